This design comes from an exercise in tuning for small area on the open sky130 flow, not from production work. Where RTL was checked, it was by simulation tests only, not by an equivalence proof against the original. The runs stand in the order in which they began. Some may have run side by side, so a run need not build on the results above it, and the first need not be the original design. The series may have gaps, and a smaller design here may also do less where the tests do not look. Function not checked in run 2: the RTL went through the layout flow alone. The clock port is modelled as an ideal driver; clocking choices that lean on that would not hold on a real chip.

`flow/run.sh`:
```
#!/bin/bash
# synth_recipe.tcl (not shown) runs the flow's synth.tcl, then flattens the netlist and writes it again
# the make line also repeats each setting of config.mk as NAME=value (left out here)
make -C /OpenROAD-flow-scripts/flow DESIGN_CONFIG=/design/flow/config.mk WORK_HOME=/design/flow/orfs CLKGATE_MAP_FILE= SYNTH_SCRIPT=/design/flow/synth_recipe.tcl finish
```
`flow/config.mk`:
```
export PLATFORM = sky130hd
export DESIGN_NAME = opll_top
export DESIGN_NICKNAME = opll_top
export VERILOG_FILES = /design/flow/design.v
export SDC_FILE = /design/flow/constraint.sdc
export NUM_CORES = 4
export LEC_CHECK = 0
export CAP_MARGIN = 20
export CORE_MARGIN = 2
export CORE_UTILIZATION = 35
export SLEW_MARGIN = 20
```
`flow/constraint.sdc`:
```
create_clock -name core_clock -period 9.0 [get_ports {i_CLK}]
set_input_delay 1.8000 -clock core_clock [delete_from_list [all_inputs] [get_ports {i_CLK}]]
set_output_delay 1.8000 -clock core_clock [all_outputs]
set_load 0.01 [all_outputs]
```
`flow/design.v`:
```
module IKAOPLL_srlatch (
    input   wire            i_S,
    input   wire            i_R,
    output  reg             o_Q
);
always @(*) begin
    case({i_S, i_R})
        2'b00: o_Q = o_Q;
        2'b01: o_Q = 1'b0;
        2'b10: o_Q = 1'b1;
        2'b11: o_Q = 1'b0;  
    endcase
end
endmodule
module IKAOPLL_dlatch #(parameter WIDTH = 8) (
    input   wire                    i_EN,
    input   wire    [WIDTH-1:0]     i_D,
    output  reg     [WIDTH-1:0]     o_Q
);
always @(*) begin
    if(i_EN) o_Q = i_D;
    else o_Q = o_Q;
end
endmodule
module IKAOPLL_sr #(parameter WIDTH = 1, parameter LENGTH = 9, parameter TAP0 = LENGTH, parameter TAP1 = LENGTH, parameter TAP2 = LENGTH) (
    input   wire                    i_EMUCLK,
    input   wire                    i_CEN_n,
    input   wire    [WIDTH-1:0]     i_D,
    output  wire    [WIDTH-1:0]     o_Q_TAP0,
    output  wire    [WIDTH-1:0]     o_Q_TAP1,
    output  wire    [WIDTH-1:0]     o_Q_TAP2,
    output  wire    [WIDTH-1:0]     o_Q_LAST
);
reg     [WIDTH-1:0]     sr[0:LENGTH-1];
always @(posedge i_EMUCLK) if(!i_CEN_n) begin
    sr[0] <= i_D;
end
genvar stage;
generate
for(stage = 0; stage < LENGTH-1; stage = stage + 1) begin : primitive_sr
always @(posedge i_EMUCLK) if(!i_CEN_n) begin
    sr[stage + 1] <= sr[stage];
end
end
endgenerate
assign  o_Q_LAST = sr[LENGTH-1];
assign  o_Q_TAP0 = (TAP0 == 0) ? i_D : sr[TAP0-1];
assign  o_Q_TAP1 = (TAP1 == 0) ? i_D : sr[TAP1-1];
assign  o_Q_TAP2 = (TAP2 == 0) ? i_D : sr[TAP2-1];
endmodule
module IKAOPLL_timinggen #(parameter FULLY_SYNCHRONOUS = 1, parameter FAST_RESET = 0) (
    input   wire            i_EMUCLK,  
    input   wire            i_phiM_PCEN_n,
    input   wire            i_IC_n,
    output  wire            o_RST_n,
    output  wire            o_phi1_PCEN_n,  
    output  wire            o_phi1_NCEN_n,  
    output  wire            o_DAC_EN,
    input   wire            i_RHYTHM_EN,
    output  wire            o_CYCLE_00, o_CYCLE_12, o_CYCLE_17, o_CYCLE_20, o_CYCLE_21,
    output  wire            o_CYCLE_D3_ZZ, o_CYCLE_D4, o_CYCLE_D4_ZZ,
    output  wire            o_MnC_SEL, o_INHIBIT_FDBK,
    output  reg             o_HH_TT_SEL,
    output  wire            o_MO_CTRL, o_RO_CTRL
);
wire            phi1ncen_n = o_phi1_NCEN_n;
wire            ic_n_zzzz;
reg             ic_n_negedge;  
wire            phi1_init = ic_n_negedge;
generate
if(FULLY_SYNCHRONOUS == 0) begin : FULLY_SYNCHRONOUS_0_reset_syncchain
    reg     [2:0]   ic_n_internal;
    always @(posedge i_EMUCLK) if(!i_phiM_PCEN_n) begin 
        ic_n_internal[0] <= i_IC_n; 
        ic_n_internal[2:1] <= ic_n_internal[1:0];  
    end
    always @(posedge i_EMUCLK) if(!i_phiM_PCEN_n) begin
        ic_n_negedge <= ic_n_internal[0] & ~ic_n_internal[2];
    end
    assign  ic_n_zzzz = ic_n_internal[1];
    assign  o_RST_n = ic_n_internal[2];
end
else begin : FULLY_SYNCHRONOUS_1_reset_syncchain
    reg     [4:0]   ic_n_internal;
    always @(posedge i_EMUCLK) if(!i_phiM_PCEN_n) begin 
        ic_n_internal[0] <= i_IC_n; 
        ic_n_internal[4:1] <= ic_n_internal[3:0];  
    end
    always @(posedge i_EMUCLK) if(!i_phiM_PCEN_n) begin
        ic_n_negedge <= ic_n_internal[2] & ~ic_n_internal[4];
    end
    assign  ic_n_zzzz = ic_n_internal[3];
    assign  o_RST_n = ic_n_internal[4];
end
endgenerate
reg     [3:0]   phisr;
wire            phi1p = phisr[1];
wire            phi1n = phisr[3];
assign          o_DAC_EN = phisr[0];
generate
if(FAST_RESET == 0) begin : FAST_RESET_0_phi1gen
    always @(posedge i_EMUCLK) if(!i_phiM_PCEN_n) begin
        if(phi1_init)   phisr <= 4'b1111;  
        else      begin phisr[3:1] <= phisr[2:0]; phisr[0] <= ~&{phisr} & phisr[3]; end  
    end
end
else begin : FAST_RESET_1_phi1gen
    always @(posedge i_EMUCLK) if(!(i_phiM_PCEN_n & ic_n_zzzz)) begin
        if(phi1_init)   phisr <= 4'b1111;  
        else      begin phisr[3:1] <= phisr[2:0]; phisr[0] <= ~&{phisr} & phisr[3]; end  
    end
end
endgenerate
generate
if(FAST_RESET == 0) begin : FAST_RESET_0_cenout
    assign  o_phi1_PCEN_n = phi1p | i_phiM_PCEN_n;  
    assign  o_phi1_NCEN_n = phi1n | i_phiM_PCEN_n;
end
else begin : FAST_RESET_1_cenout
    assign  o_phi1_PCEN_n = (phi1p | i_phiM_PCEN_n | ic_n_negedge) & ic_n_zzzz;  
    assign  o_phi1_NCEN_n = (phi1n | i_phiM_PCEN_n | ic_n_negedge) & ic_n_zzzz;
end
endgenerate
reg     [2:0]   mcyccntr_lo;
reg     [1:0]   mcyccntr_hi;
wire    [4:0]   mc = {mcyccntr_hi, mcyccntr_lo};
always @(posedge i_EMUCLK) if(!phi1ncen_n || phi1_init) begin  
    if(phi1_init) begin
        mcyccntr_lo <= 3'd0;
        mcyccntr_hi <= 2'd0;
    end
    else begin
        mcyccntr_lo <= (mcyccntr_lo == 3'd5) ? 3'd0 : mcyccntr_lo + 3'd1;
        if(mcyccntr_lo == 3'd5) mcyccntr_hi <= (mcyccntr_hi == 2'd2) ? 2'd0 : mcyccntr_hi + 2'd1;
    end
end
assign  o_CYCLE_21 = mc == 5'd21;
assign  o_CYCLE_20 = mc == 5'd20;
assign  o_CYCLE_17 = mc == 5'd17;
assign  o_CYCLE_12 = mc == 5'd12;
assign  o_CYCLE_00 = mc == 5'd0;
reg     [1:0]   mc_d4_dly, mc_d3_dly;
assign  o_CYCLE_D4 = mc[4];
assign  o_CYCLE_D4_ZZ = mc_d4_dly[1];
assign  o_CYCLE_D3_ZZ = mc_d3_dly[1];
always @(posedge i_EMUCLK) if(!phi1ncen_n) begin
    mc_d4_dly[1] <= mc_d4_dly[0];
    mc_d4_dly[0] <= mc[4];
    mc_d3_dly[1] <= mc_d3_dly[0];
    mc_d3_dly[0] <= mc[3];
end
assign  o_MnC_SEL       =  &{(~mc[2] | mc[0]), (mc[2] | ~mc[1])};  
assign  o_INHIBIT_FDBK  = ~|{o_MnC_SEL, ((mc == 5'd20) & i_RHYTHM_EN), ((mc == 5'd19) & i_RHYTHM_EN)};
assign  o_MO_CTRL       = ~|{(i_RHYTHM_EN & o_CYCLE_D4_ZZ), ~o_MnC_SEL};
assign  o_RO_CTRL       =  &{(~o_MnC_SEL | o_CYCLE_D4_ZZ), ~(mc == 5'd18), ~(mc == 5'd12), i_RHYTHM_EN};  
always @(posedge i_EMUCLK) if(!phi1ncen_n) o_HH_TT_SEL <= &{o_MnC_SEL, ~((mc[4:1] == 4'b1000) & i_RHYTHM_EN)};
endmodule
module IKAOPLL_reg #(parameter FULLY_SYNCHRONOUS = 1, parameter ALTPATCH_CONFIG_MODE = 0, parameter INSTROM_STYLE = 0) (
    input   wire            i_EMUCLK,  
    input   wire            i_phiM_PCEN_n,
    input   wire            i_RST_n,
    input   wire            i_phi1_PCEN_n,  
    input   wire            i_phi1_NCEN_n,  
    input   wire            i_CS_n,
    input   wire            i_WR_n,
    input   wire            i_A0,
    input   wire    [7:0]   i_D,
    output  wire    [1:0]   o_D,
    output  wire            o_D_OE,
    input   wire            i_ALTPATCH_EN,
    input   wire            i_CYCLE_00, i_CYCLE_12, i_CYCLE_21, i_CYCLE_D3_ZZ, i_CYCLE_D4_ZZ, i_MnC_SEL,
    output  wire    [3:0]   o_TEST,
    output  wire            o_RHYTHM_EN,
    output  wire    [8:0]   o_FNUM,
    output  wire    [2:0]   o_BLOCK,
    output  reg             o_KON,
    output  wire            o_SUSEN,
    output  reg     [5:0]   o_TL,
    output  reg             o_DC, o_DM,
    output  reg     [2:0]   o_FB,
    output  reg             o_AM, o_PM, o_ETYP, o_KSR,
    output  reg     [3:0]   o_MUL,
    output  reg     [1:0]   o_KSL,
    output  wire    [3:0]   o_AR, o_DR, o_RR,
    output  reg     [3:0]   o_SL,
    output  wire            o_EG_ENVCNTR_TEST_DATA,
    input   wire    [9:0]   i_REG_TEST_PHASE,
    input   wire    [6:0]   i_REG_TEST_ATTNLV,
    input   wire    [8:0]   i_REG_TEST_SNDDATA
);
wire            emuclk = i_EMUCLK;
wire            phiMpcen_n = i_phiM_PCEN_n;
wire            phi1pcen_n = i_phi1_PCEN_n;
wire            phi1ncen_n = i_phi1_NCEN_n;
assign  o_D_OE = |{i_CS_n, ~i_WR_n, i_A0, ~i_RST_n};
wire            addrreg_wrrq, datareg_wrrq;
IKAOPLL_rw_synchronizer #(.FULLY_SYNCHRONOUS(FULLY_SYNCHRONOUS)) u_sync_addrreg(
    .i_EMUCLK(emuclk), .i_phiM_PCEN_n(phiMpcen_n), .i_phi1_PCEN_n(phi1pcen_n), .i_phi1_NCEN_n(phi1ncen_n),
    .i_RST_n(i_RST_n), .i_IN(~|{i_CS_n, i_WR_n, i_A0}), .o_OUT(addrreg_wrrq)
);
IKAOPLL_rw_synchronizer #(.FULLY_SYNCHRONOUS(FULLY_SYNCHRONOUS)) u_sync_datareg(
    .i_EMUCLK(emuclk), .i_phiM_PCEN_n(phiMpcen_n), .i_phi1_PCEN_n(phi1pcen_n), .i_phi1_NCEN_n(phi1ncen_n),
    .i_RST_n(i_RST_n), .i_IN(~|{i_CS_n, i_WR_n, ~i_A0}), .o_OUT(datareg_wrrq)
);
wire    [7:0]   dbus_inlatch;
assign  o_EG_ENVCNTR_TEST_DATA = dbus_inlatch[2];
generate
if(FULLY_SYNCHRONOUS == 0) begin : FULLY_SYNCHRONOUS_0_inlatch
wire    [7:0]   dbus_inlatch_temp;
IKAOPLL_dlatch #(.WIDTH(8)) u_dbus_inlatch_temp (
    .i_EN(~|{i_CS_n, i_WR_n, ~i_RST_n}), .i_D(i_D), .o_Q(dbus_inlatch_temp)
);
assign  dbus_inlatch = dbus_inlatch_temp;
end
else begin : FULLY_SYNCHRONOUS_1_inlatch
reg     [7:0]   din_syncchain[0:1];
reg     [1:0]   cs_n_syncchain, wr_n_syncchain;
reg     [7:0]   dbus_inlatch_temp;
wire            cs_n = cs_n_syncchain[1];
wire            wr_n = wr_n_syncchain[1];
wire    [7:0]   din = din_syncchain[1];
always @(posedge emuclk) begin
    din_syncchain[0] <= i_D;
    din_syncchain[1] <= din_syncchain[0];
    cs_n_syncchain[0] <= i_CS_n;
    cs_n_syncchain[1] <= cs_n_syncchain[0];
    wr_n_syncchain[0] <= i_WR_n;
    wr_n_syncchain[1] <= wr_n_syncchain[0];
    if(~|{cs_n, wr_n}) dbus_inlatch_temp <= din;
end
assign  dbus_inlatch = dbus_inlatch_temp;
end
endgenerate
reg     [7:0]   d1reg_addr;
always @(posedge emuclk) if(!phi1ncen_n) if(addrreg_wrrq) d1reg_addr <= dbus_inlatch;
reg     [1:0]   am_reg, pm_reg, etyp_reg, ksr_reg;
reg     [3:0]   mul_reg[0:1];
reg     [1:0]   ksl_reg[0:1];
reg     [3:0]   ar_reg[0:1];
reg     [3:0]   dr_reg[0:1];
reg     [3:0]   sl_reg[0:1];
reg     [3:0]   rr_reg[0:1];
reg     [5:0]   tl_reg;
reg             dc_reg, dm_reg;
reg     [2:0]   fb_reg;
reg     [3:0]   test_reg;
reg     [5:0]   rhythm_reg;
reg             altpatch_en_reg;
assign  o_TEST = test_reg;
assign  o_RHYTHM_EN = rhythm_reg[5];
always @(posedge emuclk)
begin
    if(!i_RST_n) begin
        am_reg <= 2'b00; pm_reg <= 2'b00; etyp_reg <= 2'b00; ksr_reg <= 2'b00;
        mul_reg[0] <= 4'd0; mul_reg[1] <= 4'd0;
        ksl_reg[0] <= 2'd0; ksl_reg[1] <= 2'd0;
        ar_reg[0] <= 4'd0; ar_reg[1] <= 4'd0;
        dr_reg[0] <= 4'd0; dr_reg[1] <= 4'd0;
        sl_reg[0] <= 4'd0; sl_reg[1] <= 4'd0;
        rr_reg[0] <= 4'd0; rr_reg[1] <= 4'd0;
        tl_reg <= 6'd0;
        dc_reg <= 1'b0; dm_reg <= 1'b0;
        fb_reg <= 1'b0;
        test_reg <= 4'b0000;
        rhythm_reg <= 6'b000000;
    end
    else begin if(!phi1ncen_n) begin
        if(datareg_wrrq) begin
                 if(d1reg_addr == 8'h0) {am_reg[0], pm_reg[0], etyp_reg[0], ksr_reg[0], mul_reg[0]} <= dbus_inlatch;
            else if(d1reg_addr == 8'h1) {am_reg[1], pm_reg[1], etyp_reg[1], ksr_reg[1], mul_reg[1]} <= dbus_inlatch;
            else if(d1reg_addr == 8'h2) {ksl_reg[0], tl_reg} <= dbus_inlatch;
            else if(d1reg_addr == 8'h3) {ksl_reg[1], dc_reg, dm_reg, fb_reg} <= {dbus_inlatch[7:6], dbus_inlatch[4:0]};
            else if(d1reg_addr == 8'h4) {ar_reg[0], dr_reg[0]} <= dbus_inlatch;
            else if(d1reg_addr == 8'h5) {ar_reg[1], dr_reg[1]} <= dbus_inlatch;
            else if(d1reg_addr == 8'h6) {sl_reg[0], rr_reg[0]} <= dbus_inlatch;
            else if(d1reg_addr == 8'h7) {sl_reg[1], rr_reg[1]} <= dbus_inlatch;
            else if(d1reg_addr == 8'hE) rhythm_reg <= dbus_inlatch[5:0];
            else if(d1reg_addr == 8'hF) {altpatch_en_reg, test_reg} <= dbus_inlatch[4:0];
        end
    end end
end
reg     [5:0]   d9reg_addr;
always @(posedge emuclk) if(!phi1ncen_n) if(addrreg_wrrq && dbus_inlatch[7:6] == 2'b00) d9reg_addr <= dbus_inlatch[5:0];
reg             d9reg_en;
always @(posedge emuclk) begin
    if(!i_RST_n) d9reg_en <= 1'b0;
    else begin if(!phi1ncen_n) begin
        if(addrreg_wrrq) d9reg_en <= dbus_inlatch[7:6] == 2'b00;
    end end
end
reg     [7:0]   d9reg_data;
always @(posedge emuclk) begin
    if(!i_RST_n) d9reg_data <= 8'h00;
    else begin if(!phi1ncen_n) begin
        if(d9reg_en && datareg_wrrq) d9reg_data <= dbus_inlatch;
    end end
end
reg     [4:0]   d9reg_addrcntr;
always @(posedge emuclk) if(!phi1ncen_n) begin
    if(i_CYCLE_21) d9reg_addrcntr <= 5'd0;
    else d9reg_addrcntr <= d9reg_addrcntr + 5'd1;
end
reg             d9reg_wrdata_queued_n;  
wire            trace_d9reg_addrcntr = ~|{~i_RST_n, addrreg_wrrq, d9reg_wrdata_queued_n};
always @(posedge emuclk) if(!phi1ncen_n) begin
    d9reg_wrdata_queued_n <= ~(trace_d9reg_addrcntr | (d9reg_en && datareg_wrrq));
end
wire            d9reg_addr_match = ~d9reg_addrcntr[4] & (d9reg_addrcntr[3:0] == d9reg_addr[3:0]) & trace_d9reg_addrcntr;
wire            reg10_18_en = ((d9reg_addr[5:4] == 2'b01) & d9reg_addr_match) | ~i_RST_n;
wire            reg20_28_en = ((d9reg_addr[5:4] == 2'b10) & d9reg_addr_match) | ~i_RST_n;
wire            reg30_38_en = ((d9reg_addr[5:4] == 2'b11) & d9reg_addr_match) | ~i_RST_n;
wire            kon_reg;
wire    [3:0]   vol_reg, inst_reg;
IKAOPLL_d9reg #(8) u_fnum_lsbs (.i_EMUCLK(emuclk), .i_phi1_NCEN_n(phi1ncen_n), 
                                .i_EN(reg10_18_en), .i_TAPSEL({i_CYCLE_D4_ZZ, i_CYCLE_D3_ZZ}), .i_D(i_RST_n ? d9reg_data : 8'd0), .o_Q(o_FNUM[7:0]));
IKAOPLL_d9reg #(1) u_fnum_msb  (.i_EMUCLK(emuclk), .i_phi1_NCEN_n(phi1ncen_n), 
                                .i_EN(reg20_28_en), .i_TAPSEL({i_CYCLE_D4_ZZ, i_CYCLE_D3_ZZ}), .i_D(i_RST_n ? d9reg_data[0]: 1'b0), .o_Q(o_FNUM[8]));
IKAOPLL_d9reg #(3) u_block     (.i_EMUCLK(emuclk), .i_phi1_NCEN_n(phi1ncen_n), 
                                .i_EN(reg20_28_en), .i_TAPSEL({i_CYCLE_D4_ZZ, i_CYCLE_D3_ZZ}), .i_D(i_RST_n ? d9reg_data[3:1] : 3'd0), .o_Q(o_BLOCK));
IKAOPLL_d9reg #(1) u_kon       (.i_EMUCLK(emuclk), .i_phi1_NCEN_n(phi1ncen_n), 
                                .i_EN(reg20_28_en), .i_TAPSEL({i_CYCLE_D4_ZZ, i_CYCLE_D3_ZZ}), .i_D(i_RST_n ? d9reg_data[4] : 1'b0), .o_Q(kon_reg));
IKAOPLL_d9reg #(1) u_susen     (.i_EMUCLK(emuclk), .i_phi1_NCEN_n(phi1ncen_n), 
                                .i_EN(reg20_28_en), .i_TAPSEL({i_CYCLE_D4_ZZ, i_CYCLE_D3_ZZ}), .i_D(i_RST_n ? d9reg_data[5] : 1'b0), .o_Q(o_SUSEN));
IKAOPLL_d9reg #(4) u_vol       (.i_EMUCLK(emuclk), .i_phi1_NCEN_n(phi1ncen_n), 
                                .i_EN(reg30_38_en), .i_TAPSEL({i_CYCLE_D4_ZZ, i_CYCLE_D3_ZZ}), .i_D(i_RST_n ? d9reg_data[3:0] : 4'd0), .o_Q(vol_reg));
IKAOPLL_d9reg #(4) u_inst      (.i_EMUCLK(emuclk), .i_phi1_NCEN_n(phi1ncen_n), 
                                .i_EN(reg30_38_en), .i_TAPSEL({i_CYCLE_D4_ZZ, i_CYCLE_D3_ZZ}), .i_D(i_RST_n ? d9reg_data[7:4] : 4'd0), .o_Q(inst_reg));
reg             cyc13;
always @(posedge i_EMUCLK) if(!phi1ncen_n) cyc13 <= i_CYCLE_12;
wire            perc_proc_d = rhythm_reg[5] & cyc13;
reg     [4:0]   perc_proc;
always @(posedge i_EMUCLK) if(!phi1ncen_n) begin
    perc_proc[0] <= perc_proc_d;
    perc_proc[4:1] <= perc_proc[3:0];
end
wire            am_rom, pm_rom, etyp_rom, ksr_rom;
wire    [3:0]   mul_rom;
wire    [1:0]   ksl_rom;
wire    [3:0]   ar_rom;
wire    [3:0]   dr_rom;
wire    [3:0]   sl_rom;
wire    [3:0]   rr_rom;
wire    [5:0]   tl_rom;
wire            dc_rom, dm_rom;
wire    [2:0]   fb_rom;
IKAOPLL_instrom #(INSTROM_STYLE) u_instrom (
    .i_EMUCLK                   (emuclk                     ),
    .i_phi1_PCEN_n              (phi1pcen_n                 ),
    .i_ALTPATCH_EN              (ALTPATCH_CONFIG_MODE ? altpatch_en_reg : i_ALTPATCH_EN),
    .i_INST_ADDR                (inst_reg                   ),
    .i_BD0_SEL(perc_proc_d), .i_HH_SEL(perc_proc[0]), .i_TT_SEL(perc_proc[1]), .i_BD1_SEL(perc_proc[2]), .i_SD_SEL(perc_proc[3]), .i_TC_SEL(perc_proc[4]), 
    .i_MnC_SEL(i_MnC_SEL),
    .o_TL_ROM(tl_rom), .o_DC_ROM(dc_rom), .o_DM_ROM(dm_rom), .o_FB_ROM(fb_rom),
    .o_AM_ROM(am_rom), .o_PM_ROM(pm_rom), .o_ETYP_ROM(etyp_rom), .o_KSR_ROM(ksr_rom),
    .o_MUL_ROM(mul_rom), .o_KSL_ROM(ksl_rom),
    .o_AR_ROM(ar_rom), .o_DR_ROM(dr_rom), .o_SL_ROM(sl_rom), .o_RR_ROM(rr_rom)
);
always @(*) begin
    o_KON = (rhythm_reg[4] & perc_proc_d) |
            (rhythm_reg[0] & perc_proc[0]) |
            (rhythm_reg[2] & perc_proc[1]) |
            (rhythm_reg[4] & perc_proc[2]) |
            (rhythm_reg[3] & perc_proc[3]) | 
            (rhythm_reg[1] & perc_proc[4]) | 
            kon_reg;
end
wire            cust_inst_sel = ~|{perc_proc_d, perc_proc[0], perc_proc[1], perc_proc[2], perc_proc[3], perc_proc[4]} & inst_reg == 4'h0;
reg             m_nc_sel_z, cust_inst_sel_z;
always @(posedge i_EMUCLK) if(!phi1pcen_n) begin  
    m_nc_sel_z <= i_MnC_SEL;
    cust_inst_sel_z <= cust_inst_sel;
end
wire            reg_mod_oe = cust_inst_sel_z &  m_nc_sel_z;  
wire            reg_car_oe = cust_inst_sel_z & ~m_nc_sel_z;  
wire            fdbk_reg_oe = cust_inst_sel_z;  
wire            vol_latch_oe = ~m_nc_sel_z;  
reg             inst_latch_oe;
always @(posedge i_EMUCLK) if(!phi1pcen_n) inst_latch_oe <= perc_proc[0] | perc_proc[1];
wire            rom_general_oe = ~cust_inst_sel_z;
wire            tl_rom_oe = ~|{inst_latch_oe, reg_mod_oe, vol_latch_oe};
reg     [3:0]   vol_reg_latch, inst_reg_latch;
always @(posedge i_EMUCLK) if(!phi1pcen_n) vol_reg_latch <= vol_reg;
always @(posedge i_EMUCLK) if(!phi1pcen_n) inst_reg_latch <= inst_reg;
reg             kon_z;
always @(posedge i_EMUCLK) if(!phi1pcen_n) begin
    kon_z <= o_KON;
end
wire            force_egparam_zero = ~inst_latch_oe & m_nc_sel_z & ~kon_z;
reg     [3:0]   ar_muxed, dr_muxed, rr_muxed;
assign  o_AR = force_egparam_zero ? 4'd0 : ar_muxed;
assign  o_DR = force_egparam_zero ? 4'd0 : dr_muxed;
assign  o_RR = force_egparam_zero ? 4'd0 : rr_muxed;
always @(*) begin
    case({tl_rom_oe, reg_mod_oe, vol_latch_oe, inst_latch_oe})
        4'b1000: o_TL = tl_rom;
        4'b0100: o_TL = tl_reg;
        4'b0010: o_TL = {vol_reg_latch, 2'b00};
        4'b0001: o_TL = {inst_reg_latch, 2'b00};
        default: o_TL = {6{1'b0}};
    endcase
    case({rom_general_oe, fdbk_reg_oe})
        2'b10:   begin o_DC = dc_rom; o_DM = dm_rom; o_FB = fb_rom; end
        2'b01:   begin o_DC = dc_reg; o_DM = dm_reg; o_FB = fb_reg; end
        default: begin o_DC = 1'b0; o_DM = 1'b0; o_FB = {3{1'b0}}; end
    endcase
    case({rom_general_oe, reg_mod_oe, reg_car_oe})
        3'b100: begin
            o_AM = am_rom; o_PM = pm_rom; o_ETYP = etyp_rom; o_KSR = ksr_rom;
            o_MUL = mul_rom;
            o_KSL = ksl_rom;
            ar_muxed = ar_rom; dr_muxed = dr_rom; rr_muxed = rr_rom; o_SL = sl_rom; 
        end
        3'b010: begin
            o_AM = am_reg[0]; o_PM = pm_reg[0]; o_ETYP = etyp_reg[0]; o_KSR = ksr_reg[0];
            o_MUL = mul_reg[0];
            o_KSL = ksl_reg[0];
            ar_muxed = ar_reg[0]; dr_muxed = dr_reg[0]; rr_muxed = rr_reg[0]; o_SL = sl_reg[0]; 
        end
        3'b001: begin
            o_AM = am_reg[1]; o_PM = pm_reg[1]; o_ETYP = etyp_reg[1]; o_KSR = ksr_reg[1];
            o_MUL = mul_reg[1];
            o_KSL = ksl_reg[1];
            ar_muxed = ar_reg[1]; dr_muxed = dr_reg[1]; rr_muxed = rr_reg[1]; o_SL = sl_reg[1]; 
        end
        default: begin
            o_AM = 1'b0; o_PM = 1'b0; o_ETYP = 1'b0; o_KSR = 1'b0;
            o_MUL = {4{1'b0}};
            o_KSL = {2{1'b0}};
            ar_muxed = {4{1'b0}}; dr_muxed = {4{1'b0}}; rr_muxed = {4{1'b0}}; o_SL = {4{1'b0}}; 
        end
    endcase
end
reg     [16:0]  d0_testreg;
reg     [8:0]   d1_testreg;
assign  o_D[0] = d0_testreg[0];
assign  o_D[1] = d1_testreg[8];
always @(posedge emuclk) if(!phi1ncen_n) begin
    if(i_CYCLE_00) d0_testreg <= {i_REG_TEST_ATTNLV, i_REG_TEST_PHASE};
    else d0_testreg <= d0_testreg >> 1;
    if(i_CYCLE_00) d1_testreg <= i_REG_TEST_SNDDATA;
    else d1_testreg <= d1_testreg << 1;
end
endmodule
module IKAOPLL_rw_synchronizer #(parameter FULLY_SYNCHRONOUS = 1) (
    input   wire            i_EMUCLK,
    input   wire            i_phiM_PCEN_n,
    input   wire            i_phi1_PCEN_n,
    input   wire            i_phi1_NCEN_n,
    input   wire            i_RST_n,
    input   wire            i_IN,
    output  wire            o_OUT
);
generate
if(FULLY_SYNCHRONOUS == 0) begin : FULLY_SYNCHRONOUS_0_busrq
wire            busrq_latched;
IKAOPLL_srlatch u_busrq_srlatch (
    .i_S((i_IN & i_RST_n) & ~o_OUT), .i_R(o_OUT | ~i_RST_n), .o_Q(busrq_latched)
);
reg     [2:0]   inreg;
assign          o_OUT = inreg[2];
always @(posedge i_EMUCLK) begin
    if(!i_RST_n) inreg <= 3'b000;
    else begin
        if(!i_phiM_PCEN_n) inreg[0] <= busrq_latched;
        if(!i_phi1_PCEN_n) inreg[1] <= inreg[0];
        if(!i_phi1_NCEN_n) inreg[2] <= inreg[1];
    end
end
end
else begin : FULLY_SYNCHRONOUS_1_busrq
reg     [2:0]   inreg;
assign          o_OUT = inreg[2];
always @(posedge i_EMUCLK) begin
    if(!i_RST_n) inreg <= 3'b000;
    else begin
        if(!i_phiM_PCEN_n) begin
            case({o_OUT, i_IN})
                2'b00: inreg[0] <= inreg[0];
                2'b01: inreg[0] <= 1'b1;
                2'b10: inreg[0] <= 1'b0;
                2'b11: inreg[0] <= 1'b0;
            endcase
        end
        if(!i_phi1_PCEN_n) inreg[1] <= inreg[0];
        if(!i_phi1_NCEN_n) inreg[2] <= inreg[1];
    end
end
end
endgenerate
endmodule
module IKAOPLL_d9reg #(parameter WIDTH = 1) (
    input   wire                    i_EMUCLK,
    input   wire                    i_phi1_NCEN_n,
    input   wire                    i_EN,
    input   wire    [1:0]           i_TAPSEL,
    input   wire    [WIDTH-1:0]     i_D,
    output  reg     [WIDTH-1:0]     o_Q
);
wire    [WIDTH-1:0]     d, q_0, q_1, q_2, q_last;
IKAOPLL_sr #(.WIDTH(WIDTH), .LENGTH(9), .TAP0(2), .TAP1(5), .TAP2(8)) u_d9reg 
(.i_EMUCLK(i_EMUCLK), .i_CEN_n(i_phi1_NCEN_n), .i_D(d), .o_Q_TAP0(q_0), .o_Q_TAP1(q_1), .o_Q_TAP2(q_2), .o_Q_LAST(q_last));
assign  d = i_EN ? i_D : q_last;
always @(*) begin
    case(i_TAPSEL)
        2'd0: o_Q = q_0;
        2'd1: o_Q = q_1;
        2'd2: o_Q = q_2;
        2'd3: o_Q = {WIDTH{1'b0}};
    endcase
end
endmodule
module IKAOPLL_instrom #(parameter INSTROM_STYLE = 0) (
    input   wire            i_EMUCLK,
    input   wire            i_phi1_PCEN_n,  
    input   wire            i_ALTPATCH_EN,
    input   wire    [3:0]   i_INST_ADDR,
    input   wire            i_BD0_SEL, i_HH_SEL, i_TT_SEL, i_BD1_SEL, i_SD_SEL, i_TC_SEL,
    input   wire            i_MnC_SEL,  
    output  wire    [5:0]   o_TL_ROM,
    output  wire            o_DC_ROM, o_DM_ROM,
    output  wire    [2:0]   o_FB_ROM,
    output  wire            o_AM_ROM, o_PM_ROM, o_ETYP_ROM, o_KSR_ROM,
    output  wire    [3:0]   o_MUL_ROM,
    output  wire    [1:0]   o_KSL_ROM,
    output  wire    [3:0]   o_AR_ROM, o_DR_ROM, o_SL_ROM, o_RR_ROM
);
wire            percussion_sel = |{i_BD0_SEL, i_HH_SEL, i_TT_SEL, i_BD1_SEL, i_SD_SEL, i_TC_SEL};
reg     [5:0]   mem_addr;
always @(*) begin
    if(percussion_sel) begin
        case({i_BD0_SEL, i_HH_SEL, i_TT_SEL, i_BD1_SEL, i_SD_SEL, i_TC_SEL})
            6'b100000: mem_addr = {i_ALTPATCH_EN, 1'b1, 4'h0};
            6'b010000: mem_addr = {i_ALTPATCH_EN, 1'b1, 4'h1};
            6'b001000: mem_addr = {i_ALTPATCH_EN, 1'b1, 4'h2};
            6'b000100: mem_addr = {i_ALTPATCH_EN, 1'b1, 4'h3};
            6'b000010: mem_addr = {i_ALTPATCH_EN, 1'b1, 4'h4};
            6'b000001: mem_addr = {i_ALTPATCH_EN, 1'b1, 4'h5};
            default:   mem_addr = {i_ALTPATCH_EN, 1'b1, 4'hF};
        endcase
    end
    else begin
        mem_addr = {i_ALTPATCH_EN, 1'b0, i_INST_ADDR};
    end
end
reg     [62:0]  mem_q;
generate
if(INSTROM_STYLE == 0) begin
always @(posedge i_EMUCLK) if(!i_phi1_PCEN_n) begin
    case(mem_addr)
        6'h00: mem_q <= 63'b000000_0_0_000_00_00_00_00_00000000_0000_00000000_00000000_00000000_00000000;
        6'h01: mem_q <= 63'b011110_1_0_111_00_11_11_10_00010001_0000_11010111_00001000_00000001_00000111;
        6'h02: mem_q <= 63'b011010_0_1_101_00_01_00_10_00110001_0000_11011111_10000111_00100001_00110011;
        6'h03: mem_q <= 63'b011001_0_0_000_00_00_00_10_00110001_1000_11111100_00100100_00010010_00010011;
        6'h04: mem_q <= 63'b001110_0_0_111_00_01_11_10_00010001_0000_10100110_10000100_01110010_00000111;
        6'h05: mem_q <= 63'b011110_0_0_110_00_00_11_10_00100001_0000_11100111_00000110_00000010_00001000;
        6'h06: mem_q <= 63'b010110_0_0_101_00_00_11_10_00010010_0000_11100111_00000001_00000001_00001000;
        6'h07: mem_q <= 63'b011101_0_0_111_00_01_11_00_00010001_0000_10001000_00100001_00010000_00000111;
        6'h08: mem_q <= 63'b101101_1_0_100_00_00_11_00_00110001_0000_10100111_00100010_00000000_00000111;
        6'h09: mem_q <= 63'b011011_0_0_110_00_11_11_00_00010001_0000_01100110_01000101_00010001_00000111;
        6'h0A: mem_q <= 63'b001011_1_1_000_00_11_01_00_00010001_0000_10001111_01010111_01110000_00010111;
        6'h0B: mem_q <= 63'b000011_1_0_001_00_00_00_10_00110001_1000_11111110_10100100_00010000_00000100;
        6'h0C: mem_q <= 63'b100100_0_0_111_01_01_00_10_01110001_0000_11111111_10001000_00100001_00100010;
        6'h0D: mem_q <= 63'b001100_0_0_101_00_11_10_01_00010000_0000_11001111_00100101_00100100_00000010;
        6'h0E: mem_q <= 63'b010101_0_0_011_00_00_00_00_00010001_0100_11001001_10010101_00000000_00110010;
        6'h0F: mem_q <= 63'b001001_0_0_011_00_11_10_00_00010001_1000_11111110_00010100_01000001_00000011;
        6'h10: mem_q <= 63'b011000_0_1_111_00_00_00_00_00010000_0000_11010000_11110000_01100000_10100000;  
        6'h11: mem_q <= 63'b000000_0_0_000_00_00_00_00_00010000_0000_11000000_10000000_10100000_01110000;  
        6'h12: mem_q <= 63'b000000_0_0_000_00_00_00_00_01010000_0000_11110000_10000000_01010000_10010000;  
        6'h13: mem_q <= 63'b000000_0_0_000_00_00_00_00_00000001_0000_00001111_00001000_00000110_00001101;  
        6'h14: mem_q <= 63'b000000_0_0_000_00_00_00_00_00000001_0000_00001101_00001000_00000100_00001000;  
        6'h15: mem_q <= 63'b000000_0_0_000_00_00_00_00_00000001_0000_00001010_00001010_00000101_00000101;  
        6'h16: mem_q <= 63'b000000_0_0_000_00_00_00_00_00000000_0000_00000000_00000000_00000000_00000000;
        6'h17: mem_q <= 63'b000000_0_0_000_00_00_00_00_00000000_0000_00000000_00000000_00000000_00000000;
        6'h18: mem_q <= 63'b000000_0_0_000_00_00_00_00_00000000_0000_00000000_00000000_00000000_00000000;
        6'h19: mem_q <= 63'b000000_0_0_000_00_00_00_00_00000000_0000_00000000_00000000_00000000_00000000;
        6'h1A: mem_q <= 63'b000000_0_0_000_00_00_00_00_00000000_0000_00000000_00000000_00000000_00000000;
        6'h1B: mem_q <= 63'b000000_0_0_000_00_00_00_00_00000000_0000_00000000_00000000_00000000_00000000;
        6'h1C: mem_q <= 63'b000000_0_0_000_00_00_00_00_00000000_0000_00000000_00000000_00000000_00000000;
        6'h1D: mem_q <= 63'b000000_0_0_000_00_00_00_00_00000000_0000_00000000_00000000_00000000_00000000;
        6'h1E: mem_q <= 63'b000000_0_0_000_00_00_00_00_00000000_0000_00000000_00000000_00000000_00000000;
        6'h1F: mem_q <= 63'b000000_0_0_000_00_00_00_00_00000000_0000_00000000_00000000_00000000_00000000;
        6'h20: mem_q <= 63'b000000_0_0_000_00_00_00_00_00000000_0000_00000000_00000000_00000000_00000000;
        6'h21: mem_q <= 63'b000101_0_0_110_00_00_01_00_00110001_0000_11101000_10000001_01000010_00100111;
        6'h22: mem_q <= 63'b010100_0_1_101_00_01_00_10_00110001_0000_11011111_10000110_00100001_00110010;
        6'h23: mem_q <= 63'b001000_0_1_000_00_00_00_11_00010001_0000_11111011_10100010_00100001_00000010;
        6'h24: mem_q <= 63'b001100_0_0_111_00_01_11_10_00010001_0000_10100110_10000100_01100010_00010111;
        6'h25: mem_q <= 63'b011110_0_0_110_00_00_11_10_00100001_0000_11100111_00010110_00000010_00011000;
        6'h26: mem_q <= 63'b000110_0_0_000_00_00_00_00_00100001_0000_10101110_00110010_11111111_01000100;
        6'h27: mem_q <= 63'b011101_0_0_111_00_01_11_00_00010001_0000_10001000_00100001_00010000_00010111;
        6'h28: mem_q <= 63'b100010_1_0_111_00_00_11_00_00110001_0000_10100111_00100010_00000001_00010111;
        6'h29: mem_q <= 63'b100101_0_0_000_00_00_10_11_01010001_0000_01000111_00000011_01110000_00100001;
        6'h2A: mem_q <= 63'b001111_0_1_111_10_00_10_10_01010001_0000_10101010_10000101_01010000_00010010;
        6'h2B: mem_q <= 63'b100100_0_0_111_01_01_00_10_01110001_0000_11111111_10001000_00100001_00100010;
        6'h2C: mem_q <= 63'b010001_0_0_110_00_10_11_10_00010011_0000_01100111_01010100_00010001_10000110;
        6'h2D: mem_q <= 63'b010011_0_0_101_00_00_00_00_00010010_1100_11001001_10010101_00000000_00110010;
        6'h2E: mem_q <= 63'b001100_0_0_000_00_11_11_00_00010011_0000_10011100_01000000_00111111_00110110;
        6'h2F: mem_q <= 63'b001101_0_0_000_00_01_11_01_00010010_0000_11001101_00010101_01010000_01100110;
        6'h30: mem_q <= 63'b011000_0_1_111_00_00_00_00_00010000_0000_11010000_11110000_01100000_10100000;  
        6'h31: mem_q <= 63'b000000_0_0_000_00_00_00_00_00010000_0000_11000000_10000000_10100000_01110000;  
        6'h32: mem_q <= 63'b000000_0_0_000_00_00_00_00_01010000_0000_11110000_10000000_01010000_10010000;  
        6'h33: mem_q <= 63'b000000_0_0_000_00_00_00_00_00000001_0000_00001111_00001000_00000110_00001101;  
        6'h34: mem_q <= 63'b000000_0_0_000_00_00_00_00_00000001_0000_00001101_00001000_00000100_00001000;  
        6'h35: mem_q <= 63'b000000_0_0_000_00_00_00_00_00000001_0000_00001010_00001010_00000101_00000101;  
        6'h36: mem_q <= 63'b000000_0_0_000_00_00_00_00_00000000_0000_00000000_00000000_00000000_00000000;
        6'h37: mem_q <= 63'b000000_0_0_000_00_00_00_00_00000000_0000_00000000_00000000_00000000_00000000;
        6'h38: mem_q <= 63'b000000_0_0_000_00_00_00_00_00000000_0000_00000000_00000000_00000000_00000000;
        6'h39: mem_q <= 63'b000000_0_0_000_00_00_00_00_00000000_0000_00000000_00000000_00000000_00000000;
        6'h3A: mem_q <= 63'b000000_0_0_000_00_00_00_00_00000000_0000_00000000_00000000_00000000_00000000;
        6'h3B: mem_q <= 63'b000000_0_0_000_00_00_00_00_00000000_0000_00000000_00000000_00000000_00000000;
        6'h3C: mem_q <= 63'b000000_0_0_000_00_00_00_00_00000000_0000_00000000_00000000_00000000_00000000;
        6'h3D: mem_q <= 63'b000000_0_0_000_00_00_00_00_00000000_0000_00000000_00000000_00000000_00000000;
        6'h3E: mem_q <= 63'b000000_0_0_000_00_00_00_00_00000000_0000_00000000_00000000_00000000_00000000;
        6'h3F: mem_q <= 63'b000000_0_0_000_00_00_00_00_00000000_0000_00000000_00000000_00000000_00000000;
    endcase
end
end
else if(INSTROM_STYLE == 1) begin
reg     [62:0]  inst_q;
reg     [62:0]  perc_q;
reg             ipsel;  
always @(posedge i_EMUCLK) if(!i_phi1_PCEN_n) ipsel <= mem_addr[4];  
always @(*) mem_q = ipsel ? perc_q : inst_q;
always @(posedge i_EMUCLK) if(!i_phi1_PCEN_n) begin
    case({mem_addr[5], mem_addr[3:0]})
        5'h00: inst_q <= 63'b000000_0_0_000_00_00_00_00_00000000_0000_00000000_00000000_00000000_00000000;
        5'h01: inst_q <= 63'b011110_1_0_111_00_11_11_10_00010001_0000_11010111_00001000_00000001_00000111;
        5'h02: inst_q <= 63'b011010_0_1_101_00_01_00_10_00110001_0000_11011111_10000111_00100001_00110011;
        5'h03: inst_q <= 63'b011001_0_0_000_00_00_00_10_00110001_1000_11111100_00100100_00010010_00010011;
        5'h04: inst_q <= 63'b001110_0_0_111_00_01_11_10_00010001_0000_10100110_10000100_01110010_00000111;
        5'h05: inst_q <= 63'b011110_0_0_110_00_00_11_10_00100001_0000_11100111_00000110_00000010_00001000;
        5'h06: inst_q <= 63'b010110_0_0_101_00_00_11_10_00010010_0000_11100111_00000001_00000001_00001000;
        5'h07: inst_q <= 63'b011101_0_0_111_00_01_11_00_00010001_0000_10001000_00100001_00010000_00000111;
        5'h08: inst_q <= 63'b101101_1_0_100_00_00_11_00_00110001_0000_10100111_00100010_00000000_00000111;
        5'h09: inst_q <= 63'b011011_0_0_110_00_11_11_00_00010001_0000_01100110_01000101_00010001_00000111;
        5'h0A: inst_q <= 63'b001011_1_1_000_00_11_01_00_00010001_0000_10001111_01010111_01110000_00010111;
        5'h0B: inst_q <= 63'b000011_1_0_001_00_00_00_10_00110001_1000_11111110_10100100_00010000_00000100;
        5'h0C: inst_q <= 63'b100100_0_0_111_01_01_00_10_01110001_0000_11111111_10001000_00100001_00100010;
        5'h0D: inst_q <= 63'b001100_0_0_101_00_11_10_01_00010000_0000_11001111_00100101_00100100_00000010;
        5'h0E: inst_q <= 63'b010101_0_0_011_00_00_00_00_00010001_0100_11001001_10010101_00000000_00110010;
        5'h0F: inst_q <= 63'b001001_0_0_011_00_11_10_00_00010001_1000_11111110_00010100_01000001_00000011;
        5'h10: inst_q <= 63'b000000_0_0_000_00_00_00_00_00000000_0000_00000000_00000000_00000000_00000000;
        5'h11: inst_q <= 63'b000101_0_0_110_00_00_01_00_00110001_0000_11101000_10000001_01000010_00100111;
        5'h12: inst_q <= 63'b010100_0_1_101_00_01_00_10_00110001_0000_11011111_10000110_00100001_00110010;
        5'h13: inst_q <= 63'b001000_0_1_000_00_00_00_11_00010001_0000_11111011_10100010_00100001_00000010;
        5'h14: inst_q <= 63'b001100_0_0_111_00_01_11_10_00010001_0000_10100110_10000100_01100010_00010111;
        5'h15: inst_q <= 63'b011110_0_0_110_00_00_11_10_00100001_0000_11100111_00010110_00000010_00011000;
        5'h16: inst_q <= 63'b000110_0_0_000_00_00_00_00_00100001_0000_10101110_00110010_11111111_01000100;
        5'h17: inst_q <= 63'b011101_0_0_111_00_01_11_00_00010001_0000_10001000_00100001_00010000_00010111;
        5'h18: inst_q <= 63'b100010_1_0_111_00_00_11_00_00110001_0000_10100111_00100010_00000001_00010111;
        5'h19: inst_q <= 63'b100101_0_0_000_00_00_10_11_01010001_0000_01000111_00000011_01110000_00100001;
        5'h1A: inst_q <= 63'b001111_0_1_111_10_00_10_10_01010001_0000_10101010_10000101_01010000_00010010;
        5'h1B: inst_q <= 63'b100100_0_0_111_01_01_00_10_01110001_0000_11111111_10001000_00100001_00100010;
        5'h1C: inst_q <= 63'b010001_0_0_110_00_10_11_10_00010011_0000_01100111_01010100_00010001_10000110;
        5'h1D: inst_q <= 63'b010011_0_0_101_00_00_00_00_00010010_1100_11001001_10010101_00000000_00110010;
        5'h1E: inst_q <= 63'b001100_0_0_000_00_11_11_00_00010011_0000_10011100_01000000_00111111_00110110;
        5'h1F: inst_q <= 63'b001101_0_0_000_00_01_11_01_00010010_0000_11001101_00010101_01010000_01100110;
    endcase
    case(mem_addr[2:0])
        3'h0:  perc_q <= 63'b011000_0_1_111_00_00_00_00_00010000_0000_11010000_11110000_01100000_10100000;  
        3'h1:  perc_q <= 63'b000000_0_0_000_00_00_00_00_00010000_0000_11000000_10000000_10100000_01110000;  
        3'h2:  perc_q <= 63'b000000_0_0_000_00_00_00_00_01010000_0000_11110000_10000000_01010000_10010000;  
        3'h3:  perc_q <= 63'b000000_0_0_000_00_00_00_00_00000001_0000_00001111_00001000_00000110_00001101;  
        3'h4:  perc_q <= 63'b000000_0_0_000_00_00_00_00_00000001_0000_00001101_00001000_00000100_00001000;  
        3'h5:  perc_q <= 63'b000000_0_0_000_00_00_00_00_00000001_0000_00001010_00001010_00000101_00000101;  
        default: perc_q <= 63'b000000_0_0_000_00_00_00_00_00000000_0000_00000000_00000000_00000000_00000000;  
    endcase
end
end
else if(INSTROM_STYLE == 2) begin
always @(posedge i_EMUCLK) if(!i_phi1_PCEN_n) begin
    case(mem_addr)
        6'h01: mem_q <= 63'b011110_1_0_111_00_11_11_10_00010001_0000_11010111_00001000_00000001_00000111;
        6'h02: mem_q <= 63'b011010_0_1_101_00_01_00_10_00110001_0000_11011111_10000111_00100001_00110011;
        6'h03: mem_q <= 63'b011001_0_0_000_00_00_00_10_00110001_1000_11111100_00100100_00010010_00010011;
        6'h04: mem_q <= 63'b001110_0_0_111_00_01_11_10_00010001_0000_10100110_10000100_01110010_00000111;
        6'h05: mem_q <= 63'b011110_0_0_110_00_00_11_10_00100001_0000_11100111_00000110_00000010_00001000;
        6'h06: mem_q <= 63'b010110_0_0_101_00_00_11_10_00010010_0000_11100111_00000001_00000001_00001000;
        6'h07: mem_q <= 63'b011101_0_0_111_00_01_11_00_00010001_0000_10001000_00100001_00010000_00000111;
        6'h08: mem_q <= 63'b101101_1_0_100_00_00_11_00_00110001_0000_10100111_00100010_00000000_00000111;
        6'h09: mem_q <= 63'b011011_0_0_110_00_11_11_00_00010001_0000_01100110_01000101_00010001_00000111;
        6'h0A: mem_q <= 63'b001011_1_1_000_00_11_01_00_00010001_0000_10001111_01010111_01110000_00010111;
        6'h0B: mem_q <= 63'b000011_1_0_001_00_00_00_10_00110001_1000_11111110_10100100_00010000_00000100;
        6'h0C: mem_q <= 63'b100100_0_0_111_01_01_00_10_01110001_0000_11111111_10001000_00100001_00100010;
        6'h0D: mem_q <= 63'b001100_0_0_101_00_11_10_01_00010000_0000_11001111_00100101_00100100_00000010;
        6'h0E: mem_q <= 63'b010101_0_0_011_00_00_00_00_00010001_0100_11001001_10010101_00000000_00110010;
        6'h0F: mem_q <= 63'b001001_0_0_011_00_11_10_00_00010001_1000_11111110_00010100_01000001_00000011;
        6'h10: mem_q <= 63'b011000_0_1_111_00_00_00_00_00010000_0000_11010000_11110000_01100000_10100000;  
        6'h11: mem_q <= 63'b000000_0_0_000_00_00_00_00_00010000_0000_11000000_10000000_10100000_01110000;  
        6'h12: mem_q <= 63'b000000_0_0_000_00_00_00_00_01010000_0000_11110000_10000000_01010000_10010000;  
        6'h13: mem_q <= 63'b000000_0_0_000_00_00_00_00_00000001_0000_00001111_00001000_00000110_00001101;  
        6'h14: mem_q <= 63'b000000_0_0_000_00_00_00_00_00000001_0000_00001101_00001000_00000100_00001000;  
        6'h15: mem_q <= 63'b000000_0_0_000_00_00_00_00_00000001_0000_00001010_00001010_00000101_00000101;  
        6'h21: mem_q <= 63'b000101_0_0_110_00_00_01_00_00110001_0000_11101000_10000001_01000010_00100111;
        6'h22: mem_q <= 63'b010100_0_1_101_00_01_00_10_00110001_0000_11011111_10000110_00100001_00110010;
        6'h23: mem_q <= 63'b001000_0_1_000_00_00_00_11_00010001_0000_11111011_10100010_00100001_00000010;
        6'h24: mem_q <= 63'b001100_0_0_111_00_01_11_10_00010001_0000_10100110_10000100_01100010_00010111;
        6'h25: mem_q <= 63'b011110_0_0_110_00_00_11_10_00100001_0000_11100111_00010110_00000010_00011000;
        6'h26: mem_q <= 63'b000110_0_0_000_00_00_00_00_00100001_0000_10101110_00110010_11111111_01000100;
        6'h27: mem_q <= 63'b011101_0_0_111_00_01_11_00_00010001_0000_10001000_00100001_00010000_00010111;
        6'h28: mem_q <= 63'b100010_1_0_111_00_00_11_00_00110001_0000_10100111_00100010_00000001_00010111;
        6'h29: mem_q <= 63'b100101_0_0_000_00_00_10_11_01010001_0000_01000111_00000011_01110000_00100001;
        6'h2A: mem_q <= 63'b001111_0_1_111_10_00_10_10_01010001_0000_10101010_10000101_01010000_00010010;
        6'h2B: mem_q <= 63'b100100_0_0_111_01_01_00_10_01110001_0000_11111111_10001000_00100001_00100010;
        6'h2C: mem_q <= 63'b010001_0_0_110_00_10_11_10_00010011_0000_01100111_01010100_00010001_10000110;
        6'h2D: mem_q <= 63'b010011_0_0_101_00_00_00_00_00010010_1100_11001001_10010101_00000000_00110010;
        6'h2E: mem_q <= 63'b001100_0_0_000_00_11_11_00_00010011_0000_10011100_01000000_00111111_00110110;
        6'h2F: mem_q <= 63'b001101_0_0_000_00_01_11_01_00010010_0000_11001101_00010101_01010000_01100110;
        6'h30: mem_q <= 63'b011000_0_1_111_00_00_00_00_00010000_0000_11010000_11110000_01100000_10100000;  
        6'h31: mem_q <= 63'b000000_0_0_000_00_00_00_00_00010000_0000_11000000_10000000_10100000_01110000;  
        6'h32: mem_q <= 63'b000000_0_0_000_00_00_00_00_01010000_0000_11110000_10000000_01010000_10010000;  
        6'h33: mem_q <= 63'b000000_0_0_000_00_00_00_00_00000001_0000_00001111_00001000_00000110_00001101;  
        6'h34: mem_q <= 63'b000000_0_0_000_00_00_00_00_00000001_0000_00001101_00001000_00000100_00001000;  
        6'h35: mem_q <= 63'b000000_0_0_000_00_00_00_00_00000001_0000_00001010_00001010_00000101_00000101;  
        default: mem_q <= 63'b000000_0_0_000_00_00_00_00_00000000_0000_00000000_00000000_00000000_00000000;   
    endcase
end
end
endgenerate
reg             m_nc_sel_z;
always @(posedge i_EMUCLK) if(!i_phi1_PCEN_n) m_nc_sel_z <= i_MnC_SEL;  
assign  o_RR_ROM   = m_nc_sel_z ? mem_q[7:4] : mem_q[3:0];
assign  o_SL_ROM   = m_nc_sel_z ? mem_q[15:12] : mem_q[11:8];
assign  o_DR_ROM   = m_nc_sel_z ? mem_q[23:20] : mem_q[19:16];
assign  o_AR_ROM   = m_nc_sel_z ? mem_q[31:28] : mem_q[27:24];
assign  o_KSL_ROM  = m_nc_sel_z ? mem_q[35:34] : mem_q[33:32];
assign  o_MUL_ROM  = m_nc_sel_z ? mem_q[43:40] : mem_q[39:36];
assign  o_KSR_ROM  = m_nc_sel_z ? mem_q[45] : mem_q[44];
assign  o_ETYP_ROM = m_nc_sel_z ? mem_q[47] : mem_q[46];
assign  o_PM_ROM   = m_nc_sel_z ? mem_q[49] : mem_q[48];
assign  o_AM_ROM   = m_nc_sel_z ? mem_q[51] : mem_q[50];
assign  o_FB_ROM   = mem_q[54:52];
assign  o_DM_ROM   = mem_q[55];
assign  o_DC_ROM   = mem_q[56];
assign  o_TL_ROM   = mem_q[62:57];
endmodule
module IKAOPLL_lfo (
    input   wire            i_EMUCLK,  
    input   wire            i_phi1_PCEN_n,  
    input   wire            i_phi1_NCEN_n,  
    input   wire            i_RST_n,
    input   wire            i_CYCLE_00, i_CYCLE_21, i_CYCLE_D4, i_CYCLE_D3_ZZ,
    input   wire    [3:0]   i_TEST,
    output  wire    [2:0]   o_PMVAL,
    output  reg     [3:0]   o_AMVAL
);
wire            emuclk = i_EMUCLK;
wire            phi1pcen_n = i_phi1_PCEN_n;
wire            phi1ncen_n = i_phi1_NCEN_n;
reg     [5:0]   prescaler;
wire            prescaler_co = (prescaler == 6'd63) & i_CYCLE_21;
always @(posedge emuclk) if(!phi1ncen_n) begin
    if(i_TEST[1] || ~i_RST_n) prescaler <= 6'd0;
    else begin
        if(i_CYCLE_21) prescaler <= prescaler + 6'd1;
    end
end
reg     [3:0]   pm_prescaler;
wire            pm_prescaler_co = (pm_prescaler == 4'd15) & prescaler_co;
always @(posedge emuclk) if(!phi1ncen_n) begin
    if(i_TEST[1] || ~i_RST_n) pm_prescaler <= 4'd0;
    else begin
        if(prescaler_co) pm_prescaler <= pm_prescaler + 4'd1;
    end
end
reg     [2:0]   pm_cntr;
always @(posedge emuclk) if(!phi1ncen_n) begin
    if(i_TEST[1] || ~i_RST_n) pm_cntr <= 3'd0;
    else begin
        if(pm_prescaler_co || (i_CYCLE_21 && i_TEST[3])) pm_cntr <= pm_cntr + 3'd1;
    end
end
assign  o_PMVAL = pm_cntr;
reg             amval_cntup;
always @(posedge emuclk) if(!phi1pcen_n) if(i_CYCLE_21) amval_cntup <= prescaler_co;
reg             cycle_d3_zzz;
always @(posedge emuclk) if(!phi1ncen_n) cycle_d3_zzz <= i_CYCLE_D3_ZZ;
wire            amval_addend_en0 = amval_cntup | i_TEST[3];  
wire            amval_addend_en1 = ~(i_CYCLE_D4 | cycle_d3_zzz);
wire            amval_addend_src0;  
wire            amval_addend_src1 = i_CYCLE_00;
reg             amval_addend_co_z;  
wire            amval_addend_cin = amval_addend_co_z & amval_addend_en1;
wire            amval_addend_a;  
wire            amval_addend_b = ((amval_addend_src0 & amval_addend_en0) | (amval_addend_src1 & amval_addend_en0)) & amval_addend_en1;
wire    [1:0]   sum = amval_addend_a + amval_addend_b + amval_addend_cin;
always @(posedge emuclk) if(!phi1ncen_n) amval_addend_co_z <= sum[1] & i_RST_n;
wire            amval_sr_000_000_0XX;
wire            amval_sr_1XX_1X1_1XX;
reg             amval_tff;
assign  amval_addend_src0 = amval_tff;
always @(posedge emuclk) if(!phi1ncen_n) begin
    if(i_TEST[1] || ~i_RST_n) amval_tff <= 1'b0;
    else begin
        if((amval_sr_000_000_0XX || amval_sr_1XX_1X1_1XX) && amval_cntup) amval_tff <= ~amval_tff;
    end    
end
reg     [8:0]   amval_sr;
wire            amval_sr_d = ~(~i_RST_n | i_TEST[1] | ~sum[0]);
assign  amval_addend_a = amval_sr[0];
always @(posedge emuclk) if(!phi1ncen_n) begin
    amval_sr[8] <= amval_sr_d;
    amval_sr[7:0] <= amval_sr[8:1];
end
assign  amval_sr_000_000_0XX = ~|{amval_sr[6:0], ~amval_tff, ~i_CYCLE_00};
assign  amval_sr_1XX_1X1_1XX = ~|{~amval_sr[6:5], ~amval_sr[3], ~amval_sr[0], amval_tff, ~i_CYCLE_00};
always @(posedge emuclk) if(!phi1pcen_n) if(i_CYCLE_00) o_AMVAL <= amval_sr[6:3];
endmodule
module IKAOPLL_pg #(parameter USE_PIPELINED_MULTIPLIER = 1) (
    input   wire            i_EMUCLK,  
    input   wire            i_RST_n,
    input   wire            i_phi1_PCEN_n,  
    input   wire            i_phi1_NCEN_n,  
    input   wire            i_CYCLE_17, i_CYCLE_20, i_CYCLE_21,
    input   wire    [3:0]   i_TEST,
    input   wire            i_RHYTHM_EN,
    input   wire    [8:0]   i_FNUM,
    input   wire    [2:0]   i_BLOCK,
    input   wire            i_PM,
    input   wire    [2:0]   i_PMVAL,
    input   wire    [3:0]   i_MUL,
    input   wire            i_PG_PHASE_RST,
    output  wire    [9:0]   o_OP_PHASE
);
wire            emuclk = i_EMUCLK;
wire            phi1pcen_n = i_phi1_PCEN_n;
wire            phi1ncen_n = i_phi1_NCEN_n;
reg     [8:0]   cyc0r_fnum;
reg     [2:0]   cyc0r_block;
reg     [3:0]   cyc0r_mul;
reg             cyc0r_pm;
always @(posedge emuclk) if(!phi1ncen_n) begin
    cyc0r_fnum <= i_FNUM;
    cyc0r_block <= i_BLOCK;
    cyc0r_mul <= i_MUL;
    cyc0r_pm <= i_PM;
end
reg     [18:0]  cyc3r_phase_current;
wire    [18:0]  cyc18r_phase_sr_out;
generate
if(USE_PIPELINED_MULTIPLIER == 1) begin : USE_PIPELINED_MULTIPLIER_1
wire            cyc1c_pmamt_sign = i_PMVAL[2] & cyc0r_pm;
reg     [2:0]   cyc1c_pmamt_val;
always @(*) begin
    case(i_PMVAL[1:0] & {2{cyc0r_pm}})
        2'b00: cyc1c_pmamt_val = 3'b000                  ^ {3{cyc1c_pmamt_sign}};
        2'b01: cyc1c_pmamt_val = {1'b0, cyc0r_fnum[8:7]} ^ {3{cyc1c_pmamt_sign}};
        2'b10: cyc1c_pmamt_val = {cyc0r_fnum[8:6]}       ^ {3{cyc1c_pmamt_sign}};
        2'b11: cyc1c_pmamt_val = {1'b0, cyc0r_fnum[8:7]} ^ {3{cyc1c_pmamt_sign}};
    endcase
end
wire    [9:0]   debug_cyc1c_pmamt_full = {{7{cyc1c_pmamt_sign}}, cyc1c_pmamt_val} + cyc1c_pmamt_sign;
wire    [10:0]  cyc1c_phase_modded_val = {cyc0r_fnum, 1'b0} + {{7{cyc1c_pmamt_sign}}, cyc1c_pmamt_val} + cyc1c_pmamt_sign;
wire            cyc1c_phase_modded_msb = cyc1c_phase_modded_val[10] & ~cyc1c_pmamt_sign;
wire    [10:0]  cyc1c_phase_modded = {cyc1c_phase_modded_msb, cyc1c_phase_modded_val[9:0]}; 
reg     [13:0]  cyc1c_blockshifter0;
reg     [16:0]  cyc1c_blockshifter1;
always @(*) begin
    case(cyc0r_block[1:0])
        2'b00: cyc1c_blockshifter0 = {3'b000, cyc1c_phase_modded};
        2'b01: cyc1c_blockshifter0 = {2'b00, cyc1c_phase_modded, 1'b0};
        2'b10: cyc1c_blockshifter0 = {1'b0, cyc1c_phase_modded, 2'b00};
        2'b11: cyc1c_blockshifter0 = {cyc1c_phase_modded, 3'b000};
    endcase
    case(cyc0r_block[2])
        1'b0: cyc1c_blockshifter1 = {4'b0000, cyc1c_blockshifter0[13:1]};
        1'b1: cyc1c_blockshifter1 = {cyc1c_blockshifter0, 3'b000};
    endcase
end
reg     [3:0]   cyc1r_mul;
reg     [16:0]  cyc1r_phase_shifted;
reg     [18:0]  cyc1r_phase_prev;
always @(posedge emuclk) if(!phi1ncen_n) begin
    case(cyc0r_mul)
        4'h0: cyc1r_mul <= 4'd0;
        4'h1: cyc1r_mul <= 4'd1;
        4'h2: cyc1r_mul <= 4'd2;
        4'h3: cyc1r_mul <= 4'd3;
        4'h4: cyc1r_mul <= 4'd4;
        4'h5: cyc1r_mul <= 4'd5;
        4'h6: cyc1r_mul <= 4'd6;
        4'h7: cyc1r_mul <= 4'd7;
        4'h8: cyc1r_mul <= 4'd8;
        4'h9: cyc1r_mul <= 4'd9;
        4'hA: cyc1r_mul <= 4'd10;
        4'hB: cyc1r_mul <= 4'd10;
        4'hC: cyc1r_mul <= 4'd12;
        4'hD: cyc1r_mul <= 4'd12;
        4'hE: cyc1r_mul <= 4'd15;
        4'hF: cyc1r_mul <= 4'd15;
    endcase
    cyc1r_phase_shifted <= cyc1c_blockshifter1;
    cyc1r_phase_prev <= ~(i_PG_PHASE_RST | i_TEST[2]) ? cyc18r_phase_sr_out : 19'd0;
end
reg     [20:0]  cyc2r_phase_multiplied;  
reg     [18:0]  cyc2r_phase_prev;
always @(posedge emuclk) if(!phi1ncen_n) begin
    if(cyc1r_mul == 4'd0) cyc2r_phase_multiplied <= {5'b00000, cyc1r_phase_shifted[16:1]};
    else begin
        cyc2r_phase_multiplied <= cyc1r_phase_shifted * cyc1r_mul;
    end
    cyc2r_phase_prev <= cyc1r_phase_prev;
end
always @(posedge emuclk) if(!phi1ncen_n) begin
    cyc3r_phase_current <= cyc2r_phase_multiplied[18:0] + cyc2r_phase_prev;
end
end
else begin : USE_PIPELINED_MULTIPLIER_0
wire            cyc1c_pmamt_sign = i_PMVAL[2] & cyc0r_pm;
reg     [2:0]   cyc1c_pmamt_val;
always @(*) begin
    case(i_PMVAL[1:0] & {2{cyc0r_pm}})
        2'b00: cyc1c_pmamt_val = 3'b000                  ^ {3{cyc1c_pmamt_sign}};
        2'b01: cyc1c_pmamt_val = {1'b0, cyc0r_fnum[8:7]} ^ {3{cyc1c_pmamt_sign}};
        2'b10: cyc1c_pmamt_val = {cyc0r_fnum[8:6]}       ^ {3{cyc1c_pmamt_sign}};
        2'b11: cyc1c_pmamt_val = {1'b0, cyc0r_fnum[8:7]} ^ {3{cyc1c_pmamt_sign}};
    endcase
end
wire    [10:0]  cyc1c_phase_modded_val = {cyc0r_fnum, 1'b0} + {{7{cyc1c_pmamt_sign}}, cyc1c_pmamt_val} + cyc1c_pmamt_sign;
wire            cyc1c_phase_modded_sign = cyc1c_phase_modded_val[10] & ~cyc1c_pmamt_sign;
wire    [10:0]  cyc1c_phase_modded = {cyc1c_phase_modded_sign, cyc1c_phase_modded_val[9:0]}; 
reg     [13:0]  cyc1c_blockshifter0;
reg     [16:0]  cyc1c_blockshifter1;
always @(*) begin
    case(cyc0r_block[1:0])
        2'b00: cyc1c_blockshifter0 = {3'b000, cyc1c_phase_modded};
        2'b01: cyc1c_blockshifter0 = {2'b00, cyc1c_phase_modded, 1'b0};
        2'b10: cyc1c_blockshifter0 = {1'b0, cyc1c_phase_modded, 2'b00};
        2'b11: cyc1c_blockshifter0 = {cyc1c_phase_modded, 3'b000};
    endcase
    case(cyc0r_block[2])
        1'b0: cyc1c_blockshifter1 = {4'b0000, cyc1c_blockshifter0[13:1]};
        1'b1: cyc1c_blockshifter1 = {cyc1c_blockshifter0, 3'b000};
    endcase
end
reg     [20:0]  cyc1c_phase_multiplied;
always @(*) begin
    case(cyc0r_mul)
        4'h0: cyc1c_phase_multiplied = {5'b00000, cyc1c_blockshifter1[16:1]};
        4'h1: cyc1c_phase_multiplied = cyc1c_blockshifter1 * 4'd1;
        4'h2: cyc1c_phase_multiplied = cyc1c_blockshifter1 * 4'd2;
        4'h3: cyc1c_phase_multiplied = cyc1c_blockshifter1 * 4'd3;
        4'h4: cyc1c_phase_multiplied = cyc1c_blockshifter1 * 4'd4;
        4'h5: cyc1c_phase_multiplied = cyc1c_blockshifter1 * 4'd5;
        4'h6: cyc1c_phase_multiplied = cyc1c_blockshifter1 * 4'd6;
        4'h7: cyc1c_phase_multiplied = cyc1c_blockshifter1 * 4'd7;
        4'h8: cyc1c_phase_multiplied = cyc1c_blockshifter1 * 4'd8;
        4'h9: cyc1c_phase_multiplied = cyc1c_blockshifter1 * 4'd9;
        4'hA: cyc1c_phase_multiplied = cyc1c_blockshifter1 * 4'd10;
        4'hB: cyc1c_phase_multiplied = cyc1c_blockshifter1 * 4'd10;
        4'hC: cyc1c_phase_multiplied = cyc1c_blockshifter1 * 4'd12;
        4'hD: cyc1c_phase_multiplied = cyc1c_blockshifter1 * 4'd12;
        4'hE: cyc1c_phase_multiplied = cyc1c_blockshifter1 * 4'd15;
        4'hF: cyc1c_phase_multiplied = cyc1c_blockshifter1 * 4'd15;
    endcase
end
wire    [18:0]  cyc1c_phase_prev;
reg     [18:0]  cyc1r_phase_multiplied;
reg     [18:0]  cyc1r_phase_prev;
always @(posedge emuclk) if(!phi1ncen_n) begin
    cyc1r_phase_multiplied <= cyc1c_phase_multiplied[18:0];
    cyc1r_phase_prev <= ~(~i_PG_PHASE_RST | i_TEST[2]) ? cyc18r_phase_sr_out : 19'd0;
end
reg     [18:0]  cyc2r_phase_current;
always @(posedge emuclk) if(!phi1ncen_n) begin
    cyc2r_phase_current <= cyc1r_phase_multiplied + cyc1r_phase_prev;
end
always @(posedge emuclk) if(!phi1ncen_n) begin
    cyc3r_phase_current <= cyc2r_phase_current;
end
end
endgenerate
IKAOPLL_sr #(.WIDTH(19), .LENGTH(15)) u_cyc4r_cyc18r_phase_sr
(.i_EMUCLK(emuclk), .i_CEN_n(phi1ncen_n), .i_D(i_RST_n ? cyc3r_phase_current : 19'd0), .o_Q_LAST(cyc18r_phase_sr_out),
 .o_Q_TAP0(), .o_Q_TAP1(), .o_Q_TAP2());  
wire            hh_phase_en = i_CYCLE_17 & i_RHYTHM_EN;
wire            sd_phase_en = i_CYCLE_20 & i_RHYTHM_EN;
wire            tc_phase_en = i_CYCLE_21 & i_RHYTHM_EN;
reg     [3:0]   hh_phase_z;
reg     [1:0]   tc_phase_z;
always @(posedge emuclk) if(!phi1pcen_n) begin
    if(i_CYCLE_17)  hh_phase_z <= {cyc18r_phase_sr_out[17:16], cyc18r_phase_sr_out[12:11]};
    if(!i_RST_n) tc_phase_z <= 2'b00;  
    else if(tc_phase_en) tc_phase_z <= {cyc18r_phase_sr_out[14], cyc18r_phase_sr_out[12]};
end
wire            hh_phase_z_d17 = hh_phase_z[3];
wire            hh_phase_z_d16 = hh_phase_z[2];
wire            hh_phase_z_d12 = hh_phase_z[1];
wire            hh_phase_z_d11 = hh_phase_z[0];
wire            tc_phase_z_d14 = tc_phase_z[1];
wire            tc_phase_z_d12 = tc_phase_z[0];
wire            scramble_phase = |{(hh_phase_z_d16 ^ hh_phase_z_d11),
                                   (hh_phase_z_d12 ^ tc_phase_z_d14),
                                   (tc_phase_z_d14 ^ tc_phase_z_d12)};
wire            noise_out;
wire            noise_inv = noise_out ^ scramble_phase;
reg     [9:0]   rhythm_phase;
always @(*) begin
    case({hh_phase_en, sd_phase_en, tc_phase_en})
        3'b100:  rhythm_phase = {scramble_phase, 1'b0, {2{noise_inv}}, ~noise_inv, 1'b1, 1'b0, ~noise_inv, 2'b00};  
        3'b010:  rhythm_phase = {hh_phase_z_d17, noise_out ^ hh_phase_z_d17, 8'b0000_0000};  
        3'b001:  rhythm_phase = {scramble_phase, 1'b1, 8'b0000_0000};
        default: rhythm_phase = 10'b00_0000_0000;
    endcase
end
wire            pgmem_out_en = ~((i_CYCLE_17 | i_CYCLE_20 | i_CYCLE_21) & i_RHYTHM_EN);
assign  o_OP_PHASE = rhythm_phase | (cyc18r_phase_sr_out[18:9] & {10{pgmem_out_en}});
reg     [22:0]  noise_lfsr;
wire            noise_lfsr_zero = noise_lfsr == 23'd0;
assign  noise_out = noise_lfsr[22];
always @(posedge emuclk) begin
    if(!i_RST_n) noise_lfsr <= 23'd0;  
    else begin if(!phi1ncen_n) begin
        noise_lfsr[0] <= (noise_lfsr[22] ^ noise_lfsr[8]) | noise_lfsr_zero | i_TEST[1];
        noise_lfsr[22:1] <= noise_lfsr[21:0];
    end end
end
reg     [4:0]   debug_cyccntr;
reg     [9:0]   debug_phasereg_static[0:17];
always @(posedge emuclk) if(!phi1ncen_n) begin
    if(i_CYCLE_21) debug_cyccntr <= 5'd0;
    else debug_cyccntr <= debug_cyccntr + 5'd1;
    case(debug_cyccntr)
        5'd0 : debug_phasereg_static[0]  <= o_OP_PHASE;  
        5'd3 : debug_phasereg_static[1]  <= o_OP_PHASE;  
        5'd1 : debug_phasereg_static[2]  <= o_OP_PHASE;  
        5'd4 : debug_phasereg_static[3]  <= o_OP_PHASE;  
        5'd2 : debug_phasereg_static[4]  <= o_OP_PHASE;  
        5'd5 : debug_phasereg_static[5]  <= o_OP_PHASE;  
        5'd6 : debug_phasereg_static[6]  <= o_OP_PHASE;  
        5'd9 : debug_phasereg_static[7]  <= o_OP_PHASE;  
        5'd7 : debug_phasereg_static[8]  <= o_OP_PHASE;  
        5'd10: debug_phasereg_static[9]  <= o_OP_PHASE;  
        5'd8 : debug_phasereg_static[10] <= o_OP_PHASE;  
        5'd11: debug_phasereg_static[11] <= o_OP_PHASE;  
        5'd12: debug_phasereg_static[12] <= o_OP_PHASE;  
        5'd15: debug_phasereg_static[13] <= o_OP_PHASE;  
        5'd13: debug_phasereg_static[14] <= o_OP_PHASE;  
        5'd16: debug_phasereg_static[15] <= o_OP_PHASE;  
        5'd14: debug_phasereg_static[16] <= o_OP_PHASE;  
        5'd17: debug_phasereg_static[17] <= o_OP_PHASE;  
        default: ;
    endcase
end
endmodule
module IKAOPLL_eg (
    input   wire            i_EMUCLK,  
    input   wire            i_RST_n,
    input   wire            i_phi1_PCEN_n,  
    input   wire            i_phi1_NCEN_n,  
    input   wire            i_CYCLE_00, i_CYCLE_21, i_MnC_SEL, i_HH_TT_SEL,
    input   wire    [3:0]   i_TEST,
    input   wire    [8:0]   i_FNUM,
    input   wire    [2:0]   i_BLOCK,
    input   wire            i_KON,
    input   wire            i_SUSEN,
    input   wire    [5:0]   i_TL,
    input   wire            i_ETYP,
    input   wire            i_AM,
    input   wire    [3:0]   i_AMVAL,
    input   wire            i_KSR,
    input   wire    [1:0]   i_KSL,
    input   wire    [3:0]   i_AR, i_DR, i_RR, i_SL,
    input   wire            i_EG_ENVCNTR_TEST_DATA,
    output  wire            o_PG_PHASE_RST,
    output  wire    [6:0]   o_OP_ATTNLV,
    output  wire            o_OP_ATTNLV_MAX
);
wire            emuclk = i_EMUCLK;
wire            phi1pcen_n = i_phi1_PCEN_n;
wire            phi1ncen_n = i_phi1_NCEN_n;
reg     [1:0]   eg_prescaler;
reg             eg_prescaler_d0_z;
wire            serial_val_latch = i_CYCLE_00 & eg_prescaler_d0_z;
always @(posedge emuclk) begin
    if(!i_RST_n) eg_prescaler <= 2'd0;
    else begin if(!phi1ncen_n) begin
        if(i_CYCLE_21) eg_prescaler <= eg_prescaler + 2'd1;
    end end
    if(!phi1ncen_n) eg_prescaler_d0_z <= eg_prescaler[0];
end
reg     [17:0]  envcntr_sr;
reg             envcntr_adder_co_z;
wire    [1:0]   envcntr_adder = ((envcntr_adder_co_z | i_CYCLE_00) & eg_prescaler == 2'd3) + envcntr_sr[0];
always @(posedge emuclk) if(!phi1ncen_n) begin
    envcntr_adder_co_z <= envcntr_adder[1] & i_RST_n;  
    envcntr_sr[17] <= envcntr_adder[0] & i_RST_n;
    envcntr_sr[16] <= i_TEST[3] ? i_EG_ENVCNTR_TEST_DATA : envcntr_sr[17];
    envcntr_sr[15:0] <= envcntr_sr[16:1]; 
end
reg     [1:0]   envcntr;
always @(posedge emuclk) if(!phi1pcen_n) if(serial_val_latch) envcntr <= envcntr_sr[1:0];
reg     [16:0]  debug_envcntr;
always @(posedge emuclk) if(!phi1pcen_n) if(serial_val_latch) debug_envcntr <= envcntr_sr[16:0];
reg             rst_z;
reg             det_one;
reg     [16:0]  zb_sr;
always @(posedge emuclk) if(!phi1ncen_n) begin
    rst_z <= ~i_RST_n;
    det_one <= ~(~(i_CYCLE_00 | rst_z) & (envcntr_sr[17] | ~det_one));
    zb_sr[16] <= det_one & envcntr_sr[17];
    zb_sr[15:0] <= zb_sr[16:1];
end
reg     [3:0]   conseczerobitcntr;
always @(posedge emuclk) if(!phi1pcen_n) if(serial_val_latch) begin
    conseczerobitcntr[3] <= zb_sr[7] | zb_sr[8] | zb_sr[9] | zb_sr[10] | zb_sr[11] | zb_sr[12];
    conseczerobitcntr[2] <= zb_sr[3] | zb_sr[4] | zb_sr[5] | zb_sr[6]  | zb_sr[11] | zb_sr[12];
    conseczerobitcntr[1] <= zb_sr[1] | zb_sr[2] | zb_sr[5] | zb_sr[6]  | zb_sr[9]  | zb_sr[10];
    conseczerobitcntr[0] <= zb_sr[0] | zb_sr[2] | zb_sr[4] | zb_sr[6]  | zb_sr[8]  | zb_sr[10] | zb_sr[12];
end
wire    [1:0]   cyc2c_next_envstat;
wire    [1:0]   cyc17r_envstat, cyc19r_envstat;
IKAOPLL_sr #(.WIDTH(2), .LENGTH(18), .TAP0(16)) u_cyc2r_cyc19r_envstatreg
(.i_EMUCLK(i_EMUCLK), .i_CEN_n(i_phi1_NCEN_n), .i_D(cyc2c_next_envstat), .o_Q_TAP0(cyc17r_envstat), .o_Q_LAST(cyc19r_envstat),
 .o_Q_TAP1(), .o_Q_TAP2());
wire            cyc2c_decay_end, cyc2c_attnlv_min, cyc18c_attnlv_quite;  
reg             cyc18r_kon, cyc19r_kon;
reg             cyc18r_attnlv_quite, cyc19r_attnlv_quite;
always @(posedge emuclk) if(!phi1ncen_n) begin
    cyc18r_kon <= i_KON;
    cyc19r_kon <= cyc18r_kon;
    cyc18r_attnlv_quite <= cyc18c_attnlv_quite;
    cyc19r_attnlv_quite <= cyc18r_attnlv_quite;
end
wire            cyc18c_start_attack = cyc17r_envstat == 2'd3 & cyc18c_attnlv_quite & i_KON;
reg             cyc18r_start_attack, cyc19r_start_attack;
always @(posedge emuclk) if(!phi1ncen_n) begin
    cyc18r_start_attack <= cyc18c_start_attack;
    cyc19r_start_attack <= cyc18r_start_attack;
end
reg     [14:0]  hh_tt_start_attack_dly;  
assign  o_PG_PHASE_RST = i_HH_TT_SEL ? hh_tt_start_attack_dly[14] : cyc18r_start_attack;
always @(posedge emuclk) if(!phi1ncen_n) begin
    hh_tt_start_attack_dly[0] <= cyc18r_start_attack;
    hh_tt_start_attack_dly[14:1] <= hh_tt_start_attack_dly[13:0];
end
wire    [1:0]   envstat_masked = cyc17r_envstat & {2{~cyc18c_start_attack}};
assign  cyc2c_next_envstat[1] = |{~i_RST_n,
                                  ~cyc19r_start_attack & ~cyc19r_kon,
                                  ~cyc19r_start_attack &  cyc19r_envstat == 2'd3,
                                  ~cyc19r_start_attack &  cyc19r_envstat == 2'd2,
                                  ~cyc19r_start_attack &  cyc19r_envstat == 2'd1 &  cyc2c_decay_end};
assign  cyc2c_next_envstat[0] = |{~i_RST_n,
                                  ~cyc19r_start_attack & ~cyc19r_kon,
                                  ~cyc19r_start_attack &  cyc19r_envstat == 2'd3,
                                  ~cyc19r_start_attack &  cyc19r_envstat == 2'd1 & ~cyc2c_decay_end,
                                  ~cyc19r_start_attack &  cyc19r_envstat == 2'd0 &  cyc2c_attnlv_min};
wire    [1:0]   cyc0c_egparam_sel = {( i_KON & cyc17r_envstat == 2'd3 & ~cyc18c_attnlv_quite), (~i_KON & ~i_SUSEN & ~i_MnC_SEL & ~i_ETYP)};
reg     [3:0]   cyc0r_egparam_muxed;
reg     [3:0]   cyc0r_ksr_factor;
always @(posedge emuclk) if(!phi1ncen_n) begin
    case(cyc0c_egparam_sel)
        2'b10: cyc0r_egparam_muxed <= 4'd12;  
        2'b01: cyc0r_egparam_muxed <= 4'd7;   
        2'b00: begin
            case(envstat_masked)
                2'd0: cyc0r_egparam_muxed <= i_AR;
                2'd1: cyc0r_egparam_muxed <= i_DR;
                2'd2: cyc0r_egparam_muxed <= i_ETYP ? 4'd0 : i_RR;
                2'd3: cyc0r_egparam_muxed <= i_SUSEN ? 4'd5 : i_RR;
            endcase
        end
        2'b11: cyc0r_egparam_muxed <= 4'd15;  
    endcase
    cyc0r_ksr_factor <= i_KSR ? {i_BLOCK[2:0], i_FNUM[8]} : {2'b00, i_BLOCK[2:1]};
end
wire    [4:0]   cyc1c_egparam_scaled = cyc0r_egparam_muxed + cyc0r_ksr_factor[3:2];
wire    [3:0]   cyc1c_egparam_saturated = cyc1c_egparam_scaled[4] ? 4'd15 : cyc1c_egparam_scaled[3:0];  
reg     [1:0]   cyc1r_eg_prescaler;
reg     [3:0]   cyc1r_egparam_saturated;
reg     [3:0]   cyc1r_attenrate;  
reg             cyc1r_envdeltaweight_intensity;
reg     [1:0]   cyc1r_ksr_factor_lo;
reg             cyc1r_egparam_zero;
always @(posedge emuclk) if(!phi1ncen_n) begin
    cyc1r_eg_prescaler <= eg_prescaler;
    cyc1r_egparam_saturated <= cyc1c_egparam_saturated;
    cyc1r_attenrate <= conseczerobitcntr;
    cyc1r_envdeltaweight_intensity <= (cyc0r_ksr_factor[1]      & ~envcntr[0]) |
							          (cyc0r_ksr_factor[0]      &  envcntr == 2'd0) |
							          (cyc0r_ksr_factor == 2'd3 &  envcntr == 2'd1);
    cyc1r_ksr_factor_lo <= cyc0r_ksr_factor[1:0];
    cyc1r_egparam_zero <= cyc0r_egparam_muxed == 4'd0;
end
wire    [3:0]   cyc2c_egparam_final = cyc1r_egparam_saturated + cyc1r_attenrate;  
wire            cyc2c_slow_atten = (cyc2c_egparam_final == 4'd12 & cyc1r_egparam_saturated < 4'd12 & ~cyc1r_egparam_zero) |
                                   (cyc2c_egparam_final == 4'd13 & cyc1r_egparam_saturated < 4'd12 & ~cyc1r_egparam_zero & cyc1r_ksr_factor_lo[1]) |
                                   (cyc2c_egparam_final == 4'd14 & cyc1r_egparam_saturated < 4'd12 & ~cyc1r_egparam_zero & cyc1r_ksr_factor_lo[0]);
wire            cyc2c_attn_act = (~cyc19r_attnlv_quite & cyc19r_envstat[1]      & ~cyc19r_start_attack) |
                                 (~cyc19r_attnlv_quite & cyc19r_envstat == 2'd1 & ~cyc19r_start_attack & ~cyc2c_decay_end);
wire    [3:0]   cyc2c_attndelta_sel;
assign  cyc2c_attndelta_sel[0] =  cyc2c_slow_atten | 
                                 (cyc1r_egparam_saturated == 4'd12 & ~cyc1r_envdeltaweight_intensity);
assign  cyc2c_attndelta_sel[1] = (cyc1r_egparam_saturated == 4'd12 &  cyc1r_envdeltaweight_intensity) |
                                 (cyc1r_egparam_saturated == 4'd13 & ~cyc1r_envdeltaweight_intensity);
assign  cyc2c_attndelta_sel[2] = (cyc1r_egparam_saturated == 4'd13 &                               cyc1r_envdeltaweight_intensity) |
                                 (cyc1r_egparam_saturated == 4'd14 &                              ~cyc1r_envdeltaweight_intensity) |
                                 (cyc1r_egparam_saturated == 4'd12 & cyc1r_eg_prescaler == 2'd3 & ~cyc1r_envdeltaweight_intensity & cyc2c_attn_act) |
                                 (cyc1r_egparam_saturated == 4'd12 & cyc1r_eg_prescaler[0]      &  cyc1r_envdeltaweight_intensity & cyc2c_attn_act) |
                                 (cyc1r_egparam_saturated == 4'd13 & cyc1r_eg_prescaler[0]      & ~cyc1r_envdeltaweight_intensity & cyc2c_attn_act) |
                                 (cyc2c_slow_atten                 & cyc1r_eg_prescaler == 2'd3                                   & cyc2c_attn_act);
assign  cyc2c_attndelta_sel[3] = (cyc1r_egparam_saturated == 4'd14 &  cyc1r_envdeltaweight_intensity) |
                                  cyc1r_egparam_saturated == 4'd15;
wire            cyc2c_dec_attnlv = cyc19r_envstat == 2'd0 & cyc19r_kon & cyc1r_egparam_saturated != 4'd15 & ~cyc2c_attnlv_min;
wire    [6:0]   cyc19r_attnlv;
wire    [6:0]   cyc19r_attnlv_masked = cyc2c_dec_attnlv ? ~cyc19r_attnlv : 7'd0;
wire    [6:0]   cyc2c_attndelta_in0 = cyc2c_attndelta_sel[0] ? {{4{cyc2c_dec_attnlv}}, cyc19r_attnlv_masked[6:4]} : 7'd0;
wire    [6:0]   cyc2c_attndelta_in1 = cyc2c_attndelta_sel[1] ? {{3{cyc2c_dec_attnlv}}, cyc19r_attnlv_masked[6:3]} : 7'd0;
wire    [6:0]   cyc2c_attndelta_in2 = cyc2c_attndelta_sel[2] ? {{2{cyc2c_dec_attnlv}}, cyc19r_attnlv_masked[6:3], cyc2c_attn_act | cyc19r_attnlv_masked[2]} : 7'd0;
wire    [6:0]   cyc2c_attndelta_in3 = cyc2c_attndelta_sel[3] ? {{1{cyc2c_dec_attnlv}}, cyc19r_attnlv_masked[6:3], cyc2c_attn_act | cyc19r_attnlv_masked[2], cyc19r_attnlv_masked[1]} : 7'd0;
wire    [6:0]   cyc2c_attndelta = cyc2c_attndelta_in0 | cyc2c_attndelta_in1 | cyc2c_attndelta_in2 | cyc2c_attndelta_in3;
wire            cyc2c_curr_attnlv_en = ~(cyc1r_egparam_saturated == 4'd15 & cyc19r_start_attack);
wire            cyc2c_curr_attnlv_force_max = (cyc19r_attnlv_quite & |{cyc19r_envstat} & ~cyc19r_start_attack) | ~i_RST_n;
wire    [6:0]   cyc2c_curr_attnlv = cyc2c_curr_attnlv_force_max ? 7'd127 :
                                                                  cyc2c_curr_attnlv_en ? cyc19r_attnlv : 7'd0;
wire    [6:0]   cyc2c_next_attnlv = cyc2c_curr_attnlv + cyc2c_attndelta;  
reg     [6:0]   cyc2r_attnlv;
always @(posedge emuclk) if(!phi1ncen_n) cyc2r_attnlv <= i_RST_n ? cyc2c_next_attnlv : 7'd127;
wire    [6:0]   cyc17r_attnlv, cyc18r_attnlv;
IKAOPLL_sr #(.WIDTH(7), .LENGTH(17), .TAP0(15), .TAP1(16)) u_cyc3r_cyc19r_attnlvreg
(.i_EMUCLK(i_EMUCLK), .i_CEN_n(phi1ncen_n), .i_D(cyc2r_attnlv), .o_Q_TAP0(cyc17r_attnlv), .o_Q_TAP1(cyc18r_attnlv), .o_Q_LAST(cyc19r_attnlv),
 .o_Q_TAP2());
assign  cyc18c_attnlv_quite = cyc17r_attnlv[6:2] == 5'b11111;
reg     [3:0]   cyc18r_sl;
always @(posedge emuclk) if(!phi1ncen_n) cyc18r_sl <= i_SL;
reg     [3:0]   cyc19r_sl;
always @(posedge emuclk) if(!phi1ncen_n) cyc19r_sl <= cyc18r_sl;
assign  cyc2c_attnlv_min = cyc19r_attnlv == 7'd0;
assign  o_OP_ATTNLV_MAX = cyc19r_attnlv == 7'd127;
assign  cyc2c_decay_end = cyc19r_attnlv[6:3] == cyc19r_sl;
reg     [6:0]   cyc18c_ksval_base;
always @(*) begin
    case(i_FNUM[8:5])
        4'h0: cyc18c_ksval_base = 7'd0;
        4'h1: cyc18c_ksval_base = 7'd32;
        4'h2: cyc18c_ksval_base = 7'd40;
        4'h3: cyc18c_ksval_base = 7'd45;
        4'h4: cyc18c_ksval_base = 7'd48;
        4'h5: cyc18c_ksval_base = 7'd51;
        4'h6: cyc18c_ksval_base = 7'd53;
        4'h7: cyc18c_ksval_base = 7'd55;
        4'h8: cyc18c_ksval_base = 7'd56;
        4'h9: cyc18c_ksval_base = 7'd58;
        4'hA: cyc18c_ksval_base = 7'd59;
        4'hB: cyc18c_ksval_base = 7'd60;
        4'hC: cyc18c_ksval_base = 7'd61;
        4'hD: cyc18c_ksval_base = 7'd62;
        4'hE: cyc18c_ksval_base = 7'd63;
        4'hF: cyc18c_ksval_base = 7'd64;
    endcase
end
wire    [3:0]   cyc18c_ksval_adder_hi = cyc18c_ksval_base[5:3] + i_BLOCK;
wire    [5:0]   cyc18c_ksval = (cyc18c_ksval_adder_hi[3] | cyc18c_ksval_base[6]) ? {cyc18c_ksval_adder_hi[2:0], cyc18c_ksval_base[2:0]} : 6'd0;
reg     [6:0]   cyc18c_ksval_shifted;
always @(*) begin
    case(i_KSL)
        2'd0: cyc18c_ksval_shifted = 7'd0;
        2'd1: cyc18c_ksval_shifted = {2'b00, cyc18c_ksval[5:1]};
        2'd2: cyc18c_ksval_shifted = {1'b0, cyc18c_ksval};
        2'd3: cyc18c_ksval_shifted = {cyc18c_ksval, 1'b0};
    endcase
end
reg     [7:0]   cyc18r_ksval_tl;
always @(posedge emuclk) if(!phi1ncen_n) cyc18r_ksval_tl <= cyc18c_ksval_shifted + {i_TL, 1'b0};
reg     [7:0]   cyc18r_am;
always @(posedge emuclk) if(!phi1ncen_n) cyc18r_am <= i_AM;
wire    [7:0]   cyc19c_ksval_am = cyc18r_ksval_tl[6:0] + (cyc18r_am ? i_AMVAL : 4'd0);
wire    [7:0]   cyc19c_attnlv_scaled = cyc19c_ksval_am[6:0] + cyc18r_attnlv;
wire            cyc19c_ksval_ovfl = cyc18r_ksval_tl[7] | cyc19c_ksval_am[7] | cyc19c_attnlv_scaled[7];
wire    [6:0]   cyc19c_attnlv_saturated = cyc19c_ksval_ovfl ? 7'd127 : cyc19c_attnlv_scaled[6:0];
reg     [6:0]   cyc19r_final_attnlv;
always @(posedge emuclk) if(!phi1ncen_n) cyc19r_final_attnlv <= i_TEST[0] ? 7'd0 : cyc19c_attnlv_saturated;
assign  o_OP_ATTNLV = cyc19r_final_attnlv;
reg     [4:0]   debug_cyccntr;
reg     [6:0]   debug_envreg_static[0:17];
reg     [1:0]   debug_envstat_static[0:17];
reg     [1:0]   debug_cyc2r_next_envstat;
always @(posedge emuclk) if(!phi1ncen_n) begin
    if(i_CYCLE_21) debug_cyccntr <= 5'd0;
    else debug_cyccntr <= debug_cyccntr + 5'd1;
    case(debug_cyccntr)
        5'd1 : debug_envreg_static[0]  <= ~o_OP_ATTNLV;  
        5'd4 : debug_envreg_static[1]  <= ~o_OP_ATTNLV;  
        5'd2 : debug_envreg_static[2]  <= ~o_OP_ATTNLV;  
        5'd5 : debug_envreg_static[3]  <= ~o_OP_ATTNLV;  
        5'd3 : debug_envreg_static[4]  <= ~o_OP_ATTNLV;  
        5'd6 : debug_envreg_static[5]  <= ~o_OP_ATTNLV;  
        5'd7 : debug_envreg_static[6]  <= ~o_OP_ATTNLV;  
        5'd10: debug_envreg_static[7]  <= ~o_OP_ATTNLV;  
        5'd8 : debug_envreg_static[8]  <= ~o_OP_ATTNLV;  
        5'd11: debug_envreg_static[9]  <= ~o_OP_ATTNLV;  
        5'd9 : debug_envreg_static[10] <= ~o_OP_ATTNLV;  
        5'd12: debug_envreg_static[11] <= ~o_OP_ATTNLV;  
        5'd13: debug_envreg_static[12] <= ~o_OP_ATTNLV;  
        5'd16: debug_envreg_static[13] <= ~o_OP_ATTNLV;  
        5'd14: debug_envreg_static[14] <= ~o_OP_ATTNLV;  
        5'd17: debug_envreg_static[15] <= ~o_OP_ATTNLV;  
        5'd15: debug_envreg_static[16] <= ~o_OP_ATTNLV;  
        5'd0 : debug_envreg_static[17] <= ~o_OP_ATTNLV;  
        default: ;
    endcase
    debug_cyc2r_next_envstat <= cyc2c_next_envstat;
    case(debug_cyccntr)
        5'd2 : debug_envstat_static[0]  <= debug_cyc2r_next_envstat;  
        5'd5 : debug_envstat_static[1]  <= debug_cyc2r_next_envstat;  
        5'd3 : debug_envstat_static[2]  <= debug_cyc2r_next_envstat;  
        5'd6 : debug_envstat_static[3]  <= debug_cyc2r_next_envstat;  
        5'd4 : debug_envstat_static[4]  <= debug_cyc2r_next_envstat;  
        5'd7 : debug_envstat_static[5]  <= debug_cyc2r_next_envstat;  
        5'd8 : debug_envstat_static[6]  <= debug_cyc2r_next_envstat;  
        5'd11: debug_envstat_static[7]  <= debug_cyc2r_next_envstat;  
        5'd9 : debug_envstat_static[8]  <= debug_cyc2r_next_envstat;  
        5'd12: debug_envstat_static[9]  <= debug_cyc2r_next_envstat;  
        5'd10: debug_envstat_static[10] <= debug_cyc2r_next_envstat;  
        5'd13: debug_envstat_static[11] <= debug_cyc2r_next_envstat;  
        5'd14: debug_envstat_static[12] <= debug_cyc2r_next_envstat;  
        5'd17: debug_envstat_static[13] <= debug_cyc2r_next_envstat;  
        5'd15: debug_envstat_static[14] <= debug_cyc2r_next_envstat;  
        5'd0 : debug_envstat_static[15] <= debug_cyc2r_next_envstat;  
        5'd16: debug_envstat_static[16] <= debug_cyc2r_next_envstat;  
        5'd1 : debug_envstat_static[17] <= debug_cyc2r_next_envstat;  
        default: ;
    endcase
end
endmodule
module IKAOPLL_op (
    input   wire            i_EMUCLK,  
    input   wire            i_RST_n,
    input   wire            i_phi1_PCEN_n,  
    input   wire            i_phi1_NCEN_n,  
    input   wire            i_CYCLE_00, i_CYCLE_21, i_HH_TT_SEL, i_INHIBIT_FDBK,
    input   wire    [3:0]   i_TEST,
    input   wire            i_DC, i_DM,
    input   wire    [2:0]   i_FB,
    input   wire    [9:0]   i_OP_PHASE,
    input   wire    [6:0]   i_OP_ATTNLV,
    input   wire            i_OP_ATTNLV_MAX,
    output  wire    [8:0]   o_DAC_OPDATA
);
wire            emuclk = i_EMUCLK;
wire            phi1pcen_n = i_phi1_PCEN_n;
wire            phi1ncen_n = i_phi1_NCEN_n;
reg             cyc18r_dc, cyc18r_dm;
reg     [2:0]   cyc18r_fb;
always @(posedge emuclk) if(!phi1ncen_n) begin
    cyc18r_dc <= i_DC;
    cyc18r_dm <= i_DM;
    cyc18r_fb <= i_FB;
end
reg     [9:0]   cyc19c_op_fdbk;
wire    [9:0]   cyc19c_phase_modded = i_OP_PHASE + cyc19c_op_fdbk;
wire    [7:0]   cyc19c_logsin_addr = cyc19c_phase_modded[8] ? ~cyc19c_phase_modded[7:0] : cyc19c_phase_modded[7:0];  
wire    [45:0]  cyc19c_logsin_data;
IKAOPLL_logsinrom u_cyc19c_logsinrom (.i_EMUCLK(emuclk), .i_CEN_n(phi1pcen_n), .i_ADDR(cyc19c_logsin_addr[5:1]), .o_DATA(cyc19c_logsin_data));
wire    [45:0]  ls = cyc19c_logsin_data;
reg     [10:0]  cyc19c_logsin_op0, cyc19c_logsin_op1;
always @(*) begin
    case(cyc19c_logsin_addr[7:6])
        2'd0: cyc19c_logsin_op0 = {ls[45], ls[44], ls[42], ls[40], ls[36], ls[32], ls[27], ls[22], ls[17], ls[11],  ls[4]};
        2'd1: cyc19c_logsin_op0 = {  1'b0,   1'b0, ls[43], ls[41], ls[37], ls[33], ls[28], ls[23], ls[18], ls[12],  ls[5]};
        2'd2: cyc19c_logsin_op0 = {  1'b0,   1'b0,   1'b0,   1'b0, ls[38], ls[34], ls[29], ls[24], ls[19], ls[13],  ls[6]};
        2'd3: cyc19c_logsin_op0 = {  1'b0,   1'b0,   1'b0,   1'b0,   1'b0,   1'b0, ls[30], ls[25], ls[20], ls[14],  ls[7]};
    endcase
    case(cyc19c_logsin_addr[7:6])
        2'd0: cyc19c_logsin_op1 = {  1'b0,   1'b0, ls[39], ls[39], ls[35], ls[31], ls[26], ls[21], ls[15],  ls[8],  ls[0]} & {10{~cyc19c_logsin_addr[0]}};
        2'd1: cyc19c_logsin_op1 = {  1'b0,   1'b0,   1'b0,   1'b0,   1'b0,   1'b0,   1'b0,   1'b0, ls[16],  ls[9],  ls[1]} & {10{~cyc19c_logsin_addr[0]}};
        2'd2: cyc19c_logsin_op1 = {  1'b0,   1'b0,   1'b0,   1'b0,   1'b0,   1'b0,   1'b0,   1'b0,   1'b0, ls[10],  ls[2]} & {10{~cyc19c_logsin_addr[0]}};
        2'd3: cyc19c_logsin_op1 = {  1'b0,   1'b0,   1'b0,   1'b0,   1'b0,   1'b0,   1'b0,   1'b0,   1'b0,   1'b0,  ls[3]} & {10{~cyc19c_logsin_addr[0]}};
    endcase 
end
reg     [11:0]  cyc19r_lswave_raw;
reg             cyc19r_lswave_sign;
reg             cyc19r_dc, cyc19r_dm;
always @(posedge emuclk) if(!phi1ncen_n) begin
    cyc19r_lswave_raw <= cyc19c_logsin_op0 + cyc19c_logsin_op1;
    cyc19r_lswave_sign <= cyc19c_phase_modded[9];
    cyc19r_dc <= cyc18r_dc;
    cyc19r_dm <= cyc18r_dm;
end
wire    [12:0]  cyc20c_lswave_attenuated = cyc19r_lswave_raw + {i_OP_ATTNLV, 4'd0};  
wire    [11:0]  cyc20c_lswave_saturated = cyc20c_lswave_attenuated[12] ? 11'd0 : ~cyc20c_lswave_attenuated[11:0];  
wire    [47:0]  cyc20c_exp_data;
IKAOPLL_exprom u_cyc20c_exprom (.i_EMUCLK(emuclk), .i_CEN_n(phi1pcen_n), .i_ADDR(cyc20c_lswave_saturated[5:1]), .o_DATA(cyc20c_exp_data));
wire    [47:0]  e = cyc20c_exp_data;
reg     [9:0]   cyc20c_exp_op0, cyc20c_exp_op1;
always @(*) begin
    case(cyc20c_lswave_saturated[7:6])
        2'd0: cyc20c_exp_op0 = {  1'b0,   1'b0,  e[39],  e[35],  e[31],  e[27],  e[23],  e[15],   e[8],   e[0]};
        2'd1: cyc20c_exp_op0 = {  1'b0,  e[43],  e[40],  e[36],  e[32],  e[28],  e[24],  e[16],   e[9],   e[1]};
        2'd2: cyc20c_exp_op0 = { e[46],  e[44],  e[41],  e[37],  e[33],  e[29],  e[25],  e[17],  e[10],   e[2]};
        2'd3: cyc20c_exp_op0 = { e[47],  e[45],  e[42],  e[38],  e[34],  e[30],  e[26],  e[18],  e[11],   e[3]};
    endcase
    case(cyc20c_lswave_saturated[7:6])
        2'd0: cyc20c_exp_op1 = {  1'b0,   1'b0,   1'b0,   1'b0,   1'b0,   1'b0,   1'b0,  e[19],  e[12],   e[4]} & {7'b0000000, {3{cyc20c_lswave_saturated[0]}}};
        2'd1: cyc20c_exp_op1 = {  1'b0,   1'b0,   1'b0,   1'b0,   1'b0,   1'b0,   1'b0,  e[20],  e[13],   e[5]} & {7'b0000000, {3{cyc20c_lswave_saturated[0]}}};
        2'd2: cyc20c_exp_op1 = {  1'b0,   1'b0,   1'b0,   1'b0,   1'b0,   1'b0,   1'b0,  e[21],   1'b0,   e[6]} & {7'b0000000, {3{cyc20c_lswave_saturated[0]}}};
        2'd3: cyc20c_exp_op1 = {  1'b0,   1'b0,   1'b0,   1'b0,   1'b0,   1'b0,   1'b0,  e[22],  e[14],   e[7]} & {7'b0000000, {3{cyc20c_lswave_saturated[0]}}};
    endcase 
end
reg     [9:0]   cyc20r_fpwave_mantissa;
reg     [3:0]   cyc20r_fpwave_exponent;
reg             cyc20r_fpwave_sign;
reg             cyc20r_dc, cyc20r_dm, cyc20r_attnlv_max;
always @(posedge emuclk) if(!phi1ncen_n) begin
    cyc20r_fpwave_mantissa <= cyc20c_exp_op0 + cyc20c_exp_op1;  
    cyc20r_fpwave_exponent <= cyc20c_lswave_saturated[11:8];
    cyc20r_fpwave_sign <= cyc19r_lswave_sign;
    cyc20r_dc <= cyc19r_dc;
    cyc20r_dm <= cyc19r_dm;
    cyc20r_attnlv_max <= i_OP_ATTNLV_MAX;
end
wire            cyc21c_fpwave_shifter_mute =  cyc20r_attnlv_max | 
                                             ( i_INHIBIT_FDBK & cyc20r_dm & cyc20r_fpwave_sign) | 
                                             (~i_INHIBIT_FDBK & cyc20r_dc & cyc20r_fpwave_sign);
wire            cyc21c_intwave_flip = cyc20r_fpwave_sign & ~cyc20r_attnlv_max;
reg     [10:0]  cyc21c_fpwave_shifter0, cyc21c_fpwave_shifter1;
always @(*) begin
    case(cyc20r_fpwave_exponent[1:0])
        2'd0: cyc21c_fpwave_shifter0 = {4'b0001, cyc20r_fpwave_mantissa[9:3]};
        2'd1: cyc21c_fpwave_shifter0 = {3'b001, cyc20r_fpwave_mantissa[9:2]};
        2'd2: cyc21c_fpwave_shifter0 = {2'b01, cyc20r_fpwave_mantissa[9:1]};
        2'd3: cyc21c_fpwave_shifter0 = {1'b1, cyc20r_fpwave_mantissa[9:0]};
    endcase
    if(cyc21c_fpwave_shifter_mute) cyc21c_fpwave_shifter1 = 11'd0;
    else begin
        case(cyc20r_fpwave_exponent[3:2])
            2'd0: cyc21c_fpwave_shifter1 = 11'd0;
            2'd1: cyc21c_fpwave_shifter1 = {8'b0, cyc21c_fpwave_shifter0[10:8]};
            2'd2: cyc21c_fpwave_shifter1 = {4'b0, cyc21c_fpwave_shifter0[10:4]};
            2'd3: cyc21c_fpwave_shifter1 = cyc21c_fpwave_shifter0;
        endcase
    end
end
wire    [11:0]  cyc21c_intwave_flipped = cyc21c_intwave_flip ? {1'b1, ~cyc21c_fpwave_shifter1} : {1'b0, cyc21c_fpwave_shifter1};
assign  o_DAC_OPDATA = cyc21c_intwave_flipped[11:3];
wire    [11:0]  cyc21c_mod_z_tap6, cyc21c_mod_zz_tap6;
wire    [11:0]  cyc21c_mod_z_tap9, cyc21c_mod_zz_tap9;
wire    [12:0]  cyc21c_modsum = {cyc21c_mod_z_tap6[11], cyc21c_mod_z_tap6} + {cyc21c_mod_zz_tap6[11], cyc21c_mod_zz_tap6};
wire    [11:0]  op_z_reg_d = i_RST_n ? (i_INHIBIT_FDBK ? cyc21c_intwave_flipped : cyc21c_mod_z_tap9) : 12'd0;
IKAOPLL_sr #(.WIDTH(12), .LENGTH(9), .TAP0(6)) u_op_z_reg
(.i_EMUCLK(i_EMUCLK), .i_CEN_n(phi1ncen_n), .i_D(op_z_reg_d), .o_Q_TAP0(cyc21c_mod_z_tap6), .o_Q_LAST(cyc21c_mod_z_tap9),
 .o_Q_TAP1(), .o_Q_TAP2());
wire    [11:0]  op_zz_reg_d = i_RST_n ? (i_INHIBIT_FDBK ? cyc21c_mod_z_tap9 : cyc21c_mod_zz_tap9) : 12'd0;
IKAOPLL_sr #(.WIDTH(12), .LENGTH(9), .TAP0(6)) u_op_zz_reg
(.i_EMUCLK(i_EMUCLK), .i_CEN_n(phi1ncen_n), .i_D(op_zz_reg_d), .o_Q_TAP0(cyc21c_mod_zz_tap6), .o_Q_LAST(cyc21c_mod_zz_tap9),
 .o_Q_TAP1(), .o_Q_TAP2());
reg     [8:0]   cyc21r_intwave;
reg     [11:0]  cyc21r_modsum;
reg             cyc21r_inhibit_fdbk;
always @(posedge emuclk) if(!phi1ncen_n) begin
    cyc21r_intwave <= cyc21c_intwave_flipped[8:0];  
    cyc21r_modsum <= cyc21c_modsum[12:1];  
    cyc21r_inhibit_fdbk <= i_INHIBIT_FDBK;
end
always @(*) begin
    case({i_HH_TT_SEL, cyc21r_inhibit_fdbk})
        2'b10: begin
            case(cyc18r_fb)
                3'd1: cyc19c_op_fdbk = {{4{cyc21r_modsum[11]}}, cyc21r_modsum[11:6]}; 
                3'd2: cyc19c_op_fdbk = {{3{cyc21r_modsum[11]}}, cyc21r_modsum[11:5]}; 
                3'd3: cyc19c_op_fdbk = {{2{cyc21r_modsum[11]}}, cyc21r_modsum[11:4]}; 
                3'd4: cyc19c_op_fdbk = {{1{cyc21r_modsum[11]}}, cyc21r_modsum[11:3]}; 
                3'd5: cyc19c_op_fdbk = cyc21r_modsum[11:2];
                3'd6: cyc19c_op_fdbk = cyc21r_modsum[10:1];
                3'd7: cyc19c_op_fdbk = cyc21r_modsum[9:0];
                3'd0: cyc19c_op_fdbk = 10'd0;
            endcase
        end
        2'b01: cyc19c_op_fdbk = {cyc21r_intwave, 1'b0};
        default: cyc19c_op_fdbk = 10'd0;
    endcase
end
reg     [4:0]   debug_cyccntr;
reg     [11:0]  debug_opwavereg_static[0:17];
always @(posedge emuclk) if(!phi1ncen_n) begin
    if(i_CYCLE_21) debug_cyccntr <= 5'd0;
    else debug_cyccntr <= debug_cyccntr + 5'd1;
    case(debug_cyccntr)
        5'd2 : debug_opwavereg_static[0]  <= cyc21c_intwave_flipped;  
        5'd5 : debug_opwavereg_static[1]  <= cyc21c_intwave_flipped;  
        5'd3 : debug_opwavereg_static[2]  <= cyc21c_intwave_flipped;  
        5'd6 : debug_opwavereg_static[3]  <= cyc21c_intwave_flipped;  
        5'd4 : debug_opwavereg_static[4]  <= cyc21c_intwave_flipped;  
        5'd7 : debug_opwavereg_static[5]  <= cyc21c_intwave_flipped;  
        5'd8 : debug_opwavereg_static[6]  <= cyc21c_intwave_flipped;  
        5'd11: debug_opwavereg_static[7]  <= cyc21c_intwave_flipped;  
        5'd9 : debug_opwavereg_static[8]  <= cyc21c_intwave_flipped;  
        5'd12: debug_opwavereg_static[9]  <= cyc21c_intwave_flipped;  
        5'd10: debug_opwavereg_static[10] <= cyc21c_intwave_flipped;  
        5'd13: debug_opwavereg_static[11] <= cyc21c_intwave_flipped;  
        5'd14: debug_opwavereg_static[12] <= cyc21c_intwave_flipped;  
        5'd17: debug_opwavereg_static[13] <= cyc21c_intwave_flipped;  
        5'd15: debug_opwavereg_static[14] <= cyc21c_intwave_flipped;  
        5'd0 : debug_opwavereg_static[15] <= cyc21c_intwave_flipped;  
        5'd16: debug_opwavereg_static[16] <= cyc21c_intwave_flipped;  
        5'd1 : debug_opwavereg_static[17] <= cyc21c_intwave_flipped;  
        default: ;
    endcase
end
endmodule
module IKAOPLL_logsinrom (
    input   wire            i_EMUCLK,  
    input   wire            i_CEN_n,  
    input   wire    [4:0]   i_ADDR,
    output  reg     [45:0]  o_DATA
);
always @(posedge i_EMUCLK) if(!i_CEN_n) begin
    case(i_ADDR)
        5'd0 : o_DATA <= 46'b11100111110100011101111_00110011001110101111010;
        5'd1 : o_DATA <= 46'b10110101101100111101110_11000011100110000011010;
        5'd2 : o_DATA <= 46'b10100101111101011000100_01011110001010100001010;
        5'd3 : o_DATA <= 46'b10100001010111111111001_00101011100010010010011;
        5'd4 : o_DATA <= 46'b10100001000110110110010_11110010001110010101001;
        5'd5 : o_DATA <= 46'b01110101010110110010011_00100010000110100110010;
        5'd6 : o_DATA <= 46'b01110101000110010011000_11010011100010000101001;
        5'd7 : o_DATA <= 46'b01110001010101010101001_01000110000010010010001;
        5'd8 : o_DATA <= 46'b01110001000001001011111_10111011101010010111011;
        5'd9 : o_DATA <= 46'b01110001000000001011110_00101010101010101111001;
        5'd10: o_DATA <= 46'b01001101110011001101101_10111110001010111110000;
        5'd11: o_DATA <= 46'b01001101110010001100101_11100101010001100010111;
        5'd12: o_DATA <= 46'b01001101100011000100110_11010111110110100011000;
        5'd13: o_DATA <= 46'b01001101100010000010111_01000001010111011111011;
        5'd14: o_DATA <= 46'b01001001110011000010110_11000001001011000011011;
        5'd15: o_DATA <= 46'b01001001110001000100001_01110001101001011111110;
        5'd16: o_DATA <= 46'b01001001110000000100000_11101000110101110010111;
        5'd17: o_DATA <= 46'b01001000100101001010011_01111110110100101100100;
        5'd18: o_DATA <= 46'b01001000100101001000010_01111000001111110100010;
        5'd19: o_DATA <= 46'b01001000100100001000010_11100100000111001111011;
        5'd20: o_DATA <= 46'b00011100010111001110001_11110100011001001110111;
        5'd21: o_DATA <= 46'b00011100010111001100000_11011100100001010100111;
        5'd22: o_DATA <= 46'b00011100010110001010001_11001100101011001101010;
        5'd23: o_DATA <= 46'b00011100010110000000011_10010101110001101110111;
        5'd24: o_DATA <= 46'b00011100000111000010010_10011101000101111001111;
        5'd25: o_DATA <= 46'b00011100000101000110011_00001001011001110100101;
        5'd26: o_DATA <= 46'b00011100000101000100011_00000001000101110100111;
        5'd27: o_DATA <= 46'b00011100000100000110000_00011101010001110010110;
        5'd28: o_DATA <= 46'b00011100000100000000001_10011001001001100100111;
        5'd29: o_DATA <= 46'b00011000010101000010001_10000101011001100000110;
        5'd30: o_DATA <= 46'b00011000010101000010000_00001001001001100010100;
        5'd31: o_DATA <= 46'b00011000010001001000010_00010101010101000100101;
    endcase
end
endmodule
module IKAOPLL_exprom (
    input   wire            i_EMUCLK,  
    input   wire            i_CEN_n,  
    input   wire    [4:0]   i_ADDR,
    output  reg     [47:0]  o_DATA
);
always @(posedge i_EMUCLK) if(!i_CEN_n) begin
    case(i_ADDR)
        5'd0 : o_DATA <= 48'b1001011100010110010001100_11000000011101010110000;
        5'd1 : o_DATA <= 48'b1001011101010010001000010_11101001001000100000000;
        5'd2 : o_DATA <= 48'b1001011101010010001001111_11001010011001110111011;
        5'd3 : o_DATA <= 48'b1001011101110000010110000_11001010011101010110001;
        5'd4 : o_DATA <= 48'b1001011101110100000110110_11100011001000110010000;
        5'd5 : o_DATA <= 48'b1001011101110101001011001_11100001001001010011010;
        5'd6 : o_DATA <= 48'b1001011101110101111000110_11000000011101110111000;
        5'd7 : o_DATA <= 48'b1001011101110111110101001_11001000011000010101010;
        5'd8 : o_DATA <= 48'b1011001100110011100100111_11001001011100010110001;
        5'd9 : o_DATA <= 48'b1011001100110011111110010_11000010011001111110011;
        5'd10: o_DATA <= 48'b1011101000100010111011101_11000010011101010110101;
        5'd11: o_DATA <= 48'b1110100000000100100010011_11101011001000110010101;
        5'd12: o_DATA <= 48'b1110100000001100000101100_11001011011100011110101;
        5'd13: o_DATA <= 48'b1110100000001100011101011_11000000011011110110011;
        5'd14: o_DATA <= 48'b1110100001001001001010100_11000000011111010110001;
        5'd15: o_DATA <= 48'b1110100001001011000011010_11001001011010110110111;
        5'd16: o_DATA <= 48'b1110100001001011010110101_11101001001110011010101;
        5'd17: o_DATA <= 48'b1110100001001111101100000_11100110001001110010011;
        5'd18: o_DATA <= 48'b1110100001001111101101111_11100110101101001010001;
        5'd19: o_DATA <= 48'b1110100001111100110000001_11001111011001110111101;
        5'd20: o_DATA <= 48'b1110100001111100110011110_11101111001110010011011;
        5'd21: o_DATA <= 48'b1110110000111000101111001_11100110001110110010101;
        5'd22: o_DATA <= 48'b1110110010110000011100110_11101110001010111010100;
        5'd23: o_DATA <= 48'b1110110010110011010001101_11101000001101011011010;
        5'd24: o_DATA <= 48'b1110110010110111001001011_11100001001001111011110;
        5'd25: o_DATA <= 48'b1110110010110111011110100_11111001000011011000000;
        5'd26: o_DATA <= 48'b1110111010010101010111011_11101000001111111011101;
        5'd27: o_DATA <= 48'b1110111111000000100001100_11100100101000001011011;
        5'd28: o_DATA <= 48'b1110111111000000111000011_11101100101000001010110;
        5'd29: o_DATA <= 48'b1110111111000000111101101_11101101001110111011010;
        5'd30: o_DATA <= 48'b1110111111000110100111110_11000001011100010110011;
        5'd31: o_DATA <= 48'b1110111111000111111010001_11101000001000110011101;
    endcase
end
endmodule
module IKAOPLL_dac (
    input   wire            i_EMUCLK,  
    input   wire            i_RST_n,
    input   wire            i_phi1_NCEN_n,  
    input   wire            i_DAC_EN, i_CYCLE_00, i_MO_CTRL, i_RO_CTRL, i_INHIBIT_FDBK,
    input   wire            i_RHYTHM_EN,
    output  wire    [8:0]   o_REG_TEST_SNDDATA,
    input   wire    [8:0]   i_DAC_OPDATA,
    output  wire                o_DAC_EN_MO,
    output  wire                o_DAC_EN_RO,
    output  wire                o_IMP_NOFLUC_SIGN,
    output  wire        [7:0]   o_IMP_NOFLUC_MAG,
    output  wire signed [9:0]   o_IMP_FLUC_SIGNED_MO,    
    output  wire signed [9:0]   o_IMP_FLUC_SIGNED_RO,
    input   wire signed [4:0]   i_ACC_SIGNED_MOVOL,
    input   wire signed [4:0]   i_ACC_SIGNED_ROVOL,
    output  reg                 o_ACC_SIGNED_STRB,
    output  reg  signed [15:0]  o_ACC_SIGNED
);
wire            emuclk = i_EMUCLK;
wire            phi1ncen_n = i_phi1_NCEN_n;
wire            perc_sr_shift_n = ~(~i_RHYTHM_EN | i_RO_CTRL) & i_RST_n;
wire    [8:0]   perc_sr_q;
wire    [8:0]   perc_sr_d = i_INHIBIT_FDBK ? ((i_RHYTHM_EN & i_RST_n) ? perc_sr_q : 9'd0) : i_DAC_OPDATA;
IKAOPLL_sr #(.WIDTH(9), .LENGTH(5)) u_percussion_sr
(.i_EMUCLK(emuclk), .i_CEN_n(phi1ncen_n | perc_sr_shift_n), .i_D(perc_sr_d), .o_Q_LAST(perc_sr_q),
 .o_Q_TAP0(), .o_Q_TAP1(), .o_Q_TAP2());
reg     [8:0]   snddata_signmag;
assign  o_REG_TEST_SNDDATA = snddata_signmag;
always @(posedge emuclk) if(!phi1ncen_n) begin
    snddata_signmag[8] <= perc_sr_d[8];
    snddata_signmag[7:0] <= perc_sr_d[8] ? ~perc_sr_d[7:0] : perc_sr_d[7:0];
end
reg             mo_ctrl_z, ro_ctrl_z;
wire            fm_dac_en = mo_ctrl_z & i_DAC_EN;
wire            perc_dac_en = ro_ctrl_z & i_DAC_EN;
assign  o_DAC_EN_MO = fm_dac_en;
assign  o_DAC_EN_RO = perc_dac_en;
always @(posedge emuclk) if(!phi1ncen_n) begin
    mo_ctrl_z <= i_MO_CTRL;
    ro_ctrl_z <= i_RO_CTRL;
end
assign  o_IMP_NOFLUC_SIGN = snddata_signmag[8];
assign  o_IMP_NOFLUC_MAG = snddata_signmag[7:0];
wire signed [9:0]   dac_out = snddata_signmag[8] ? {2'b11, ~snddata_signmag[7:0]}: {2'b00, snddata_signmag[7:0]} + 10'b1;
wire signed [9:0]   dac_zlv = snddata_signmag[8] ? 10'h3FF : 10'h1;  
assign  o_IMP_FLUC_SIGNED_MO = fm_dac_en   ? dac_out : dac_zlv;
assign  o_IMP_FLUC_SIGNED_RO = perc_dac_en ? dac_out : dac_zlv;
reg         [2:0]   cyc0_dly;
reg                 dac_acc_en;
reg signed  [16:0]  dac_acc;
always @(posedge emuclk) if(!phi1ncen_n) begin
    cyc0_dly[0] <= i_CYCLE_00;
    cyc0_dly[2:1] <= cyc0_dly[1:0];
    dac_acc_en <= ~i_INHIBIT_FDBK;
    if(cyc0_dly[2]) begin
        dac_acc <= 17'sd0;
             if(dac_acc >  17'sd32767) o_ACC_SIGNED <= 16'sd32767;
        else if(dac_acc < -17'sd32768) o_ACC_SIGNED <= -16'sd32768;
        else o_ACC_SIGNED <= dac_acc[15:0];
    end
    else begin if(dac_acc_en) begin
        if(ro_ctrl_z) dac_acc <= dac_acc + ($signed(snddata_signmag[8] ? {1'b1, ~snddata_signmag[7:0]} : {1'b0, snddata_signmag[7:0]}) * i_ACC_SIGNED_ROVOL);
        else          dac_acc <= dac_acc + ($signed(snddata_signmag[8] ? {1'b1, ~snddata_signmag[7:0]} : {1'b0, snddata_signmag[7:0]}) * i_ACC_SIGNED_MOVOL);
    end end
end
reg     [4:0]   dac_acc_outcyc;
always @(posedge emuclk) if(!phi1ncen_n) begin
    if(cyc0_dly[2]) dac_acc_outcyc <= 5'd0;
    else dac_acc_outcyc <= dac_acc_outcyc + 5'd1;
    if(dac_acc_outcyc == 5'd1) o_ACC_SIGNED_STRB <= 1'b1;
    else if(dac_acc_outcyc == 5'd10) o_ACC_SIGNED_STRB <= 1'b0;
end
endmodule
module IKAOPLL #(
    parameter FULLY_SYNCHRONOUS = 1,         
    parameter FAST_RESET = 0,                
    parameter ALTPATCH_CONFIG_MODE = 0,      
    parameter USE_PIPELINED_MULTIPLIER = 0   
    ) (
    input   wire                i_XIN_EMUCLK,  
    input   wire                i_phiM_PCEN_n,  
    input   wire                i_IC_n,
    input   wire                i_ALTPATCH_EN,
    input   wire                i_CS_n,
    input   wire                i_WR_n,
    input   wire                i_A0,
    input   wire        [7:0]   i_D,
    output  wire        [1:0]   o_D,  
    output  wire                o_D_OE,
    output  wire                o_DAC_EN_MO,
    output  wire                o_DAC_EN_RO,
    output  wire                o_IMP_NOFLUC_SIGN,
    output  wire        [7:0]   o_IMP_NOFLUC_MAG,
    output  wire signed [9:0]   o_IMP_FLUC_SIGNED_MO,    
    output  wire signed [9:0]   o_IMP_FLUC_SIGNED_RO,
    input   wire signed [4:0]   i_ACC_SIGNED_MOVOL,
    input   wire signed [4:0]   i_ACC_SIGNED_ROVOL,
    output  wire                o_ACC_SIGNED_STRB,
    output  wire signed [15:0]  o_ACC_SIGNED
);
wire            emuclk = i_XIN_EMUCLK;
wire            phi1pcen_n, phi1ncen_n, dac_en;
wire            rst_n;
wire            cycle_00, cycle_12, cycle_17, cycle_20, cycle_21;
wire            cycle_d4, cycle_d3_zz, cycle_d4_zz;
wire            m_nc_sel, inhibit_fdbk, hh_tt_sel;
wire            mo_ctrl, ro_ctrl;
wire    [3:0]   test;
wire            rhythm_en;
wire    [8:0]   fnum;
wire    [2:0]   block;
wire            kon, susen;
wire    [5:0]   tl;
wire            dc, dm;
wire    [2:0]   fb;
wire            am, pm, etyp, ksr;
wire    [3:0]   mul;
wire    [1:0]   ksl;
wire    [3:0]   ar, dr, rr, sl;
wire            eg_envcntr_test_data;
wire    [8:0]   reg_test_snddata;
wire    [2:0]   pmval;  
wire    [3:0]   amval;
wire            pg_phase_rst;
wire    [9:0]   op_phase;
wire    [6:0]   op_attnlv;
wire            op_attnlv_max;
wire    [8:0]   dac_opdata;
IKAOPLL_timinggen #(.FULLY_SYNCHRONOUS(FULLY_SYNCHRONOUS), .FAST_RESET(FAST_RESET)) u_TIMINGGEN (
    .i_EMUCLK                   (emuclk                     ),
    .i_phiM_PCEN_n              (i_phiM_PCEN_n              ),
    .i_IC_n                     (i_IC_n                     ),
    .o_RST_n                    (rst_n                      ),
    .o_phi1_PCEN_n              (phi1pcen_n                 ),
    .o_phi1_NCEN_n              (phi1ncen_n                 ),
    .o_DAC_EN                   (dac_en                     ),
    .i_RHYTHM_EN                (rhythm_en                  ),
    .o_CYCLE_00                 (cycle_00                   ), 
    .o_CYCLE_12                 (cycle_12                   ), 
    .o_CYCLE_17                 (cycle_17                   ), 
    .o_CYCLE_20                 (cycle_20                   ), 
    .o_CYCLE_21                 (cycle_21                   ),
    .o_CYCLE_D4                 (cycle_d4                   ),
    .o_CYCLE_D3_ZZ              (cycle_d3_zz                ),
    .o_CYCLE_D4_ZZ              (cycle_d4_zz                ),
    .o_MnC_SEL                  (m_nc_sel                   ),
    .o_INHIBIT_FDBK             (inhibit_fdbk               ),
    .o_HH_TT_SEL                (hh_tt_sel                  ),
    .o_MO_CTRL                  (mo_ctrl                    ),
    .o_RO_CTRL                  (ro_ctrl                    )
);
IKAOPLL_reg #(.FULLY_SYNCHRONOUS(FULLY_SYNCHRONOUS), .ALTPATCH_CONFIG_MODE(ALTPATCH_CONFIG_MODE), .INSTROM_STYLE(0)) u_REG (
    .i_EMUCLK                   (emuclk                     ),
    .i_phiM_PCEN_n              (i_phiM_PCEN_n              ),
    .i_RST_n                    (rst_n                      ),
    .i_phi1_PCEN_n              (phi1pcen_n                 ),
    .i_phi1_NCEN_n              (phi1ncen_n                 ),
    .i_CS_n                     (i_CS_n                     ),
    .i_WR_n                     (i_WR_n                     ),
    .i_A0                       (i_A0                       ),
    .i_D                        (i_D                        ),
    .o_D                        (o_D                        ),
    .o_D_OE                     (o_D_OE                     ),
    .i_ALTPATCH_EN              (i_ALTPATCH_EN              ),
    .i_CYCLE_00                 (cycle_00                   ),
    .i_CYCLE_12                 (cycle_12                   ),
    .i_CYCLE_21                 (cycle_21                   ),
    .i_CYCLE_D3_ZZ              (cycle_d3_zz                ),
    .i_CYCLE_D4_ZZ              (cycle_d4_zz                ),
    .i_MnC_SEL                  (m_nc_sel                   ),
    .o_TEST                     (test                       ),
    .o_RHYTHM_EN                (rhythm_en                  ),
    .o_FNUM                     (fnum                       ),
    .o_BLOCK                    (block                      ),
    .o_KON                      (kon                        ),
    .o_SUSEN                    (susen                      ),
    .o_TL                       (tl                         ),
    .o_DC                       (dc                         ), 
    .o_DM                       (dm                         ),
    .o_FB                       (fb                         ),
    .o_AM                       (am                         ),
    .o_PM                       (pm                         ),
    .o_ETYP                     (etyp                       ),
    .o_KSR                      (ksr                        ),
    .o_MUL                      (mul                        ),
    .o_KSL                      (ksl                        ),
    .o_AR                       (ar                         ),
    .o_DR                       (dr                         ),
    .o_RR                       (rr                         ),
    .o_SL                       (sl                         ),
    .o_EG_ENVCNTR_TEST_DATA     (eg_envcntr_test_data       ),
    .i_REG_TEST_PHASE           (op_phase                   ),
    .i_REG_TEST_ATTNLV          (op_attnlv                  ),
    .i_REG_TEST_SNDDATA         (reg_test_snddata           )
);
IKAOPLL_lfo u_LFO (
    .i_EMUCLK                   (emuclk                     ),
    .i_RST_n                    (rst_n                      ),
    .i_phi1_PCEN_n              (phi1pcen_n                 ),
    .i_phi1_NCEN_n              (phi1ncen_n                 ),
    .i_CYCLE_00                 (cycle_00                   ),
    .i_CYCLE_21                 (cycle_21                   ),
    .i_CYCLE_D4                 (cycle_d4                   ),
    .i_CYCLE_D3_ZZ              (cycle_d3_zz                ),
    .i_TEST                     (test                       ),
    .o_PMVAL                    (pmval                      ),
    .o_AMVAL                    (amval                      )
);
IKAOPLL_pg #(.USE_PIPELINED_MULTIPLIER(USE_PIPELINED_MULTIPLIER)) u_PG (
    .i_EMUCLK                   (emuclk                     ),
    .i_RST_n                    (rst_n                      ),
    .i_phi1_PCEN_n              (phi1pcen_n                 ),
    .i_phi1_NCEN_n              (phi1ncen_n                 ),
    .i_CYCLE_17                 (cycle_17                   ),
    .i_CYCLE_20                 (cycle_20                   ),
    .i_CYCLE_21                 (cycle_21                   ),
    .i_TEST                     (test                       ),
    .i_RHYTHM_EN                (rhythm_en                  ),
    .i_FNUM                     (fnum                       ),
    .i_BLOCK                    (block                      ),
    .i_PM                       (pm                         ),
    .i_PMVAL                    (pmval                      ),
    .i_MUL                      (mul                        ),
    .i_PG_PHASE_RST             (pg_phase_rst               ),
    .o_OP_PHASE                 (op_phase                   )
);
IKAOPLL_eg u_EG (
    .i_EMUCLK                   (emuclk                     ),
    .i_RST_n                    (rst_n                      ),
    .i_phi1_PCEN_n              (phi1pcen_n                 ),
    .i_phi1_NCEN_n              (phi1ncen_n                 ),
    .i_CYCLE_00                 (cycle_00                   ),
    .i_CYCLE_21                 (cycle_21                   ),
    .i_MnC_SEL                  (m_nc_sel                   ),
    .i_HH_TT_SEL                (hh_tt_sel                  ),
    .i_TEST                     (test                       ),
    .i_FNUM                     (fnum                       ),
    .i_BLOCK                    (block                      ),
    .i_KON                      (kon                        ),
    .i_SUSEN                    (susen                      ),
    .i_TL                       (tl                         ),
    .i_ETYP                     (etyp                       ),
    .i_AM                       (am                         ),
    .i_AMVAL                    (amval                      ),
    .i_KSR                      (ksr                        ),
    .i_KSL                      (ksl                        ),
    .i_AR                       (ar                         ),
    .i_DR                       (dr                         ),
    .i_RR                       (rr                         ),
    .i_SL                       (sl                         ),
    .i_EG_ENVCNTR_TEST_DATA     (eg_envcntr_test_data       ),
    .o_PG_PHASE_RST             (pg_phase_rst               ),
    .o_OP_ATTNLV                (op_attnlv                  ),
    .o_OP_ATTNLV_MAX            (op_attnlv_max              )
);
IKAOPLL_op u_OP (
    .i_EMUCLK                   (emuclk                     ),
    .i_RST_n                    (rst_n                      ),
    .i_phi1_PCEN_n              (phi1pcen_n                 ),
    .i_phi1_NCEN_n              (phi1ncen_n                 ),
    .i_CYCLE_00                 (cycle_00                   ),
    .i_CYCLE_21                 (cycle_21                   ),
    .i_HH_TT_SEL                (hh_tt_sel                  ),
    .i_INHIBIT_FDBK             (inhibit_fdbk               ),
    .i_TEST                     (test                       ),
    .i_DC                       (dc                         ),
    .i_DM                       (dm                         ),
    .i_FB                       (fb                         ),
    .i_OP_PHASE                 (op_phase                   ),
    .i_OP_ATTNLV                (op_attnlv                  ),
    .i_OP_ATTNLV_MAX            (op_attnlv_max              ),
    .o_DAC_OPDATA               (dac_opdata                 )
);
IKAOPLL_dac u_DAC (
    .i_EMUCLK                   (emuclk                     ),
    .i_RST_n                    (rst_n                      ),
    .i_phi1_NCEN_n              (phi1ncen_n                 ),
    .i_DAC_EN                   (dac_en                     ),
    .i_CYCLE_00                 (cycle_00                   ),
    .i_MO_CTRL                  (mo_ctrl                    ),
    .i_RO_CTRL                  (ro_ctrl                    ),
    .i_INHIBIT_FDBK             (inhibit_fdbk               ),
    .i_RHYTHM_EN                (rhythm_en                  ),
    .o_REG_TEST_SNDDATA         (reg_test_snddata           ),
    .i_DAC_OPDATA               (dac_opdata                 ),
    .o_DAC_EN_MO                (o_DAC_EN_MO                ),
    .o_DAC_EN_RO                (o_DAC_EN_RO                ),
    .o_IMP_NOFLUC_SIGN          (o_IMP_NOFLUC_SIGN          ),
    .o_IMP_NOFLUC_MAG           (o_IMP_NOFLUC_MAG           ),
    .o_IMP_FLUC_SIGNED_MO       (o_IMP_FLUC_SIGNED_MO       ),
    .o_IMP_FLUC_SIGNED_RO       (o_IMP_FLUC_SIGNED_RO       ),
    .i_ACC_SIGNED_MOVOL         (i_ACC_SIGNED_MOVOL         ),
    .i_ACC_SIGNED_ROVOL         (i_ACC_SIGNED_ROVOL         ),
    .o_ACC_SIGNED_STRB          (o_ACC_SIGNED_STRB          ),
    .o_ACC_SIGNED               (o_ACC_SIGNED               )
);
endmodule 
module opll_top (
    input   wire                i_CLK,
    input   wire                i_IC_n,
    input   wire                i_ALTPATCH_EN,
    input   wire                i_CS_n,
    input   wire                i_WR_n,
    input   wire                i_A0,
    input   wire        [7:0]   i_D,
    output  wire        [1:0]   o_D,
    output  wire                o_D_OE,
    output  wire                o_DAC_EN_MO,
    output  wire                o_DAC_EN_RO,
    output  wire                o_IMP_NOFLUC_SIGN,
    output  wire        [7:0]   o_IMP_NOFLUC_MAG,
    output  wire signed [9:0]   o_IMP_FLUC_SIGNED_MO,
    output  wire signed [9:0]   o_IMP_FLUC_SIGNED_RO,
    input   wire signed [4:0]   i_ACC_SIGNED_MOVOL,
    input   wire signed [4:0]   i_ACC_SIGNED_ROVOL,
    output  wire                o_ACC_SIGNED_STRB,
    output  wire signed [15:0]  o_ACC_SIGNED
);
IKAOPLL #(
    .FULLY_SYNCHRONOUS          (1),
    .FAST_RESET                 (1),
    .ALTPATCH_CONFIG_MODE       (0),
    .USE_PIPELINED_MULTIPLIER   (1)
) u_IKAOPLL (
    .i_XIN_EMUCLK               (i_CLK),
    .i_phiM_PCEN_n              (1'b0),
    .i_IC_n                     (i_IC_n),
    .i_ALTPATCH_EN              (i_ALTPATCH_EN),
    .i_CS_n                     (i_CS_n),
    .i_WR_n                     (i_WR_n),
    .i_A0                       (i_A0),
    .i_D                        (i_D),
    .o_D                        (o_D),
    .o_D_OE                     (o_D_OE),
    .o_DAC_EN_MO                (o_DAC_EN_MO),
    .o_DAC_EN_RO                (o_DAC_EN_RO),
    .o_IMP_NOFLUC_SIGN          (o_IMP_NOFLUC_SIGN),
    .o_IMP_NOFLUC_MAG           (o_IMP_NOFLUC_MAG),
    .o_IMP_FLUC_SIGNED_MO       (o_IMP_FLUC_SIGNED_MO),
    .o_IMP_FLUC_SIGNED_RO       (o_IMP_FLUC_SIGNED_RO),
    .i_ACC_SIGNED_MOVOL         (i_ACC_SIGNED_MOVOL),
    .i_ACC_SIGNED_ROVOL         (i_ACC_SIGNED_ROVOL),
    .o_ACC_SIGNED_STRB          (o_ACC_SIGNED_STRB),
    .o_ACC_SIGNED               (o_ACC_SIGNED)
);
endmodule
```
==> results of run 1 <==
-- layout by cell type (no fill, tap or decap), types with 19 or more instances in the layout --
| cell | count |
|---|---|
| edfxtp_1 | 1510 |
| nand2_1 | 618 |
| nor2_1 | 467 |
| a21oi_1 | 307 |
| o21ai_0 | 283 |
| ha_1 | 254 |
| inv_1 | 226 |
| mux2i_1 | 209 |
| clkbuf_16 | 174 |
| and2_1 | 148 |
| fa_1 | 146 |
| dfxtp_1 | 142 |
| xnor2_1 | 124 |
| nand3_1 | 97 |
| buf_4 | 76 |
| clkdlybuf4s50_1 | 74 |
| nor3_1 | 69 |
| xor2_1 | 68 |
| a21o_1 | 62 |
| nor2b_1 | 53 |
| o211ai_1 | 48 |
| nand2b_1 | 42 |
| a211oi_1 | 41 |
| o22ai_1 | 40 |
| a31oi_1 | 35 |
| mux2_2 | 33 |
| clkbuf_1 | 32 |
| mux4_2 | 28 |
| clkinv_2 | 27 |
| and3_1 | 26 |
| clkinv_1 | 24 |
| o21a_1 | 21 |
| nor4_1 | 21 |
| a22o_1 | 19 |
| or3_1 | 19 |
| bufinv_16 | 19 |
-- layer usage --
layer	share of wire	wire length, um	vias up	track usage
met5	0	0	-	0
met4	0.026	4505	0	0.04774
met1	0.46	79210	22680	0.2194
li1	-	-	21260	-
met2	0.46	78640	1155	0.2412
met3	0.050	8599	273	0.02454
-- metrics by stage --
step           hold slack, ns    util  cell area, sq um  std cells  setup slack [ns]
2_1_floorplan          0.3096       -             75730       5788             1.036
3_3_place_gp           0.3101  0.3704             79580       8494             1.774
3_5_place_dp           0.3121  0.3705             79590       8494             1.794
4_1_cts                0.3252  0.3972             85320       8808             1.897
5_1_grt                0.3290  0.3973             85350       8811             1.217
6_report               0.3233  0.3973             85350       8811             1.905
-- final cells by class --
cell class,instances,share of cell area
Antenna cell,2,0.00005864
Clock buffer,215,0.05387
Clock inverter,99,0.01327
Inverter,237,0.01061
Multi-Input combinational cell,3613,0.2997
Sequential cell,1653,0.5648
Tap cell,2838,0.04160
Timing Repair Buffer,154,0.01605
-- path summary, 6_finish.rpt --
path,end,slack (ns)
max,u_IKAOPLL.u_OP.cyc19r_lswave_raw[10],1.90
min,register,0.32
max reg2reg,u_IKAOPLL.u_OP.cyc19r_lswave_raw[10],1.90
min reg2reg,register,0.32
-- cell families (layout without fill, tap and decap cells) --
kind of cell / Yosys count / in the layout / synth area share
AO/OA/AOI/OAI: 1099 / 1099 / 0.09179
XOR/XNOR: 203 / 203 / 0.02490
adder cells (fa/ha/maj): 401 / 401 / 0.08074
buffers and inverters: 522 / 705 / 0.02695
flip-flops: 1653 / 1653 / 0.6366
multiplexers: 271 / 271 / 0.04116
other: 0 / 2 / 0
AND/OR/NAND/NOR: 1639 / 1639 / 0.09782
-- critical path: stages (launching register included) --
cell	delay, ns
edfxtp_1	0.97
nor2b_1	0.31
a22oi_1	0.13
o21ai_0	0.26
o211ai_1	0.14
a21oi_1	0.29
ha_1	0.30
a211o_1	0.31
a211oi_1	0.34
nor2_1	0.11
o31ai_2	0.39
xnor3_1	0.86
mux2i_1	0.17
a211oi_1	0.30
ha_1	0.21
inv_1	0.06
fa_1	0.39
nor2b_1	0.12
o21ai_0	0.11
a21boi_0	0.25
o21a_1	0.17
o21a_1	0.15
o2111ai_1	0.13
and3_1	0.19
o21a_1	0.18
==> impl_metrics.json, run 1 <==
{
  "run_status": "no timing/DRC/antenna violations",
  "areaGrowthSynthToFinish_pct": 12.72,
  "grt_pass1_vias": 44580,
  "initial_core_util": 0.3525,
  "cts_buffers": 171,
  "dr_total_vias": 45380,
  "ctsResizeCount": 0,
  "viasPerCell": 5.150,
  "regMostFlops": "u_IKAOPLL.u_PG.u_cyc4r_cyc18r_phase_sr.sr",
  "whs_path_depth": 0,
  "synth_edf_count": 1510,
  "grt_pass1_wl_mm": 265.7,
  "finalSetupViolCount": 0,
  "die_w_um": 469.1,
  "hold_buffers": 0,
  "rows": 170,
  "final.min_clock_period_ns": 7.095,
  "yosys-top-cells-count": "1510 x edfxtp_1, 618 x nand2_1, 469 x nor2_1, 308 x a21oi_1, 284 x o21ai_0",
  "yosysMostFrequentCell": "edfxtp_1",
  "boundaryPins": 75,
  "max-slew-margin-rel": 0.2707,
  "grt_antenna_before_repair": 3,
  "overflow": 0,
  "dr.pass1.iters": 6,
  "synth_top_area_frac": 0.5988,
  "postSynth.asyncResetShare": 0,
  "grt_max_degree": 194,
  "tns_ns": 0,
  "tightestPinTransition_ns": 1.094,
  "cp.required_ns": 9.56,
  "finalHoldViolations": 0,
  "yosysSeqAreaShare": 0.6366,
  "chipHeight_um": 469.1,
  "finalClockSkew_ns": 0.02922,
  "seq_area_sq_um": 48210,
  "ys_ff_latch": 1653,
  "cp-end-kind": "register",
  "nets": 6255,
  "synth_cell_type_count": 94,
  "core_sq_um": 214800,
  "ys.flop_type": "edfxtp_1",
  "h-tree-depth": 4,
  "postCtsSetupBuffers": 0,
  "grt_setup_unrepaired": "no",
  "cp.arrival_ns": 7.65,
  "rr_startpoint": "u_IKAOPLL.u_OP.cyc18r_fb[1]",
  "path_clk_slew_ns": 0.06,
  "n_fill_cell": 20020,
  "wire_per_inst_um": 19.40,
  "synth_area_per_cell_sq_um": 13.08,
  "critPathLaunch": "u_IKAOPLL.u_OP.cyc18r_fb[1]",
  "synth_area_leaders": "edfxtp_1 60%, ha_1 4.2%, fa_1 3.9%",
  "dr.first_iter.drc_count": 4258,
  "clkSinkCount": 1653,
  "clkLatencyLatePin_ns": 0.80,
  "routed_wl_mm": 171.0,
  "multi_input_area_sq_um": 25580,
  "yosysWarnings": 44,
  "finalWeightedCongestion": 0.8733,
  "syn_nets": 6213,
  "drtAntennaViolNets": 0,
  "clk_path_buf_depth": 3,
  "syn_inst": 5788,
  "synth_area_sq_um": 75720,
  "fmax_mhz": 140.9,
  "drive_above_1_share": 0.07922,
  "cts_tree": "done",
  "synth_largest_area_cell": "edfxtp_1",
  "io_buffers": 74,
  "fin_crit_sh": 0.7884,
  "path_class": "reg2reg",
  "maxCapViolCount": 0,
  "startpoint_type": "register",
  "reg2reg_depth": 24,
  "finalMaxSlewViolations": 0,
  "largest_reg_flops": 285,
  "worstPathMaxFanout": 29,
  "dp_hpwl_mm": 113.9,
  "drc": 0,
  "die_area_sq_um": 220100,
  "top_regs": "u_IKAOPLL.u_PG.u_cyc4r_cyc18r_phase_sr.sr x285, u_IKAOPLL.u_EG.u_cyc3r_cyc19r_attnlvreg.sr x119",
  "min_path_type": "reg2reg",
  "root_buffer": "clkbuf_16",
  "grt_use_total": 0.1540
}
Power of run 1 is not shown: the default activity estimate is doubtful for this run.
==> run 2, diff against run 1 <==
--- a/flow/design.v
+++ b/flow/design.v
@@ -58,2 +58,3 @@
     output  wire            o_DAC_EN,
+    output  wire    [3:0]   o_DSEL,  
     input   wire            i_RHYTHM_EN,
@@ -99,2 +100,3 @@
 assign          o_DAC_EN = phisr[0];
+assign          o_DSEL = ~phisr;
 generate
@@ -159,2 +161,3 @@
     input   wire            i_EMUCLK,  
+    input   wire    [3:0]   i_DSEL,  
     input   wire            i_phiM_PCEN_n,
@@ -311,18 +314,37 @@
 wire            reg30_38_en = ((d9reg_addr[5:4] == 2'b11) & d9reg_addr_match) | ~i_RST_n;
-wire            kon_reg;
-wire    [3:0]   vol_reg, inst_reg;
-IKAOPLL_d9reg #(8) u_fnum_lsbs (.i_EMUCLK(emuclk), .i_phi1_NCEN_n(phi1ncen_n), 
-                                .i_EN(reg10_18_en), .i_TAPSEL({i_CYCLE_D4_ZZ, i_CYCLE_D3_ZZ}), .i_D(i_RST_n ? d9reg_data : 8'd0), .o_Q(o_FNUM[7:0]));
-IKAOPLL_d9reg #(1) u_fnum_msb  (.i_EMUCLK(emuclk), .i_phi1_NCEN_n(phi1ncen_n), 
-                                .i_EN(reg20_28_en), .i_TAPSEL({i_CYCLE_D4_ZZ, i_CYCLE_D3_ZZ}), .i_D(i_RST_n ? d9reg_data[0]: 1'b0), .o_Q(o_FNUM[8]));
-IKAOPLL_d9reg #(3) u_block     (.i_EMUCLK(emuclk), .i_phi1_NCEN_n(phi1ncen_n), 
-                                .i_EN(reg20_28_en), .i_TAPSEL({i_CYCLE_D4_ZZ, i_CYCLE_D3_ZZ}), .i_D(i_RST_n ? d9reg_data[3:1] : 3'd0), .o_Q(o_BLOCK));
-IKAOPLL_d9reg #(1) u_kon       (.i_EMUCLK(emuclk), .i_phi1_NCEN_n(phi1ncen_n), 
-                                .i_EN(reg20_28_en), .i_TAPSEL({i_CYCLE_D4_ZZ, i_CYCLE_D3_ZZ}), .i_D(i_RST_n ? d9reg_data[4] : 1'b0), .o_Q(kon_reg));
-IKAOPLL_d9reg #(1) u_susen     (.i_EMUCLK(emuclk), .i_phi1_NCEN_n(phi1ncen_n), 
-                                .i_EN(reg20_28_en), .i_TAPSEL({i_CYCLE_D4_ZZ, i_CYCLE_D3_ZZ}), .i_D(i_RST_n ? d9reg_data[5] : 1'b0), .o_Q(o_SUSEN));
-IKAOPLL_d9reg #(4) u_vol       (.i_EMUCLK(emuclk), .i_phi1_NCEN_n(phi1ncen_n), 
-                                .i_EN(reg30_38_en), .i_TAPSEL({i_CYCLE_D4_ZZ, i_CYCLE_D3_ZZ}), .i_D(i_RST_n ? d9reg_data[3:0] : 4'd0), .o_Q(vol_reg));
-IKAOPLL_d9reg #(4) u_inst      (.i_EMUCLK(emuclk), .i_phi1_NCEN_n(phi1ncen_n), 
-                                .i_EN(reg30_38_en), .i_TAPSEL({i_CYCLE_D4_ZZ, i_CYCLE_D3_ZZ}), .i_D(i_RST_n ? d9reg_data[7:4] : 4'd0), .o_Q(inst_reg));
+wire    [23:0]  d9_wdata = i_RST_n ? {2'b00, d9reg_data[7:4], d9reg_data[3:0], d9reg_data[5], d9reg_data[4], d9reg_data[3:1], d9reg_data[0], d9reg_data[7:0]} : 24'd0;
+wire    [23:0]  d9_wen   = {{2{~i_RST_n}}, {8{reg30_38_en}}, {6{reg20_28_en}}, {8{reg10_18_en}}};
+wire    [5:0]   d9_wdata_dig = ({6{i_DSEL[0]}} & d9_wdata[5:0])   | ({6{i_DSEL[1]}} & d9_wdata[11:6]) |
+                               ({6{i_DSEL[2]}} & d9_wdata[17:12]) | ({6{i_DSEL[3]}} & d9_wdata[23:18]);
+wire    [5:0]   d9_wen_dig   = ({6{i_DSEL[0]}} & d9_wen[5:0])     | ({6{i_DSEL[1]}} & d9_wen[11:6]) |
+                               ({6{i_DSEL[2]}} & d9_wen[17:12])   | ({6{i_DSEL[3]}} & d9_wen[23:18]);
+reg     [215:0] d9_ser;
+wire    [5:0]   d9_ser_last = d9_ser[215:210];
+always @(posedge emuclk) d9_ser <= {d9_ser[209:0], (d9_wen_dig & d9_wdata_dig) | (~d9_wen_dig & d9_ser_last)};
+wire    [23:0]  d9_n_tap2 = {d9_ser[7*6+:6],  d9_ser[8*6+:6],  d9_ser[9*6+:6],  d9_ser[10*6+:6]};
+wire    [23:0]  d9_n_tap5 = {d9_ser[19*6+:6], d9_ser[20*6+:6], d9_ser[21*6+:6], d9_ser[22*6+:6]};
+wire    [23:0]  d9_n_tap8 = {d9_ser[31*6+:6], d9_ser[32*6+:6], d9_ser[33*6+:6], d9_ser[34*6+:6]};
+wire    [23:0]  d9_p_tap2 = {d9_ser[5*6+:6],  d9_ser[6*6+:6],  d9_ser[7*6+:6],  d9_ser[8*6+:6]};
+wire    [23:0]  d9_p_tap5 = {d9_ser[17*6+:6], d9_ser[18*6+:6], d9_ser[19*6+:6], d9_ser[20*6+:6]};
+wire    [23:0]  d9_p_tap8 = {d9_ser[29*6+:6], d9_ser[30*6+:6], d9_ser[31*6+:6], d9_ser[32*6+:6]};
+reg     [23:0]  d9_n_q, d9_p_q;
+always @(*) begin
+    case({i_CYCLE_D4_ZZ, i_CYCLE_D3_ZZ})
+        2'd0: begin d9_n_q = d9_n_tap2; d9_p_q = d9_p_tap2; end
+        2'd1: begin d9_n_q = d9_n_tap5; d9_p_q = d9_p_tap5; end
+        2'd2: begin d9_n_q = d9_n_tap8; d9_p_q = d9_p_tap8; end
+        2'd3: begin d9_n_q = 24'd0;     d9_p_q = 24'd0;     end
+    endcase
+end
+wire            kon_reg;         
+wire            kon_reg_p;       
+wire    [3:0]   vol_reg, inst_reg;   
+assign  o_FNUM[7:0] = d9_n_q[7:0];
+assign  o_FNUM[8]   = d9_n_q[8];
+assign  o_BLOCK     = d9_n_q[11:9];
+assign  kon_reg     = d9_n_q[12];
+assign  o_SUSEN     = d9_n_q[13];
+assign  kon_reg_p   = d9_p_q[12];
+assign  vol_reg     = d9_p_q[17:14];
+assign  inst_reg    = d9_p_q[21:18];
 reg             cyc13;
@@ -366,2 +388,9 @@
 end
+wire            kon_p = (rhythm_reg[4] & perc_proc_d) |
+                        (rhythm_reg[0] & perc_proc[0]) |
+                        (rhythm_reg[2] & perc_proc[1]) |
+                        (rhythm_reg[4] & perc_proc[2]) |
+                        (rhythm_reg[3] & perc_proc[3]) | 
+                        (rhythm_reg[1] & perc_proc[4]) | 
+                        kon_reg_p;
 wire            cust_inst_sel = ~|{perc_proc_d, perc_proc[0], perc_proc[1], perc_proc[2], perc_proc[3], perc_proc[4]} & inst_reg == 4'h0;
@@ -385,3 +414,3 @@
 always @(posedge i_EMUCLK) if(!phi1pcen_n) begin
-    kon_z <= o_KON;
+    kon_z <= kon_p;
 end
@@ -547,68 +576,70 @@
 if(INSTROM_STYLE == 0) begin
-always @(posedge i_EMUCLK) if(!i_phi1_PCEN_n) begin
-    case(mem_addr)
-        6'h00: mem_q <= 63'b000000_0_0_000_00_00_00_00_00000000_0000_00000000_00000000_00000000_00000000;
-        6'h01: mem_q <= 63'b011110_1_0_111_00_11_11_10_00010001_0000_11010111_00001000_00000001_00000111;
-        6'h02: mem_q <= 63'b011010_0_1_101_00_01_00_10_00110001_0000_11011111_10000111_00100001_00110011;
-        6'h03: mem_q <= 63'b011001_0_0_000_00_00_00_10_00110001_1000_11111100_00100100_00010010_00010011;
-        6'h04: mem_q <= 63'b001110_0_0_111_00_01_11_10_00010001_0000_10100110_10000100_01110010_00000111;
-        6'h05: mem_q <= 63'b011110_0_0_110_00_00_11_10_00100001_0000_11100111_00000110_00000010_00001000;
-        6'h06: mem_q <= 63'b010110_0_0_101_00_00_11_10_00010010_0000_11100111_00000001_00000001_00001000;
-        6'h07: mem_q <= 63'b011101_0_0_111_00_01_11_00_00010001_0000_10001000_00100001_00010000_00000111;
-        6'h08: mem_q <= 63'b101101_1_0_100_00_00_11_00_00110001_0000_10100111_00100010_00000000_00000111;
-        6'h09: mem_q <= 63'b011011_0_0_110_00_11_11_00_00010001_0000_01100110_01000101_00010001_00000111;
-        6'h0A: mem_q <= 63'b001011_1_1_000_00_11_01_00_00010001_0000_10001111_01010111_01110000_00010111;
-        6'h0B: mem_q <= 63'b000011_1_0_001_00_00_00_10_00110001_1000_11111110_10100100_00010000_00000100;
-        6'h0C: mem_q <= 63'b100100_0_0_111_01_01_00_10_01110001_0000_11111111_10001000_00100001_00100010;
-        6'h0D: mem_q <= 63'b001100_0_0_101_00_11_10_01_00010000_0000_11001111_00100101_00100100_00000010;
-        6'h0E: mem_q <= 63'b010101_0_0_011_00_00_00_00_00010001_0100_11001001_10010101_00000000_00110010;
-        6'h0F: mem_q <= 63'b001001_0_0_011_00_11_10_00_00010001_1000_11111110_00010100_01000001_00000011;
-        6'h10: mem_q <= 63'b011000_0_1_111_00_00_00_00_00010000_0000_11010000_11110000_01100000_10100000;  
-        6'h11: mem_q <= 63'b000000_0_0_000_00_00_00_00_00010000_0000_11000000_10000000_10100000_01110000;  
-        6'h12: mem_q <= 63'b000000_0_0_000_00_00_00_00_01010000_0000_11110000_10000000_01010000_10010000;  
-        6'h13: mem_q <= 63'b000000_0_0_000_00_00_00_00_00000001_0000_00001111_00001000_00000110_00001101;  
-        6'h14: mem_q <= 63'b000000_0_0_000_00_00_00_00_00000001_0000_00001101_00001000_00000100_00001000;  
-        6'h15: mem_q <= 63'b000000_0_0_000_00_00_00_00_00000001_0000_00001010_00001010_00000101_00000101;  
-        6'h16: mem_q <= 63'b000000_0_0_000_00_00_00_00_00000000_0000_00000000_00000000_00000000_00000000;
-        6'h17: mem_q <= 63'b000000_0_0_000_00_00_00_00_00000000_0000_00000000_00000000_00000000_00000000;
-        6'h18: mem_q <= 63'b000000_0_0_000_00_00_00_00_00000000_0000_00000000_00000000_00000000_00000000;
-        6'h19: mem_q <= 63'b000000_0_0_000_00_00_00_00_00000000_0000_00000000_00000000_00000000_00000000;
-        6'h1A: mem_q <= 63'b000000_0_0_000_00_00_00_00_00000000_0000_00000000_00000000_00000000_00000000;
-        6'h1B: mem_q <= 63'b000000_0_0_000_00_00_00_00_00000000_0000_00000000_00000000_00000000_00000000;
-        6'h1C: mem_q <= 63'b000000_0_0_000_00_00_00_00_00000000_0000_00000000_00000000_00000000_00000000;
-        6'h1D: mem_q <= 63'b000000_0_0_000_00_00_00_00_00000000_0000_00000000_00000000_00000000_00000000;
-        6'h1E: mem_q <= 63'b000000_0_0_000_00_00_00_00_00000000_0000_00000000_00000000_00000000_00000000;
-        6'h1F: mem_q <= 63'b000000_0_0_000_00_00_00_00_00000000_0000_00000000_00000000_00000000_00000000;
-        6'h20: mem_q <= 63'b000000_0_0_000_00_00_00_00_00000000_0000_00000000_00000000_00000000_00000000;
-        6'h21: mem_q <= 63'b000101_0_0_110_00_00_01_00_00110001_0000_11101000_10000001_01000010_00100111;
-        6'h22: mem_q <= 63'b010100_0_1_101_00_01_00_10_00110001_0000_11011111_10000110_00100001_00110010;
-        6'h23: mem_q <= 63'b001000_0_1_000_00_00_00_11_00010001_0000_11111011_10100010_00100001_00000010;
-        6'h24: mem_q <= 63'b001100_0_0_111_00_01_11_10_00010001_0000_10100110_10000100_01100010_00010111;
-        6'h25: mem_q <= 63'b011110_0_0_110_00_00_11_10_00100001_0000_11100111_00010110_00000010_00011000;
-        6'h26: mem_q <= 63'b000110_0_0_000_00_00_00_00_00100001_0000_10101110_00110010_11111111_01000100;
-        6'h27: mem_q <= 63'b011101_0_0_111_00_01_11_00_00010001_0000_10001000_00100001_00010000_00010111;
-        6'h28: mem_q <= 63'b100010_1_0_111_00_00_11_00_00110001_0000_10100111_00100010_00000001_00010111;
-        6'h29: mem_q <= 63'b100101_0_0_000_00_00_10_11_01010001_0000_01000111_00000011_01110000_00100001;
-        6'h2A: mem_q <= 63'b001111_0_1_111_10_00_10_10_01010001_0000_10101010_10000101_01010000_00010010;
-        6'h2B: mem_q <= 63'b100100_0_0_111_01_01_00_10_01110001_0000_11111111_10001000_00100001_00100010;
-        6'h2C: mem_q <= 63'b010001_0_0_110_00_10_11_10_00010011_0000_01100111_01010100_00010001_10000110;
-        6'h2D: mem_q <= 63'b010011_0_0_101_00_00_00_00_00010010_1100_11001001_10010101_00000000_00110010;
-        6'h2E: mem_q <= 63'b001100_0_0_000_00_11_11_00_00010011_0000_10011100_01000000_00111111_00110110;
-        6'h2F: mem_q <= 63'b001101_0_0_000_00_01_11_01_00010010_0000_11001101_00010101_01010000_01100110;
-        6'h30: mem_q <= 63'b011000_0_1_111_00_00_00_00_00010000_0000_11010000_11110000_01100000_10100000;  
-        6'h31: mem_q <= 63'b000000_0_0_000_00_00_00_00_00010000_0000_11000000_10000000_10100000_01110000;  
-        6'h32: mem_q <= 63'b000000_0_0_000_00_00_00_00_01010000_0000_11110000_10000000_01010000_10010000;  
-        6'h33: mem_q <= 63'b000000_0_0_000_00_00_00_00_00000001_0000_00001111_00001000_00000110_00001101;  
-        6'h34: mem_q <= 63'b000000_0_0_000_00_00_00_00_00000001_0000_00001101_00001000_00000100_00001000;  
-        6'h35: mem_q <= 63'b000000_0_0_000_00_00_00_00_00000001_0000_00001010_00001010_00000101_00000101;  
-        6'h36: mem_q <= 63'b000000_0_0_000_00_00_00_00_00000000_0000_00000000_00000000_00000000_00000000;
-        6'h37: mem_q <= 63'b000000_0_0_000_00_00_00_00_00000000_0000_00000000_00000000_00000000_00000000;
-        6'h38: mem_q <= 63'b000000_0_0_000_00_00_00_00_00000000_0000_00000000_00000000_00000000_00000000;
-        6'h39: mem_q <= 63'b000000_0_0_000_00_00_00_00_00000000_0000_00000000_00000000_00000000_00000000;
-        6'h3A: mem_q <= 63'b000000_0_0_000_00_00_00_00_00000000_0000_00000000_00000000_00000000_00000000;
-        6'h3B: mem_q <= 63'b000000_0_0_000_00_00_00_00_00000000_0000_00000000_00000000_00000000_00000000;
-        6'h3C: mem_q <= 63'b000000_0_0_000_00_00_00_00_00000000_0000_00000000_00000000_00000000_00000000;
-        6'h3D: mem_q <= 63'b000000_0_0_000_00_00_00_00_00000000_0000_00000000_00000000_00000000_00000000;
-        6'h3E: mem_q <= 63'b000000_0_0_000_00_00_00_00_00000000_0000_00000000_00000000_00000000_00000000;
-        6'h3F: mem_q <= 63'b000000_0_0_000_00_00_00_00_00000000_0000_00000000_00000000_00000000_00000000;
+reg     [5:0]   mem_addr_z;
+always @(posedge i_EMUCLK) if(!i_phi1_PCEN_n) mem_addr_z <= mem_addr;
+always @(*) begin
+    case(mem_addr_z)
+        6'h00: mem_q = 63'b000000_0_0_000_00_00_00_00_00000000_0000_00000000_00000000_00000000_00000000;
+        6'h01: mem_q = 63'b011110_1_0_111_00_11_11_10_00010001_0000_11010111_00001000_00000001_00000111;
+        6'h02: mem_q = 63'b011010_0_1_101_00_01_00_10_00110001_0000_11011111_10000111_00100001_00110011;
+        6'h03: mem_q = 63'b011001_0_0_000_00_00_00_10_00110001_1000_11111100_00100100_00010010_00010011;
+        6'h04: mem_q = 63'b001110_0_0_111_00_01_11_10_00010001_0000_10100110_10000100_01110010_00000111;
+        6'h05: mem_q = 63'b011110_0_0_110_00_00_11_10_00100001_0000_11100111_00000110_00000010_00001000;
+        6'h06: mem_q = 63'b010110_0_0_101_00_00_11_10_00010010_0000_11100111_00000001_00000001_00001000;
+        6'h07: mem_q = 63'b011101_0_0_111_00_01_11_00_00010001_0000_10001000_00100001_00010000_00000111;
+        6'h08: mem_q = 63'b101101_1_0_100_00_00_11_00_00110001_0000_10100111_00100010_00000000_00000111;
+        6'h09: mem_q = 63'b011011_0_0_110_00_11_11_00_00010001_0000_01100110_01000101_00010001_00000111;
+        6'h0A: mem_q = 63'b001011_1_1_000_00_11_01_00_00010001_0000_10001111_01010111_01110000_00010111;
+        6'h0B: mem_q = 63'b000011_1_0_001_00_00_00_10_00110001_1000_11111110_10100100_00010000_00000100;
+        6'h0C: mem_q = 63'b100100_0_0_111_01_01_00_10_01110001_0000_11111111_10001000_00100001_00100010;
+        6'h0D: mem_q = 63'b001100_0_0_101_00_11_10_01_00010000_0000_11001111_00100101_00100100_00000010;
+        6'h0E: mem_q = 63'b010101_0_0_011_00_00_00_00_00010001_0100_11001001_10010101_00000000_00110010;
+        6'h0F: mem_q = 63'b001001_0_0_011_00_11_10_00_00010001_1000_11111110_00010100_01000001_00000011;
+        6'h10: mem_q = 63'b011000_0_1_111_00_00_00_00_00010000_0000_11010000_11110000_01100000_10100000;  
+        6'h11: mem_q = 63'b000000_0_0_000_00_00_00_00_00010000_0000_11000000_10000000_10100000_01110000;  
+        6'h12: mem_q = 63'b000000_0_0_000_00_00_00_00_01010000_0000_11110000_10000000_01010000_10010000;  
+        6'h13: mem_q = 63'b000000_0_0_000_00_00_00_00_00000001_0000_00001111_00001000_00000110_00001101;  
+        6'h14: mem_q = 63'b000000_0_0_000_00_00_00_00_00000001_0000_00001101_00001000_00000100_00001000;  
+        6'h15: mem_q = 63'b000000_0_0_000_00_00_00_00_00000001_0000_00001010_00001010_00000101_00000101;  
+        6'h16: mem_q = 63'b000000_0_0_000_00_00_00_00_00000000_0000_00000000_00000000_00000000_00000000;
+        6'h17: mem_q = 63'b000000_0_0_000_00_00_00_00_00000000_0000_00000000_00000000_00000000_00000000;
+        6'h18: mem_q = 63'b000000_0_0_000_00_00_00_00_00000000_0000_00000000_00000000_00000000_00000000;
+        6'h19: mem_q = 63'b000000_0_0_000_00_00_00_00_00000000_0000_00000000_00000000_00000000_00000000;
+        6'h1A: mem_q = 63'b000000_0_0_000_00_00_00_00_00000000_0000_00000000_00000000_00000000_00000000;
+        6'h1B: mem_q = 63'b000000_0_0_000_00_00_00_00_00000000_0000_00000000_00000000_00000000_00000000;
+        6'h1C: mem_q = 63'b000000_0_0_000_00_00_00_00_00000000_0000_00000000_00000000_00000000_00000000;
+        6'h1D: mem_q = 63'b000000_0_0_000_00_00_00_00_00000000_0000_00000000_00000000_00000000_00000000;
+        6'h1E: mem_q = 63'b000000_0_0_000_00_00_00_00_00000000_0000_00000000_00000000_00000000_00000000;
+        6'h1F: mem_q = 63'b000000_0_0_000_00_00_00_00_00000000_0000_00000000_00000000_00000000_00000000;
+        6'h20: mem_q = 63'b000000_0_0_000_00_00_00_00_00000000_0000_00000000_00000000_00000000_00000000;
+        6'h21: mem_q = 63'b000101_0_0_110_00_00_01_00_00110001_0000_11101000_10000001_01000010_00100111;
+        6'h22: mem_q = 63'b010100_0_1_101_00_01_00_10_00110001_0000_11011111_10000110_00100001_00110010;
+        6'h23: mem_q = 63'b001000_0_1_000_00_00_00_11_00010001_0000_11111011_10100010_00100001_00000010;
+        6'h24: mem_q = 63'b001100_0_0_111_00_01_11_10_00010001_0000_10100110_10000100_01100010_00010111;
+        6'h25: mem_q = 63'b011110_0_0_110_00_00_11_10_00100001_0000_11100111_00010110_00000010_00011000;
+        6'h26: mem_q = 63'b000110_0_0_000_00_00_00_00_00100001_0000_10101110_00110010_11111111_01000100;
+        6'h27: mem_q = 63'b011101_0_0_111_00_01_11_00_00010001_0000_10001000_00100001_00010000_00010111;
+        6'h28: mem_q = 63'b100010_1_0_111_00_00_11_00_00110001_0000_10100111_00100010_00000001_00010111;
+        6'h29: mem_q = 63'b100101_0_0_000_00_00_10_11_01010001_0000_01000111_00000011_01110000_00100001;
+        6'h2A: mem_q = 63'b001111_0_1_111_10_00_10_10_01010001_0000_10101010_10000101_01010000_00010010;
+        6'h2B: mem_q = 63'b100100_0_0_111_01_01_00_10_01110001_0000_11111111_10001000_00100001_00100010;
+        6'h2C: mem_q = 63'b010001_0_0_110_00_10_11_10_00010011_0000_01100111_01010100_00010001_10000110;
+        6'h2D: mem_q = 63'b010011_0_0_101_00_00_00_00_00010010_1100_11001001_10010101_00000000_00110010;
+        6'h2E: mem_q = 63'b001100_0_0_000_00_11_11_00_00010011_0000_10011100_01000000_00111111_00110110;
+        6'h2F: mem_q = 63'b001101_0_0_000_00_01_11_01_00010010_0000_11001101_00010101_01010000_01100110;
+        6'h30: mem_q = 63'b011000_0_1_111_00_00_00_00_00010000_0000_11010000_11110000_01100000_10100000;  
+        6'h31: mem_q = 63'b000000_0_0_000_00_00_00_00_00010000_0000_11000000_10000000_10100000_01110000;  
+        6'h32: mem_q = 63'b000000_0_0_000_00_00_00_00_01010000_0000_11110000_10000000_01010000_10010000;  
+        6'h33: mem_q = 63'b000000_0_0_000_00_00_00_00_00000001_0000_00001111_00001000_00000110_00001101;  
+        6'h34: mem_q = 63'b000000_0_0_000_00_00_00_00_00000001_0000_00001101_00001000_00000100_00001000;  
+        6'h35: mem_q = 63'b000000_0_0_000_00_00_00_00_00000001_0000_00001010_00001010_00000101_00000101;  
+        6'h36: mem_q = 63'b000000_0_0_000_00_00_00_00_00000000_0000_00000000_00000000_00000000_00000000;
+        6'h37: mem_q = 63'b000000_0_0_000_00_00_00_00_00000000_0000_00000000_00000000_00000000_00000000;
+        6'h38: mem_q = 63'b000000_0_0_000_00_00_00_00_00000000_0000_00000000_00000000_00000000_00000000;
+        6'h39: mem_q = 63'b000000_0_0_000_00_00_00_00_00000000_0000_00000000_00000000_00000000_00000000;
+        6'h3A: mem_q = 63'b000000_0_0_000_00_00_00_00_00000000_0000_00000000_00000000_00000000_00000000;
+        6'h3B: mem_q = 63'b000000_0_0_000_00_00_00_00_00000000_0000_00000000_00000000_00000000_00000000;
+        6'h3C: mem_q = 63'b000000_0_0_000_00_00_00_00_00000000_0000_00000000_00000000_00000000_00000000;
+        6'h3D: mem_q = 63'b000000_0_0_000_00_00_00_00_00000000_0000_00000000_00000000_00000000_00000000;
+        6'h3E: mem_q = 63'b000000_0_0_000_00_00_00_00_00000000_0000_00000000_00000000_00000000_00000000;
+        6'h3F: mem_q = 63'b000000_0_0_000_00_00_00_00_00000000_0000_00000000_00000000_00000000_00000000;
     endcase
@@ -809,2 +840,3 @@
     input   wire            i_EMUCLK,  
+    input   wire    [3:0]   i_DSEL,  
     input   wire            i_RST_n,
@@ -836,6 +868,3 @@
 end
-reg     [18:0]  cyc3r_phase_current;
 wire    [18:0]  cyc18r_phase_sr_out;
-generate
-if(USE_PIPELINED_MULTIPLIER == 1) begin : USE_PIPELINED_MULTIPLIER_1
 wire            cyc1c_pmamt_sign = i_PMVAL[2] & cyc0r_pm;
@@ -870,3 +899,2 @@
 reg     [16:0]  cyc1r_phase_shifted;
-reg     [18:0]  cyc1r_phase_prev;
 always @(posedge emuclk) if(!phi1ncen_n) begin
@@ -891,6 +919,4 @@
     cyc1r_phase_shifted <= cyc1c_blockshifter1;
-    cyc1r_phase_prev <= ~(i_PG_PHASE_RST | i_TEST[2]) ? cyc18r_phase_sr_out : 19'd0;
 end
 reg     [20:0]  cyc2r_phase_multiplied;  
-reg     [18:0]  cyc2r_phase_prev;
 always @(posedge emuclk) if(!phi1ncen_n) begin
@@ -900,76 +926,25 @@
     end
-    cyc2r_phase_prev <= cyc1r_phase_prev;
-end
-always @(posedge emuclk) if(!phi1ncen_n) begin
-    cyc3r_phase_current <= cyc2r_phase_multiplied[18:0] + cyc2r_phase_prev;
-end
 end
-else begin : USE_PIPELINED_MULTIPLIER_0
-wire            cyc1c_pmamt_sign = i_PMVAL[2] & cyc0r_pm;
-reg     [2:0]   cyc1c_pmamt_val;
-always @(*) begin
-    case(i_PMVAL[1:0] & {2{cyc0r_pm}})
-        2'b00: cyc1c_pmamt_val = 3'b000                  ^ {3{cyc1c_pmamt_sign}};
-        2'b01: cyc1c_pmamt_val = {1'b0, cyc0r_fnum[8:7]} ^ {3{cyc1c_pmamt_sign}};
-        2'b10: cyc1c_pmamt_val = {cyc0r_fnum[8:6]}       ^ {3{cyc1c_pmamt_sign}};
-        2'b11: cyc1c_pmamt_val = {1'b0, cyc0r_fnum[8:7]} ^ {3{cyc1c_pmamt_sign}};
-    endcase
-end
-wire    [10:0]  cyc1c_phase_modded_val = {cyc0r_fnum, 1'b0} + {{7{cyc1c_pmamt_sign}}, cyc1c_pmamt_val} + cyc1c_pmamt_sign;
-wire            cyc1c_phase_modded_sign = cyc1c_phase_modded_val[10] & ~cyc1c_pmamt_sign;
-wire    [10:0]  cyc1c_phase_modded = {cyc1c_phase_modded_sign, cyc1c_phase_modded_val[9:0]}; 
-reg     [13:0]  cyc1c_blockshifter0;
-reg     [16:0]  cyc1c_blockshifter1;
-always @(*) begin
-    case(cyc0r_block[1:0])
-        2'b00: cyc1c_blockshifter0 = {3'b000, cyc1c_phase_modded};
-        2'b01: cyc1c_blockshifter0 = {2'b00, cyc1c_phase_modded, 1'b0};
-        2'b10: cyc1c_blockshifter0 = {1'b0, cyc1c_phase_modded, 2'b00};
-        2'b11: cyc1c_blockshifter0 = {cyc1c_phase_modded, 3'b000};
-    endcase
-    case(cyc0r_block[2])
-        1'b0: cyc1c_blockshifter1 = {4'b0000, cyc1c_blockshifter0[13:1]};
-        1'b1: cyc1c_blockshifter1 = {cyc1c_blockshifter0, 3'b000};
-    endcase
-end
-reg     [20:0]  cyc1c_phase_multiplied;
-always @(*) begin
-    case(cyc0r_mul)
-        4'h0: cyc1c_phase_multiplied = {5'b00000, cyc1c_blockshifter1[16:1]};
-        4'h1: cyc1c_phase_multiplied = cyc1c_blockshifter1 * 4'd1;
-        4'h2: cyc1c_phase_multiplied = cyc1c_blockshifter1 * 4'd2;
-        4'h3: cyc1c_phase_multiplied = cyc1c_blockshifter1 * 4'd3;
-        4'h4: cyc1c_phase_multiplied = cyc1c_blockshifter1 * 4'd4;
-        4'h5: cyc1c_phase_multiplied = cyc1c_blockshifter1 * 4'd5;
-        4'h6: cyc1c_phase_multiplied = cyc1c_blockshifter1 * 4'd6;
-        4'h7: cyc1c_phase_multiplied = cyc1c_blockshifter1 * 4'd7;
-        4'h8: cyc1c_phase_multiplied = cyc1c_blockshifter1 * 4'd8;
-        4'h9: cyc1c_phase_multiplied = cyc1c_blockshifter1 * 4'd9;
-        4'hA: cyc1c_phase_multiplied = cyc1c_blockshifter1 * 4'd10;
-        4'hB: cyc1c_phase_multiplied = cyc1c_blockshifter1 * 4'd10;
-        4'hC: cyc1c_phase_multiplied = cyc1c_blockshifter1 * 4'd12;
-        4'hD: cyc1c_phase_multiplied = cyc1c_blockshifter1 * 4'd12;
-        4'hE: cyc1c_phase_multiplied = cyc1c_blockshifter1 * 4'd15;
-        4'hF: cyc1c_phase_multiplied = cyc1c_blockshifter1 * 4'd15;
-    endcase
-end
-wire    [18:0]  cyc1c_phase_prev;
-reg     [18:0]  cyc1r_phase_multiplied;
-reg     [18:0]  cyc1r_phase_prev;
-always @(posedge emuclk) if(!phi1ncen_n) begin
-    cyc1r_phase_multiplied <= cyc1c_phase_multiplied[18:0];
-    cyc1r_phase_prev <= ~(~i_PG_PHASE_RST | i_TEST[2]) ? cyc18r_phase_sr_out : 19'd0;
-end
-reg     [18:0]  cyc2r_phase_current;
-always @(posedge emuclk) if(!phi1ncen_n) begin
-    cyc2r_phase_current <= cyc1r_phase_multiplied + cyc1r_phase_prev;
-end
-always @(posedge emuclk) if(!phi1ncen_n) begin
-    cyc3r_phase_current <= cyc2r_phase_current;
-end
-end
-endgenerate
-IKAOPLL_sr #(.WIDTH(19), .LENGTH(15)) u_cyc4r_cyc18r_phase_sr
-(.i_EMUCLK(emuclk), .i_CEN_n(phi1ncen_n), .i_D(i_RST_n ? cyc3r_phase_current : 19'd0), .o_Q_LAST(cyc18r_phase_sr_out),
- .o_Q_TAP0(), .o_Q_TAP1(), .o_Q_TAP2());  
+wire    [19:0]  phase_out_ext = {1'b0, cyc18r_phase_sr_out};
+wire    [4:0]   prev_dig_raw = ({5{i_DSEL[0]}} & phase_out_ext[4:0]) |
+                               ({5{i_DSEL[1]}} & phase_out_ext[9:5]) |
+                               ({5{i_DSEL[2]}} & phase_out_ext[14:10]) |
+                               ({5{i_DSEL[3]}} & phase_out_ext[19:15]);
+wire    [4:0]   prev_dig = (i_PG_PHASE_RST | i_TEST[2]) ? 5'd0 : prev_dig_raw;
+reg     [39:0]  prev_ser;
+always @(posedge emuclk) prev_ser <= {prev_ser[34:0], prev_dig};
+wire    [4:0]   prev_ser_last = prev_ser[39:35];
+wire    [19:0]  mul_ext = {1'b0, cyc2r_phase_multiplied[18:0]};
+wire    [4:0]   mul_dig = ({5{i_DSEL[0]}} & mul_ext[4:0]) |
+                          ({5{i_DSEL[1]}} & mul_ext[9:5]) |
+                          ({5{i_DSEL[2]}} & mul_ext[14:10]) |
+                          ({5{i_DSEL[3]}} & mul_ext[19:15]);
+reg             sum_carry;
+wire    [5:0]   sum_dig = mul_dig + prev_ser_last + (sum_carry & ~i_DSEL[0]);
+always @(posedge emuclk) sum_carry <= sum_dig[5];
+reg     [314:0] cur_ser;
+always @(posedge emuclk) cur_ser <= {cur_ser[309:0], (i_RST_n ? sum_dig[4:0] : 5'd0)};
+reg     [18:0]  cyc18r_phase_reg;
+always @(posedge emuclk) if(!phi1ncen_n) cyc18r_phase_reg <= {cur_ser[59*5+:4], cur_ser[60*5+:5], cur_ser[61*5+:5], cur_ser[62*5+:5]};
+assign  cyc18r_phase_sr_out = cyc18r_phase_reg;
 wire            hh_phase_en = i_CYCLE_17 & i_RHYTHM_EN;
@@ -1046,2 +1021,3 @@
     input   wire            i_EMUCLK,  
+    input   wire    [3:0]   i_DSEL,  
     input   wire            i_RST_n,
@@ -1111,4 +1087,4 @@
 wire    [1:0]   cyc17r_envstat, cyc19r_envstat;
-IKAOPLL_sr #(.WIDTH(2), .LENGTH(18), .TAP0(16)) u_cyc2r_cyc19r_envstatreg
-(.i_EMUCLK(i_EMUCLK), .i_CEN_n(i_phi1_NCEN_n), .i_D(cyc2c_next_envstat), .o_Q_TAP0(cyc17r_envstat), .o_Q_LAST(cyc19r_envstat),
+IKAOPLL_sr #(.WIDTH(1), .LENGTH(18), .TAP0(16)) u_cyc2r_cyc19r_envstatreg
+(.i_EMUCLK(i_EMUCLK), .i_CEN_n(i_phi1_NCEN_n), .i_D(cyc2c_next_envstat[1]), .o_Q_TAP0(cyc17r_envstat[1]), .o_Q_LAST(cyc19r_envstat[1]),
  .o_Q_TAP1(), .o_Q_TAP2());
@@ -1217,6 +1193,18 @@
 always @(posedge emuclk) if(!phi1ncen_n) cyc2r_attnlv <= i_RST_n ? cyc2c_next_attnlv : 7'd127;
-wire    [6:0]   cyc17r_attnlv, cyc18r_attnlv;
-IKAOPLL_sr #(.WIDTH(7), .LENGTH(17), .TAP0(15), .TAP1(16)) u_cyc3r_cyc19r_attnlvreg
-(.i_EMUCLK(i_EMUCLK), .i_CEN_n(phi1ncen_n), .i_D(cyc2r_attnlv), .o_Q_TAP0(cyc17r_attnlv), .o_Q_TAP1(cyc18r_attnlv), .o_Q_LAST(cyc19r_attnlv),
- .o_Q_TAP2());
+reg             cyc2r_envstat0;
+always @(posedge emuclk) if(!phi1ncen_n) cyc2r_envstat0 <= cyc2c_next_envstat[0];
+wire    [7:0]   att_word = {cyc2r_envstat0, cyc2r_attnlv};
+wire    [1:0]   att_dig = i_DSEL[0] ? att_word[1:0] :
+                          i_DSEL[1] ? att_word[3:2] :
+                          i_DSEL[2] ? att_word[5:4] : att_word[7:6];
+reg     [141:0] att_ser;
+always @(posedge emuclk) att_ser <= {att_ser[139:0], att_dig};
+wire    [7:0]   cyc17r_att_word = {att_ser[59*2+:2], att_ser[60*2+:2], att_ser[61*2+:2], att_ser[62*2+:2]};
+wire    [7:0]   cyc18r_att_word = {att_ser[63*2+:2], att_ser[64*2+:2], att_ser[65*2+:2], att_ser[66*2+:2]};
+wire    [7:0]   cyc19r_att_word = {att_ser[67*2+:2], att_ser[68*2+:2], att_ser[69*2+:2], att_ser[70*2+:2]};
+wire    [6:0]   cyc17r_attnlv = cyc17r_att_word[6:0];
+wire    [6:0]   cyc18r_attnlv = cyc18r_att_word[6:0];
+assign          cyc19r_attnlv = cyc19r_att_word[6:0];
+assign          cyc17r_envstat[0] = cyc17r_att_word[7];
+assign          cyc19r_envstat[0] = cyc19r_att_word[7];
 assign  cyc18c_attnlv_quite = cyc17r_attnlv[6:2] == 5'b11111;
@@ -1326,2 +1314,3 @@
     input   wire            i_EMUCLK,  
+    input   wire    [3:0]   i_DSEL,  
     input   wire            i_RST_n,
@@ -1435,12 +1424,18 @@
 wire    [11:0]  cyc21c_mod_z_tap6, cyc21c_mod_zz_tap6;
-wire    [11:0]  cyc21c_mod_z_tap9, cyc21c_mod_zz_tap9;
 wire    [12:0]  cyc21c_modsum = {cyc21c_mod_z_tap6[11], cyc21c_mod_z_tap6} + {cyc21c_mod_zz_tap6[11], cyc21c_mod_zz_tap6};
-wire    [11:0]  op_z_reg_d = i_RST_n ? (i_INHIBIT_FDBK ? cyc21c_intwave_flipped : cyc21c_mod_z_tap9) : 12'd0;
-IKAOPLL_sr #(.WIDTH(12), .LENGTH(9), .TAP0(6)) u_op_z_reg
-(.i_EMUCLK(i_EMUCLK), .i_CEN_n(phi1ncen_n), .i_D(op_z_reg_d), .o_Q_TAP0(cyc21c_mod_z_tap6), .o_Q_LAST(cyc21c_mod_z_tap9),
- .o_Q_TAP1(), .o_Q_TAP2());
-wire    [11:0]  op_zz_reg_d = i_RST_n ? (i_INHIBIT_FDBK ? cyc21c_mod_z_tap9 : cyc21c_mod_zz_tap9) : 12'd0;
-IKAOPLL_sr #(.WIDTH(12), .LENGTH(9), .TAP0(6)) u_op_zz_reg
-(.i_EMUCLK(i_EMUCLK), .i_CEN_n(phi1ncen_n), .i_D(op_zz_reg_d), .o_Q_TAP0(cyc21c_mod_zz_tap6), .o_Q_LAST(cyc21c_mod_zz_tap9),
- .o_Q_TAP1(), .o_Q_TAP2());
+reg     [107:0] op_z_ser, op_zz_ser;
+wire    [2:0]   op_z_ser_last  = op_z_ser[107:105];
+wire    [2:0]   op_zz_ser_last = op_zz_ser[107:105];
+wire    [2:0]   intwave_dig = ({3{i_DSEL[0]}} & cyc21c_intwave_flipped[2:0]) |
+                              ({3{i_DSEL[1]}} & cyc21c_intwave_flipped[5:3]) |
+                              ({3{i_DSEL[2]}} & cyc21c_intwave_flipped[8:6]) |
+                              ({3{i_DSEL[3]}} & cyc21c_intwave_flipped[11:9]);
+wire    [2:0]   op_z_ser_d  = i_RST_n ? (i_INHIBIT_FDBK ? intwave_dig : op_z_ser_last) : 3'd0;
+wire    [2:0]   op_zz_ser_d = i_RST_n ? (i_INHIBIT_FDBK ? op_z_ser_last : op_zz_ser_last) : 3'd0;
+always @(posedge emuclk) begin
+    op_z_ser  <= {op_z_ser[104:0],  op_z_ser_d};
+    op_zz_ser <= {op_zz_ser[104:0], op_zz_ser_d};
+end
+assign  cyc21c_mod_z_tap6  = {op_z_ser[23*3+:3],  op_z_ser[24*3+:3],  op_z_ser[25*3+:3],  op_z_ser[26*3+:3]};
+assign  cyc21c_mod_zz_tap6 = {op_zz_ser[23*3+:3], op_zz_ser[24*3+:3], op_zz_ser[25*3+:3], op_zz_ser[26*3+:3]};
 reg     [8:0]   cyc21r_intwave;
@@ -1505,36 +1500,38 @@
 );
-always @(posedge i_EMUCLK) if(!i_CEN_n) begin
-    case(i_ADDR)
-        5'd0 : o_DATA <= 46'b11100111110100011101111_00110011001110101111010;
-        5'd1 : o_DATA <= 46'b10110101101100111101110_11000011100110000011010;
-        5'd2 : o_DATA <= 46'b10100101111101011000100_01011110001010100001010;
-        5'd3 : o_DATA <= 46'b10100001010111111111001_00101011100010010010011;
-        5'd4 : o_DATA <= 46'b10100001000110110110010_11110010001110010101001;
-        5'd5 : o_DATA <= 46'b01110101010110110010011_00100010000110100110010;
-        5'd6 : o_DATA <= 46'b01110101000110010011000_11010011100010000101001;
-        5'd7 : o_DATA <= 46'b01110001010101010101001_01000110000010010010001;
-        5'd8 : o_DATA <= 46'b01110001000001001011111_10111011101010010111011;
-        5'd9 : o_DATA <= 46'b01110001000000001011110_00101010101010101111001;
-        5'd10: o_DATA <= 46'b01001101110011001101101_10111110001010111110000;
-        5'd11: o_DATA <= 46'b01001101110010001100101_11100101010001100010111;
-        5'd12: o_DATA <= 46'b01001101100011000100110_11010111110110100011000;
-        5'd13: o_DATA <= 46'b01001101100010000010111_01000001010111011111011;
-        5'd14: o_DATA <= 46'b01001001110011000010110_11000001001011000011011;
-        5'd15: o_DATA <= 46'b01001001110001000100001_01110001101001011111110;
-        5'd16: o_DATA <= 46'b01001001110000000100000_11101000110101110010111;
-        5'd17: o_DATA <= 46'b01001000100101001010011_01111110110100101100100;
-        5'd18: o_DATA <= 46'b01001000100101001000010_01111000001111110100010;
-        5'd19: o_DATA <= 46'b01001000100100001000010_11100100000111001111011;
-        5'd20: o_DATA <= 46'b00011100010111001110001_11110100011001001110111;
-        5'd21: o_DATA <= 46'b00011100010111001100000_11011100100001010100111;
-        5'd22: o_DATA <= 46'b00011100010110001010001_11001100101011001101010;
-        5'd23: o_DATA <= 46'b00011100010110000000011_10010101110001101110111;
-        5'd24: o_DATA <= 46'b00011100000111000010010_10011101000101111001111;
-        5'd25: o_DATA <= 46'b00011100000101000110011_00001001011001110100101;
-        5'd26: o_DATA <= 46'b00011100000101000100011_00000001000101110100111;
-        5'd27: o_DATA <= 46'b00011100000100000110000_00011101010001110010110;
-        5'd28: o_DATA <= 46'b00011100000100000000001_10011001001001100100111;
-        5'd29: o_DATA <= 46'b00011000010101000010001_10000101011001100000110;
-        5'd30: o_DATA <= 46'b00011000010101000010000_00001001001001100010100;
-        5'd31: o_DATA <= 46'b00011000010001001000010_00010101010101000100101;
+reg     [4:0]   addr_z;
+always @(posedge i_EMUCLK) if(!i_CEN_n) addr_z <= i_ADDR;
+always @(*) begin
+    case(addr_z)
+        5'd0 : o_DATA = 46'b11100111110100011101111_00110011001110101111010;
+        5'd1 : o_DATA = 46'b10110101101100111101110_11000011100110000011010;
+        5'd2 : o_DATA = 46'b10100101111101011000100_01011110001010100001010;
+        5'd3 : o_DATA = 46'b10100001010111111111001_00101011100010010010011;
+        5'd4 : o_DATA = 46'b10100001000110110110010_11110010001110010101001;
+        5'd5 : o_DATA = 46'b01110101010110110010011_00100010000110100110010;
+        5'd6 : o_DATA = 46'b01110101000110010011000_11010011100010000101001;
+        5'd7 : o_DATA = 46'b01110001010101010101001_01000110000010010010001;
+        5'd8 : o_DATA = 46'b01110001000001001011111_10111011101010010111011;
+        5'd9 : o_DATA = 46'b01110001000000001011110_00101010101010101111001;
+        5'd10: o_DATA = 46'b01001101110011001101101_10111110001010111110000;
+        5'd11: o_DATA = 46'b01001101110010001100101_11100101010001100010111;
+        5'd12: o_DATA = 46'b01001101100011000100110_11010111110110100011000;
+        5'd13: o_DATA = 46'b01001101100010000010111_01000001010111011111011;
+        5'd14: o_DATA = 46'b01001001110011000010110_11000001001011000011011;
+        5'd15: o_DATA = 46'b01001001110001000100001_01110001101001011111110;
+        5'd16: o_DATA = 46'b01001001110000000100000_11101000110101110010111;
+        5'd17: o_DATA = 46'b01001000100101001010011_01111110110100101100100;
+        5'd18: o_DATA = 46'b01001000100101001000010_01111000001111110100010;
+        5'd19: o_DATA = 46'b01001000100100001000010_11100100000111001111011;
+        5'd20: o_DATA = 46'b00011100010111001110001_11110100011001001110111;
+        5'd21: o_DATA = 46'b00011100010111001100000_11011100100001010100111;
+        5'd22: o_DATA = 46'b00011100010110001010001_11001100101011001101010;
+        5'd23: o_DATA = 46'b00011100010110000000011_10010101110001101110111;
+        5'd24: o_DATA = 46'b00011100000111000010010_10011101000101111001111;
+        5'd25: o_DATA = 46'b00011100000101000110011_00001001011001110100101;
+        5'd26: o_DATA = 46'b00011100000101000100011_00000001000101110100111;
+        5'd27: o_DATA = 46'b00011100000100000110000_00011101010001110010110;
+        5'd28: o_DATA = 46'b00011100000100000000001_10011001001001100100111;
+        5'd29: o_DATA = 46'b00011000010101000010001_10000101011001100000110;
+        5'd30: o_DATA = 46'b00011000010101000010000_00001001001001100010100;
+        5'd31: o_DATA = 46'b00011000010001001000010_00010101010101000100101;
     endcase
@@ -1548,36 +1545,38 @@
 );
-always @(posedge i_EMUCLK) if(!i_CEN_n) begin
-    case(i_ADDR)
-        5'd0 : o_DATA <= 48'b1001011100010110010001100_11000000011101010110000;
-        5'd1 : o_DATA <= 48'b1001011101010010001000010_11101001001000100000000;
-        5'd2 : o_DATA <= 48'b1001011101010010001001111_11001010011001110111011;
-        5'd3 : o_DATA <= 48'b1001011101110000010110000_11001010011101010110001;
-        5'd4 : o_DATA <= 48'b1001011101110100000110110_11100011001000110010000;
-        5'd5 : o_DATA <= 48'b1001011101110101001011001_11100001001001010011010;
-        5'd6 : o_DATA <= 48'b1001011101110101111000110_11000000011101110111000;
-        5'd7 : o_DATA <= 48'b1001011101110111110101001_11001000011000010101010;
-        5'd8 : o_DATA <= 48'b1011001100110011100100111_11001001011100010110001;
-        5'd9 : o_DATA <= 48'b1011001100110011111110010_11000010011001111110011;
-        5'd10: o_DATA <= 48'b1011101000100010111011101_11000010011101010110101;
-        5'd11: o_DATA <= 48'b1110100000000100100010011_11101011001000110010101;
-        5'd12: o_DATA <= 48'b1110100000001100000101100_11001011011100011110101;
-        5'd13: o_DATA <= 48'b1110100000001100011101011_11000000011011110110011;
-        5'd14: o_DATA <= 48'b1110100001001001001010100_11000000011111010110001;
-        5'd15: o_DATA <= 48'b1110100001001011000011010_11001001011010110110111;
-        5'd16: o_DATA <= 48'b1110100001001011010110101_11101001001110011010101;
-        5'd17: o_DATA <= 48'b1110100001001111101100000_11100110001001110010011;
-        5'd18: o_DATA <= 48'b1110100001001111101101111_11100110101101001010001;
-        5'd19: o_DATA <= 48'b1110100001111100110000001_11001111011001110111101;
-        5'd20: o_DATA <= 48'b1110100001111100110011110_11101111001110010011011;
-        5'd21: o_DATA <= 48'b1110110000111000101111001_11100110001110110010101;
-        5'd22: o_DATA <= 48'b1110110010110000011100110_11101110001010111010100;
-        5'd23: o_DATA <= 48'b1110110010110011010001101_11101000001101011011010;
-        5'd24: o_DATA <= 48'b1110110010110111001001011_11100001001001111011110;
-        5'd25: o_DATA <= 48'b1110110010110111011110100_11111001000011011000000;
-        5'd26: o_DATA <= 48'b1110111010010101010111011_11101000001111111011101;
-        5'd27: o_DATA <= 48'b1110111111000000100001100_11100100101000001011011;
-        5'd28: o_DATA <= 48'b1110111111000000111000011_11101100101000001010110;
-        5'd29: o_DATA <= 48'b1110111111000000111101101_11101101001110111011010;
-        5'd30: o_DATA <= 48'b1110111111000110100111110_11000001011100010110011;
-        5'd31: o_DATA <= 48'b1110111111000111111010001_11101000001000110011101;
+reg     [4:0]   addr_z;
+always @(posedge i_EMUCLK) if(!i_CEN_n) addr_z <= i_ADDR;
+always @(*) begin
+    case(addr_z)
+        5'd0 : o_DATA = 48'b1001011100010110010001100_11000000011101010110000;
+        5'd1 : o_DATA = 48'b1001011101010010001000010_11101001001000100000000;
+        5'd2 : o_DATA = 48'b1001011101010010001001111_11001010011001110111011;
+        5'd3 : o_DATA = 48'b1001011101110000010110000_11001010011101010110001;
+        5'd4 : o_DATA = 48'b1001011101110100000110110_11100011001000110010000;
+        5'd5 : o_DATA = 48'b1001011101110101001011001_11100001001001010011010;
+        5'd6 : o_DATA = 48'b1001011101110101111000110_11000000011101110111000;
+        5'd7 : o_DATA = 48'b1001011101110111110101001_11001000011000010101010;
+        5'd8 : o_DATA = 48'b1011001100110011100100111_11001001011100010110001;
+        5'd9 : o_DATA = 48'b1011001100110011111110010_11000010011001111110011;
+        5'd10: o_DATA = 48'b1011101000100010111011101_11000010011101010110101;
+        5'd11: o_DATA = 48'b1110100000000100100010011_11101011001000110010101;
+        5'd12: o_DATA = 48'b1110100000001100000101100_11001011011100011110101;
+        5'd13: o_DATA = 48'b1110100000001100011101011_11000000011011110110011;
+        5'd14: o_DATA = 48'b1110100001001001001010100_11000000011111010110001;
+        5'd15: o_DATA = 48'b1110100001001011000011010_11001001011010110110111;
+        5'd16: o_DATA = 48'b1110100001001011010110101_11101001001110011010101;
+        5'd17: o_DATA = 48'b1110100001001111101100000_11100110001001110010011;
+        5'd18: o_DATA = 48'b1110100001001111101101111_11100110101101001010001;
+        5'd19: o_DATA = 48'b1110100001111100110000001_11001111011001110111101;
+        5'd20: o_DATA = 48'b1110100001111100110011110_11101111001110010011011;
+        5'd21: o_DATA = 48'b1110110000111000101111001_11100110001110110010101;
+        5'd22: o_DATA = 48'b1110110010110000011100110_11101110001010111010100;
+        5'd23: o_DATA = 48'b1110110010110011010001101_11101000001101011011010;
+        5'd24: o_DATA = 48'b1110110010110111001001011_11100001001001111011110;
+        5'd25: o_DATA = 48'b1110110010110111011110100_11111001000011011000000;
+        5'd26: o_DATA = 48'b1110111010010101010111011_11101000001111111011101;
+        5'd27: o_DATA = 48'b1110111111000000100001100_11100100101000001011011;
+        5'd28: o_DATA = 48'b1110111111000000111000011_11101100101000001010110;
+        5'd29: o_DATA = 48'b1110111111000000111101101_11101101001110111011010;
+        5'd30: o_DATA = 48'b1110111111000110100111110_11000001011100010110011;
+        5'd31: o_DATA = 48'b1110111111000111111010001_11101000001000110011101;
     endcase
@@ -1688,2 +1687,3 @@
 wire            phi1pcen_n, phi1ncen_n, dac_en;
+wire    [3:0]   dsel;
 wire            rst_n;
@@ -1722,2 +1722,3 @@
     .o_DAC_EN                   (dac_en                     ),
+    .o_DSEL                     (dsel                       ),
     .i_RHYTHM_EN                (rhythm_en                  ),
@@ -1739,2 +1740,3 @@
     .i_EMUCLK                   (emuclk                     ),
+    .i_DSEL                     (dsel                       ),
     .i_phiM_PCEN_n              (i_phiM_PCEN_n              ),
@@ -1796,2 +1798,3 @@
     .i_EMUCLK                   (emuclk                     ),
+    .i_DSEL                     (dsel                       ),
     .i_RST_n                    (rst_n                      ),
@@ -1814,2 +1817,3 @@
     .i_EMUCLK                   (emuclk                     ),
+    .i_DSEL                     (dsel                       ),
     .i_RST_n                    (rst_n                      ),
@@ -1843,2 +1847,3 @@
     .i_EMUCLK                   (emuclk                     ),
+    .i_DSEL                     (dsel                       ),
     .i_RST_n                    (rst_n                      ),
--- a/flow/config.mk
+++ b/flow/config.mk
@@ -7,5 +7,7 @@
 export LEC_CHECK = 0
+export ABC_AREA = 1
 export CAP_MARGIN = 20
 export CORE_MARGIN = 2
-export CORE_UTILIZATION = 35
+export CORE_UTILIZATION = 50
+export CTS_CLUSTER_SIZE = 25
 export SLEW_MARGIN = 20
==> run 2 against run 1 <==
  * Still clean on timing, DRC and antenna
  * Register-to-register slack better by 0.65 ns
  * Critical path depth is 7 higher
  * Synthesized cell count is 9.7% higher
  * Critical path type unchanged
  * Critical endpoint unchanged
  * Largest cell class unchanged
  * Highest routed layer is now met5
==> impl_metrics.json, run 2 <==
{
  "synth_largest_area_cell": "dfxtp_1",
  "grt_max_degree": 159,
  "synth_edf_count": 505,
  "cts_tree": "done",
  "hp-start": "u_IKAOPLL.u_EG.att_ser[117]",
  "synth_top_area_frac": 0.3635,
  "rr_startpoint": "u_IKAOPLL.u_TIMINGGEN.mcyccntr_lo[0]",
  "fmax_mhz": 155.1,
  "io_buffers": 74,
  "dr.first_iter.drc_count": 3970,
  "final_cells": 8255,
  "yosysWarnings": 26,
  "regMostFlops": "u_IKAOPLL.u_PG.cur_ser",
  "grt_pass1_wl_mm": 232.1,
  "routed_wl_mm": 149.1,
  "ctsResizeCount": 0,
  "cts_buffers": 162,
  "critPathBufInv": 6,
  "grt_pass1_vias": 41320,
  "yosysSeqAreaShare": 0.6003,
  "cp_slowest_cell": "xor2_1",
  "tns_ns": 0,
  "cp.arrival_ns": 6.97,
  "drc": 0,
  "path_delay_family": "simple AND/OR/NAND/NOR gates",
  "hold_buffers": 0,
  "areaGrowthSynthToFinish_pct": 12.41,
  "dp_hpwl_mm": 106.4,
  "clkSinkCount": 1668,
  "tightestPinTransition_ns": 1.061,
  "placed_area_sq_um": 66430,
  "cp.required_ns": 9.53,
  "cp_common_cell": "inv_1",
  "finalWeightedCongestion": 0.9568,
  "viasPerCell": 5.244,
  "dr.pass1.iters": 6,
  "final_area_sq_um": 71990,
  "boundaryPins": 75,
  "worstPathMaxFanout": 15,
  "critPathLaunch": "u_IKAOPLL.u_TIMINGGEN.mcyccntr_lo[0]",
  "slowest_delay_ns": 0.69,
  "path_clk_slew_ns": 0.06,
  "chipHeight_um": 361.9,
  "final_common_cell": "nand2_1",
  "min_path_type": "reg2reg",
  "syn_inst": 6349,
  "core_sq_um": 127400,
  "overflow": 0,
  "yosys-top-cells-count": "1365 x nand2_1, 1163 x dfxtp_1, 647 x inv_1, 505 x edfxtp_1, 439 x nor2_1",
  "fin_crit_sh": 0.7163,
  "synth_area_per_cell_sq_um": 10.09,
  "finalSetupViolCount": 0,
  "h-tree-depth": 4,
  "synth_area_leaders": "dfxtp_1 36%, edfxtp_1 24%, nand2_1 8.0%",
  "dr_total_vias": 43290,
  "die_area_sq_um": 131000,
  "synth_area_sq_um": 64040,
  "maxCapViolCount": 0,
  "final_util": 0.5653,
  "grt_setup_unrepaired": "no",
  "rows": 131,
  "max-slew-margin-rel": 0.2890,
  "drive_above_1_share": 0.06266,
  "largest_reg_flops": 315,
  "placedCellCount": 7956,
  "syn_nets": 6752,
  "cp-end-kind": "register",
  "grt_use_total": 0.2267,
  "postCtsSetupBuffers": 0,
  "multi_input_area_sq_um": 22330,
  "ys.flop_type": "dfxtp_1",
  "grt_antenna_before_repair": 4,
  "drtAntennaViolNets": 0,
  "clk_path_buf_depth": 3,
  "layout_common_cells": "1365 x nand2_1, 1162 x dfxtp_1, 647 x inv_1",
  "seq_area_sq_um": 38450,
  "yosysMostFrequentCell": "nand2_1",
  "postSynth.asyncResetShare": 0,
  "path_class": "reg2reg",
  "finalMaxSlewViolations": 0,
  "top_regs": "u_IKAOPLL.u_PG.cur_ser x315, u_IKAOPLL.u_REG.d9_ser x216, u_IKAOPLL.u_EG.att_ser x142",
  "ys_ff_latch": 1668,
  "finalHoldViolations": 0,
  "wire_per_inst_um": 18.06,
  "die_w_um": 361.9,
  "finalClockSkew_ns": 0.04654,
  "run_status": "no timing/DRC/antenna violations",
  "nets": 6863,
  "startpoint_type": "register",
  "final.min_clock_period_ns": 6.446,
  "n_fill_cell": 10970,
  "initial_core_util": 0.5029,
  "synth_cell_type_count": 72,
  "root_buffer": "clkbuf_16",
  "clkLatencyLatePin_ns": 0.80
}
run 2: kinds of logic after synthesis:
| kind of cell | share of synthesized area |
|---|---|
| adder cells (fa/ha/maj) | 0.09116 |
| XOR/XNOR | 0.01356 |
| AO/OA/AOI/OAI | 0.08559 |
| AND/OR/NAND/NOR | 0.1580 |
| buffers and inverters | 0.05138 |
| flip-flops | 0.6003 |
run 2: worst register-to-register path: cells and delay by family (launching register included):
kind / cells / cell delay (ns)
adders and majority gates: 4 / 1.23
buffers and inverters: 6 / 0.50
and+or+nand+nor: 17 / 2.74
xor gates and xnor gates: 2 / 0.84
AOI/OAI and AO/OA: 2 / 0.44
DFF: 1 / 0.44
run 2: per-stage QoR:
stage | worst slack [ns] | hold slack [ns]
3_3_place_gp | 2.537 | 0.3096
5_1_grt | 1.920 | 0.3159
2_1_floorplan | 3.318 | 0.3096
6_report | 2.554 | 0.3167
4_1_cts | 2.632 | 0.3163
3_5_place_dp | 2.477 | 0.3121
run 2: final cells by class:
| type | instances | share of cell area |
|---|---|---|
| Clock buffer | 209 | 0.06317 |
| Antenna cell | 2 | 0.00006952 |
| Tap cell | 1662 | 0.02888 |
| Inverter | 673 | 0.03512 |
| Multi-Input combinational cell | 3841 | 0.3102 |
| Timing Repair Buffer | 114 | 0.01463 |
| Clock inverter | 86 | 0.01383 |
| Sequential cell | 1668 | 0.5341 |
run 2: metal layers:
layer | track usage | up-vias | part of all wire
li1 | - | 21230 | -
met1 | 0.3291 | 20470 | 0.47
met2 | 0.3447 | 1319 | 0.44
met3 | 0.03942 | 266 | 0.060
met4 | 0.07328 | 2 | 0.026
met5 | 0 | - | 0.000087
run 2: final timing paths:
| check | end | slack (ns) | cells past startpoint |
|---|---|---|---|
| worst max-delay path | u_IKAOPLL.u_OP.cyc19r_lswave_raw[10] | 2.55 | 31 |
| worst min-delay path | u_IKAOPLL.u_EG.att_ser[119] | 0.32 | 0 |
| worst max register to register | u_IKAOPLL.u_OP.cyc19r_lswave_raw[10] | 2.55 | 31 |
| worst min register to register | u_IKAOPLL.u_EG.att_ser[119] | 0.32 | 0 |
Power of run 2 is not shown: the default activity estimate is doubtful for this run.
==> run 3, diff against run 2 <==
--- a/flow/design.v
+++ b/flow/design.v
@@ -897,31 +897,10 @@
 end
-reg     [3:0]   cyc1r_mul;
-reg     [16:0]  cyc1r_phase_shifted;
-always @(posedge emuclk) if(!phi1ncen_n) begin
+reg     [3:0]   cyc1c_mul;
+always @(*) begin
     case(cyc0r_mul)
-        4'h0: cyc1r_mul <= 4'd0;
-        4'h1: cyc1r_mul <= 4'd1;
-        4'h2: cyc1r_mul <= 4'd2;
-        4'h3: cyc1r_mul <= 4'd3;
-        4'h4: cyc1r_mul <= 4'd4;
-        4'h5: cyc1r_mul <= 4'd5;
-        4'h6: cyc1r_mul <= 4'd6;
-        4'h7: cyc1r_mul <= 4'd7;
-        4'h8: cyc1r_mul <= 4'd8;
-        4'h9: cyc1r_mul <= 4'd9;
-        4'hA: cyc1r_mul <= 4'd10;
-        4'hB: cyc1r_mul <= 4'd10;
-        4'hC: cyc1r_mul <= 4'd12;
-        4'hD: cyc1r_mul <= 4'd12;
-        4'hE: cyc1r_mul <= 4'd15;
-        4'hF: cyc1r_mul <= 4'd15;
+        4'hB: cyc1c_mul = 4'd10;
+        4'hD: cyc1c_mul = 4'd12;
+        4'hE: cyc1c_mul = 4'd15;
+        default: cyc1c_mul = cyc0r_mul;
     endcase
-    cyc1r_phase_shifted <= cyc1c_blockshifter1;
-end
-reg     [20:0]  cyc2r_phase_multiplied;  
-always @(posedge emuclk) if(!phi1ncen_n) begin
-    if(cyc1r_mul == 4'd0) cyc2r_phase_multiplied <= {5'b00000, cyc1r_phase_shifted[16:1]};
-    else begin
-        cyc2r_phase_multiplied <= cyc1r_phase_shifted * cyc1r_mul;
-    end
 end
@@ -933,17 +912,20 @@
 wire    [4:0]   prev_dig = (i_PG_PHASE_RST | i_TEST[2]) ? 5'd0 : prev_dig_raw;
-reg     [39:0]  prev_ser;
-always @(posedge emuclk) prev_ser <= {prev_ser[34:0], prev_dig};
-wire    [4:0]   prev_ser_last = prev_ser[39:35];
-wire    [19:0]  mul_ext = {1'b0, cyc2r_phase_multiplied[18:0]};
-wire    [4:0]   mul_dig = ({5{i_DSEL[0]}} & mul_ext[4:0]) |
-                          ({5{i_DSEL[1]}} & mul_ext[9:5]) |
-                          ({5{i_DSEL[2]}} & mul_ext[14:10]) |
-                          ({5{i_DSEL[3]}} & mul_ext[19:15]);
+wire            mul_zero = cyc1c_mul == 4'd0;
+wire    [19:0]  mul_x = mul_zero ? {4'b0000, cyc1c_blockshifter1[16:1]} : {3'b000, cyc1c_blockshifter1};
+wire    [3:0]   mul_m = mul_zero ? 4'd1 : cyc1c_mul;
+wire    [4:0]   mul_x_dig = ({5{i_DSEL[0]}} & mul_x[4:0]) |
+                            ({5{i_DSEL[1]}} & mul_x[9:5]) |
+                            ({5{i_DSEL[2]}} & mul_x[14:10]) |
+                            ({5{i_DSEL[3]}} & mul_x[19:15]);
+reg     [3:0]   mul_carry;
+wire    [8:0]   mul_prod = mul_x_dig * mul_m + (mul_carry & {4{~i_DSEL[0]}});
+always @(posedge emuclk) mul_carry <= mul_prod[8:5];
+wire    [4:0]   mul_dig = {mul_prod[4] & ~i_DSEL[3], mul_prod[3:0]};  
 reg             sum_carry;
-wire    [5:0]   sum_dig = mul_dig + prev_ser_last + (sum_carry & ~i_DSEL[0]);
+wire    [5:0]   sum_dig = mul_dig + prev_dig + (sum_carry & ~i_DSEL[0]);
 always @(posedge emuclk) sum_carry <= sum_dig[5];
-reg     [314:0] cur_ser;
-always @(posedge emuclk) cur_ser <= {cur_ser[309:0], (i_RST_n ? sum_dig[4:0] : 5'd0)};
+reg     [354:0] cur_ser;
+always @(posedge emuclk) cur_ser <= {cur_ser[349:0], (i_RST_n ? sum_dig[4:0] : 5'd0)};
 reg     [18:0]  cyc18r_phase_reg;
-always @(posedge emuclk) if(!phi1ncen_n) cyc18r_phase_reg <= {cur_ser[59*5+:4], cur_ser[60*5+:5], cur_ser[61*5+:5], cur_ser[62*5+:5]};
+always @(posedge emuclk) if(!phi1ncen_n) cyc18r_phase_reg <= {cur_ser[67*5+:4], cur_ser[68*5+:5], cur_ser[69*5+:5], cur_ser[70*5+:5]};
 assign  cyc18r_phase_sr_out = cyc18r_phase_reg;
@@ -1502,38 +1484,35 @@
 always @(posedge i_EMUCLK) if(!i_CEN_n) addr_z <= i_ADDR;
-always @(*) begin
-    case(addr_z)
-        5'd0 : o_DATA = 46'b11100111110100011101111_00110011001110101111010;
-        5'd1 : o_DATA = 46'b10110101101100111101110_11000011100110000011010;
-        5'd2 : o_DATA = 46'b10100101111101011000100_01011110001010100001010;
-        5'd3 : o_DATA = 46'b10100001010111111111001_00101011100010010010011;
-        5'd4 : o_DATA = 46'b10100001000110110110010_11110010001110010101001;
-        5'd5 : o_DATA = 46'b01110101010110110010011_00100010000110100110010;
-        5'd6 : o_DATA = 46'b01110101000110010011000_11010011100010000101001;
-        5'd7 : o_DATA = 46'b01110001010101010101001_01000110000010010010001;
-        5'd8 : o_DATA = 46'b01110001000001001011111_10111011101010010111011;
-        5'd9 : o_DATA = 46'b01110001000000001011110_00101010101010101111001;
-        5'd10: o_DATA = 46'b01001101110011001101101_10111110001010111110000;
-        5'd11: o_DATA = 46'b01001101110010001100101_11100101010001100010111;
-        5'd12: o_DATA = 46'b01001101100011000100110_11010111110110100011000;
-        5'd13: o_DATA = 46'b01001101100010000010111_01000001010111011111011;
-        5'd14: o_DATA = 46'b01001001110011000010110_11000001001011000011011;
-        5'd15: o_DATA = 46'b01001001110001000100001_01110001101001011111110;
-        5'd16: o_DATA = 46'b01001001110000000100000_11101000110101110010111;
-        5'd17: o_DATA = 46'b01001000100101001010011_01111110110100101100100;
-        5'd18: o_DATA = 46'b01001000100101001000010_01111000001111110100010;
-        5'd19: o_DATA = 46'b01001000100100001000010_11100100000111001111011;
-        5'd20: o_DATA = 46'b00011100010111001110001_11110100011001001110111;
-        5'd21: o_DATA = 46'b00011100010111001100000_11011100100001010100111;
-        5'd22: o_DATA = 46'b00011100010110001010001_11001100101011001101010;
-        5'd23: o_DATA = 46'b00011100010110000000011_10010101110001101110111;
-        5'd24: o_DATA = 46'b00011100000111000010010_10011101000101111001111;
-        5'd25: o_DATA = 46'b00011100000101000110011_00001001011001110100101;
-        5'd26: o_DATA = 46'b00011100000101000100011_00000001000101110100111;
-        5'd27: o_DATA = 46'b00011100000100000110000_00011101010001110010110;
-        5'd28: o_DATA = 46'b00011100000100000000001_10011001001001100100111;
-        5'd29: o_DATA = 46'b00011000010101000010001_10000101011001100000110;
-        5'd30: o_DATA = 46'b00011000010101000010000_00001001001001100010100;
-        5'd31: o_DATA = 46'b00011000010001001000010_00010101010101000100101;
-    endcase
-end
+always @(*) o_DATA =
+    ({46{addr_z == 5'd0}} & 46'b11100111110100011101111_00110011001110101111010) |
+    ({46{addr_z == 5'd1}} & 46'b10110101101100111101110_11000011100110000011010) |
+    ({46{addr_z == 5'd2}} & 46'b10100101111101011000100_01011110001010100001010) |
+    ({46{addr_z == 5'd3}} & 46'b10100001010111111111001_00101011100010010010011) |
+    ({46{addr_z == 5'd4}} & 46'b10100001000110110110010_11110010001110010101001) |
+    ({46{addr_z == 5'd5}} & 46'b01110101010110110010011_00100010000110100110010) |
+    ({46{addr_z == 5'd6}} & 46'b01110101000110010011000_11010011100010000101001) |
+    ({46{addr_z == 5'd7}} & 46'b01110001010101010101001_01000110000010010010001) |
+    ({46{addr_z == 5'd8}} & 46'b01110001000001001011111_10111011101010010111011) |
+    ({46{addr_z == 5'd9}} & 46'b01110001000000001011110_00101010101010101111001) |
+    ({46{addr_z == 5'd10}} & 46'b01001101110011001101101_10111110001010111110000) |
+    ({46{addr_z == 5'd11}} & 46'b01001101110010001100101_11100101010001100010111) |
+    ({46{addr_z == 5'd12}} & 46'b01001101100011000100110_11010111110110100011000) |
+    ({46{addr_z == 5'd13}} & 46'b01001101100010000010111_01000001010111011111011) |
+    ({46{addr_z == 5'd14}} & 46'b01001001110011000010110_11000001001011000011011) |
+    ({46{addr_z == 5'd15}} & 46'b01001001110001000100001_01110001101001011111110) |
+    ({46{addr_z == 5'd16}} & 46'b01001001110000000100000_11101000110101110010111) |
+    ({46{addr_z == 5'd17}} & 46'b01001000100101001010011_01111110110100101100100) |
+    ({46{addr_z == 5'd18}} & 46'b01001000100101001000010_01111000001111110100010) |
+    ({46{addr_z == 5'd19}} & 46'b01001000100100001000010_11100100000111001111011) |
+    ({46{addr_z == 5'd20}} & 46'b00011100010111001110001_11110100011001001110111) |
+    ({46{addr_z == 5'd21}} & 46'b00011100010111001100000_11011100100001010100111) |
+    ({46{addr_z == 5'd22}} & 46'b00011100010110001010001_11001100101011001101010) |
+    ({46{addr_z == 5'd23}} & 46'b00011100010110000000011_10010101110001101110111) |
+    ({46{addr_z == 5'd24}} & 46'b00011100000111000010010_10011101000101111001111) |
+    ({46{addr_z == 5'd25}} & 46'b00011100000101000110011_00001001011001110100101) |
+    ({46{addr_z == 5'd26}} & 46'b00011100000101000100011_00000001000101110100111) |
+    ({46{addr_z == 5'd27}} & 46'b00011100000100000110000_00011101010001110010110) |
+    ({46{addr_z == 5'd28}} & 46'b00011100000100000000001_10011001001001100100111) |
+    ({46{addr_z == 5'd29}} & 46'b00011000010101000010001_10000101011001100000110) |
+    ({46{addr_z == 5'd30}} & 46'b00011000010101000010000_00001001001001100010100) |
+    ({46{addr_z == 5'd31}} & 46'b00011000010001001000010_00010101010101000100101);
 endmodule
@@ -1547,38 +1526,35 @@
 always @(posedge i_EMUCLK) if(!i_CEN_n) addr_z <= i_ADDR;
-always @(*) begin
-    case(addr_z)
-        5'd0 : o_DATA = 48'b1001011100010110010001100_11000000011101010110000;
-        5'd1 : o_DATA = 48'b1001011101010010001000010_11101001001000100000000;
-        5'd2 : o_DATA = 48'b1001011101010010001001111_11001010011001110111011;
-        5'd3 : o_DATA = 48'b1001011101110000010110000_11001010011101010110001;
-        5'd4 : o_DATA = 48'b1001011101110100000110110_11100011001000110010000;
-        5'd5 : o_DATA = 48'b1001011101110101001011001_11100001001001010011010;
-        5'd6 : o_DATA = 48'b1001011101110101111000110_11000000011101110111000;
-        5'd7 : o_DATA = 48'b1001011101110111110101001_11001000011000010101010;
-        5'd8 : o_DATA = 48'b1011001100110011100100111_11001001011100010110001;
-        5'd9 : o_DATA = 48'b1011001100110011111110010_11000010011001111110011;
-        5'd10: o_DATA = 48'b1011101000100010111011101_11000010011101010110101;
-        5'd11: o_DATA = 48'b1110100000000100100010011_11101011001000110010101;
-        5'd12: o_DATA = 48'b1110100000001100000101100_11001011011100011110101;
-        5'd13: o_DATA = 48'b1110100000001100011101011_11000000011011110110011;
-        5'd14: o_DATA = 48'b1110100001001001001010100_11000000011111010110001;
-        5'd15: o_DATA = 48'b1110100001001011000011010_11001001011010110110111;
-        5'd16: o_DATA = 48'b1110100001001011010110101_11101001001110011010101;
-        5'd17: o_DATA = 48'b1110100001001111101100000_11100110001001110010011;
-        5'd18: o_DATA = 48'b1110100001001111101101111_11100110101101001010001;
-        5'd19: o_DATA = 48'b1110100001111100110000001_11001111011001110111101;
-        5'd20: o_DATA = 48'b1110100001111100110011110_11101111001110010011011;
-        5'd21: o_DATA = 48'b1110110000111000101111001_11100110001110110010101;
-        5'd22: o_DATA = 48'b1110110010110000011100110_11101110001010111010100;
-        5'd23: o_DATA = 48'b1110110010110011010001101_11101000001101011011010;
-        5'd24: o_DATA = 48'b1110110010110111001001011_11100001001001111011110;
-        5'd25: o_DATA = 48'b1110110010110111011110100_11111001000011011000000;
-        5'd26: o_DATA = 48'b1110111010010101010111011_11101000001111111011101;
-        5'd27: o_DATA = 48'b1110111111000000100001100_11100100101000001011011;
-        5'd28: o_DATA = 48'b1110111111000000111000011_11101100101000001010110;
-        5'd29: o_DATA = 48'b1110111111000000111101101_11101101001110111011010;
-        5'd30: o_DATA = 48'b1110111111000110100111110_11000001011100010110011;
-        5'd31: o_DATA = 48'b1110111111000111111010001_11101000001000110011101;
-    endcase
-end
+always @(*) o_DATA =
+    ({48{addr_z == 5'd0}} & 48'b1001011100010110010001100_11000000011101010110000) |
+    ({48{addr_z == 5'd1}} & 48'b1001011101010010001000010_11101001001000100000000) |
+    ({48{addr_z == 5'd2}} & 48'b1001011101010010001001111_11001010011001110111011) |
+    ({48{addr_z == 5'd3}} & 48'b1001011101110000010110000_11001010011101010110001) |
+    ({48{addr_z == 5'd4}} & 48'b1001011101110100000110110_11100011001000110010000) |
+    ({48{addr_z == 5'd5}} & 48'b1001011101110101001011001_11100001001001010011010) |
+    ({48{addr_z == 5'd6}} & 48'b1001011101110101111000110_11000000011101110111000) |
+    ({48{addr_z == 5'd7}} & 48'b1001011101110111110101001_11001000011000010101010) |
+    ({48{addr_z == 5'd8}} & 48'b1011001100110011100100111_11001001011100010110001) |
+    ({48{addr_z == 5'd9}} & 48'b1011001100110011111110010_11000010011001111110011) |
+    ({48{addr_z == 5'd10}} & 48'b1011101000100010111011101_11000010011101010110101) |
+    ({48{addr_z == 5'd11}} & 48'b1110100000000100100010011_11101011001000110010101) |
+    ({48{addr_z == 5'd12}} & 48'b1110100000001100000101100_11001011011100011110101) |
+    ({48{addr_z == 5'd13}} & 48'b1110100000001100011101011_11000000011011110110011) |
+    ({48{addr_z == 5'd14}} & 48'b1110100001001001001010100_11000000011111010110001) |
+    ({48{addr_z == 5'd15}} & 48'b1110100001001011000011010_11001001011010110110111) |
+    ({48{addr_z == 5'd16}} & 48'b1110100001001011010110101_11101001001110011010101) |
+    ({48{addr_z == 5'd17}} & 48'b1110100001001111101100000_11100110001001110010011) |
+    ({48{addr_z == 5'd18}} & 48'b1110100001001111101101111_11100110101101001010001) |
+    ({48{addr_z == 5'd19}} & 48'b1110100001111100110000001_11001111011001110111101) |
+    ({48{addr_z == 5'd20}} & 48'b1110100001111100110011110_11101111001110010011011) |
+    ({48{addr_z == 5'd21}} & 48'b1110110000111000101111001_11100110001110110010101) |
+    ({48{addr_z == 5'd22}} & 48'b1110110010110000011100110_11101110001010111010100) |
+    ({48{addr_z == 5'd23}} & 48'b1110110010110011010001101_11101000001101011011010) |
+    ({48{addr_z == 5'd24}} & 48'b1110110010110111001001011_11100001001001111011110) |
+    ({48{addr_z == 5'd25}} & 48'b1110110010110111011110100_11111001000011011000000) |
+    ({48{addr_z == 5'd26}} & 48'b1110111010010101010111011_11101000001111111011101) |
+    ({48{addr_z == 5'd27}} & 48'b1110111111000000100001100_11100100101000001011011) |
+    ({48{addr_z == 5'd28}} & 48'b1110111111000000111000011_11101100101000001010110) |
+    ({48{addr_z == 5'd29}} & 48'b1110111111000000111101101_11101101001110111011010) |
+    ({48{addr_z == 5'd30}} & 48'b1110111111000110100111110_11000001011100010110011) |
+    ({48{addr_z == 5'd31}} & 48'b1110111111000111111010001_11101000001000110011101);
 endmodule
--- a/flow/config.mk
+++ b/flow/config.mk
@@ -11,3 +11,4 @@
 export CORE_UTILIZATION = 50
-export CTS_CLUSTER_SIZE = 25
+export CTS_CLUSTER_DIAMETER = 100
+export CTS_CLUSTER_SIZE = 24
 export SLEW_MARGIN = 20
==> run 3 against run 2 <==
  * Still clean on timing, DRC and antenna
  * Non-clock buffer count is 2 lower
  * Hold slack worse by 0.020 ns
  * Fmax is 9.8% lower
  * Die area is 7.7% lower
  * Count of clock-buffer cells in the layout is 100 lower
  * Synthesized cell count is 7.6% lower
  * Area after synthesis is 7.8% lower
  * Clock skew is 0.011 ns higher
  * Final cell count is 9.3% lower
  * Utilization is 2.2 points lower
  * Via count is 7.3% lower
  * Critical path type unchanged
  * Critical endpoint unchanged
  * Largest cell class unchanged
==> impl_metrics.json, run 3 <==
{
  "grt_setup_unrepaired": "no",
  "nets": 6270,
  "grt_antenna_before_repair": 1,
  "clkSinkCount": 1542,
  "cp.arrival_ns": 7.57,
  "rows": 126,
  "slowest_delay_ns": 0.73,
  "maxCapViolCount": 0,
  "dr.pass1.iters": 6,
  "die_area_sq_um": 120900,
  "ys_ff_latch": 1542,
  "rr_startpoint": "u_IKAOPLL.u_TIMINGGEN.mcyccntr_lo[1]",
  "final.min_clock_period_ns": 7.150,
  "path_class": "reg2reg",
  "final_common_cell": "dfxtp_1",
  "routed_wl_mm": 145.3,
  "drtAntennaViolNets": 0,
  "layout_common_cells": "1076 x dfxtp_1, 1063 x nand2_1, 644 x inv_1",
  "path_delay_family": "simple AND/OR/NAND/NOR gates",
  "postSynth.asyncResetShare": 0,
  "hold_buffers": 0,
  "io_buffers": 74,
  "reg2reg_to": "u_IKAOPLL.u_OP.cyc19r_lswave_raw[10]",
  "cp_slowest_cell": "xor2_1",
  "n_fill_cell": 10530,
  "max-slew-margin-rel": 0.2680,
  "viasPerCell": 5.357,
  "holdPathEnd": "u_IKAOPLL.u_REG.d9_ser[78]",
  "chipHeight_um": 347.7,
  "grt_pass1_wl_mm": 226.7,
  "min_path_type": "reg2reg",
  "grt_max_degree": 175,
  "finalMaxSlewViolations": 0,
  "run_status": "no timing/DRC/antenna violations",
  "finalHoldViolations": 0,
  "startpoint_type": "register",
  "grt_use_total": 0.2413,
  "tightestPinTransition_ns": 1.070,
  "fmax_mhz": 139.9,
  "overflow": 0,
  "core_sq_um": 117600,
  "cts_tree": "done",
  "drive_above_1_share": 0.03325,
  "yosysMostFrequentCell": "dfxtp_1",
  "postCtsSetupBuffers": 0,
  "cts_buffers": 79,
  "finalClockSkew_ns": 0.05802,
  "regMostFlops": "u_IKAOPLL.u_PG.cur_ser",
  "reg2reg_depth": 36,
  "ctsResizeCount": 0,
  "synth_area_leaders": "dfxtp_1 37%, edfxtp_1 24%, nand2_1 6.8%",
  "drc": 0,
  "cp.required_ns": 9.42,
  "dr_total_vias": 40120,
  "cp_common_cell": "nand2_1",
  "finalSetupViolCount": 0,
  "yosysSeqAreaShare": 0.6015,
  "boundaryPins": 75,
  "synth_edf_count": 465,
  "yosysWarnings": 26,
  "synth_area_sq_um": 59060,
  "areaGrowthSynthToFinish_pct": 8.231,
  "wire_per_inst_um": 19.39,
  "hp-start": "u_IKAOPLL.u_REG.d9_ser[72]",
  "top_regs": "u_IKAOPLL.u_PG.cur_ser x355, u_IKAOPLL.u_REG.d9_ser x216, u_IKAOPLL.u_EG.att_ser x142",
  "critPathBufInv": 7,
  "largest_reg_flops": 355,
  "worstPathMaxFanout": 12,
  "fin_crit_sh": 0.7944,
  "diodes": 0,
  "syn_inst": 5868,
  "h-tree-depth": 3,
  "ys.flop_type": "dfxtp_1",
  "r2r_setup_slack_ns": 1.85,
  "syn_nets": 6228,
  "yosys-top-cells-count": "1077 x dfxtp_1, 1063 x nand2_1, 646 x inv_1, 465 x edfxtp_1, 437 x nor2_1",
  "dp_hpwl_mm": 106.0,
  "finalWeightedCongestion": 1.013,
  "clkLatencyLatePin_ns": 0.72,
  "synth_cell_type_count": 60,
  "cp-end-kind": "register",
  "whs_path_depth": 0,
  "path_clk_slew_ns": 0.09,
  "grt_pass1_vias": 39280,
  "clk_path_buf_depth": 3,
  "root_buffer": "clkbuf_16",
  "initial_core_util": 0.5022,
  "dr.first_iter.drc_count": 3436,
  "die_w_um": 347.7,
  "tns_ns": 0,
  "synth_area_per_cell_sq_um": 10.06,
  "synth_top_area_frac": 0.3651,
  "synth_largest_area_cell": "dfxtp_1"
}
## run 3: changes by cell type after synthesis, moves of 20 or more
cell,before,now
nor4_1,15,45
a21oi_1,302,335
edfxtp_1,505,465
nand2_2,21,1
dfxtp_1,1163,1077
nor3_1,35,78
nand3_1,391,353
nand2_1,1365,1063
ha_1,233,211
a211oi_1,30,10
fa_1,146,125
## run 3: how the worst max path moves through the flow
| stage | from | endpoint | depth (start not counted) |
|---|---|---|---|
| after global routing | u_IKAOPLL.u_PG.cyc0r_pm | u_IKAOPLL.u_PG.cur_ser[4] | 35 |
| after global placement | u_IKAOPLL.u_PG.cyc0r_pm | u_IKAOPLL.u_PG.cur_ser[4] | 35 |
| after floorplan | u_IKAOPLL.u_TIMINGGEN.phisr[3] | u_IKAOPLL.u_PG.noise_lfsr[18] | 6 |
| after CTS | u_IKAOPLL.u_PG.cyc0r_pm | u_IKAOPLL.u_PG.cur_ser[4] | 35 |
| final | u_IKAOPLL.u_TIMINGGEN.mcyccntr_lo[1] | u_IKAOPLL.u_OP.cyc19r_lswave_raw[10] | 36 |
| after detailed placement | u_IKAOPLL.u_PG.cyc0r_pm | u_IKAOPLL.u_PG.cur_ser[4] | 35 |
## run 3: final cells by class
| class | count | area [sq um] | area share |
|---|---|---|---|
| clock buffer | 109 | 2111 | 0.03302 |
| clock inverter | 16 | 356.6 | 0.005579 |
| inverter | 674 | 2537 | 0.03970 |
| multi-input combinational | 3501 | 20430 | 0.3196 |
| sequential | 1542 | 35530 | 0.5558 |
| tap | 1536 | 1922 | 0.03007 |
| timing repair buffer | 112 | 1036 | 0.01621 |
## run 3: through the flow
| stage | hold WS (ns) | setup slack [ns] | area [sq um] | std cells | util |
|---|---|---|---|---|---|
| 3_3_place_gp | 0.3096 | 2.007 | 61450 | 7364 | 0.5225 |
| 2_1_floorplan | 0.3096 | 0.02275 | 59070 | 5868 | - |
| 5_1_grt | 0.3119 | 1.037 | 63920 | 7490 | 0.5435 |
| 3_5_place_dp | 0.3121 | 1.907 | 61450 | 7364 | 0.5225 |
| 6_report | 0.2962 | 1.850 | 63920 | 7490 | 0.5435 |
| 4_1_cts | 0.3053 | 1.835 | 63910 | 7489 | 0.5434 |
## run 3: metal layers
| metal | part of all wire | vias up | global-route usage |
|---|---|---|---|
| li1 | - | 19590 | - |
| met2 | 0.46 | 1286 | 0.3943 |
| met5 | 0 | - | 0 |
| met3 | 0.052 | 294 | 0.02672 |
| met1 | 0.44 | 18960 | 0.3290 |
| met4 | 0.041 | 0 | 0.09833 |
## run 3: logic make-up after synthesis
group / after synthesis / share of synthesized area
AOI/OAI and AO/OA: 950 / 0.09061
xor gates and xnor gates: 107 / 0.01587
adders and majority gates: 336 / 0.08707
buffers and inverters: 825 / 0.05339
DFF: 1542 / 0.6015
and+or+nand+nor: 2108 / 0.1516
Power of run 3 is not shown: the default activity estimate is doubtful for this run.
==> run 4, diff against run 3 <==
--- a/flow/design.v
+++ b/flow/design.v
@@ -58,3 +58,4 @@
     output  wire            o_DAC_EN,
-    output  wire    [3:0]   o_DSEL,  
+    output  wire    [3:0]   o_DSEL,
+    output  wire    [4:0]   o_MC,  
     input   wire            i_RHYTHM_EN,
@@ -128,2 +129,3 @@
 wire    [4:0]   mc = {mcyccntr_hi, mcyccntr_lo};
+assign  o_MC = mc;
 always @(posedge i_EMUCLK) if(!phi1ncen_n || phi1_init) begin  
@@ -162,2 +164,4 @@
     input   wire    [3:0]   i_DSEL,  
+    input   wire            i_START_ATTACK,
+    output  wire            o_START_ATTACK_DLY13,
     input   wire            i_phiM_PCEN_n,
@@ -253,32 +257,26 @@
 assign  o_RHYTHM_EN = rhythm_reg[5];
-always @(posedge emuclk)
-begin
-    if(!i_RST_n) begin
-        am_reg <= 2'b00; pm_reg <= 2'b00; etyp_reg <= 2'b00; ksr_reg <= 2'b00;
-        mul_reg[0] <= 4'd0; mul_reg[1] <= 4'd0;
-        ksl_reg[0] <= 2'd0; ksl_reg[1] <= 2'd0;
-        ar_reg[0] <= 4'd0; ar_reg[1] <= 4'd0;
-        dr_reg[0] <= 4'd0; dr_reg[1] <= 4'd0;
-        sl_reg[0] <= 4'd0; sl_reg[1] <= 4'd0;
-        rr_reg[0] <= 4'd0; rr_reg[1] <= 4'd0;
-        tl_reg <= 6'd0;
-        dc_reg <= 1'b0; dm_reg <= 1'b0;
-        fb_reg <= 1'b0;
-        test_reg <= 4'b0000;
-        rhythm_reg <= 6'b000000;
-    end
-    else begin if(!phi1ncen_n) begin
-        if(datareg_wrrq) begin
-                 if(d1reg_addr == 8'h0) {am_reg[0], pm_reg[0], etyp_reg[0], ksr_reg[0], mul_reg[0]} <= dbus_inlatch;
-            else if(d1reg_addr == 8'h1) {am_reg[1], pm_reg[1], etyp_reg[1], ksr_reg[1], mul_reg[1]} <= dbus_inlatch;
-            else if(d1reg_addr == 8'h2) {ksl_reg[0], tl_reg} <= dbus_inlatch;
-            else if(d1reg_addr == 8'h3) {ksl_reg[1], dc_reg, dm_reg, fb_reg} <= {dbus_inlatch[7:6], dbus_inlatch[4:0]};
-            else if(d1reg_addr == 8'h4) {ar_reg[0], dr_reg[0]} <= dbus_inlatch;
-            else if(d1reg_addr == 8'h5) {ar_reg[1], dr_reg[1]} <= dbus_inlatch;
-            else if(d1reg_addr == 8'h6) {sl_reg[0], rr_reg[0]} <= dbus_inlatch;
-            else if(d1reg_addr == 8'h7) {sl_reg[1], rr_reg[1]} <= dbus_inlatch;
-            else if(d1reg_addr == 8'hE) rhythm_reg <= dbus_inlatch[5:0];
-            else if(d1reg_addr == 8'hF) {altpatch_en_reg, test_reg} <= dbus_inlatch[4:0];
-        end
-    end end
+wire            d1_we = ~phi1ncen_n & datareg_wrrq;
+wire    [7:0]   d1_wd = i_RST_n ? dbus_inlatch : 8'h00;
+wire    [9:0]   d1_en;
+assign  d1_en[0] = ~i_RST_n | (d1_we & d1reg_addr == 8'h0);
+assign  d1_en[1] = ~i_RST_n | (d1_we & d1reg_addr == 8'h1);
+assign  d1_en[2] = ~i_RST_n | (d1_we & d1reg_addr == 8'h2);
+assign  d1_en[3] = ~i_RST_n | (d1_we & d1reg_addr == 8'h3);
+assign  d1_en[4] = ~i_RST_n | (d1_we & d1reg_addr == 8'h4);
+assign  d1_en[5] = ~i_RST_n | (d1_we & d1reg_addr == 8'h5);
+assign  d1_en[6] = ~i_RST_n | (d1_we & d1reg_addr == 8'h6);
+assign  d1_en[7] = ~i_RST_n | (d1_we & d1reg_addr == 8'h7);
+assign  d1_en[8] = ~i_RST_n | (d1_we & d1reg_addr == 8'hE);
+assign  d1_en[9] = ~i_RST_n | (d1_we & d1reg_addr == 8'hF);
+always @(posedge emuclk) begin
+    if(d1_en[0]) {am_reg[0], pm_reg[0], etyp_reg[0], ksr_reg[0], mul_reg[0]} <= d1_wd;
+    if(d1_en[1]) {am_reg[1], pm_reg[1], etyp_reg[1], ksr_reg[1], mul_reg[1]} <= d1_wd;
+    if(d1_en[2]) {ksl_reg[0], tl_reg} <= d1_wd;
+    if(d1_en[3]) {ksl_reg[1], dc_reg, dm_reg, fb_reg} <= {d1_wd[7:6], d1_wd[4:0]};
+    if(d1_en[4]) {ar_reg[0], dr_reg[0]} <= d1_wd;
+    if(d1_en[5]) {ar_reg[1], dr_reg[1]} <= d1_wd;
+    if(d1_en[6]) {sl_reg[0], rr_reg[0]} <= d1_wd;
+    if(d1_en[7]) {sl_reg[1], rr_reg[1]} <= d1_wd;
+    if(d1_en[8]) rhythm_reg <= d1_wd[5:0];
+    if(d1_en[9]) test_reg <= d1_wd[3:0];
 end
@@ -314,4 +312,7 @@
 wire            reg30_38_en = ((d9reg_addr[5:4] == 2'b11) & d9reg_addr_match) | ~i_RST_n;
-wire    [23:0]  d9_wdata = i_RST_n ? {2'b00, d9reg_data[7:4], d9reg_data[3:0], d9reg_data[5], d9reg_data[4], d9reg_data[3:1], d9reg_data[0], d9reg_data[7:0]} : 24'd0;
-wire    [23:0]  d9_wen   = {{2{~i_RST_n}}, {8{reg30_38_en}}, {6{reg20_28_en}}, {8{reg10_18_en}}};
+reg     [215:0] d9_ser;
+wire    [5:0]   d9_ser_last = d9_ser[215:210];
+assign  o_START_ATTACK_DLY13 = d9_ser[19*6+5];
+wire    [23:0]  d9_wdata = i_RST_n ? {d9_ser_last[4], i_START_ATTACK, d9reg_data[7:4], d9reg_data[3:0], d9reg_data[5], d9reg_data[4], d9reg_data[3:1], d9reg_data[0], d9reg_data[7:0]} : 24'd0;
+wire    [23:0]  d9_wen   = {2'b11, {8{reg30_38_en}}, {6{reg20_28_en}}, {8{reg10_18_en}}};
 wire    [5:0]   d9_wdata_dig = ({6{i_DSEL[0]}} & d9_wdata[5:0])   | ({6{i_DSEL[1]}} & d9_wdata[11:6]) |
@@ -320,5 +321,3 @@
                                ({6{i_DSEL[2]}} & d9_wen[17:12])   | ({6{i_DSEL[3]}} & d9_wen[23:18]);
-reg     [215:0] d9_ser;
-wire    [5:0]   d9_ser_last = d9_ser[215:210];
-always @(posedge emuclk) d9_ser <= {d9_ser[209:0], (d9_wen_dig & d9_wdata_dig) | (~d9_wen_dig & d9_ser_last)};
+always @(posedge emuclk) d9_ser <= {d9_ser[209:0], i_RST_n ? ((d9_wen_dig & d9_wdata_dig) | (~d9_wen_dig & d9_ser_last)) : 6'd0};
 wire    [23:0]  d9_n_tap2 = {d9_ser[7*6+:6],  d9_ser[8*6+:6],  d9_ser[9*6+:6],  d9_ser[10*6+:6]};
@@ -853,3 +852,6 @@
     input   wire            i_PG_PHASE_RST,
-    output  wire    [9:0]   o_OP_PHASE
+    output  wire    [9:0]   o_OP_PHASE,
+    input   wire            i_ENVSTAT1_CYC2R,
+    output  wire            o_ENVSTAT1_CYC17R,
+    output  wire            o_ENVSTAT1_CYC19R
 );
@@ -906,7 +908,3 @@
 end
-wire    [19:0]  phase_out_ext = {1'b0, cyc18r_phase_sr_out};
-wire    [4:0]   prev_dig_raw = ({5{i_DSEL[0]}} & phase_out_ext[4:0]) |
-                               ({5{i_DSEL[1]}} & phase_out_ext[9:5]) |
-                               ({5{i_DSEL[2]}} & phase_out_ext[14:10]) |
-                               ({5{i_DSEL[3]}} & phase_out_ext[19:15]);
+wire    [4:0]   prev_dig_raw = {cur_ser[71*5+4] & ~i_DSEL[3], cur_ser[71*5+:4]};  
 wire    [4:0]   prev_dig = (i_PG_PHASE_RST | i_TEST[2]) ? 5'd0 : prev_dig_raw;
@@ -921,3 +919,3 @@
 wire    [8:0]   mul_prod = mul_x_dig * mul_m + (mul_carry & {4{~i_DSEL[0]}});
-always @(posedge emuclk) mul_carry <= mul_prod[8:5];
+always @(posedge emuclk) mul_carry <= i_RST_n ? mul_prod[8:5] : 4'd0;
 wire    [4:0]   mul_dig = {mul_prod[4] & ~i_DSEL[3], mul_prod[3:0]};  
@@ -925,8 +923,12 @@
 wire    [5:0]   sum_dig = mul_dig + prev_dig + (sum_carry & ~i_DSEL[0]);
-always @(posedge emuclk) sum_carry <= sum_dig[5];
-reg     [354:0] cur_ser;
-always @(posedge emuclk) cur_ser <= {cur_ser[349:0], (i_RST_n ? sum_dig[4:0] : 5'd0)};
-reg     [18:0]  cyc18r_phase_reg;
-always @(posedge emuclk) if(!phi1ncen_n) cyc18r_phase_reg <= {cur_ser[67*5+:4], cur_ser[68*5+:5], cur_ser[69*5+:5], cur_ser[70*5+:5]};
-assign  cyc18r_phase_sr_out = cyc18r_phase_reg;
+always @(posedge emuclk) sum_carry <= i_RST_n & sum_dig[5];
+reg     [369:0] cur_ser;
+wire    [4:0]   cur_ser_d = {(i_DSEL[3] ? ~i_ENVSTAT1_CYC2R : sum_dig[4]), sum_dig[3:0]};
+always @(posedge emuclk) cur_ser <= {cur_ser[364:0], (i_RST_n ? cur_ser_d : 5'd0)};
+assign  o_ENVSTAT1_CYC17R = ~cur_ser[59*5+4];
+assign  o_ENVSTAT1_CYC19R = ~cur_ser[67*5+4];
+wire    [18:0]  cyc18p_phase = {cur_ser[69*5+:4], cur_ser[70*5+:5], cur_ser[71*5+:5], cur_ser[72*5+:5]};
+wire    [18:9]  cyc18n_phase = {cur_ser[71*5+:4], cur_ser[72*5+:5], cur_ser[73*5+4]};
+assign  cyc18r_phase_sr_out[18:9] = i_DSEL[1] ? cyc18p_phase[18:9] : cyc18n_phase;
+assign  cyc18r_phase_sr_out[8:0] = cyc18p_phase[8:0];  
 wire            hh_phase_en = i_CYCLE_17 & i_RHYTHM_EN;
@@ -1003,2 +1005,3 @@
     input   wire            i_EMUCLK,  
+    input   wire    [4:0]   i_MC,  
     input   wire    [3:0]   i_DSEL,  
@@ -1023,3 +1026,8 @@
     output  wire    [6:0]   o_OP_ATTNLV,
-    output  wire            o_OP_ATTNLV_MAX
+    output  wire            o_OP_ATTNLV_MAX,
+    output  reg             o_ENVSTAT1_CYC2R,
+    output  wire            o_START_ATTACK,
+    input   wire            i_START_ATTACK_DLY13,
+    input   wire            i_ENVSTAT1_CYC17R,
+    input   wire            i_ENVSTAT1_CYC19R
 );
@@ -1053,3 +1061,22 @@
 reg             det_one;
-reg     [16:0]  zb_sr;
+reg     [3:0]   zb_pos;
+reg     [3:0]   cyc_idx;
+always @(*) begin
+    case(i_MC)
+        5'd1:  cyc_idx = 4'd1;
+        5'd2:  cyc_idx = 4'd2;
+        5'd3:  cyc_idx = 4'd3;
+        5'd4:  cyc_idx = 4'd4;
+        5'd5:  cyc_idx = 4'd5;
+        5'd8:  cyc_idx = 4'd6;
+        5'd9:  cyc_idx = 4'd7;
+        5'd10: cyc_idx = 4'd8;
+        5'd11: cyc_idx = 4'd9;
+        5'd12: cyc_idx = 4'd10;
+        5'd13: cyc_idx = 4'd11;
+        5'd16: cyc_idx = 4'd12;
+        5'd17: cyc_idx = 4'd13;
+        default: cyc_idx = 4'd0;
+    endcase
+end
 always @(posedge emuclk) if(!phi1ncen_n) begin
@@ -1057,4 +1084,4 @@
     det_one <= ~(~(i_CYCLE_00 | rst_z) & (envcntr_sr[17] | ~det_one));
-    zb_sr[16] <= det_one & envcntr_sr[17];
-    zb_sr[15:0] <= zb_sr[16:1];
+    if(i_CYCLE_00) zb_pos <= 4'd0;
+    else if(det_one & envcntr_sr[17]) zb_pos <= cyc_idx;
 end
@@ -1062,6 +1089,3 @@
 always @(posedge emuclk) if(!phi1pcen_n) if(serial_val_latch) begin
-    conseczerobitcntr[3] <= zb_sr[7] | zb_sr[8] | zb_sr[9] | zb_sr[10] | zb_sr[11] | zb_sr[12];
-    conseczerobitcntr[2] <= zb_sr[3] | zb_sr[4] | zb_sr[5] | zb_sr[6]  | zb_sr[11] | zb_sr[12];
-    conseczerobitcntr[1] <= zb_sr[1] | zb_sr[2] | zb_sr[5] | zb_sr[6]  | zb_sr[9]  | zb_sr[10];
-    conseczerobitcntr[0] <= zb_sr[0] | zb_sr[2] | zb_sr[4] | zb_sr[6]  | zb_sr[8]  | zb_sr[10] | zb_sr[12];
+    conseczerobitcntr <= zb_pos;
 end
@@ -1069,5 +1093,5 @@
 wire    [1:0]   cyc17r_envstat, cyc19r_envstat;
-IKAOPLL_sr #(.WIDTH(1), .LENGTH(18), .TAP0(16)) u_cyc2r_cyc19r_envstatreg
-(.i_EMUCLK(i_EMUCLK), .i_CEN_n(i_phi1_NCEN_n), .i_D(cyc2c_next_envstat[1]), .o_Q_TAP0(cyc17r_envstat[1]), .o_Q_LAST(cyc19r_envstat[1]),
- .o_Q_TAP1(), .o_Q_TAP2());
+always @(posedge emuclk) if(!phi1ncen_n) o_ENVSTAT1_CYC2R <= cyc2c_next_envstat[1];
+assign  cyc17r_envstat[1] = i_ENVSTAT1_CYC17R;
+assign  cyc19r_envstat[1] = i_ENVSTAT1_CYC19R;
 wire            cyc2c_decay_end, cyc2c_attnlv_min, cyc18c_attnlv_quite;  
@@ -1087,7 +1111,7 @@
 end
-reg     [14:0]  hh_tt_start_attack_dly;  
-assign  o_PG_PHASE_RST = i_HH_TT_SEL ? hh_tt_start_attack_dly[14] : cyc18r_start_attack;
+reg             hh_tt_start_attack_dly14;  
+assign  o_START_ATTACK = cyc18r_start_attack;
+assign  o_PG_PHASE_RST = i_HH_TT_SEL ? hh_tt_start_attack_dly14 : cyc18r_start_attack;
 always @(posedge emuclk) if(!phi1ncen_n) begin
-    hh_tt_start_attack_dly[0] <= cyc18r_start_attack;
-    hh_tt_start_attack_dly[14:1] <= hh_tt_start_attack_dly[13:0];
+    hh_tt_start_attack_dly14 <= i_START_ATTACK_DLY13;
 end
@@ -1182,3 +1206,3 @@
 reg     [141:0] att_ser;
-always @(posedge emuclk) att_ser <= {att_ser[139:0], att_dig};
+always @(posedge emuclk) att_ser <= {att_ser[139:0], (i_RST_n ? att_dig : 2'b11)};
 wire    [7:0]   cyc17r_att_word = {att_ser[59*2+:2], att_ser[60*2+:2], att_ser[61*2+:2], att_ser[62*2+:2]};
@@ -1611,2 +1635,3 @@
 reg signed  [16:0]  dac_acc;
+wire signed [4:0]   acc_vol = ro_ctrl_z ? i_ACC_SIGNED_ROVOL : i_ACC_SIGNED_MOVOL;
 always @(posedge emuclk) if(!phi1ncen_n) begin
@@ -1622,4 +1647,3 @@
     else begin if(dac_acc_en) begin
-        if(ro_ctrl_z) dac_acc <= dac_acc + ($signed(snddata_signmag[8] ? {1'b1, ~snddata_signmag[7:0]} : {1'b0, snddata_signmag[7:0]}) * i_ACC_SIGNED_ROVOL);
-        else          dac_acc <= dac_acc + ($signed(snddata_signmag[8] ? {1'b1, ~snddata_signmag[7:0]} : {1'b0, snddata_signmag[7:0]}) * i_ACC_SIGNED_MOVOL);
+        dac_acc <= dac_acc + ($signed(snddata_signmag[8] ? {1'b1, ~snddata_signmag[7:0]} : {1'b0, snddata_signmag[7:0]}) * acc_vol);
     end end
@@ -1664,2 +1688,3 @@
 wire    [3:0]   dsel;
+wire    [4:0]   mc;
 wire            rst_n;
@@ -1686,2 +1711,4 @@
 wire            pg_phase_rst;
+wire            envstat1_cyc2r, envstat1_cyc17r, envstat1_cyc19r;
+wire            eg_start_attack, eg_start_attack_dly13;
 wire    [9:0]   op_phase;
@@ -1699,2 +1726,3 @@
     .o_DSEL                     (dsel                       ),
+    .o_MC                       (mc                         ),
     .i_RHYTHM_EN                (rhythm_en                  ),
@@ -1716,2 +1744,4 @@
     .i_EMUCLK                   (emuclk                     ),
+    .i_START_ATTACK             (eg_start_attack            ),
+    .o_START_ATTACK_DLY13       (eg_start_attack_dly13      ),
     .i_DSEL                     (dsel                       ),
@@ -1789,3 +1819,6 @@
     .i_PG_PHASE_RST             (pg_phase_rst               ),
-    .o_OP_PHASE                 (op_phase                   )
+    .o_OP_PHASE                 (op_phase                   ),
+    .i_ENVSTAT1_CYC2R           (envstat1_cyc2r             ),
+    .o_ENVSTAT1_CYC17R          (envstat1_cyc17r            ),
+    .o_ENVSTAT1_CYC19R          (envstat1_cyc19r            )
 );
@@ -1793,2 +1826,3 @@
     .i_EMUCLK                   (emuclk                     ),
+    .i_MC                       (mc                         ),
     .i_DSEL                     (dsel                       ),
@@ -1819,3 +1853,8 @@
     .o_OP_ATTNLV                (op_attnlv                  ),
-    .o_OP_ATTNLV_MAX            (op_attnlv_max              )
+    .o_OP_ATTNLV_MAX            (op_attnlv_max              ),
+    .o_ENVSTAT1_CYC2R           (envstat1_cyc2r             ),
+    .o_START_ATTACK             (eg_start_attack            ),
+    .i_START_ATTACK_DLY13       (eg_start_attack_dly13      ),
+    .i_ENVSTAT1_CYC17R          (envstat1_cyc17r            ),
+    .i_ENVSTAT1_CYC19R          (envstat1_cyc19r            )
 );
==> run 4 against run 3 <==
  * Fmax is 3.9% higher
  * Utilization is 0.23 points higher
  * Routed wire length is 5.0% lower
  * Synthesized cell count is 7.5% lower
  * Cell area is 5.9% lower
  * Non-clock buffer count is 6 higher
  * Area after synthesis is 6.2% lower
  * Critical endpoint is now u_IKAOPLL.u_PG.cur_ser[4]
  * Final cell count is 6.0% lower
  * First-iteration DRC count is 3.8% lower
  * Setup slack better by 0.27 ns
  * Clock skew is 0.0067 ns lower
  * Via count is 6.8% lower
==> impl_metrics.json, run 4 <==
{
  "run_status": "no timing/DRC/antenna violations",
  "die_area_sq_um": 113500,
  "final_util": 0.5458,
  "final_common_cell": "nand2_1",
  "ctsResizeCount": 0,
  "r2r_setup_slack_ns": 2.12,
  "drive_above_1_share": 0.03838,
  "synth_largest_area_cell": "dfxtp_1",
  "regMostFlops": "u_IKAOPLL.u_PG.cur_ser",
  "path_delay_family": "adder cells",
  "syn_nets": 5708,
  "tns_ns": 0,
  "chipHeight_um": 336.9,
  "synth_area_per_cell_sq_um": 10.20,
  "finalSetupViolCount": 0,
  "postSynth.asyncResetShare": 0,
  "fin_crit_sh": 0.7643,
  "cts_buffers": 75,
  "grtUsageMet3": 0.02991,
  "cp-end-kind": "register",
  "whs_ns": 0.3118,
  "clkSinkCount": 1491,
  "synth_cell_type_count": 66,
  "initial_core_util": 0.5027,
  "cp.required_ns": 9.59,
  "finalWeightedCongestion": 0.9519,
  "top_usage_layer": "met2",
  "hold_buffers": 0,
  "fmax_mhz": 145.4,
  "overflow": 0,
  "viasPerCell": 5.314,
  "grt_max_degree": 119,
  "final.min_clock_period_ns": 6.879,
  "ys.flop_type": "dfxtp_1",
  "clk_path_buf_depth": 3,
  "crit_cells": 32,
  "finalClockSkew_ns": 0.05127,
  "cp.arrival_ns": 7.47,
  "boundaryPins": 75,
  "grt_pass1_wl_mm": 211.1,
  "dp_hpwl_mm": 102.1,
  "grt_pass1_vias": 36040,
  "synth_area_leaders": "dfxtp_1 37%, edfxtp_1 26%, nand2_1 7.2%",
  "dr_total_vias": 37410,
  "drc": 0,
  "worstPathMaxFanout": 8,
  "yosysSeqAreaShare": 0.6248,
  "dr.pass1.iters": 6,
  "globalRouteMet1Util": 0.3259,
  "cp_slowest_cell": "fa_1",
  "wire_per_inst_um": 19.59,
  "largest_reg_flops": 366,
  "n_fill_cell": 9845,
  "synth_area_sq_um": 55400,
  "yosysMostFrequentCell": "nand2_1",
  "syn_inst": 5430,
  "core_sq_um": 110200,
  "grt_use_total": 0.2432,
  "critPathLaunch": "u_IKAOPLL.u_LFO.pm_cntr[2]",
  "areaGrowthSynthToFinish_pct": 8.580,
  "min_path_type": "reg2reg",
  "cts_tree": "done",
  "clkLatencyLatePin_ns": 0.71,
  "critPathBufInv": 5,
  "tightestPinTransition_ns": 1.197,
  "startpoint_type": "register",
  "max-slew-margin-rel": 0.1937,
  "reg2reg_depth": 32,
  "path_clk_slew_ns": 0.10,
  "yosysWarnings": 24,
  "dr.first_iter.drc_count": 3305,
  "die_w_um": 336.9,
  "setup_ws_ns": 2.121,
  "rows": 122,
  "synth_edf_count": 476,
  "slowest_delay_ns": 0.54,
  "place_ws_ns": 1.831,
  "grt_antenna_before_repair": 1,
  "finalHoldViolations": 0,
  "nets": 5784,
  "routed_wl_mm": 137.9,
  "drtAntennaViolNets": 0,
  "top_regs": "u_IKAOPLL.u_PG.cur_ser x366, u_IKAOPLL.u_REG.d9_ser x216, u_IKAOPLL.u_EG.att_ser x142",
  "crit_path_end": "u_IKAOPLL.u_PG.cur_ser[4]",
  "finalMaxSlewViolations": 0,
  "yosys-top-cells-count": "1061 x nand2_1, 1015 x dfxtp_1, 578 x inv_1, 476 x edfxtp_1, 441 x nor2_1",
  "ys_ff_latch": 1491,
  "synth_top_area_frac": 0.3668,
  "postCtsSetupBuffers": 0,
  "io_buffers": 74,
  "h-tree-depth": 3,
  "hp-start": "u_IKAOPLL.u_EG.att_ser[0]",
  "path_class": "reg2reg",
  "layout_common_cells": "1060 x nand2_1, 1014 x dfxtp_1, 577 x inv_1",
  "reg2reg_to": "u_IKAOPLL.u_PG.cur_ser[4]",
  "maxCapViolCount": 0,
  "rr_startpoint": "u_IKAOPLL.u_LFO.pm_cntr[2]",
  "root_buffer": "clkbuf_16",
  "use_met2": 0.3993,
  "grt_setup_unrepaired": "no"
}
==> run 4: metal layers <==
metal	wire, um	share of wire
met4	6203	0.045
met3	6847	0.050
met1	61070	0.44
met5	0	0
met2	63810	0.46
==> run 4: worst reg2reg max path: cells and delay by family, from the launching register on <==
family	cells	cell delay [ns]
AND/OR/NAND/NOR	11	1.21
flip-flops	1	0.43
adder cells (fa/ha/maj)	8	3.29
AO/OA/AOI/OAI	7	1.25
XOR/XNOR	1	0.12
buffers and inverters	5	0.49
==> run 4: how the worst min path moves through the flow <==
stage / to / slack [ns] / cells past startpoint
floorplan: u_IKAOPLL.u_EG.att_ser[100] / 0.31 / 0
global route: u_IKAOPLL.u_EG.att_ser[9] / 0.31 / 0
finish: u_IKAOPLL.u_EG.att_ser[2] / 0.31 / 0
CTS: u_IKAOPLL.u_EG.att_ser[2] / 0.31 / 0
global placement: u_IKAOPLL.u_PG.cur_ser[230] / 0.31 / 0
detailed placement: u_IKAOPLL.u_REG.d9_ser[72] / 0.31 / 0
==> run 4: cell families after synthesis <==
kind of cell | count (synthesis) | synth area share
buffers and inverters | 720 | 0.05084
AO/OA/AOI/OAI | 732 | 0.07636
flip-flops | 1491 | 0.6248
multiplexers | 2 | 0.0003614
XOR/XNOR | 88 | 0.01425
AND/OR/NAND/NOR | 2143 | 0.1658
adder cells (fa/ha/maj) | 254 | 0.06753
==> run 4: area by class of cell <==
| type | instances | area, sq um | share of cell area |
|---|---|---|---|
| timing repair buffer | 118 | 1084 | 0.01801 |
| sequential | 1491 | 34620 | 0.5755 |
| tap | 1488 | 1862 | 0.03095 |
| clock buffer | 106 | 2014 | 0.03349 |
| multi-input combinational | 3219 | 18000 | 0.2993 |
| clock inverter | 15 | 302.8 | 0.005034 |
| inverter | 601 | 2266 | 0.03767 |
| antenna | 2 | 5.005 | 0.00008320 |
==> run 4: per-stage QoR <==
step	std cells	cell area, sq um
global placement	6917	57830
CTS	7038	60140
floorplan	5430	55400
global route	7038	60150
detailed placement	6917	57830
finish	7040	60150
Power of run 4 is not shown: the default activity estimate is doubtful for this run.
==> run 5, diff against run 4 <==
==> flow/flow/run.sh (new file) <==
#!/bin/bash
set -e
export BUFFER_PORTS_ARGS="-buffer_cell sky130_fd_sc_hd__buf_1"
export CTS_ARGS="-sink_clustering_enable -repair_clock_nets -sink_clustering_size 24 -sink_clustering_max_diameter 100 -dont_use_dummy_load"
bash standard.sh > standard.log 2>&1
==> flow/standard.sh (new file) <==
#!/bin/bash
# synth_recipe.tcl (not shown) runs the flow's synth.tcl, then flattens the netlist and writes it again
# the make line also repeats each setting of config.mk as NAME=value (left out here)
make -C /OpenROAD-flow-scripts/flow DESIGN_CONFIG=/design/flow/config.mk WORK_HOME=/design/flow/orfs CLKGATE_MAP_FILE= SYNTH_SCRIPT=/design/flow/synth_recipe.tcl "${@:-finish}"
removed: flow/run.sh
==> run 5 against run 4 <==
  * Routed wire length fell by 2.4%
  * Sequential share of layout area grew 0.88 points
  * Die area did not move
  * Global-route usage fell by 0.63 points
  * Critical path depth grew 3
  * Final cell count decreased by 0.70%
  * Area after synthesis is the same
  * Cell area shrank 1.5%
  * Critical endpoint unchanged
==> impl_metrics.json, run 5 <==
{
  "cts_buffers": 76,
  "cp_common_cell": "nand2_1",
  "boundaryPins": 75,
  "finalClockSkew_ns": 0.1128,
  "cp_slowest_cell": "fa_1",
  "grt_pass1_vias": 35590,
  "drive_above_1_share": 0.03562,
  "ctsResizeCount": 0,
  "run_status": "no timing/DRC/antenna violations",
  "synth_area_sq_um": 55400,
  "die_area_sq_um": 113500,
  "fmax_mhz": 147.9,
  "largest_reg_flops": 366,
  "tns_ns": 0,
  "routed_wl_mm": 134.7,
  "synth_largest_area_cell": "dfxtp_1",
  "finalWeightedCongestion": 0.9767,
  "rows": 122,
  "dr.pass1.iters": 6,
  "synth_edf_count": 476,
  "initial_core_util": 0.5027,
  "nets": 5783,
  "slowest_delay_ns": 0.54,
  "synth_cell_type_count": 66,
  "core_sq_um": 110200,
  "min_path_type": "reg2reg",
  "overflow": 0,
  "seq_area_sq_um": 34620,
  "multi_input_area_sq_um": 18000,
  "synth_top_area_frac": 0.3668,
  "regMostFlops": "u_IKAOPLL.u_PG.cur_ser",
  "cp.required_ns": 9.57,
  "io_buffers": 74,
  "postCtsSetupBuffers": 0,
  "yosysMostFrequentCell": "nand2_1",
  "synth_area_leaders": "dfxtp_1 37%, edfxtp_1 26%, nand2_1 7.2%",
  "drtAntennaViolNets": 0,
  "root_buffer": "clkbuf_16",
  "grt_max_degree": 135,
  "path_class": "reg2reg",
  "layout_common_cells": "1060 x nand2_1, 1014 x dfxtp_1, 577 x inv_1",
  "final.min_clock_period_ns": 6.762,
  "cp-end-kind": "register",
  "grt_pass1_wl_mm": 206.0,
  "cts_tree": "done",
  "clk_path_buf_depth": 3,
  "fin_crit_sh": 0.7513,
  "maxCapViolCount": 0,
  "ys.flop_type": "dfxtp_1",
  "syn_inst": 5430,
  "finalMaxSlewViolations": 0,
  "diodes": 0,
  "path_clk_slew_ns": 0.09,
  "dr.first_iter.drc_count": 3309,
  "die_w_um": 336.9,
  "synth_area_per_cell_sq_um": 10.20,
  "h-tree-depth": 3,
  "drc": 0,
  "hold_buffers": 0,
  "dp_hpwl_mm": 99.12,
  "areaGrowthSynthToFinish_pct": 6.936,
  "final_common_cell": "nand2_1",
  "grt_use_total": 0.2368,
  "cp.arrival_ns": 7.33,
  "worstPathMaxFanout": 8,
  "dr_total_vias": 37390,
  "yosys-top-cells-count": "1061 x nand2_1, 1015 x dfxtp_1, 578 x inv_1, 476 x edfxtp_1, 441 x nor2_1",
  "finalHoldViolations": 0,
  "startpoint_type": "register",
  "clkLatencyLatePin_ns": 0.69,
  "clkSinkCount": 1491,
  "grt_antenna_before_repair": 0,
  "grt_setup_unrepaired": "no",
  "top_regs": "u_IKAOPLL.u_PG.cur_ser x366, u_IKAOPLL.u_REG.d9_ser x216, u_IKAOPLL.u_EG.att_ser x142",
  "yosysWarnings": 24,
  "wire_per_inst_um": 19.26,
  "finalSetupViolCount": 0,
  "ys_ff_latch": 1491,
  "yosysSeqAreaShare": 0.6248,
  "postSynth.asyncResetShare": 0,
  "max-slew-margin-rel": 0.3027,
  "n_fill_cell": 9971,
  "chipHeight_um": 336.9,
  "tightestPinTransition_ns": 1.039,
  "syn_nets": 5708,
  "viasPerCell": 5.348
}
run 5: cell counts after synthesis:
No cell type changed its count.
run 5: metrics by stage:
| step | util | worst slack [ns] | hold slack, ns | cells | cell area, sq um |
|---|---|---|---|---|---|
| global placement | 0.5202 | 2.138 | 0.3095 | 6915 | 57340 |
| global route | 0.5375 | 1.733 | 0.3028 | 6991 | 59240 |
| floorplan | - | 0.9745 | 0.3096 | 5430 | 55400 |
| CTS | 0.5375 | 2.198 | 0.2981 | 6991 | 59240 |
| detailed placement | 0.5202 | 2.132 | 0.3121 | 6915 | 57340 |
| finish | 0.5375 | 2.238 | 0.3013 | 6991 | 59240 |
run 5: per-layer routing:
| layer | vias up | global-route usage | wire (um) |
|---|---|---|---|
| li1 | 18170 | - | - |
| met1 | 17670 | 0.3235 | 60420 |
| met2 | 1260 | 0.3850 | 61690 |
| met3 | 291 | 0.02657 | 7021 |
| met4 | 0 | 0.09802 | 5528 |
| met5 | - | 0 | 0 |
run 5: cell families (layout without fill, tap and decap cells):
family,after synthesis,count (layout),synth area share
simple gates,2143,2143,0.1658
flops,1491,1491,0.6248
compound gates,732,732,0.07636
buf+inv,720,793,0.05084
fa+ha+maj,254,254,0.06753
xor+xnor,88,88,0.01425
mux,2,2,0.0003614
run 5: worst paths after layout:
kind | start | to | slack (ns) | depth (start not counted)
min | u_IKAOPLL.u_OP.op_z_ser[18] | u_IKAOPLL.u_OP.op_z_ser[21] | 0.30 | 0
max reg2reg | u_IKAOPLL.u_LFO.pm_cntr[2] | u_IKAOPLL.u_PG.cur_ser[4] | 2.24 | 35
max | u_IKAOPLL.u_LFO.pm_cntr[2] | u_IKAOPLL.u_PG.cur_ser[4] | 2.24 | 35
min reg2reg | u_IKAOPLL.u_OP.op_z_ser[18] | u_IKAOPLL.u_OP.op_z_ser[21] | 0.30 | 0
run 5: area by class of cell:
cell class,instances,area share
repair buffers,116,0.01001
multi-input cells,3219,0.3039
well taps,1488,0.03143
inverters,601,0.03825
flip-flops and latches,1491,0.5843
clock buffers,76,0.03210
run 5: worst max-delay path: cells and delay by family, from the launching register on:
kind / cells / cell delay [ns]
adders and majority gates: 8 / 3.25
AOI/OAI and AO/OA: 7 / 1.18
and+or+nand+nor: 13 / 1.13
buffers and inverters: 6 / 0.53
DFF: 1 / 0.42
xor gates and xnor gates: 1 / 0.14
Power of run 5 is not shown: the default activity estimate is doubtful for this run.
==> run 6, diff against run 5 <==
==> flow/flow/run.sh (replaced) <==
#!/bin/bash
set -e
export BUFFER_PORTS_ARGS="-buffer_cell sky130_fd_sc_hd__buf_1"
export CTS_ARGS="-sink_clustering_enable -repair_clock_nets -sink_clustering_size 28 -sink_clustering_max_diameter 90 -dont_use_dummy_load"
bash standard.sh > standard.log 2>&1
--- a/flow/config.mk
+++ b/flow/config.mk
@@ -11,4 +11,4 @@
 export CORE_UTILIZATION = 50
-export CTS_CLUSTER_DIAMETER = 100
-export CTS_CLUSTER_SIZE = 24
+export CTS_CLUSTER_DIAMETER = 90
+export CTS_CLUSTER_SIZE = 28
 export SLEW_MARGIN = 20
==> run 6 against run 5 <==
  * Clock skew is 0.019 ns lower
  * Die area stayed put
  * Register-to-register slack got worse by 0.03 ns
  * Area after synthesis is the same
  * Critical endpoint unchanged
==> impl_metrics.json, run 6 <==
{
  "cp_slowest_cell": "fa_1",
  "tightestPinTransition_ns": 1.043,
  "layout_common_cells": "1060 x nand2_1, 1014 x dfxtp_1, 577 x inv_1",
  "path_class": "reg2reg",
  "synth_area_leaders": "dfxtp_1 37%, edfxtp_1 26%, nand2_1 7.2%",
  "root_buffer": "clkbuf_16",
  "postSynth.asyncResetShare": 0,
  "cts_buffers": 69,
  "dp_hpwl_mm": 99.12,
  "clk_path_buf_depth": 3,
  "ys.flop_type": "dfxtp_1",
  "reg2reg_to": "u_IKAOPLL.u_PG.cur_ser[4]",
  "dr_total_vias": 37350,
  "tns_ns": 0,
  "final.min_clock_period_ns": 6.795,
  "whs_path_depth": 0,
  "finalMaxSlewViolations": 0,
  "dr.first_iter.drc_count": 3369,
  "run_status": "no timing/DRC/antenna violations",
  "synth_largest_area_cell": "dfxtp_1",
  "yosys-top-cells-count": "1061 x nand2_1, 1015 x dfxtp_1, 578 x inv_1, 476 x edfxtp_1, 441 x nor2_1",
  "postCtsSetupBuffers": 0,
  "finalSetupViolCount": 0,
  "nets": 5776,
  "regMostFlops": "u_IKAOPLL.u_PG.cur_ser",
  "fin_crit_sh": 0.7550,
  "dr.pass1.iters": 6,
  "boundaryPins": 75,
  "wire_per_inst_um": 19.29,
  "whs_ns": 0.2457,
  "clkLatencyLatePin_ns": 0.68,
  "areaGrowthSynthToFinish_pct": 6.620,
  "cts_tree": "done",
  "diodes": 0,
  "finalHoldViolations": 0,
  "cp.arrival_ns": 7.33,
  "yosysMostFrequentCell": "nand2_1",
  "synth_edf_count": 476,
  "place_ws_ns": 2.132,
  "rows": 122,
  "cp.required_ns": 9.54,
  "grt_pass1_vias": 35640,
  "io_buffers": 74,
  "max-slew-margin-rel": 0.2976,
  "top_regs": "u_IKAOPLL.u_PG.cur_ser x366, u_IKAOPLL.u_REG.d9_ser x216, u_IKAOPLL.u_EG.att_ser x142",
  "cp_common_cell": "nand2_1",
  "min_path_type": "reg2reg",
  "rr_startpoint": "u_IKAOPLL.u_LFO.pm_cntr[2]",
  "chipHeight_um": 336.9,
  "ctsResizeCount": 0,
  "synth_area_per_cell_sq_um": 10.20,
  "drtAntennaViolNets": 0,
  "finalClockSkew_ns": 0.09387,
  "hp-start": "u_IKAOPLL.u_REG.d9_ser[18]",
  "finalWeightedCongestion": 0.9767,
  "reg2reg_depth": 35,
  "synth_top_area_frac": 0.3668,
  "viasPerCell": 5.348,
  "grt_pass1_wl_mm": 206.4,
  "drc": 0,
  "die_area_sq_um": 113500,
  "grt_antenna_before_repair": 2,
  "final_common_cell": "nand2_1",
  "n_fill_cell": 9997,
  "hold_buffers": 0,
  "initial_core_util": 0.5027,
  "cp-end-kind": "register",
  "drive_above_1_share": 0.03439,
  "setup_ws_ns": 2.205,
  "yosysWarnings": 24,
  "clkSinkCount": 1491,
  "core_sq_um": 110200,
  "fmax_mhz": 147.2,
  "syn_inst": 5430,
  "holdPathEnd": "u_IKAOPLL.u_REG.d9_ser[24]",
  "path_clk_slew_ns": 0.10,
  "slowest_delay_ns": 0.54,
  "overflow": 0,
  "yosysSeqAreaShare": 0.6248,
  "routed_wl_mm": 134.7,
  "largest_reg_flops": 366,
  "worstPathMaxFanout": 8,
  "ys_ff_latch": 1491,
  "grt_use_total": 0.2372,
  "r2r_setup_slack_ns": 2.21,
  "die_w_um": 336.9,
  "synth_area_sq_um": 55400,
  "grt_setup_unrepaired": "no",
  "synth_cell_type_count": 66,
  "maxCapViolCount": 0,
  "h-tree-depth": 3,
  "startpoint_type": "register",
  "syn_nets": 5708,
  "grt_max_degree": 135
}
run 6: cell counts after synthesis:
No cell type changed its count.
run 6: area by class of cell:
class,instances,area (sq um),share of cell area
sequential,1491,34620,0.5861
multi-input combinational,3219,18000,0.3048
inverter,601,2266,0.03836
tap,1488,1862,0.03152
clock buffer,69,1727,0.02923
timing repair buffer,116,593.1,0.01004
run 6: critical path, delay by kind of cell (launching register included):
family	cells	cell delay, ns
adder cells (fa/ha/maj)	8	3.23
XOR/XNOR	1	0.15
AND/OR/NAND/NOR	13	1.14
buffers and inverters	6	0.52
AO/OA/AOI/OAI	7	1.18
flip-flops	1	0.42
run 6: worst max path at each step:
stage / start / endpoint / cells after the start
2_1_floorplan: u_IKAOPLL.u_TIMINGGEN.phisr[3] / u_IKAOPLL.u_PG.noise_lfsr[11] / 6
3_3_place_gp: i_ACC_SIGNED_MOVOL[4] / u_IKAOPLL.u_DAC.dac_acc[15] / 22
3_5_place_dp: i_ACC_SIGNED_MOVOL[4] / u_IKAOPLL.u_DAC.dac_acc[15] / 22
4_1_cts: u_IKAOPLL.u_LFO.pm_cntr[2] / u_IKAOPLL.u_PG.cur_ser[4] / 35
5_1_grt: u_IKAOPLL.u_LFO.pm_cntr[2] / u_IKAOPLL.u_PG.cur_ser[4] / 35
6_report: u_IKAOPLL.u_LFO.pm_cntr[2] / u_IKAOPLL.u_PG.cur_ser[4] / 35
run 6: cells by family after synthesis:
| kind of cell | Yosys count | share of synthesized area |
|---|---|---|
| adders and majority gates | 254 | 0.06753 |
| DFF | 1491 | 0.6248 |
| buffers and inverters | 720 | 0.05084 |
| xor gates and xnor gates | 88 | 0.01425 |
| muxes | 2 | 0.0003614 |
| AOI/OAI and AO/OA | 732 | 0.07636 |
| and+or+nand+nor | 2143 | 0.1658 |
run 6: through the flow:
step	area, sq um	std cells	utilization
after CTS	59060	6984	0.5359
after detailed placement	57340	6915	0.5202
after global routing	59070	6984	0.5359
final	59070	6984	0.5359
after floorplan	55400	5430	-
after global placement	57340	6915	0.5202
run 6: per-layer routing:
layer  up-vias  part of all wire  track usage
li1      18130                 -            -
met1     17650              0.45       0.3236
met2      1253              0.46       0.3843
met3       318             0.054      0.02824
met4         0             0.043      0.09926
met5         -                 0            0
Power of run 6 is not shown: the default activity estimate is doubtful for this run.
==> run 7, diff against run 6 <==
==> flow/flow/run.sh (replaced) <==
#!/bin/bash
set -e
export BUFFER_PORTS_ARGS="-buffer_cell sky130_fd_sc_hd__buf_1"
export CTS_ARGS="-sink_clustering_enable -repair_clock_nets -sink_clustering_size 32 -sink_clustering_max_diameter 100 -dont_use_dummy_load"
bash standard.sh > standard.log 2>&1
--- a/flow/config.mk
+++ b/flow/config.mk
@@ -10,5 +10,6 @@
 export CORE_MARGIN = 2
-export CORE_UTILIZATION = 50
-export CTS_CLUSTER_DIAMETER = 90
-export CTS_CLUSTER_SIZE = 28
+export CORE_UTILIZATION = 60
+export CTS_CLUSTER_DIAMETER = 100
+export CTS_CLUSTER_SIZE = 32
+export PLACE_DENSITY = 0.72
 export SLEW_MARGIN = 20
==> run 7 against run 6 <==
  * Utilization rose by 10 points
  * Non-clock buffer count shrank 8
  * Area after synthesis stayed put
  * First-iteration DRC count rose by 13%
  * Hold slack better by 0.023 ns
  * Clock skew rose by 0.013 ns
  * Final cell count decreased by 4.6%
  * Flip-flop and latch count stayed put
  * Critical path type unchanged
  * Largest cell class unchanged
==> impl_metrics.json, run 7 <==
{
  "finalHoldViolations": 0,
  "drtAntennaViolNets": 0,
  "routed_wl_mm": 135.4,
  "chipHeight_um": 307.9,
  "drive_above_1_share": 0.03051,
  "grt_antenna_before_repair": 2,
  "viasPerCell": 5.698,
  "synth_top_area_frac": 0.3668,
  "cp.arrival_ns": 7.36,
  "path_clk_slew_ns": 0.11,
  "cp_common_cell": "nand2_1",
  "top_usage_layer": "met2",
  "wire_per_inst_um": 20.33,
  "cp_slowest_cell": "fa_1",
  "nets": 5754,
  "largest_reg_flops": 366,
  "yosysSeqAreaShare": 0.6248,
  "tns_ns": 0,
  "grt_pass1_vias": 36480,
  "place_ws_ns": 2.123,
  "synth_area_leaders": "dfxtp_1 37%, edfxtp_1 26%, nand2_1 7.2%",
  "synth_cell_type_count": 66,
  "hold_buffers": 0,
  "slowest_delay_ns": 0.54,
  "run_status": "no timing/DRC/antenna violations",
  "postSynth.asyncResetShare": 0,
  "critPathBufInv": 6,
  "path_delay_family": "adder cells",
  "regMostFlops": "u_IKAOPLL.u_PG.cur_ser",
  "cp-end-kind": "register",
  "finalWeightedCongestion": 1.041,
  "final.min_clock_period_ns": 6.789,
  "finalSetupViolCount": 0,
  "grtUsageMet3": 0.03305,
  "rows": 111,
  "finalClockSkew_ns": 0.1065,
  "areaGrowthSynthToFinish_pct": 5.197,
  "synth_area_per_cell_sq_um": 10.20,
  "ctsResizeCount": 0,
  "yosysWarnings": 24,
  "maxCapViolCount": 0,
  "io_buffers": 74,
  "synth_largest_area_cell": "dfxtp_1",
  "min_path_type": "reg2reg",
  "worstPathMaxFanout": 8,
  "dr.first_iter.drc_count": 3807,
  "grt_pass1_wl_mm": 207.9,
  "cts_tree": "done",
  "globalRouteMet1Util": 0.3872,
  "dp_hpwl_mm": 98.79,
  "boundaryPins": 75,
  "die_area_sq_um": 94780,
  "top_regs": "u_IKAOPLL.u_PG.cur_ser x366, u_IKAOPLL.u_REG.d9_ser x216, u_IKAOPLL.u_EG.att_ser x142",
  "ys.flop_type": "dfxtp_1",
  "finalMaxSlewViolations": 0,
  "syn_inst": 5430,
  "fin_crit_sh": 0.7543,
  "path_class": "reg2reg",
  "root_buffer": "clkbuf_16",
  "diodes": 0,
  "multi_input_area_sq_um": 18000,
  "overflow": 0,
  "core_sq_um": 91520,
  "yosysMostFrequentCell": "nand2_1",
  "synth_area_sq_um": 55400,
  "ys_ff_latch": 1491,
  "die_w_um": 307.9,
  "seq_area_sq_um": 34610,
  "synth_edf_count": 476,
  "syn_nets": 5708,
  "layout_common_cells": "1060 x nand2_1, 1014 x dfxtp_1, 577 x inv_1",
  "dr_total_vias": 37950,
  "startpoint_type": "register",
  "tightestPinTransition_ns": 1.098,
  "grt_setup_unrepaired": "no",
  "final_common_cell": "nand2_1",
  "cts_buffers": 55,
  "clkLatencyLatePin_ns": 0.71,
  "h-tree-depth": 2,
  "fmax_mhz": 147.3,
  "dr.pass1.iters": 8,
  "cp.required_ns": 9.57,
  "clk_path_buf_depth": 3,
  "max-slew-margin-rel": 0.2633,
  "drc": 0,
  "initial_core_util": 0.6053,
  "setup_ws_ns": 2.211,
  "n_fill_cell": 7230,
  "yosys-top-cells-count": "1061 x nand2_1, 1015 x dfxtp_1, 578 x inv_1, 476 x edfxtp_1, 441 x nor2_1",
  "clkSinkCount": 1491,
  "use_met2": 0.4712,
  "grt_use_total": 0.2848,
  "grt_max_degree": 116,
  "postCtsSetupBuffers": 0
}
==> run 7: cell counts after synthesis <==
Identical to the previous run, type by type.
==> run 7: kinds of logic after synthesis <==
logic type	Yosys count	share of synthesized area
AOI/OAI and AO/OA	732	0.07636
xor gates and xnor gates	88	0.01425
adders and majority gates	254	0.06753
buffers and inverters	720	0.05084
DFF	1491	0.6248
muxes	2	0.0003614
and+or+nand+nor	2143	0.1658
==> run 7: per-stage QoR <==
step / instance area, sq um / instances / util / hold slack, ns
final: 58280 / 6660 / 0.6367 / 0.2682
after global routing: 58280 / 6660 / 0.6367 / 0.2672
after CTS: 58280 / 6660 / 0.6367 / 0.2766
after detailed placement: 56900 / 6605 / 0.6217 / 0.3121
after global placement: 56900 / 6605 / 0.6217 / 0.3096
after floorplan: 55400 / 5430 / - / 0.3096
==> run 7: cell type report <==
cell class / count / share of cell area
Inverter: 601 / 0.03888
Multi-Input combinational cell: 3219 / 0.3089
Clock buffer: 55 / 0.02362
Timing Repair Buffer: 108 / 0.009146
Tap cell: 1186 / 0.02546
Sequential cell: 1491 / 0.5940
==> run 7: final timing paths <==
kind                                    start                     endpoint  slack [ns]  cells past startpoint
setup reg to reg   u_IKAOPLL.u_LFO.pm_cntr[2]    u_IKAOPLL.u_PG.cur_ser[4]        2.21                     35
hold reg to reg   u_IKAOPLL.u_PG.cur_ser[116]  u_IKAOPLL.u_PG.cur_ser[121]        0.27                      0
hold / removal    u_IKAOPLL.u_PG.cur_ser[116]  u_IKAOPLL.u_PG.cur_ser[121]        0.27                      0
setup / recovery   u_IKAOPLL.u_LFO.pm_cntr[2]    u_IKAOPLL.u_PG.cur_ser[4]        2.21                     35
==> run 7: routing by layer <==
metal	wire length [um]	vias to the layer above	share of wire
met4	5565	2	0.041
met3	9284	308	0.069
met1	57220	18000	0.42
li1	-	18110	-
met5	13	-	0.000096
met2	63320	1522	0.47
Power of run 7 is not shown: the default activity estimate is doubtful for this run.
==> run 8, diff against run 7 <==
--- a/flow/design.v
+++ b/flow/design.v
@@ -240,4 +240,9 @@
 endgenerate
-reg     [7:0]   d1reg_addr;
-always @(posedge emuclk) if(!phi1ncen_n) if(addrreg_wrrq) d1reg_addr <= dbus_inlatch;
+reg             d1reg_addr_hit;
+reg     [3:0]   d1reg_addr_lo;
+always @(posedge emuclk) if(!phi1ncen_n) if(addrreg_wrrq) begin
+    d1reg_addr_hit <= (dbus_inlatch[7:4] == 4'h0) & (~dbus_inlatch[3] | (dbus_inlatch[2] & dbus_inlatch[1]));
+    d1reg_addr_lo <= dbus_inlatch[3:0];
+end
+wire    [8:0]   d1reg_addr = {~d1reg_addr_hit, 4'h0, d1reg_addr_lo};
 reg     [1:0]   am_reg, pm_reg, etyp_reg, ksr_reg;
@@ -260,12 +265,12 @@
 wire    [9:0]   d1_en;
-assign  d1_en[0] = ~i_RST_n | (d1_we & d1reg_addr == 8'h0);
-assign  d1_en[1] = ~i_RST_n | (d1_we & d1reg_addr == 8'h1);
-assign  d1_en[2] = ~i_RST_n | (d1_we & d1reg_addr == 8'h2);
-assign  d1_en[3] = ~i_RST_n | (d1_we & d1reg_addr == 8'h3);
-assign  d1_en[4] = ~i_RST_n | (d1_we & d1reg_addr == 8'h4);
-assign  d1_en[5] = ~i_RST_n | (d1_we & d1reg_addr == 8'h5);
-assign  d1_en[6] = ~i_RST_n | (d1_we & d1reg_addr == 8'h6);
-assign  d1_en[7] = ~i_RST_n | (d1_we & d1reg_addr == 8'h7);
-assign  d1_en[8] = ~i_RST_n | (d1_we & d1reg_addr == 8'hE);
-assign  d1_en[9] = ~i_RST_n | (d1_we & d1reg_addr == 8'hF);
+assign  d1_en[0] = ~i_RST_n | (d1_we & d1reg_addr == 9'h0);
+assign  d1_en[1] = ~i_RST_n | (d1_we & d1reg_addr == 9'h1);
+assign  d1_en[2] = ~i_RST_n | (d1_we & d1reg_addr == 9'h2);
+assign  d1_en[3] = ~i_RST_n | (d1_we & d1reg_addr == 9'h3);
+assign  d1_en[4] = ~i_RST_n | (d1_we & d1reg_addr == 9'h4);
+assign  d1_en[5] = ~i_RST_n | (d1_we & d1reg_addr == 9'h5);
+assign  d1_en[6] = ~i_RST_n | (d1_we & d1reg_addr == 9'h6);
+assign  d1_en[7] = ~i_RST_n | (d1_we & d1reg_addr == 9'h7);
+assign  d1_en[8] = ~i_RST_n | (d1_we & d1reg_addr == 9'hE);
+assign  d1_en[9] = ~i_RST_n | (d1_we & d1reg_addr == 9'hF);
 always @(posedge emuclk) begin
@@ -1642,4 +1647,4 @@
         dac_acc <= 17'sd0;
-             if(dac_acc >  17'sd32767) o_ACC_SIGNED <= 16'sd32767;
-        else if(dac_acc < -17'sd32768) o_ACC_SIGNED <= -16'sd32768;
+             if(dac_acc[16:15] == 2'b01) o_ACC_SIGNED <= 16'sd32767;   
+        else if(dac_acc[16:15] == 2'b10) o_ACC_SIGNED <= -16'sd32768;  
         else o_ACC_SIGNED <= dac_acc[15:0];
==> run 8 against run 7 <==
  * Non-clock buffer count rose by 6
  * Still clean
  * Utilization barely moved
  * Critical path depth is 2 lower
  * Synthesized cell count shrank 0.33%
  * Setup slack better by 0.00052 ns
  * Die area fell by 0.38%
  * Area after synthesis is 0.38% lower
==> impl_metrics.json, run 8 <==
{
  "slowest_delay_ns": 0.56,
  "initial_core_util": 0.6039,
  "final.min_clock_period_ns": 6.788,
  "areaGrowthSynthToFinish_pct": 5.421,
  "syn_inst": 5412,
  "drt-met1-wl_mm": 56.62,
  "cts_buffers": 55,
  "drc": 0,
  "min_path_type": "reg2reg",
  "wl_met2_mm": 59.96,
  "yosys-top-cells-count": "1015 x dfxtp_1, 1010 x nand2_1, 605 x inv_1, 473 x edfxtp_1, 445 x nor2_1",
  "whs_path_depth": 0,
  "cp.required_ns": 9.59,
  "finalSetupViolCount": 0,
  "yosysWarnings": 24,
  "clkLatencyLatePin_ns": 0.72,
  "grt_setup_unrepaired": "no",
  "synth_area_leaders": "dfxtp_1 37%, edfxtp_1 26%, nand2_1 6.9%",
  "top_regs": "u_IKAOPLL.u_PG.cur_ser x366, u_IKAOPLL.u_REG.d9_ser x216, u_IKAOPLL.u_EG.att_ser x142",
  "tightestPinTransition_ns": 1.014,
  "whs_ns": 0.2659,
  "io_buffers": 74,
  "ys_ff_latch": 1488,
  "wire_per_inst_um": 19.66,
  "setup_ws_ns": 2.212,
  "max-slew-margin-rel": 0.3177,
  "boundaryPins": 75,
  "wl_met3_mm": 9.036,
  "grt_pass1_vias": 36080,
  "path_clk_slew_ns": 0.11,
  "grt_use_total": 0.2767,
  "top_layer": "met4",
  "rows": 111,
  "clk_path_buf_depth": 3,
  "nets": 5741,
  "largest_reg_flops": 366,
  "ys.flop_type": "dfxtp_1",
  "ctsResizeCount": 0,
  "dr.pass1.iters": 9,
  "postSynth.asyncResetShare": 0,
  "synth_cell_type_count": 62,
  "finalMaxSlewViolations": 0,
  "drive_above_1_share": 0.03076,
  "finalClockSkew_ns": 0.1347,
  "regMostFlops": "u_IKAOPLL.u_PG.cur_ser",
  "grt_pass1_wl_mm": 203.5,
  "synth_area_sq_um": 55190,
  "synth_top_area_frac": 0.3682,
  "final_common_cell": "dfxtp_1",
  "tns_ns": 0,
  "die_w_um": 307.3,
  "cp-end-kind": "register",
  "run_status": "no timing/DRC/antenna violations",
  "synth_area_per_cell_sq_um": 10.20,
  "diodes": 0,
  "dr_total_vias": 37570,
  "clkSinkCount": 1488,
  "layout_common_cells": "1014 x dfxtp_1, 1009 x nand2_1, 604 x inv_1",
  "fin_crit_sh": 0.7543,
  "worstPathMaxFanout": 9,
  "path_class": "reg2reg",
  "syn_nets": 5690,
  "chipHeight_um": 307.3,
  "viasPerCell": 5.653,
  "maxCapViolCount": 0,
  "core_sq_um": 91390,
  "die_area_sq_um": 94420,
  "startpoint_type": "register",
  "postCtsSetupBuffers": 0,
  "overflow": 0,
  "fmax_mhz": 147.3,
  "yosysSeqAreaShare": 0.6256,
  "drtAntennaViolNets": 0,
  "cp_common_cell": "nand2_1",
  "reg2reg_depth": 33,
  "grt_antenna_before_repair": 0,
  "h-tree-depth": 2,
  "grt_max_degree": 111,
  "cp.arrival_ns": 7.38,
  "finalHoldViolations": 0,
  "synth_edf_count": 473,
  "root_buffer": "clkbuf_16",
  "cts_tree": "done",
  "dr.first_iter.drc_count": 3676,
  "cp_slowest_cell": "a221oi_1",
  "place_ws_ns": 2.280,
  "yosysMostFrequentCell": "dfxtp_1",
  "hold_buffers": 0,
  "routed_wl_mm": 130.7,
  "dp_hpwl_mm": 94.75,
  "synth_largest_area_cell": "dfxtp_1",
  "finalWeightedCongestion": 1.030
}
run 8: cell count changes after synthesis, sizes merged, moves of 5 or more:
cell and change:
nand2 -56, inv +29, o21ai +18, nand3 -11
o211ai +10, nor3 -9, o2111ai +9, a31oi -6
a221o -5, a221oi +5, o21a -5
run 8: cell families (layout without fill, tap and decap cells):
| family | Yosys count | count (layout) | share of synthesized area |
|---|---|---|---|
| buffers and inverters | 748 | 797 | 0.05199 |
| DFF | 1488 | 1488 | 0.6256 |
| AOI/OAI and AO/OA | 762 | 762 | 0.08017 |
| adders and majority gates | 254 | 254 | 0.06779 |
| muxes | 1 | 1 | 0.0001814 |
| xor gates and xnor gates | 88 | 88 | 0.01397 |
| and+or+nand+nor | 2071 | 2071 | 0.1603 |
run 8: final cells by class:
class	instances	area, sq um
Sequential cell	1488	34520
Fill cell	7278	33210
Multi-Input combinational cell	3176	17820
Inverter	628	2365
Tap cell	1186	1484
Clock buffer	55	1376
Timing Repair Buffer	114	610.6
run 8: worst max-delay path, delay by kind of cell (launching register included):
family / cells / cell delay [ns]
compound gates: 4 / 0.99
xor+xnor: 1 / 0.13
fa+ha+maj: 7 / 2.98
buf+inv: 4 / 0.39
flops: 1 / 0.42
simple gates: 17 / 1.74
run 8: stage by stage:
step | std cells | util | cell area (sq um)
6_report | 6647 | 0.6366 | 58180
3_3_place_gp | 6590 | 0.6210 | 56750
5_1_grt | 6647 | 0.6366 | 58180
3_5_place_dp | 6590 | 0.6210 | 56750
4_1_cts | 6645 | 0.6361 | 58130
2_1_floorplan | 5412 | - | 55190
run 8: final timing paths:
kind	start	to	slack [ns]
hold / removal	u_IKAOPLL.u_PG.cur_ser[225]	u_IKAOPLL.u_PG.cur_ser[230]	0.27
setup reg to reg	u_IKAOPLL.u_LFO.pm_cntr[2]	u_IKAOPLL.u_PG.cur_ser[4]	2.21
setup / recovery	u_IKAOPLL.u_LFO.pm_cntr[2]	u_IKAOPLL.u_PG.cur_ser[4]	2.21
hold reg to reg	u_IKAOPLL.u_PG.cur_ser[225]	u_IKAOPLL.u_PG.cur_ser[230]	0.27
run 8: per-layer routing:
layer,track usage,vias up
met5,0,-
met3,0.04102,292
li1,-,18080
met1,0.3796,17750
met4,0.1020,0
met2,0.4484,1460
Power of run 8 is not shown: the default activity estimate is doubtful for this run.
==> run 9, diff against run 8 <==
--- a/flow/design.v
+++ b/flow/design.v
@@ -413,5 +413,4 @@
 wire            tl_rom_oe = ~|{inst_latch_oe, reg_mod_oe, vol_latch_oe};
-reg     [3:0]   vol_reg_latch, inst_reg_latch;
-always @(posedge i_EMUCLK) if(!phi1pcen_n) vol_reg_latch <= vol_reg;
-always @(posedge i_EMUCLK) if(!phi1pcen_n) inst_reg_latch <= inst_reg;
+wire    [3:0]   vol_reg_latch  = d9_n_q[17:14];
+wire    [3:0]   inst_reg_latch = d9_n_q[21:18];
 reg             kon_z;
==> run 9 against run 8 <==
  * Global-route usage increased by 0.67 points
  * Hold slack better by 0.0063 ns
  * Clock skew shrank 0.032 ns
  * Non-clock buffer count shrank 3
  * Critical path depth rose by 3
  * Count of clock-buffer cells in the layout is 1 higher
  * Flip-flop and latch count shrank 8
  * Sequential share of layout area fell by 0.094 points
  * Via count rose by 0.16%
==> impl_metrics.json, run 9 <==
{
  "core_sq_um": 90420,
  "synthXorXnorAreaFrac": 0.01451,
  "synth_area_per_cell_sq_um": 10.16,
  "wire_per_inst_um": 20.13,
  "boundaryPins": 75,
  "finalClockSkew_ns": 0.1030,
  "grt_max_degree": 105,
  "top_usage_layer": "met2",
  "final_util": 0.6399,
  "overflow": 0,
  "hp-start": "u_IKAOPLL.u_OP.op_z_ser[1]",
  "drc": 0,
  "muxShareOfSynthArea": 0.0003645,
  "top_regs": "u_IKAOPLL.u_PG.cur_ser x366, u_IKAOPLL.u_REG.d9_ser x216, u_IKAOPLL.u_EG.att_ser x142",
  "slowest_delay_ns": 0.54,
  "grt_pass1_wl_mm": 206.9,
  "use_met2": 0.4696,
  "yosysMostFrequentCell": "nand2_1",
  "io_buffers": 74,
  "cp_slowest_cell": "fa_1",
  "synth_adder_area_share": 0.06811,
  "syn_inst": 5404,
  "final.min_clock_period_ns": 7.010,
  "dp_hpwl_mm": 97.42,
  "path_class": "reg2reg",
  "synth_largest_area_cell": "dfxtp_1",
  "root_buffer": "clkbuf_16",
  "fmax_mhz": 142.7,
  "placedCellCount": 6570,
  "grt_use_total": 0.2834,
  "chipHeight_um": 306.6,
  "synth_top_family_by_area": "simple AND/OR/NAND/NOR gates",
  "clkSinkCount": 1480,
  "cp-end-kind": "register",
  "critPathLaunch": "u_IKAOPLL.u_PG.cyc0r_pm",
  "maxCapViolCount": 0,
  "rr_startpoint": "u_IKAOPLL.u_PG.cyc0r_pm",
  "die_area_sq_um": 93980,
  "postSynth.asyncResetShare": 0,
  "synth_area_leaders": "dfxtp_1 37%, edfxtp_1 25%, nand2_1 7.2%",
  "tns_ns": 0,
  "grtUsageMet3": 0.03363,
  "rows": 110,
  "clk_path_buf_depth": 3,
  "synth_top_area_frac": 0.3700,
  "reg2reg_to": "u_IKAOPLL.u_PG.cur_ser[4]",
  "largest_reg_flops": 366,
  "syn_nets": 5682,
  "h-tree-depth": 2,
  "n_fill_cell": 7120,
  "final_common_cell": "nand2_1",
  "yosysSeqAreaShare": 0.6242,
  "dr_total_vias": 37640,
  "run_status": "no timing/DRC/antenna violations",
  "min_path_type": "reg2reg",
  "ys.flop_type": "dfxtp_1",
  "ys_ff_latch": 1480,
  "grt_pass1_vias": 36390,
  "whs_ns": 0.2722,
  "dr.first_iter.drc_count": 3692,
  "areaGrowthSynthToFinish_pct": 5.356,
  "layout_common_cells": "1055 x nand2_1, 1014 x dfxtp_1, 575 x inv_1",
  "cts_tree": "done",
  "finalMaxSlewViolations": 0,
  "worstPathMaxFanout": 8,
  "cts_buffers": 56,
  "regMostFlops": "u_IKAOPLL.u_PG.cur_ser",
  "tightestPinTransition_ns": 1.079,
  "grt_antenna_before_repair": 3,
  "cp.arrival_ns": 7.54,
  "synth_cell_type_count": 65,
  "initial_core_util": 0.6074,
  "finalHoldViolations": 0,
  "drive_above_1_share": 0.03229,
  "routed_wl_mm": 133.4,
  "viasPerCell": 5.679,
  "synth_area_sq_um": 54920,
  "dr.pass1.iters": 6,
  "reg2reg_depth": 36,
  "hold_buffers": 0,
  "finalWeightedCongestion": 1.016,
  "max-slew-margin-rel": 0.2810,
  "die_w_um": 306.6,
  "yosys-top-cells-count": "1055 x nand2_1, 1015 x dfxtp_1, 576 x inv_1, 465 x edfxtp_1, 440 x nor2_1",
  "finalSetupViolCount": 0,
  "yosys.area_share.simple": 0.1629,
  "clkLatencyLatePin_ns": 0.73,
  "cp.required_ns": 9.53,
  "fin_crit_sh": 0.7788,
  "r2r_setup_slack_ns": 1.99,
  "path_clk_slew_ns": 0.11,
  "yosysWarnings": 24,
  "globalRouteMet1Util": 0.3865,
  "cp_common_cell": "nand2_1",
  "synth_edf_count": 465,
  "ctsResizeCount": 0,
  "final_cells": 6627,
  "grt_setup_unrepaired": "no",
  "startpoint_type": "register",
  "crit_path_end": "u_IKAOPLL.u_PG.cur_ser[4]",
  "synth-compound-area-share": 0.07916,
  "postCtsSetupBuffers": 0,
  "nets": 5730,
  "drtAntennaViolNets": 0
}
run 9: cell count changes after synthesis, moves of 8 or more:
cell,before,now
a21oi_1,242,234
edfxtp_1,473,465
inv_1,605,576
nand2_1,1010,1055
nand3_1,362,341
o2111ai_1,20,10
o21ai_0,290,307
o221ai_1,18,10
run 9: final cells by class:
cell class / count / area (sq um) / share of cell area
Sequential cell: 1480 / 34280 / 0.5925
Inverter: 600 / 2262 / 0.03909
Antenna cell: 1 / 2.502 / 0.00004325
Clock buffer: 56 / 1401 / 0.02422
Tap cell: 1176 / 1471 / 0.02543
Timing Repair Buffer: 111 / 555.5 / 0.009600
Multi-Input combinational cell: 3203 / 17890 / 0.3091
run 9: routing by layer:
metal / vias up / routed length [um] / part of all wire
met5: - / 13 / 0.000097
met4: 2 / 5156 / 0.039
met3: 313 / 8749 / 0.066
met2: 1550 / 62120 / 0.47
met1: 17800 / 57340 / 0.43
li1: 17970 / - / -
run 9: kinds of logic after synthesis:
family                   after synthesis
AO/OA/AOI/OAI                        758
XOR/XNOR                              91
adder cells (fa/ha/maj)              254
buffers and inverters                721
flip-flops                          1480
multiplexers                           2
AND/OR/NAND/NOR                     2098
run 9: metrics by stage:
step / instance area [sq um] / worst slack, ns
after global routing: 57860 / 1.324
after global placement: 56460 / 2.169
after CTS: 57860 / 2.019
after floorplan: 54920 / 1.120
final: 57870 / 1.990
after detailed placement: 56460 / 2.086
run 9: worst min path at each step:
| stage | end | depth (start not counted) |
|---|---|---|
| 3_5_place_dp | u_IKAOPLL.u_PG.cur_ser[146] | 0 |
| 5_1_grt | u_IKAOPLL.u_OP.op_z_ser[4] | 0 |
| 2_1_floorplan | u_IKAOPLL.u_EG.att_ser[100] | 0 |
| 4_1_cts | u_IKAOPLL.u_OP.op_z_ser[4] | 0 |
| 6_report | u_IKAOPLL.u_OP.op_z_ser[4] | 0 |
| 3_3_place_gp | u_IKAOPLL.u_REG.d9_ser[44] | 0 |
run 9: worst max-delay path, delay by kind of cell (launching register included):
kind            cells  cell delay (ns)
simple gates       15             1.52
xor+xnor            1             0.14
fa+ha+maj           8             3.22
buf+inv             6             0.57
flops               1             0.44
compound gates      6             0.94
Power of run 9 is not shown: the default activity estimate is doubtful for this run.
==> run 10, diff against run 9 <==
==> flow/flow/run.sh (replaced) <==
#!/bin/bash
set -e
export BUFFER_PORTS_ARGS="-buffer_cell sky130_fd_sc_hd__buf_1"
export CTS_ARGS="-sink_clustering_enable -repair_clock_nets -sink_clustering_size 28 -sink_clustering_max_diameter 100 -dont_use_dummy_load"
bash standard.sh > standard.log 2>&1
--- a/flow/config.mk
+++ b/flow/config.mk
@@ -12,3 +12,3 @@
 export CTS_CLUSTER_DIAMETER = 100
-export CTS_CLUSTER_SIZE = 32
+export CTS_CLUSTER_SIZE = 28
 export PLACE_DENSITY = 0.72
==> run 10 against run 9 <==
  * Still clean
  * Non-clock buffer count did not move
  * Final cell count rose by 0.17%
  * Register-to-register slack improved by 0.05 ns
  * Synthesized cell count did not move
  * Sequential share of layout area fell by 0.26 points
  * Utilization rose by 0.28 points
  * Setup slack improved by 0.049 ns
  * Count of clock-buffer cells in the layout rose by 10
  * Clock skew fell by 0.016 ns
  * Routed wire length rose by 0.74%
  * Critical path type unchanged
  * Critical endpoint is now u_IKAOPLL.u_PG.mul_carry[3]
  * Largest cell class unchanged
  * Highest routed layer unchanged
==> impl_metrics.json, run 10 <==
{
  "run_status": "no timing/DRC/antenna violations",
  "drive_above_1_share": 0.03407,
  "dr.pass1.iters": 8,
  "final_common_cell": "nand2_1",
  "dr_total_vias": 37760,
  "cp.required_ns": 9.51,
  "initial_core_util": 0.6074,
  "viasPerCell": 5.688,
  "maxCapViolCount": 0,
  "cp_common_cell": "nand2_1",
  "syn_nets": 5682,
  "boundaryPins": 75,
  "startpoint_type": "register",
  "rr_startpoint": "u_IKAOPLL.u_LFO.pm_cntr[2]",
  "final.min_clock_period_ns": 6.960,
  "finalMaxSlewViolations": 0,
  "grt_setup_unrepaired": "no",
  "fmax_mhz": 143.7,
  "dr.first_iter.drc_count": 3676,
  "routed_wl_mm": 134.4,
  "cp.arrival_ns": 7.47,
  "yosysWarnings": 24,
  "largest_reg_flops": 366,
  "postSynth.asyncResetShare": 0,
  "dp_hpwl_mm": 97.42,
  "finalWeightedCongestion": 1.016,
  "overflow": 0,
  "yosysSeqAreaShare": 0.6242,
  "regMostFlops": "u_IKAOPLL.u_PG.cur_ser",
  "wire_per_inst_um": 20.24,
  "hold_buffers": 0,
  "synth_cell_type_count": 65,
  "grt_antenna_before_repair": 4,
  "h-tree-depth": 3,
  "slowest_delay_ns": 0.54,
  "yosysMostFrequentCell": "nand2_1",
  "layout_common_cells": "1055 x nand2_1, 1014 x dfxtp_1, 575 x inv_1",
  "final_cells": 6638,
  "yosys-top-cells-count": "1055 x nand2_1, 1015 x dfxtp_1, 576 x inv_1, 465 x edfxtp_1, 440 x nor2_1",
  "whs_ns": 0.2906,
  "syn_inst": 5404,
  "cts_tree": "done",
  "nets": 5740,
  "tns_ns": 0,
  "worstPathMaxFanout": 8,
  "areaGrowthSynthToFinish_pct": 5.816,
  "rows": 110,
  "synth_largest_area_cell": "dfxtp_1",
  "max-slew-margin-rel": 0.2755,
  "clkSinkCount": 1480,
  "min_path_type": "reg2reg",
  "path_class": "reg2reg",
  "grt_pass1_wl_mm": 208.5,
  "core_sq_um": 90420,
  "finalHoldViolations": 0,
  "clk_path_buf_depth": 3,
  "top_regs": "u_IKAOPLL.u_PG.cur_ser x366, u_IKAOPLL.u_REG.d9_ser x216, u_IKAOPLL.u_EG.att_ser x142",
  "path_clk_slew_ns": 0.10,
  "synth_area_per_cell_sq_um": 10.16,
  "synth_area_leaders": "dfxtp_1 37%, edfxtp_1 25%, nand2_1 7.2%",
  "finalSetupViolCount": 0,
  "ctsResizeCount": 0,
  "synth_area_sq_um": 54920,
  "placedCellCount": 6570,
  "fin_crit_sh": 0.7734,
  "grt_max_degree": 105,
  "die_w_um": 306.6,
  "io_buffers": 74,
  "postCtsSetupBuffers": 0,
  "drtAntennaViolNets": 0,
  "grt_use_total": 0.2864,
  "critPathLaunch": "u_IKAOPLL.u_LFO.pm_cntr[2]",
  "finalClockSkew_ns": 0.08676,
  "ys.flop_type": "dfxtp_1",
  "synth_edf_count": 465,
  "hp-start": "u_IKAOPLL.u_PG.cur_ser[186]",
  "cp_slowest_cell": "fa_1",
  "cp-end-kind": "register",
  "root_buffer": "clkbuf_16",
  "drc": 0,
  "tightestPinTransition_ns": 1.087,
  "ys_ff_latch": 1480,
  "cts_buffers": 66,
  "die_area_sq_um": 93980,
  "grt_pass1_vias": 36840,
  "synth_top_area_frac": 0.3700,
  "clkLatencyLatePin_ns": 0.67,
  "n_fill_cell": 7090,
  "chipHeight_um": 306.6
}
## run 10: cell counts after synthesis
No cell type changed its count.
## run 10: path summary, 6_finish.rpt
path / end / slack (ns) / cells after the start
max: u_IKAOPLL.u_PG.mul_carry[3] / 2.04 / 36
min: u_IKAOPLL.u_PG.cur_ser[191] / 0.29 / 0
max reg2reg: u_IKAOPLL.u_PG.mul_carry[3] / 2.04 / 36
min reg2reg: u_IKAOPLL.u_PG.cur_ser[191] / 0.29 / 0
## run 10: metal layers
| layer | global-route usage | vias up | wire length (um) |
|---|---|---|---|
| li1 | - | 18000 | - |
| met1 | 0.3846 | 17840 | 57010 |
| met2 | 0.4741 | 1563 | 62660 |
| met3 | 0.04204 | 351 | 9159 |
| met4 | 0.1073 | 2 | 5516 |
| met5 | 0 | - | 16 |
## run 10: final cells by class
cell class / count / area [sq um] / share of cell area
multi-input combinational: 3203 / 17890 / 0.3078
timing repair buffer: 111 / 555.5 / 0.009559
sequential: 1480 / 34280 / 0.5899
tap: 1176 / 1471 / 0.02532
inverter: 600 / 2262 / 0.03892
clock buffer: 66 / 1652 / 0.02842
antenna: 2 / 5.005 / 0.00008611
## run 10: stage by stage
stage / setup WS (ns) / util / cell area [sq um]
after global placement: 2.169 / 0.6243 / 56460
after detailed placement: 2.086 / 0.6243 / 56460
after CTS: 2.063 / 0.6426 / 58110
after global routing: 1.368 / 0.6427 / 58110
final: 2.040 / 0.6427 / 58120
after floorplan: 1.120 / - / 54920
## run 10: kinds of logic (layout without fill, tap and decap cells)
group | Yosys count | in the layout | synth area share
muxes | 2 | 2 | 0.0003645
other | 0 | 2 | 0
and+or+nand+nor | 2098 | 2098 | 0.1629
adders and majority gates | 254 | 254 | 0.06811
AOI/OAI and AO/OA | 758 | 758 | 0.07916
buffers and inverters | 721 | 777 | 0.05073
xor gates and xnor gates | 91 | 91 | 0.01451
DFF | 1480 | 1480 | 0.6242
## run 10: critical path: cells and delay by family, from the launching register on
kind	cells	cell delay, ns
AOI/OAI and AO/OA	9	1.44
adders and majority gates	7	2.92
buffers and inverters	5	0.52
DFF	1	0.42
and+or+nand+nor	15	1.50
Power of run 10 is not shown: the default activity estimate is doubtful for this run.
==> run 11, diff against run 10 <==
--- a/flow/design.v
+++ b/flow/design.v
@@ -330,12 +330,9 @@
 wire    [23:0]  d9_n_tap8 = {d9_ser[31*6+:6], d9_ser[32*6+:6], d9_ser[33*6+:6], d9_ser[34*6+:6]};
-wire    [23:0]  d9_p_tap2 = {d9_ser[5*6+:6],  d9_ser[6*6+:6],  d9_ser[7*6+:6],  d9_ser[8*6+:6]};
-wire    [23:0]  d9_p_tap5 = {d9_ser[17*6+:6], d9_ser[18*6+:6], d9_ser[19*6+:6], d9_ser[20*6+:6]};
-wire    [23:0]  d9_p_tap8 = {d9_ser[29*6+:6], d9_ser[30*6+:6], d9_ser[31*6+:6], d9_ser[32*6+:6]};
-reg     [23:0]  d9_n_q, d9_p_q;
+reg     [23:0]  d9_n_q;
 always @(*) begin
     case({i_CYCLE_D4_ZZ, i_CYCLE_D3_ZZ})
-        2'd0: begin d9_n_q = d9_n_tap2; d9_p_q = d9_p_tap2; end
-        2'd1: begin d9_n_q = d9_n_tap5; d9_p_q = d9_p_tap5; end
-        2'd2: begin d9_n_q = d9_n_tap8; d9_p_q = d9_p_tap8; end
-        2'd3: begin d9_n_q = 24'd0;     d9_p_q = 24'd0;     end
+        2'd0: begin d9_n_q = d9_n_tap2; end
+        2'd1: begin d9_n_q = d9_n_tap5; end
+        2'd2: begin d9_n_q = d9_n_tap8; end
+        2'd3: begin d9_n_q = 24'd0;     end
     endcase
@@ -343,4 +340,3 @@
 wire            kon_reg;         
-wire            kon_reg_p;       
-wire    [3:0]   vol_reg, inst_reg;   
+wire    [3:0]   inst_reg;
 assign  o_FNUM[7:0] = d9_n_q[7:0];
@@ -350,5 +346,3 @@
 assign  o_SUSEN     = d9_n_q[13];
-assign  kon_reg_p   = d9_p_q[12];
-assign  vol_reg     = d9_p_q[17:14];
-assign  inst_reg    = d9_p_q[21:18];
+assign  inst_reg    = d9_n_q[21:18];
 reg             cyc13;
@@ -392,15 +386,5 @@
 end
-wire            kon_p = (rhythm_reg[4] & perc_proc_d) |
-                        (rhythm_reg[0] & perc_proc[0]) |
-                        (rhythm_reg[2] & perc_proc[1]) |
-                        (rhythm_reg[4] & perc_proc[2]) |
-                        (rhythm_reg[3] & perc_proc[3]) | 
-                        (rhythm_reg[1] & perc_proc[4]) | 
-                        kon_reg_p;
 wire            cust_inst_sel = ~|{perc_proc_d, perc_proc[0], perc_proc[1], perc_proc[2], perc_proc[3], perc_proc[4]} & inst_reg == 4'h0;
-reg             m_nc_sel_z, cust_inst_sel_z;
-always @(posedge i_EMUCLK) if(!phi1pcen_n) begin  
-    m_nc_sel_z <= i_MnC_SEL;
-    cust_inst_sel_z <= cust_inst_sel;
-end
+wire            m_nc_sel_z = i_MnC_SEL;
+wire            cust_inst_sel_z = cust_inst_sel;
 wire            reg_mod_oe = cust_inst_sel_z &  m_nc_sel_z;  
@@ -409,4 +393,3 @@
 wire            vol_latch_oe = ~m_nc_sel_z;  
-reg             inst_latch_oe;
-always @(posedge i_EMUCLK) if(!phi1pcen_n) inst_latch_oe <= perc_proc[0] | perc_proc[1];
+wire            inst_latch_oe = perc_proc[0] | perc_proc[1];
 wire            rom_general_oe = ~cust_inst_sel_z;
@@ -415,6 +398,3 @@
 wire    [3:0]   inst_reg_latch = d9_n_q[21:18];
-reg             kon_z;
-always @(posedge i_EMUCLK) if(!phi1pcen_n) begin
-    kon_z <= kon_p;
-end
+wire            kon_z = o_KON;
 wire            force_egparam_zero = ~inst_latch_oe & m_nc_sel_z & ~kon_z;
@@ -579,4 +559,5 @@
 if(INSTROM_STYLE == 0) begin
-reg     [5:0]   mem_addr_z;
-always @(posedge i_EMUCLK) if(!i_phi1_PCEN_n) mem_addr_z <= mem_addr;
+reg             altpatch_z;
+always @(posedge i_EMUCLK) if(!i_phi1_PCEN_n) altpatch_z <= i_ALTPATCH_EN;
+wire    [5:0]   mem_addr_z = {altpatch_z, mem_addr[4:0]};
 always @(*) begin
@@ -752,4 +733,3 @@
 endgenerate
-reg             m_nc_sel_z;
-always @(posedge i_EMUCLK) if(!i_phi1_PCEN_n) m_nc_sel_z <= i_MnC_SEL;  
+wire            m_nc_sel_z = i_MnC_SEL;  
 assign  o_RR_ROM   = m_nc_sel_z ? mem_q[7:4] : mem_q[3:0];
@@ -1552,4 +1532,3 @@
 );
-reg     [4:0]   addr_z;
-always @(posedge i_EMUCLK) if(!i_CEN_n) addr_z <= i_ADDR;
+wire    [4:0]   addr_z = i_ADDR;
 always @(*) o_DATA =
==> flow/flow/run.sh (replaced) <==
#!/bin/bash
set -e
export BUFFER_PORTS_ARGS="-buffer_cell sky130_fd_sc_hd__buf_1"
export CTS_ARGS="-sink_clustering_enable -repair_clock_nets -sink_clustering_size 32 -sink_clustering_max_diameter 100 -dont_use_dummy_load"
bash standard.sh > standard.log 2>&1
--- a/flow/config.mk
+++ b/flow/config.mk
@@ -12,3 +12,3 @@
 export CTS_CLUSTER_DIAMETER = 100
-export CTS_CLUSTER_SIZE = 28
+export CTS_CLUSTER_SIZE = 32
 export PLACE_DENSITY = 0.72
==> run 11 against run 10 <==
  * Utilization fell by 0.61 points
  * Flip-flop and latch count down 14
  * Sequential share of layout area rose by 0.28 points
  * Count of clock-buffer cells in the layout down 11
  * Hold slack got worse by 0.017 ns
  * First-iteration DRC count grew 1.4%
  * Fmax is 6.5% lower
  * Clock skew increased by 0.0022 ns
  * Final cell count down 2.1%
  * Still clean
  * Global-route usage decreased by 1.2 points
  * Highest routed layer unchanged
==> impl_metrics.json, run 11 <==
{
  "tns_ns": 0,
  "synthXorXnorAreaFrac": 0.01891,
  "ys.flop_type": "dfxtp_1",
  "layout_common_cells": "1014 x dfxtp_1, 914 x nand2_1, 594 x inv_1",
  "fin_crit_sh": 0.8272,
  "cp_slowest_cell": "fa_1",
  "hold_buffers": 0,
  "drive_above_1_share": 0.02874,
  "largest_reg_flops": 366,
  "final_area_sq_um": 57130,
  "yosysWarnings": 24,
  "viasPerCell": 5.628,
  "initial_core_util": 0.6032,
  "io_buffers": 74,
  "dr.pass1.iters": 9,
  "yosys-top-cells-count": "1015 x dfxtp_1, 914 x nand2_1, 596 x inv_1, 492 x nor2_1, 451 x edfxtp_1",
  "grt_setup_unrepaired": "no",
  "synth_adder_area_share": 0.07073,
  "drtAntennaViolNets": 0,
  "grt_antenna_before_repair": 2,
  "synth_largest_area_cell": "dfxtp_1",
  "routed_wl_mm": 128.2,
  "root_buffer": "clkbuf_16",
  "clk_path_buf_depth": 3,
  "finalMaxSlewViolations": 0,
  "finalSetupViolCount": 0,
  "whs_ns": 0.2741,
  "placed_area_sq_um": 55750,
  "yosysMostFrequentCell": "dfxtp_1",
  "cts_buffers": 55,
  "synth_top_family_by_area": "simple AND/OR/NAND/NOR gates",
  "synth_edf_count": 451,
  "muxShareOfSynthArea": 0.0001849,
  "run_status": "no timing/DRC/antenna violations",
  "slowest_delay_ns": 0.55,
  "rows": 110,
  "finalHoldViolations": 0,
  "final_util": 0.6367,
  "synth_area_sq_um": 54130,
  "cp.required_ns": 9.58,
  "yosys.area_share.simple": 0.1487,
  "top_regs": "u_IKAOPLL.u_PG.cur_ser x366, u_IKAOPLL.u_REG.d9_ser x216, u_IKAOPLL.u_EG.att_ser x142",
  "regMostFlops": "u_IKAOPLL.u_PG.cur_ser",
  "boundaryPins": 75,
  "overflow": 0,
  "clkSinkCount": 1466,
  "wire_per_inst_um": 19.72,
  "ys_ff_latch": 1466,
  "finalWeightedCongestion": 1.041,
  "maxCapViolCount": 0,
  "cts_tree": "done",
  "postSynth.asyncResetShare": 0,
  "startpoint_type": "register",
  "grt_use_total": 0.2747,
  "die_area_sq_um": 92640,
  "tightestPinTransition_ns": 1.071,
  "synth_area_leaders": "dfxtp_1 38%, edfxtp_1 25%, nand2_1 6.3%",
  "fmax_mhz": 134.3,
  "final_common_cell": "dfxtp_1",
  "grt_pass1_vias": 35330,
  "core_sq_um": 89740,
  "h-tree-depth": 2,
  "clkLatencyLatePin_ns": 0.70,
  "synth_area_per_cell_sq_um": 10.28,
  "finalClockSkew_ns": 0.08893,
  "grt_pass1_wl_mm": 199.0,
  "cp-end-kind": "register",
  "synth_top_area_frac": 0.3754,
  "dp_hpwl_mm": 92.96,
  "dr.first_iter.drc_count": 3728,
  "path_class": "reg2reg",
  "chipHeight_um": 304.4,
  "path_clk_slew_ns": 0.11,
  "nets": 5610,
  "drc": 0,
  "final.min_clock_period_ns": 7.445,
  "postCtsSetupBuffers": 0,
  "synth_cell_type_count": 63,
  "worstPathMaxFanout": 8,
  "ctsResizeCount": 0,
  "cp.arrival_ns": 8.03,
  "cp_common_cell": "inv_1",
  "dr_total_vias": 36580,
  "syn_inst": 5268,
  "yosysSeqAreaShare": 0.6256,
  "syn_nets": 5553,
  "grt_max_degree": 117,
  "areaGrowthSynthToFinish_pct": 5.545,
  "synth-compound-area-share": 0.08481,
  "die_w_um": 304.4,
  "max-slew-margin-rel": 0.2786,
  "min_path_type": "reg2reg"
}
-- run 11: cell types whose count changed after synthesis, moves of 7 or more --
cell	previous run	this run
nand2_1	1055	914
nand3_1	341	271
nor2_1	440	492
inv_1	576	596
nor3_1	64	83
nand4_1	81	65
edfxtp_1	465	451
xor2_1	53	66
a21oi_1	234	246
nor2_2	17	6
a221oi_1	4	14
o221ai_1	10	19
ha_1	179	186
inv_2	13	6
-- run 11: area by class of cell --
type / count / area [sq um]
sequential: 1466 / 33860
fill: 7229 / 32610
multi-input combinational: 3079 / 17540
inverter: 610 / 2297
tap: 1176 / 1471
clock buffer: 55 / 1376
timing repair buffer: 113 / 580.6
antenna: 1 / 2.502
-- run 11: worst max-delay path, delay by kind of cell (launching register included) --
family	cells	cell delay, ns
xor gates and xnor gates	2	0.41
buffers and inverters	7	0.63
and+or+nand+nor	11	1.19
DFF	1	0.44
adders and majority gates	8	3.22
AOI/OAI and AO/OA	8	1.44
-- run 11: final timing paths --
kind	slack [ns]	end	cells after the start	start
hold reg to reg	0.27	u_IKAOPLL.u_PG.cur_ser[104]	0	u_IKAOPLL.u_PG.cur_ser[99]
setup reg to reg	1.56	u_IKAOPLL.u_PG.cur_ser[4]	36	u_IKAOPLL.u_PG.cyc0r_pm
hold / removal	0.27	u_IKAOPLL.u_PG.cur_ser[104]	0	u_IKAOPLL.u_PG.cur_ser[99]
setup / recovery	1.56	u_IKAOPLL.u_PG.cur_ser[4]	36	u_IKAOPLL.u_PG.cyc0r_pm
-- run 11: kinds of logic after synthesis --
kind of cell / Yosys count
buf+inv: 723
simple gates: 1912
xor+xnor: 113
fa+ha+maj: 261
compound gates: 792
flops: 1466
mux: 1
-- run 11: layer usage --
| layer | global-route usage | up-vias | share of wire |
|---|---|---|---|
| li1 | - | 17540 | - |
| met1 | 0.3737 | 17230 | 0.43 |
| met2 | 0.4461 | 1486 | 0.46 |
| met3 | 0.03670 | 328 | 0.067 |
| met4 | 0.1148 | 2 | 0.045 |
| met5 | 0 | - | 0.00015 |
-- run 11: per-stage QoR --
stage,instances,setup slack (ns)
floorplan,5268,1.149
global placement,6442,1.731
detailed placement,6444,1.686
CTS,6499,1.612
global route,6499,0.8254
finish,6500,1.555
Power of run 11 is not shown: the default activity estimate is doubtful for this run.
==> run 12, diff against run 11 <==
--- a/flow/config.mk
+++ b/flow/config.mk
@@ -13,2 +13,3 @@
 export CTS_CLUSTER_SIZE = 32
+export GPL_TIMING_DRIVEN = 0
 export PLACE_DENSITY = 0.72
==> run 12 against run 11 <==
  * Still clean on timing, DRC and antenna
  * First-iteration DRC count rose by 13%
  * Utilization rose by 0.43 points
  * Count of clock-buffer cells in the layout decreased by 1
  * Non-clock buffer count up 87
  * Global-route usage is 1.6 points higher
  * Hold slack lost 0.0038 ns
  * Flip-flop and latch count stayed put
  * Critical path depth decreased by 2
  * Clock skew increased by 0.017 ns
  * Fmax decreased by 8.2%
  * Register-to-register slack lost 0.66 ns
  * Routed wire length up 6.4%
==> impl_metrics.json, run 12 <==
{
  "chipHeight_um": 304.4,
  "yosysSeqAreaShare": 0.6256,
  "whs_path_depth": 0,
  "reg2reg_depth": 34,
  "rr_startpoint": "u_IKAOPLL.u_PG.cyc0r_pm",
  "maxCapViolCount": 0,
  "holdPathEnd": "u_IKAOPLL.u_PG.cur_ser[78]",
  "max-slew-margin-rel": 0.2541,
  "io_buffers": 74,
  "r2r_setup_slack_ns": 0.89,
  "placed_area_sq_um": 56150,
  "core_sq_um": 89740,
  "ys_ff_latch": 1466,
  "postSynth.asyncResetShare": 0,
  "dr.first_iter.drc_count": 4221,
  "ys.flop_type": "dfxtp_1",
  "finalWeightedCongestion": 1.065,
  "yosysMostFrequentCell": "dfxtp_1",
  "run_status": "no timing/DRC/antenna violations",
  "synth_largest_area_cell": "dfxtp_1",
  "viasPerCell": 5.702,
  "grt_max_degree": 33,
  "clkLatencyLatePin_ns": 0.70,
  "drc": 0,
  "cp_common_cell": "inv_1",
  "worstPathMaxFanout": 8,
  "startpoint_type": "register",
  "path_clk_slew_ns": 0.11,
  "die_area_sq_um": 92640,
  "reg2reg_to": "u_IKAOPLL.u_PG.cur_ser[4]",
  "finalHoldViolations": 0,
  "n_fill_cell": 7182,
  "synth_area_leaders": "dfxtp_1 38%, edfxtp_1 25%, nand2_1 6.3%",
  "postCtsSetupBuffers": 0,
  "h-tree-depth": 2,
  "boundaryPins": 75,
  "syn_nets": 5553,
  "grt_antenna_before_repair": 4,
  "final_common_cell": "dfxtp_1",
  "hp-start": "u_IKAOPLL.u_PG.cur_ser[73]",
  "cts_tree": "done",
  "clkSinkCount": 1466,
  "synth_top_area_frac": 0.3754,
  "critPathBufInv": 6,
  "synth_edf_count": 451,
  "areaGrowthSynthToFinish_pct": 6.260,
  "tightestPinTransition_ns": 1.115,
  "cts_buffers": 54,
  "dp_hpwl_mm": 101.6,
  "die_w_um": 304.4,
  "cp.required_ns": 9.52,
  "fmax_mhz": 123.3,
  "synth_cell_type_count": 63,
  "fin_crit_sh": 0.9009,
  "top_regs": "u_IKAOPLL.u_PG.cur_ser x366, u_IKAOPLL.u_REG.d9_ser x216, u_IKAOPLL.u_EG.att_ser x142",
  "grt_pass1_wl_mm": 209.0,
  "critPathLaunch": "u_IKAOPLL.u_PG.cyc0r_pm",
  "cp_slowest_cell": "fa_1",
  "routed_wl_mm": 136.4,
  "wire_per_inst_um": 20.71,
  "syn_inst": 5268,
  "root_buffer": "clkbuf_16",
  "rows": 110,
  "largest_reg_flops": 366,
  "grt_setup_unrepaired": "no",
  "layout_common_cells": "1015 x dfxtp_1, 914 x nand2_1, 596 x inv_1",
  "finalSetupViolCount": 0,
  "cp.arrival_ns": 8.63,
  "initial_core_util": 0.6032,
  "grt_use_total": 0.2910,
  "clk_path_buf_depth": 3,
  "placedCellCount": 6530,
  "finalMaxSlewViolations": 0,
  "whs_ns": 0.2703,
  "grt_pass1_vias": 36380,
  "regMostFlops": "u_IKAOPLL.u_PG.cur_ser",
  "diodes": 0,
  "path_delay_family": "adder cells",
  "final_cells": 6585,
  "drtAntennaViolNets": 0,
  "final_area_sq_um": 57520,
  "final.min_clock_period_ns": 8.108,
  "overflow": 0,
  "dr.pass1.iters": 7,
  "min_path_type": "reg2reg",
  "hold_buffers": 0,
  "ctsResizeCount": 0,
  "cp-end-kind": "register",
  "yosys-top-cells-count": "1015 x dfxtp_1, 914 x nand2_1, 596 x inv_1, 492 x nor2_1, 451 x edfxtp_1",
  "synth_area_per_cell_sq_um": 10.28,
  "path_class": "reg2reg",
  "nets": 5696,
  "dr_total_vias": 37550,
  "synth_area_sq_um": 54130,
  "drive_above_1_share": 0.02736,
  "slowest_delay_ns": 0.55,
  "finalClockSkew_ns": 0.1056,
  "yosysWarnings": 24
}
==> run 12: per-stage QoR <==
stage | setup TNS [ns] | util | setup WS, ns
5_1_grt | 0 | 0.6410 | 0.3020
2_1_floorplan | 0 | - | 1.149
6_report | 0 | 0.6410 | 0.8916
4_1_cts | 0 | 0.6408 | 0.8479
3_5_place_dp | 0 | 0.6257 | 0.9659
3_3_place_gp | -493.80 | 0.6227 | -2.213
==> run 12: how the worst max path moves through the flow <==
stage	end	slack [ns]	depth (start not counted)
final	u_IKAOPLL.u_PG.cur_ser[4]	0.89	34
after global routing	u_IKAOPLL.u_PG.cur_ser[4]	0.30	34
after CTS	u_IKAOPLL.u_PG.cur_ser[4]	0.85	34
after detailed placement	u_IKAOPLL.u_PG.cur_ser[4]	0.97	34
after global placement	u_IKAOPLL.u_PG.noise_lfsr[11]	-2.21	5
after floorplan	u_IKAOPLL.u_PG.noise_lfsr[11]	1.15	5
==> run 12: final cells by class <==
cell class              count  area, sq um  share of cell area
plain buffers             113        474.2            0.008245
repair buffers             87        528.0            0.009180
inverters                 610         2290             0.03981
multi-input cells        3079        17540              0.3050
clock buffers              54         1351             0.02349
flip-flops and latches   1466        33860              0.5887
well taps                1176         1471             0.02558
==> run 12: routing by layer <==
| layer | track usage | share of wire | vias to the layer above |
|---|---|---|---|
| li1 | - | - | 17740 |
| met1 | 0.3898 | 0.41 | 17760 |
| met2 | 0.4779 | 0.46 | 1674 |
| met3 | 0.03809 | 0.072 | 382 |
| met4 | 0.1265 | 0.049 | 0 |
| met5 | 0 | 0 | - |
==> run 12: logic make-up after synthesis <==
kind of cell,after synthesis,synth area share
flip-flops,1466,0.6256
adder cells (fa/ha/maj),261,0.07073
multiplexers,1,0.0001849
buffers and inverters,723,0.05104
AO/OA/AOI/OAI,792,0.08481
XOR/XNOR,113,0.01891
AND/OR/NAND/NOR,1912,0.1487
==> run 12: worst reg2reg max path, delay by kind of cell (launching register included) <==
family          cells  cell delay, ns
fa+ha+maj           8            3.28
simple gates        8            0.70
compound gates     10            2.48
xor+xnor            2            0.44
flops               1            0.47
buf+inv             6            0.59
Power of run 12 is not shown: the default activity estimate is doubtful for this run.

## re-timing with driven ports
Ports are ideal in the flow. The routed layouts listed here were re-timed in OpenROAD. Step 1 assumes that a clkbuf_16 drives the clock port and a buf_2 every other input. Step 2 also shifts input and output timing later by t, the mid clock arrival at the registers, as if the neighbouring blocks saw the same clock. a / b / c = ideal / step 1 / step 2; a / b = the first two.
run | t (ns) | slack for setup (ns) | worst setup path at the end | cell pins on the clock port's net
run 1 | 0.879 | 1.905 / 1.905 / 1.804 | input to register | 1
run 2 | 0.854 | 2.554 / 2.554 / 2.501 | input to register | 1
run 3 | 0.766 | 1.850 / 1.850 / 1.850 | register to register | 1
run 4 | 0.761 | 2.121 / 2.121 / 1.777 | input to register | 1
run 5 | 0.721 | 2.238 / 2.238 / 2.057 | input to register | 1
run 6 | 0.715 | 2.205 / 2.205 / 2.026 | input to register | 1
run 7 | 0.727 | 2.211 / 2.211 / 2.083 | input to register | 1
run 8 | 0.725 | 2.212 / 2.212 / 2.212 | register to register | 1
run 9 | 0.741 | 1.990 / 1.990 / 1.990 | register to register | 1
run 10 | 0.691 | 2.040 / 2.040 / 2.040 | register to register | 1
run 11 | 0.724 | 1.555 / 1.555 / 1.555 | register to register | 1
run 12 | 0.713 | 0.892 / 0.892 / 0.892 | register to register | 1
After both steps every run listed still meets setup and hold. The setup slack of run 4, which loses most, moves by 0.000 ns with the drivers and by -0.344 ns with both steps.
